Source: an optimization exercise on an open RTL-to-GDS flow (aim: small area). Production flows keep margins and buffers that such runs may drop. Where RTL was checked, it was by simulation tests only, not by an equivalence proof against the original. The runs stand in the order in which they began. Some may have run side by side, so a run need not build on the results above it, and the first need not be the original design. Not every run is shown, and edits may drop behaviour that the tests do not exercise. Only the layout flow was run in runs 1, 2, 12 and 15 to 19; the RTL was not checked for function there.

## config.mk

```make
export PLATFORM = sky130hd
export DESIGN_NAME = fir
export DESIGN_NICKNAME = fir
export VERILOG_FILES = /design/flow/design.v
export SDC_FILE = /design/flow/constraint.sdc
export NUM_CORES = 4
export LEC_CHECK = 0
export CAP_MARGIN = 20
export CORE_MARGIN = 2
export CORE_UTILIZATION = 40
export SLEW_MARGIN = 20
```

## constraint.sdc

```tcl
create_clock -name core_clock -period 8.0 [get_ports {clk}]
set_input_delay 1.6000 -clock core_clock [delete_from_list [all_inputs] [get_ports {clk}]]
set_output_delay 1.6000 -clock core_clock [all_outputs]
set_load 0.01 [all_outputs]
```

## design.v

```verilog
`timescale 1ns / 1ps
module fir_stage #(parameter DWIDTH = 16)
(
	input clk, 
	input rstn, 
	input signed [DWIDTH-1:0] i_data,
	input signed [DWIDTH-1:0] coeff,
	input signed [(2*DWIDTH)-1:0] i_accdata,
	output signed [DWIDTH-1:0]     o_data,
	output signed [(2*DWIDTH)-1:0] o_accdata
);
reg signed [DWIDTH-1:0]     xin_d;		 
reg signed [DWIDTH-1:0]     xin_dd;		 
reg signed [(2*DWIDTH)-1:0] a_data;    
always @(posedge clk) begin
	if (!rstn) begin
		xin_d  <= {DWIDTH{1'b0}};
		xin_dd <= {DWIDTH{1'b0}};
		a_data <= {2*DWIDTH{1'b0}};
	end else begin
		xin_d  <= i_data;
		xin_dd <= xin_d;
		a_data <= i_accdata + (i_data * coeff);
	end
end
assign o_accdata = a_data;
assign o_data    = xin_dd;
endmodule
`timescale 1ns / 1ps
module fir #(parameter DWIDTH = 16)
(
  input clk,
  input rstn,
	input signed [DWIDTH-1:0] i_data,
	output signed [(2*DWIDTH)-1:0] o_data
 );
localparam NUM_TAPS = 15;
wire signed [DWIDTH-1:0] taps[0:NUM_TAPS-1];
wire signed [DWIDTH-1:0] stage_data[0:NUM_TAPS];
wire signed [(2*DWIDTH)-1:0] stage_accdata[0:NUM_TAPS];
assign stage_data[0]    = i_data;
assign stage_accdata[0] = {2*DWIDTH{1'b0}};
assign taps[0]  = 16'hFC9C;   
assign taps[1]  = 16'h0000;   
assign taps[2]  = 16'h05A5;   
assign taps[3]  = 16'h0000;   
assign taps[4]  = 16'hF40C;   
assign taps[5]  = 16'h0000;   
assign taps[6]  = 16'h282D;   
assign taps[7]  = 16'h4000;   
assign taps[8]  = 16'h282D;   
assign taps[9]  = 16'h0000;   
assign taps[10] = 16'hF40C;   
assign taps[11] = 16'h0000;   
assign taps[12] = 16'h05A5;   
assign taps[13] = 16'h0000;   
assign taps[14] = 16'hFC9C;   
genvar i;
generate 
	for (i = 0; i < NUM_TAPS; i = i+1) begin  : stage
		fir_stage #(.DWIDTH(DWIDTH)) u_fir_stage
		(
			.clk       (clk),
			.rstn      (rstn),
			.i_data    (stage_data[i]),
			.coeff     (taps[i]),
			.i_accdata (stage_accdata[i]),
			.o_data    (stage_data[i+1]),
			.o_accdata (stage_accdata[i+1])
		);
	end
endgenerate
assign o_data = stage_accdata[NUM_TAPS];
endmodule
```

## run.sh

```bash
#!/bin/bash
# synth_recipe.tcl (not shown) runs the flow's synth.tcl, then flattens the netlist and writes it again
# the make line also repeats each setting of config.mk as NAME=value (left out here)
make -C /OpenROAD-flow-scripts/flow DESIGN_CONFIG=/design/flow/config.mk WORK_HOME=/design/flow/orfs CLKGATE_MAP_FILE= SYNTH_SCRIPT=/design/flow/synth_recipe.tcl finish
```

==> results by group, run 1 <==
GRT
  • Antenna violations before repair: 3
  • Vias in the first global route: between 40000 and 50000
  • First-pass GRT wire length: between 200000 and 250000 um
  • GRT overflow: 0
  • Met3 Usage GRT: under 10%
  • GR Layer Usage met2: approximately 29%
  • GRT busiest layer: met2
  • GRT met1 Usage: a little under a quarter
  • GR Util All Layers: 16.9%
  • Largest net degree at the start of global routing: about 250

Run
  • Max-cap violations: 0

Timing
  • Final TNS setup: 0 ps
  • Slew HR: around 28%
  • RSZ-0062 raised after global routing: no
  • Final hold vios: 0
  • Slew Limit Fails: 0
  • Setup violations, final: 0
  • Final clock skew: between 40 and 50 ps
  • Fin crit period: ~7400 ps
  • Worst setup margin: about 640 ps
  • Max frequency: about 140 MHz
  • Hold Slack: 406 ps
  • Worst Max-Slew Pin Slew: about 1100 ps
  • Ratio of final minimum period to clock period: 92.1%

Critical path
  • CP peak stage delay: 530 ps
  • Critical path class: flop to flop
  • Crit start category: flop
  • Critical-path top delay cell: fa_1
  • Worst Path Arrival: between 7000 and 8000 ps
  • CP Max Fanout: 7
  • CP Capture Type: flop
  • Most used cell along the critical path: ha_1
  • Critical path required time: about 8500 ps

Yosys
  • Net count after synthesis: ~7600
  • Ys Warns: 2
  • Syn avg cell area: around 9.6 um^2
  • Area of the mapped netlist: 0.0597 mm^2
  • Post-synthesis sequential area ratio: a little under a third
  • Fraction of registers with async set/reset: 0%
  • Flops & latches, synth: ~900
  • Distinct cells, synth: between 80 and 90
  • Primary FF master, synth: dfxtp_1
  • Cells after synthesis: 6192
  • Number of synthesized flops with an enable pin: 0

Place
  • Routability Congestion: roughly 0.86
  • I/O Buffers: 49
  • Pre-CTS WS: 621 ps
  • DP HPWL: between 100000 and 150000 um

Clock tree
  • Clock sink total: ~900
  • Hold buffers post-CTS: 0
  • CTS tree: yes
  • Clock Pin Slew Worst Setup and Hold Paths: around 60 ps
  • Htree depth: 3
  • # resized after CTS: 0
  • Latest clock arrival within the worst-skew pair: 700 ps
  • Post-CTS Setup Bufs: 0
  • Longest Clk Path Bufs: 3
  • CTS buffer count: 96
  • Root buffer cell: clkbuf_16

Detailed routing
  • Total iterations of the first detailed-routing run: 5
  • Vias: 39784
  • Initial DRC Count: approximately 1500
  • DRC Markers: 0
  • Antenna-violating nets left: 0
  • Final wirelength: between 100000 and 150000 um
  • Post-DR vias/cell: 4.82
  • Routed length per instance: 15.2 um

Die
  • I/O pin count: 50
  • Die H: 390 um
  • Cell Rows: between 100 and 150
  • Starting density of the core: approximately two fifths
  • CORE AREA: approximately 0.15 mm^2
  • Chip width: 390 um
  • Die area: between 0.15 and 0.2 mm^2

Final layout
  • Layout cells sized above 1: between 3 and 4%
  • Post-layout util: between 40 and 50%
  • Nets: 7655
  • Syn-to-layout area delta: 10.0%

Status
  • Status: complete, no violations

Hold path
  • HP Class: flop to flop
[critical path: cells and delay by family, from the launching register on]
kind	cells	cell delay (ps)
simple gates	5	410
buf+inv	4	190
flops	1	360
compound gates	13	2770
fa+ha+maj	8	3140
xor+xnor	2	320
[logic make-up after synthesis]
| group | count (synthesis) | synth area share (%) |
|---|---|---|
| XOR/XNOR | 335 | 4.97 |
| flip-flops | 904 | 30.3 |
| AND/OR/NAND/NOR | 1584 | 14.1 |
| adder cells (fa/ha/maj) | 1392 | 33.9 |
| multiplexers | 4 | 0.0671 |
| AO/OA/AOI/OAI | 927 | 10.0 |
| buffers and inverters | 1046 | 6.58 |
[final cells by class]
class                   instances  area (um^2)
diodes                          2         5.00
clock buffers                 121         2630
clock inverters                55          684
fillers                     14249        82200
inverters                     937         3520
multi-input cells            4242        37600
flip-flops and latches        904        18100
well taps                    1930         2410
repair buffers                 64          633
[placed cells by master, fill, tap and decap left out, types with 15 or more instances in the layout]
master,synthesis,layout
a21o_1,147,147
clkdlybuf4s50_1,0,48
or3_1,17,17
nand2_1,141,141
nor3_1,70,70
and4_1,15,15
dfxtp_1,904,904
and3_1,34,34
nand2b_1,63,63
o21ai_0,170,170
clkinv_2,0,18
fa_1,377,377
a211oi_1,34,34
nand3_1,80,80
o21a_1,49,49
o31ai_1,19,19
inv_1,937,936
xor2_1,129,129
ha_1,1015,1015
nor2b_1,54,54
a21oi_1,299,299
and2_1,631,631
nor2_1,422,422
o21bai_1,33,33
clkbuf_16,0,97
a31oi_1,31,31
xnor2_1,204,204
[routing by layer]
layer | wire length (um) | vias up
met5 | 13 | -
met4 | 3020 | 2
li1 | - | 20385
met1 | 60600 | 18805
met3 | 3380 | 169
met2 | 58200 | 423
[metrics by stage]
stage	cells	area [um^2]
finish	8255	65600
CTS	8253	65600
floorplan	6192	59700
global placement	8077	62300
global route	8253	65600
detailed placement	8077	62300
[registers in the layout (all words and copies together), names as in the netlist]
register                  flops
stage.u_fir_stage.xin_dd    224
stage.u_fir_stage.xin_d     221
stage.u_fir_stage.a_data    459
[path summary, 6_finish.rpt]
check	startpoint	endpoint	slack (ps)	depth (start not counted)
worst min register to register	stage[10].u_fir_stage.xin_d[15]$_SDFF_PN0_	stage[10].u_fir_stage.xin_dd[15]$_SDFF_PN0_	410	1
worst max-delay path	stage[7].u_fir_stage.xin_dd[14]$_SDFF_PN0_	stage[8].u_fir_stage.a_data[31]$_SDFF_PN0_	640	32
worst max register to register	stage[7].u_fir_stage.xin_dd[14]$_SDFF_PN0_	stage[8].u_fir_stage.a_data[31]$_SDFF_PN0_	640	32
worst min-delay path	stage[10].u_fir_stage.xin_d[15]$_SDFF_PN0_	stage[10].u_fir_stage.xin_dd[15]$_SDFF_PN0_	410	1
[Yosys cell counts, drive strengths merged, types with 13 or more instances]
master | instances | share of area, %
nand3 | 80 | 0.67
and2 | 631 | 6.6
o21ai | 179 | 1.5
nand2 | 141 | 0.89
inv | 937 | 5.9
nor2b | 54 | 0.57
o21bai | 33 | 0.42
a21oi | 300 | 2.5
a31oi | 31 | 0.33
o31ai | 21 | 0.28
xor2 | 129 | 1.9
xnor2 | 204 | 3.0
nor2 | 422 | 2.7
clkbuf | 105 | 0.66
or2 | 13 | 0.14
nand2b | 63 | 0.66
or3 | 17 | 0.18
a211oi | 34 | 0.43
fa | 377 | 13
and4 | 15 | 0.22
dfxtp | 904 | 30
a21o | 147 | 1.9
o211ai | 13 | 0.16
and3 | 34 | 0.36
ha | 1015 | 21
nor3 | 70 | 0.59
o21a | 49 | 0.62
Power of run 1 is not shown: the default activity estimate is doubtful for this run.
==> run 2, diff against run 1 <==
==> design.v (replaced) <==
`timescale 1ns / 1ps
`timescale 1ns / 1ps
module fir #(parameter DWIDTH = 16)
(
  input clk,
  input rstn,
  input signed [DWIDTH-1:0] i_data,
  output signed [(2*DWIDTH)-1:0] o_data
);
reg signed [DWIDTH-1:0] d [0:27];
reg [4:0] cnt;                   
reg signed [(2*DWIDTH)-1:0] acc;
integer m;
always @(posedge clk) begin
  d[0] <= i_data;
  for (m = 1; m < 28; m = m + 1) d[m] <= d[m-1];
end
always @(posedge clk) begin
  if (!rstn)          cnt <= 5'd0;
  else if (cnt != 28) cnt <= cnt + 5'd1;
end
wire signed [DWIDTH-1:0] t [0:14];
genvar g;
generate
  for (g = 0; g < 15; g = g + 1) begin : taps
    assign t[g] = (rstn && cnt >= 14 + g) ? d[13+g] : {DWIDTH{1'b0}};
  end
endgenerate
wire signed [DWIDTH:0] p0 = t[0]  + t[14];
wire signed [DWIDTH:0] p2 = t[2]  + t[12];
wire signed [DWIDTH:0] p4 = t[4]  + t[10];
wire signed [DWIDTH:0] p6 = t[6]  + t[8];
wire signed [DWIDTH-1:0] c7 = t[7];
wire signed [31:0] q0 = p0, q2 = p2, q4 = p4, q6 = p6, q7 = c7;
wire signed [31:0] sum = -(q0<<10) + (q0<<7) + (q0<<5) - (q0<<2)
                       + (q2<<11) - (q2<<9) - (q2<<7) + (q2<<5) + (q2<<2) + q2
                       - (q4<<12) + (q4<<10) + (q4<<4) - (q4<<2)
                       + (q6<<13) + (q6<<11) + (q6<<6) - (q6<<4) - (q6<<2) + q6
                       + (q7<<14);
always @(posedge clk) acc <= sum;
assign o_data = acc;
endmodule
==> results by group, run 2 <==
Status
  • Status: complete, but fails checks (was complete, no violations)
  • SO Viols: setup timing

Clock tree
  • Htree depth: 2 (was 3)
  • Root buffer cell: clkbuf_16 (unchanged)
  • Longest Clk Path Bufs: 3 (unchanged)
  • Hold buffers post-CTS: 0 (unchanged)
  • Clock Pin Slew Worst Setup and Hold Paths: 60 ps (about the same)
  • CTS buffer count: 49 (was 96)
  • Latest clock arrival within the worst-skew pair: 610 ps (was 700 ps)
  • Clock sink total: 485 (was 904)
  • CTS tree: yes (unchanged)

Final layout
  • Area of the multi-input gates: 0.0147 mm^2 (was 0.0376 mm^2)
  • Biggest register: d (was stage.u_fir_stage.a_data)
  • Commonest non-fill, non-tap cell in the layout: dfxtp_1 (was ha_1)
  • FILL cells: 5387 (was 14249)
  • Layout cells sized above 1: 28.2% (was 3.42%)
  • Post-layout util: 53.8% (was 44.4%)
  • Top flop regs: d (448), acc (32), cnt (5) (was stage.u_fir_stage.a_data (459), stage.u_fir_stage.xin_dd (224), stage.u_fir_stage.xin_d (221))
  • Nets: 3240 (was 7655)
  • Commonest cells after routing, fill and taps aside: 485 x dfxtp_1, 448 x buf_4, 391 x inv_1 (was 1015 x ha_1, 936 x inv_1, 904 x dfxtp_1)
  • Post-route cell area: 0.0332 mm^2 (was 0.0656 mm^2)
  • Syn-to-layout area delta: 32.8% (was 10.0%)
  • Max reg flops: 448 (was 459)
  • Ant diodes: 0 (was 2)
  • Register area: 0.00971 mm^2 (was 0.0181 mm^2)

Run
  • Max-cap violations: 0 (unchanged)

Detailed routing
  • Vias: 15721 (was 39784)
  • Final wirelength: 61600 um (was 125000 um)
  • DRC Markers: 0 (unchanged)
  • Antenna-violating nets left: 0 (unchanged)
  • Total iterations of the first detailed-routing run: 5 (unchanged)
  • Routed length per instance: 17.4 um (was 15.2 um)
  • Post-DR vias/cell: 4.44 (was 4.82)
  • Initial DRC Count: 692 (was 1514)

Yosys
  • Net count after synthesis: 2674 (was 7602)
  • Flops & latches, synth: 485 (was 904)
  • Syn avg cell area: 11.9 um^2 (was 9.63 um^2)
  • Ys Warns: 2 (unchanged)
  • Number of synthesized flops with an enable pin: 0 (unchanged)
  • Area of the mapped netlist: 0.0250 mm^2 (was 0.0597 mm^2)
  • Post-synth top area share: 38.8% (was 30.3%)
  • Cells after synthesis: 2097 (was 6192)
  • Primary FF master, synth: dfxtp_1 (unchanged)
  • Synth area leaders: dfxtp_1 39%, fa_1 29%, ha_1 9.8%, inv_1 6.3%, and2_1 2.4% (was dfxtp_1 30%, ha_1 21%, fa_1 13%, and2_1 6.6%, inv_1 5.9%)
  • Most frequent cell after synthesis: dfxtp_1 (was ha_1)
  • Distinct cells, synth: 59 (was 82)
  • Synth cell count leaders: 485 x dfxtp_1, 419 x inv_1, 364 x fa_1 (was 1015 x ha_1, 937 x inv_1, 904 x dfxtp_1)
  • Fraction of registers with async set/reset: 0% (unchanged)
  • Area leader, netlist: dfxtp_1 (unchanged)
  • Post-synthesis sequential area ratio: 38.8% (was 30.3%)

Die
  • Die area: 0.0645 mm^2 (was 0.152 mm^2)
  • Chip width: 254 um (was 390 um)
  • Starting density of the core: 40.5% (was 40.3%)
  • I/O pin count: 50 (unchanged)
  • Cell Rows: 91 (was 141)
  • Die H: 254 um (was 390 um)
  • CORE AREA: 0.0617 mm^2 (was 0.148 mm^2)

Timing
  • Final TNS setup: -23990 ps (was 0 ps)
  • Max frequency: 103 MHz (was 136 MHz)
  • Slew Limit Fails: 0 (unchanged)
  • RSZ-0062 raised after global routing: yes (was no)
  • Final hold vios: 0 (unchanged)
  • Fin crit period: 9740 ps (was 7360 ps)
  • Worst setup margin: -1740 ps (was 635 ps)
  • Final clock skew: 48.2 ps (was 42.9 ps)
  • Worst Max-Slew Pin Slew: 717 ps (was 1070 ps)
  • Setup violations, final: 21 (was 0)
  • Slew HR: 51.8% (was 27.8%)
  • Ratio of final minimum period to clock period: 122% (was 92.1%)

Hold path
  • Hold path endpoint: d[17][13]$_DFF_P_ (was stage[10].u_fir_stage.xin_dd[15]$_SDFF_PN0_)
  • Hold Path Origin: d[16][13]$_DFF_P_ (was stage[10].u_fir_stage.xin_d[15]$_SDFF_PN0_)
  • Hold path depth: 0 (was 1)
  • HP Class: flop to flop (unchanged)

Critical path
  • Most used cell along the critical path: fa_1 (was ha_1)
  • Worst R2R End: acc[31]$_DFF_P_ (was stage[8].u_fir_stage.a_data[31]$_SDFF_PN0_)
  • Critical path required time: 8540 ps (about the same)
  • Critical path class: input port to flop (was flop to flop)
  • Worst r2r src: cnt[0]$_SDFFE_PN0P_ (was stage[7].u_fir_stage.xin_dd[14]$_SDFF_PN0_)
  • Reg2Reg Setup Slack: -1220 ps (was 640 ps)
  • Worst Reg-to-Reg Cells: 40 (was 32)
  • CP Capture Type: flop (unchanged)
  • Critical-path top delay cell: fa_1 (unchanged)
  • CP peak stage delay: 550 ps (was 530 ps)
  • Worst Path Arrival: 10280 ps (was 7900 ps)
  • Crit start category: input port (was flop)
  • CP Max Fanout: 3 (was 7)

GRT
  • Antenna violations before repair: 1 (was 3)
  • GRT overflow: 0 (unchanged)
  • First-pass GRT wire length: 94900 um (was 209000 um)
  • Vias in the first global route: 17228 (was 41000)
  • Largest net degree at the start of global routing: 20 (was 245)
  • GR Util All Layers: 19.7% (was 16.9%)

Place
  • Routability Congestion: 0.924 (was 0.858)
  • I/O Buffers: 49 (unchanged)
  • Placed inst area: 0.0300 mm^2 (was 0.0623 mm^2)
  • DP HPWL: 51800 um (was 100000 um)
==> run 2: cell count changes after synthesis, moves of 94 or more <==
cell | before | now
ha_1 | 1015 | 195
and2_1 | 631 | 94
inv_1 | 937 | 419
dfxtp_1 | 904 | 485
nor2_1 | 422 | 54
a21oi_1 | 299 | 50
o21ai_0 | 170 | 22
xnor2_1 | 204 | 67
a21o_1 | 147 | 21
nand2_1 | 141 | 46
xor2_1 | 129 | 35
==> run 2: routing by layer <==
layer,part of all wire [%],GRT usage (%),vias up,routed length [um]
met5,0,0,-,0
met4,3.4,6.86,0,2100
met3,3.7,3.21,113,2260
met2,47,32.4,277,28900
met1,46,26.3,7730,28300
li1,-,-,7601,-
==> run 2: through the flow <==
step,hold WS [ps],worst slack [ps],cells
3_3_place_gp,310,-3190,3388
3_5_place_dp,312,-3310,3388
2_1_floorplan,310,-1920,2097
4_1_cts,279,-1770,3511
6_report,277,-1740,3541
5_1_grt,288,-2030,3541
==> run 2: logic make-up after synthesis <==
kind of cell | after synthesis | synth area share, %
buf+inv | 441 | 6.62
simple gates | 325 | 6.99
xor+xnor | 103 | 3.64
mux | 1 | 0.0600
fa+ha+maj | 559 | 38.9
flops | 485 | 38.8
compound gates | 183 | 4.99
==> run 2: worst max path at each step <==
| stage | from | to | depth (start not counted) |
|---|---|---|---|
| final | rstn | acc[31]$_DFF_P_ | 39 |
| after global routing | rstn | acc[31]$_DFF_P_ | 39 |
| after CTS | rstn | acc[31]$_DFF_P_ | 39 |
| after detailed placement | rstn | acc[31]$_DFF_P_ | 37 |
| after global placement | rstn | acc[31]$_DFF_P_ | 36 |
| after floorplan | rstn | acc[31]$_DFF_P_ | 34 |
==> run 2: timing repair <==
action                     in CTS  in global routing
buffers inserted               31                 37
cloned                          1                  0
setup endpoints to repair      25                 24
pin swaps                      92                128
gates resized for setup       103                122
==> run 2: cell type report <==
class	instances	area share, %
repair buffers	535	13.2
clock buffers	65	4.17
well taps	837	3.15
multi-input cells	1171	44.4
flip-flops and latches	485	29.2
clock inverters	27	1.02
inverters	421	4.81
==> run 2: critical path: cells and delay by family <==
| kind | cells | cell delay (ps) |
|---|---|---|
| compound gates | 13 | 2900 |
| xor+xnor | 2 | 240 |
| fa+ha+maj | 10 | 4210 |
| buf+inv | 8 | 750 |
| simple gates | 6 | 590 |
Power of run 2 is not shown: the default activity estimate is doubtful for this run.
==> run 3, diff against run 2 <==
==> design.v (replaced) <==
`timescale 1ns / 1ps
module fir_fa (input a, input b, input c, output s, output co);
  assign s  = a ^ b ^ c;
  assign co = (a & b) | (a & c) | (b & c);
endmodule
module fir_ha (input a, input b, output s, output co);
  assign s  = a ^ b;
  assign co = a & b;
endmodule
`timescale 1ns / 1ps
module fir #(parameter DWIDTH = 16)
(
  input clk,
  input rstn,
  input signed [DWIDTH-1:0] i_data,
  output signed [(2*DWIDTH)-1:0] o_data
);
reg [15:0] d [0:26];
reg [4:0] cnt;       
reg [31:0] acc;
integer m;
always @(posedge clk) begin
  d[0] <= i_data;
  for (m = 1; m < 27; m = m + 1) d[m] <= d[m-1];
end
always @(posedge clk) begin
  if (!rstn)          cnt <= 5'd0;
  else if (cnt != 28) cnt <= cnt + 5'd1;
end
wire [15:0] u0 = ~(d[12] & {16{cnt >= 5'd13}});
wire [15:0] u2 = ~(d[14] & {16{cnt >= 5'd15}});
wire [15:0] u4 = ~(d[16] & {16{cnt >= 5'd17}});
wire [15:0] u6 = ~(d[18] & {16{cnt >= 5'd19}});
wire [15:0] u8 = ~(d[20] & {16{cnt >= 5'd21}});
wire [15:0] u10 = ~(d[22] & {16{cnt >= 5'd23}});
wire [15:0] u12 = ~(d[24] & {16{cnt >= 5'd25}});
wire [15:0] u14 = ~(d[26] & {16{cnt >= 5'd27}});
wire a_n1 = ~u0[15];
wire a_n2 = ~u14[15];
wire a_s3, a_c4;
fir_ha u_a_s3 (.a(u0[0]), .b(u14[0]), .s(a_s3), .co(a_c4));
wire a_s5, a_c6;
fir_fa u_a_s5 (.a(u0[1]), .b(u14[1]), .c(a_c4), .s(a_s5), .co(a_c6));
wire a_s7, a_c8;
fir_fa u_a_s7 (.a(u0[2]), .b(u14[2]), .c(a_c6), .s(a_s7), .co(a_c8));
wire a_s9, a_c10;
fir_fa u_a_s9 (.a(u0[3]), .b(u14[3]), .c(a_c8), .s(a_s9), .co(a_c10));
wire a_s11, a_c12;
fir_fa u_a_s11 (.a(u0[4]), .b(u14[4]), .c(a_c10), .s(a_s11), .co(a_c12));
wire a_s13, a_c14;
fir_fa u_a_s13 (.a(u0[5]), .b(u14[5]), .c(a_c12), .s(a_s13), .co(a_c14));
wire a_s15, a_c16;
fir_fa u_a_s15 (.a(u0[6]), .b(u14[6]), .c(a_c14), .s(a_s15), .co(a_c16));
wire a_s17, a_c18;
fir_fa u_a_s17 (.a(u0[7]), .b(u14[7]), .c(a_c16), .s(a_s17), .co(a_c18));
wire a_s19, a_c20;
fir_ha u_a_s19 (.a(u0[8]), .b(u14[8]), .s(a_s19), .co(a_c20));
wire a_s21, a_c22;
fir_fa u_a_s21 (.a(u0[9]), .b(u14[9]), .c(a_c20), .s(a_s21), .co(a_c22));
wire a_s23, a_c24;
fir_fa u_a_s23 (.a(u0[10]), .b(u14[10]), .c(a_c22), .s(a_s23), .co(a_c24));
wire a_s25, a_c26;
fir_fa u_a_s25 (.a(u0[11]), .b(u14[11]), .c(a_c24), .s(a_s25), .co(a_c26));
wire a_s27, a_c28;
fir_fa u_a_s27 (.a(u0[12]), .b(u14[12]), .c(a_c26), .s(a_s27), .co(a_c28));
wire a_s29, a_c30;
fir_fa u_a_s29 (.a(u0[13]), .b(u14[13]), .c(a_c28), .s(a_s29), .co(a_c30));
wire a_s31, a_c32;
fir_fa u_a_s31 (.a(u0[14]), .b(u14[14]), .c(a_c30), .s(a_s31), .co(a_c32));
wire a_s33, a_c34;
fir_fa u_a_s33 (.a(a_n1), .b(a_n2), .c(a_c32), .s(a_s33), .co(a_c34));
wire a_n35 = ~a_c34;
wire a_n36 = ~a_n35;
wire a_n37 = ~a_s3;
wire a_n38 = ~a_s5;
wire a_n39 = ~a_s7;
wire a_n40 = ~a_s9;
wire a_n41 = ~a_s11;
wire a_n42 = ~a_s13;
wire a_n43 = ~a_s15;
wire a_n44 = ~a_s17;
wire a_n45 = ~a_s19;
wire a_n46 = ~a_s21;
wire a_n47 = ~a_s23;
wire a_n48 = ~a_s25;
wire a_n49 = ~a_s27;
wire a_n50 = ~a_s29;
wire a_n51 = ~a_s31;
wire a_n52 = ~a_s33;
wire a_n53 = ~a_n36;
wire a_n54 = ~a_c18;
wire a_n55 = ~a_n37;
wire a_s56, a_c57;
fir_ha u_a_s56 (.a(a_n37), .b(a_n38), .s(a_s56), .co(a_c57));
wire a_s58, a_c59;
fir_ha u_a_s58 (.a(a_c57), .b(a_n39), .s(a_s58), .co(a_c59));
wire a_s60, a_c61;
fir_fa u_a_s60 (.a(a_s3), .b(a_c59), .c(a_n40), .s(a_s60), .co(a_c61));
wire a_s62, a_c63;
fir_fa u_a_s62 (.a(a_s5), .b(a_n41), .c(a_c61), .s(a_s62), .co(a_c63));
wire a_s64, a_c65;
fir_fa u_a_s64 (.a(a_s7), .b(a_n42), .c(a_c63), .s(a_s64), .co(a_c65));
wire a_s66, a_c67;
fir_fa u_a_s66 (.a(a_s9), .b(a_n43), .c(a_c65), .s(a_s66), .co(a_c67));
wire a_s68, a_c69;
fir_fa u_a_s68 (.a(a_s11), .b(a_c67), .c(a_n44), .s(a_s68), .co(a_c69));
wire a_s70 = ~(a_n45 ^ a_s13);
wire a_c71 = a_n45 | a_s13;
wire a_s72, a_c73;
fir_fa u_a_s72 (.a(a_s70), .b(a_n54), .c(a_c69), .s(a_s72), .co(a_c73));
wire a_s74 = ~(a_n46 ^ a_c71);
wire a_c75 = a_n46 | a_c71;
wire a_s76, a_c77;
fir_fa u_a_s76 (.a(a_s15), .b(a_s74), .c(a_c73), .s(a_s76), .co(a_c77));
wire a_s78 = ~(a_n47 ^ a_c75);
wire a_c79 = a_n47 | a_c75;
wire a_s80, a_c81;
fir_fa u_a_s80 (.a(a_s78), .b(a_s17), .c(a_c77), .s(a_s80), .co(a_c81));
wire a_s82 = ~(a_s19 ^ a_n48);
wire a_c83 = a_s19 | a_n48;
wire a_s84, a_c85;
fir_ha u_a_s84 (.a(a_s82), .b(a_c18), .s(a_s84), .co(a_c85));
wire a_s86 = ~(a_s21 ^ a_c83);
wire a_c87 = a_s21 | a_c83;
wire a_s88, a_c89;
fir_fa u_a_s88 (.a(a_n49), .b(a_s86), .c(a_c85), .s(a_s88), .co(a_c89));
wire a_s90 = ~(a_s23 ^ a_c87);
wire a_c91 = a_s23 | a_c87;
wire a_s92, a_c93;
fir_fa u_a_s92 (.a(a_s90), .b(a_n50), .c(a_c89), .s(a_s92), .co(a_c93));
wire a_s94 = ~(a_s25 ^ a_c91);
wire a_c95 = a_s25 | a_c91;
wire a_s96, a_c97;
fir_fa u_a_s96 (.a(a_s94), .b(a_n51), .c(a_c93), .s(a_s96), .co(a_c97));
wire a_s98 = ~(a_s27 ^ a_c95);
wire a_c99 = a_s27 | a_c95;
wire a_s100, a_c101;
fir_fa u_a_s100 (.a(a_s98), .b(a_n52), .c(a_c97), .s(a_s100), .co(a_c101));
wire a_s102 = ~(a_s29 ^ a_c99);
wire a_c103 = a_s29 | a_c99;
wire a_s104, a_c105;
fir_fa u_a_s104 (.a(a_s102), .b(a_n36), .c(a_c101), .s(a_s104), .co(a_c105));
wire a_s106, a_c107;
fir_fa u_a_s106 (.a(a_s31), .b(a_c103), .c(a_n53), .s(a_s106), .co(a_c107));
wire a_s108, a_c109;
fir_ha u_a_s108 (.a(a_s106), .b(a_c105), .s(a_s108), .co(a_c109));
wire a_s110 = ~(a_s33 ^ a_c107);
wire a_c111 = a_s33 | a_c107;
wire a_s112, a_c113;
fir_ha u_a_s112 (.a(a_s110), .b(a_c109), .s(a_s112), .co(a_c113));
wire a_s114 = ~(a_n35 ^ a_c111);
wire a_c115 = a_n35 | a_c111;
wire a_s116, a_c117;
fir_ha u_a_s116 (.a(a_s114), .b(a_c113), .s(a_s116), .co(a_c117));
wire a_s118, a_c119;
fir_fa u_a_s118 (.a(a_n36), .b(a_c115), .c(a_c117), .s(a_s118), .co(a_c119));
wire a_n120 = ~u2[15];
wire a_n121 = ~u12[15];
wire a_s122, a_c123;
fir_ha u_a_s122 (.a(u2[0]), .b(u12[0]), .s(a_s122), .co(a_c123));
wire a_s124, a_c125;
fir_fa u_a_s124 (.a(u2[1]), .b(u12[1]), .c(a_c123), .s(a_s124), .co(a_c125));
wire a_s126, a_c127;
fir_fa u_a_s126 (.a(u2[2]), .b(u12[2]), .c(a_c125), .s(a_s126), .co(a_c127));
wire a_s128, a_c129;
fir_fa u_a_s128 (.a(u2[3]), .b(u12[3]), .c(a_c127), .s(a_s128), .co(a_c129));
wire a_s130, a_c131;
fir_fa u_a_s130 (.a(u2[4]), .b(u12[4]), .c(a_c129), .s(a_s130), .co(a_c131));
wire a_s132, a_c133;
fir_fa u_a_s132 (.a(u2[5]), .b(u12[5]), .c(a_c131), .s(a_s132), .co(a_c133));
wire a_s134, a_c135;
fir_fa u_a_s134 (.a(u2[6]), .b(u12[6]), .c(a_c133), .s(a_s134), .co(a_c135));
wire a_s136, a_c137;
fir_fa u_a_s136 (.a(u2[7]), .b(u12[7]), .c(a_c135), .s(a_s136), .co(a_c137));
wire a_s138, a_c139;
fir_ha u_a_s138 (.a(u2[8]), .b(u12[8]), .s(a_s138), .co(a_c139));
wire a_s140, a_c141;
fir_fa u_a_s140 (.a(u2[9]), .b(u12[9]), .c(a_c139), .s(a_s140), .co(a_c141));
wire a_s142, a_c143;
fir_fa u_a_s142 (.a(u2[10]), .b(u12[10]), .c(a_c141), .s(a_s142), .co(a_c143));
wire a_s144, a_c145;
fir_fa u_a_s144 (.a(u2[11]), .b(u12[11]), .c(a_c143), .s(a_s144), .co(a_c145));
wire a_s146, a_c147;
fir_fa u_a_s146 (.a(u2[12]), .b(u12[12]), .c(a_c145), .s(a_s146), .co(a_c147));
wire a_s148, a_c149;
fir_fa u_a_s148 (.a(u2[13]), .b(u12[13]), .c(a_c147), .s(a_s148), .co(a_c149));
wire a_s150, a_c151;
fir_fa u_a_s150 (.a(u2[14]), .b(u12[14]), .c(a_c149), .s(a_s150), .co(a_c151));
wire a_s152, a_c153;
fir_fa u_a_s152 (.a(a_n120), .b(a_n121), .c(a_c151), .s(a_s152), .co(a_c153));
wire a_n154 = ~a_c153;
wire a_n155 = ~a_n154;
wire a_s156, a_c157;
fir_ha u_a_s156 (.a(a_s122), .b(a_s126), .s(a_s156), .co(a_c157));
wire a_s158, a_c159;
fir_fa u_a_s158 (.a(a_s124), .b(a_c157), .c(a_s128), .s(a_s158), .co(a_c159));
wire a_s160, a_c161;
fir_fa u_a_s160 (.a(a_s126), .b(a_s130), .c(a_c159), .s(a_s160), .co(a_c161));
wire a_s162, a_c163;
fir_fa u_a_s162 (.a(a_s128), .b(a_s132), .c(a_c161), .s(a_s162), .co(a_c163));
wire a_s164, a_c165;
fir_fa u_a_s164 (.a(a_s130), .b(a_s134), .c(a_c163), .s(a_s164), .co(a_c165));
wire a_s166, a_c167;
fir_fa u_a_s166 (.a(a_s132), .b(a_s136), .c(a_c165), .s(a_s166), .co(a_c167));
wire a_s168, a_c169;
fir_fa u_a_s168 (.a(a_s138), .b(a_s134), .c(a_c137), .s(a_s168), .co(a_c169));
wire a_s170, a_c171;
fir_ha u_a_s170 (.a(a_c167), .b(a_s168), .s(a_s170), .co(a_c171));
wire a_s172, a_c173;
fir_fa u_a_s172 (.a(a_s140), .b(a_s136), .c(a_c169), .s(a_s172), .co(a_c173));
wire a_s174, a_c175;
fir_ha u_a_s174 (.a(a_c171), .b(a_s172), .s(a_s174), .co(a_c175));
wire a_s176, a_c177;
fir_fa u_a_s176 (.a(a_s138), .b(a_s142), .c(a_c137), .s(a_s176), .co(a_c177));
wire a_s178, a_c179;
fir_fa u_a_s178 (.a(a_s176), .b(a_c173), .c(a_c175), .s(a_s178), .co(a_c179));
wire a_s180, a_c181;
fir_ha u_a_s180 (.a(a_s140), .b(a_s144), .s(a_s180), .co(a_c181));
wire a_s182, a_c183;
fir_fa u_a_s182 (.a(a_s142), .b(a_c181), .c(a_s146), .s(a_s182), .co(a_c183));
wire a_s184, a_c185;
fir_fa u_a_s184 (.a(a_s144), .b(a_s148), .c(a_c183), .s(a_s184), .co(a_c185));
wire a_s186, a_c187;
fir_fa u_a_s186 (.a(a_s146), .b(a_s150), .c(a_c185), .s(a_s186), .co(a_c187));
wire a_s188, a_c189;
fir_fa u_a_s188 (.a(a_s148), .b(a_s152), .c(a_c187), .s(a_s188), .co(a_c189));
wire a_s190, a_c191;
fir_fa u_a_s190 (.a(a_s150), .b(a_n154), .c(a_c189), .s(a_s190), .co(a_c191));
wire a_s192 = ~(a_s152 ^ a_n155);
wire a_c193 = a_s152 | a_n155;
wire a_s194, a_c195;
fir_ha u_a_s194 (.a(a_s192), .b(a_c191), .s(a_s194), .co(a_c195));
wire a_s196 = ~(a_n154 ^ a_c193);
wire a_c197 = a_n154 | a_c193;
wire a_s198, a_c199;
fir_ha u_a_s198 (.a(a_s196), .b(a_c195), .s(a_s198), .co(a_c199));
wire a_s200, a_c201;
fir_fa u_a_s200 (.a(a_n155), .b(a_c197), .c(a_c199), .s(a_s200), .co(a_c201));
wire a_n202 = ~a_c201;
wire a_n203 = ~u4[15];
wire a_n204 = ~u10[15];
wire a_s205, a_c206;
fir_ha u_a_s205 (.a(u4[0]), .b(u10[0]), .s(a_s205), .co(a_c206));
wire a_s207, a_c208;
fir_fa u_a_s207 (.a(u4[1]), .b(u10[1]), .c(a_c206), .s(a_s207), .co(a_c208));
wire a_s209, a_c210;
fir_fa u_a_s209 (.a(u4[2]), .b(u10[2]), .c(a_c208), .s(a_s209), .co(a_c210));
wire a_s211, a_c212;
fir_fa u_a_s211 (.a(u4[3]), .b(u10[3]), .c(a_c210), .s(a_s211), .co(a_c212));
wire a_s213, a_c214;
fir_fa u_a_s213 (.a(u4[4]), .b(u10[4]), .c(a_c212), .s(a_s213), .co(a_c214));
wire a_s215, a_c216;
fir_fa u_a_s215 (.a(u4[5]), .b(u10[5]), .c(a_c214), .s(a_s215), .co(a_c216));
wire a_s217, a_c218;
fir_fa u_a_s217 (.a(u4[6]), .b(u10[6]), .c(a_c216), .s(a_s217), .co(a_c218));
wire a_s219, a_c220;
fir_fa u_a_s219 (.a(u4[7]), .b(u10[7]), .c(a_c218), .s(a_s219), .co(a_c220));
wire a_s221, a_c222;
fir_ha u_a_s221 (.a(u4[8]), .b(u10[8]), .s(a_s221), .co(a_c222));
wire a_s223, a_c224;
fir_fa u_a_s223 (.a(u4[9]), .b(u10[9]), .c(a_c222), .s(a_s223), .co(a_c224));
wire a_s225, a_c226;
fir_fa u_a_s225 (.a(u4[10]), .b(u10[10]), .c(a_c224), .s(a_s225), .co(a_c226));
wire a_s227, a_c228;
fir_fa u_a_s227 (.a(u4[11]), .b(u10[11]), .c(a_c226), .s(a_s227), .co(a_c228));
wire a_s229, a_c230;
fir_fa u_a_s229 (.a(u4[12]), .b(u10[12]), .c(a_c228), .s(a_s229), .co(a_c230));
wire a_s231, a_c232;
fir_fa u_a_s231 (.a(u4[13]), .b(u10[13]), .c(a_c230), .s(a_s231), .co(a_c232));
wire a_s233, a_c234;
fir_fa u_a_s233 (.a(u4[14]), .b(u10[14]), .c(a_c232), .s(a_s233), .co(a_c234));
wire a_s235, a_c236;
fir_fa u_a_s235 (.a(a_n203), .b(a_n204), .c(a_c234), .s(a_s235), .co(a_c236));
wire a_n237 = ~a_c236;
wire a_n238 = ~a_n237;
wire a_s239, a_c240;
fir_ha u_a_s239 (.a(a_s205), .b(a_s207), .s(a_s239), .co(a_c240));
wire a_s241, a_c242;
fir_fa u_a_s241 (.a(a_s207), .b(a_c240), .c(a_s209), .s(a_s241), .co(a_c242));
wire a_s243, a_c244;
fir_fa u_a_s243 (.a(a_s209), .b(a_s211), .c(a_c242), .s(a_s243), .co(a_c244));
wire a_s245, a_c246;
fir_fa u_a_s245 (.a(a_s211), .b(a_s213), .c(a_c244), .s(a_s245), .co(a_c246));
wire a_s247, a_c248;
fir_fa u_a_s247 (.a(a_s213), .b(a_s215), .c(a_c246), .s(a_s247), .co(a_c248));
wire a_s249, a_c250;
fir_fa u_a_s249 (.a(a_s215), .b(a_s217), .c(a_c248), .s(a_s249), .co(a_c250));
wire a_s251, a_c252;
fir_fa u_a_s251 (.a(a_s217), .b(a_s219), .c(a_c250), .s(a_s251), .co(a_c252));
wire a_s253, a_c254;
fir_fa u_a_s253 (.a(a_s221), .b(a_c220), .c(a_s219), .s(a_s253), .co(a_c254));
wire a_s255, a_c256;
fir_ha u_a_s255 (.a(a_c252), .b(a_s253), .s(a_s255), .co(a_c256));
wire a_s257, a_c258;
fir_fa u_a_s257 (.a(a_s221), .b(a_s223), .c(a_c220), .s(a_s257), .co(a_c258));
wire a_s259, a_c260;
fir_fa u_a_s259 (.a(a_c254), .b(a_s257), .c(a_c256), .s(a_s259), .co(a_c260));
wire a_s261, a_c262;
fir_fa u_a_s261 (.a(a_s223), .b(a_s225), .c(a_c258), .s(a_s261), .co(a_c262));
wire a_s263, a_c264;
fir_ha u_a_s263 (.a(a_s261), .b(a_c260), .s(a_s263), .co(a_c264));
wire a_s265, a_c266;
fir_ha u_a_s265 (.a(a_s225), .b(a_s227), .s(a_s265), .co(a_c266));
wire a_s267, a_c268;
fir_fa u_a_s267 (.a(a_s227), .b(a_c266), .c(a_s229), .s(a_s267), .co(a_c268));
wire a_s269, a_c270;
fir_fa u_a_s269 (.a(a_s229), .b(a_s231), .c(a_c268), .s(a_s269), .co(a_c270));
wire a_s271, a_c272;
fir_fa u_a_s271 (.a(a_s231), .b(a_s233), .c(a_c270), .s(a_s271), .co(a_c272));
wire a_s273, a_c274;
fir_fa u_a_s273 (.a(a_s233), .b(a_s235), .c(a_c272), .s(a_s273), .co(a_c274));
wire a_s275, a_c276;
fir_fa u_a_s275 (.a(a_n237), .b(a_s235), .c(a_c274), .s(a_s275), .co(a_c276));
wire a_s277 = ~(a_n237 ^ a_n238);
wire a_c278 = a_n237 | a_n238;
wire a_s279, a_c280;
fir_ha u_a_s279 (.a(a_s277), .b(a_c276), .s(a_s279), .co(a_c280));
wire a_s281, a_c282;
fir_fa u_a_s281 (.a(a_n238), .b(a_c278), .c(a_c280), .s(a_s281), .co(a_c282));
wire a_n283 = ~a_c282;
wire a_n284 = ~u6[15];
wire a_n285 = ~u8[15];
wire a_s286, a_c287;
fir_ha u_a_s286 (.a(u6[0]), .b(u8[0]), .s(a_s286), .co(a_c287));
wire a_s288, a_c289;
fir_fa u_a_s288 (.a(u6[1]), .b(u8[1]), .c(a_c287), .s(a_s288), .co(a_c289));
wire a_s290, a_c291;
fir_fa u_a_s290 (.a(u6[2]), .b(u8[2]), .c(a_c289), .s(a_s290), .co(a_c291));
wire a_s292, a_c293;
fir_fa u_a_s292 (.a(u6[3]), .b(u8[3]), .c(a_c291), .s(a_s292), .co(a_c293));
wire a_s294, a_c295;
fir_fa u_a_s294 (.a(u6[4]), .b(u8[4]), .c(a_c293), .s(a_s294), .co(a_c295));
wire a_s296, a_c297;
fir_fa u_a_s296 (.a(u6[5]), .b(u8[5]), .c(a_c295), .s(a_s296), .co(a_c297));
wire a_s298, a_c299;
fir_fa u_a_s298 (.a(u6[6]), .b(u8[6]), .c(a_c297), .s(a_s298), .co(a_c299));
wire a_s300, a_c301;
fir_fa u_a_s300 (.a(u6[7]), .b(u8[7]), .c(a_c299), .s(a_s300), .co(a_c301));
wire a_s302, a_c303;
fir_ha u_a_s302 (.a(u6[8]), .b(u8[8]), .s(a_s302), .co(a_c303));
wire a_s304, a_c305;
fir_fa u_a_s304 (.a(u6[9]), .b(u8[9]), .c(a_c303), .s(a_s304), .co(a_c305));
wire a_s306, a_c307;
fir_fa u_a_s306 (.a(u6[10]), .b(u8[10]), .c(a_c305), .s(a_s306), .co(a_c307));
wire a_s308, a_c309;
fir_fa u_a_s308 (.a(u6[11]), .b(u8[11]), .c(a_c307), .s(a_s308), .co(a_c309));
wire a_s310, a_c311;
fir_fa u_a_s310 (.a(u6[12]), .b(u8[12]), .c(a_c309), .s(a_s310), .co(a_c311));
wire a_s312, a_c313;
fir_fa u_a_s312 (.a(u6[13]), .b(u8[13]), .c(a_c311), .s(a_s312), .co(a_c313));
wire a_s314, a_c315;
fir_fa u_a_s314 (.a(u6[14]), .b(u8[14]), .c(a_c313), .s(a_s314), .co(a_c315));
wire a_s316, a_c317;
fir_fa u_a_s316 (.a(a_n284), .b(a_n285), .c(a_c315), .s(a_s316), .co(a_c317));
wire a_n318 = ~a_c317;
wire a_n319 = ~a_n318;
wire a_s320, a_c321;
fir_ha u_a_s320 (.a(a_s286), .b(a_s290), .s(a_s320), .co(a_c321));
wire a_s322, a_c323;
fir_fa u_a_s322 (.a(a_s288), .b(a_c321), .c(a_s292), .s(a_s322), .co(a_c323));
wire a_s324, a_c325;
fir_fa u_a_s324 (.a(a_s290), .b(a_s294), .c(a_c323), .s(a_s324), .co(a_c325));
wire a_s326, a_c327;
fir_fa u_a_s326 (.a(a_s292), .b(a_s296), .c(a_c325), .s(a_s326), .co(a_c327));
wire a_s328, a_c329;
fir_fa u_a_s328 (.a(a_s294), .b(a_s298), .c(a_c327), .s(a_s328), .co(a_c329));
wire a_s330, a_c331;
fir_fa u_a_s330 (.a(a_s296), .b(a_s300), .c(a_c329), .s(a_s330), .co(a_c331));
wire a_s332, a_c333;
fir_fa u_a_s332 (.a(a_s302), .b(a_s298), .c(a_c301), .s(a_s332), .co(a_c333));
wire a_s334, a_c335;
fir_ha u_a_s334 (.a(a_c331), .b(a_s332), .s(a_s334), .co(a_c335));
wire a_s336, a_c337;
fir_fa u_a_s336 (.a(a_s304), .b(a_s300), .c(a_c333), .s(a_s336), .co(a_c337));
wire a_s338, a_c339;
fir_ha u_a_s338 (.a(a_c335), .b(a_s336), .s(a_s338), .co(a_c339));
wire a_s340, a_c341;
fir_fa u_a_s340 (.a(a_s302), .b(a_s306), .c(a_c301), .s(a_s340), .co(a_c341));
wire a_s342, a_c343;
fir_fa u_a_s342 (.a(a_s340), .b(a_c337), .c(a_c339), .s(a_s342), .co(a_c343));
wire a_s344, a_c345;
fir_ha u_a_s344 (.a(a_s304), .b(a_s308), .s(a_s344), .co(a_c345));
wire a_s346, a_c347;
fir_fa u_a_s346 (.a(a_s306), .b(a_c345), .c(a_s310), .s(a_s346), .co(a_c347));
wire a_s348, a_c349;
fir_fa u_a_s348 (.a(a_s308), .b(a_s312), .c(a_c347), .s(a_s348), .co(a_c349));
wire a_s350, a_c351;
fir_fa u_a_s350 (.a(a_s310), .b(a_s314), .c(a_c349), .s(a_s350), .co(a_c351));
wire a_s352, a_c353;
fir_fa u_a_s352 (.a(a_s312), .b(a_s316), .c(a_c351), .s(a_s352), .co(a_c353));
wire a_s354, a_c355;
fir_fa u_a_s354 (.a(a_s314), .b(a_n318), .c(a_c353), .s(a_s354), .co(a_c355));
wire a_s356 = ~(a_s316 ^ a_n319);
wire a_c357 = a_s316 | a_n319;
wire a_s358, a_c359;
fir_ha u_a_s358 (.a(a_s356), .b(a_c355), .s(a_s358), .co(a_c359));
wire a_s360 = ~(a_n318 ^ a_c357);
wire a_c361 = a_n318 | a_c357;
wire a_s362, a_c363;
fir_ha u_a_s362 (.a(a_s360), .b(a_c359), .s(a_s362), .co(a_c363));
wire a_s364, a_c365;
fir_fa u_a_s364 (.a(a_n319), .b(a_c361), .c(a_c363), .s(a_s364), .co(a_c365));
wire a_n366 = ~a_c365;
reg [22:0] x0;
reg [22:0] x2;
reg [21:0] x4;
reg [22:0] x6;
always @(posedge clk) begin
  x0 <= {a_c81, a_c79, a_s118, a_s116, a_s112, a_s108, a_s104, a_s100, a_s96, a_s92, a_s88, a_s84, a_s80, a_s76, a_s72, a_s68, a_s66, a_s64, a_s62, a_s60, a_s58, a_s56, a_n55};
  x2 <= {a_c179, a_c177, a_n202, a_s200, a_s198, a_s194, a_s190, a_s188, a_s186, a_s184, a_s182, a_s180, a_s178, a_s174, a_s170, a_s166, a_s164, a_s162, a_s160, a_s158, a_s156, a_s124, a_s122};
  x4 <= {a_c264, a_c262, a_n283, a_s281, a_s279, a_s275, a_s273, a_s271, a_s269, a_s267, a_s265, a_s263, a_s259, a_s255, a_s251, a_s249, a_s247, a_s245, a_s243, a_s241, a_s239, a_s205};
  x6 <= {a_c343, a_c341, a_n366, a_s364, a_s362, a_s358, a_s354, a_s352, a_s350, a_s348, a_s346, a_s344, a_s342, a_s338, a_s334, a_s330, a_s328, a_s326, a_s324, a_s322, a_s320, a_s288, a_s286};
end
wire [15:0] t7 = d[20] & {16{cnt >= 5'd21}};
wire b_n1 = ~x0[20];
wire b_n2 = ~x0[0];
wire b_n3 = ~x0[1];
wire b_n4 = ~x0[2];
wire b_n5 = ~x0[3];
wire b_n6 = ~x0[4];
wire b_n7 = ~x0[5];
wire b_n8 = ~x0[6];
wire b_n9 = ~x0[7];
wire b_n10 = ~x0[8];
wire b_n11 = ~x0[9];
wire b_n12 = ~x0[10];
wire b_n13 = ~x0[11];
wire b_n14 = ~x0[12];
wire b_n15 = ~x0[13];
wire b_n16 = ~x0[14];
wire b_n17 = ~x0[15];
wire b_n18 = ~x0[16];
wire b_n19 = ~x0[17];
wire b_n20 = ~x0[18];
wire b_n21 = ~x0[19];
wire b_n22 = ~b_n1;
wire b_n23 = ~x0[21];
wire b_n24 = ~x0[22];
wire b_n25 = ~x2[20];
wire b_n26 = ~x2[0];
wire b_n27 = ~x2[1];
wire b_n28 = ~x2[2];
wire b_n29 = ~x2[3];
wire b_n30 = ~x2[4];
wire b_n31 = ~x2[5];
wire b_n32 = ~x2[6];
wire b_n33 = ~x2[7];
wire b_n34 = ~x2[8];
wire b_n35 = ~x2[9];
wire b_n36 = ~x2[10];
wire b_n37 = ~x2[11];
wire b_n38 = ~x2[12];
wire b_n39 = ~x2[13];
wire b_n40 = ~x2[14];
wire b_n41 = ~x2[15];
wire b_n42 = ~x2[16];
wire b_n43 = ~x2[17];
wire b_n44 = ~x2[18];
wire b_n45 = ~x2[19];
wire b_n46 = ~b_n25;
wire b_n47 = ~x2[21];
wire b_n48 = ~x2[22];
wire b_n49 = ~x4[19];
wire b_n50 = ~x4[0];
wire b_n51 = ~x4[1];
wire b_n52 = ~x4[2];
wire b_n53 = ~x4[3];
wire b_n54 = ~x4[4];
wire b_n55 = ~x4[5];
wire b_n56 = ~x4[6];
wire b_n57 = ~x4[7];
wire b_n58 = ~x4[8];
wire b_n59 = ~x4[9];
wire b_n60 = ~x4[10];
wire b_n61 = ~x4[11];
wire b_n62 = ~x4[12];
wire b_n63 = ~x4[13];
wire b_n64 = ~x4[14];
wire b_n65 = ~x4[15];
wire b_n66 = ~x4[16];
wire b_n67 = ~x4[17];
wire b_n68 = ~x4[18];
wire b_n69 = ~b_n49;
wire b_n70 = ~x4[20];
wire b_n71 = ~x4[21];
wire b_n72 = ~x6[20];
wire b_n73 = ~x6[0];
wire b_n74 = ~x6[1];
wire b_n75 = ~x6[2];
wire b_n76 = ~x6[3];
wire b_n77 = ~x6[4];
wire b_n78 = ~x6[5];
wire b_n79 = ~x6[6];
wire b_n80 = ~x6[7];
wire b_n81 = ~x6[8];
wire b_n82 = ~x6[9];
wire b_n83 = ~x6[10];
wire b_n84 = ~x6[11];
wire b_n85 = ~x6[12];
wire b_n86 = ~x6[13];
wire b_n87 = ~x6[14];
wire b_n88 = ~x6[15];
wire b_n89 = ~x6[16];
wire b_n90 = ~x6[17];
wire b_n91 = ~x6[18];
wire b_n92 = ~x6[19];
wire b_n93 = ~b_n72;
wire b_n94 = ~x6[21];
wire b_n95 = ~x6[22];
wire b_n96 = ~t7[15];
wire b_s97 = ~(b_n27 ^ b_n74);
wire b_c98 = b_n27 | b_n74;
wire b_s99 = ~(b_n2 ^ b_n28);
wire b_c100 = b_n2 | b_n28;
wire b_s101, b_c102;
fir_fa u_b_s101 (.a(b_n50), .b(b_n75), .c(b_c98), .s(b_s101), .co(b_c102));
wire b_s103 = ~(b_n3 ^ b_n29);
wire b_c104 = b_n3 | b_n29;
wire b_s105, b_c106;
fir_fa u_b_s105 (.a(b_n51), .b(b_n73), .c(b_n76), .s(b_s105), .co(b_c106));
wire b_s107, b_c108;
fir_fa u_b_s107 (.a(b_c100), .b(b_s103), .c(b_s105), .s(b_s107), .co(b_c108));
wire b_s109 = ~(b_n4 ^ b_n30);
wire b_c110 = b_n4 | b_n30;
wire b_s111, b_c112;
fir_fa u_b_s111 (.a(b_n52), .b(b_n74), .c(b_n77), .s(b_s111), .co(b_c112));
wire b_s113, b_c114;
fir_fa u_b_s113 (.a(b_c104), .b(b_s109), .c(b_c106), .s(b_s113), .co(b_c114));
wire b_s115, b_c116;
fir_fa u_b_s115 (.a(b_s111), .b(b_c108), .c(b_s113), .s(b_s115), .co(b_c116));
wire b_s117 = ~(b_n5 ^ b_n26);
wire b_c118 = b_n5 | b_n26;
wire b_s119, b_c120;
fir_fa u_b_s119 (.a(b_n31), .b(b_n53), .c(b_n75), .s(b_s119), .co(b_c120));
wire b_s121, b_c122;
fir_fa u_b_s121 (.a(b_n78), .b(b_c110), .c(b_s117), .s(b_s121), .co(b_c122));
wire b_s123, b_c124;
fir_fa u_b_s123 (.a(b_c112), .b(b_s119), .c(b_s121), .s(b_s123), .co(b_c124));
wire b_s125, b_c126;
fir_fa u_b_s125 (.a(b_c114), .b(b_s123), .c(b_c116), .s(b_s125), .co(b_c126));
wire b_s127, b_c128;
fir_fa u_b_s127 (.a(b_n6), .b(b_n27), .c(b_n32), .s(b_s127), .co(b_c128));
wire b_s129, b_c130;
fir_fa u_b_s129 (.a(b_n54), .b(b_n76), .c(b_n79), .s(b_s129), .co(b_c130));
wire b_s131, b_c132;
fir_fa u_b_s131 (.a(b_c118), .b(b_c120), .c(b_s127), .s(b_s131), .co(b_c132));
wire b_s133, b_c134;
fir_fa u_b_s133 (.a(b_s129), .b(b_c122), .c(b_s131), .s(b_s133), .co(b_c134));
wire b_s135, b_c136;
fir_fa u_b_s135 (.a(b_c124), .b(b_s133), .c(b_c126), .s(b_s135), .co(b_c136));
wire b_s137, b_c138;
fir_fa u_b_s137 (.a(x0[0]), .b(b_n7), .c(b_n28), .s(b_s137), .co(b_c138));
wire b_s139, b_c140;
fir_fa u_b_s139 (.a(b_n33), .b(b_n55), .c(b_n77), .s(b_s139), .co(b_c140));
wire b_s141, b_c142;
fir_fa u_b_s141 (.a(b_n80), .b(b_c128), .c(b_c130), .s(b_s141), .co(b_c142));
wire b_s143, b_c144;
fir_fa u_b_s143 (.a(b_s137), .b(b_s139), .c(b_c132), .s(b_s143), .co(b_c144));
wire b_s145, b_c146;
fir_fa u_b_s145 (.a(b_s141), .b(b_c134), .c(b_s143), .s(b_s145), .co(b_c146));
wire b_s147, b_c148;
fir_fa u_b_s147 (.a(x0[1]), .b(b_n8), .c(b_n26), .s(b_s147), .co(b_c148));
wire b_s149, b_c150;
fir_fa u_b_s149 (.a(b_n29), .b(b_n34), .c(b_n56), .s(b_s149), .co(b_c150));
wire b_s151, b_c152;
fir_fa u_b_s151 (.a(b_n78), .b(b_n81), .c(b_c138), .s(b_s151), .co(b_c152));
wire b_s153, b_c154;
fir_fa u_b_s153 (.a(b_c140), .b(b_s147), .c(b_s149), .s(b_s153), .co(b_c154));
wire b_s155, b_c156;
fir_fa u_b_s155 (.a(b_c142), .b(b_s151), .c(b_s153), .s(b_s155), .co(b_c156));
wire b_s157, b_c158;
fir_fa u_b_s157 (.a(b_c144), .b(b_s155), .c(b_c146), .s(b_s157), .co(b_c158));
wire b_s159, b_c160;
fir_fa u_b_s159 (.a(x0[2]), .b(b_n9), .c(b_n27), .s(b_s159), .co(b_c160));
wire b_s161, b_c162;
fir_fa u_b_s161 (.a(b_n30), .b(b_n35), .c(b_n57), .s(b_s161), .co(b_c162));
wire b_s163, b_c164;
fir_fa u_b_s163 (.a(b_n79), .b(b_n82), .c(b_c148), .s(b_s163), .co(b_c164));
wire b_s165, b_c166;
fir_fa u_b_s165 (.a(b_c150), .b(b_s159), .c(b_s161), .s(b_s165), .co(b_c166));
wire b_s167, b_c168;
fir_fa u_b_s167 (.a(b_c152), .b(b_c154), .c(b_s163), .s(b_s167), .co(b_c168));
wire b_s169, b_c170;
fir_fa u_b_s169 (.a(b_s165), .b(b_c156), .c(b_s167), .s(b_s169), .co(b_c170));
wire b_s171 = ~(x0[3] ^ x4[0]);
wire b_c172 = x0[3] | x4[0];
wire b_s173, b_c174;
fir_fa u_b_s173 (.a(b_n10), .b(b_n28), .c(b_n31), .s(b_s173), .co(b_c174));
wire b_s175, b_c176;
fir_fa u_b_s175 (.a(b_n36), .b(b_n58), .c(b_n80), .s(b_s175), .co(b_c176));
wire b_s177, b_c178;
fir_fa u_b_s177 (.a(b_n83), .b(b_s171), .c(b_c160), .s(b_s177), .co(b_c178));
wire b_s179, b_c180;
fir_fa u_b_s179 (.a(b_c162), .b(b_s173), .c(b_s175), .s(b_s179), .co(b_c180));
wire b_s181, b_c182;
fir_fa u_b_s181 (.a(b_c164), .b(b_c166), .c(b_s177), .s(b_s181), .co(b_c182));
wire b_s183, b_c184;
fir_fa u_b_s183 (.a(b_s179), .b(b_c168), .c(b_s181), .s(b_s183), .co(b_c184));
wire b_s185 = ~(x0[4] ^ x4[1]);
wire b_c186 = x0[4] | x4[1];
wire b_s187, b_c188;
fir_fa u_b_s187 (.a(b_n11), .b(b_n29), .c(b_n32), .s(b_s187), .co(b_c188));
wire b_s189, b_c190;
fir_fa u_b_s189 (.a(b_n37), .b(b_n47), .c(b_n48), .s(b_s189), .co(b_c190));
wire b_s191, b_c192;
fir_fa u_b_s191 (.a(b_n59), .b(b_n73), .c(b_n81), .s(b_s191), .co(b_c192));
wire b_s193, b_c194;
fir_fa u_b_s193 (.a(b_n84), .b(b_n94), .c(b_n95), .s(b_s193), .co(b_c194));
wire b_s195, b_c196;
fir_fa u_b_s195 (.a(b_c172), .b(b_s185), .c(b_c174), .s(b_s195), .co(b_c196));
wire b_s197, b_c198;
fir_fa u_b_s197 (.a(b_c176), .b(b_s187), .c(b_s189), .s(b_s197), .co(b_c198));
wire b_s199, b_c200;
fir_fa u_b_s199 (.a(b_s191), .b(b_s193), .c(b_c178), .s(b_s199), .co(b_c200));
wire b_s201, b_c202;
fir_fa u_b_s201 (.a(b_c180), .b(b_s195), .c(b_s197), .s(b_s201), .co(b_c202));
wire b_s203, b_c204;
fir_fa u_b_s203 (.a(b_c182), .b(b_s199), .c(b_s201), .s(b_s203), .co(b_c204));
wire b_s205, b_c206;
fir_fa u_b_s205 (.a(x0[5]), .b(x4[2]), .c(b_n12), .s(b_s205), .co(b_c206));
wire b_s207, b_c208;
fir_fa u_b_s207 (.a(b_n30), .b(b_n33), .c(b_n38), .s(b_s207), .co(b_c208));
wire b_s209, b_c210;
fir_fa u_b_s209 (.a(b_n60), .b(b_n74), .c(b_n82), .s(b_s209), .co(b_c210));
wire b_s211, b_c212;
fir_fa u_b_s211 (.a(b_n85), .b(b_c186), .c(b_c188), .s(b_s211), .co(b_c212));
wire b_s213, b_c214;
fir_fa u_b_s213 (.a(b_c190), .b(b_c192), .c(b_c194), .s(b_s213), .co(b_c214));
wire b_s215, b_c216;
fir_fa u_b_s215 (.a(b_s205), .b(b_s207), .c(b_s209), .s(b_s215), .co(b_c216));
wire b_s217, b_c218;
fir_fa u_b_s217 (.a(b_c196), .b(b_c198), .c(b_s211), .s(b_s217), .co(b_c218));
wire b_s219, b_c220;
fir_fa u_b_s219 (.a(b_s213), .b(b_s215), .c(b_c200), .s(b_s219), .co(b_c220));
wire b_s221, b_c222;
fir_fa u_b_s221 (.a(b_c202), .b(b_s217), .c(b_s219), .s(b_s221), .co(b_c222));
wire b_s223 = ~(x0[6] ^ x4[3]);
wire b_c224 = x0[6] | x4[3];
wire b_s225, b_c226;
fir_fa u_b_s225 (.a(b_n13), .b(b_n23), .c(b_n24), .s(b_s225), .co(b_c226));
wire b_s227, b_c228;
fir_fa u_b_s227 (.a(b_n31), .b(b_n34), .c(b_n39), .s(b_s227), .co(b_c228));
wire b_s229, b_c230;
fir_fa u_b_s229 (.a(b_n61), .b(b_n70), .c(b_n71), .s(b_s229), .co(b_c230));
wire b_s231, b_c232;
fir_fa u_b_s231 (.a(b_n75), .b(b_n83), .c(b_n86), .s(b_s231), .co(b_c232));
wire b_s233, b_c234;
fir_fa u_b_s233 (.a(b_s223), .b(b_c206), .c(b_c208), .s(b_s233), .co(b_c234));
wire b_s235, b_c236;
fir_fa u_b_s235 (.a(b_c210), .b(b_s225), .c(b_s227), .s(b_s235), .co(b_c236));
wire b_s237, b_c238;
fir_fa u_b_s237 (.a(b_s229), .b(b_s231), .c(b_c212), .s(b_s237), .co(b_c238));
wire b_s239, b_c240;
fir_fa u_b_s239 (.a(b_c214), .b(b_c216), .c(b_s233), .s(b_s239), .co(b_c240));
wire b_s241, b_c242;
fir_fa u_b_s241 (.a(b_s235), .b(b_c218), .c(b_s237), .s(b_s241), .co(b_c242));
wire b_s243, b_c244;
fir_fa u_b_s243 (.a(b_s239), .b(b_c220), .c(b_s241), .s(b_s243), .co(b_c244));
wire b_s245, b_c246;
fir_fa u_b_s245 (.a(x0[7]), .b(x4[4]), .c(b_n14), .s(b_s245), .co(b_c246));
wire b_s247, b_c248;
fir_fa u_b_s247 (.a(b_n32), .b(b_n35), .c(b_n40), .s(b_s247), .co(b_c248));
wire b_s249, b_c250;
fir_fa u_b_s249 (.a(b_n62), .b(b_n76), .c(b_n84), .s(b_s249), .co(b_c250));
wire b_s251, b_c252;
fir_fa u_b_s251 (.a(b_n94), .b(b_n95), .c(b_n87), .s(b_s251), .co(b_c252));
wire b_s253, b_c254;
fir_fa u_b_s253 (.a(t7[0]), .b(b_c224), .c(b_c226), .s(b_s253), .co(b_c254));
wire b_s255, b_c256;
fir_fa u_b_s255 (.a(b_c228), .b(b_c230), .c(b_c232), .s(b_s255), .co(b_c256));
wire b_s257, b_c258;
fir_fa u_b_s257 (.a(b_s245), .b(b_s247), .c(b_s249), .s(b_s257), .co(b_c258));
wire b_s259, b_c260;
fir_fa u_b_s259 (.a(b_s251), .b(b_c234), .c(b_c236), .s(b_s259), .co(b_c260));
wire b_s261, b_c262;
fir_fa u_b_s261 (.a(b_s253), .b(b_s255), .c(b_s257), .s(b_s261), .co(b_c262));
wire b_s263, b_c264;
fir_fa u_b_s263 (.a(b_c238), .b(b_c240), .c(b_s259), .s(b_s263), .co(b_c264));
wire b_s265, b_c266;
fir_fa u_b_s265 (.a(b_s261), .b(b_c242), .c(b_s263), .s(b_s265), .co(b_c266));
wire b_s267 = ~(x0[8] ^ x4[5]);
wire b_c268 = x0[8] | x4[5];
wire b_s269, b_c270;
fir_fa u_b_s269 (.a(b_n15), .b(b_n33), .c(b_n36), .s(b_s269), .co(b_c270));
wire b_s271, b_c272;
fir_fa u_b_s271 (.a(b_n41), .b(b_n63), .c(b_n77), .s(b_s271), .co(b_c272));
wire b_s273, b_c274;
fir_fa u_b_s273 (.a(b_n85), .b(b_n88), .c(t7[1]), .s(b_s273), .co(b_c274));
wire b_s275, b_c276;
fir_fa u_b_s275 (.a(b_s267), .b(b_c246), .c(b_c248), .s(b_s275), .co(b_c276));
wire b_s277, b_c278;
fir_fa u_b_s277 (.a(b_c250), .b(b_c252), .c(b_s269), .s(b_s277), .co(b_c278));
wire b_s279, b_c280;
fir_fa u_b_s279 (.a(b_s271), .b(b_s273), .c(b_c254), .s(b_s279), .co(b_c280));
wire b_s281, b_c282;
fir_fa u_b_s281 (.a(b_c256), .b(b_c258), .c(b_s275), .s(b_s281), .co(b_c282));
wire b_s283, b_c284;
fir_fa u_b_s283 (.a(b_s277), .b(b_c260), .c(b_s279), .s(b_s283), .co(b_c284));
wire b_s285, b_c286;
fir_fa u_b_s285 (.a(b_c262), .b(b_s281), .c(b_c264), .s(b_s285), .co(b_c286));
wire b_s287, b_c288;
fir_fa u_b_s287 (.a(b_s283), .b(b_c266), .c(b_s285), .s(b_s287), .co(b_c288));
wire b_s289, b_c290;
fir_fa u_b_s289 (.a(x0[9]), .b(x4[6]), .c(b_n16), .s(b_s289), .co(b_c290));
wire b_s291, b_c292;
fir_fa u_b_s291 (.a(b_n34), .b(b_n37), .c(b_n47), .s(b_s291), .co(b_c292));
wire b_s293, b_c294;
fir_fa u_b_s293 (.a(b_n48), .b(b_n42), .c(b_n64), .s(b_s293), .co(b_c294));
wire b_s295, b_c296;
fir_fa u_b_s295 (.a(b_n78), .b(b_n86), .c(b_n89), .s(b_s295), .co(b_c296));
wire b_s297, b_c298;
fir_fa u_b_s297 (.a(t7[2]), .b(b_c268), .c(b_c270), .s(b_s297), .co(b_c298));
wire b_s299, b_c300;
fir_fa u_b_s299 (.a(b_c272), .b(b_s289), .c(b_s291), .s(b_s299), .co(b_c300));
wire b_s301, b_c302;
fir_fa u_b_s301 (.a(b_s293), .b(b_s295), .c(b_c274), .s(b_s301), .co(b_c302));
wire b_s303, b_c304;
fir_fa u_b_s303 (.a(b_c276), .b(b_c278), .c(b_s297), .s(b_s303), .co(b_c304));
wire b_s305, b_c306;
fir_fa u_b_s305 (.a(b_s299), .b(b_s301), .c(b_c280), .s(b_s305), .co(b_c306));
wire b_s307, b_c308;
fir_fa u_b_s307 (.a(b_c282), .b(b_s303), .c(b_c284), .s(b_s307), .co(b_c308));
wire b_s309, b_c310;
fir_fa u_b_s309 (.a(b_s305), .b(b_s307), .c(b_c286), .s(b_s309), .co(b_c310));
wire b_s311, b_c312;
fir_fa u_b_s311 (.a(x0[10]), .b(x4[7]), .c(b_n17), .s(b_s311), .co(b_c312));
wire b_s313, b_c314;
fir_fa u_b_s313 (.a(b_n35), .b(b_n38), .c(b_n43), .s(b_s313), .co(b_c314));
wire b_s315, b_c316;
fir_fa u_b_s315 (.a(b_n65), .b(b_n79), .c(b_n87), .s(b_s315), .co(b_c316));
wire b_s317, b_c318;
fir_fa u_b_s317 (.a(b_n90), .b(t7[3]), .c(b_c290), .s(b_s317), .co(b_c318));
wire b_s319, b_c320;
fir_fa u_b_s319 (.a(b_c292), .b(b_c294), .c(b_c296), .s(b_s319), .co(b_c320));
wire b_s321, b_c322;
fir_fa u_b_s321 (.a(b_s311), .b(b_s313), .c(b_s315), .s(b_s321), .co(b_c322));
wire b_s323, b_c324;
fir_fa u_b_s323 (.a(b_c298), .b(b_c300), .c(b_s317), .s(b_s323), .co(b_c324));
wire b_s325, b_c326;
fir_fa u_b_s325 (.a(b_s319), .b(b_c302), .c(b_s321), .s(b_s325), .co(b_c326));
wire b_s327, b_c328;
fir_fa u_b_s327 (.a(b_c304), .b(b_s323), .c(b_s325), .s(b_s327), .co(b_c328));
wire b_s329, b_c330;
fir_fa u_b_s329 (.a(b_c306), .b(b_s327), .c(b_c308), .s(b_s329), .co(b_c330));
wire b_s331 = ~(x0[11] ^ x0[21]);
wire b_c332 = x0[11] | x0[21];
wire b_s333, b_c334;
fir_fa u_b_s333 (.a(x0[22]), .b(x4[8]), .c(b_n18), .s(b_s333), .co(b_c334));
wire b_s335, b_c336;
fir_fa u_b_s335 (.a(b_n36), .b(b_n39), .c(b_n44), .s(b_s335), .co(b_c336));
wire b_s337, b_c338;
fir_fa u_b_s337 (.a(b_n66), .b(b_n80), .c(b_n88), .s(b_s337), .co(b_c338));
wire b_s339, b_c340;
fir_fa u_b_s339 (.a(b_n91), .b(t7[4]), .c(b_s331), .s(b_s339), .co(b_c340));
wire b_s341, b_c342;
fir_fa u_b_s341 (.a(b_c312), .b(b_c314), .c(b_c316), .s(b_s341), .co(b_c342));
wire b_s343, b_c344;
fir_fa u_b_s343 (.a(b_s333), .b(b_s335), .c(b_s337), .s(b_s343), .co(b_c344));
wire b_s345, b_c346;
fir_fa u_b_s345 (.a(b_s339), .b(b_c318), .c(b_c320), .s(b_s345), .co(b_c346));
wire b_s347, b_c348;
fir_fa u_b_s347 (.a(b_c322), .b(b_s341), .c(b_s343), .s(b_s347), .co(b_c348));
wire b_s349, b_c350;
fir_fa u_b_s349 (.a(b_c324), .b(b_s345), .c(b_c326), .s(b_s349), .co(b_c350));
wire b_s351, b_c352;
fir_fa u_b_s351 (.a(b_s347), .b(b_c328), .c(b_s349), .s(b_s351), .co(b_c352));
wire b_s353 = ~(x0[12] ^ x4[9]);
wire b_c354 = x0[12] | x4[9];
wire b_s355, b_c356;
fir_fa u_b_s355 (.a(b_n19), .b(b_n37), .c(b_n47), .s(b_s355), .co(b_c356));
wire b_s357, b_c358;
fir_fa u_b_s357 (.a(b_n48), .b(b_n40), .c(b_n45), .s(b_s357), .co(b_c358));
wire b_s359, b_c360;
fir_fa u_b_s359 (.a(b_n67), .b(b_n81), .c(b_n89), .s(b_s359), .co(b_c360));
wire b_s361, b_c362;
fir_fa u_b_s361 (.a(b_n92), .b(t7[5]), .c(b_c332), .s(b_s361), .co(b_c362));
wire b_s363, b_c364;
fir_fa u_b_s363 (.a(b_s353), .b(b_c334), .c(b_c336), .s(b_s363), .co(b_c364));
wire b_s365, b_c366;
fir_fa u_b_s365 (.a(b_c338), .b(b_s355), .c(b_s357), .s(b_s365), .co(b_c366));
wire b_s367, b_c368;
fir_fa u_b_s367 (.a(b_s359), .b(b_c340), .c(b_s361), .s(b_s367), .co(b_c368));
wire b_s369, b_c370;
fir_fa u_b_s369 (.a(b_c342), .b(b_c344), .c(b_s363), .s(b_s369), .co(b_c370));
wire b_s371, b_c372;
fir_fa u_b_s371 (.a(b_s365), .b(b_s367), .c(b_c346), .s(b_s371), .co(b_c372));
wire b_s373, b_c374;
fir_fa u_b_s373 (.a(b_c348), .b(b_s369), .c(b_s371), .s(b_s373), .co(b_c374));
wire b_s375, b_c376;
fir_fa u_b_s375 (.a(b_c350), .b(b_s373), .c(b_c352), .s(b_s375), .co(b_c376));
wire b_s377, b_c378;
fir_fa u_b_s377 (.a(x0[13]), .b(x4[10]), .c(b_n20), .s(b_s377), .co(b_c378));
wire b_s379, b_c380;
fir_fa u_b_s379 (.a(b_n38), .b(b_n41), .c(b_n68), .s(b_s379), .co(b_c380));
wire b_s381, b_c382;
fir_fa u_b_s381 (.a(b_n82), .b(b_n90), .c(b_n46), .s(b_s381), .co(b_c382));
wire b_s383, b_c384;
fir_fa u_b_s383 (.a(b_n93), .b(t7[6]), .c(b_c354), .s(b_s383), .co(b_c384));
wire b_s385, b_c386;
fir_fa u_b_s385 (.a(b_c356), .b(b_c358), .c(b_c360), .s(b_s385), .co(b_c386));
wire b_s387, b_c388;
fir_fa u_b_s387 (.a(b_s377), .b(b_s379), .c(b_c362), .s(b_s387), .co(b_c388));
wire b_s389, b_c390;
fir_fa u_b_s389 (.a(b_s381), .b(b_s383), .c(b_c364), .s(b_s389), .co(b_c390));
wire b_s391, b_c392;
fir_fa u_b_s391 (.a(b_c366), .b(b_s385), .c(b_c368), .s(b_s391), .co(b_c392));
wire b_s393, b_c394;
fir_fa u_b_s393 (.a(b_s387), .b(b_c370), .c(b_s389), .s(b_s393), .co(b_c394));
wire b_s395, b_c396;
fir_fa u_b_s395 (.a(b_s391), .b(b_c372), .c(b_s393), .s(b_s395), .co(b_c396));
wire b_s397, b_c398;
fir_fa u_b_s397 (.a(b_c374), .b(b_s395), .c(b_c376), .s(b_s397), .co(b_c398));
wire b_s399 = ~(x0[14] ^ x4[11]);
wire b_c400 = x0[14] | x4[11];
wire b_s401, b_c402;
fir_fa u_b_s401 (.a(x4[20]), .b(x4[21]), .c(b_n21), .s(b_s401), .co(b_c402));
wire b_s403, b_c404;
fir_fa u_b_s403 (.a(b_n39), .b(b_n42), .c(b_n83), .s(b_s403), .co(b_c404));
wire b_s405, b_c406;
fir_fa u_b_s405 (.a(b_n91), .b(b_n69), .c(t7[7]), .s(b_s405), .co(b_c406));
wire b_s407, b_c408;
fir_fa u_b_s407 (.a(b_s399), .b(b_c378), .c(b_c380), .s(b_s407), .co(b_c408));
wire b_s409, b_c410;
fir_fa u_b_s409 (.a(b_c382), .b(b_s401), .c(b_s403), .s(b_s409), .co(b_c410));
wire b_s411, b_c412;
fir_fa u_b_s411 (.a(b_c384), .b(b_s405), .c(b_c386), .s(b_s411), .co(b_c412));
wire b_s413, b_c414;
fir_fa u_b_s413 (.a(b_s407), .b(b_c388), .c(b_s409), .s(b_s413), .co(b_c414));
wire b_s415, b_c416;
fir_fa u_b_s415 (.a(b_c390), .b(b_s411), .c(b_c392), .s(b_s415), .co(b_c416));
wire b_s417, b_c418;
fir_fa u_b_s417 (.a(b_s413), .b(b_c394), .c(b_s415), .s(b_s417), .co(b_c418));
wire b_s419, b_c420;
fir_fa u_b_s419 (.a(b_c396), .b(b_s417), .c(b_c398), .s(b_s419), .co(b_c420));
wire b_s421 = ~(x0[15] ^ x4[12]);
wire b_c422 = x0[15] | x4[12];
wire b_s423, b_c424;
fir_fa u_b_s423 (.a(b_n40), .b(b_n43), .c(b_n84), .s(b_s423), .co(b_c424));
wire b_s425, b_c426;
fir_fa u_b_s425 (.a(b_n94), .b(b_n95), .c(b_n92), .s(b_s425), .co(b_c426));
wire b_s427, b_c428;
fir_fa u_b_s427 (.a(b_n22), .b(t7[8]), .c(b_c400), .s(b_s427), .co(b_c428));
wire b_s429, b_c430;
fir_fa u_b_s429 (.a(b_s421), .b(b_c402), .c(b_c404), .s(b_s429), .co(b_c430));
wire b_s431, b_c432;
fir_fa u_b_s431 (.a(b_s423), .b(b_s425), .c(b_c406), .s(b_s431), .co(b_c432));
wire b_s433, b_c434;
fir_fa u_b_s433 (.a(b_s427), .b(b_c408), .c(b_c410), .s(b_s433), .co(b_c434));
wire b_s435, b_c436;
fir_fa u_b_s435 (.a(b_s429), .b(b_s431), .c(b_c412), .s(b_s435), .co(b_c436));
wire b_s437, b_c438;
fir_fa u_b_s437 (.a(b_c414), .b(b_s433), .c(b_s435), .s(b_s437), .co(b_c438));
wire b_s439, b_c440;
fir_fa u_b_s439 (.a(b_c416), .b(b_s437), .c(b_c418), .s(b_s439), .co(b_c440));
wire b_s441, b_c442;
fir_fa u_b_s441 (.a(x0[16]), .b(x4[13]), .c(b_n41), .s(b_s441), .co(b_c442));
wire b_s443, b_c444;
fir_fa u_b_s443 (.a(b_n44), .b(b_n85), .c(b_n93), .s(b_s443), .co(b_c444));
wire b_s445, b_c446;
fir_fa u_b_s445 (.a(t7[9]), .b(b_c422), .c(b_c424), .s(b_s445), .co(b_c446));
wire b_s447, b_c448;
fir_fa u_b_s447 (.a(b_c426), .b(b_s441), .c(b_c428), .s(b_s447), .co(b_c448));
wire b_s449, b_c450;
fir_fa u_b_s449 (.a(b_s443), .b(b_c430), .c(b_s445), .s(b_s449), .co(b_c450));
wire b_s451, b_c452;
fir_fa u_b_s451 (.a(b_c432), .b(b_s447), .c(b_c434), .s(b_s451), .co(b_c452));
wire b_s453, b_c454;
fir_fa u_b_s453 (.a(b_s449), .b(b_c436), .c(b_s451), .s(b_s453), .co(b_c454));
wire b_s455, b_c456;
fir_fa u_b_s455 (.a(b_c438), .b(b_s453), .c(b_c440), .s(b_s455), .co(b_c456));
wire b_s457, b_c458;
fir_fa u_b_s457 (.a(x0[17]), .b(x4[14]), .c(b_n42), .s(b_s457), .co(b_c458));
wire b_s459, b_c460;
fir_fa u_b_s459 (.a(b_n45), .b(b_n86), .c(t7[10]), .s(b_s459), .co(b_c460));
wire b_s461, b_c462;
fir_fa u_b_s461 (.a(b_c442), .b(b_c444), .c(b_s457), .s(b_s461), .co(b_c462));
wire b_s463, b_c464;
fir_fa u_b_s463 (.a(b_s459), .b(b_c446), .c(b_c448), .s(b_s463), .co(b_c464));
wire b_s465, b_c466;
fir_fa u_b_s465 (.a(b_s461), .b(b_c450), .c(b_s463), .s(b_s465), .co(b_c466));
wire b_s467, b_c468;
fir_fa u_b_s467 (.a(b_c452), .b(b_s465), .c(b_c454), .s(b_s467), .co(b_c468));
wire b_s469, b_c470;
fir_fa u_b_s469 (.a(x0[18]), .b(x4[15]), .c(b_n43), .s(b_s469), .co(b_c470));
wire b_s471, b_c472;
fir_fa u_b_s471 (.a(b_n87), .b(b_n46), .c(t7[11]), .s(b_s471), .co(b_c472));
wire b_s473, b_c474;
fir_fa u_b_s473 (.a(b_c458), .b(b_s469), .c(b_c460), .s(b_s473), .co(b_c474));
wire b_s475, b_c476;
fir_fa u_b_s475 (.a(b_s471), .b(b_c462), .c(b_s473), .s(b_s475), .co(b_c476));
wire b_s477, b_c478;
fir_fa u_b_s477 (.a(b_c464), .b(b_s475), .c(b_c466), .s(b_s477), .co(b_c478));
wire b_s479 = ~(x0[19] ^ x4[16]);
wire b_c480 = x0[19] | x4[16];
wire b_s481, b_c482;
fir_fa u_b_s481 (.a(b_n44), .b(b_n88), .c(t7[12]), .s(b_s481), .co(b_c482));
wire b_s483, b_c484;
fir_fa u_b_s483 (.a(b_s479), .b(b_c470), .c(b_c472), .s(b_s483), .co(b_c484));
wire b_s485, b_c486;
fir_fa u_b_s485 (.a(b_s481), .b(b_c474), .c(b_s483), .s(b_s485), .co(b_c486));
wire b_s487, b_c488;
fir_fa u_b_s487 (.a(b_c476), .b(b_s485), .c(b_c478), .s(b_s487), .co(b_c488));
wire b_s489, b_c490;
fir_fa u_b_s489 (.a(x4[17]), .b(b_n1), .c(b_n45), .s(b_s489), .co(b_c490));
wire b_s491, b_c492;
fir_fa u_b_s491 (.a(b_n89), .b(t7[13]), .c(b_c480), .s(b_s491), .co(b_c492));
wire b_s493, b_c494;
fir_fa u_b_s493 (.a(b_s489), .b(b_c482), .c(b_s491), .s(b_s493), .co(b_c494));
wire b_s495, b_c496;
fir_fa u_b_s495 (.a(b_c484), .b(b_s493), .c(b_c486), .s(b_s495), .co(b_c496));
wire b_s497, b_c498;
fir_fa u_b_s497 (.a(x4[18]), .b(b_n90), .c(b_n46), .s(b_s497), .co(b_c498));
wire b_s499, b_c500;
fir_fa u_b_s499 (.a(t7[14]), .b(b_c490), .c(b_c492), .s(b_s499), .co(b_c500));
wire b_s501, b_c502;
fir_fa u_b_s501 (.a(b_s497), .b(b_c494), .c(b_s499), .s(b_s501), .co(b_c502));
wire b_s503 = ~(b_n49 ^ b_n91);
wire b_c504 = b_n49 | b_n91;
wire b_s505, b_c506;
fir_fa u_b_s505 (.a(b_n96), .b(b_s503), .c(b_c498), .s(b_s505), .co(b_c506));
wire b_s507, b_c508;
fir_fa u_b_s507 (.a(b_c500), .b(b_s505), .c(b_c502), .s(b_s507), .co(b_c508));
wire b_s509, b_c510;
fir_fa u_b_s509 (.a(b_n92), .b(b_c504), .c(b_c506), .s(b_s509), .co(b_c510));
wire b_s511, b_c512;
fir_ha u_b_s511 (.a(b_n26), .b(b_n73), .s(b_s511), .co(b_c512));
wire b_s513, b_c514;
fir_ha u_b_s513 (.a(b_c512), .b(b_s97), .s(b_s513), .co(b_c514));
wire b_s515, b_c516;
fir_fa u_b_s515 (.a(b_s99), .b(b_c514), .c(b_s101), .s(b_s515), .co(b_c516));
wire b_s517, b_c518;
fir_fa u_b_s517 (.a(b_c102), .b(b_s107), .c(b_c516), .s(b_s517), .co(b_c518));
wire b_s519, b_c520;
fir_ha u_b_s519 (.a(b_s115), .b(b_c518), .s(b_s519), .co(b_c520));
wire b_s521, b_c522;
fir_ha u_b_s521 (.a(b_c520), .b(b_s125), .s(b_s521), .co(b_c522));
wire b_s523, b_c524;
fir_ha u_b_s523 (.a(b_c522), .b(b_s135), .s(b_s523), .co(b_c524));
wire b_s525, b_c526;
fir_fa u_b_s525 (.a(b_s145), .b(b_c136), .c(b_c524), .s(b_s525), .co(b_c526));
wire b_s527, b_c528;
fir_ha u_b_s527 (.a(b_c158), .b(b_s169), .s(b_s527), .co(b_c528));
wire b_s529, b_c530;
fir_ha u_b_s529 (.a(b_c170), .b(b_s183), .s(b_s529), .co(b_c530));
wire b_s531, b_c532;
fir_ha u_b_s531 (.a(b_c184), .b(b_s203), .s(b_s531), .co(b_c532));
wire b_s533, b_c534;
fir_ha u_b_s533 (.a(b_c204), .b(b_s221), .s(b_s533), .co(b_c534));
wire b_s535, b_c536;
fir_ha u_b_s535 (.a(b_c222), .b(b_s243), .s(b_s535), .co(b_c536));
wire b_s537, b_c538;
fir_ha u_b_s537 (.a(b_c244), .b(b_s265), .s(b_s537), .co(b_c538));
wire b_s539, b_c540;
fir_ha u_b_s539 (.a(b_c288), .b(b_s309), .s(b_s539), .co(b_c540));
wire b_s541, b_c542;
fir_ha u_b_s541 (.a(b_c310), .b(b_s329), .s(b_s541), .co(b_c542));
wire b_s543, b_c544;
fir_ha u_b_s543 (.a(b_c330), .b(b_s351), .s(b_s543), .co(b_c544));
wire b_s545, b_c546;
fir_ha u_b_s545 (.a(b_c420), .b(b_s439), .s(b_s545), .co(b_c546));
wire b_s547, b_c548;
fir_ha u_b_s547 (.a(b_c456), .b(b_s467), .s(b_s547), .co(b_c548));
wire b_s549, b_c550;
fir_ha u_b_s549 (.a(b_c468), .b(b_s477), .s(b_s549), .co(b_c550));
wire b_s551, b_c552;
fir_ha u_b_s551 (.a(b_c488), .b(b_s495), .s(b_s551), .co(b_c552));
wire b_s553, b_c554;
fir_ha u_b_s553 (.a(b_c496), .b(b_s501), .s(b_s553), .co(b_c554));
wire b_s555, b_c556;
fir_ha u_b_s555 (.a(b_c508), .b(b_s509), .s(b_s555), .co(b_c556));
wire b_s557, b_c558;
fir_ha u_b_s557 (.a(b_n93), .b(b_c510), .s(b_s557), .co(b_c558));
wire b_g559 = 1'b0 | (b_s157 & b_c526);
wire b_g560 = b_c528 | (b_s527 & b_g559);
wire b_p561 = b_s527 & b_s157;
wire b_g562 = b_c532 | (b_s531 & b_c530);
wire b_p563 = b_s531 & b_s529;
wire b_g564 = b_c536 | (b_s535 & b_c534);
wire b_p565 = b_s535 & b_s533;
wire b_g566 = 1'b0 | (b_s287 & b_c538);
wire b_p567 = b_s287 & b_s537;
wire b_g568 = b_c542 | (b_s541 & b_c540);
wire b_p569 = b_s541 & b_s539;
wire b_g570 = 1'b0 | (b_s375 & b_c544);
wire b_p571 = b_s375 & b_s543;
wire b_g572 = 1'b0 | (b_s419 & 1'b0);
wire b_p573 = b_s419 & b_s397;
wire b_g574 = 1'b0 | (b_s455 & b_c546);
wire b_p575 = b_s455 & b_s545;
wire b_g576 = b_c550 | (b_s549 & b_c548);
wire b_p577 = b_s549 & b_s547;
wire b_g578 = b_c552 | (b_s551 & 1'b0);
wire b_p579 = b_s551 & b_s487;
wire b_g580 = 1'b0 | (b_s507 & b_c554);
wire b_p581 = b_s507 & b_s553;
wire b_g582 = b_c558 | (b_s557 & b_c556);
wire b_p583 = b_s557 & b_s555;
wire b_g584 = b_g562 | (b_p563 & b_g560);
wire b_p585 = b_p563 & b_p561;
wire b_g586 = b_g566 | (b_p567 & b_g564);
wire b_p587 = b_p567 & b_p565;
wire b_g588 = b_g570 | (b_p571 & b_g568);
wire b_p589 = b_p571 & b_p569;
wire b_g590 = b_g574 | (b_p575 & b_g572);
wire b_p591 = b_p575 & b_p573;
wire b_g592 = b_g578 | (b_p579 & b_g576);
wire b_p593 = b_p579 & b_p577;
wire b_g594 = b_g582 | (b_p583 & b_g580);
wire b_p595 = b_p583 & b_p581;
wire b_g596 = b_g586 | (b_p587 & b_g584);
wire b_p597 = b_p587 & b_p585;
wire b_g598 = b_g590 | (b_p591 & b_g588);
wire b_p599 = b_p591 & b_p589;
wire b_g600 = b_g594 | (b_p595 & b_g592);
wire b_p601 = b_p595 & b_p593;
wire b_g602 = b_g598 | (b_p599 & b_g596);
wire b_p603 = b_p599 & b_p597;
wire b_g604 = b_g600 | (b_p601 & b_g602);
wire b_p605 = b_p601 & b_p603;
wire b_g606 = b_g588 | (b_p589 & b_g596);
wire b_p607 = b_p589 & b_p597;
wire b_g608 = b_g592 | (b_p593 & b_g602);
wire b_p609 = b_p593 & b_p603;
wire b_g610 = b_g564 | (b_p565 & b_g584);
wire b_p611 = b_p565 & b_p585;
wire b_g612 = b_g568 | (b_p569 & b_g596);
wire b_p613 = b_p569 & b_p597;
wire b_g614 = b_g572 | (b_p573 & b_g606);
wire b_p615 = b_p573 & b_p607;
wire b_g616 = b_g576 | (b_p577 & b_g602);
wire b_p617 = b_p577 & b_p603;
wire b_g618 = b_g580 | (b_p581 & b_g608);
wire b_p619 = b_p581 & b_p609;
wire b_g620 = b_c530 | (b_s529 & b_g560);
wire b_p621 = b_s529 & b_p561;
wire b_g622 = b_c534 | (b_s533 & b_g584);
wire b_p623 = b_s533 & b_p585;
wire b_g624 = b_c538 | (b_s537 & b_g610);
wire b_p625 = b_s537 & b_p611;
wire b_g626 = b_c540 | (b_s539 & b_g596);
wire b_p627 = b_s539 & b_p597;
wire b_g628 = b_c544 | (b_s543 & b_g612);
wire b_p629 = b_s543 & b_p613;
wire b_g630 = 1'b0 | (b_s397 & b_g606);
wire b_p631 = b_s397 & b_p607;
wire b_g632 = b_c546 | (b_s545 & b_g614);
wire b_p633 = b_s545 & b_p615;
wire b_g634 = b_c548 | (b_s547 & b_g602);
wire b_p635 = b_s547 & b_p603;
wire b_g636 = 1'b0 | (b_s487 & b_g616);
wire b_p637 = b_s487 & b_p617;
wire b_g638 = b_c554 | (b_s553 & b_g608);
wire b_p639 = b_s553 & b_p609;
wire b_g640 = b_c556 | (b_s555 & b_g618);
wire b_p641 = b_s555 & b_p619;
wire b_z642 = b_s157 ^ b_c526;
wire b_z643 = b_s527 ^ b_g559;
wire b_z644 = b_s529 ^ b_g560;
wire b_z645 = b_s531 ^ b_g620;
wire b_z646 = b_s533 ^ b_g584;
wire b_z647 = b_s535 ^ b_g622;
wire b_z648 = b_s537 ^ b_g610;
wire b_z649 = b_s287 ^ b_g624;
wire b_z650 = b_s539 ^ b_g596;
wire b_z651 = b_s541 ^ b_g626;
wire b_z652 = b_s543 ^ b_g612;
wire b_z653 = b_s375 ^ b_g628;
wire b_z654 = b_s397 ^ b_g606;
wire b_z655 = b_s419 ^ b_g630;
wire b_z656 = b_s545 ^ b_g614;
wire b_z657 = b_s455 ^ b_g632;
wire b_z658 = b_s547 ^ b_g602;
wire b_z659 = b_s549 ^ b_g634;
wire b_z660 = b_s487 ^ b_g616;
wire b_z661 = b_s551 ^ b_g636;
wire b_z662 = b_s553 ^ b_g608;
wire b_z663 = b_s507 ^ b_g638;
wire b_z664 = b_s555 ^ b_g618;
wire b_z665 = b_s557 ^ b_g640;
wire [31:0] sum = {b_z665, b_z664, b_z663, b_z662, b_z661, b_z660, b_z659, b_z658, b_z657, b_z656, b_z655, b_z654, b_z653, b_z652, b_z651, b_z650, b_z649, b_z648, b_z647, b_z646, b_z645, b_z644, b_z643, b_z642, b_s525, b_s523, b_s521, b_s519, b_s517, b_s515, b_s513, b_s511};
always @(posedge clk) acc <= sum & {32{rstn && cnt != 5'd0}};
assign o_data = acc;
endmodule
--- a/config.mk
+++ b/config.mk
@@ -10,2 +10,5 @@
 export CORE_UTILIZATION = 40
+export CTS_BUF_LIST = sky130_fd_sc_hd__clkbuf_4
 export SLEW_MARGIN = 20
+export SYNTH_HIERARCHICAL = 1
+export SYNTH_MINIMUM_KEEP_SIZE = 0
==> results by group, run 3 <==
Clock tree
  • Clock Pin Slew Worst Setup and Hold Paths: 70 ps (was 60 ps)
  • Clock sink total: 560 (was 485)
  • Htree depth: 4 (was 2)
  • Longest Clk Path Bufs: 3 (unchanged)
  • # resized after CTS: 0 (was 103)
  • Hold buffers post-CTS: 0 (unchanged)
  • Post-CTS Setup Bufs: 0 (was 31)
  • CTS tree: yes (unchanged)
  • CTS buffer count: 144 (was 49)
  • Latest clock arrival within the worst-skew pair: 920 ps (was 610 ps)
  • Root buffer cell: clkbuf_4 (was clkbuf_16)

Yosys
  • Ys Warns: 8 (was 2)
  • Post-synthesis mux area share: 0% (was 0.0600%)
  • Synth area leaders: dfxtp_1 54%, fa_1 30%, ha_1 6.0%, inv_1 3.3%, nand2_1 2.4% (was dfxtp_1 39%, fa_1 29%, ha_1 9.8%, inv_1 6.3%, and2_1 2.4%)
  • Largest family of logic cells by synthesized area: adder cells (unchanged)
  • Most frequent cell after synthesis: dfxtp_1 (unchanged)
  • Primary FF master, synth: dfxtp_1 (unchanged)
  • Syn avg cell area: 14.6 um^2 (was 11.9 um^2)
  • Area leader, netlist: dfxtp_1 (unchanged)
  • Post-synthesis sequential area ratio: 54.2% (was 38.8%)
  • Number of synthesized flops with an enable pin: 0 (unchanged)
  • Fraction of registers with async set/reset: 0% (unchanged)
  • Simple-gate share of the synthesized area: 4.16% (was 6.99%)
  • Distinct cells, synth: 39 (was 59)
  • Cells after synthesis: 1413 (was 2097)
  • Area of the mapped netlist: 0.0207 mm^2 (was 0.0250 mm^2)
  • Synth Area in Adders: 36.2% (was 38.9%)
  • Net count after synthesis: 1842 (was 2674)
  • Synth Area in XOR/XNOR: 0.550% (was 3.64%)
  • Flops & latches, synth: 560 (was 485)
  • Compound-Gate Fraction of Synth Area: 1.29% (was 4.99%)
  • Post-synth top area share: 54.2% (was 38.8%)
  • Synth cell count leaders: 560 x dfxtp_1, 312 x fa_1, 181 x inv_1 (was 485 x dfxtp_1, 419 x inv_1, 364 x fa_1)

GRT
  • Antenna violations before repair: 1 (unchanged)
  • GRT busiest layer: met2 (unchanged)
  • Largest net degree at the start of global routing: 22 (was 20)
  • Vias in the first global route: 11358 (was 17228)
  • GR Layer Usage met2: 26.0% (was 32.4%)
  • GR Util All Layers: 15.9% (was 19.7%)
  • Met3 Usage GRT: 5.91% (was 3.21%)
  • GRT met1 Usage: 19.3% (was 26.3%)
  • GRT overflow: 0 (unchanged)
  • First-pass GRT wire length: 61900 um (was 94900 um)

Timing
  • Final TNS setup: 0 ps (was -23990 ps)
  • Setup violations, final: 0 (was 21)
  • RSZ-0062 raised after global routing: no (was yes)
  • Fin crit period: 7510 ps (was 9740 ps)
  • Slew HR: 42.2% (was 51.8%)
  • Final clock skew: 52.1 ps (was 48.2 ps)
  • Worst Max-Slew Pin Slew: 867 ps (was 717 ps)
  • Max frequency: 133 MHz (was 103 MHz)
  • Ratio of final minimum period to clock period: 93.8% (was 122%)
  • Final hold vios: 0 (unchanged)
  • Slew Limit Fails: 0 (unchanged)
  • Worst setup margin: 492 ps (was -1740 ps)

Place
  • I/O Buffers: 49 (unchanged)
  • Routability Congestion: 0.863 (was 0.924)
  • DP HPWL: 31400 um (was 51800 um)
  • Pre-CTS WS: 449 ps (was -3310 ps)

Critical path
  • Crit start category: flop (was input port)
  • CP Max Fanout: 15 (was 3)
  • Critical path class: flop to flop (was input port to flop)
  • Critical path required time: 8770 ps (was 8540 ps)
  • Worst Path Arrival: 8280 ps (was 10280 ps)
  • CP Capture Type: flop (unchanged)

Detailed routing
  • Antenna-violating nets left: 0 (unchanged)
  • Post-DR vias/cell: 4.19 (was 4.44)
  • Final wirelength: 39100 um (was 61600 um)
  • Total iterations of the first detailed-routing run: 4 (was 5)
  • DRC Markers: 0 (unchanged)
  • Routed length per instance: 16.5 um (was 17.4 um)
  • Initial DRC Count: 281 (was 692)
  • Vias: 9960 (was 15721)

Final layout
  • Commonest cells after routing, fill and taps aside: 559 x dfxtp_1, 312 x fa_1, 205 x clkbuf_4 (was 485 x dfxtp_1, 448 x buf_4, 391 x inv_1)
  • Biggest register: d (unchanged)
  • Syn-to-layout area delta: 14.8% (was 32.8%)
  • Top flop regs: d (432), acc (32) (was d (448), acc (32), cnt (5))
  • Max reg flops: 432 (was 448)
  • Layout cells sized above 1: 14.4% (was 28.2%)
  • Commonest non-fill, non-tap cell in the layout: dfxtp_1 (unchanged)
  • Nets: 2030 (was 3240)
  • FILL cells: 4601 (was 5387)

Run
  • Max-cap violations: 0 (unchanged)

Die
  • CORE AREA: 0.0512 mm^2 (was 0.0617 mm^2)
  • Die area: 0.0535 mm^2 (was 0.0645 mm^2)
  • Starting density of the core: 40.4% (was 40.5%)
  • Die H: 231 um (was 254 um)
  • Chip width: 231 um (was 254 um)
  • Cell Rows: 83 (was 91)
  • I/O pin count: 50 (unchanged)

Hold path
  • HP Class: flop to flop (unchanged)

Status
  • Status: complete, no violations (was complete, but fails checks)
==> run 3: cell types whose count changed in the layout (fill, tap and decap cells not counted), moves of 56 or more <==
cell      change
inv_1       -210
dfxtp_1      +74
ha_1         -75
nand2_1      +91
buf_4       -442
and2_1       -56
clkbuf_4    +205
==> run 3: area by class of cell <==
type | instances | area, um^2 | area share, %
flip-flops and latches | 560 | 11200 | 47.2
multi-input cells | 659 | 8740 | 36.8
clock buffers | 205 | 1540 | 6.48
well taps | 680 | 851 | 3.58
inverters | 181 | 679 | 2.86
repair buffers | 55 | 536 | 2.25
clock inverters | 36 | 188 | 0.790
diodes | 1 | 2.50 | 0.0105
==> run 3: through the flow <==
step                      instance area, um^2  std cells  util, %  hold slack, ps
final                                   23800       2377     46.4             301
after global routing                    23800       2377     46.4             298
after CTS                               23700       2376     46.4             302
after detailed placement                22000       2135     43.0             312
after global placement                  22000       2135     43.0             310
after floorplan                         20700       1413        -             310
==> run 3: logic make-up after synthesis <==
| family | count (synthesis) |
|---|---|
| xor gates and xnor gates | 13 |
| adders and majority gates | 411 |
| other | 2 |
| DFF | 560 |
| AOI/OAI and AO/OA | 34 |
| and+or+nand+nor | 199 |
| buffers and inverters | 194 |
==> run 3: worst paths after layout <==
kind                      endpoint  depth (start not counted)  slack, ps                start
setup / recovery    x0[20]$_DFF_P_                         22        490  cnt[1]$_SDFFE_PN0P_
hold / removal    d[21][5]$_DFF_P_                          0        300     d[20][5]$_DFF_P_
setup reg to reg    x0[20]$_DFF_P_                         22        490  cnt[1]$_SDFFE_PN0P_
hold reg to reg   d[21][5]$_DFF_P_                          0        300     d[20][5]$_DFF_P_
==> run 3: worst max-delay path: stages, from the launching register on <==
cell	delay, ps
dfxtp_1	440
ha_1	250
a21oi_1	90
a21oi_1	250
buf_4	250
nand2_1	100
fa_1	410
fa_1	400
fa_1	400
fa_1	400
fa_1	410
fa_1	400
fa_1	420
ha_1	220
fa_1	390
fa_1	390
fa_1	410
fa_1	400
fa_1	390
ha_1	190
ha_1	180
ha_1	190
fa_1	420
==> run 3: layer usage <==
layer / vias up / share of wire [%]
met3: 59 / 5.1
met5: - / 0
met4: 0 / 1.9
met1: 4950 / 45
met2: 211 / 48
li1: 4740 / -
==> run 3: per-module statistics from Yosys (local to each module, per instance) <==
module,flops+latches,copies in the design,cells inside,area [um^2]
fir_fa,0,312,1,20.0
fir_ha,0,52,1,12.5
fir,560,1,1049,13800
Power of run 3 is not shown: the default activity estimate is doubtful for this run.
==> run 4, diff against run 3 <==
--- a/config.mk
+++ b/config.mk
@@ -10,3 +10,4 @@
 export CORE_UTILIZATION = 40
-export CTS_BUF_LIST = sky130_fd_sc_hd__clkbuf_4
+export CTS_BUF_LIST = sky130_fd_sc_hd__clkbuf_2 sky130_fd_sc_hd__clkbuf_4 sky130_fd_sc_hd__clkbuf_8
+export CTS_CLUSTER_SIZE = 20
 export SLEW_MARGIN = 20
==> results by group, run 4 <==
Final layout
  • Biggest register: d (unchanged)
  • Nets: 1975 (was 2030)
  • Top flop regs: d (432), acc (32) (unchanged)
  • Ant diodes: 0 (was 1)
  • Post-layout util: 46.8% (was 46.4%)
  • Syn-to-layout area delta: 15.8% (was 14.8%)
  • Commonest cells after routing, fill and taps aside: 559 x dfxtp_1, 312 x fa_1, 181 x inv_1 (was 559 x dfxtp_1, 312 x fa_1, 205 x clkbuf_4)
  • Max reg flops: 432 (unchanged)
  • Layout cells sized above 1: 11.0% (was 14.4%)
  • Commonest non-fill, non-tap cell in the layout: dfxtp_1 (unchanged)

Clock tree
  • Clock sink total: 560 (unchanged)
  • # resized after CTS: 0 (unchanged)
  • Clock Pin Slew Worst Setup and Hold Paths: 70 ps (about the same)
  • CTS buffer count: 89 (was 144)
  • Hold buffers post-CTS: 0 (unchanged)
  • Latest clock arrival within the worst-skew pair: 660 ps (was 920 ps)
  • Root buffer cell: clkbuf_8 (was clkbuf_4)
  • Longest Clk Path Bufs: 3 (unchanged)
  • Post-CTS Setup Bufs: 0 (unchanged)
  • Htree depth: 3 (was 4)
  • CTS tree: yes (unchanged)

Yosys
  • Post-synthesis mux area share: 0% (unchanged)
  • Synth Area in XOR/XNOR: 0.550% (unchanged)
  • Flops & latches, synth: 560 (unchanged)
  • Net count after synthesis: 1842 (unchanged)
  • Post-synthesis sequential area ratio: 54.2% (unchanged)
  • Ys Warns: 8 (unchanged)
  • Largest family of logic cells by synthesized area: adder cells (unchanged)
  • Most frequent cell after synthesis: dfxtp_1 (unchanged)
  • Distinct cells, synth: 39 (unchanged)
  • Compound-Gate Fraction of Synth Area: 1.29% (unchanged)
  • Synth cell count leaders: 560 x dfxtp_1, 312 x fa_1, 181 x inv_1 (unchanged)
  • Simple-gate share of the synthesized area: 4.16% (unchanged)
  • Syn avg cell area: 14.6 um^2 (unchanged)
  • Cells after synthesis: 1413 (unchanged)
  • Synth area leaders: dfxtp_1 54%, fa_1 30%, ha_1 6.0%, inv_1 3.3%, nand2_1 2.4% (unchanged)
  • Number of synthesized flops with an enable pin: 0 (unchanged)
  • Area of the mapped netlist: 0.0207 mm^2 (unchanged)
  • Area leader, netlist: dfxtp_1 (unchanged)
  • Synth Area in Adders: 36.2% (unchanged)
  • Post-synth top area share: 54.2% (unchanged)
  • Fraction of registers with async set/reset: 0% (unchanged)
  • Primary FF master, synth: dfxtp_1 (unchanged)

Hold path
  • Hold path depth: 0 (unchanged)
  • HP Class: flop to flop (unchanged)
  • Hold Path Origin: d[19][4]$_DFF_P_ (was d[20][5]$_DFF_P_)
  • Hold path endpoint: d[20][4]$_DFF_P_ (was d[21][5]$_DFF_P_)

Timing
  • Worst Max-Slew Pin Slew: 860 ps (was 867 ps)
  • Final TNS setup: 0 ps (unchanged)
  • Final hold vios: 0 (unchanged)
  • Ratio of final minimum period to clock period: 94.3% (was 93.8%)
  • Slew Limit Fails: 0 (unchanged)
  • Slew HR: 42.7% (was 42.2%)
  • Fin crit period: 7540 ps (was 7510 ps)
  • Setup violations, final: 0 (unchanged)
  • Max frequency: 133 MHz (about the same)
  • RSZ-0062 raised after global routing: no (unchanged)
  • Final clock skew: 19.5 ps (was 52.1 ps)

Die
  • Cell Rows: 83 (unchanged)
  • Die area: 0.0535 mm^2 (unchanged)
  • I/O pin count: 50 (unchanged)
  • CORE AREA: 0.0512 mm^2 (unchanged)
  • Chip width: 231 um (unchanged)
  • Starting density of the core: 40.4% (unchanged)
  • Die H: 231 um (unchanged)

Detailed routing
  • Vias: 9642 (was 9960)
  • Final wirelength: 38900 um (was 39100 um)
  • Antenna-violating nets left: 0 (unchanged)
  • Total iterations of the first detailed-routing run: 4 (unchanged)
  • Uppermost layer routed: met4 (unchanged)
  • Initial DRC Count: 277 (was 281)
  • Wire length on met2: 18500 um (was 18900 um)
  • Post-DR vias/cell: 4.21 (was 4.19)
  • Routed length per instance: 17.0 um (was 16.5 um)
  • Met3 wire length: 1960 um (was 2020 um)
  • DRC Markers: 0 (unchanged)
  • Met1 wire length: 17400 um (was 17500 um)

Critical path
  • Critical path required time: 8520 ps (was 8770 ps)
  • Reg2Reg Setup Slack: 460 ps (was 490 ps)
  • CP Capture Type: flop (unchanged)
  • Worst Reg-to-Reg Cells: 22 (unchanged)
  • Worst Path Arrival: 8060 ps (was 8280 ps)
  • Worst r2r src: cnt[1]$_SDFFE_PN0P_ (unchanged)
  • Worst R2R End: x0[20]$_DFF_P_ (unchanged)
  • Critical path class: flop to flop (unchanged)
  • Crit start category: flop (unchanged)
  • CP Max Fanout: 15 (unchanged)

GRT
  • Largest net degree at the start of global routing: 22 (unchanged)
  • GRT overflow: 0 (unchanged)
  • First-pass GRT wire length: 61100 um (was 61900 um)
  • GR Util All Layers: 15.5% (was 15.9%)
  • Vias in the first global route: 10851 (was 11358)
  • Antenna violations before repair: 0 (was 1)

Run
  • Max-cap violations: 0 (unchanged)

Status
  • Status: complete, no violations (unchanged)

Place
  • I/O Buffers: 49 (unchanged)
  • Routability Congestion: 0.863 (unchanged)
  • DP HPWL: 31400 um (unchanged)
==> run 4: changes by cell type in the layout (fill, tap and decap cells not counted), sizes merged <==
cell and delta:
inv +1, diode -1, bufinv +2, clkinv -18, clkinvlp -1, clkbuf -71
==> run 4: layout make-up <==
cell class,count,area (um^2)
clock buffers,134,1700
clock inverters,20,225
fillers,4508,27300
inverters,181,679
multi-input cells,659,8740
flip-flops and latches,560,11200
well taps,680,851
repair buffers,55,536
==> run 4: per-stage QoR <==
stage               instances  area (um^2)  setup slack (ps)  hold slack [ps]
global route             2289        23900              83.2              323
CTS                      2289        23900               322              310
finish                   2289        23900               459              316
global placement         2135        22000               564              310
floorplan                1413        20700               843              310
detailed placement       2135        22000               449              312
==> run 4: how the worst max path moves through the flow <==
stage / from / endpoint / slack (ps) / depth (start not counted)
final: cnt[1]$_SDFFE_PN0P_ / x0[20]$_DFF_P_ / 460 / 22
after global routing: cnt[1]$_SDFFE_PN0P_ / x0[20]$_DFF_P_ / 80 / 22
after CTS: cnt[0]$_SDFFE_PN0P_ / x0[20]$_DFF_P_ / 320 / 22
after detailed placement: cnt[0]$_SDFFE_PN0P_ / x0[20]$_DFF_P_ / 450 / 22
after global placement: cnt[0]$_SDFFE_PN0P_ / x0[20]$_DFF_P_ / 560 / 22
after floorplan: cnt[0]$_SDFFE_PN0P_ / x0[20]$_DFF_P_ / 840 / 22
==> run 4: logic make-up (layout without fill, tap and decap cells) <==
| group | after synthesis | count (layout) |
|---|---|---|
| xor+xnor | 13 | 13 |
| simple gates | 199 | 199 |
| buf+inv | 194 | 390 |
| fa+ha+maj | 411 | 411 |
| flops | 560 | 560 |
| compound gates | 34 | 34 |
| other cells | 2 | 2 |
==> run 4: per-layer routing <==
layer / vias up / global-route usage [%]
met5: - / 0
met4: 0 / 4.94
met3: 77 / 4.07
met2: 203 / 25.7
met1: 4805 / 19.7
li1: 4557 / -
==> run 4: Yosys stat by module, one instance, submodules excluded <==
| module | cell area (um^2) | flops+latches |
|---|---|---|
| fir_fa | 20.0 | 0 |
| fir | 13800 | 560 |
| fir_ha | 12.5 | 0 |
==> run 4: worst max-delay path, cell delays in order (launching register included) <==
cell	delay, ps
dfxtp_1	440
ha_1	250
a21oi_1	90
a21oi_1	240
buf_4	250
nand2_1	100
fa_1	420
fa_1	420
fa_1	400
fa_1	400
fa_1	410
fa_1	400
fa_1	420
ha_1	220
fa_1	390
fa_1	390
fa_1	410
fa_1	400
fa_1	390
ha_1	190
ha_1	180
ha_1	190
fa_1	420
Power of run 4 is not shown: the default activity estimate is doubtful for this run.
==> run 5, diff against run 4 <==
--- a/config.mk
+++ b/config.mk
@@ -9,5 +9,3 @@
 export CORE_MARGIN = 2
-export CORE_UTILIZATION = 40
-export CTS_BUF_LIST = sky130_fd_sc_hd__clkbuf_2 sky130_fd_sc_hd__clkbuf_4 sky130_fd_sc_hd__clkbuf_8
-export CTS_CLUSTER_SIZE = 20
+export CORE_UTILIZATION = 70
 export SLEW_MARGIN = 20
==> results by group, run 5 <==
Critical path
  • Most used cell along the critical path: fa_1 (unchanged)
  • CP Max Fanout: 8 (was 15)
  • Critical-path top delay cell: fa_1 (was dfxtp_1)
  • Reg2Reg Setup Slack: -120 ps (was 460 ps)
  • Crit path cell chain: ha_2, a21oi_1, a21oi_2, nand2_1, ha_1, fa_1, fa_1, fa_1, fa_1, fa_1, fa_1, fa_2, ha_1, fa_1, fa_1, fa_1, fa_2, fa_1, ha_1, ha_1, ha_1, fa_1 (was ha_1, a21oi_1, a21oi_1, buf_4, nand2_1, fa_1, fa_1, fa_1, fa_1, fa_1, fa_1, fa_1, ha_1, fa_1, fa_1, fa_1, fa_1, fa_1, ha_1, ha_1, ha_1, fa_1)
  • Crit start category: flop (unchanged)
  • CP top delay family: adder cells (unchanged)
  • Critical path class: flop to flop (unchanged)
  • Worst Path Arrival: 8550 ps (was 8060 ps)
  • WP buf/inv: 0 (was 1)
  • CP Capture Type: flop (unchanged)
  • CP peak stage delay: 500 ps (was 440 ps)
  • Critical path required time: 8430 ps (was 8520 ps)

Clock tree
  • Latest clock arrival within the worst-skew pair: 600 ps (was 660 ps)
  • Root buffer cell: clkbuf_16 (was clkbuf_8)
  • Clock Pin Slew Worst Setup and Hold Paths: 70 ps (about the same)
  • CTS tree: yes (unchanged)
  • CTS buffer count: 51 (was 89)
  • Htree depth: 2 (was 3)
  • Post-CTS Setup Bufs: 0 (unchanged)
  • Hold buffers post-CTS: 0 (unchanged)
  • Longest Clk Path Bufs: 3 (unchanged)
  • Clock sink total: 560 (unchanged)

Final layout
  • Post-layout util: 80.9% (was 46.8%)
  • Nets: 1939 (was 1975)
  • FILL cells: 1340 (was 4508)
  • Top flop regs: d (432), acc (32) (unchanged)
  • Commonest non-fill, non-tap cell in the layout: dfxtp_1 (unchanged)
  • Max reg flops: 432 (unchanged)
  • Register area: 0.0112 mm^2 (about the same)
  • Layout cells sized above 1: 7.23% (was 11.0%)
  • Commonest cells after routing, fill and taps aside: 558 x dfxtp_1, 310 x fa_1, 181 x inv_1 (was 559 x dfxtp_1, 312 x fa_1, 181 x inv_1)
  • Ant diodes: 0 (unchanged)
  • Area of the multi-input gates: 0.00875 mm^2 (was 0.00874 mm^2)
  • Syn-to-layout area delta: 13.2% (was 15.8%)
  • Biggest register: d (unchanged)

Yosys
  • Syn avg cell area: 14.6 um^2 (unchanged)
  • Fraction of registers with async set/reset: 0% (unchanged)
  • Most frequent cell after synthesis: dfxtp_1 (unchanged)
  • Compound-Gate Fraction of Synth Area: 1.29% (unchanged)
  • Synth Area in Adders: 36.2% (unchanged)
  • Cells after synthesis: 1413 (unchanged)
  • Area leader, netlist: dfxtp_1 (unchanged)
  • Simple-gate share of the synthesized area: 4.16% (unchanged)
  • Synth Area in XOR/XNOR: 0.550% (unchanged)
  • Net count after synthesis: 1842 (unchanged)
  • Area of the mapped netlist: 0.0207 mm^2 (unchanged)
  • Ys Warns: 8 (unchanged)
  • Post-synthesis sequential area ratio: 54.2% (unchanged)
  • Flops & latches, synth: 560 (unchanged)
  • Post-synthesis mux area share: 0% (unchanged)
  • Primary FF master, synth: dfxtp_1 (unchanged)
  • Number of synthesized flops with an enable pin: 0 (unchanged)
  • Synth area leaders: dfxtp_1 54%, fa_1 30%, ha_1 6.0%, inv_1 3.3%, nand2_1 2.4% (unchanged)
  • Largest family of logic cells by synthesized area: adder cells (unchanged)
  • Post-synth top area share: 54.2% (unchanged)
  • Distinct cells, synth: 39 (unchanged)
  • Synth cell count leaders: 560 x dfxtp_1, 312 x fa_1, 181 x inv_1 (unchanged)

GRT
  • GR Util All Layers: 36.1% (was 15.5%)
  • GRT overflow: 0 (unchanged)
  • Antenna violations before repair: 1 (was 0)
  • Vias in the first global route: 12635 (was 10851)
  • Largest net degree at the start of global routing: 22 (unchanged)
  • First-pass GRT wire length: 79700 um (was 61100 um)

Timing
  • Fin crit period: 8120 ps (was 7540 ps)
  • Worst Max-Slew Pin Slew: 591 ps (was 860 ps)
  • Max frequency: 123 MHz (was 133 MHz)
  • Slew HR: 60.4% (was 42.7%)
  • Slew Limit Fails: 0 (unchanged)
  • Worst setup margin: -118 ps (was 459 ps)
  • Ratio of final minimum period to clock period: 101% (was 94.3%)
  • Final hold vios: 0 (unchanged)
  • Setup violations, final: 1 (was 0)
  • Final clock skew: 50.7 ps (was 19.5 ps)

Die
  • Die H: 176 um (was 231 um)
  • CORE AREA: 0.0289 mm^2 (was 0.0512 mm^2)
  • Cell Rows: 62 (was 83)
  • Starting density of the core: 71.5% (was 40.4%)
  • I/O pin count: 50 (unchanged)
  • Die area: 0.0309 mm^2 (was 0.0535 mm^2)
  • Chip width: 176 um (was 231 um)

Detailed routing
  • Final wirelength: 54500 um (was 38900 um)
  • Antenna-violating nets left: 0 (unchanged)
  • Total iterations of the first detailed-routing run: 5 (was 4)
  • Post-DR vias/cell: 5.72 (was 4.21)
  • DRC Markers: 0 (unchanged)
  • Vias: 11072 (was 9642)
  • Routed length per instance: 28.2 um (was 17.0 um)
  • Initial DRC Count: 1170 (was 277)

Status
  • SO Viols: setup timing
  • Status: complete, but fails checks (was complete, no violations)

Place
  • Routability Congestion: 0.898 (was 0.863)
  • DP HPWL: 32500 um (was 31400 um)
  • I/O Buffers: 49 (unchanged)

Run
  • Max-cap violations: 0 (unchanged)

Hold path
  • HP Class: flop to flop (unchanged)
-- run 5: cell counts after synthesis --
Identical to the previous run, type by type.
-- run 5: per-stage QoR --
stage	setup WS [ps]	setup TNS (ps)	cells	instance area, um^2	hold WS (ps)
floorplan	843	0	1413	20700	310
global placement	634	0	1841	21700	310
detailed placement	330	0	1841	21700	312
CTS	21.2	0	1934	23400	307
global route	-51.2	-51.2	1934	23400	319
finish	-118	-118	1934	23400	320
-- run 5: logic make-up after synthesis --
family                     count (synthesis)
xor gates and xnor gates                  13
DFF                                      560
adders and majority gates                411
AOI/OAI and AO/OA                         34
and+or+nand+nor                          199
other                                      2
buffers and inverters                    194
-- run 5: area by class of cell --
cell class,instances,share of cell area [%]
Timing Repair Buffer,57,2.38
Clock buffer,70,6.14
Tap cell,384,2.05
Sequential cell,560,47.9
Inverter,181,2.90
Clock inverter,23,1.23
Multi-Input combinational cell,659,37.4
-- run 5: modules after synthesis, one instance, submodules excluded --
module / flops+latches / copies in the design / area, um^2 / cells inside
fir: 560 / 1 / 13800 / 1049
fir_ha: 0 / 52 / 12.5 / 1
fir_fa: 0 / 312 / 20.0 / 1
-- run 5: worst register-to-register path: cells and delay by family (launching register included) --
kind	cells	cell delay [ps]
compound gates	2	390
fa+ha+maj	19	6980
flops	1	430
simple gates	1	170
-- run 5: final timing paths --
check        cells past startpoint                start         endpoint
max                             22  cnt[0]$_SDFFE_PN0P_   x0[20]$_DFF_P_
min                              0      d[8][0]$_DFF_P_  d[9][0]$_DFF_P_
max reg2reg                     22  cnt[0]$_SDFFE_PN0P_   x0[20]$_DFF_P_
min reg2reg                      0      d[8][0]$_DFF_P_  d[9][0]$_DFF_P_
-- run 5: layer usage --
layer | vias up | routed length (um) | track usage, %
met1 | 5587 | 20200 | 43.8
met5 | - | 0 | 0
met3 | 237 | 3900 | 5.82
met4 | 0 | 3400 | 17.7
met2 | 795 | 27000 | 63.3
li1 | 4453 | - | -
-- run 5: timing repair --
item | CTS | global route
resized for setup | 2 | 9
pin swaps | 0 | 1
cloned | 0 | 0
endpoints found under the setup margin | 1 | 2
Power of run 5 is not shown: the default activity estimate is doubtful for this run.
==> run 6, diff against run 5 <==
--- a/config.mk
+++ b/config.mk
@@ -10,2 +10,3 @@
 export CORE_UTILIZATION = 70
+export CTS_BUF_LIST = sky130_fd_sc_hd__clkbuf_8
 export SLEW_MARGIN = 20
==> results by group, run 6 <==
Status
  • Status: complete, but fails checks (unchanged)
  • SO Viols: setup timing (unchanged)

Die
  • CORE AREA: 0.0289 mm^2 (unchanged)
  • I/O pin count: 50 (unchanged)
  • Starting density of the core: 71.5% (unchanged)
  • Die area: 0.0309 mm^2 (unchanged)
  • Chip width: 176 um (unchanged)
  • Die H: 176 um (unchanged)
  • Cell Rows: 62 (unchanged)

GRT
  • First-pass GRT wire length: 71500 um (was 79700 um)
  • Antenna violations before repair: 0 (was 1)
  • Vias in the first global route: 12189 (was 12635)
  • Largest net degree at the start of global routing: 22 (unchanged)
  • GR Util All Layers: 32.0% (was 36.1%)
  • GRT overflow: 0 (unchanged)

Final layout
  • Biggest register: d (unchanged)
  • Commonest cells after routing, fill and taps aside: 558 x dfxtp_1, 312 x fa_1, 199 x inv_1 (was 558 x dfxtp_1, 310 x fa_1, 181 x inv_1)
  • Layout cells sized above 1: 9.38% (was 7.23%)
  • Max reg flops: 432 (unchanged)
  • Top flop regs: d (432), acc (32) (unchanged)
  • Final std cells w/o fill: 1983 (was 1934)
  • Nets: 1967 (was 1939)
  • Syn-to-layout area delta: 13.4% (was 13.2%)
  • Commonest non-fill, non-tap cell in the layout: dfxtp_1 (unchanged)
  • Ant diodes: 0 (unchanged)

Clock tree
  • CTS tree: yes (unchanged)
  • Root buffer cell: clkbuf_8 (was clkbuf_16)
  • Clock Pin Slew Worst Setup and Hold Paths: 70 ps (about the same)
  • Longest Clk Path Bufs: 3 (unchanged)
  • CTS buffer count: 79 (was 51)
  • Clock sink total: 560 (unchanged)
  • Htree depth: 3 (was 2)
  • Latest clock arrival within the worst-skew pair: 650 ps (was 600 ps)

Place
  • DP HPWL: 32500 um (unchanged)
  • Cells after DPL: 1841 (unchanged)
  • Routability Congestion: 0.898 (unchanged)
  • I/O Buffers: 49 (unchanged)

Yosys
  • Net count after synthesis: 1842 (unchanged)
  • Post-synth top area share: 54.2% (unchanged)
  • Most frequent cell after synthesis: dfxtp_1 (unchanged)
  • Area leader, netlist: dfxtp_1 (unchanged)
  • Primary FF master, synth: dfxtp_1 (unchanged)
  • Area of the mapped netlist: 0.0207 mm^2 (unchanged)
  • Cells after synthesis: 1413 (unchanged)
  • Post-synthesis sequential area ratio: 54.2% (unchanged)
  • Fraction of registers with async set/reset: 0% (unchanged)
  • Distinct cells, synth: 39 (unchanged)
  • Synth area leaders: dfxtp_1 54%, fa_1 30%, ha_1 6.0%, inv_1 3.3%, nand2_1 2.4% (unchanged)
  • Ys Warns: 8 (unchanged)
  • Flops & latches, synth: 560 (unchanged)
  • Synth cell count leaders: 560 x dfxtp_1, 312 x fa_1, 181 x inv_1 (unchanged)
  • Number of synthesized flops with an enable pin: 0 (unchanged)
  • Syn avg cell area: 14.6 um^2 (unchanged)

Detailed routing
  • Met3 wire length: 2770 um (was 3900 um)
  • Wire length on met2: 23200 um (was 27000 um)
  • Total iterations of the first detailed-routing run: 5 (unchanged)
  • Antenna-violating nets left: 0 (unchanged)
  • Final wirelength: 46500 um (was 54500 um)
  • Post-DR vias/cell: 5.28 (was 5.72)
  • Routed length per instance: 23.4 um (was 28.2 um)
  • Uppermost layer routed: met4 (unchanged)
  • Met1 wire length: 18800 um (was 20200 um)
  • Initial DRC Count: 787 (was 1170)
  • DRC Markers: 0 (unchanged)
  • Vias: 10473 (was 11072)

Timing
  • Slew Limit Fails: 0 (unchanged)
  • Ratio of final minimum period to clock period: 100% (was 101%)
  • Setup violations, final: 1 (unchanged)
  • Final hold vios: 0 (unchanged)
  • Final clock skew: 46.7 ps (was 50.7 ps)
  • Max frequency: 125 MHz (was 123 MHz)
  • Fin crit period: 8020 ps (was 8120 ps)
  • Worst setup margin: -20.8 ps (was -118 ps)

Critical path
  • CP Max Fanout: 15 (was 8)
  • Critical path class: flop to flop (unchanged)
  • Worst Path Arrival: 8520 ps (was 8550 ps)
  • Critical path required time: 8500 ps (was 8430 ps)
  • Crit start category: flop (unchanged)
  • CP Capture Type: flop (unchanged)

Run
  • Max-cap violations: 0 (unchanged)

Hold path
  • HP Class: flop to flop (unchanged)
[run 6: changes by cell type in the layout (fill, tap and decap cells not counted), sizes merged]
cell / before / now
inv: 185 / 202
clkinvlp: 3 / 1
clkinv: 13 / 10
bufinv: 3 / 4
clkbuf: 70 / 106
[run 6: path summary, 6_finish.rpt]
| kind | startpoint | endpoint | slack [ps] | cells after the start |
|---|---|---|---|---|
| max | cnt[1]$_SDFFE_PN0P_ | x0[20]$_DFF_P_ | -20 | 23 |
| min | d[9][12]$_DFF_P_ | d[10][12]$_DFF_P_ | 300 | 0 |
| max reg2reg | cnt[1]$_SDFFE_PN0P_ | x0[20]$_DFF_P_ | -20 | 23 |
| min reg2reg | d[9][12]$_DFF_P_ | d[10][12]$_DFF_P_ | 300 | 0 |
[run 6: routing by layer]
layer | GRT usage [%] | up-vias
li1 | - | 4526
met1 | 40.5 | 5333
met2 | 55.4 | 476
met3 | 6.19 | 138
met4 | 11.6 | 0
met5 | 0 | -
[run 6: cell families after synthesis]
family,count (synthesis),synth area share [%]
AOI/OAI and AO/OA,34,1.29
xor gates and xnor gates,13,0.550
adders and majority gates,411,36.2
other,2,0.0363
buffers and inverters,194,3.58
and+or+nand+nor,199,4.16
DFF,560,54.2
[run 6: cell type report]
class | count | area [um^2]
Sequential cell | 560 | 11200
Multi-Input combinational cell | 659 | 8740
Fill cell | 1352 | 5480
Clock buffer | 106 | 1460
Inverter | 181 | 679
Timing Repair Buffer | 57 | 558
Tap cell | 384 | 480
Clock inverter | 36 | 323
[run 6: stage by stage]
step           utilization, %  worst slack, ps  area, um^2  hold WS, ps  setup TNS [ps]
2_1_floorplan               -              843       20700          310               0
3_3_place_gp             74.8              634       21700          310               0
3_5_place_dp             74.8              330       21700          312               0
4_1_cts                  81.0             3.93       23400          295               0
5_1_grt                  81.1             -176       23500          305            -176
6_report                 81.1            -20.8       23500          303           -20.8
[run 6: modules after synthesis (local to each module, per instance)]
module | copies in the design | flops+latches
fir | 1 | 560
fir_fa | 312 | 0
fir_ha | 52 | 0
[run 6: timing repair]
| item | 4_1_cts | 5_1_grt |
|---|---|---|
| setup endpoints to repair | 0 | 1 |
| setup buffers | 0 | 0 |
| gates resized for setup | 0 | 6 |
| hold buffers | 0 | 0 |
[run 6: worst max-delay path, cell delays in order (launching register included)]
cell and delay (ps):
dfxtp_2 370, inv_1 140, ha_1 230, nor3_2 110, o21ai_2 290, buf_6 230
nand2_1 100, fa_1 470, fa_1 430, fa_1 490, fa_1 500, fa_1 420
fa_1 400, fa_1 450, ha_1 230, fa_1 380, fa_1 390, fa_1 400
fa_1 410, fa_1 430, ha_1 210, ha_1 190, ha_1 200, fa_1 420
Power of run 6 is not shown: the default activity estimate is doubtful for this run.
==> run 7, diff against run 6 <==
--- a/config.mk
+++ b/config.mk
@@ -9,4 +9,3 @@
 export CORE_MARGIN = 2
-export CORE_UTILIZATION = 70
-export CTS_BUF_LIST = sky130_fd_sc_hd__clkbuf_8
+export CORE_UTILIZATION = 40
 export SLEW_MARGIN = 20
==> results by group, run 7 <==
Timing
  • Ratio of final minimum period to clock period: 93.8% (was 100%)
  • Slew HR: between 40 and 50%
  • Setup violations, final: 0 (was 1)
  • Final hold vios: 0 (unchanged)
  • Max frequency: 133 MHz (was 125 MHz)
  • Slew Limit Fails: 0 (unchanged)
  • Worst Max-Slew Pin Slew: roughly 840 ps
  • Fin crit period: 7510 ps (was 8020 ps)
  • Final TNS setup: 0 ps (was -20.8 ps)
  • RSZ-0062 raised after global routing: no
  • Final clock skew: 26.3 ps (was 46.7 ps)
  • Hold Slack: 312 ps (was 303 ps)

Critical path
  • Reg2Reg Setup Slack: 490 ps (was -20 ps)
  • CP Capture Type: flop (unchanged)
  • Worst R2R End: x0[20]$_DFF_P_ (unchanged)
  • CP Max Fanout: 15 (unchanged)
  • Worst Reg-to-Reg Cells: 22 (was 23)
  • Crit start category: flop (unchanged)
  • Critical path required time: 8470 ps (was 8500 ps)
  • Worst Path Arrival: 7980 ps (was 8520 ps)
  • Critical path class: flop to flop (unchanged)
  • Worst r2r src: cnt[1]$_SDFFE_PN0P_ (unchanged)

Final layout
  • Max reg flops: 432 (unchanged)
  • Area of the multi-input gates: 0.00874 mm^2 (about the same)
  • Top flop regs: d (432), acc (32) (unchanged)
  • Post-layout util: 46.7% (was 81.1%)
  • Biggest register: d (unchanged)
  • Ant diodes: 0 (unchanged)
  • Register area: 0.0112 mm^2 (about the same)
  • Commonest non-fill, non-tap cell in the layout: dfxtp_1 (unchanged)
  • FILL cells: 4510 (was 1352)
  • Layout cells sized above 1: 7.27% (was 9.38%)
  • Nets: 1940 (was 1967)
  • Post-route cell area: 0.0239 mm^2 (was 0.0235 mm^2)
  • Commonest cells after routing, fill and taps aside: 559 x dfxtp_1, 312 x fa_1, 181 x inv_1 (was 558 x dfxtp_1, 312 x fa_1, 199 x inv_1)
  • Syn-to-layout area delta: 15.5% (was 13.4%)

Detailed routing
  • Post-DR vias/cell: 4.24 (was 5.28)
  • Routed length per instance: 17.2 um (was 23.4 um)
  • Uppermost layer routed: met4 (unchanged)
  • Antenna-violating nets left: 0 (unchanged)
  • Wire length on met2: 18300 um (was 23200 um)
  • Initial DRC Count: 307 (was 787)
  • DRC Markers: 0 (unchanged)
  • Total iterations of the first detailed-routing run: 4 (was 5)
  • Final wirelength: 38400 um (was 46500 um)
  • Met1 wire length: 17600 um (was 18800 um)
  • Met3 wire length: 1350 um (was 2770 um)
  • Vias: 9471 (was 10473)

Yosys
  • Net count after synthesis: 1842 (unchanged)
  • Most frequent cell after synthesis: dfxtp_1 (unchanged)
  • Post-synth top area share: 54.2% (unchanged)
  • Primary FF master, synth: dfxtp_1 (unchanged)
  • Cells after synthesis: 1413 (unchanged)
  • Area of the mapped netlist: 0.0207 mm^2 (unchanged)
  • Syn avg cell area: 14.6 um^2 (unchanged)
  • Fraction of registers with async set/reset: 0% (unchanged)
  • Number of synthesized flops with an enable pin: 0 (unchanged)
  • Post-synthesis sequential area ratio: 54.2% (unchanged)
  • Synth cell count leaders: 560 x dfxtp_1, 312 x fa_1, 181 x inv_1 (unchanged)
  • Distinct cells, synth: 39 (unchanged)
  • Synth area leaders: dfxtp_1 54%, fa_1 30%, ha_1 6.0%, inv_1 3.3%, nand2_1 2.4% (unchanged)
  • Ys Warns: 8 (unchanged)
  • Flops & latches, synth: 560 (unchanged)
  • Area leader, netlist: dfxtp_1 (unchanged)

Hold path
  • Hold path depth: 0 (unchanged)
  • Hold path endpoint: d[22][0]$_DFF_P_ (was d[10][12]$_DFF_P_)
  • HP Class: flop to flop (unchanged)
  • Hold Path Origin: d[21][0]$_DFF_P_ (was d[9][12]$_DFF_P_)

GRT
  • First-pass GRT wire length: 60400 um (was 71500 um)
  • Vias in the first global route: 10547 (was 12189)
  • GRT overflow: 0 (unchanged)
  • Antenna violations before repair: 0 (unchanged)
  • Largest net degree at the start of global routing: 22 (unchanged)
  • GR Util All Layers: 15.2% (was 32.0%)

Clock tree
  • CTS tree: yes (unchanged)
  • Root buffer cell: clkbuf_16 (was clkbuf_8)
  • Latest clock arrival within the worst-skew pair: 610 ps (was 650 ps)
  • CTS buffer count: 54 (was 79)
  • Post-CTS Setup Bufs: 0 (unchanged)
  • Htree depth: 2 (was 3)
  • Clock sink total: 560 (unchanged)
  • Clock Pin Slew Worst Setup and Hold Paths: 60 ps (was 70 ps)
  • Longest Clk Path Bufs: 3 (unchanged)

Place
  • DP HPWL: 31400 um (was 32500 um)
  • I/O Buffers: 49 (unchanged)
  • Routability Congestion: 0.863 (was 0.898)
  • Placed inst area: 0.0220 mm^2 (was 0.0217 mm^2)

Run
  • Max-cap violations: 0 (unchanged)

Die
  • Cell Rows: 83 (was 62)
  • Chip width: 231 um (was 176 um)
  • Die H: 231 um (was 176 um)
  • I/O pin count: 50 (unchanged)
  • Die area: 0.0535 mm^2 (was 0.0309 mm^2)
  • Starting density of the core: 40.4% (was 71.5%)
  • CORE AREA: 0.0512 mm^2 (was 0.0289 mm^2)

Status
  • Status: complete, no violations (was complete, but fails checks)
==> run 7: per-layer routing <==
layer	up-vias	track usage [%]
met2	155	25.5
met4	0	5.60
li1	4473	-
met1	4765	19.8
met5	-	0
met3	78	2.81
==> run 7: worst max path at each step <==
stage | start | end | cells after the start
detailed placement | cnt[0]$_SDFFE_PN0P_ | x0[20]$_DFF_P_ | 22
finish | cnt[1]$_SDFFE_PN0P_ | x0[20]$_DFF_P_ | 22
global route | cnt[1]$_SDFFE_PN0P_ | x0[20]$_DFF_P_ | 22
global placement | cnt[0]$_SDFFE_PN0P_ | x0[20]$_DFF_P_ | 22
floorplan | cnt[0]$_SDFFE_PN0P_ | x0[20]$_DFF_P_ | 22
CTS | cnt[0]$_SDFFE_PN0P_ | x0[20]$_DFF_P_ | 22
==> run 7: Yosys stat by module (local to each module, per instance) <==
module  flip-flops and latches  cells
fir_ha                       0      1
fir_fa                       0      1
fir                        560   1049
==> run 7: final cells by class <==
class                   instances  area share [%]
flip-flops and latches        560            46.9
repair buffers                 55            2.24
multi-input cells             659            36.6
clock inverters                27            1.55
inverters                     181            2.84
clock buffers                  72            6.31
well taps                     680            3.56
==> run 7: kinds of logic (layout without fill, tap and decap cells) <==
logic type,after synthesis,in the layout,synth area share [%]
other,2,2,0.0363
AO/OA/AOI/OAI,34,34,1.29
adder cells (fa/ha/maj),411,411,36.2
XOR/XNOR,13,13,0.550
AND/OR/NAND/NOR,199,199,4.16
flip-flops,560,560,54.2
buffers and inverters,194,335,3.58
==> run 7: what timing repair did <==
action,4_1_cts,5_1_grt
hold buffers,0,0
hold endpoints to repair,0,0
gates resized for setup,0,1
endpoints found under the setup margin,0,1
==> run 7: metrics by stage <==
stage	instances	setup WS, ps
3_5_place_dp	2135	449
5_1_grt	2234	91.4
6_report	2234	495
2_1_floorplan	1413	843
4_1_cts	2234	377
3_3_place_gp	2135	564
==> run 7: worst max-delay path: stages (launching register included) <==
cell and delay [ps]:
dfxtp_1 440, ha_1 250, a21oi_1 90, a21oi_1 240, buf_4 250, nand2_1 100
fa_1 410, fa_1 390, fa_1 400, fa_1 400, fa_1 410, fa_1 400
fa_1 410, ha_1 210, fa_1 390, fa_1 390, fa_1 410, fa_1 400
fa_1 390, ha_1 190, ha_1 180, ha_1 190, fa_1 410
Power of run 7 is not shown: the default activity estimate is doubtful for this run.
==> run 8, diff against run 7 <==
==> flow/run.sh (new file) <==
#!/bin/bash
set -euo pipefail
cd "$(dirname "$0")/.."
export CTS_ARGS="-sink_clustering_enable -repair_clock_nets -dont_use_dummy_load -buf_list {sky130_fd_sc_hd__clkbuf_4 sky130_fd_sc_hd__clkbuf_8}"
export BUFFER_PORTS_ARGS="-buffer_cell sky130_fd_sc_hd__buf_1"
bash standard.sh > flow_make.log 2>&1
==> standard.sh (new file) <==
#!/bin/bash
# synth_recipe.tcl (not shown) runs the flow's synth.tcl, then flattens the netlist and writes it again
# the make line also repeats each setting of config.mk as NAME=value (left out here)
make -C /OpenROAD-flow-scripts/flow DESIGN_CONFIG=/design/flow/config.mk WORK_HOME=/design/flow/orfs CLKGATE_MAP_FILE= SYNTH_SCRIPT=/design/flow/synth_recipe.tcl "${@:-finish}"
removed: run.sh
==> results by group, run 8 <==
Timing
  • Setup violations, final: 0 (unchanged)
  • Max frequency: 133 MHz (about the same)
  • Final hold vios: 0 (unchanged)
  • Fin crit period: 7500 ps (was 7510 ps)
  • Slew HR: 42.6% (was 43.8%)
  • Worst Max-Slew Pin Slew: 860 ps (was 843 ps)
  • Final clock skew: 59.3 ps (was 26.3 ps)
  • Hold Slack: 309 ps (was 312 ps)
  • Ratio of final minimum period to clock period: 93.8% (about the same)
  • RSZ-0062 raised after global routing: no (unchanged)
  • Slew Limit Fails: 0 (unchanged)
  • Final TNS setup: 0 ps (unchanged)

Final layout
  • Syn-to-layout area delta: 10.9% (was 15.5%)
  • Biggest register: d (unchanged)
  • Layout cells sized above 1: 7.32% (was 7.27%)
  • Commonest non-fill, non-tap cell in the layout: dfxtp_1 (unchanged)
  • Area of the multi-input gates: 0.00875 mm^2 (was 0.00874 mm^2)
  • Register area: 0.0112 mm^2 (unchanged)
  • Commonest cells after routing, fill and taps aside: 559 x dfxtp_1, 312 x fa_1, 181 x inv_1 (unchanged)
  • Final std cells w/o fill: 2224 (was 2234)
  • Nets: 1975 (was 1940)
  • Max reg flops: 432 (unchanged)
  • Ant diodes: 0 (unchanged)
  • FILL cells: 4609 (was 4510)
  • Post-route cell area: 0.0229 mm^2 (was 0.0239 mm^2)
  • Top flop regs: d (432), acc (32) (unchanged)

Critical path
  • Worst Path Arrival: 7980 ps (about the same)
  • Most used cell along the critical path: fa_1 (unchanged)
  • Critical-path top delay cell: dfxtp_1 (unchanged)
  • Worst Reg-to-Reg Cells: 22 (unchanged)
  • CP Capture Type: flop (unchanged)
  • Crit path cell chain: ha_1, a21oi_1, a21oi_2, buf_4, nand2_1, fa_1, fa_1, fa_1, fa_1, fa_1, fa_1, fa_1, ha_1, fa_1, fa_1, fa_1, fa_1, fa_1, ha_1, ha_1, ha_1, fa_1 (was ha_1, a21oi_1, a21oi_1, buf_4, nand2_1, fa_1, fa_1, fa_1, fa_1, fa_1, fa_1, fa_1, ha_1, fa_1, fa_1, fa_1, fa_1, fa_1, ha_1, ha_1, ha_1, fa_1)
  • CP peak stage delay: 420 ps (was 440 ps)
  • Crit start category: flop (unchanged)
  • Critical path class: flop to flop (unchanged)
  • CP Max Fanout: 15 (unchanged)
  • Critical path required time: 8480 ps (was 8470 ps)

Detailed routing
  • Vias: 9518 (was 9471)
  • Total iterations of the first detailed-routing run: 4 (unchanged)
  • DRC Markers: 0 (unchanged)
  • Initial DRC Count: 273 (was 307)
  • Final wirelength: 38800 um (was 38400 um)
  • Routed length per instance: 17.5 um (was 17.2 um)
  • Antenna-violating nets left: 0 (unchanged)
  • Post-DR vias/cell: 4.28 (was 4.24)

Die
  • Die H: 231 um (unchanged)
  • Cell Rows: 83 (unchanged)
  • I/O pin count: 50 (unchanged)
  • Die area: 0.0535 mm^2 (unchanged)
  • CORE AREA: 0.0512 mm^2 (unchanged)
  • Chip width: 231 um (unchanged)
  • Starting density of the core: 40.4% (unchanged)

Yosys
  • Fraction of registers with async set/reset: 0% (unchanged)
  • Cells after synthesis: 1413 (unchanged)
  • Synth cell count leaders: 560 x dfxtp_1, 312 x fa_1, 181 x inv_1 (unchanged)
  • Synth area leaders: dfxtp_1 54%, fa_1 30%, ha_1 6.0%, inv_1 3.3%, nand2_1 2.4% (unchanged)
  • Ys Warns: 8 (unchanged)
  • Post-synthesis mux area share: 0% (unchanged)
  • Number of synthesized flops with an enable pin: 0 (unchanged)
  • Synth Area in Adders: 36.2% (unchanged)
  • Area leader, netlist: dfxtp_1 (unchanged)
  • Primary FF master, synth: dfxtp_1 (unchanged)
  • Synth Area in XOR/XNOR: 0.550% (unchanged)
  • Post-synthesis sequential area ratio: 54.2% (unchanged)
  • Area of the mapped netlist: 0.0207 mm^2 (unchanged)
  • Flops & latches, synth: 560 (unchanged)
  • Net count after synthesis: 1842 (unchanged)
  • Compound-Gate Fraction of Synth Area: 1.29% (unchanged)
  • Most frequent cell after synthesis: dfxtp_1 (unchanged)
  • Post-synth top area share: 54.2% (unchanged)
  • Largest family of logic cells by synthesized area: adder cells (unchanged)
  • Distinct cells, synth: 39 (unchanged)
  • Syn avg cell area: 14.6 um^2 (unchanged)
  • Simple-gate share of the synthesized area: 4.16% (unchanged)

GRT
  • Largest net degree at the start of global routing: 22 (unchanged)
  • First-pass GRT wire length: 61400 um (was 60400 um)
  • GRT overflow: 0 (unchanged)
  • GR Util All Layers: 15.5% (was 15.2%)
  • Antenna violations before repair: 0 (unchanged)
  • Vias in the first global route: 11017 (was 10547)

Clock tree
  • Hold buffers post-CTS: 0 (unchanged)
  • CTS buffer count: 89 (was 54)
  • Longest Clk Path Bufs: 3 (unchanged)
  • Latest clock arrival within the worst-skew pair: 640 ps (was 610 ps)
  • Htree depth: 3 (was 2)
  • Root buffer cell: clkbuf_8 (was clkbuf_16)
  • Clock sink total: 560 (unchanged)
  • CTS tree: yes (unchanged)
  • Clock Pin Slew Worst Setup and Hold Paths: 60 ps (about the same)

Run
  • Max-cap violations: 0 (unchanged)

Hold path
  • HP Class: flop to flop (unchanged)
  • Hold path depth: 0 (unchanged)

Place
  • Cells after DPL: 2135 (unchanged)
  • Placed inst area: 0.0217 mm^2 (was 0.0220 mm^2)
  • Routability Congestion: 0.843 (was 0.863)
  • I/O Buffers: 49 (unchanged)
  • DP HPWL: 31900 um (was 31400 um)

Status
  • Status: complete, no violations (unchanged)
==> run 8: logic make-up after synthesis <==
family | after synthesis
buffers and inverters | 194
and+or+nand+nor | 199
other | 2
DFF | 560
AOI/OAI and AO/OA | 34
xor gates and xnor gates | 13
adders and majority gates | 411
==> run 8: stage by stage <==
stage               util, %  setup slack [ps]
floorplan                 -               843
global placement       42.4               562
detailed placement     42.4               387
CTS                    44.8               341
global route           44.8              91.1
finish                 44.8               499
==> run 8: metal layers <==
metal,GRT usage (%),wire (um),vias to the layer above
met5,0,0,-
met4,4.94,979,0
met3,3.54,1550,79
met2,26.2,18800,182
met1,19.7,17400,4767
li1,-,-,4490
==> run 8: worst paths after layout <==
check,start,end,slack [ps]
hold / removal,d[2][8]$_DFF_P_,d[3][8]$_DFF_P_,310
setup / recovery,cnt[1]$_SDFFE_PN0P_,x0[20]$_DFF_P_,500
setup reg to reg,cnt[1]$_SDFFE_PN0P_,x0[20]$_DFF_P_,500
hold reg to reg,d[2][8]$_DFF_P_,d[3][8]$_DFF_P_,310
==> run 8: worst max-delay path, delay by kind of cell, from the launching register on <==
family | cells | cell delay (ps)
fa+ha+maj | 18 | 6250
simple gates | 1 | 100
buf+inv | 1 | 240
flops | 1 | 420
compound gates | 2 | 350
==> run 8: repair_timing <==
item | in CTS | in global routing
gates resized for setup | 0 | 2
setup buffers | 0 | 0
endpoints found under the setup margin | 0 | 1
==> run 8: Yosys stat by module (local to each module, per instance) <==
module / flip-flops and latches / area (um^2) / cells inside
fir_ha: 0 / 12.5 / 1
fir_fa: 0 / 20.0 / 1
fir: 560 / 13800 / 1049
==> run 8: area by class of cell <==
class / instances / area share (%)
Sequential cell: 560 / 48.9
Multi-Input combinational cell: 659 / 38.1
Clock buffer: 89 / 5.34
Tap cell: 680 / 3.71
Inverter: 181 / 2.96
Timing Repair Buffer: 55 / 0.998
Power of run 8 is not shown: the default activity estimate is doubtful for this run.
==> run 9, diff against run 8 <==
==> flow/run.sh (replaced) <==
#!/bin/bash
set -euo pipefail
cd "$(dirname "$0")/.."
export CTS_ARGS="-sink_clustering_enable -repair_clock_nets -dont_use_dummy_load -sink_clustering_size 25 -sink_clustering_max_diameter 100 -buf_list {sky130_fd_sc_hd__clkbuf_16}"
export BUFFER_PORTS_ARGS="-buffer_cell sky130_fd_sc_hd__buf_1"
bash standard.sh > flow_make.log 2>&1
==> results by group, run 9 <==
Yosys
  • Synth cell count leaders: 560 x dfxtp_1, 312 x fa_1, 181 x inv_1 (unchanged)
  • Area of the mapped netlist: 0.0207 mm^2 (unchanged)
  • Syn avg cell area: 14.6 um^2 (unchanged)
  • Most frequent cell after synthesis: dfxtp_1 (unchanged)
  • Fraction of registers with async set/reset: 0% (unchanged)
  • Area leader, netlist: dfxtp_1 (unchanged)
  • Flops & latches, synth: 560 (unchanged)
  • Net count after synthesis: 1842 (unchanged)
  • Cells after synthesis: 1413 (unchanged)
  • Post-synthesis sequential area ratio: 54.2% (unchanged)
  • Distinct cells, synth: 39 (unchanged)
  • Synth area leaders: dfxtp_1 54%, fa_1 30%, ha_1 6.0%, inv_1 3.3%, nand2_1 2.4% (unchanged)
  • Number of synthesized flops with an enable pin: 0 (unchanged)
  • Post-synth top area share: 54.2% (unchanged)
  • Primary FF master, synth: dfxtp_1 (unchanged)
  • Ys Warns: 8 (unchanged)

Critical path
  • Critical-path top delay cell: dfxtp_1 (unchanged)
  • Worst r2r src: cnt[1]$_SDFFE_PN0P_ (unchanged)
  • Critical path launch point: cnt[1]$_SDFFE_PN0P_ (unchanged)
  • Crit start category: flop (unchanged)
  • Worst Path Arrival: 8070 ps (was 7980 ps)
  • Critical path required time: 8510 ps (was 8480 ps)
  • CP Max Fanout: 15 (unchanged)
  • Critical path class: flop to flop (unchanged)
  • CP Capture Type: flop (unchanged)
  • CP peak stage delay: 440 ps (was 420 ps)
  • Most used cell along the critical path: fa_1 (unchanged)
  • Crit path cell chain: ha_1, a21oi_1, a21oi_1, buf_4, nand2_1, fa_1, fa_1, fa_1, fa_1, fa_1, fa_1, fa_1, ha_1, fa_1, fa_1, fa_1, fa_1, fa_1, ha_1, ha_1, ha_1, fa_1 (was ha_1, a21oi_1, a21oi_2, buf_4, nand2_1, fa_1, fa_1, fa_1, fa_1, fa_1, fa_1, fa_1, ha_1, fa_1, fa_1, fa_1, fa_1, fa_1, ha_1, ha_1, ha_1, fa_1)

Place
  • Cells after DPL: 2135 (unchanged)
  • I/O Buffers: 49 (unchanged)
  • Routability Congestion: 0.843 (unchanged)
  • DP HPWL: 31900 um (unchanged)

Final layout
  • Ant diodes: 0 (unchanged)
  • Commonest non-fill, non-tap cell in the layout: dfxtp_1 (unchanged)
  • Final std cells w/o fill: 2163 (was 2224)
  • Top flop regs: d (432), acc (32) (unchanged)
  • Syn-to-layout area delta: 8.37% (was 10.9%)
  • Max reg flops: 432 (unchanged)
  • FILL cells: 4619 (was 4609)
  • Layout cells sized above 1: 3.44% (was 7.32%)
  • Commonest cells after routing, fill and taps aside: 559 x dfxtp_1, 312 x fa_1, 181 x inv_1 (unchanged)
  • Register area: 0.0112 mm^2 (unchanged)
  • Nets: 1914 (was 1975)
  • Biggest register: d (unchanged)
  • Area of the multi-input gates: 0.00874 mm^2 (was 0.00875 mm^2)

Timing
  • RSZ-0062 raised after global routing: no (unchanged)
  • Slew HR: 42.3% (was 42.6%)
  • Setup violations, final: 0 (unchanged)
  • Final clock skew: 98.4 ps (was 59.3 ps)
  • Worst Max-Slew Pin Slew: 865 ps (was 860 ps)
  • Final hold vios: 0 (unchanged)
  • Max frequency: 132 MHz (was 133 MHz)
  • Ratio of final minimum period to clock period: 94.5% (was 93.8%)
  • Slew Limit Fails: 0 (unchanged)
  • Fin crit period: 7560 ps (was 7500 ps)
  • Final TNS setup: 0 ps (unchanged)

Die
  • Die H: 231 um (unchanged)
  • Cell Rows: 83 (unchanged)
  • Starting density of the core: 40.4% (unchanged)
  • I/O pin count: 50 (unchanged)
  • Die area: 0.0535 mm^2 (unchanged)
  • CORE AREA: 0.0512 mm^2 (unchanged)
  • Chip width: 231 um (unchanged)

Clock tree
  • Latest clock arrival within the worst-skew pair: 620 ps (was 640 ps)
  • Htree depth: 1 (was 3)
  • Post-CTS Setup Bufs: 0 (unchanged)
  • CTS buffer count: 28 (was 89)
  • Root buffer cell: clkbuf_16 (was clkbuf_8)
  • Clock sink total: 560 (unchanged)
  • CTS tree: yes (unchanged)
  • Longest Clk Path Bufs: 3 (unchanged)
  • Clock Pin Slew Worst Setup and Hold Paths: 90 ps (was 60 ps)
  • Hold buffers post-CTS: 0 (unchanged)

Detailed routing
  • Antenna-violating nets left: 0 (unchanged)
  • Final wirelength: 38100 um (was 38800 um)
  • Vias: 9157 (was 9518)
  • Total iterations of the first detailed-routing run: 4 (unchanged)
  • Initial DRC Count: 356 (was 273)
  • Post-DR vias/cell: 4.23 (was 4.28)
  • DRC Markers: 0 (unchanged)
  • Routed length per instance: 17.6 um (was 17.5 um)

GRT
  • GR Util All Layers: 15.0% (was 15.5%)
  • First-pass GRT wire length: 59900 um (was 61400 um)
  • Vias in the first global route: 10421 (was 11017)
  • Antenna violations before repair: 0 (unchanged)
  • Largest net degree at the start of global routing: 26 (was 22)
  • GRT overflow: 0 (unchanged)

Hold path
  • Hold Path Origin: d[20][7]$_DFF_P_ (was d[2][8]$_DFF_P_)
  • HP Class: flop to flop (unchanged)

Status
  • Status: complete, no violations (unchanged)

Run
  • Max-cap violations: 0 (unchanged)
==> run 9: changes by cell type in the layout (fill, tap and decap cells not counted), sizes merged <==
cell    before  now
clkbuf      89   28
==> run 9: logic make-up after synthesis <==
group                      synth area share [%]
DFF                                        54.2
buffers and inverters                      3.58
adders and majority gates                  36.2
and+or+nand+nor                            4.16
AOI/OAI and AO/OA                          1.29
other                                    0.0363
xor gates and xnor gates                  0.550
==> run 9: layout make-up <==
| type | count | area share (%) |
|---|---|---|
| well taps | 680 | 3.80 |
| multi-input cells | 659 | 39.0 |
| flip-flops and latches | 560 | 50.0 |
| inverters | 181 | 3.03 |
| clock buffers | 28 | 3.13 |
| repair buffers | 55 | 1.02 |
==> run 9: path summary, 6_finish.rpt <==
check / to / slack (ps) / cells after the start
hold / removal: d[21][7]$_DFF_P_ / 270 / 0
setup reg to reg: x0[20]$_DFF_P_ / 440 / 22
hold reg to reg: d[21][7]$_DFF_P_ / 270 / 0
setup / recovery: x0[20]$_DFF_P_ / 440 / 22
==> run 9: modules after synthesis (local to each module, per instance) <==
module	times used	cells inside	cell area [um^2]	flip-flops and latches
fir	1	1049	13800	560
fir_fa	312	1	20.0	0
fir_ha	52	1	12.5	0
==> run 9: stage by stage <==
stage                     worst slack, ps  area, um^2  hold slack [ps]  util [%]
after global placement                562       21700              310      42.4
after CTS                             373       22400              264      43.8
after floorplan                       843       20700              310         -
after global routing                 27.2       22400              270      43.8
after detailed placement              387       21700              312      42.4
final                                 443       22400              272      43.8
==> run 9: critical path, delay by kind of cell (launching register included) <==
kind	cells	cell delay, ps
simple gates	1	100
fa+ha+maj	18	6250
flops	1	440
compound gates	2	390
buf+inv	1	260
==> run 9: routing by layer <==
layer	share of wire [%]	up-vias	wire length, um	global-route usage (%)
li1	-	4368	-	-
met1	47	4638	17900	20.0
met2	48	101	18400	25.9
met3	2.2	50	842	1.86
met4	2.4	0	919	3.77
met5	0	-	0	0
==> run 9: repair_timing <==
item | CTS | global route
hold endpoints to repair | 0 | 0
setup endpoints to repair | 0 | 1
gates resized for setup | 0 | 1
Power of run 9 is not shown: the default activity estimate is doubtful for this run.
==> run 10, diff against run 9 <==
==> flow/run.sh (replaced) <==
#!/bin/bash
set -euo pipefail
cd "$(dirname "$0")/.."
export CTS_ARGS="-sink_clustering_enable -repair_clock_nets -dont_use_dummy_load -sink_clustering_size 18 -sink_clustering_max_diameter 70 -buf_list {sky130_fd_sc_hd__clkbuf_8}"
export BUFFER_PORTS_ARGS="-buffer_cell sky130_fd_sc_hd__buf_1"
bash standard.sh > flow_make.log 2>&1
==> results by group, run 10 <==
Status
  • Status: complete, no violations (unchanged)

Timing
  • Slew HR: 42.6% (was 42.3%)
  • Hold Slack: 297 ps (was 272 ps)
  • Max frequency: 132 MHz (about the same)
  • Setup violations, final: 0 (unchanged)
  • Fin crit period: 7550 ps (was 7560 ps)
  • Final hold vios: 0 (unchanged)
  • Final TNS setup: 0 ps (unchanged)
  • Ratio of final minimum period to clock period: 94.4% (was 94.5%)
  • Worst setup margin: 445 ps (was 443 ps)
  • Slew Limit Fails: 0 (unchanged)
  • Worst Max-Slew Pin Slew: 861 ps (was 865 ps)
  • RSZ-0062 raised after global routing: no (unchanged)
  • Final clock skew: 86.1 ps (was 98.4 ps)

Place
  • DP HPWL: 31900 um (unchanged)
  • I/O Buffers: 49 (unchanged)
  • Pre-CTS WS: 387 ps (unchanged)
  • Routability Congestion: 0.843 (unchanged)
  • Cells after DPL: 2135 (unchanged)

Yosys
  • Net count after synthesis: 1842 (unchanged)
  • Post-synthesis mux area share: 0% (unchanged)
  • Compound-Gate Fraction of Synth Area: 1.29% (unchanged)
  • Syn avg cell area: 14.6 um^2 (unchanged)
  • Flops & latches, synth: 560 (unchanged)
  • Distinct cells, synth: 39 (unchanged)
  • Ys Warns: 8 (unchanged)
  • Area leader, netlist: dfxtp_1 (unchanged)
  • Cells after synthesis: 1413 (unchanged)
  • Primary FF master, synth: dfxtp_1 (unchanged)
  • Synth area leaders: dfxtp_1 54%, fa_1 30%, ha_1 6.0%, inv_1 3.3%, nand2_1 2.4% (unchanged)
  • Most frequent cell after synthesis: dfxtp_1 (unchanged)
  • Post-synth top area share: 54.2% (unchanged)
  • Area of the mapped netlist: 0.0207 mm^2 (unchanged)
  • Synth Area in XOR/XNOR: 0.550% (unchanged)
  • Synth Area in Adders: 36.2% (unchanged)
  • Largest family of logic cells by synthesized area: adder cells (unchanged)
  • Post-synthesis sequential area ratio: 54.2% (unchanged)
  • Simple-gate share of the synthesized area: 4.16% (unchanged)
  • Number of synthesized flops with an enable pin: 0 (unchanged)
  • Synth cell count leaders: 560 x dfxtp_1, 312 x fa_1, 181 x inv_1 (unchanged)
  • Fraction of registers with async set/reset: 0% (unchanged)

Die
  • Cell Rows: 83 (unchanged)
  • Starting density of the core: 40.4% (unchanged)
  • Die H: 231 um (unchanged)
  • I/O pin count: 50 (unchanged)
  • Chip width: 231 um (unchanged)
  • CORE AREA: 0.0512 mm^2 (unchanged)
  • Die area: 0.0535 mm^2 (unchanged)

Final layout
  • Syn-to-layout area delta: 7.65% (was 8.37%)
  • Final std cells w/o fill: 2176 (was 2163)
  • Commonest cells after routing, fill and taps aside: 559 x dfxtp_1, 312 x fa_1, 181 x inv_1 (unchanged)
  • Max reg flops: 432 (unchanged)
  • Layout cells sized above 1: 4.21% (was 3.44%)
  • Register area: 0.0112 mm^2 (unchanged)
  • Top flop regs: d (432), acc (32) (unchanged)
  • FILL cells: 4644 (was 4619)
  • Area of the multi-input gates: 0.00874 mm^2 (unchanged)
  • Commonest non-fill, non-tap cell in the layout: dfxtp_1 (unchanged)
  • Nets: 1926 (was 1914)
  • Biggest register: d (unchanged)

Critical path
  • Worst Reg-to-Reg Cells: 22 (unchanged)
  • Worst Path Arrival: 8050 ps (was 8070 ps)
  • Most used cell along the critical path: fa_1 (unchanged)
  • End of the critical path: x0[20]$_DFF_P_ (unchanged)
  • Worst R2R End: x0[20]$_DFF_P_ (unchanged)
  • Critical path launch point: cnt[1]$_SDFFE_PN0P_ (unchanged)
  • Instance count on the critical path: 22 (unchanged)
  • CP Max Fanout: 15 (unchanged)
  • Critical-path top delay cell: dfxtp_1 (unchanged)
  • Crit start category: flop (unchanged)
  • Crit path cell chain: ha_1, a21oi_1, a21oi_1, buf_4, nand2_1, fa_1, fa_1, fa_1, fa_1, fa_1, fa_1, fa_1, ha_1, fa_1, fa_1, fa_1, fa_1, fa_1, ha_1, ha_1, ha_1, fa_1 (unchanged)
  • Critical path class: flop to flop (unchanged)
  • CP peak stage delay: 440 ps (about the same)
  • Critical path required time: 8490 ps (was 8510 ps)
  • Reg2Reg Setup Slack: 450 ps (was 440 ps)
  • CP Capture Type: flop (unchanged)
  • CP top delay family: adder cells (unchanged)
  • WP buf/inv: 1 (unchanged)
  • Worst r2r src: cnt[1]$_SDFFE_PN0P_ (unchanged)

Hold path
  • HP Class: flop to flop (unchanged)

Clock tree
  • Clock Pin Slew Worst Setup and Hold Paths: 100 ps (was 90 ps)
  • Clock sink total: 560 (unchanged)
  • Longest Clk Path Bufs: 3 (unchanged)
  • Htree depth: 2 (was 1)
  • Latest clock arrival within the worst-skew pair: 640 ps (was 620 ps)
  • CTS buffer count: 40 (was 28)
  • Root buffer cell: clkbuf_8 (was clkbuf_16)
  • CTS tree: yes (unchanged)

GRT
  • Antenna violations before repair: 0 (unchanged)
  • GR Util All Layers: 15.2% (was 15.0%)
  • Vias in the first global route: 10553 (was 10421)
  • Largest net degree at the start of global routing: 22 (was 26)
  • GRT overflow: 0 (unchanged)
  • First-pass GRT wire length: 60000 um (was 59900 um)

Detailed routing
  • Routed length per instance: 17.6 um (about the same)
  • Initial DRC Count: 297 (was 356)
  • Final wirelength: 38300 um (was 38100 um)
  • Vias: 9211 (was 9157)
  • Post-DR vias/cell: 4.23 (about the same)
  • Total iterations of the first detailed-routing run: 4 (unchanged)
  • Antenna-violating nets left: 0 (unchanged)
  • DRC Markers: 0 (unchanged)

Run
  • Max-cap violations: 0 (unchanged)
==> run 10: Yosys stat by module, one instance, submodules excluded <==
module  flip-flops and latches  cell area (um^2)  copies in the design  cells inside
fir                        560             13800                     1          1049
fir_fa                       0              20.0                   312             1
fir_ha                       0              12.5                    52             1
==> run 10: metal layers <==
metal / wire [um] / track usage, %
met5: 0 / 0
met4: 981 / 5.02
met1: 17600 / 19.9
met3: 1330 / 2.04
met2: 18400 / 25.9
==> run 10: stage by stage <==
step / instance area (um^2) / util (%)
floorplan: 20700 / -
global placement: 21700 / 42.4
detailed placement: 21700 / 42.4
CTS: 22300 / 43.5
global route: 22300 / 43.5
finish: 22300 / 43.5
==> run 10: worst min path at each step <==
stage                     slack (ps)                 to  cells after the start         startpoint
after floorplan                  310   d[10][0]$_DFF_P_                      0    d[9][0]$_DFF_P_
after global placement           310  d[20][15]$_DFF_P_                      0  d[19][15]$_DFF_P_
after detailed placement         310   d[11][8]$_DFF_P_                      0   d[10][8]$_DFF_P_
after CTS                        280   d[22][6]$_DFF_P_                      0   d[21][6]$_DFF_P_
after global routing             290   d[22][6]$_DFF_P_                      0   d[21][6]$_DFF_P_
final                            300   d[9][13]$_DFF_P_                      0   d[8][13]$_DFF_P_
==> run 10: timing repair <==
action / in CTS / in global routing
hold buffers: 0 / 0
endpoints found under the hold margin: 0 / 0
endpoints found under the setup margin: 0 / 1
gates resized for setup: 0 / 1
buffers inserted: 0 / 0
==> run 10: logic make-up (layout without fill, tap and decap cells) <==
| group | after synthesis | after routing |
|---|---|---|
| flops | 560 | 560 |
| fa+ha+maj | 411 | 411 |
| simple gates | 199 | 199 |
| buf+inv | 194 | 276 |
| compound gates | 34 | 34 |
| xor+xnor | 13 | 13 |
| other cells | 2 | 3 |
==> run 10: final cells by class <==
type,instances,share of cell area (%)
tap,680,3.82
multi-input combinational,659,39.3
sequential,560,50.4
timing repair buffer,55,1.03
clock buffer,40,2.47
inverter,181,3.05
antenna,1,0.0112
==> run 10: worst reg2reg max path: stages (launching register included) <==
cell	delay (ps)
dfxtp_1	440
ha_1	280
a21oi_1	110
a21oi_1	290
buf_4	260
nand2_1	100
fa_1	420
fa_1	390
fa_1	390
fa_1	400
fa_1	400
fa_1	400
fa_1	410
ha_1	210
fa_1	390
fa_1	390
fa_1	410
fa_1	400
fa_1	380
ha_1	190
ha_1	180
ha_1	190
fa_1	420
Power of run 10 is not shown: the default activity estimate is doubtful for this run.
==> run 11, diff against run 10 <==
==> flow/run.sh (replaced) <==
#!/bin/bash
set -euo pipefail
cd "$(dirname "$0")/.."
export CTS_ARGS="-sink_clustering_enable -repair_clock_nets -dont_use_dummy_load -sink_clustering_size 10 -sink_clustering_max_diameter 50 -buf_list {sky130_fd_sc_hd__clkbuf_4}"
export BUFFER_PORTS_ARGS="-buffer_cell sky130_fd_sc_hd__buf_1"
bash standard.sh > flow_make.log 2>&1
==> results by group, run 11 <==
Status
  • Status: complete, no violations (unchanged)

Place
  • I/O Buffers: 49 (unchanged)
  • Cells after DPL: 2135 (unchanged)
  • DP HPWL: 31900 um (unchanged)
  • Placed inst area: 0.0217 mm^2 (unchanged)
  • Routability Congestion: 0.843 (unchanged)

Critical path
  • Worst r2r src: cnt[0]$_SDFFE_PN0P_ (was cnt[1]$_SDFFE_PN0P_)
  • CP Capture Type: flop (unchanged)
  • Reg2Reg Setup Slack: 400 ps (was 450 ps)
  • Critical path required time: 8640 ps (was 8490 ps)
  • Crit start category: flop (unchanged)
  • Critical path class: flop to flop (unchanged)
  • Worst Reg-to-Reg Cells: 22 (unchanged)
  • Worst Path Arrival: 8240 ps (was 8050 ps)
  • Worst R2R End: x0[20]$_DFF_P_ (unchanged)
  • CP Max Fanout: 15 (unchanged)

Yosys
  • Fraction of registers with async set/reset: 0% (unchanged)
  • Primary FF master, synth: dfxtp_1 (unchanged)
  • Post-synth top area share: 54.2% (unchanged)
  • Cells after synthesis: 1413 (unchanged)
  • Net count after synthesis: 1842 (unchanged)
  • Synth cell count leaders: 560 x dfxtp_1, 312 x fa_1, 181 x inv_1 (unchanged)
  • Most frequent cell after synthesis: dfxtp_1 (unchanged)
  • Flops & latches, synth: 560 (unchanged)
  • Area of the mapped netlist: 0.0207 mm^2 (unchanged)
  • Post-synthesis sequential area ratio: 54.2% (unchanged)
  • Distinct cells, synth: 39 (unchanged)
  • Syn avg cell area: 14.6 um^2 (unchanged)
  • Area leader, netlist: dfxtp_1 (unchanged)
  • Ys Warns: 8 (unchanged)
  • Number of synthesized flops with an enable pin: 0 (unchanged)
  • Synth area leaders: dfxtp_1 54%, fa_1 30%, ha_1 6.0%, inv_1 3.3%, nand2_1 2.4% (unchanged)

Detailed routing
  • Post-DR vias/cell: 4.24 (was 4.23)
  • DRC Markers: 0 (unchanged)
  • Routed length per instance: 17.4 um (was 17.6 um)
  • Initial DRC Count: 306 (was 297)
  • Antenna-violating nets left: 0 (unchanged)
  • Total iterations of the first detailed-routing run: 4 (unchanged)
  • Final wirelength: 38500 um (was 38300 um)
  • Vias: 9366 (was 9211)

Timing
  • RSZ-0062 raised after global routing: no (unchanged)
  • Slew Limit Fails: 0 (unchanged)
  • Setup violations, final: 0 (unchanged)
  • Hold Slack: 265 ps (was 297 ps)
  • Ratio of final minimum period to clock period: 95.0% (was 94.4%)
  • Max frequency: 132 MHz (about the same)
  • Worst Max-Slew Pin Slew: 851 ps (was 861 ps)
  • Final clock skew: 71.6 ps (was 86.1 ps)
  • Slew HR: 43.2% (was 42.6%)
  • Final hold vios: 0 (unchanged)
  • Fin crit period: 7600 ps (was 7550 ps)
  • Final TNS setup: 0 ps (unchanged)

Final layout
  • Register area: 0.0112 mm^2 (about the same)
  • Max reg flops: 432 (unchanged)
  • Nets: 1958 (was 1926)
  • Syn-to-layout area delta: 7.62% (was 7.65%)
  • Final std cells w/o fill: 2210 (was 2176)
  • Commonest cells after routing, fill and taps aside: 560 x dfxtp_1, 312 x fa_1, 181 x inv_1 (was 559 x dfxtp_1, 312 x fa_1, 181 x inv_1)
  • Commonest non-fill, non-tap cell in the layout: dfxtp_1 (unchanged)
  • Top flop regs: d (432), acc (32) (unchanged)
  • Biggest register: d (unchanged)
  • Area of the multi-input gates: 0.00874 mm^2 (unchanged)
  • FILL cells: 4671 (was 4644)
  • Post-route cell area: 0.0223 mm^2 (about the same)
  • Layout cells sized above 1: 6.16% (was 4.21%)

Hold path
  • Hold Path Origin: d[0][1]$_DFF_P_ (was d[8][13]$_DFF_P_)
  • HP Class: flop to flop (unchanged)
  • Hold path depth: 0 (unchanged)
  • Hold path endpoint: d[1][1]$_DFF_P_ (was d[9][13]$_DFF_P_)

Clock tree
  • Post-CTS Setup Bufs: 0 (unchanged)
  • CTS tree: yes (unchanged)
  • Htree depth: 3 (was 2)
  • Root buffer cell: clkbuf_4 (was clkbuf_8)
  • Clock Pin Slew Worst Setup and Hold Paths: 100 ps (about the same)
  • CTS buffer count: 72 (was 40)
  • # resized after CTS: 0 (unchanged)
  • Hold buffers post-CTS: 0 (unchanged)
  • Longest Clk Path Bufs: 3 (unchanged)
  • Latest clock arrival within the worst-skew pair: 760 ps (was 640 ps)
  • Clock sink total: 560 (unchanged)

Die
  • Chip width: 231 um (unchanged)
  • Die area: 0.0535 mm^2 (unchanged)
  • Die H: 231 um (unchanged)
  • CORE AREA: 0.0512 mm^2 (unchanged)
  • Starting density of the core: 40.4% (unchanged)
  • Cell Rows: 83 (unchanged)
  • I/O pin count: 50 (unchanged)

Run
  • Max-cap violations: 0 (unchanged)

GRT
  • GRT overflow: 0 (unchanged)
  • Vias in the first global route: 10830 (was 10553)
  • First-pass GRT wire length: 60700 um (was 60000 um)
  • Largest net degree at the start of global routing: 22 (unchanged)
  • Antenna violations before repair: 3 (was 0)
  • GR Util All Layers: 15.4% (was 15.2%)
-- run 11: cell counts after synthesis --
Identical to the previous run, type by type.
-- run 11: worst max-delay path: stages (launching register included) --
cell and delay [ps]:
dfxtp_1 490, ha_1 300, a21oi_1 110, a21oi_1 300, buf_4 260, nand2_1 100
fa_1 420, fa_1 390, fa_1 390, fa_1 400, fa_1 400, fa_1 400
fa_1 410, ha_1 210, fa_1 390, fa_1 390, fa_1 410, fa_1 400
fa_1 380, ha_1 190, ha_1 180, ha_1 190, fa_1 420
-- run 11: per-stage QoR --
stage | setup slack (ps) | util (%)
finish | 399 | 43.5
floorplan | 843 | -
global placement | 562 | 42.4
global route | 7.75 | 43.5
CTS | 422 | 43.5
detailed placement | 387 | 42.4
-- run 11: layout make-up --
class / count / area share (%)
Tap cell: 680 / 3.82
Sequential cell: 560 / 50.4
Inverter: 181 / 3.05
Clock buffer: 72 / 2.43
Antenna cell: 3 / 0.0337
Multi-Input combinational cell: 659 / 39.3
Timing Repair Buffer: 55 / 1.03
-- run 11: worst max-delay path by stage --
stage | startpoint | endpoint | slack, ps | depth (start not counted)
2_1_floorplan | cnt[0]$_SDFFE_PN0P_ | x0[20]$_DFF_P_ | 840 | 22
3_3_place_gp | cnt[0]$_SDFFE_PN0P_ | x0[20]$_DFF_P_ | 560 | 22
3_5_place_dp | cnt[0]$_SDFFE_PN0P_ | x0[20]$_DFF_P_ | 390 | 22
4_1_cts | cnt[0]$_SDFFE_PN0P_ | x0[20]$_DFF_P_ | 420 | 22
5_1_grt | cnt[0]$_SDFFE_PN0P_ | x0[20]$_DFF_P_ | 8 | 22
6_report | cnt[0]$_SDFFE_PN0P_ | x0[20]$_DFF_P_ | 400 | 22
-- run 11: Yosys stat by module, one instance, submodules excluded --
module,cells inside,times used
fir,1049,1
fir_fa,1,312
fir_ha,1,52
-- run 11: kinds of logic (layout without fill, tap and decap cells) --
family                     after synthesis  count (layout)  share of synthesized area [%]
AOI/OAI and AO/OA                       34              34                           1.29
other                                    2               5                         0.0363
adders and majority gates              411             411                           36.2
buffers and inverters                  194             308                           3.58
DFF                                    560             560                           54.2
and+or+nand+nor                        199             199                           4.16
xor gates and xnor gates                13              13                          0.550
-- run 11: layer usage --
metal	share of wire [%]	global-route usage [%]
met1	46	19.7
met2	48	26.1
met3	3.8	3.43
met4	2.1	4.44
met5	0	0
Power of run 11 is not shown: the default activity estimate is doubtful for this run.
==> run 12, diff against run 11 <==
==> design.v (replaced) <==
`timescale 1ns / 1ps
module fir_fa (input a, input b, input c, output s, output co);
  assign s  = a ^ b ^ c;
  assign co = (a & b) | (a & c) | (b & c);
endmodule
module fir_ha (input a, input b, output s, output co);
  assign s  = a ^ b;
  assign co = a & b;
endmodule
`timescale 1ns / 1ps
module fir #(parameter DWIDTH = 16)
(
  input clk,
  input rstn,
  input signed [DWIDTH-1:0] i_data,
  output signed [(2*DWIDTH)-1:0] o_data
);
reg [15:0] d [0:26];
reg [4:0] cnt;       
reg [31:0] acc;
integer m;
always @(posedge clk) begin
  d[0] <= i_data;
  for (m = 1; m < 27; m = m + 1) d[m] <= d[m-1];
end
always @(posedge clk) begin
  if (!rstn)          cnt <= 5'd0;
  else if (cnt != 28) cnt <= cnt + 5'd1;
end
reg v14, v15, v17, v19, v21, v23, v25, v27;
always @(posedge clk) begin
  v14 <= rstn && cnt >= 5'd13;
  v15 <= rstn && cnt >= 5'd14;
  v17 <= rstn && cnt >= 5'd16;
  v19 <= rstn && cnt >= 5'd18;
  v21 <= rstn && cnt >= 5'd20;
  v23 <= rstn && cnt >= 5'd22;
  v25 <= rstn && cnt >= 5'd24;
  v27 <= rstn && cnt >= 5'd26;
end
wire [15:0] u0 = ~d[12];
wire [15:0] u2 = (d[14] & {16{v15}});
wire [15:0] u4 = ~(d[16] & {16{v17}});
wire [15:0] u6 = (d[18] & {16{v19}});
wire [15:0] u8 = (d[20] & {16{v21}});
wire [15:0] u10 = ~(d[22] & {16{v23}});
wire [15:0] u12 = (d[24] & {16{v25}});
wire [15:0] u14 = ~(d[26] & {16{v27}});
wire a_n1 = ~u0[15];
wire a_n2 = ~u14[15];
wire a_s3, a_c4;
fir_ha u_a_s3 (.a(u0[0]), .b(u14[0]), .s(a_s3), .co(a_c4));
wire a_s5, a_c6;
fir_fa u_a_s5 (.a(u0[1]), .b(u14[1]), .c(a_c4), .s(a_s5), .co(a_c6));
wire a_s7, a_c8;
fir_fa u_a_s7 (.a(u0[2]), .b(u14[2]), .c(a_c6), .s(a_s7), .co(a_c8));
wire a_s9, a_c10;
fir_fa u_a_s9 (.a(u0[3]), .b(u14[3]), .c(a_c8), .s(a_s9), .co(a_c10));
wire a_s11, a_c12;
fir_fa u_a_s11 (.a(u0[4]), .b(u14[4]), .c(a_c10), .s(a_s11), .co(a_c12));
wire a_s13, a_c14;
fir_fa u_a_s13 (.a(u0[5]), .b(u14[5]), .c(a_c12), .s(a_s13), .co(a_c14));
wire a_s15, a_c16;
fir_fa u_a_s15 (.a(u0[6]), .b(u14[6]), .c(a_c14), .s(a_s15), .co(a_c16));
wire a_s17, a_c18;
fir_fa u_a_s17 (.a(u0[7]), .b(u14[7]), .c(a_c16), .s(a_s17), .co(a_c18));
wire a_s19, a_c20;
fir_fa u_a_s19 (.a(u0[8]), .b(u14[8]), .c(a_c18), .s(a_s19), .co(a_c20));
wire a_s21, a_c22;
fir_fa u_a_s21 (.a(u0[9]), .b(u14[9]), .c(a_c20), .s(a_s21), .co(a_c22));
wire a_s23, a_c24;
fir_fa u_a_s23 (.a(u0[10]), .b(u14[10]), .c(a_c22), .s(a_s23), .co(a_c24));
wire a_s25, a_c26;
fir_fa u_a_s25 (.a(u0[11]), .b(u14[11]), .c(a_c24), .s(a_s25), .co(a_c26));
wire a_s27, a_c28;
fir_fa u_a_s27 (.a(u0[12]), .b(u14[12]), .c(a_c26), .s(a_s27), .co(a_c28));
wire a_s29, a_c30;
fir_fa u_a_s29 (.a(u0[13]), .b(u14[13]), .c(a_c28), .s(a_s29), .co(a_c30));
wire a_s31, a_c32;
fir_fa u_a_s31 (.a(u0[14]), .b(u14[14]), .c(a_c30), .s(a_s31), .co(a_c32));
wire a_s33, a_c34;
fir_fa u_a_s33 (.a(a_n1), .b(a_n2), .c(a_c32), .s(a_s33), .co(a_c34));
wire a_n35 = ~a_c34;
wire a_n36 = ~a_s3;
wire a_n37 = ~a_s5;
wire a_n38 = ~a_s7;
wire a_n39 = ~a_s9;
wire a_n40 = ~a_s11;
wire a_n41 = ~a_s13;
wire a_n42 = ~a_s15;
wire a_n43 = ~a_s17;
wire a_n44 = ~a_s19;
wire a_n45 = ~a_s21;
wire a_n46 = ~a_s23;
wire a_n47 = ~a_s25;
wire a_n48 = ~a_s27;
wire a_n49 = ~a_s29;
wire a_n50 = ~a_s31;
wire a_n51 = ~a_s33;
wire a_s52, a_c53;
fir_ha u_a_s52 (.a(a_n36), .b(a_n37), .s(a_s52), .co(a_c53));
wire a_s54, a_c55;
fir_ha u_a_s54 (.a(a_c53), .b(a_n38), .s(a_s54), .co(a_c55));
wire a_s56, a_c57;
fir_fa u_a_s56 (.a(a_s3), .b(a_c55), .c(a_n39), .s(a_s56), .co(a_c57));
wire a_s58, a_c59;
fir_fa u_a_s58 (.a(a_s5), .b(a_n40), .c(a_c57), .s(a_s58), .co(a_c59));
wire a_s60, a_c61;
fir_fa u_a_s60 (.a(a_s7), .b(a_n41), .c(a_c59), .s(a_s60), .co(a_c61));
wire a_s62, a_c63;
fir_fa u_a_s62 (.a(a_s9), .b(a_n42), .c(a_c61), .s(a_s62), .co(a_c63));
wire a_s64, a_c65;
fir_fa u_a_s64 (.a(a_s11), .b(a_c63), .c(a_n43), .s(a_s64), .co(a_c65));
wire a_s66, a_c67;
fir_fa u_a_s66 (.a(a_s13), .b(a_n44), .c(a_c65), .s(a_s66), .co(a_c67));
wire a_s68, a_c69;
fir_fa u_a_s68 (.a(a_s15), .b(a_n45), .c(a_c67), .s(a_s68), .co(a_c69));
wire a_s70, a_c71;
fir_fa u_a_s70 (.a(a_s17), .b(a_n46), .c(a_c69), .s(a_s70), .co(a_c71));
wire a_s72, a_c73;
fir_fa u_a_s72 (.a(a_s19), .b(a_n47), .c(a_c71), .s(a_s72), .co(a_c73));
wire a_s74, a_c75;
fir_fa u_a_s74 (.a(a_s21), .b(a_n48), .c(a_c73), .s(a_s74), .co(a_c75));
wire a_s76, a_c77;
fir_fa u_a_s76 (.a(a_s23), .b(a_n49), .c(a_c75), .s(a_s76), .co(a_c77));
wire a_s78, a_c79;
fir_fa u_a_s78 (.a(a_s25), .b(a_n50), .c(a_c77), .s(a_s78), .co(a_c79));
wire a_s80, a_c81;
fir_fa u_a_s80 (.a(a_s27), .b(a_n51), .c(a_c79), .s(a_s80), .co(a_c81));
wire a_s82 = ~(a_s29 ^ a_n35);
wire a_c83 = a_s29 | a_n35;
wire a_s84, a_c85;
fir_ha u_a_s84 (.a(a_s82), .b(a_c81), .s(a_s84), .co(a_c85));
wire a_s86 = ~(a_s31 ^ a_c83);
wire a_c87 = a_s31 | a_c83;
wire a_s88, a_c89;
fir_ha u_a_s88 (.a(a_s86), .b(a_c85), .s(a_s88), .co(a_c89));
wire a_s90 = ~(a_s33 ^ a_c87);
wire a_c91 = a_s33 | a_c87;
wire a_s92, a_c93;
fir_ha u_a_s92 (.a(a_s90), .b(a_c89), .s(a_s92), .co(a_c93));
wire a_s94, a_c95;
fir_fa u_a_s94 (.a(a_c34), .b(a_c91), .c(a_c93), .s(a_s94), .co(a_c95));
wire a_n96 = ~u2[15];
wire a_n97 = ~u12[15];
wire a_s98, a_c99;
fir_ha u_a_s98 (.a(u2[0]), .b(u12[0]), .s(a_s98), .co(a_c99));
wire a_s100, a_c101;
fir_fa u_a_s100 (.a(u2[1]), .b(u12[1]), .c(a_c99), .s(a_s100), .co(a_c101));
wire a_s102, a_c103;
fir_fa u_a_s102 (.a(u2[2]), .b(u12[2]), .c(a_c101), .s(a_s102), .co(a_c103));
wire a_s104, a_c105;
fir_fa u_a_s104 (.a(u2[3]), .b(u12[3]), .c(a_c103), .s(a_s104), .co(a_c105));
wire a_s106, a_c107;
fir_fa u_a_s106 (.a(u2[4]), .b(u12[4]), .c(a_c105), .s(a_s106), .co(a_c107));
wire a_s108, a_c109;
fir_fa u_a_s108 (.a(u2[5]), .b(u12[5]), .c(a_c107), .s(a_s108), .co(a_c109));
wire a_s110, a_c111;
fir_fa u_a_s110 (.a(u2[6]), .b(u12[6]), .c(a_c109), .s(a_s110), .co(a_c111));
wire a_s112, a_c113;
fir_fa u_a_s112 (.a(u2[7]), .b(u12[7]), .c(a_c111), .s(a_s112), .co(a_c113));
wire a_s114, a_c115;
fir_fa u_a_s114 (.a(u2[8]), .b(u12[8]), .c(a_c113), .s(a_s114), .co(a_c115));
wire a_s116, a_c117;
fir_fa u_a_s116 (.a(u2[9]), .b(u12[9]), .c(a_c115), .s(a_s116), .co(a_c117));
wire a_s118, a_c119;
fir_fa u_a_s118 (.a(u2[10]), .b(u12[10]), .c(a_c117), .s(a_s118), .co(a_c119));
wire a_s120, a_c121;
fir_fa u_a_s120 (.a(u2[11]), .b(u12[11]), .c(a_c119), .s(a_s120), .co(a_c121));
wire a_s122, a_c123;
fir_fa u_a_s122 (.a(u2[12]), .b(u12[12]), .c(a_c121), .s(a_s122), .co(a_c123));
wire a_s124, a_c125;
fir_fa u_a_s124 (.a(u2[13]), .b(u12[13]), .c(a_c123), .s(a_s124), .co(a_c125));
wire a_s126, a_c127;
fir_fa u_a_s126 (.a(u2[14]), .b(u12[14]), .c(a_c125), .s(a_s126), .co(a_c127));
wire a_s128, a_c129;
fir_fa u_a_s128 (.a(a_n96), .b(a_n97), .c(a_c127), .s(a_s128), .co(a_c129));
wire a_n130 = ~a_c129;
wire a_s131, a_c132;
fir_ha u_a_s131 (.a(a_s98), .b(a_s102), .s(a_s131), .co(a_c132));
wire a_s133, a_c134;
fir_fa u_a_s133 (.a(a_s100), .b(a_c132), .c(a_s104), .s(a_s133), .co(a_c134));
wire a_s135, a_c136;
fir_fa u_a_s135 (.a(a_s102), .b(a_s106), .c(a_c134), .s(a_s135), .co(a_c136));
wire a_s137, a_c138;
fir_fa u_a_s137 (.a(a_s104), .b(a_s108), .c(a_c136), .s(a_s137), .co(a_c138));
wire a_s139, a_c140;
fir_fa u_a_s139 (.a(a_s106), .b(a_s110), .c(a_c138), .s(a_s139), .co(a_c140));
wire a_s141, a_c142;
fir_fa u_a_s141 (.a(a_s108), .b(a_s112), .c(a_c140), .s(a_s141), .co(a_c142));
wire a_s143, a_c144;
fir_fa u_a_s143 (.a(a_s110), .b(a_s114), .c(a_c142), .s(a_s143), .co(a_c144));
wire a_s145, a_c146;
fir_fa u_a_s145 (.a(a_s112), .b(a_s116), .c(a_c144), .s(a_s145), .co(a_c146));
wire a_s147, a_c148;
fir_fa u_a_s147 (.a(a_s114), .b(a_s118), .c(a_c146), .s(a_s147), .co(a_c148));
wire a_s149, a_c150;
fir_fa u_a_s149 (.a(a_s116), .b(a_s120), .c(a_c148), .s(a_s149), .co(a_c150));
wire a_s151, a_c152;
fir_fa u_a_s151 (.a(a_s118), .b(a_s122), .c(a_c150), .s(a_s151), .co(a_c152));
wire a_s153, a_c154;
fir_fa u_a_s153 (.a(a_s120), .b(a_s124), .c(a_c152), .s(a_s153), .co(a_c154));
wire a_s155, a_c156;
fir_fa u_a_s155 (.a(a_s122), .b(a_s126), .c(a_c154), .s(a_s155), .co(a_c156));
wire a_s157, a_c158;
fir_fa u_a_s157 (.a(a_s124), .b(a_s128), .c(a_c156), .s(a_s157), .co(a_c158));
wire a_s159 = ~(a_s126 ^ a_c129);
wire a_c160 = a_s126 | a_c129;
wire a_s161, a_c162;
fir_ha u_a_s161 (.a(a_s159), .b(a_c158), .s(a_s161), .co(a_c162));
wire a_s163 = ~(a_s128 ^ a_c160);
wire a_c164 = a_s128 | a_c160;
wire a_s165, a_c166;
fir_ha u_a_s165 (.a(a_s163), .b(a_c162), .s(a_s165), .co(a_c166));
wire a_s167, a_c168;
fir_fa u_a_s167 (.a(a_c129), .b(a_c164), .c(a_c166), .s(a_s167), .co(a_c168));
wire a_n169 = ~a_c168;
wire a_n170 = ~u4[15];
wire a_n171 = ~u10[15];
wire a_s172, a_c173;
fir_ha u_a_s172 (.a(u4[0]), .b(u10[0]), .s(a_s172), .co(a_c173));
wire a_s174, a_c175;
fir_fa u_a_s174 (.a(u4[1]), .b(u10[1]), .c(a_c173), .s(a_s174), .co(a_c175));
wire a_s176, a_c177;
fir_fa u_a_s176 (.a(u4[2]), .b(u10[2]), .c(a_c175), .s(a_s176), .co(a_c177));
wire a_s178, a_c179;
fir_fa u_a_s178 (.a(u4[3]), .b(u10[3]), .c(a_c177), .s(a_s178), .co(a_c179));
wire a_s180, a_c181;
fir_fa u_a_s180 (.a(u4[4]), .b(u10[4]), .c(a_c179), .s(a_s180), .co(a_c181));
wire a_s182, a_c183;
fir_fa u_a_s182 (.a(u4[5]), .b(u10[5]), .c(a_c181), .s(a_s182), .co(a_c183));
wire a_s184, a_c185;
fir_fa u_a_s184 (.a(u4[6]), .b(u10[6]), .c(a_c183), .s(a_s184), .co(a_c185));
wire a_s186, a_c187;
fir_fa u_a_s186 (.a(u4[7]), .b(u10[7]), .c(a_c185), .s(a_s186), .co(a_c187));
wire a_s188, a_c189;
fir_fa u_a_s188 (.a(u4[8]), .b(u10[8]), .c(a_c187), .s(a_s188), .co(a_c189));
wire a_s190, a_c191;
fir_fa u_a_s190 (.a(u4[9]), .b(u10[9]), .c(a_c189), .s(a_s190), .co(a_c191));
wire a_s192, a_c193;
fir_fa u_a_s192 (.a(u4[10]), .b(u10[10]), .c(a_c191), .s(a_s192), .co(a_c193));
wire a_s194, a_c195;
fir_fa u_a_s194 (.a(u4[11]), .b(u10[11]), .c(a_c193), .s(a_s194), .co(a_c195));
wire a_s196, a_c197;
fir_fa u_a_s196 (.a(u4[12]), .b(u10[12]), .c(a_c195), .s(a_s196), .co(a_c197));
wire a_s198, a_c199;
fir_fa u_a_s198 (.a(u4[13]), .b(u10[13]), .c(a_c197), .s(a_s198), .co(a_c199));
wire a_s200, a_c201;
fir_fa u_a_s200 (.a(u4[14]), .b(u10[14]), .c(a_c199), .s(a_s200), .co(a_c201));
wire a_s202, a_c203;
fir_fa u_a_s202 (.a(a_n170), .b(a_n171), .c(a_c201), .s(a_s202), .co(a_c203));
wire a_n204 = ~a_c203;
wire a_s205, a_c206;
fir_ha u_a_s205 (.a(a_s172), .b(a_s174), .s(a_s205), .co(a_c206));
wire a_s207, a_c208;
fir_fa u_a_s207 (.a(a_s174), .b(a_c206), .c(a_s176), .s(a_s207), .co(a_c208));
wire a_s209, a_c210;
fir_fa u_a_s209 (.a(a_s176), .b(a_s178), .c(a_c208), .s(a_s209), .co(a_c210));
wire a_s211, a_c212;
fir_fa u_a_s211 (.a(a_s178), .b(a_s180), .c(a_c210), .s(a_s211), .co(a_c212));
wire a_s213, a_c214;
fir_fa u_a_s213 (.a(a_s180), .b(a_s182), .c(a_c212), .s(a_s213), .co(a_c214));
wire a_s215, a_c216;
fir_fa u_a_s215 (.a(a_s182), .b(a_s184), .c(a_c214), .s(a_s215), .co(a_c216));
wire a_s217, a_c218;
fir_fa u_a_s217 (.a(a_s184), .b(a_s186), .c(a_c216), .s(a_s217), .co(a_c218));
wire a_s219, a_c220;
fir_fa u_a_s219 (.a(a_s186), .b(a_s188), .c(a_c218), .s(a_s219), .co(a_c220));
wire a_s221, a_c222;
fir_fa u_a_s221 (.a(a_s188), .b(a_s190), .c(a_c220), .s(a_s221), .co(a_c222));
wire a_s223, a_c224;
fir_fa u_a_s223 (.a(a_s190), .b(a_s192), .c(a_c222), .s(a_s223), .co(a_c224));
wire a_s225, a_c226;
fir_fa u_a_s225 (.a(a_s192), .b(a_s194), .c(a_c224), .s(a_s225), .co(a_c226));
wire a_s227, a_c228;
fir_fa u_a_s227 (.a(a_s194), .b(a_s196), .c(a_c226), .s(a_s227), .co(a_c228));
wire a_s229, a_c230;
fir_fa u_a_s229 (.a(a_s196), .b(a_s198), .c(a_c228), .s(a_s229), .co(a_c230));
wire a_s231, a_c232;
fir_fa u_a_s231 (.a(a_s198), .b(a_s200), .c(a_c230), .s(a_s231), .co(a_c232));
wire a_s233, a_c234;
fir_fa u_a_s233 (.a(a_s200), .b(a_s202), .c(a_c232), .s(a_s233), .co(a_c234));
wire a_s235 = ~(a_c203 ^ a_s202);
wire a_c236 = a_c203 | a_s202;
wire a_s237, a_c238;
fir_ha u_a_s237 (.a(a_s235), .b(a_c234), .s(a_s237), .co(a_c238));
wire a_s239, a_c240;
fir_fa u_a_s239 (.a(a_c203), .b(a_c236), .c(a_c238), .s(a_s239), .co(a_c240));
wire a_n241 = ~a_c240;
wire a_n242 = ~u6[15];
wire a_n243 = ~u8[15];
wire a_s244, a_c245;
fir_ha u_a_s244 (.a(u6[0]), .b(u8[0]), .s(a_s244), .co(a_c245));
wire a_s246, a_c247;
fir_fa u_a_s246 (.a(u6[1]), .b(u8[1]), .c(a_c245), .s(a_s246), .co(a_c247));
wire a_s248, a_c249;
fir_fa u_a_s248 (.a(u6[2]), .b(u8[2]), .c(a_c247), .s(a_s248), .co(a_c249));
wire a_s250, a_c251;
fir_fa u_a_s250 (.a(u6[3]), .b(u8[3]), .c(a_c249), .s(a_s250), .co(a_c251));
wire a_s252, a_c253;
fir_fa u_a_s252 (.a(u6[4]), .b(u8[4]), .c(a_c251), .s(a_s252), .co(a_c253));
wire a_s254, a_c255;
fir_fa u_a_s254 (.a(u6[5]), .b(u8[5]), .c(a_c253), .s(a_s254), .co(a_c255));
wire a_s256, a_c257;
fir_fa u_a_s256 (.a(u6[6]), .b(u8[6]), .c(a_c255), .s(a_s256), .co(a_c257));
wire a_s258, a_c259;
fir_fa u_a_s258 (.a(u6[7]), .b(u8[7]), .c(a_c257), .s(a_s258), .co(a_c259));
wire a_s260, a_c261;
fir_fa u_a_s260 (.a(u6[8]), .b(u8[8]), .c(a_c259), .s(a_s260), .co(a_c261));
wire a_s262, a_c263;
fir_fa u_a_s262 (.a(u6[9]), .b(u8[9]), .c(a_c261), .s(a_s262), .co(a_c263));
wire a_s264, a_c265;
fir_fa u_a_s264 (.a(u6[10]), .b(u8[10]), .c(a_c263), .s(a_s264), .co(a_c265));
wire a_s266, a_c267;
fir_fa u_a_s266 (.a(u6[11]), .b(u8[11]), .c(a_c265), .s(a_s266), .co(a_c267));
wire a_s268, a_c269;
fir_fa u_a_s268 (.a(u6[12]), .b(u8[12]), .c(a_c267), .s(a_s268), .co(a_c269));
wire a_s270, a_c271;
fir_fa u_a_s270 (.a(u6[13]), .b(u8[13]), .c(a_c269), .s(a_s270), .co(a_c271));
wire a_s272, a_c273;
fir_fa u_a_s272 (.a(u6[14]), .b(u8[14]), .c(a_c271), .s(a_s272), .co(a_c273));
wire a_s274, a_c275;
fir_fa u_a_s274 (.a(a_n242), .b(a_n243), .c(a_c273), .s(a_s274), .co(a_c275));
wire a_n276 = ~a_c275;
wire a_s277, a_c278;
fir_ha u_a_s277 (.a(a_s244), .b(a_s248), .s(a_s277), .co(a_c278));
wire a_s279, a_c280;
fir_fa u_a_s279 (.a(a_s246), .b(a_c278), .c(a_s250), .s(a_s279), .co(a_c280));
wire a_s281, a_c282;
fir_fa u_a_s281 (.a(a_s248), .b(a_s252), .c(a_c280), .s(a_s281), .co(a_c282));
wire a_s283, a_c284;
fir_fa u_a_s283 (.a(a_s250), .b(a_s254), .c(a_c282), .s(a_s283), .co(a_c284));
wire a_s285, a_c286;
fir_fa u_a_s285 (.a(a_s252), .b(a_s256), .c(a_c284), .s(a_s285), .co(a_c286));
wire a_s287, a_c288;
fir_fa u_a_s287 (.a(a_s254), .b(a_s258), .c(a_c286), .s(a_s287), .co(a_c288));
wire a_s289, a_c290;
fir_fa u_a_s289 (.a(a_s256), .b(a_s260), .c(a_c288), .s(a_s289), .co(a_c290));
wire a_s291, a_c292;
fir_fa u_a_s291 (.a(a_s258), .b(a_s262), .c(a_c290), .s(a_s291), .co(a_c292));
wire a_s293, a_c294;
fir_fa u_a_s293 (.a(a_s260), .b(a_s264), .c(a_c292), .s(a_s293), .co(a_c294));
wire a_s295, a_c296;
fir_fa u_a_s295 (.a(a_s262), .b(a_s266), .c(a_c294), .s(a_s295), .co(a_c296));
wire a_s297, a_c298;
fir_fa u_a_s297 (.a(a_s264), .b(a_s268), .c(a_c296), .s(a_s297), .co(a_c298));
wire a_s299, a_c300;
fir_fa u_a_s299 (.a(a_s266), .b(a_s270), .c(a_c298), .s(a_s299), .co(a_c300));
wire a_s301, a_c302;
fir_fa u_a_s301 (.a(a_s268), .b(a_s272), .c(a_c300), .s(a_s301), .co(a_c302));
wire a_s303, a_c304;
fir_fa u_a_s303 (.a(a_s270), .b(a_s274), .c(a_c302), .s(a_s303), .co(a_c304));
wire a_s305 = ~(a_s272 ^ a_c275);
wire a_c306 = a_s272 | a_c275;
wire a_s307, a_c308;
fir_ha u_a_s307 (.a(a_s305), .b(a_c304), .s(a_s307), .co(a_c308));
wire a_s309 = ~(a_s274 ^ a_c306);
wire a_c310 = a_s274 | a_c306;
wire a_s311, a_c312;
fir_ha u_a_s311 (.a(a_s309), .b(a_c308), .s(a_s311), .co(a_c312));
wire a_s313, a_c314;
fir_fa u_a_s313 (.a(a_c275), .b(a_c310), .c(a_c312), .s(a_s313), .co(a_c314));
wire a_n315 = ~a_c314;
reg [19:0] x0;
reg [19:0] x2;
reg [18:0] x4;
reg [19:0] x6;
always @(posedge clk) begin
  x0 <= {a_s94, a_s92, a_s88, a_s84, a_s80, a_s78, a_s76, a_s74, a_s72, a_s70, a_s68, a_s66, a_s64, a_s62, a_s60, a_s58, a_s56, a_s54, a_s52, a_s3};
  x2 <= {a_n169, a_s167, a_s165, a_s161, a_s157, a_s155, a_s153, a_s151, a_s149, a_s147, a_s145, a_s143, a_s141, a_s139, a_s137, a_s135, a_s133, a_s131, a_s100, a_s98};
  x4 <= {a_n241, a_s239, a_s237, a_s233, a_s231, a_s229, a_s227, a_s225, a_s223, a_s221, a_s219, a_s217, a_s215, a_s213, a_s211, a_s209, a_s207, a_s205, a_s172};
  x6 <= {a_n315, a_s313, a_s311, a_s307, a_s303, a_s301, a_s299, a_s297, a_s295, a_s293, a_s291, a_s289, a_s287, a_s285, a_s283, a_s281, a_s279, a_s277, a_s246, a_s244};
end
wire [15:0] t7 = d[20] & {16{v21}};
wire b_n1 = ~x0[19];
wire b_n2 = ~x0[0];
wire b_n3 = ~x0[1];
wire b_n4 = ~x0[2];
wire b_n5 = ~x0[3];
wire b_n6 = ~x0[4];
wire b_n7 = ~x0[5];
wire b_n8 = ~x0[6];
wire b_n9 = ~x0[7];
wire b_n10 = ~x0[8];
wire b_n11 = ~x0[9];
wire b_n12 = ~x0[10];
wire b_n13 = ~x0[11];
wire b_n14 = ~x0[12];
wire b_n15 = ~x0[13];
wire b_n16 = ~x0[14];
wire b_n17 = ~x0[15];
wire b_n18 = ~x0[16];
wire b_n19 = ~x0[17];
wire b_n20 = ~x0[18];
wire b_n21 = ~x2[19];
wire b_n22 = ~x4[18];
wire b_n23 = ~x4[0];
wire b_n24 = ~x4[1];
wire b_n25 = ~x4[2];
wire b_n26 = ~x4[3];
wire b_n27 = ~x4[4];
wire b_n28 = ~x4[5];
wire b_n29 = ~x4[6];
wire b_n30 = ~x4[7];
wire b_n31 = ~x4[8];
wire b_n32 = ~x4[9];
wire b_n33 = ~x4[10];
wire b_n34 = ~x4[11];
wire b_n35 = ~x4[12];
wire b_n36 = ~x4[13];
wire b_n37 = ~x4[14];
wire b_n38 = ~x4[15];
wire b_n39 = ~x4[16];
wire b_n40 = ~x4[17];
wire b_n41 = ~x6[19];
wire b_n42 = ~t7[15];
wire b_s43, b_c44;
fir_fa u_b_s43 (.a(x2[2]), .b(x6[2]), .c(b_n2), .s(b_s43), .co(b_c44));
wire b_s45 = ~(x2[3] ^ x6[0]);
wire b_c46 = x2[3] | x6[0];
wire b_s47, b_c48;
fir_fa u_b_s47 (.a(x6[3]), .b(b_n3), .c(b_n24), .s(b_s47), .co(b_c48));
wire b_s49, b_c50;
fir_fa u_b_s49 (.a(b_s45), .b(b_c44), .c(b_s47), .s(b_s49), .co(b_c50));
wire b_s51 = ~(x2[4] ^ x6[1]);
wire b_c52 = x2[4] | x6[1];
wire b_s53, b_c54;
fir_fa u_b_s53 (.a(x6[4]), .b(b_n4), .c(b_n25), .s(b_s53), .co(b_c54));
wire b_s55, b_c56;
fir_fa u_b_s55 (.a(b_c46), .b(b_s51), .c(b_c48), .s(b_s55), .co(b_c56));
wire b_s57, b_c58;
fir_fa u_b_s57 (.a(b_s53), .b(b_c50), .c(b_s55), .s(b_s57), .co(b_c58));
wire b_s59 = ~(x2[0] ^ x2[5]);
wire b_c60 = x2[0] | x2[5];
wire b_s61, b_c62;
fir_fa u_b_s61 (.a(x6[2]), .b(x6[5]), .c(b_n5), .s(b_s61), .co(b_c62));
wire b_s63, b_c64;
fir_fa u_b_s63 (.a(b_n26), .b(b_c52), .c(b_s59), .s(b_s63), .co(b_c64));
wire b_s65, b_c66;
fir_fa u_b_s65 (.a(b_c54), .b(b_s61), .c(b_s63), .s(b_s65), .co(b_c66));
wire b_s67, b_c68;
fir_fa u_b_s67 (.a(b_c56), .b(b_s65), .c(b_c58), .s(b_s67), .co(b_c68));
wire b_s69, b_c70;
fir_fa u_b_s69 (.a(x2[1]), .b(x2[6]), .c(x6[3]), .s(b_s69), .co(b_c70));
wire b_s71, b_c72;
fir_fa u_b_s71 (.a(x6[6]), .b(b_n6), .c(b_n27), .s(b_s71), .co(b_c72));
wire b_s73, b_c74;
fir_fa u_b_s73 (.a(b_c60), .b(b_c62), .c(b_s69), .s(b_s73), .co(b_c74));
wire b_s75, b_c76;
fir_fa u_b_s75 (.a(b_s71), .b(b_c64), .c(b_s73), .s(b_s75), .co(b_c76));
wire b_s77, b_c78;
fir_fa u_b_s77 (.a(b_c66), .b(b_s75), .c(b_c68), .s(b_s77), .co(b_c78));
wire b_s79 = ~(x0[0] ^ x2[2]);
wire b_c80 = x0[0] | x2[2];
wire b_s81, b_c82;
fir_fa u_b_s81 (.a(x2[7]), .b(x6[4]), .c(x6[7]), .s(b_s81), .co(b_c82));
wire b_s83, b_c84;
fir_fa u_b_s83 (.a(b_n7), .b(b_n28), .c(b_s79), .s(b_s83), .co(b_c84));
wire b_s85, b_c86;
fir_fa u_b_s85 (.a(b_c70), .b(b_c72), .c(b_s81), .s(b_s85), .co(b_c86));
wire b_s87, b_c88;
fir_fa u_b_s87 (.a(b_s83), .b(b_c74), .c(b_s85), .s(b_s87), .co(b_c88));
wire b_s89, b_c90;
fir_fa u_b_s89 (.a(b_c76), .b(b_s87), .c(b_c78), .s(b_s89), .co(b_c90));
wire b_s91, b_c92;
fir_fa u_b_s91 (.a(x0[1]), .b(x2[0]), .c(x2[3]), .s(b_s91), .co(b_c92));
wire b_s93, b_c94;
fir_fa u_b_s93 (.a(x2[8]), .b(x6[5]), .c(x6[8]), .s(b_s93), .co(b_c94));
wire b_s95, b_c96;
fir_fa u_b_s95 (.a(b_n8), .b(b_n29), .c(b_c80), .s(b_s95), .co(b_c96));
wire b_s97, b_c98;
fir_fa u_b_s97 (.a(b_c82), .b(b_s91), .c(b_s93), .s(b_s97), .co(b_c98));
wire b_s99, b_c100;
fir_fa u_b_s99 (.a(b_c84), .b(b_s95), .c(b_c86), .s(b_s99), .co(b_c100));
wire b_s101, b_c102;
fir_fa u_b_s101 (.a(b_s97), .b(b_c88), .c(b_s99), .s(b_s101), .co(b_c102));
wire b_s103 = ~(x0[2] ^ x2[1]);
wire b_c104 = x0[2] | x2[1];
wire b_s105, b_c106;
fir_fa u_b_s105 (.a(x2[4]), .b(x2[9]), .c(x6[6]), .s(b_s105), .co(b_c106));
wire b_s107, b_c108;
fir_fa u_b_s107 (.a(x6[9]), .b(b_n9), .c(b_n30), .s(b_s107), .co(b_c108));
wire b_s109, b_c110;
fir_fa u_b_s109 (.a(b_s103), .b(b_c92), .c(b_c94), .s(b_s109), .co(b_c110));
wire b_s111, b_c112;
fir_fa u_b_s111 (.a(b_s105), .b(b_s107), .c(b_c96), .s(b_s111), .co(b_c112));
wire b_s113, b_c114;
fir_fa u_b_s113 (.a(b_c98), .b(b_s109), .c(b_s111), .s(b_s113), .co(b_c114));
wire b_s115, b_c116;
fir_fa u_b_s115 (.a(b_c100), .b(b_s113), .c(b_c102), .s(b_s115), .co(b_c116));
wire b_s117 = ~(x0[3] ^ x2[2]);
wire b_c118 = x0[3] | x2[2];
wire b_s119, b_c120;
fir_fa u_b_s119 (.a(x2[5]), .b(x2[10]), .c(x4[0]), .s(b_s119), .co(b_c120));
wire b_s121, b_c122;
fir_fa u_b_s121 (.a(x6[7]), .b(x6[10]), .c(b_n10), .s(b_s121), .co(b_c122));
wire b_s123, b_c124;
fir_fa u_b_s123 (.a(b_n31), .b(b_c104), .c(b_s117), .s(b_s123), .co(b_c124));
wire b_s125, b_c126;
fir_fa u_b_s125 (.a(b_c106), .b(b_c108), .c(b_s119), .s(b_s125), .co(b_c126));
wire b_s127, b_c128;
fir_fa u_b_s127 (.a(b_s121), .b(b_s123), .c(b_c110), .s(b_s127), .co(b_c128));
wire b_s129, b_c130;
fir_fa u_b_s129 (.a(b_s125), .b(b_c112), .c(b_s127), .s(b_s129), .co(b_c130));
wire b_s131, b_c132;
fir_fa u_b_s131 (.a(b_c114), .b(b_s129), .c(b_c116), .s(b_s131), .co(b_c132));
wire b_s133 = ~(x0[4] ^ x2[3]);
wire b_c134 = x0[4] | x2[3];
wire b_s135, b_c136;
fir_fa u_b_s135 (.a(x2[6]), .b(x2[11]), .c(x4[1]), .s(b_s135), .co(b_c136));
wire b_s137, b_c138;
fir_fa u_b_s137 (.a(x6[0]), .b(x6[8]), .c(x6[11]), .s(b_s137), .co(b_c138));
wire b_s139, b_c140;
fir_fa u_b_s139 (.a(b_n11), .b(b_n32), .c(b_c118), .s(b_s139), .co(b_c140));
wire b_s141, b_c142;
fir_fa u_b_s141 (.a(b_s133), .b(b_c120), .c(b_c122), .s(b_s141), .co(b_c142));
wire b_s143, b_c144;
fir_fa u_b_s143 (.a(b_s135), .b(b_s137), .c(b_c124), .s(b_s143), .co(b_c144));
wire b_s145, b_c146;
fir_fa u_b_s145 (.a(b_s139), .b(b_c126), .c(b_s141), .s(b_s145), .co(b_c146));
wire b_s147, b_c148;
fir_fa u_b_s147 (.a(b_s143), .b(b_c128), .c(b_s145), .s(b_s147), .co(b_c148));
wire b_s149, b_c150;
fir_fa u_b_s149 (.a(b_c130), .b(b_s147), .c(b_c132), .s(b_s149), .co(b_c150));
wire b_s151 = ~(x0[5] ^ x2[4]);
wire b_c152 = x0[5] | x2[4];
wire b_s153, b_c154;
fir_fa u_b_s153 (.a(x2[7]), .b(x2[12]), .c(x4[2]), .s(b_s153), .co(b_c154));
wire b_s155, b_c156;
fir_fa u_b_s155 (.a(x6[1]), .b(x6[9]), .c(x6[12]), .s(b_s155), .co(b_c156));
wire b_s157, b_c158;
fir_fa u_b_s157 (.a(b_n12), .b(b_n33), .c(b_c134), .s(b_s157), .co(b_c158));
wire b_s159, b_c160;
fir_fa u_b_s159 (.a(b_s151), .b(b_c136), .c(b_c138), .s(b_s159), .co(b_c160));
wire b_s161, b_c162;
fir_fa u_b_s161 (.a(b_s153), .b(b_s155), .c(b_c140), .s(b_s161), .co(b_c162));
wire b_s163, b_c164;
fir_fa u_b_s163 (.a(b_s157), .b(b_c142), .c(b_s159), .s(b_s163), .co(b_c164));
wire b_s165, b_c166;
fir_fa u_b_s165 (.a(b_c144), .b(b_s161), .c(b_c146), .s(b_s165), .co(b_c166));
wire b_s167, b_c168;
fir_fa u_b_s167 (.a(b_s163), .b(b_s165), .c(b_c148), .s(b_s167), .co(b_c168));
wire b_s169, b_c170;
fir_fa u_b_s169 (.a(x0[6]), .b(x2[5]), .c(x2[8]), .s(b_s169), .co(b_c170));
wire b_s171, b_c172;
fir_fa u_b_s171 (.a(x2[13]), .b(x4[3]), .c(x6[2]), .s(b_s171), .co(b_c172));
wire b_s173, b_c174;
fir_fa u_b_s173 (.a(x6[10]), .b(x6[13]), .c(b_n13), .s(b_s173), .co(b_c174));
wire b_s175, b_c176;
fir_fa u_b_s175 (.a(b_n34), .b(b_c152), .c(b_c154), .s(b_s175), .co(b_c176));
wire b_s177, b_c178;
fir_fa u_b_s177 (.a(b_c156), .b(b_s169), .c(b_s171), .s(b_s177), .co(b_c178));
wire b_s179, b_c180;
fir_fa u_b_s179 (.a(b_s173), .b(b_c158), .c(b_c160), .s(b_s179), .co(b_c180));
wire b_s181, b_c182;
fir_fa u_b_s181 (.a(b_s175), .b(b_s177), .c(b_c162), .s(b_s181), .co(b_c182));
wire b_s183, b_c184;
fir_fa u_b_s183 (.a(b_c164), .b(b_s179), .c(b_s181), .s(b_s183), .co(b_c184));
wire b_s185, b_c186;
fir_fa u_b_s185 (.a(b_c166), .b(b_s183), .c(b_c168), .s(b_s185), .co(b_c186));
wire b_s187, b_c188;
fir_fa u_b_s187 (.a(x0[7]), .b(x2[6]), .c(x2[9]), .s(b_s187), .co(b_c188));
wire b_s189, b_c190;
fir_fa u_b_s189 (.a(x2[14]), .b(x4[4]), .c(x6[3]), .s(b_s189), .co(b_c190));
wire b_s191, b_c192;
fir_fa u_b_s191 (.a(x6[11]), .b(x6[14]), .c(b_n14), .s(b_s191), .co(b_c192));
wire b_s193, b_c194;
fir_fa u_b_s193 (.a(b_n35), .b(t7[0]), .c(b_c170), .s(b_s193), .co(b_c194));
wire b_s195, b_c196;
fir_fa u_b_s195 (.a(b_c172), .b(b_c174), .c(b_s187), .s(b_s195), .co(b_c196));
wire b_s197, b_c198;
fir_fa u_b_s197 (.a(b_s189), .b(b_s191), .c(b_c176), .s(b_s197), .co(b_c198));
wire b_s199, b_c200;
fir_fa u_b_s199 (.a(b_c178), .b(b_s193), .c(b_s195), .s(b_s199), .co(b_c200));
wire b_s201, b_c202;
fir_fa u_b_s201 (.a(b_c180), .b(b_s197), .c(b_c182), .s(b_s201), .co(b_c202));
wire b_s203, b_c204;
fir_fa u_b_s203 (.a(b_s199), .b(b_s201), .c(b_c184), .s(b_s203), .co(b_c204));
wire b_s205, b_c206;
fir_fa u_b_s205 (.a(x0[8]), .b(x2[7]), .c(x2[10]), .s(b_s205), .co(b_c206));
wire b_s207, b_c208;
fir_fa u_b_s207 (.a(x2[15]), .b(x4[5]), .c(x6[4]), .s(b_s207), .co(b_c208));
wire b_s209, b_c210;
fir_fa u_b_s209 (.a(x6[12]), .b(x6[15]), .c(b_n15), .s(b_s209), .co(b_c210));
wire b_s211, b_c212;
fir_fa u_b_s211 (.a(b_n36), .b(t7[1]), .c(b_c188), .s(b_s211), .co(b_c212));
wire b_s213, b_c214;
fir_fa u_b_s213 (.a(b_c190), .b(b_c192), .c(b_s205), .s(b_s213), .co(b_c214));
wire b_s215, b_c216;
fir_fa u_b_s215 (.a(b_s207), .b(b_s209), .c(b_c194), .s(b_s215), .co(b_c216));
wire b_s217, b_c218;
fir_fa u_b_s217 (.a(b_c196), .b(b_s211), .c(b_s213), .s(b_s217), .co(b_c218));
wire b_s219, b_c220;
fir_fa u_b_s219 (.a(b_c198), .b(b_s215), .c(b_c200), .s(b_s219), .co(b_c220));
wire b_s221, b_c222;
fir_fa u_b_s221 (.a(b_s217), .b(b_c202), .c(b_s219), .s(b_s221), .co(b_c222));
wire b_s223, b_c224;
fir_fa u_b_s223 (.a(x0[9]), .b(x2[8]), .c(x2[11]), .s(b_s223), .co(b_c224));
wire b_s225, b_c226;
fir_fa u_b_s225 (.a(x2[16]), .b(x4[6]), .c(x6[5]), .s(b_s225), .co(b_c226));
wire b_s227, b_c228;
fir_fa u_b_s227 (.a(x6[13]), .b(x6[16]), .c(b_n16), .s(b_s227), .co(b_c228));
wire b_s229, b_c230;
fir_fa u_b_s229 (.a(b_n37), .b(t7[2]), .c(b_c206), .s(b_s229), .co(b_c230));
wire b_s231, b_c232;
fir_fa u_b_s231 (.a(b_c208), .b(b_c210), .c(b_s223), .s(b_s231), .co(b_c232));
wire b_s233, b_c234;
fir_fa u_b_s233 (.a(b_s225), .b(b_s227), .c(b_c212), .s(b_s233), .co(b_c234));
wire b_s235, b_c236;
fir_fa u_b_s235 (.a(b_c214), .b(b_s229), .c(b_s231), .s(b_s235), .co(b_c236));
wire b_s237, b_c238;
fir_fa u_b_s237 (.a(b_c216), .b(b_s233), .c(b_c218), .s(b_s237), .co(b_c238));
wire b_s239, b_c240;
fir_fa u_b_s239 (.a(b_s235), .b(b_c220), .c(b_s237), .s(b_s239), .co(b_c240));
wire b_s241, b_c242;
fir_fa u_b_s241 (.a(x0[10]), .b(x2[9]), .c(x2[12]), .s(b_s241), .co(b_c242));
wire b_s243, b_c244;
fir_fa u_b_s243 (.a(x2[17]), .b(x4[7]), .c(x6[6]), .s(b_s243), .co(b_c244));
wire b_s245, b_c246;
fir_fa u_b_s245 (.a(x6[14]), .b(x6[17]), .c(b_n17), .s(b_s245), .co(b_c246));
wire b_s247, b_c248;
fir_fa u_b_s247 (.a(b_n38), .b(t7[3]), .c(b_c224), .s(b_s247), .co(b_c248));
wire b_s249, b_c250;
fir_fa u_b_s249 (.a(b_c226), .b(b_c228), .c(b_s241), .s(b_s249), .co(b_c250));
wire b_s251, b_c252;
fir_fa u_b_s251 (.a(b_s243), .b(b_s245), .c(b_c230), .s(b_s251), .co(b_c252));
wire b_s253, b_c254;
fir_fa u_b_s253 (.a(b_c232), .b(b_s247), .c(b_s249), .s(b_s253), .co(b_c254));
wire b_s255, b_c256;
fir_fa u_b_s255 (.a(b_c234), .b(b_s251), .c(b_c236), .s(b_s255), .co(b_c256));
wire b_s257, b_c258;
fir_fa u_b_s257 (.a(b_s253), .b(b_c238), .c(b_s255), .s(b_s257), .co(b_c258));
wire b_s259, b_c260;
fir_fa u_b_s259 (.a(x0[11]), .b(x2[10]), .c(x2[13]), .s(b_s259), .co(b_c260));
wire b_s261, b_c262;
fir_fa u_b_s261 (.a(x2[18]), .b(x4[8]), .c(x6[7]), .s(b_s261), .co(b_c262));
wire b_s263, b_c264;
fir_fa u_b_s263 (.a(x6[15]), .b(x6[18]), .c(b_n18), .s(b_s263), .co(b_c264));
wire b_s265, b_c266;
fir_fa u_b_s265 (.a(b_n39), .b(t7[4]), .c(b_c242), .s(b_s265), .co(b_c266));
wire b_s267, b_c268;
fir_fa u_b_s267 (.a(b_c244), .b(b_c246), .c(b_s259), .s(b_s267), .co(b_c268));
wire b_s269, b_c270;
fir_fa u_b_s269 (.a(b_s261), .b(b_s263), .c(b_c248), .s(b_s269), .co(b_c270));
wire b_s271, b_c272;
fir_fa u_b_s271 (.a(b_c250), .b(b_s265), .c(b_s267), .s(b_s271), .co(b_c272));
wire b_s273, b_c274;
fir_fa u_b_s273 (.a(b_c252), .b(b_s269), .c(b_c254), .s(b_s273), .co(b_c274));
wire b_s275, b_c276;
fir_fa u_b_s275 (.a(b_s271), .b(b_c256), .c(b_s273), .s(b_s275), .co(b_c276));
wire b_s277, b_c278;
fir_fa u_b_s277 (.a(x0[12]), .b(x2[11]), .c(x2[14]), .s(b_s277), .co(b_c278));
wire b_s279, b_c280;
fir_fa u_b_s279 (.a(x4[9]), .b(x6[8]), .c(x6[16]), .s(b_s279), .co(b_c280));
wire b_s281, b_c282;
fir_fa u_b_s281 (.a(b_n19), .b(b_n21), .c(b_n40), .s(b_s281), .co(b_c282));
wire b_s283, b_c284;
fir_fa u_b_s283 (.a(b_n41), .b(t7[5]), .c(b_c260), .s(b_s283), .co(b_c284));
wire b_s285, b_c286;
fir_fa u_b_s285 (.a(b_c262), .b(b_c264), .c(b_s277), .s(b_s285), .co(b_c286));
wire b_s287, b_c288;
fir_fa u_b_s287 (.a(b_s279), .b(b_s281), .c(b_c266), .s(b_s287), .co(b_c288));
wire b_s289, b_c290;
fir_fa u_b_s289 (.a(b_c268), .b(b_s283), .c(b_s285), .s(b_s289), .co(b_c290));
wire b_s291, b_c292;
fir_fa u_b_s291 (.a(b_c270), .b(b_s287), .c(b_c272), .s(b_s291), .co(b_c292));
wire b_s293, b_c294;
fir_fa u_b_s293 (.a(b_s289), .b(b_c274), .c(b_s291), .s(b_s293), .co(b_c294));
wire b_s295, b_c296;
fir_fa u_b_s295 (.a(x0[13]), .b(x2[12]), .c(x2[15]), .s(b_s295), .co(b_c296));
wire b_s297, b_c298;
fir_fa u_b_s297 (.a(x4[10]), .b(x4[18]), .c(x6[9]), .s(b_s297), .co(b_c298));
wire b_s299, b_c300;
fir_fa u_b_s299 (.a(x6[17]), .b(b_n20), .c(t7[6]), .s(b_s299), .co(b_c300));
wire b_s301, b_c302;
fir_fa u_b_s301 (.a(b_c278), .b(b_c280), .c(b_c282), .s(b_s301), .co(b_c302));
wire b_s303, b_c304;
fir_fa u_b_s303 (.a(b_s295), .b(b_s297), .c(b_s299), .s(b_s303), .co(b_c304));
wire b_s305, b_c306;
fir_fa u_b_s305 (.a(b_c284), .b(b_c286), .c(b_s301), .s(b_s305), .co(b_c306));
wire b_s307, b_c308;
fir_fa u_b_s307 (.a(b_s303), .b(b_c288), .c(b_c290), .s(b_s307), .co(b_c308));
wire b_s309, b_c310;
fir_fa u_b_s309 (.a(b_s305), .b(b_c292), .c(b_s307), .s(b_s309), .co(b_c310));
wire b_s311, b_c312;
fir_fa u_b_s311 (.a(x0[14]), .b(x0[19]), .c(x2[13]), .s(b_s311), .co(b_c312));
wire b_s313, b_c314;
fir_fa u_b_s313 (.a(x2[16]), .b(x4[11]), .c(x6[10]), .s(b_s313), .co(b_c314));
wire b_s315, b_c316;
fir_fa u_b_s315 (.a(x6[18]), .b(t7[7]), .c(b_c296), .s(b_s315), .co(b_c316));
wire b_s317, b_c318;
fir_fa u_b_s317 (.a(b_c298), .b(b_s311), .c(b_s313), .s(b_s317), .co(b_c318));
wire b_s319, b_c320;
fir_fa u_b_s319 (.a(b_c300), .b(b_c302), .c(b_s315), .s(b_s319), .co(b_c320));
wire b_s321, b_c322;
fir_fa u_b_s321 (.a(b_s317), .b(b_c304), .c(b_c306), .s(b_s321), .co(b_c322));
wire b_s323, b_c324;
fir_fa u_b_s323 (.a(b_s319), .b(b_c308), .c(b_s321), .s(b_s323), .co(b_c324));
wire b_s325, b_c326;
fir_fa u_b_s325 (.a(x0[15]), .b(x2[14]), .c(x2[17]), .s(b_s325), .co(b_c326));
wire b_s327, b_c328;
fir_fa u_b_s327 (.a(x4[12]), .b(x6[11]), .c(b_n41), .s(b_s327), .co(b_c328));
wire b_s329, b_c330;
fir_fa u_b_s329 (.a(t7[8]), .b(b_c312), .c(b_c314), .s(b_s329), .co(b_c330));
wire b_s331, b_c332;
fir_fa u_b_s331 (.a(b_s325), .b(b_s327), .c(b_c316), .s(b_s331), .co(b_c332));
wire b_s333, b_c334;
fir_fa u_b_s333 (.a(b_c318), .b(b_s329), .c(b_c320), .s(b_s333), .co(b_c334));
wire b_s335, b_c336;
fir_fa u_b_s335 (.a(b_s331), .b(b_c322), .c(b_s333), .s(b_s335), .co(b_c336));
wire b_s337 = ~(x0[16] ^ x2[15]);
wire b_c338 = x0[16] | x2[15];
wire b_s339, b_c340;
fir_fa u_b_s339 (.a(x2[18]), .b(x4[13]), .c(x6[12]), .s(b_s339), .co(b_c340));
wire b_s341, b_c342;
fir_fa u_b_s341 (.a(t7[9]), .b(b_s337), .c(b_c326), .s(b_s341), .co(b_c342));
wire b_s343, b_c344;
fir_fa u_b_s343 (.a(b_c328), .b(b_s339), .c(b_c330), .s(b_s343), .co(b_c344));
wire b_s345, b_c346;
fir_fa u_b_s345 (.a(b_s341), .b(b_c332), .c(b_s343), .s(b_s345), .co(b_c346));
wire b_s347, b_c348;
fir_fa u_b_s347 (.a(b_c334), .b(b_s345), .c(b_c336), .s(b_s347), .co(b_c348));
wire b_s349, b_c350;
fir_fa u_b_s349 (.a(x0[17]), .b(x2[16]), .c(x4[14]), .s(b_s349), .co(b_c350));
wire b_s351, b_c352;
fir_fa u_b_s351 (.a(x6[13]), .b(b_n21), .c(t7[10]), .s(b_s351), .co(b_c352));
wire b_s353, b_c354;
fir_fa u_b_s353 (.a(b_c338), .b(b_c340), .c(b_s349), .s(b_s353), .co(b_c354));
wire b_s355, b_c356;
fir_fa u_b_s355 (.a(b_s351), .b(b_c342), .c(b_s353), .s(b_s355), .co(b_c356));
wire b_s357, b_c358;
fir_fa u_b_s357 (.a(b_c344), .b(b_s355), .c(b_c346), .s(b_s357), .co(b_c358));
wire b_s359 = ~(x0[18] ^ x2[17]);
wire b_c360 = x0[18] | x2[17];
wire b_s361, b_c362;
fir_fa u_b_s361 (.a(x4[15]), .b(x6[14]), .c(t7[11]), .s(b_s361), .co(b_c362));
wire b_s363, b_c364;
fir_fa u_b_s363 (.a(b_s359), .b(b_c350), .c(b_c352), .s(b_s363), .co(b_c364));
wire b_s365, b_c366;
fir_fa u_b_s365 (.a(b_s361), .b(b_c354), .c(b_s363), .s(b_s365), .co(b_c366));
wire b_s367, b_c368;
fir_fa u_b_s367 (.a(b_c356), .b(b_s365), .c(b_c358), .s(b_s367), .co(b_c368));
wire b_s369, b_c370;
fir_fa u_b_s369 (.a(x2[18]), .b(x4[16]), .c(x6[15]), .s(b_s369), .co(b_c370));
wire b_s371, b_c372;
fir_fa u_b_s371 (.a(b_n1), .b(t7[12]), .c(b_c360), .s(b_s371), .co(b_c372));
wire b_s373, b_c374;
fir_fa u_b_s373 (.a(b_s369), .b(b_c362), .c(b_s371), .s(b_s373), .co(b_c374));
wire b_s375, b_c376;
fir_fa u_b_s375 (.a(b_c364), .b(b_s373), .c(b_c366), .s(b_s375), .co(b_c376));
wire b_s377, b_c378;
fir_fa u_b_s377 (.a(x4[17]), .b(x6[16]), .c(b_n21), .s(b_s377), .co(b_c378));
wire b_s379, b_c380;
fir_fa u_b_s379 (.a(t7[13]), .b(b_c370), .c(b_s377), .s(b_s379), .co(b_c380));
wire b_s381, b_c382;
fir_fa u_b_s381 (.a(b_c372), .b(b_s379), .c(b_c374), .s(b_s381), .co(b_c382));
wire b_s383, b_c384;
fir_fa u_b_s383 (.a(x6[17]), .b(b_n22), .c(t7[14]), .s(b_s383), .co(b_c384));
wire b_s385, b_c386;
fir_fa u_b_s385 (.a(b_c378), .b(b_s383), .c(b_c380), .s(b_s385), .co(b_c386));
wire b_s387, b_c388;
fir_fa u_b_s387 (.a(x6[18]), .b(b_n42), .c(b_c384), .s(b_s387), .co(b_c388));
wire b_s389, b_c390;
fir_ha u_b_s389 (.a(x2[0]), .b(x6[0]), .s(b_s389), .co(b_c390));
wire b_s391, b_c392;
fir_fa u_b_s391 (.a(x2[1]), .b(x6[1]), .c(b_c390), .s(b_s391), .co(b_c392));
wire b_s393, b_c394;
fir_fa u_b_s393 (.a(b_n23), .b(b_s43), .c(b_c392), .s(b_s393), .co(b_c394));
wire b_s395, b_c396;
fir_ha u_b_s395 (.a(b_c394), .b(b_s49), .s(b_s395), .co(b_c396));
wire b_s397, b_c398;
fir_ha u_b_s397 (.a(b_c396), .b(b_s57), .s(b_s397), .co(b_c398));
wire b_s399, b_c400;
fir_ha u_b_s399 (.a(b_c398), .b(b_s67), .s(b_s399), .co(b_c400));
wire b_s401, b_c402;
fir_ha u_b_s401 (.a(b_c400), .b(b_s77), .s(b_s401), .co(b_c402));
wire b_s403, b_c404;
fir_ha u_b_s403 (.a(b_c402), .b(b_s89), .s(b_s403), .co(b_c404));
wire b_s405, b_c406;
fir_fa u_b_s405 (.a(b_s101), .b(b_c90), .c(b_c404), .s(b_s405), .co(b_c406));
wire b_s407, b_c408;
fir_ha u_b_s407 (.a(b_s115), .b(b_c406), .s(b_s407), .co(b_c408));
wire b_s409, b_c410;
fir_ha u_b_s409 (.a(b_s131), .b(b_c408), .s(b_s409), .co(b_c410));
wire b_s411, b_c412;
fir_ha u_b_s411 (.a(b_s149), .b(b_c410), .s(b_s411), .co(b_c412));
wire b_s413, b_c414;
fir_fa u_b_s413 (.a(b_s167), .b(b_c150), .c(b_c412), .s(b_s413), .co(b_c414));
wire b_s415, b_c416;
fir_ha u_b_s415 (.a(b_s185), .b(b_c414), .s(b_s415), .co(b_c416));
wire b_s417, b_c418;
fir_ha u_b_s417 (.a(b_c186), .b(b_s203), .s(b_s417), .co(b_c418));
wire b_s419, b_c420;
fir_ha u_b_s419 (.a(b_c204), .b(b_s221), .s(b_s419), .co(b_c420));
wire b_s421, b_c422;
fir_ha u_b_s421 (.a(b_c222), .b(b_s239), .s(b_s421), .co(b_c422));
wire b_s423, b_c424;
fir_ha u_b_s423 (.a(b_c240), .b(b_s257), .s(b_s423), .co(b_c424));
wire b_s425, b_c426;
fir_ha u_b_s425 (.a(b_c258), .b(b_s275), .s(b_s425), .co(b_c426));
wire b_s427, b_c428;
fir_ha u_b_s427 (.a(b_c276), .b(b_s293), .s(b_s427), .co(b_c428));
wire b_s429, b_c430;
fir_ha u_b_s429 (.a(b_c294), .b(b_s309), .s(b_s429), .co(b_c430));
wire b_s431, b_c432;
fir_ha u_b_s431 (.a(b_c310), .b(b_s323), .s(b_s431), .co(b_c432));
wire b_s433, b_c434;
fir_ha u_b_s433 (.a(b_c324), .b(b_s335), .s(b_s433), .co(b_c434));
wire b_s435, b_c436;
fir_ha u_b_s435 (.a(b_c348), .b(b_s357), .s(b_s435), .co(b_c436));
wire b_s437, b_c438;
fir_ha u_b_s437 (.a(b_c368), .b(b_s375), .s(b_s437), .co(b_c438));
wire b_s439, b_c440;
fir_ha u_b_s439 (.a(b_c376), .b(b_s381), .s(b_s439), .co(b_c440));
wire b_s441, b_c442;
fir_ha u_b_s441 (.a(b_c382), .b(b_s385), .s(b_s441), .co(b_c442));
wire b_s443, b_c444;
fir_ha u_b_s443 (.a(b_c386), .b(b_s387), .s(b_s443), .co(b_c444));
wire b_s445, b_c446;
fir_ha u_b_s445 (.a(b_n41), .b(b_c388), .s(b_s445), .co(b_c446));
wire b_g447 = b_c418 | (b_s417 & b_c416);
wire b_g448 = b_c420 | (b_s419 & b_g447);
wire b_p449 = b_s419 & b_s417;
wire b_g450 = b_c424 | (b_s423 & b_c422);
wire b_p451 = b_s423 & b_s421;
wire b_g452 = b_c428 | (b_s427 & b_c426);
wire b_p453 = b_s427 & b_s425;
wire b_g454 = b_c432 | (b_s431 & b_c430);
wire b_p455 = b_s431 & b_s429;
wire b_g456 = 1'b0 | (b_s347 & b_c434);
wire b_p457 = b_s347 & b_s433;
wire b_g458 = 1'b0 | (b_s367 & b_c436);
wire b_p459 = b_s367 & b_s435;
wire b_g460 = b_c440 | (b_s439 & b_c438);
wire b_p461 = b_s439 & b_s437;
wire b_g462 = b_c444 | (b_s443 & b_c442);
wire b_p463 = b_s443 & b_s441;
wire b_g464 = 1'b0 | (1'b1 & b_c446);
wire b_p465 = 1'b1 & b_s445;
wire b_g466 = b_g450 | (b_p451 & b_g448);
wire b_p467 = b_p451 & b_p449;
wire b_g468 = b_g454 | (b_p455 & b_g452);
wire b_p469 = b_p455 & b_p453;
wire b_g470 = b_g458 | (b_p459 & b_g456);
wire b_p471 = b_p459 & b_p457;
wire b_g472 = b_g462 | (b_p463 & b_g460);
wire b_p473 = b_p463 & b_p461;
wire b_g474 = b_g468 | (b_p469 & b_g466);
wire b_p475 = b_p469 & b_p467;
wire b_g476 = b_g472 | (b_p473 & b_g470);
wire b_p477 = b_p473 & b_p471;
wire b_g478 = b_g476 | (b_p477 & b_g474);
wire b_p479 = b_p477 & b_p475;
wire b_g480 = b_g470 | (b_p471 & b_g474);
wire b_p481 = b_p471 & b_p475;
wire b_g482 = b_g452 | (b_p453 & b_g466);
wire b_p483 = b_p453 & b_p467;
wire b_g484 = b_g456 | (b_p457 & b_g474);
wire b_p485 = b_p457 & b_p475;
wire b_g486 = b_g460 | (b_p461 & b_g480);
wire b_p487 = b_p461 & b_p481;
wire b_g488 = b_g464 | (b_p465 & b_g478);
wire b_p489 = b_p465 & b_p479;
wire b_g490 = b_c422 | (b_s421 & b_g448);
wire b_p491 = b_s421 & b_p449;
wire b_g492 = b_c426 | (b_s425 & b_g466);
wire b_p493 = b_s425 & b_p467;
wire b_g494 = b_c430 | (b_s429 & b_g482);
wire b_p495 = b_s429 & b_p483;
wire b_g496 = b_c434 | (b_s433 & b_g474);
wire b_p497 = b_s433 & b_p475;
wire b_g498 = b_c436 | (b_s435 & b_g484);
wire b_p499 = b_s435 & b_p485;
wire b_g500 = b_c438 | (b_s437 & b_g480);
wire b_p501 = b_s437 & b_p481;
wire b_g502 = b_c442 | (b_s441 & b_g486);
wire b_p503 = b_s441 & b_p487;
wire b_g504 = b_c446 | (b_s445 & b_g478);
wire b_p505 = b_s445 & b_p479;
wire b_z506 = b_s417 ^ b_c416;
wire b_z507 = b_s419 ^ b_g447;
wire b_z508 = b_s421 ^ b_g448;
wire b_z509 = b_s423 ^ b_g490;
wire b_z510 = b_s425 ^ b_g466;
wire b_z511 = b_s427 ^ b_g492;
wire b_z512 = b_s429 ^ b_g482;
wire b_z513 = b_s431 ^ b_g494;
wire b_z514 = b_s433 ^ b_g474;
wire b_z515 = b_s347 ^ b_g496;
wire b_z516 = b_s435 ^ b_g484;
wire b_z517 = b_s367 ^ b_g498;
wire b_z518 = b_s437 ^ b_g480;
wire b_z519 = b_s439 ^ b_g500;
wire b_z520 = b_s441 ^ b_g486;
wire b_z521 = b_s443 ^ b_g502;
wire b_z522 = b_s445 ^ b_g478;
wire b_z523 = 1'b1 ^ b_g504;
wire [31:0] sum = {b_z523, b_z522, b_z521, b_z520, b_z519, b_z518, b_z517, b_z516, b_z515, b_z514, b_z513, b_z512, b_z511, b_z510, b_z509, b_z508, b_z507, b_z506, b_s415, b_s413, b_s411, b_s409, b_s407, b_s405, b_s403, b_s401, b_s399, b_s397, b_s395, b_s393, b_s391, b_s389};
always @(posedge clk) acc <= sum & {32{rstn && v14}};
assign o_data = acc;
endmodule
==> flow/run.sh (replaced) <==
#!/bin/bash
set -euo pipefail
cd "$(dirname "$0")/.."
export CTS_ARGS="-sink_clustering_enable -repair_clock_nets -dont_use_dummy_load -sink_clustering_size 18 -sink_clustering_max_diameter 70 -buf_list {sky130_fd_sc_hd__clkbuf_8}"
export BUFFER_PORTS_ARGS="-buffer_cell sky130_fd_sc_hd__buf_1"
bash standard.sh > flow_make.log 2>&1
==> results by group, run 12 <==
Critical path
  • Worst R2R End: x2[18]$_DFF_P_ (was x0[20]$_DFF_P_)
  • CP Max Fanout: 2 (was 15)
  • Worst r2r src: d[14][0]$_DFF_P_ (was cnt[0]$_SDFFE_PN0P_)
  • Critical path class: flop to flop (unchanged)
  • Crit start category: flop (unchanged)
  • CP Capture Type: flop (unchanged)
  • Worst Reg-to-Reg Cells: 21 (was 22)
  • Reg2Reg Setup Slack: 220 ps (was 400 ps)
  • Critical path required time: 8520 ps (was 8640 ps)
  • Worst Path Arrival: 8300 ps (was 8240 ps)

Clock tree
  • Longest Clk Path Bufs: 3 (unchanged)
  • CTS tree: yes (unchanged)
  • CTS buffer count: 42 (was 72)
  • Clock Pin Slew Worst Setup and Hold Paths: 100 ps (about the same)
  • Clock sink total: 556 (was 560)
  • Latest clock arrival within the worst-skew pair: 630 ps (was 760 ps)
  • Hold buffers post-CTS: 0 (unchanged)
  • Root buffer cell: clkbuf_8 (was clkbuf_4)
  • Htree depth: 2 (was 3)

Timing
  • Final hold vios: 0 (unchanged)
  • Slew Limit Fails: 0 (unchanged)
  • Max frequency: 128 MHz (was 132 MHz)
  • Fin crit period: 7780 ps (was 7600 ps)
  • Setup violations, final: 0 (unchanged)
  • Final clock skew: 74.7 ps (was 71.6 ps)
  • Ratio of final minimum period to clock period: 97.3% (was 95.0%)
  • RSZ-0062 raised after global routing: no (unchanged)
  • Slew HR: 72.4% (was 43.2%)
  • Final TNS setup: 0 ps (unchanged)
  • Worst Max-Slew Pin Slew: 413 ps (was 851 ps)

Final layout
  • Ant diodes: 0 (was 3)
  • Layout cells sized above 1: 12.5% (was 6.16%)
  • Max reg flops: 432 (unchanged)
  • Commonest non-fill, non-tap cell in the layout: dfxtp_1 (unchanged)
  • Nets: 1794 (was 1958)
  • Top flop regs: d (432), acc (32) (unchanged)
  • FILL cells: 4271 (was 4671)
  • Biggest register: d (unchanged)
  • Syn-to-layout area delta: 10.9% (was 7.62%)
  • Post-route cell area: 0.0216 mm^2 (was 0.0223 mm^2)
  • Commonest cells after routing, fill and taps aside: 552 x dfxtp_1, 225 x fa_1, 131 x inv_1 (was 560 x dfxtp_1, 312 x fa_1, 181 x inv_1)

Detailed routing
  • Antenna-violating nets left: 0 (unchanged)
  • Vias: 8734 (was 9366)
  • Total iterations of the first detailed-routing run: 4 (unchanged)
  • Initial DRC Count: 297 (was 306)
  • Post-DR vias/cell: 4.30 (was 4.24)
  • Routed length per instance: 16.8 um (was 17.4 um)
  • Final wirelength: 34200 um (was 38500 um)
  • DRC Markers: 0 (unchanged)

Yosys
  • Fraction of registers with async set/reset: 0% (unchanged)
  • Primary FF master, synth: dfxtp_1 (unchanged)
  • Syn avg cell area: 15.3 um^2 (was 14.6 um^2)
  • Post-synth top area share: 57.1% (was 54.2%)
  • Synth area leaders: dfxtp_1 57%, fa_1 29%, ha_1 4.8%, inv_1 2.5%, and2_1 2.0% (was dfxtp_1 54%, fa_1 30%, ha_1 6.0%, inv_1 3.3%, nand2_1 2.4%)
  • Most frequent cell after synthesis: dfxtp_1 (unchanged)
  • Number of synthesized flops with an enable pin: 0 (unchanged)
  • Post-synthesis sequential area ratio: 57.1% (was 54.2%)
  • Flops & latches, synth: 556 (was 560)
  • Ys Warns: 8 (unchanged)
  • Synth cell count leaders: 556 x dfxtp_1, 284 x fa_1, 131 x inv_1 (was 560 x dfxtp_1, 312 x fa_1, 181 x inv_1)
  • Distinct cells, synth: 32 (was 39)
  • Net count after synthesis: 1649 (was 1842)
  • Area leader, netlist: dfxtp_1 (unchanged)
  • Area of the mapped netlist: 0.0195 mm^2 (was 0.0207 mm^2)
  • Cells after synthesis: 1273 (was 1413)

GRT
  • GRT overflow: 0 (unchanged)
  • Antenna violations before repair: 1 (was 3)
  • Largest net degree at the start of global routing: 29 (was 22)
  • Vias in the first global route: 9710 (was 10830)
  • GR Util All Layers: 14.5% (was 15.4%)
  • First-pass GRT wire length: 53900 um (was 60700 um)

Die
  • Cell Rows: 80 (was 83)
  • Die area: 0.0505 mm^2 (was 0.0535 mm^2)
  • Starting density of the core: 40.6% (was 40.4%)
  • I/O pin count: 50 (unchanged)
  • Chip width: 225 um (was 231 um)
  • CORE AREA: 0.0479 mm^2 (was 0.0512 mm^2)
  • Die H: 225 um (was 231 um)

Place
  • I/O Buffers: 49 (unchanged)
  • Placed inst area: 0.0209 mm^2 (was 0.0217 mm^2)
  • Routability Congestion: 0.854 (was 0.843)
  • DP HPWL: 27900 um (was 31900 um)

Run
  • Max-cap violations: 0 (unchanged)

Hold path
  • Hold Path Origin: d[21][7]$_DFF_P_ (was d[0][1]$_DFF_P_)
  • Hold path depth: 0 (unchanged)
  • HP Class: flop to flop (unchanged)
  • Hold path endpoint: d[22][7]$_DFF_P_ (was d[1][1]$_DFF_P_)

Status
  • Status: complete, no violations (unchanged)
## run 12: area by class of cell
cell class / instances / area [um^2] / share of cell area [%]
Sequential cell: 556 / 11100 / 51.5
Multi-Input combinational cell: 572 / 7960 / 36.8
Tap cell: 615 / 769 / 3.56
Timing Repair Buffer: 115 / 679 / 3.14
Clock buffer: 42 / 578 / 2.67
Inverter: 131 / 492 / 2.28
## run 12: kinds of logic (layout without fill, tap and decap cells)
| group | Yosys count | in the layout | synth area share (%) |
|---|---|---|---|
| flip-flops | 556 | 556 | 57.1 |
| adder cells (fa/ha/maj) | 358 | 358 | 33.9 |
| AND/OR/NAND/NOR | 180 | 180 | 4.75 |
| buffers and inverters | 145 | 288 | 2.81 |
| AO/OA/AOI/OAI | 24 | 24 | 0.938 |
| XOR/XNOR | 10 | 10 | 0.450 |
## run 12: timing repair
item                                    in CTS  in global routing
gates cloned                                 0                  0
endpoints found under the setup margin       7                  7
resized for setup                           27                 35
setup buffers                                0                  1
pin swaps                                    6                  7
## run 12: routing by layer
layer	track usage, %	routed length, um	up-vias
met5	0	0	-
met3	2.76	1280	63
met4	5.43	1030	0
met1	19.2	15900	4424
met2	23.6	15900	119
li1	-	-	4128
## run 12: critical path, cell delays in order (launching register included)
cell and delay (ps):
dfxtp_1 330, and2_1 150, ha_1 200, fa_1 390, fa_2 360, fa_2 350, fa_1 390, fa_2 360
fa_2 350, fa_1 430, fa_1 430, fa_2 360, fa_2 350, fa_2 350, fa_1 410, fa_1 390
fa_2 360, fa_1 490, fa_1 410, ha_1 200, ha_1 190, fa_1 420
## run 12: worst max-delay path by stage
stage                     startpoint        endpoint  depth (start not counted)
floorplan                v27$_DFF_P_  x0[19]$_DFF_P_                         23
global placement         v27$_DFF_P_  x0[19]$_DFF_P_                         23
detailed placement  d[12][0]$_DFF_P_  x0[19]$_DFF_P_                         23
CTS                      v21$_DFF_P_  x6[18]$_DFF_P_                         21
global route             v23$_DFF_P_  x4[17]$_DFF_P_                         20
finish              d[14][0]$_DFF_P_  x2[18]$_DFF_P_                         21
## run 12: stage by stage
stage | hold slack (ps) | setup slack (ps) | instances | util [%]
2_1_floorplan | 310 | 23.6 | 1273 | -
3_3_place_gp | 310 | -151 | 1988 | 43.5
3_5_place_dp | 312 | -230 | 1988 | 43.5
4_1_cts | 265 | 3.00 | 2030 | 44.9
5_1_grt | 263 | 14.2 | 2031 | 45.1
6_report | 285 | 217 | 2031 | 45.1
## run 12: modules after synthesis (local to each module, per instance)
| module | cell area, um^2 | flops+latches | copies in the design |
|---|---|---|---|
| fir_ha | 12.5 | 0 | 42 |
| fir_fa | 20.0 | 0 | 284 |
| fir | 13300 | 556 | 1 |
Power of run 12 is not shown: the default activity estimate is doubtful for this run.
==> run 13, diff against run 12 <==
==> design.v (replaced) <==
`timescale 1ns / 1ps
module fir_fa (input a, input b, input c, output s, output co);
  assign s  = a ^ b ^ c;
  assign co = (a & b) | (a & c) | (b & c);
endmodule
module fir_ha (input a, input b, output s, output co);
  assign s  = a ^ b;
  assign co = a & b;
endmodule
`timescale 1ns / 1ps
module fir #(parameter DWIDTH = 16)
(
  input clk,
  input rstn,
  input signed [DWIDTH-1:0] i_data,
  output signed [(2*DWIDTH)-1:0] o_data
);
reg [15:0] d [0:26];
reg [4:0] cnt;       
reg [31:0] acc;
integer m;
always @(posedge clk) begin
  d[0] <= i_data;
  for (m = 1; m < 27; m = m + 1) d[m] <= d[m-1];
end
always @(posedge clk) begin
  if (!rstn)          cnt <= 5'd0;
  else if (cnt != 28) cnt <= cnt + 5'd1;
end
reg v14, v15, v17, v19, v21, v23, v25, v27;
always @(posedge clk) begin
  v14 <= rstn && cnt >= 5'd13;
  v15 <= rstn && cnt >= 5'd14;
  v17 <= rstn && cnt >= 5'd16;
  v19 <= rstn && cnt >= 5'd18;
  v21 <= rstn && cnt >= 5'd20;
  v23 <= rstn && cnt >= 5'd22;
  v25 <= rstn && cnt >= 5'd24;
  v27 <= rstn && cnt >= 5'd26;
end
wire [15:0] u0 = ~d[12];
wire [15:0] u2 = (d[14] & {16{v15}});
wire [15:0] u4 = ~(d[16] & {16{v17}});
wire [15:0] u6 = (d[18] & {16{v19}});
wire [15:0] u8 = (d[20] & {16{v21}});
wire [15:0] u10 = ~(d[22] & {16{v23}});
wire [15:0] u12 = (d[24] & {16{v25}});
wire [15:0] u14 = ~(d[26] & {16{v27}});
wire a_n1 = ~u0[15];
wire a_n2 = ~u14[15];
wire a_s3, a_c4;
fir_ha u_a_s3 (.a(u0[0]), .b(u14[0]), .s(a_s3), .co(a_c4));
wire a_s5, a_c6;
fir_fa u_a_s5 (.a(u0[1]), .b(u14[1]), .c(a_c4), .s(a_s5), .co(a_c6));
wire a_s7, a_c8;
fir_fa u_a_s7 (.a(u0[2]), .b(u14[2]), .c(a_c6), .s(a_s7), .co(a_c8));
wire a_s9, a_c10;
fir_fa u_a_s9 (.a(u0[3]), .b(u14[3]), .c(a_c8), .s(a_s9), .co(a_c10));
wire a_s11, a_c12;
fir_fa u_a_s11 (.a(u0[4]), .b(u14[4]), .c(a_c10), .s(a_s11), .co(a_c12));
wire a_s13, a_c14;
fir_fa u_a_s13 (.a(u0[5]), .b(u14[5]), .c(a_c12), .s(a_s13), .co(a_c14));
wire a_s15, a_c16;
fir_fa u_a_s15 (.a(u0[6]), .b(u14[6]), .c(a_c14), .s(a_s15), .co(a_c16));
wire a_s17, a_c18;
fir_fa u_a_s17 (.a(u0[7]), .b(u14[7]), .c(a_c16), .s(a_s17), .co(a_c18));
wire a_s19, a_c20;
fir_fa u_a_s19 (.a(u0[8]), .b(u14[8]), .c(a_c18), .s(a_s19), .co(a_c20));
wire a_s21, a_c22;
fir_fa u_a_s21 (.a(u0[9]), .b(u14[9]), .c(a_c20), .s(a_s21), .co(a_c22));
wire a_s23, a_c24;
fir_fa u_a_s23 (.a(u0[10]), .b(u14[10]), .c(a_c22), .s(a_s23), .co(a_c24));
wire a_s25, a_c26;
fir_fa u_a_s25 (.a(u0[11]), .b(u14[11]), .c(a_c24), .s(a_s25), .co(a_c26));
wire a_s27, a_c28;
fir_fa u_a_s27 (.a(u0[12]), .b(u14[12]), .c(a_c26), .s(a_s27), .co(a_c28));
wire a_s29, a_c30;
fir_fa u_a_s29 (.a(u0[13]), .b(u14[13]), .c(a_c28), .s(a_s29), .co(a_c30));
wire a_s31, a_c32;
fir_fa u_a_s31 (.a(u0[14]), .b(u14[14]), .c(a_c30), .s(a_s31), .co(a_c32));
wire a_s33, a_c34;
fir_fa u_a_s33 (.a(a_n1), .b(a_n2), .c(a_c32), .s(a_s33), .co(a_c34));
wire a_n35 = ~a_c34;
wire a_n36 = ~u2[15];
wire a_n37 = ~u12[15];
wire a_s38, a_c39;
fir_ha u_a_s38 (.a(u2[0]), .b(u12[0]), .s(a_s38), .co(a_c39));
wire a_s40, a_c41;
fir_fa u_a_s40 (.a(u2[1]), .b(u12[1]), .c(a_c39), .s(a_s40), .co(a_c41));
wire a_s42, a_c43;
fir_fa u_a_s42 (.a(u2[2]), .b(u12[2]), .c(a_c41), .s(a_s42), .co(a_c43));
wire a_s44, a_c45;
fir_fa u_a_s44 (.a(u2[3]), .b(u12[3]), .c(a_c43), .s(a_s44), .co(a_c45));
wire a_s46, a_c47;
fir_fa u_a_s46 (.a(u2[4]), .b(u12[4]), .c(a_c45), .s(a_s46), .co(a_c47));
wire a_s48, a_c49;
fir_fa u_a_s48 (.a(u2[5]), .b(u12[5]), .c(a_c47), .s(a_s48), .co(a_c49));
wire a_s50, a_c51;
fir_fa u_a_s50 (.a(u2[6]), .b(u12[6]), .c(a_c49), .s(a_s50), .co(a_c51));
wire a_s52, a_c53;
fir_fa u_a_s52 (.a(u2[7]), .b(u12[7]), .c(a_c51), .s(a_s52), .co(a_c53));
wire a_s54, a_c55;
fir_fa u_a_s54 (.a(u2[8]), .b(u12[8]), .c(a_c53), .s(a_s54), .co(a_c55));
wire a_s56, a_c57;
fir_fa u_a_s56 (.a(u2[9]), .b(u12[9]), .c(a_c55), .s(a_s56), .co(a_c57));
wire a_s58, a_c59;
fir_fa u_a_s58 (.a(u2[10]), .b(u12[10]), .c(a_c57), .s(a_s58), .co(a_c59));
wire a_s60, a_c61;
fir_fa u_a_s60 (.a(u2[11]), .b(u12[11]), .c(a_c59), .s(a_s60), .co(a_c61));
wire a_s62, a_c63;
fir_fa u_a_s62 (.a(u2[12]), .b(u12[12]), .c(a_c61), .s(a_s62), .co(a_c63));
wire a_s64, a_c65;
fir_fa u_a_s64 (.a(u2[13]), .b(u12[13]), .c(a_c63), .s(a_s64), .co(a_c65));
wire a_s66, a_c67;
fir_fa u_a_s66 (.a(u2[14]), .b(u12[14]), .c(a_c65), .s(a_s66), .co(a_c67));
wire a_s68, a_c69;
fir_fa u_a_s68 (.a(a_n36), .b(a_n37), .c(a_c67), .s(a_s68), .co(a_c69));
wire a_n70 = ~a_c69;
wire a_s71, a_c72;
fir_ha u_a_s71 (.a(a_s38), .b(a_s42), .s(a_s71), .co(a_c72));
wire a_s73, a_c74;
fir_fa u_a_s73 (.a(a_s40), .b(a_c72), .c(a_s44), .s(a_s73), .co(a_c74));
wire a_s75, a_c76;
fir_fa u_a_s75 (.a(a_s42), .b(a_s46), .c(a_c74), .s(a_s75), .co(a_c76));
wire a_s77, a_c78;
fir_fa u_a_s77 (.a(a_s44), .b(a_s48), .c(a_c76), .s(a_s77), .co(a_c78));
wire a_s79, a_c80;
fir_fa u_a_s79 (.a(a_s46), .b(a_s50), .c(a_c78), .s(a_s79), .co(a_c80));
wire a_s81, a_c82;
fir_fa u_a_s81 (.a(a_s48), .b(a_s52), .c(a_c80), .s(a_s81), .co(a_c82));
wire a_s83, a_c84;
fir_fa u_a_s83 (.a(a_s50), .b(a_s54), .c(a_c82), .s(a_s83), .co(a_c84));
wire a_s85, a_c86;
fir_fa u_a_s85 (.a(a_s52), .b(a_s56), .c(a_c84), .s(a_s85), .co(a_c86));
wire a_s87, a_c88;
fir_fa u_a_s87 (.a(a_s54), .b(a_s58), .c(a_c86), .s(a_s87), .co(a_c88));
wire a_s89, a_c90;
fir_fa u_a_s89 (.a(a_s56), .b(a_s60), .c(a_c88), .s(a_s89), .co(a_c90));
wire a_s91, a_c92;
fir_fa u_a_s91 (.a(a_s58), .b(a_s62), .c(a_c90), .s(a_s91), .co(a_c92));
wire a_s93, a_c94;
fir_fa u_a_s93 (.a(a_s60), .b(a_s64), .c(a_c92), .s(a_s93), .co(a_c94));
wire a_s95, a_c96;
fir_fa u_a_s95 (.a(a_s62), .b(a_s66), .c(a_c94), .s(a_s95), .co(a_c96));
wire a_s97, a_c98;
fir_fa u_a_s97 (.a(a_s64), .b(a_s68), .c(a_c96), .s(a_s97), .co(a_c98));
wire a_s99 = ~(a_s66 ^ a_c69);
wire a_c100 = a_s66 | a_c69;
wire a_s101, a_c102;
fir_ha u_a_s101 (.a(a_s99), .b(a_c98), .s(a_s101), .co(a_c102));
wire a_s103 = ~(a_s68 ^ a_c100);
wire a_c104 = a_s68 | a_c100;
wire a_s105, a_c106;
fir_ha u_a_s105 (.a(a_s103), .b(a_c102), .s(a_s105), .co(a_c106));
wire a_s107, a_c108;
fir_fa u_a_s107 (.a(a_c69), .b(a_c104), .c(a_c106), .s(a_s107), .co(a_c108));
wire a_n109 = ~a_c108;
wire a_n110 = ~u4[15];
wire a_n111 = ~u10[15];
wire a_s112, a_c113;
fir_ha u_a_s112 (.a(u4[0]), .b(u10[0]), .s(a_s112), .co(a_c113));
wire a_s114, a_c115;
fir_fa u_a_s114 (.a(u4[1]), .b(u10[1]), .c(a_c113), .s(a_s114), .co(a_c115));
wire a_s116, a_c117;
fir_fa u_a_s116 (.a(u4[2]), .b(u10[2]), .c(a_c115), .s(a_s116), .co(a_c117));
wire a_s118, a_c119;
fir_fa u_a_s118 (.a(u4[3]), .b(u10[3]), .c(a_c117), .s(a_s118), .co(a_c119));
wire a_s120, a_c121;
fir_fa u_a_s120 (.a(u4[4]), .b(u10[4]), .c(a_c119), .s(a_s120), .co(a_c121));
wire a_s122, a_c123;
fir_fa u_a_s122 (.a(u4[5]), .b(u10[5]), .c(a_c121), .s(a_s122), .co(a_c123));
wire a_s124, a_c125;
fir_fa u_a_s124 (.a(u4[6]), .b(u10[6]), .c(a_c123), .s(a_s124), .co(a_c125));
wire a_s126, a_c127;
fir_fa u_a_s126 (.a(u4[7]), .b(u10[7]), .c(a_c125), .s(a_s126), .co(a_c127));
wire a_s128, a_c129;
fir_fa u_a_s128 (.a(u4[8]), .b(u10[8]), .c(a_c127), .s(a_s128), .co(a_c129));
wire a_s130, a_c131;
fir_fa u_a_s130 (.a(u4[9]), .b(u10[9]), .c(a_c129), .s(a_s130), .co(a_c131));
wire a_s132, a_c133;
fir_fa u_a_s132 (.a(u4[10]), .b(u10[10]), .c(a_c131), .s(a_s132), .co(a_c133));
wire a_s134, a_c135;
fir_fa u_a_s134 (.a(u4[11]), .b(u10[11]), .c(a_c133), .s(a_s134), .co(a_c135));
wire a_s136, a_c137;
fir_fa u_a_s136 (.a(u4[12]), .b(u10[12]), .c(a_c135), .s(a_s136), .co(a_c137));
wire a_s138, a_c139;
fir_fa u_a_s138 (.a(u4[13]), .b(u10[13]), .c(a_c137), .s(a_s138), .co(a_c139));
wire a_s140, a_c141;
fir_fa u_a_s140 (.a(u4[14]), .b(u10[14]), .c(a_c139), .s(a_s140), .co(a_c141));
wire a_s142, a_c143;
fir_fa u_a_s142 (.a(a_n110), .b(a_n111), .c(a_c141), .s(a_s142), .co(a_c143));
wire a_n144 = ~a_c143;
wire a_s145, a_c146;
fir_ha u_a_s145 (.a(a_s112), .b(a_s114), .s(a_s145), .co(a_c146));
wire a_s147, a_c148;
fir_fa u_a_s147 (.a(a_s114), .b(a_c146), .c(a_s116), .s(a_s147), .co(a_c148));
wire a_s149, a_c150;
fir_fa u_a_s149 (.a(a_s116), .b(a_s118), .c(a_c148), .s(a_s149), .co(a_c150));
wire a_s151, a_c152;
fir_fa u_a_s151 (.a(a_s118), .b(a_s120), .c(a_c150), .s(a_s151), .co(a_c152));
wire a_s153, a_c154;
fir_fa u_a_s153 (.a(a_s120), .b(a_s122), .c(a_c152), .s(a_s153), .co(a_c154));
wire a_s155, a_c156;
fir_fa u_a_s155 (.a(a_s122), .b(a_s124), .c(a_c154), .s(a_s155), .co(a_c156));
wire a_s157, a_c158;
fir_fa u_a_s157 (.a(a_s124), .b(a_s126), .c(a_c156), .s(a_s157), .co(a_c158));
wire a_s159, a_c160;
fir_fa u_a_s159 (.a(a_s126), .b(a_s128), .c(a_c158), .s(a_s159), .co(a_c160));
wire a_s161, a_c162;
fir_fa u_a_s161 (.a(a_s128), .b(a_s130), .c(a_c160), .s(a_s161), .co(a_c162));
wire a_s163, a_c164;
fir_fa u_a_s163 (.a(a_s130), .b(a_s132), .c(a_c162), .s(a_s163), .co(a_c164));
wire a_s165, a_c166;
fir_fa u_a_s165 (.a(a_s132), .b(a_s134), .c(a_c164), .s(a_s165), .co(a_c166));
wire a_s167, a_c168;
fir_fa u_a_s167 (.a(a_s134), .b(a_s136), .c(a_c166), .s(a_s167), .co(a_c168));
wire a_s169, a_c170;
fir_fa u_a_s169 (.a(a_s136), .b(a_s138), .c(a_c168), .s(a_s169), .co(a_c170));
wire a_s171, a_c172;
fir_fa u_a_s171 (.a(a_s138), .b(a_s140), .c(a_c170), .s(a_s171), .co(a_c172));
wire a_s173, a_c174;
fir_fa u_a_s173 (.a(a_s140), .b(a_s142), .c(a_c172), .s(a_s173), .co(a_c174));
wire a_s175 = ~(a_c143 ^ a_s142);
wire a_c176 = a_c143 | a_s142;
wire a_s177, a_c178;
fir_ha u_a_s177 (.a(a_s175), .b(a_c174), .s(a_s177), .co(a_c178));
wire a_s179, a_c180;
fir_fa u_a_s179 (.a(a_c143), .b(a_c176), .c(a_c178), .s(a_s179), .co(a_c180));
wire a_n181 = ~a_c180;
wire a_n182 = ~u6[15];
wire a_n183 = ~u8[15];
wire a_s184, a_c185;
fir_ha u_a_s184 (.a(u6[0]), .b(u8[0]), .s(a_s184), .co(a_c185));
wire a_s186, a_c187;
fir_fa u_a_s186 (.a(u6[1]), .b(u8[1]), .c(a_c185), .s(a_s186), .co(a_c187));
wire a_s188, a_c189;
fir_fa u_a_s188 (.a(u6[2]), .b(u8[2]), .c(a_c187), .s(a_s188), .co(a_c189));
wire a_s190, a_c191;
fir_fa u_a_s190 (.a(u6[3]), .b(u8[3]), .c(a_c189), .s(a_s190), .co(a_c191));
wire a_s192, a_c193;
fir_fa u_a_s192 (.a(u6[4]), .b(u8[4]), .c(a_c191), .s(a_s192), .co(a_c193));
wire a_s194, a_c195;
fir_fa u_a_s194 (.a(u6[5]), .b(u8[5]), .c(a_c193), .s(a_s194), .co(a_c195));
wire a_s196, a_c197;
fir_fa u_a_s196 (.a(u6[6]), .b(u8[6]), .c(a_c195), .s(a_s196), .co(a_c197));
wire a_s198, a_c199;
fir_fa u_a_s198 (.a(u6[7]), .b(u8[7]), .c(a_c197), .s(a_s198), .co(a_c199));
wire a_s200, a_c201;
fir_fa u_a_s200 (.a(u6[8]), .b(u8[8]), .c(a_c199), .s(a_s200), .co(a_c201));
wire a_s202, a_c203;
fir_fa u_a_s202 (.a(u6[9]), .b(u8[9]), .c(a_c201), .s(a_s202), .co(a_c203));
wire a_s204, a_c205;
fir_fa u_a_s204 (.a(u6[10]), .b(u8[10]), .c(a_c203), .s(a_s204), .co(a_c205));
wire a_s206, a_c207;
fir_fa u_a_s206 (.a(u6[11]), .b(u8[11]), .c(a_c205), .s(a_s206), .co(a_c207));
wire a_s208, a_c209;
fir_fa u_a_s208 (.a(u6[12]), .b(u8[12]), .c(a_c207), .s(a_s208), .co(a_c209));
wire a_s210, a_c211;
fir_fa u_a_s210 (.a(u6[13]), .b(u8[13]), .c(a_c209), .s(a_s210), .co(a_c211));
wire a_s212, a_c213;
fir_fa u_a_s212 (.a(u6[14]), .b(u8[14]), .c(a_c211), .s(a_s212), .co(a_c213));
wire a_s214, a_c215;
fir_fa u_a_s214 (.a(a_n182), .b(a_n183), .c(a_c213), .s(a_s214), .co(a_c215));
wire a_n216 = ~a_c215;
wire a_s217, a_c218;
fir_ha u_a_s217 (.a(a_s184), .b(a_s188), .s(a_s217), .co(a_c218));
wire a_s219, a_c220;
fir_fa u_a_s219 (.a(a_s186), .b(a_c218), .c(a_s190), .s(a_s219), .co(a_c220));
wire a_s221, a_c222;
fir_fa u_a_s221 (.a(a_s188), .b(a_s192), .c(a_c220), .s(a_s221), .co(a_c222));
wire a_s223, a_c224;
fir_fa u_a_s223 (.a(a_s190), .b(a_s194), .c(a_c222), .s(a_s223), .co(a_c224));
wire a_s225, a_c226;
fir_fa u_a_s225 (.a(a_s192), .b(a_s196), .c(a_c224), .s(a_s225), .co(a_c226));
wire a_s227, a_c228;
fir_fa u_a_s227 (.a(a_s194), .b(a_s198), .c(a_c226), .s(a_s227), .co(a_c228));
wire a_s229, a_c230;
fir_fa u_a_s229 (.a(a_s196), .b(a_s200), .c(a_c228), .s(a_s229), .co(a_c230));
wire a_s231, a_c232;
fir_fa u_a_s231 (.a(a_s198), .b(a_s202), .c(a_c230), .s(a_s231), .co(a_c232));
wire a_s233, a_c234;
fir_fa u_a_s233 (.a(a_s200), .b(a_s204), .c(a_c232), .s(a_s233), .co(a_c234));
wire a_s235, a_c236;
fir_fa u_a_s235 (.a(a_s202), .b(a_s206), .c(a_c234), .s(a_s235), .co(a_c236));
wire a_s237, a_c238;
fir_fa u_a_s237 (.a(a_s204), .b(a_s208), .c(a_c236), .s(a_s237), .co(a_c238));
wire a_s239, a_c240;
fir_fa u_a_s239 (.a(a_s206), .b(a_s210), .c(a_c238), .s(a_s239), .co(a_c240));
wire a_s241, a_c242;
fir_fa u_a_s241 (.a(a_s208), .b(a_s212), .c(a_c240), .s(a_s241), .co(a_c242));
wire a_s243, a_c244;
fir_fa u_a_s243 (.a(a_s210), .b(a_s214), .c(a_c242), .s(a_s243), .co(a_c244));
wire a_s245 = ~(a_s212 ^ a_c215);
wire a_c246 = a_s212 | a_c215;
wire a_s247, a_c248;
fir_ha u_a_s247 (.a(a_s245), .b(a_c244), .s(a_s247), .co(a_c248));
wire a_s249 = ~(a_s214 ^ a_c246);
wire a_c250 = a_s214 | a_c246;
wire a_s251, a_c252;
fir_ha u_a_s251 (.a(a_s249), .b(a_c248), .s(a_s251), .co(a_c252));
wire a_s253, a_c254;
fir_fa u_a_s253 (.a(a_c215), .b(a_c250), .c(a_c252), .s(a_s253), .co(a_c254));
wire a_n255 = ~a_c254;
reg [16:0] x0;
reg [19:0] x2;
reg [18:0] x4;
reg [19:0] x6;
always @(posedge clk) begin
  x0 <= {a_n35, a_s33, a_s31, a_s29, a_s27, a_s25, a_s23, a_s21, a_s19, a_s17, a_s15, a_s13, a_s11, a_s9, a_s7, a_s5, a_s3};
  x2 <= {a_n109, a_s107, a_s105, a_s101, a_s97, a_s95, a_s93, a_s91, a_s89, a_s87, a_s85, a_s83, a_s81, a_s79, a_s77, a_s75, a_s73, a_s71, a_s40, a_s38};
  x4 <= {a_n181, a_s179, a_s177, a_s173, a_s171, a_s169, a_s167, a_s165, a_s163, a_s161, a_s159, a_s157, a_s155, a_s153, a_s151, a_s149, a_s147, a_s145, a_s112};
  x6 <= {a_n255, a_s253, a_s251, a_s247, a_s243, a_s241, a_s239, a_s237, a_s235, a_s233, a_s231, a_s229, a_s227, a_s225, a_s223, a_s221, a_s219, a_s217, a_s186, a_s184};
end
wire [15:0] t7 = d[20] & {16{v21}};
wire b_n1 = ~x0[16];
wire b_n2 = ~x0[0];
wire b_n3 = ~x0[1];
wire b_n4 = ~x0[2];
wire b_n5 = ~x0[3];
wire b_n6 = ~x0[4];
wire b_n7 = ~x0[5];
wire b_n8 = ~x0[6];
wire b_n9 = ~x0[7];
wire b_n10 = ~x0[8];
wire b_n11 = ~x0[9];
wire b_n12 = ~x0[10];
wire b_n13 = ~x0[11];
wire b_n14 = ~x0[12];
wire b_n15 = ~x0[13];
wire b_n16 = ~x0[14];
wire b_n17 = ~x0[15];
wire b_n18 = ~x2[19];
wire b_n19 = ~x4[18];
wire b_n20 = ~x4[0];
wire b_n21 = ~x4[1];
wire b_n22 = ~x4[2];
wire b_n23 = ~x4[3];
wire b_n24 = ~x4[4];
wire b_n25 = ~x4[5];
wire b_n26 = ~x4[6];
wire b_n27 = ~x4[7];
wire b_n28 = ~x4[8];
wire b_n29 = ~x4[9];
wire b_n30 = ~x4[10];
wire b_n31 = ~x4[11];
wire b_n32 = ~x4[12];
wire b_n33 = ~x4[13];
wire b_n34 = ~x4[14];
wire b_n35 = ~x4[15];
wire b_n36 = ~x4[16];
wire b_n37 = ~x4[17];
wire b_n38 = ~x6[19];
wire b_n39 = ~t7[15];
wire b_s40 = ~(x0[0] ^ x2[2]);
wire b_c41 = x0[0] | x2[2];
wire b_s42, b_c43;
fir_fa u_b_s42 (.a(x6[2]), .b(b_n20), .c(b_s40), .s(b_s42), .co(b_c43));
wire b_s44, b_c45;
fir_fa u_b_s44 (.a(x0[1]), .b(x2[3]), .c(x6[0]), .s(b_s44), .co(b_c45));
wire b_s46, b_c47;
fir_fa u_b_s46 (.a(x6[3]), .b(b_n21), .c(b_c41), .s(b_s46), .co(b_c47));
wire b_s48, b_c49;
fir_fa u_b_s48 (.a(b_s44), .b(b_c43), .c(b_s46), .s(b_s48), .co(b_c49));
wire b_s50 = ~(x0[2] ^ x2[4]);
wire b_c51 = x0[2] | x2[4];
wire b_s52, b_c53;
fir_fa u_b_s52 (.a(x6[1]), .b(x6[4]), .c(b_n22), .s(b_s52), .co(b_c53));
wire b_s54, b_c55;
fir_fa u_b_s54 (.a(b_s50), .b(b_c45), .c(b_s52), .s(b_s54), .co(b_c55));
wire b_s56, b_c57;
fir_fa u_b_s56 (.a(b_c47), .b(b_s54), .c(b_c49), .s(b_s56), .co(b_c57));
wire b_s58, b_c59;
fir_fa u_b_s58 (.a(x0[3]), .b(x2[0]), .c(x2[5]), .s(b_s58), .co(b_c59));
wire b_s60, b_c61;
fir_fa u_b_s60 (.a(x6[2]), .b(x6[5]), .c(b_n2), .s(b_s60), .co(b_c61));
wire b_s62, b_c63;
fir_fa u_b_s62 (.a(b_n23), .b(b_c51), .c(b_c53), .s(b_s62), .co(b_c63));
wire b_s64, b_c65;
fir_fa u_b_s64 (.a(b_s58), .b(b_s60), .c(b_c55), .s(b_s64), .co(b_c65));
wire b_s66, b_c67;
fir_fa u_b_s66 (.a(b_s62), .b(b_s64), .c(b_c57), .s(b_s66), .co(b_c67));
wire b_s68 = ~(x0[4] ^ x2[1]);
wire b_c69 = x0[4] | x2[1];
wire b_s70, b_c71;
fir_fa u_b_s70 (.a(x2[6]), .b(x6[3]), .c(x6[6]), .s(b_s70), .co(b_c71));
wire b_s72, b_c73;
fir_fa u_b_s72 (.a(b_n3), .b(b_n24), .c(b_s68), .s(b_s72), .co(b_c73));
wire b_s74, b_c75;
fir_fa u_b_s74 (.a(b_c59), .b(b_c61), .c(b_s70), .s(b_s74), .co(b_c75));
wire b_s76, b_c77;
fir_fa u_b_s76 (.a(b_s72), .b(b_c63), .c(b_s74), .s(b_s76), .co(b_c77));
wire b_s78, b_c79;
fir_fa u_b_s78 (.a(b_c65), .b(b_s76), .c(b_c67), .s(b_s78), .co(b_c79));
wire b_s80, b_c81;
fir_fa u_b_s80 (.a(x0[5]), .b(x2[2]), .c(x2[7]), .s(b_s80), .co(b_c81));
wire b_s82, b_c83;
fir_fa u_b_s82 (.a(x6[4]), .b(x6[7]), .c(b_n2), .s(b_s82), .co(b_c83));
wire b_s84, b_c85;
fir_fa u_b_s84 (.a(b_n4), .b(b_n25), .c(b_c69), .s(b_s84), .co(b_c85));
wire b_s86, b_c87;
fir_fa u_b_s86 (.a(b_c71), .b(b_s80), .c(b_s82), .s(b_s86), .co(b_c87));
wire b_s88, b_c89;
fir_fa u_b_s88 (.a(b_c73), .b(b_s84), .c(b_c75), .s(b_s88), .co(b_c89));
wire b_s90, b_c91;
fir_fa u_b_s90 (.a(b_s86), .b(b_c77), .c(b_s88), .s(b_s90), .co(b_c91));
wire b_s92 = ~(x0[6] ^ x2[0]);
wire b_c93 = x0[6] | x2[0];
wire b_s94, b_c95;
fir_fa u_b_s94 (.a(x2[3]), .b(x2[8]), .c(x6[5]), .s(b_s94), .co(b_c95));
wire b_s96, b_c97;
fir_fa u_b_s96 (.a(x6[8]), .b(b_n3), .c(b_n5), .s(b_s96), .co(b_c97));
wire b_s98, b_c99;
fir_fa u_b_s98 (.a(b_n26), .b(b_s92), .c(b_c81), .s(b_s98), .co(b_c99));
wire b_s100, b_c101;
fir_fa u_b_s100 (.a(b_c83), .b(b_s94), .c(b_s96), .s(b_s100), .co(b_c101));
wire b_s102, b_c103;
fir_fa u_b_s102 (.a(b_c85), .b(b_s98), .c(b_c87), .s(b_s102), .co(b_c103));
wire b_s104, b_c105;
fir_fa u_b_s104 (.a(b_s100), .b(b_c89), .c(b_s102), .s(b_s104), .co(b_c105));
wire b_s106 = ~(x0[7] ^ x2[1]);
wire b_c107 = x0[7] | x2[1];
wire b_s108, b_c109;
fir_fa u_b_s108 (.a(x2[4]), .b(x2[9]), .c(x6[6]), .s(b_s108), .co(b_c109));
wire b_s110, b_c111;
fir_fa u_b_s110 (.a(x6[9]), .b(b_n4), .c(b_n6), .s(b_s110), .co(b_c111));
wire b_s112, b_c113;
fir_fa u_b_s112 (.a(b_n27), .b(b_c93), .c(b_s106), .s(b_s112), .co(b_c113));
wire b_s114, b_c115;
fir_fa u_b_s114 (.a(b_c95), .b(b_c97), .c(b_s108), .s(b_s114), .co(b_c115));
wire b_s116, b_c117;
fir_fa u_b_s116 (.a(b_s110), .b(b_s112), .c(b_c99), .s(b_s116), .co(b_c117));
wire b_s118, b_c119;
fir_fa u_b_s118 (.a(b_c101), .b(b_s114), .c(b_s116), .s(b_s118), .co(b_c119));
wire b_s120, b_c121;
fir_fa u_b_s120 (.a(b_c103), .b(b_s118), .c(b_c105), .s(b_s120), .co(b_c121));
wire b_s122 = ~(x0[0] ^ x0[8]);
wire b_c123 = x0[0] | x0[8];
wire b_s124, b_c125;
fir_fa u_b_s124 (.a(x2[2]), .b(x2[5]), .c(x2[10]), .s(b_s124), .co(b_c125));
wire b_s126, b_c127;
fir_fa u_b_s126 (.a(x4[0]), .b(x6[7]), .c(x6[10]), .s(b_s126), .co(b_c127));
wire b_s128, b_c129;
fir_fa u_b_s128 (.a(b_n5), .b(b_n7), .c(b_n28), .s(b_s128), .co(b_c129));
wire b_s130, b_c131;
fir_fa u_b_s130 (.a(b_c107), .b(b_s122), .c(b_c109), .s(b_s130), .co(b_c131));
wire b_s132, b_c133;
fir_fa u_b_s132 (.a(b_c111), .b(b_s124), .c(b_s126), .s(b_s132), .co(b_c133));
wire b_s134, b_c135;
fir_fa u_b_s134 (.a(b_s128), .b(b_c113), .c(b_c115), .s(b_s134), .co(b_c135));
wire b_s136, b_c137;
fir_fa u_b_s136 (.a(b_s130), .b(b_s132), .c(b_c117), .s(b_s136), .co(b_c137));
wire b_s138, b_c139;
fir_fa u_b_s138 (.a(b_s134), .b(b_s136), .c(b_c119), .s(b_s138), .co(b_c139));
wire b_s140 = ~(x0[1] ^ x0[9]);
wire b_c141 = x0[1] | x0[9];
wire b_s142, b_c143;
fir_fa u_b_s142 (.a(x2[3]), .b(x2[6]), .c(x2[11]), .s(b_s142), .co(b_c143));
wire b_s144, b_c145;
fir_fa u_b_s144 (.a(x4[1]), .b(x6[0]), .c(x6[8]), .s(b_s144), .co(b_c145));
wire b_s146, b_c147;
fir_fa u_b_s146 (.a(x6[11]), .b(b_n6), .c(b_n8), .s(b_s146), .co(b_c147));
wire b_s148, b_c149;
fir_fa u_b_s148 (.a(b_n29), .b(b_c123), .c(b_s140), .s(b_s148), .co(b_c149));
wire b_s150, b_c151;
fir_fa u_b_s150 (.a(b_c125), .b(b_c127), .c(b_c129), .s(b_s150), .co(b_c151));
wire b_s152, b_c153;
fir_fa u_b_s152 (.a(b_s142), .b(b_s144), .c(b_s146), .s(b_s152), .co(b_c153));
wire b_s154, b_c155;
fir_fa u_b_s154 (.a(b_s148), .b(b_c131), .c(b_c133), .s(b_s154), .co(b_c155));
wire b_s156, b_c157;
fir_fa u_b_s156 (.a(b_s150), .b(b_s152), .c(b_c135), .s(b_s156), .co(b_c157));
wire b_s158, b_c159;
fir_fa u_b_s158 (.a(b_s154), .b(b_c137), .c(b_s156), .s(b_s158), .co(b_c159));
wire b_s160 = ~(x0[2] ^ x0[10]);
wire b_c161 = x0[2] | x0[10];
wire b_s162, b_c163;
fir_fa u_b_s162 (.a(x2[4]), .b(x2[7]), .c(x2[12]), .s(b_s162), .co(b_c163));
wire b_s164, b_c165;
fir_fa u_b_s164 (.a(x4[2]), .b(x6[1]), .c(x6[9]), .s(b_s164), .co(b_c165));
wire b_s166, b_c167;
fir_fa u_b_s166 (.a(x6[12]), .b(b_n7), .c(b_n9), .s(b_s166), .co(b_c167));
wire b_s168, b_c169;
fir_fa u_b_s168 (.a(b_n30), .b(b_c141), .c(b_s160), .s(b_s168), .co(b_c169));
wire b_s170, b_c171;
fir_fa u_b_s170 (.a(b_c143), .b(b_c145), .c(b_c147), .s(b_s170), .co(b_c171));
wire b_s172, b_c173;
fir_fa u_b_s172 (.a(b_s162), .b(b_s164), .c(b_s166), .s(b_s172), .co(b_c173));
wire b_s174, b_c175;
fir_fa u_b_s174 (.a(b_c149), .b(b_s168), .c(b_c151), .s(b_s174), .co(b_c175));
wire b_s176, b_c177;
fir_fa u_b_s176 (.a(b_c153), .b(b_s170), .c(b_s172), .s(b_s176), .co(b_c177));
wire b_s178, b_c179;
fir_fa u_b_s178 (.a(b_c155), .b(b_s174), .c(b_s176), .s(b_s178), .co(b_c179));
wire b_s180, b_c181;
fir_fa u_b_s180 (.a(b_c157), .b(b_s178), .c(b_c159), .s(b_s180), .co(b_c181));
wire b_s182, b_c183;
fir_fa u_b_s182 (.a(x0[3]), .b(x0[11]), .c(x2[5]), .s(b_s182), .co(b_c183));
wire b_s184, b_c185;
fir_fa u_b_s184 (.a(x2[8]), .b(x2[13]), .c(x4[3]), .s(b_s184), .co(b_c185));
wire b_s186, b_c187;
fir_fa u_b_s186 (.a(x6[2]), .b(x6[10]), .c(x6[13]), .s(b_s186), .co(b_c187));
wire b_s188, b_c189;
fir_fa u_b_s188 (.a(b_n8), .b(b_n10), .c(b_n31), .s(b_s188), .co(b_c189));
wire b_s190, b_c191;
fir_fa u_b_s190 (.a(b_c161), .b(b_c163), .c(b_c165), .s(b_s190), .co(b_c191));
wire b_s192, b_c193;
fir_fa u_b_s192 (.a(b_c167), .b(b_s182), .c(b_s184), .s(b_s192), .co(b_c193));
wire b_s194, b_c195;
fir_fa u_b_s194 (.a(b_s186), .b(b_s188), .c(b_c169), .s(b_s194), .co(b_c195));
wire b_s196, b_c197;
fir_fa u_b_s196 (.a(b_c171), .b(b_s190), .c(b_c173), .s(b_s196), .co(b_c197));
wire b_s198, b_c199;
fir_fa u_b_s198 (.a(b_s192), .b(b_s194), .c(b_c175), .s(b_s198), .co(b_c199));
wire b_s200, b_c201;
fir_fa u_b_s200 (.a(b_c177), .b(b_s196), .c(b_s198), .s(b_s200), .co(b_c201));
wire b_s202, b_c203;
fir_fa u_b_s202 (.a(b_c179), .b(b_s200), .c(b_c181), .s(b_s202), .co(b_c203));
wire b_s204, b_c205;
fir_fa u_b_s204 (.a(x0[4]), .b(x0[12]), .c(x2[6]), .s(b_s204), .co(b_c205));
wire b_s206, b_c207;
fir_fa u_b_s206 (.a(x2[9]), .b(x2[14]), .c(x4[4]), .s(b_s206), .co(b_c207));
wire b_s208, b_c209;
fir_fa u_b_s208 (.a(x6[3]), .b(x6[11]), .c(x6[14]), .s(b_s208), .co(b_c209));
wire b_s210, b_c211;
fir_fa u_b_s210 (.a(b_n9), .b(b_n11), .c(b_n32), .s(b_s210), .co(b_c211));
wire b_s212, b_c213;
fir_fa u_b_s212 (.a(t7[0]), .b(b_c183), .c(b_c185), .s(b_s212), .co(b_c213));
wire b_s214, b_c215;
fir_fa u_b_s214 (.a(b_c187), .b(b_c189), .c(b_s204), .s(b_s214), .co(b_c215));
wire b_s216, b_c217;
fir_fa u_b_s216 (.a(b_s206), .b(b_s208), .c(b_s210), .s(b_s216), .co(b_c217));
wire b_s218, b_c219;
fir_fa u_b_s218 (.a(b_c191), .b(b_c193), .c(b_s212), .s(b_s218), .co(b_c219));
wire b_s220, b_c221;
fir_fa u_b_s220 (.a(b_s214), .b(b_c195), .c(b_s216), .s(b_s220), .co(b_c221));
wire b_s222, b_c223;
fir_fa u_b_s222 (.a(b_c197), .b(b_s218), .c(b_s220), .s(b_s222), .co(b_c223));
wire b_s224, b_c225;
fir_fa u_b_s224 (.a(b_c199), .b(b_s222), .c(b_c201), .s(b_s224), .co(b_c225));
wire b_s226, b_c227;
fir_fa u_b_s226 (.a(x0[5]), .b(x0[13]), .c(x2[7]), .s(b_s226), .co(b_c227));
wire b_s228, b_c229;
fir_fa u_b_s228 (.a(x2[10]), .b(x2[15]), .c(x4[5]), .s(b_s228), .co(b_c229));
wire b_s230, b_c231;
fir_fa u_b_s230 (.a(x6[4]), .b(x6[12]), .c(x6[15]), .s(b_s230), .co(b_c231));
wire b_s232, b_c233;
fir_fa u_b_s232 (.a(b_n10), .b(b_n12), .c(b_n33), .s(b_s232), .co(b_c233));
wire b_s234, b_c235;
fir_fa u_b_s234 (.a(t7[1]), .b(b_c205), .c(b_c207), .s(b_s234), .co(b_c235));
wire b_s236, b_c237;
fir_fa u_b_s236 (.a(b_c209), .b(b_c211), .c(b_s226), .s(b_s236), .co(b_c237));
wire b_s238, b_c239;
fir_fa u_b_s238 (.a(b_s228), .b(b_s230), .c(b_s232), .s(b_s238), .co(b_c239));
wire b_s240, b_c241;
fir_fa u_b_s240 (.a(b_c213), .b(b_c215), .c(b_s234), .s(b_s240), .co(b_c241));
wire b_s242, b_c243;
fir_fa u_b_s242 (.a(b_c217), .b(b_s236), .c(b_s238), .s(b_s242), .co(b_c243));
wire b_s244, b_c245;
fir_fa u_b_s244 (.a(b_c219), .b(b_s240), .c(b_c221), .s(b_s244), .co(b_c245));
wire b_s246, b_c247;
fir_fa u_b_s246 (.a(b_s242), .b(b_c223), .c(b_s244), .s(b_s246), .co(b_c247));
wire b_s248, b_c249;
fir_fa u_b_s248 (.a(x0[6]), .b(x0[14]), .c(x2[8]), .s(b_s248), .co(b_c249));
wire b_s250, b_c251;
fir_fa u_b_s250 (.a(x2[11]), .b(x2[16]), .c(x4[6]), .s(b_s250), .co(b_c251));
wire b_s252, b_c253;
fir_fa u_b_s252 (.a(x6[5]), .b(x6[13]), .c(x6[16]), .s(b_s252), .co(b_c253));
wire b_s254, b_c255;
fir_fa u_b_s254 (.a(b_n11), .b(b_n13), .c(b_n34), .s(b_s254), .co(b_c255));
wire b_s256, b_c257;
fir_fa u_b_s256 (.a(t7[2]), .b(b_c227), .c(b_c229), .s(b_s256), .co(b_c257));
wire b_s258, b_c259;
fir_fa u_b_s258 (.a(b_c231), .b(b_c233), .c(b_s248), .s(b_s258), .co(b_c259));
wire b_s260, b_c261;
fir_fa u_b_s260 (.a(b_s250), .b(b_s252), .c(b_s254), .s(b_s260), .co(b_c261));
wire b_s262, b_c263;
fir_fa u_b_s262 (.a(b_c235), .b(b_c237), .c(b_s256), .s(b_s262), .co(b_c263));
wire b_s264, b_c265;
fir_fa u_b_s264 (.a(b_c239), .b(b_s258), .c(b_s260), .s(b_s264), .co(b_c265));
wire b_s266, b_c267;
fir_fa u_b_s266 (.a(b_c241), .b(b_s262), .c(b_c243), .s(b_s266), .co(b_c267));
wire b_s268, b_c269;
fir_fa u_b_s268 (.a(b_s264), .b(b_c245), .c(b_s266), .s(b_s268), .co(b_c269));
wire b_s270, b_c271;
fir_fa u_b_s270 (.a(x0[7]), .b(x0[15]), .c(x2[9]), .s(b_s270), .co(b_c271));
wire b_s272, b_c273;
fir_fa u_b_s272 (.a(x2[12]), .b(x2[17]), .c(x4[7]), .s(b_s272), .co(b_c273));
wire b_s274, b_c275;
fir_fa u_b_s274 (.a(x6[6]), .b(x6[14]), .c(x6[17]), .s(b_s274), .co(b_c275));
wire b_s276, b_c277;
fir_fa u_b_s276 (.a(b_n12), .b(b_n14), .c(b_n35), .s(b_s276), .co(b_c277));
wire b_s278, b_c279;
fir_fa u_b_s278 (.a(t7[3]), .b(b_c249), .c(b_c251), .s(b_s278), .co(b_c279));
wire b_s280, b_c281;
fir_fa u_b_s280 (.a(b_c253), .b(b_c255), .c(b_s270), .s(b_s280), .co(b_c281));
wire b_s282, b_c283;
fir_fa u_b_s282 (.a(b_s272), .b(b_s274), .c(b_s276), .s(b_s282), .co(b_c283));
wire b_s284, b_c285;
fir_fa u_b_s284 (.a(b_c257), .b(b_c259), .c(b_s278), .s(b_s284), .co(b_c285));
wire b_s286, b_c287;
fir_fa u_b_s286 (.a(b_c261), .b(b_s280), .c(b_s282), .s(b_s286), .co(b_c287));
wire b_s288, b_c289;
fir_fa u_b_s288 (.a(b_c263), .b(b_s284), .c(b_c265), .s(b_s288), .co(b_c289));
wire b_s290, b_c291;
fir_fa u_b_s290 (.a(b_s286), .b(b_c267), .c(b_s288), .s(b_s290), .co(b_c291));
wire b_s292 = ~(x0[8] ^ x2[10]);
wire b_c293 = x0[8] | x2[10];
wire b_s294, b_c295;
fir_fa u_b_s294 (.a(x2[13]), .b(x2[18]), .c(x4[8]), .s(b_s294), .co(b_c295));
wire b_s296, b_c297;
fir_fa u_b_s296 (.a(x6[7]), .b(x6[15]), .c(x6[18]), .s(b_s296), .co(b_c297));
wire b_s298, b_c299;
fir_fa u_b_s298 (.a(b_n13), .b(b_n15), .c(b_n1), .s(b_s298), .co(b_c299));
wire b_s300, b_c301;
fir_fa u_b_s300 (.a(b_n36), .b(t7[4]), .c(b_s292), .s(b_s300), .co(b_c301));
wire b_s302, b_c303;
fir_fa u_b_s302 (.a(b_c271), .b(b_c273), .c(b_c275), .s(b_s302), .co(b_c303));
wire b_s304, b_c305;
fir_fa u_b_s304 (.a(b_c277), .b(b_s294), .c(b_s296), .s(b_s304), .co(b_c305));
wire b_s306, b_c307;
fir_fa u_b_s306 (.a(b_s298), .b(b_s300), .c(b_c279), .s(b_s306), .co(b_c307));
wire b_s308, b_c309;
fir_fa u_b_s308 (.a(b_c281), .b(b_s302), .c(b_c283), .s(b_s308), .co(b_c309));
wire b_s310, b_c311;
fir_fa u_b_s310 (.a(b_s304), .b(b_c285), .c(b_s306), .s(b_s310), .co(b_c311));
wire b_s312, b_c313;
fir_fa u_b_s312 (.a(b_c287), .b(b_s308), .c(b_s310), .s(b_s312), .co(b_c313));
wire b_s314, b_c315;
fir_fa u_b_s314 (.a(b_c289), .b(b_s312), .c(b_c291), .s(b_s314), .co(b_c315));
wire b_s316 = ~(x0[9] ^ x2[11]);
wire b_c317 = x0[9] | x2[11];
wire b_s318, b_c319;
fir_fa u_b_s318 (.a(x2[14]), .b(x4[9]), .c(x6[8]), .s(b_s318), .co(b_c319));
wire b_s320, b_c321;
fir_fa u_b_s320 (.a(x6[16]), .b(b_n14), .c(b_n16), .s(b_s320), .co(b_c321));
wire b_s322, b_c323;
fir_fa u_b_s322 (.a(b_n18), .b(b_n37), .c(b_n38), .s(b_s322), .co(b_c323));
wire b_s324, b_c325;
fir_fa u_b_s324 (.a(t7[5]), .b(b_c293), .c(b_s316), .s(b_s324), .co(b_c325));
wire b_s326, b_c327;
fir_fa u_b_s326 (.a(b_c295), .b(b_c297), .c(b_c299), .s(b_s326), .co(b_c327));
wire b_s328, b_c329;
fir_fa u_b_s328 (.a(b_s318), .b(b_s320), .c(b_s322), .s(b_s328), .co(b_c329));
wire b_s330, b_c331;
fir_fa u_b_s330 (.a(b_c301), .b(b_s324), .c(b_c303), .s(b_s330), .co(b_c331));
wire b_s332, b_c333;
fir_fa u_b_s332 (.a(b_c305), .b(b_s326), .c(b_s328), .s(b_s332), .co(b_c333));
wire b_s334, b_c335;
fir_fa u_b_s334 (.a(b_c307), .b(b_s330), .c(b_c309), .s(b_s334), .co(b_c335));
wire b_s336, b_c337;
fir_fa u_b_s336 (.a(b_s332), .b(b_c311), .c(b_s334), .s(b_s336), .co(b_c337));
wire b_s338, b_c339;
fir_fa u_b_s338 (.a(b_c313), .b(b_s336), .c(b_c315), .s(b_s338), .co(b_c339));
wire b_s340 = ~(x0[10] ^ x2[12]);
wire b_c341 = x0[10] | x2[12];
wire b_s342, b_c343;
fir_fa u_b_s342 (.a(x2[15]), .b(x4[10]), .c(x4[18]), .s(b_s342), .co(b_c343));
wire b_s344, b_c345;
fir_fa u_b_s344 (.a(x6[9]), .b(x6[17]), .c(b_n15), .s(b_s344), .co(b_c345));
wire b_s346, b_c347;
fir_fa u_b_s346 (.a(b_n17), .b(t7[6]), .c(b_c317), .s(b_s346), .co(b_c347));
wire b_s348, b_c349;
fir_fa u_b_s348 (.a(b_s340), .b(b_c319), .c(b_c321), .s(b_s348), .co(b_c349));
wire b_s350, b_c351;
fir_fa u_b_s350 (.a(b_c323), .b(b_s342), .c(b_s344), .s(b_s350), .co(b_c351));
wire b_s352, b_c353;
fir_fa u_b_s352 (.a(b_c325), .b(b_s346), .c(b_c327), .s(b_s352), .co(b_c353));
wire b_s354, b_c355;
fir_fa u_b_s354 (.a(b_c329), .b(b_s348), .c(b_s350), .s(b_s354), .co(b_c355));
wire b_s356, b_c357;
fir_fa u_b_s356 (.a(b_c331), .b(b_s352), .c(b_c333), .s(b_s356), .co(b_c357));
wire b_s358, b_c359;
fir_fa u_b_s358 (.a(b_s354), .b(b_c335), .c(b_s356), .s(b_s358), .co(b_c359));
wire b_s360, b_c361;
fir_fa u_b_s360 (.a(b_c337), .b(b_s358), .c(b_c339), .s(b_s360), .co(b_c361));
wire b_s362 = ~(x0[11] ^ x0[16]);
wire b_c363 = x0[11] | x0[16];
wire b_s364, b_c365;
fir_fa u_b_s364 (.a(x2[13]), .b(x2[16]), .c(x4[11]), .s(b_s364), .co(b_c365));
wire b_s366, b_c367;
fir_fa u_b_s366 (.a(x6[10]), .b(x6[18]), .c(b_n16), .s(b_s366), .co(b_c367));
wire b_s368, b_c369;
fir_fa u_b_s368 (.a(t7[7]), .b(b_c341), .c(b_s362), .s(b_s368), .co(b_c369));
wire b_s370, b_c371;
fir_fa u_b_s370 (.a(b_c343), .b(b_c345), .c(b_s364), .s(b_s370), .co(b_c371));
wire b_s372, b_c373;
fir_fa u_b_s372 (.a(b_s366), .b(b_c347), .c(b_s368), .s(b_s372), .co(b_c373));
wire b_s374, b_c375;
fir_fa u_b_s374 (.a(b_c349), .b(b_c351), .c(b_s370), .s(b_s374), .co(b_c375));
wire b_s376, b_c377;
fir_fa u_b_s376 (.a(b_s372), .b(b_c353), .c(b_c355), .s(b_s376), .co(b_c377));
wire b_s378, b_c379;
fir_fa u_b_s378 (.a(b_s374), .b(b_c357), .c(b_s376), .s(b_s378), .co(b_c379));
wire b_s380, b_c381;
fir_fa u_b_s380 (.a(b_c359), .b(b_s378), .c(b_c361), .s(b_s380), .co(b_c381));
wire b_s382 = ~(x0[12] ^ x2[14]);
wire b_c383 = x0[12] | x2[14];
wire b_s384, b_c385;
fir_fa u_b_s384 (.a(x2[17]), .b(x4[12]), .c(x6[11]), .s(b_s384), .co(b_c385));
wire b_s386, b_c387;
fir_fa u_b_s386 (.a(b_n17), .b(b_n38), .c(t7[8]), .s(b_s386), .co(b_c387));
wire b_s388, b_c389;
fir_fa u_b_s388 (.a(b_c363), .b(b_s382), .c(b_c365), .s(b_s388), .co(b_c389));
wire b_s390, b_c391;
fir_fa u_b_s390 (.a(b_c367), .b(b_s384), .c(b_c369), .s(b_s390), .co(b_c391));
wire b_s392, b_c393;
fir_fa u_b_s392 (.a(b_s386), .b(b_c371), .c(b_s388), .s(b_s392), .co(b_c393));
wire b_s394, b_c395;
fir_fa u_b_s394 (.a(b_c373), .b(b_s390), .c(b_c375), .s(b_s394), .co(b_c395));
wire b_s396, b_c397;
fir_fa u_b_s396 (.a(b_s392), .b(b_c377), .c(b_s394), .s(b_s396), .co(b_c397));
wire b_s398, b_c399;
fir_fa u_b_s398 (.a(b_c379), .b(b_s396), .c(b_c381), .s(b_s398), .co(b_c399));
wire b_s400 = ~(x0[13] ^ x0[16]);
wire b_c401 = x0[13] | x0[16];
wire b_s402, b_c403;
fir_fa u_b_s402 (.a(x2[15]), .b(x2[18]), .c(x4[13]), .s(b_s402), .co(b_c403));
wire b_s404, b_c405;
fir_fa u_b_s404 (.a(x6[12]), .b(t7[9]), .c(b_c383), .s(b_s404), .co(b_c405));
wire b_s406, b_c407;
fir_fa u_b_s406 (.a(b_s400), .b(b_c385), .c(b_s402), .s(b_s406), .co(b_c407));
wire b_s408, b_c409;
fir_fa u_b_s408 (.a(b_c387), .b(b_s404), .c(b_c389), .s(b_s408), .co(b_c409));
wire b_s410, b_c411;
fir_fa u_b_s410 (.a(b_s406), .b(b_c391), .c(b_c393), .s(b_s410), .co(b_c411));
wire b_s412, b_c413;
fir_fa u_b_s412 (.a(b_s408), .b(b_c395), .c(b_s410), .s(b_s412), .co(b_c413));
wire b_s414, b_c415;
fir_fa u_b_s414 (.a(b_c397), .b(b_s412), .c(b_c399), .s(b_s414), .co(b_c415));
wire b_s416 = ~(x0[14] ^ x2[16]);
wire b_c417 = x0[14] | x2[16];
wire b_s418, b_c419;
fir_fa u_b_s418 (.a(x4[14]), .b(x6[13]), .c(b_n18), .s(b_s418), .co(b_c419));
wire b_s420, b_c421;
fir_fa u_b_s420 (.a(t7[10]), .b(b_c401), .c(b_s416), .s(b_s420), .co(b_c421));
wire b_s422, b_c423;
fir_fa u_b_s422 (.a(b_c403), .b(b_s418), .c(b_c405), .s(b_s422), .co(b_c423));
wire b_s424, b_c425;
fir_fa u_b_s424 (.a(b_s420), .b(b_c407), .c(b_s422), .s(b_s424), .co(b_c425));
wire b_s426, b_c427;
fir_fa u_b_s426 (.a(b_c409), .b(b_s424), .c(b_c411), .s(b_s426), .co(b_c427));
wire b_s428, b_c429;
fir_fa u_b_s428 (.a(b_c413), .b(b_s426), .c(b_c415), .s(b_s428), .co(b_c429));
wire b_s430, b_c431;
fir_fa u_b_s430 (.a(x0[15]), .b(x2[17]), .c(x4[15]), .s(b_s430), .co(b_c431));
wire b_s432, b_c433;
fir_fa u_b_s432 (.a(x6[14]), .b(t7[11]), .c(b_c417), .s(b_s432), .co(b_c433));
wire b_s434, b_c435;
fir_fa u_b_s434 (.a(b_c419), .b(b_s430), .c(b_c421), .s(b_s434), .co(b_c435));
wire b_s436, b_c437;
fir_fa u_b_s436 (.a(b_s432), .b(b_c423), .c(b_s434), .s(b_s436), .co(b_c437));
wire b_s438, b_c439;
fir_fa u_b_s438 (.a(b_c425), .b(b_s436), .c(b_c427), .s(b_s438), .co(b_c439));
wire b_s440, b_c441;
fir_fa u_b_s440 (.a(x2[18]), .b(x4[16]), .c(x6[15]), .s(b_s440), .co(b_c441));
wire b_s442, b_c443;
fir_fa u_b_s442 (.a(b_n1), .b(t7[12]), .c(b_c431), .s(b_s442), .co(b_c443));
wire b_s444, b_c445;
fir_fa u_b_s444 (.a(b_s440), .b(b_c433), .c(b_s442), .s(b_s444), .co(b_c445));
wire b_s446, b_c447;
fir_fa u_b_s446 (.a(b_c435), .b(b_s444), .c(b_c437), .s(b_s446), .co(b_c447));
wire b_s448, b_c449;
fir_fa u_b_s448 (.a(x4[17]), .b(x6[16]), .c(b_n18), .s(b_s448), .co(b_c449));
wire b_s450, b_c451;
fir_fa u_b_s450 (.a(t7[13]), .b(b_c441), .c(b_s448), .s(b_s450), .co(b_c451));
wire b_s452, b_c453;
fir_fa u_b_s452 (.a(b_c443), .b(b_s450), .c(b_c445), .s(b_s452), .co(b_c453));
wire b_s454, b_c455;
fir_fa u_b_s454 (.a(x6[17]), .b(b_n19), .c(t7[14]), .s(b_s454), .co(b_c455));
wire b_s456, b_c457;
fir_fa u_b_s456 (.a(b_c449), .b(b_s454), .c(b_c451), .s(b_s456), .co(b_c457));
wire b_s458, b_c459;
fir_fa u_b_s458 (.a(x6[18]), .b(b_n39), .c(b_c455), .s(b_s458), .co(b_c459));
wire b_s460, b_c461;
fir_ha u_b_s460 (.a(x2[0]), .b(x6[0]), .s(b_s460), .co(b_c461));
wire b_s462, b_c463;
fir_fa u_b_s462 (.a(x2[1]), .b(x6[1]), .c(b_c461), .s(b_s462), .co(b_c463));
wire b_s464, b_c465;
fir_ha u_b_s464 (.a(b_c463), .b(b_s42), .s(b_s464), .co(b_c465));
wire b_s466, b_c467;
fir_ha u_b_s466 (.a(b_c465), .b(b_s48), .s(b_s466), .co(b_c467));
wire b_s468, b_c469;
fir_ha u_b_s468 (.a(b_c467), .b(b_s56), .s(b_s468), .co(b_c469));
wire b_s470, b_c471;
fir_ha u_b_s470 (.a(b_c469), .b(b_s66), .s(b_s470), .co(b_c471));
wire b_s472, b_c473;
fir_ha u_b_s472 (.a(b_c471), .b(b_s78), .s(b_s472), .co(b_c473));
wire b_s474, b_c475;
fir_fa u_b_s474 (.a(b_s90), .b(b_c79), .c(b_c473), .s(b_s474), .co(b_c475));
wire b_s476, b_c477;
fir_fa u_b_s476 (.a(b_c91), .b(b_s104), .c(b_c475), .s(b_s476), .co(b_c477));
wire b_s478, b_c479;
fir_ha u_b_s478 (.a(b_s120), .b(b_c477), .s(b_s478), .co(b_c479));
wire b_s480, b_c481;
fir_fa u_b_s480 (.a(b_s138), .b(b_c121), .c(b_c479), .s(b_s480), .co(b_c481));
wire b_s482, b_c483;
fir_fa u_b_s482 (.a(b_c139), .b(b_s158), .c(b_c481), .s(b_s482), .co(b_c483));
wire b_s484, b_c485;
fir_ha u_b_s484 (.a(b_s180), .b(b_c483), .s(b_s484), .co(b_c485));
wire b_s486, b_c487;
fir_ha u_b_s486 (.a(b_s202), .b(b_c485), .s(b_s486), .co(b_c487));
wire b_s488, b_c489;
fir_ha u_b_s488 (.a(b_c203), .b(b_s224), .s(b_s488), .co(b_c489));
wire b_s490, b_c491;
fir_ha u_b_s490 (.a(b_c225), .b(b_s246), .s(b_s490), .co(b_c491));
wire b_s492, b_c493;
fir_ha u_b_s492 (.a(b_c247), .b(b_s268), .s(b_s492), .co(b_c493));
wire b_s494, b_c495;
fir_ha u_b_s494 (.a(b_c269), .b(b_s290), .s(b_s494), .co(b_c495));
wire b_s496, b_c497;
fir_ha u_b_s496 (.a(b_c429), .b(b_s438), .s(b_s496), .co(b_c497));
wire b_s498, b_c499;
fir_ha u_b_s498 (.a(b_c439), .b(b_s446), .s(b_s498), .co(b_c499));
wire b_s500, b_c501;
fir_ha u_b_s500 (.a(b_c447), .b(b_s452), .s(b_s500), .co(b_c501));
wire b_s502, b_c503;
fir_ha u_b_s502 (.a(b_c453), .b(b_s456), .s(b_s502), .co(b_c503));
wire b_s504, b_c505;
fir_ha u_b_s504 (.a(b_c457), .b(b_s458), .s(b_s504), .co(b_c505));
wire b_s506, b_c507;
fir_ha u_b_s506 (.a(b_n38), .b(b_c459), .s(b_s506), .co(b_c507));
wire b_g508 = b_c489 | (b_s488 & b_c487);
wire b_g509 = b_c491 | (b_s490 & b_g508);
wire b_p510 = b_s490 & b_s488;
wire b_g511 = b_c495 | (b_s494 & b_c493);
wire b_p512 = b_s494 & b_s492;
wire b_g513 = 1'b0 | (b_s338 & 1'b0);
wire b_p514 = b_s338 & b_s314;
wire b_g515 = 1'b0 | (b_s380 & 1'b0);
wire b_p516 = b_s380 & b_s360;
wire b_g517 = 1'b0 | (b_s414 & 1'b0);
wire b_p518 = b_s414 & b_s398;
wire b_g519 = b_c497 | (b_s496 & 1'b0);
wire b_p520 = b_s496 & b_s428;
wire b_g521 = b_c501 | (b_s500 & b_c499);
wire b_p522 = b_s500 & b_s498;
wire b_g523 = b_c505 | (b_s504 & b_c503);
wire b_p524 = b_s504 & b_s502;
wire b_g525 = 1'b0 | (1'b1 & b_c507);
wire b_p526 = 1'b1 & b_s506;
wire b_g527 = b_g511 | (b_p512 & b_g509);
wire b_p528 = b_p512 & b_p510;
wire b_g529 = b_g515 | (b_p516 & b_g513);
wire b_p530 = b_p516 & b_p514;
wire b_g531 = b_g519 | (b_p520 & b_g517);
wire b_p532 = b_p520 & b_p518;
wire b_g533 = b_g523 | (b_p524 & b_g521);
wire b_p534 = b_p524 & b_p522;
wire b_g535 = b_g529 | (b_p530 & b_g527);
wire b_p536 = b_p530 & b_p528;
wire b_g537 = b_g533 | (b_p534 & b_g531);
wire b_p538 = b_p534 & b_p532;
wire b_g539 = b_g537 | (b_p538 & b_g535);
wire b_p540 = b_p538 & b_p536;
wire b_g541 = b_g531 | (b_p532 & b_g535);
wire b_p542 = b_p532 & b_p536;
wire b_g543 = b_g513 | (b_p514 & b_g527);
wire b_p544 = b_p514 & b_p528;
wire b_g545 = b_g517 | (b_p518 & b_g535);
wire b_p546 = b_p518 & b_p536;
wire b_g547 = b_g521 | (b_p522 & b_g541);
wire b_p548 = b_p522 & b_p542;
wire b_g549 = b_g525 | (b_p526 & b_g539);
wire b_p550 = b_p526 & b_p540;
wire b_g551 = b_c493 | (b_s492 & b_g509);
wire b_p552 = b_s492 & b_p510;
wire b_g553 = 1'b0 | (b_s314 & b_g527);
wire b_p554 = b_s314 & b_p528;
wire b_g555 = 1'b0 | (b_s360 & b_g543);
wire b_p556 = b_s360 & b_p544;
wire b_g557 = 1'b0 | (b_s398 & b_g535);
wire b_p558 = b_s398 & b_p536;
wire b_g559 = 1'b0 | (b_s428 & b_g545);
wire b_p560 = b_s428 & b_p546;
wire b_g561 = b_c499 | (b_s498 & b_g541);
wire b_p562 = b_s498 & b_p542;
wire b_g563 = b_c503 | (b_s502 & b_g547);
wire b_p564 = b_s502 & b_p548;
wire b_g565 = b_c507 | (b_s506 & b_g539);
wire b_p566 = b_s506 & b_p540;
wire b_z567 = b_s488 ^ b_c487;
wire b_z568 = b_s490 ^ b_g508;
wire b_z569 = b_s492 ^ b_g509;
wire b_z570 = b_s494 ^ b_g551;
wire b_z571 = b_s314 ^ b_g527;
wire b_z572 = b_s338 ^ b_g553;
wire b_z573 = b_s360 ^ b_g543;
wire b_z574 = b_s380 ^ b_g555;
wire b_z575 = b_s398 ^ b_g535;
wire b_z576 = b_s414 ^ b_g557;
wire b_z577 = b_s428 ^ b_g545;
wire b_z578 = b_s496 ^ b_g559;
wire b_z579 = b_s498 ^ b_g541;
wire b_z580 = b_s500 ^ b_g561;
wire b_z581 = b_s502 ^ b_g547;
wire b_z582 = b_s504 ^ b_g563;
wire b_z583 = b_s506 ^ b_g539;
wire b_z584 = 1'b1 ^ b_g565;
wire [31:0] sum = {b_z584, b_z583, b_z582, b_z581, b_z580, b_z579, b_z578, b_z577, b_z576, b_z575, b_z574, b_z573, b_z572, b_z571, b_z570, b_z569, b_z568, b_z567, b_s486, b_s484, b_s482, b_s480, b_s478, b_s476, b_s474, b_s472, b_s470, b_s468, b_s466, b_s464, b_s462, b_s460};
always @(posedge clk) acc <= sum & {32{rstn && v14}};
assign o_data = acc;
endmodule
==> results by group, run 13 <==
Place
  • Routability Congestion: 0.858 (was 0.854)
  • Placed inst area: 0.0208 mm^2 (was 0.0209 mm^2)
  • DP HPWL: 27900 um (about the same)
  • Cells after DPL: 1954 (was 1988)
  • I/O Buffers: 49 (unchanged)

Timing
  • Max frequency: 129 MHz (was 128 MHz)
  • Worst Max-Slew Pin Slew: 455 ps (was 413 ps)
  • Slew Limit Fails: 0 (unchanged)
  • Final hold vios: 0 (unchanged)
  • Setup violations, final: 0 (unchanged)
  • Final TNS setup: 0 ps (unchanged)
  • Final clock skew: 89.3 ps (was 74.7 ps)
  • Slew HR: 69.7% (was 72.4%)
  • Ratio of final minimum period to clock period: 96.7% (was 97.3%)
  • RSZ-0062 raised after global routing: no (unchanged)
  • Fin crit period: 7740 ps (was 7780 ps)

Die
  • Starting density of the core: 40.2% (was 40.6%)
  • I/O pin count: 50 (unchanged)
  • Chip width: 225 um (about the same)
  • CORE AREA: 0.0486 mm^2 (was 0.0479 mm^2)
  • Die area: 0.0507 mm^2 (was 0.0505 mm^2)
  • Die H: 225 um (about the same)
  • Cell Rows: 81 (was 80)

Clock tree
  • CTS tree: yes (unchanged)
  • Clock sink total: 553 (was 556)
  • Latest clock arrival within the worst-skew pair: 640 ps (was 630 ps)
  • CTS buffer count: 40 (was 42)
  • Htree depth: 2 (unchanged)
  • Root buffer cell: clkbuf_8 (unchanged)
  • Longest Clk Path Bufs: 3 (unchanged)
  • Hold buffers post-CTS: 0 (unchanged)
  • Clock Pin Slew Worst Setup and Hold Paths: 100 ps (about the same)

Final layout
  • Syn-to-layout area delta: 9.52% (was 10.9%)
  • Post-layout util: 44.1% (was 45.1%)
  • Biggest register: d (unchanged)
  • Nets: 1761 (was 1794)
  • Ant diodes: 0 (unchanged)
  • Area of the multi-input gates: 0.00808 mm^2 (was 0.00796 mm^2)
  • Final std cells w/o fill: 1995 (was 2031)
  • Commonest cells after routing, fill and taps aside: 552 x dfxtp_1, 267 x fa_1, 119 x inv_1 (was 552 x dfxtp_1, 225 x fa_1, 131 x inv_1)
  • Commonest non-fill, non-tap cell in the layout: dfxtp_1 (unchanged)
  • Post-route cell area: 0.0214 mm^2 (was 0.0216 mm^2)
  • Max reg flops: 432 (unchanged)
  • Layout cells sized above 1: 9.25% (was 12.5%)
  • Register area: 0.0111 mm^2 (about the same)
  • Top flop regs: d (432), acc (32) (unchanged)
  • FILL cells: 4355 (was 4271)

Critical path
  • Critical path class: flop to flop (unchanged)
  • CP Capture Type: flop (unchanged)
  • CP Max Fanout: 2 (unchanged)
  • Crit start category: flop (unchanged)
  • Worst Path Arrival: 8190 ps (was 8300 ps)
  • Critical path required time: 8450 ps (was 8520 ps)

Yosys
  • Most frequent cell after synthesis: dfxtp_1 (unchanged)
  • Simple-gate share of the synthesized area: 4.65% (was 4.75%)
  • Number of synthesized flops with an enable pin: 0 (unchanged)
  • Compound-Gate Fraction of Synth Area: 0.588% (was 0.938%)
  • Post-synthesis sequential area ratio: 56.6% (was 57.1%)
  • Post-synthesis mux area share: 0% (unchanged)
  • Net count after synthesis: 1642 (was 1649)
  • Distinct cells, synth: 28 (was 32)
  • Ys Warns: 8 (unchanged)
  • Synth Area in XOR/XNOR: 0.448% (was 0.449%)
  • Largest family of logic cells by synthesized area: adder cells (unchanged)
  • Flops & latches, synth: 553 (was 556)
  • Synth area leaders: dfxtp_1 57%, fa_1 31%, ha_1 4.2%, inv_1 2.3%, and2_1 2.0% (was dfxtp_1 57%, fa_1 29%, ha_1 4.8%, inv_1 2.5%, and2_1 2.0%)
  • Area leader, netlist: dfxtp_1 (unchanged)
  • Synth Area in Adders: 35.2% (was 33.9%)
  • Primary FF master, synth: dfxtp_1 (unchanged)
  • Area of the mapped netlist: 0.0196 mm^2 (was 0.0195 mm^2)
  • Cells after synthesis: 1256 (was 1273)
  • Syn avg cell area: 15.6 um^2 (was 15.3 um^2)
  • Fraction of registers with async set/reset: 0% (unchanged)
  • Post-synth top area share: 56.6% (was 57.1%)
  • Synth cell count leaders: 553 x dfxtp_1, 303 x fa_1, 119 x inv_1 (was 556 x dfxtp_1, 284 x fa_1, 131 x inv_1)

Status
  • Status: complete, no violations (unchanged)

GRT
  • GR Util All Layers: 14.4% (was 14.5%)
  • Largest net degree at the start of global routing: 29 (unchanged)
  • Antenna violations before repair: 1 (unchanged)
  • GRT overflow: 0 (unchanged)
  • First-pass GRT wire length: 54000 um (was 53900 um)
  • Vias in the first global route: 9572 (was 9710)

Run
  • Max-cap violations: 0 (unchanged)

Detailed routing
  • Total iterations of the first detailed-routing run: 4 (unchanged)
  • DRC Markers: 0 (unchanged)
  • Initial DRC Count: 293 (was 297)
  • Post-DR vias/cell: 4.29 (was 4.30)
  • Antenna-violating nets left: 0 (unchanged)
  • Final wirelength: 34000 um (was 34200 um)
  • Vias: 8554 (was 8734)
  • Routed length per instance: 17.0 um (was 16.8 um)

Hold path
  • HP Class: flop to flop (unchanged)
run 13: changes by cell type after synthesis, moves of 2 or more:
cell / change
inv_1: -12
xnor2_1: +4
xor2_1: -4
nand2_1: -3
nand3_1: -3
dfxtp_1: -3
fa_1: +19
nand4_2: +2
nor2_1: -4
ha_1: -9
run 13: Yosys stat by module (local to each module, per instance):
| module | copies in the design | flip-flops and latches | cell area (um^2) |
|---|---|---|---|
| fir | 1 | 553 | 13100 |
| fir_fa | 303 | 0 | 20.0 |
| fir_ha | 31 | 0 | 12.5 |
run 13: path summary, 6_finish.rpt:
kind / from / to / slack, ps / depth (start not counted)
worst max register to register: d[18][0]$_DFF_P_ / x6[18]$_DFF_P_ / 260 / 21
worst min register to register: d[10][13]$_DFF_P_ / d[11][13]$_DFF_P_ / 310 / 0
worst max-delay path: d[18][0]$_DFF_P_ / x6[18]$_DFF_P_ / 260 / 21
worst min-delay path: d[10][13]$_DFF_P_ / d[11][13]$_DFF_P_ / 310 / 0
run 13: what timing repair did:
action	CTS	global route
endpoints found under the hold margin	0	0
pin swaps	3	6
gates resized for setup	11	26
setup buffers	0	1
setup endpoints to repair	3	6
run 13: critical path: stages, from the launching register on:
cell and delay [ps]:
dfxtp_1 320, and2_1 160, ha_1 210, fa_2 340, fa_1 390, fa_2 350, fa_2 350, fa_1 390
fa_2 360, fa_1 440, fa_2 360, fa_2 350, fa_2 360, fa_2 400, fa_2 400, fa_2 350
fa_2 350, fa_1 490, fa_1 410, ha_1 190, ha_1 190, fa_1 430
run 13: final cells by class:
class | instances | share of cell area [%]
clock buffer | 40 | 2.57
inverter | 120 | 2.10
multi-input combinational | 569 | 37.7
sequential | 553 | 51.7
tap | 622 | 3.63
timing repair buffer | 91 | 2.33
run 13: metrics by stage:
step	hold WS [ps]	setup slack, ps
final	310	262
after global routing	318	7.12
after CTS	293	19.6
after detailed placement	312	-73.6
after global placement	309	42.2
after floorplan	310	211
run 13: kinds of logic (layout without fill, tap and decap cells):
kind of cell | after synthesis | count (layout)
XOR/XNOR | 10 | 10
AND/OR/NAND/NOR | 172 | 172
adder cells (fa/ha/maj) | 368 | 368
buffers and inverters | 134 | 251
AO/OA/AOI/OAI | 19 | 19
flip-flops | 553 | 553
run 13: routing by layer:
layer	vias to the layer above	wire, um	global-route usage [%]
li1	4018	-	-
met1	4370	16300	19.5
met2	112	15900	23.7
met3	54	1020	2.32
met4	0	813	4.68
met5	-	0	0
Power of run 13 is not shown: the default activity estimate is doubtful for this run.
==> run 14, diff against run 13 <==
--- a/config.mk
+++ b/config.mk
@@ -9,3 +9,3 @@
 export CORE_MARGIN = 2
-export CORE_UTILIZATION = 40
+export CORE_UTILIZATION = 55
 export SLEW_MARGIN = 20
==> results by group, run 14 <==
Critical path
  • CP Max Fanout: 2 (unchanged)
  • WP buf/inv: 0 (unchanged)
  • Critical-path top delay cell: fa_1 (unchanged)
  • Critical path required time: 8410 ps (was 8450 ps)
  • Worst Path Arrival: 8160 ps (was 8190 ps)
  • Worst r2r src: d[18][0]$_DFF_P_ (unchanged)
  • Critical path class: flop to flop (unchanged)
  • CP peak stage delay: 480 ps (was 490 ps)
  • Crit start category: flop (unchanged)
  • CP Capture Type: flop (unchanged)
  • Most used cell along the critical path: fa_2 (unchanged)
  • Crit path cell chain: and2_1, ha_1, fa_1, fa_2, fa_1, fa_1, fa_2, fa_2, fa_2, fa_2, fa_2, fa_2, fa_2, fa_2, fa_2, fa_2, fa_1, fa_1, ha_1, ha_1, fa_1 (was and2_1, ha_1, fa_2, fa_1, fa_2, fa_2, fa_1, fa_2, fa_1, fa_2, fa_2, fa_2, fa_2, fa_2, fa_2, fa_2, fa_1, fa_1, ha_1, ha_1, fa_1)
  • Critical path launch point: d[18][0]$_DFF_P_ (unchanged)
  • CP top delay family: adder cells (unchanged)

Timing
  • RSZ-0062 raised after global routing: no (unchanged)
  • Final hold vios: 0 (unchanged)
  • Worst Max-Slew Pin Slew: 429 ps (was 455 ps)
  • Ratio of final minimum period to clock period: 96.9% (was 96.7%)
  • Slew HR: 71.3% (was 69.7%)
  • Worst setup margin: 252 ps (was 262 ps)
  • Max frequency: 129 MHz (about the same)
  • Final clock skew: 73.6 ps (was 89.3 ps)
  • Slew Limit Fails: 0 (unchanged)
  • Setup violations, final: 0 (unchanged)
  • Fin crit period: 7750 ps (was 7740 ps)

Yosys
  • Net count after synthesis: 1642 (unchanged)
  • Ys Warns: 8 (unchanged)
  • Syn avg cell area: 15.6 um^2 (unchanged)
  • Area of the mapped netlist: 0.0196 mm^2 (unchanged)
  • Primary FF master, synth: dfxtp_1 (unchanged)
  • Cells after synthesis: 1256 (unchanged)
  • Number of synthesized flops with an enable pin: 0 (unchanged)
  • Distinct cells, synth: 28 (unchanged)
  • Fraction of registers with async set/reset: 0% (unchanged)
  • Post-synth top area share: 56.6% (unchanged)
  • Synth area leaders: dfxtp_1 57%, fa_1 31%, ha_1 4.2%, inv_1 2.3%, and2_1 2.0% (unchanged)
  • Synth cell count leaders: 553 x dfxtp_1, 303 x fa_1, 119 x inv_1 (unchanged)
  • Flops & latches, synth: 553 (unchanged)
  • Most frequent cell after synthesis: dfxtp_1 (unchanged)
  • Post-synthesis sequential area ratio: 56.6% (unchanged)
  • Area leader, netlist: dfxtp_1 (unchanged)

Final layout
  • Max reg flops: 432 (unchanged)
  • Nets: 1761 (unchanged)
  • Top flop regs: d (432), acc (32) (unchanged)
  • Register area: 0.0111 mm^2 (about the same)
  • Post-route cell area: 0.0212 mm^2 (was 0.0214 mm^2)
  • Ant diodes: 0 (unchanged)
  • FILL cells: 2776 (was 4355)
  • Syn-to-layout area delta: 8.48% (was 9.52%)
  • Layout cells sized above 1: 9.40% (was 9.25%)
  • Area of the multi-input gates: 0.00808 mm^2 (about the same)
  • Commonest non-fill, non-tap cell in the layout: dfxtp_1 (unchanged)
  • Commonest cells after routing, fill and taps aside: 551 x dfxtp_1, 266 x fa_1, 119 x inv_1 (was 552 x dfxtp_1, 267 x fa_1, 119 x inv_1)
  • Final std cells w/o fill: 1834 (was 1995)
  • Biggest register: d (unchanged)

Detailed routing
  • Final wirelength: 33500 um (was 34000 um)
  • Routed length per instance: 18.3 um (was 17.0 um)
  • Antenna-violating nets left: 0 (unchanged)
  • Post-DR vias/cell: 4.58 (was 4.29)
  • Initial DRC Count: 288 (was 293)
  • Total iterations of the first detailed-routing run: 4 (unchanged)
  • DRC Markers: 0 (unchanged)
  • Vias: 8402 (was 8554)

Clock tree
  • Htree depth: 2 (unchanged)
  • Longest Clk Path Bufs: 3 (unchanged)
  • Clock sink total: 553 (unchanged)
  • Clock Pin Slew Worst Setup and Hold Paths: 100 ps (about the same)
  • Hold buffers post-CTS: 0 (unchanged)
  • CTS buffer count: 39 (was 40)
  • CTS tree: yes (unchanged)
  • Root buffer cell: clkbuf_8 (unchanged)
  • Latest clock arrival within the worst-skew pair: 610 ps (was 640 ps)

GRT
  • Largest net degree at the start of global routing: 29 (unchanged)
  • First-pass GRT wire length: 51900 um (was 54000 um)
  • Antenna violations before repair: 1 (unchanged)
  • GRT overflow: 0 (unchanged)
  • Vias in the first global route: 9267 (was 9572)
  • GR Util All Layers: 19.6% (was 14.4%)

Die
  • Die area: 0.0371 mm^2 (was 0.0507 mm^2)
  • I/O pin count: 50 (unchanged)
  • CORE AREA: 0.0353 mm^2 (was 0.0486 mm^2)
  • Starting density of the core: 55.4% (was 40.2%)
  • Chip width: 193 um (was 225 um)
  • Cell Rows: 69 (was 81)
  • Die H: 193 um (was 225 um)

Place
  • Routability Congestion: 0.850 (was 0.858)
  • I/O Buffers: 49 (unchanged)
  • Pre-CTS WS: -32.7 ps (was -73.6 ps)
  • Placed inst area: 0.0206 mm^2 (was 0.0208 mm^2)
  • DP HPWL: 27700 um (was 27900 um)
  • Cells after DPL: 1795 (was 1954)

Run
  • Max-cap violations: 0 (unchanged)

Hold path
  • HP Class: flop to flop (unchanged)
  • Hold Path Origin: d[17][9]$_DFF_P_ (was d[10][13]$_DFF_P_)

Status
  • Status: complete, no violations (unchanged)
[run 14: logic make-up (layout without fill, tap and decap cells)]
kind of cell,after synthesis,after routing,synth area share (%)
flops,553,553,56.6
fa+ha+maj,368,368,35.2
simple gates,172,172,4.65
buf+inv,134,251,2.59
compound gates,19,19,0.588
xor+xnor,10,10,0.448
[run 14: worst register-to-register path: cells and delay by family, from the launching register on]
kind | cells | cell delay [ps]
flip-flops | 1 | 320
AND/OR/NAND/NOR | 1 | 160
adder cells (fa/ha/maj) | 20 | 7110
[run 14: final timing paths]
kind	end	slack [ps]	depth (start not counted)
hold / removal	d[18][9]$_DFF_P_	310	0
hold reg to reg	d[18][9]$_DFF_P_	310	0
setup / recovery	x6[18]$_DFF_P_	250	21
setup reg to reg	x6[18]$_DFF_P_	250	21
[run 14: modules after synthesis (local to each module, per instance)]
module,times used,flip-flops and latches,cells
fir_fa,303,0,1
fir,1,553,922
fir_ha,31,0,1
[run 14: area by class of cell]
class / instances / area share (%)
Clock buffer: 39 / 2.53
Inverter: 120 / 2.12
Multi-Input combinational cell: 569 / 38.1
Sequential cell: 553 / 52.2
Tap cell: 461 / 2.72
Timing Repair Buffer: 92 / 2.39
[run 14: layer usage]
layer | vias to the layer above | part of all wire (%) | global-route usage, % | wire length (um)
li1 | 4019 | - | - | -
met1 | 4199 | 48 | 27.4 | 16000
met2 | 133 | 45 | 31.0 | 15200
met3 | 51 | 4.1 | 4.16 | 1370
met4 | 0 | 2.6 | 5.99 | 873
met5 | - | 0 | 0 | 0
[run 14: repair_timing]
item                                    CTS  global route
pin swaps                                 9             4
gates cloned                              0             0
endpoints found under the hold margin     0             0
endpoints found under the setup margin    3             6
setup buffers                             0             0
resized for setup                        22            17
[run 14: metrics by stage]
| stage | util, % | hold slack (ps) | setup TNS [ps] |
|---|---|---|---|
| finish | 60.1 | 314 | 0 |
| global route | 60.1 | 317 | 0 |
| CTS | 60.0 | 307 | 0 |
| detailed placement | 58.3 | 312 | -62.5 |
| global placement | 58.3 | 310 | 0 |
| floorplan | - | 310 | 0 |
Power of run 14 is not shown: the default activity estimate is doubtful for this run.
==> run 15, diff against run 14 <==
--- a/design.v
+++ b/design.v
@@ -802,5 +802,5 @@
 wire b_s488, b_c489;
-fir_ha u_b_s488 (.a(b_c203), .b(b_s224), .s(b_s488), .co(b_c489));
+fir_fa u_b_s488 (.a(b_s224), .b(b_c203), .c(b_c487), .s(b_s488), .co(b_c489));
 wire b_s490, b_c491;
-fir_ha u_b_s490 (.a(b_c225), .b(b_s246), .s(b_s490), .co(b_c491));
+fir_fa u_b_s490 (.a(b_s246), .b(b_c225), .c(b_c489), .s(b_s490), .co(b_c491));
 wire b_s492, b_c493;
@@ -821,80 +821,72 @@
 fir_ha u_b_s506 (.a(b_n38), .b(b_c459), .s(b_s506), .co(b_c507));
-wire b_g508 = b_c489 | (b_s488 & b_c487);
-wire b_g509 = b_c491 | (b_s490 & b_g508);
-wire b_p510 = b_s490 & b_s488;
-wire b_g511 = b_c495 | (b_s494 & b_c493);
-wire b_p512 = b_s494 & b_s492;
-wire b_g513 = 1'b0 | (b_s338 & 1'b0);
-wire b_p514 = b_s338 & b_s314;
-wire b_g515 = 1'b0 | (b_s380 & 1'b0);
-wire b_p516 = b_s380 & b_s360;
-wire b_g517 = 1'b0 | (b_s414 & 1'b0);
-wire b_p518 = b_s414 & b_s398;
-wire b_g519 = b_c497 | (b_s496 & 1'b0);
-wire b_p520 = b_s496 & b_s428;
-wire b_g521 = b_c501 | (b_s500 & b_c499);
-wire b_p522 = b_s500 & b_s498;
-wire b_g523 = b_c505 | (b_s504 & b_c503);
-wire b_p524 = b_s504 & b_s502;
-wire b_g525 = 1'b0 | (1'b1 & b_c507);
-wire b_p526 = 1'b1 & b_s506;
-wire b_g527 = b_g511 | (b_p512 & b_g509);
-wire b_p528 = b_p512 & b_p510;
-wire b_g529 = b_g515 | (b_p516 & b_g513);
-wire b_p530 = b_p516 & b_p514;
-wire b_g531 = b_g519 | (b_p520 & b_g517);
-wire b_p532 = b_p520 & b_p518;
-wire b_g533 = b_g523 | (b_p524 & b_g521);
-wire b_p534 = b_p524 & b_p522;
-wire b_g535 = b_g529 | (b_p530 & b_g527);
-wire b_p536 = b_p530 & b_p528;
-wire b_g537 = b_g533 | (b_p534 & b_g531);
-wire b_p538 = b_p534 & b_p532;
-wire b_g539 = b_g537 | (b_p538 & b_g535);
-wire b_p540 = b_p538 & b_p536;
-wire b_g541 = b_g531 | (b_p532 & b_g535);
-wire b_p542 = b_p532 & b_p536;
-wire b_g543 = b_g513 | (b_p514 & b_g527);
-wire b_p544 = b_p514 & b_p528;
-wire b_g545 = b_g517 | (b_p518 & b_g535);
-wire b_p546 = b_p518 & b_p536;
-wire b_g547 = b_g521 | (b_p522 & b_g541);
-wire b_p548 = b_p522 & b_p542;
-wire b_g549 = b_g525 | (b_p526 & b_g539);
-wire b_p550 = b_p526 & b_p540;
-wire b_g551 = b_c493 | (b_s492 & b_g509);
-wire b_p552 = b_s492 & b_p510;
-wire b_g553 = 1'b0 | (b_s314 & b_g527);
-wire b_p554 = b_s314 & b_p528;
-wire b_g555 = 1'b0 | (b_s360 & b_g543);
-wire b_p556 = b_s360 & b_p544;
-wire b_g557 = 1'b0 | (b_s398 & b_g535);
-wire b_p558 = b_s398 & b_p536;
-wire b_g559 = 1'b0 | (b_s428 & b_g545);
-wire b_p560 = b_s428 & b_p546;
-wire b_g561 = b_c499 | (b_s498 & b_g541);
-wire b_p562 = b_s498 & b_p542;
-wire b_g563 = b_c503 | (b_s502 & b_g547);
-wire b_p564 = b_s502 & b_p548;
-wire b_g565 = b_c507 | (b_s506 & b_g539);
-wire b_p566 = b_s506 & b_p540;
-wire b_z567 = b_s488 ^ b_c487;
-wire b_z568 = b_s490 ^ b_g508;
-wire b_z569 = b_s492 ^ b_g509;
-wire b_z570 = b_s494 ^ b_g551;
-wire b_z571 = b_s314 ^ b_g527;
-wire b_z572 = b_s338 ^ b_g553;
-wire b_z573 = b_s360 ^ b_g543;
-wire b_z574 = b_s380 ^ b_g555;
-wire b_z575 = b_s398 ^ b_g535;
-wire b_z576 = b_s414 ^ b_g557;
-wire b_z577 = b_s428 ^ b_g545;
-wire b_z578 = b_s496 ^ b_g559;
-wire b_z579 = b_s498 ^ b_g541;
-wire b_z580 = b_s500 ^ b_g561;
-wire b_z581 = b_s502 ^ b_g547;
-wire b_z582 = b_s504 ^ b_g563;
-wire b_z583 = b_s506 ^ b_g539;
-wire b_z584 = 1'b1 ^ b_g565;
-wire [31:0] sum = {b_z584, b_z583, b_z582, b_z581, b_z580, b_z579, b_z578, b_z577, b_z576, b_z575, b_z574, b_z573, b_z572, b_z571, b_z570, b_z569, b_z568, b_z567, b_s486, b_s484, b_s482, b_s480, b_s478, b_s476, b_s474, b_s472, b_s470, b_s468, b_s466, b_s464, b_s462, b_s460};
+wire b_g508 = b_c493 | (b_s492 & b_c491);
+wire b_g509 = b_c495 | (b_s494 & b_g508);
+wire b_p510 = b_s494 & b_s492;
+wire b_g511 = 1'b0 | (b_s338 & 1'b0);
+wire b_p512 = b_s338 & b_s314;
+wire b_g513 = 1'b0 | (b_s380 & 1'b0);
+wire b_p514 = b_s380 & b_s360;
+wire b_g515 = 1'b0 | (b_s414 & 1'b0);
+wire b_p516 = b_s414 & b_s398;
+wire b_g517 = b_c497 | (b_s496 & 1'b0);
+wire b_p518 = b_s496 & b_s428;
+wire b_g519 = b_c501 | (b_s500 & b_c499);
+wire b_p520 = b_s500 & b_s498;
+wire b_g521 = b_c505 | (b_s504 & b_c503);
+wire b_p522 = b_s504 & b_s502;
+wire b_g523 = 1'b0 | (1'b1 & b_c507);
+wire b_p524 = 1'b1 & b_s506;
+wire b_g525 = b_g511 | (b_p512 & b_g509);
+wire b_p526 = b_p512 & b_p510;
+wire b_g527 = b_g515 | (b_p516 & b_g513);
+wire b_p528 = b_p516 & b_p514;
+wire b_g529 = b_g519 | (b_p520 & b_g517);
+wire b_p530 = b_p520 & b_p518;
+wire b_g531 = b_g523 | (b_p524 & b_g521);
+wire b_p532 = b_p524 & b_p522;
+wire b_g533 = b_g527 | (b_p528 & b_g525);
+wire b_p534 = b_p528 & b_p526;
+wire b_g535 = b_g531 | (b_p532 & b_g529);
+wire b_p536 = b_p532 & b_p530;
+wire b_g537 = b_g535 | (b_p536 & b_g533);
+wire b_p538 = b_p536 & b_p534;
+wire b_g539 = b_g529 | (b_p530 & b_g533);
+wire b_p540 = b_p530 & b_p534;
+wire b_g541 = b_g513 | (b_p514 & b_g525);
+wire b_p542 = b_p514 & b_p526;
+wire b_g543 = b_g517 | (b_p518 & b_g533);
+wire b_p544 = b_p518 & b_p534;
+wire b_g545 = b_g521 | (b_p522 & b_g539);
+wire b_p546 = b_p522 & b_p540;
+wire b_g547 = 1'b0 | (b_s314 & b_g509);
+wire b_p548 = b_s314 & b_p510;
+wire b_g549 = 1'b0 | (b_s360 & b_g525);
+wire b_p550 = b_s360 & b_p526;
+wire b_g551 = 1'b0 | (b_s398 & b_g541);
+wire b_p552 = b_s398 & b_p542;
+wire b_g553 = 1'b0 | (b_s428 & b_g533);
+wire b_p554 = b_s428 & b_p534;
+wire b_g555 = b_c499 | (b_s498 & b_g543);
+wire b_p556 = b_s498 & b_p544;
+wire b_g557 = b_c503 | (b_s502 & b_g539);
+wire b_p558 = b_s502 & b_p540;
+wire b_g559 = b_c507 | (b_s506 & b_g545);
+wire b_p560 = b_s506 & b_p546;
+wire b_z561 = b_s492 ^ b_c491;
+wire b_z562 = b_s494 ^ b_g508;
+wire b_z563 = b_s314 ^ b_g509;
+wire b_z564 = b_s338 ^ b_g547;
+wire b_z565 = b_s360 ^ b_g525;
+wire b_z566 = b_s380 ^ b_g549;
+wire b_z567 = b_s398 ^ b_g541;
+wire b_z568 = b_s414 ^ b_g551;
+wire b_z569 = b_s428 ^ b_g533;
+wire b_z570 = b_s496 ^ b_g553;
+wire b_z571 = b_s498 ^ b_g543;
+wire b_z572 = b_s500 ^ b_g555;
+wire b_z573 = b_s502 ^ b_g539;
+wire b_z574 = b_s504 ^ b_g557;
+wire b_z575 = b_s506 ^ b_g545;
+wire b_z576 = 1'b1 ^ b_g559;
+wire [31:0] sum = {b_z576, b_z575, b_z574, b_z573, b_z572, b_z571, b_z570, b_z569, b_z568, b_z567, b_z566, b_z565, b_z564, b_z563, b_z562, b_z561, b_s490, b_s488, b_s486, b_s484, b_s482, b_s480, b_s478, b_s476, b_s474, b_s472, b_s470, b_s468, b_s466, b_s464, b_s462, b_s460};
 always @(posedge clk) acc <= sum & {32{rstn && v14}};
--- a/config.mk
+++ b/config.mk
@@ -9,3 +9,3 @@
 export CORE_MARGIN = 2
-export CORE_UTILIZATION = 55
+export CORE_UTILIZATION = 40
 export SLEW_MARGIN = 20
==> results by group, run 15 <==
Detailed routing
  • Vias: 8606 (was 8402)
  • Routed length per instance: 17.1 um (was 18.3 um)
  • DRC Markers: 0 (unchanged)
  • Initial DRC Count: 328 (was 288)
  • Total iterations of the first detailed-routing run: 4 (unchanged)
  • Final wirelength: 34100 um (was 33500 um)
  • Antenna-violating nets left: 0 (unchanged)
  • Post-DR vias/cell: 4.32 (was 4.58)

Yosys
  • Ys Warns: 8 (unchanged)
  • Primary FF master, synth: dfxtp_1 (unchanged)
  • Most frequent cell after synthesis: dfxtp_1 (unchanged)
  • Number of synthesized flops with an enable pin: 0 (unchanged)
  • Synth cell count leaders: 553 x dfxtp_1, 305 x fa_1, 117 x inv_1 (was 553 x dfxtp_1, 303 x fa_1, 119 x inv_1)
  • Post-synth top area share: 56.7% (was 56.6%)
  • Net count after synthesis: 1631 (was 1642)
  • Flops & latches, synth: 553 (unchanged)
  • Syn avg cell area: 15.7 um^2 (was 15.6 um^2)
  • Fraction of registers with async set/reset: 0% (unchanged)
  • Post-synthesis sequential area ratio: 56.7% (was 56.6%)
  • Area of the mapped netlist: 0.0195 mm^2 (was 0.0196 mm^2)
  • Synth area leaders: dfxtp_1 57%, fa_1 31%, ha_1 4.0%, inv_1 2.2%, and2_1 2.0% (was dfxtp_1 57%, fa_1 31%, ha_1 4.2%, inv_1 2.3%, and2_1 2.0%)
  • Area leader, netlist: dfxtp_1 (unchanged)
  • Cells after synthesis: 1246 (was 1256)
  • Distinct cells, synth: 30 (was 28)

Run
  • Max-cap violations: 0 (unchanged)

Timing
  • Slew Limit Fails: 0 (unchanged)
  • Max frequency: 129 MHz (about the same)
  • Setup violations, final: 0 (unchanged)
  • Fin crit period: 7780 ps (was 7750 ps)
  • Worst Max-Slew Pin Slew: 412 ps (was 429 ps)
  • Slew HR: 72.5% (was 71.3%)
  • Hold Slack: 292 ps (was 314 ps)
  • Final clock skew: 96.6 ps (was 73.6 ps)
  • Final hold vios: 0 (unchanged)
  • Ratio of final minimum period to clock period: 97.2% (was 96.9%)

GRT
  • Antenna violations before repair: 2 (was 1)
  • First-pass GRT wire length: 54200 um (was 51900 um)
  • GRT overflow: 0 (unchanged)
  • GR Util All Layers: 14.5% (was 19.6%)
  • Vias in the first global route: 9642 (was 9267)
  • Largest net degree at the start of global routing: 30 (was 29)

Clock tree
  • CTS tree: yes (unchanged)
  • Htree depth: 2 (unchanged)
  • Longest Clk Path Bufs: 3 (unchanged)
  • Clock sink total: 553 (unchanged)
  • Clock Pin Slew Worst Setup and Hold Paths: 100 ps (about the same)
  • Root buffer cell: clkbuf_8 (unchanged)
  • Hold buffers post-CTS: 0 (unchanged)
  • Latest clock arrival within the worst-skew pair: 620 ps (was 610 ps)
  • CTS buffer count: 41 (was 39)

Die
  • CORE AREA: 0.0479 mm^2 (was 0.0353 mm^2)
  • I/O pin count: 50 (unchanged)
  • Die H: 225 um (was 193 um)
  • Die area: 0.0506 mm^2 (was 0.0371 mm^2)
  • Chip width: 225 um (was 193 um)
  • Cell Rows: 80 (was 69)
  • Starting density of the core: 40.8% (was 55.4%)

Place
  • Routability Congestion: 0.858 (was 0.850)
  • Placed inst area: 0.0208 mm^2 (was 0.0206 mm^2)
  • Cells after DPL: 1945 (was 1795)
  • DP HPWL: 28000 um (was 27700 um)
  • I/O Buffers: 49 (unchanged)

Critical path
  • Crit start category: flop (unchanged)
  • Worst Reg-to-Reg Cells: 21 (unchanged)
  • Worst Path Arrival: 8290 ps (was 8160 ps)
  • Critical path class: flop to flop (unchanged)
  • CP Capture Type: flop (unchanged)
  • Critical path required time: 8520 ps (was 8410 ps)
  • CP Max Fanout: 2 (unchanged)

Final layout
  • Top flop regs: d (432), acc (32) (unchanged)
  • FILL cells: 4302 (was 2776)
  • Post-route cell area: 0.0216 mm^2 (was 0.0212 mm^2)
  • Final std cells w/o fill: 1994 (was 1834)
  • Layout cells sized above 1: 11.2% (was 9.40%)
  • Commonest non-fill, non-tap cell in the layout: dfxtp_1 (unchanged)
  • Biggest register: d (unchanged)
  • Nets: 1765 (was 1761)
  • Max reg flops: 432 (unchanged)
  • Syn-to-layout area delta: 10.3% (was 8.48%)
  • Commonest cells after routing, fill and taps aside: 550 x dfxtp_1, 259 x fa_1, 116 x inv_1 (was 551 x dfxtp_1, 266 x fa_1, 119 x inv_1)

Hold path
  • Hold path depth: 0 (unchanged)
  • HP Class: flop to flop (unchanged)

Status
  • Status: complete, no violations (unchanged)
==> run 15: cell count changes in the layout (fill, tap and decap cells not counted), sizes merged, moves of 2 or more <==
cell    previous run  this run
ha                65        62
buf               92       105
clkbuf            39        41
a21oi             11         7
inv              120       118
nand2             54        52
o21ai              2         0
fa               303       305
==> run 15: modules after synthesis (local to each module, per instance) <==
| module | cell area (um^2) | times used | cells | flip-flops and latches |
|---|---|---|---|---|
| fir_ha | 12.5 | 29 | 1 | 0 |
| fir_fa | 20.0 | 305 | 1 | 0 |
| fir | 13100 | 1 | 912 | 553 |
==> run 15: kinds of logic (layout without fill, tap and decap cells) <==
group | after synthesis | after routing | share of synthesized area, %
buf+inv | 132 | 264 | 2.55
simple gates | 169 | 169 | 4.57
other cells | 0 | 1 | 0
fa+ha+maj | 367 | 367 | 35.2
mux | 1 | 1 | 0.0512
xor+xnor | 9 | 9 | 0.403
compound gates | 15 | 15 | 0.563
flops | 553 | 553 | 56.7
==> run 15: timing repair <==
item,4_1_cts,5_1_grt
gates resized for setup,12,40
endpoints found under the setup margin,9,14
setup buffers,0,7
pin swaps,2,12
==> run 15: worst max-delay path, cell delays in order (launching register included) <==
cell and delay [ps]:
dfxtp_1 320, and2_1 150, ha_1 200, fa_1 390
fa_2 360, fa_1 440, fa_2 360, fa_2 360
fa_2 380, fa_2 370, fa_2 360, fa_2 370
fa_2 350, fa_1 420, fa_1 390, fa_1 390
fa_2 360, fa_1 510, fa_1 400, ha_1 190
ha_1 190, fa_1 420
==> run 15: worst paths after layout <==
kind / startpoint / end / slack, ps
worst min-delay path: d[2][1]$_DFF_P_ / d[3][1]$_DFF_P_ / 290
worst min register to register: d[2][1]$_DFF_P_ / d[3][1]$_DFF_P_ / 290
worst max register to register: d[14][0]$_DFF_P_ / x2[18]$_DFF_P_ / 220
worst max-delay path: d[14][0]$_DFF_P_ / x2[18]$_DFF_P_ / 220
==> run 15: stage by stage <==
| step | setup TNS [ps] | worst slack (ps) | utilization, % |
|---|---|---|---|
| after floorplan | 0 | 211 | - |
| final | 0 | 222 | 44.9 |
| after CTS | 0 | 1.20 | 44.6 |
| after detailed placement | -163 | -73.3 | 43.4 |
| after global placement | 0 | 21.5 | 43.4 |
| after global routing | -48.0 | -24.8 | 44.9 |
==> run 15: metal layers <==
layer	global-route usage [%]	vias up	wire length [um]
met2	23.5	136	15800
met3	2.49	65	1360
li1	-	4021	-
met4	5.26	0	965
met1	19.7	4384	15900
met5	0	-	0
==> run 15: area by class of cell <==
cell class	count	area, um^2	share of cell area [%]
clock buffer	41	564	2.62
timing repair buffer	105	604	2.80
multi-input combinational	561	8090	37.5
tap	615	769	3.57
sequential	553	11100	51.4
antenna	1	2.50	0.0116
inverter	118	443	2.06
Power of run 15 is not shown: the default activity estimate is doubtful for this run.
## Run 16: large edit since run 15, in outline
design.v: 894 -> 920 lines; modules unchanged: 2
  fir: edited, 884 -> 910 lines, shown in part
==> module fir, changes in run 16, first 40 of 1174 lines <==
@@ -138,50 +138,50 @@
 wire a_c100 = a_s66 | a_c69;
-wire a_s101, a_c102;
-fir_ha u_a_s101 (.a(a_s99), .b(a_c98), .s(a_s101), .co(a_c102));
-wire a_s103 = ~(a_s68 ^ a_c100);
-wire a_c104 = a_s68 | a_c100;
-wire a_s105, a_c106;
-fir_ha u_a_s105 (.a(a_s103), .b(a_c102), .s(a_s105), .co(a_c106));
-wire a_s107, a_c108;
-fir_fa u_a_s107 (.a(a_c69), .b(a_c104), .c(a_c106), .s(a_s107), .co(a_c108));
-wire a_n109 = ~a_c108;
-wire a_n110 = ~u4[15];
-wire a_n111 = ~u10[15];
+wire a_s101 = ~(a_s68 ^ a_c100);
+wire a_c102 = a_s68 | a_c100;
+wire a_s103, a_c104;
+fir_ha u_a_s103 (.a(a_c69), .b(a_c102), .s(a_s103), .co(a_c104));
+wire a_n105 = ~a_c104;
+wire a_n106 = ~u4[15];
+wire a_n107 = ~u10[15];
+wire a_s108, a_c109;
+fir_ha u_a_s108 (.a(u4[0]), .b(u10[0]), .s(a_s108), .co(a_c109));
+wire a_s110, a_c111;
+fir_fa u_a_s110 (.a(u4[1]), .b(u10[1]), .c(a_c109), .s(a_s110), .co(a_c111));
 wire a_s112, a_c113;
-fir_ha u_a_s112 (.a(u4[0]), .b(u10[0]), .s(a_s112), .co(a_c113));
+fir_fa u_a_s112 (.a(u4[2]), .b(u10[2]), .c(a_c111), .s(a_s112), .co(a_c113));
 wire a_s114, a_c115;
-fir_fa u_a_s114 (.a(u4[1]), .b(u10[1]), .c(a_c113), .s(a_s114), .co(a_c115));
+fir_fa u_a_s114 (.a(u4[3]), .b(u10[3]), .c(a_c113), .s(a_s114), .co(a_c115));
 wire a_s116, a_c117;
-fir_fa u_a_s116 (.a(u4[2]), .b(u10[2]), .c(a_c115), .s(a_s116), .co(a_c117));
+fir_fa u_a_s116 (.a(u4[4]), .b(u10[4]), .c(a_c115), .s(a_s116), .co(a_c117));
 wire a_s118, a_c119;
-fir_fa u_a_s118 (.a(u4[3]), .b(u10[3]), .c(a_c117), .s(a_s118), .co(a_c119));
+fir_fa u_a_s118 (.a(u4[5]), .b(u10[5]), .c(a_c117), .s(a_s118), .co(a_c119));
 wire a_s120, a_c121;
-fir_fa u_a_s120 (.a(u4[4]), .b(u10[4]), .c(a_c119), .s(a_s120), .co(a_c121));
+fir_fa u_a_s120 (.a(u4[6]), .b(u10[6]), .c(a_c119), .s(a_s120), .co(a_c121));
 wire a_s122, a_c123;
==> results by group, run 16 <==
Detailed routing
  • Vias: 8591 (was 8606)
  • Post-DR vias/cell: 4.24 (was 4.32)
  • Antenna-violating nets left: 0 (unchanged)
  • Total iterations of the first detailed-routing run: 4 (unchanged)
  • Final wirelength: 35600 um (was 34100 um)
  • Initial DRC Count: 389 (was 328)
  • DRC Markers: 0 (unchanged)
  • Routed length per instance: 17.6 um (was 17.1 um)

Timing
  • Worst Max-Slew Pin Slew: 469 ps (was 412 ps)
  • Final hold vios: 0 (unchanged)
  • Setup violations, final: 0 (unchanged)
  • Final clock skew: 85.8 ps (was 96.6 ps)
  • Slew HR: 68.7% (was 72.5%)
  • Slew Limit Fails: 0 (unchanged)
  • RSZ-0062 raised after global routing: no
  • Final TNS setup: 0 ps (unchanged)
  • Ratio of final minimum period to clock period: 94.8% (was 97.2%)
  • Max frequency: 132 MHz (was 129 MHz)
  • Fin crit period: 7580 ps (was 7780 ps)

GRT
  • Met3 Usage GRT: 2.76% (was 2.49%)
  • GRT met1 Usage: 19.9% (was 19.7%)
  • GRT overflow: 0 (unchanged)
  • First-pass GRT wire length: 55800 um (was 54200 um)
  • GRT busiest layer: met2 (unchanged)
  • Largest net degree at the start of global routing: 29 (was 30)
  • Antenna violations before repair: 0 (was 2)
  • GR Util All Layers: 14.9% (was 14.5%)
  • Vias in the first global route: 9744 (was 9642)
  • GR Layer Usage met2: 24.3% (was 23.5%)

Clock tree
  • Clock sink total: 556 (was 553)
  • CTS buffer count: 41 (unchanged)
  • # resized after CTS: 0 (was 12)
  • Hold buffers post-CTS: 0 (unchanged)
  • Latest clock arrival within the worst-skew pair: 630 ps (was 620 ps)
  • Root buffer cell: clkbuf_8 (unchanged)
  • CTS tree: yes (unchanged)
  • Htree depth: 2 (unchanged)
  • Longest Clk Path Bufs: 3 (unchanged)
  • Clock Pin Slew Worst Setup and Hold Paths: 100 ps (about the same)
  • Post-CTS Setup Bufs: 0 (unchanged)

Yosys
  • Ys Warns: 8 (unchanged)
  • Post-synthesis sequential area ratio: 56.1% (was 56.7%)
  • Area leader, netlist: dfxtp_1 (unchanged)
  • Fraction of registers with async set/reset: 0% (unchanged)
  • Synth area leaders: dfxtp_1 56%, fa_1 31%, ha_1 4.2%, inv_1 2.3%, and2_1 2.0% (was dfxtp_1 57%, fa_1 31%, ha_1 4.0%, inv_1 2.2%, and2_1 2.0%)
  • Primary FF master, synth: dfxtp_1 (unchanged)
  • Area of the mapped netlist: 0.0198 mm^2 (was 0.0195 mm^2)
  • Synth cell count leaders: 556 x dfxtp_1, 310 x fa_1, 122 x inv_1 (was 553 x dfxtp_1, 305 x fa_1, 117 x inv_1)
  • Syn avg cell area: 15.5 um^2 (was 15.7 um^2)
  • Net count after synthesis: 1673 (was 1631)
  • Most frequent cell after synthesis: dfxtp_1 (unchanged)
  • Flops & latches, synth: 556 (was 553)
  • Post-synth top area share: 56.1% (was 56.7%)
  • Cells after synthesis: 1279 (was 1246)
  • Number of synthesized flops with an enable pin: 0 (unchanged)
  • Distinct cells, synth: 28 (was 30)

Die
  • Die H: 227 um (was 225 um)
  • I/O pin count: 50 (unchanged)
  • CORE AREA: 0.0490 mm^2 (was 0.0479 mm^2)
  • Die area: 0.0514 mm^2 (was 0.0506 mm^2)
  • Starting density of the core: 40.5% (was 40.8%)
  • Cell Rows: 81 (was 80)
  • Chip width: 227 um (was 225 um)

Hold path
  • HP Class: flop to flop (unchanged)
  • Hold path endpoint: d[8][15]$_DFF_P_ (was d[3][1]$_DFF_P_)
  • Hold path depth: 0 (unchanged)
  • Hold Path Origin: d[7][15]$_DFF_P_ (was d[2][1]$_DFF_P_)

Critical path
  • Reg2Reg Setup Slack: 420 ps (was 220 ps)
  • WP buf/inv: 2 (was 0)
  • Crit path cell chain: and2_1, ha_1, fa_1, fa_1, fa_1, fa_1, fa_1, fa_1, fa_1, fa_1, fa_1, fa_1, fa_1, fa_1, fa_1, fa_1, fa_1, inv_1, ha_1, inv_1, ha_1 (was and2_1, ha_1, fa_1, fa_2, fa_1, fa_2, fa_2, fa_2, fa_2, fa_2, fa_2, fa_2, fa_1, fa_1, fa_1, fa_2, fa_1, fa_1, ha_1, ha_1, fa_1)
  • Crit start category: flop (unchanged)
  • CP Max Fanout: 16 (was 2)
  • Critical-path top delay cell: fa_1 (unchanged)
  • Worst r2r src: v21$_DFF_P_ (was d[14][0]$_DFF_P_)
  • Critical path launch point: v21$_DFF_P_ (was d[14][0]$_DFF_P_)
  • Worst Reg-to-Reg Cells: 21 (unchanged)
  • Critical path required time: 8480 ps (was 8520 ps)
  • Most used cell along the critical path: fa_1 (was fa_2)
  • Worst R2R End: x6[18]$_DFF_P_ (was x2[18]$_DFF_P_)
  • Critical path class: flop to flop (unchanged)
  • CP top delay family: adder cells (unchanged)
  • Worst Path Arrival: 8060 ps (was 8290 ps)
  • CP Capture Type: flop (unchanged)
  • CP peak stage delay: 540 ps (was 510 ps)

Final layout
  • Biggest register: d (unchanged)
  • Ant diodes: 0 (was 1)
  • Post-route cell area: 0.0214 mm^2 (was 0.0216 mm^2)
  • Top flop regs: d (432), acc (32) (unchanged)
  • Commonest cells after routing, fill and taps aside: 556 x dfxtp_1, 310 x fa_1, 122 x inv_1 (was 550 x dfxtp_1, 259 x fa_1, 116 x inv_1)
  • Nets: 1756 (was 1765)
  • Final std cells w/o fill: 2024 (was 1994)
  • Commonest non-fill, non-tap cell in the layout: dfxtp_1 (unchanged)
  • Syn-to-layout area delta: 7.86% (was 10.3%)
  • Layout cells sized above 1: 3.82% (was 11.2%)
  • Max reg flops: 432 (unchanged)

Place
  • Cells after DPL: 1983 (was 1945)
  • DP HPWL: 29200 um (was 28000 um)
  • Routability Congestion: 0.869 (was 0.858)
  • I/O Buffers: 49 (unchanged)
  • Placed inst area: 0.0208 mm^2 (about the same)

Status
  • Status: complete, no violations (unchanged)

Run
  • Max-cap violations: 0 (unchanged)
run 16: worst max-delay path by stage:
stage	to	slack (ps)	depth (start not counted)
floorplan	x6[18]$_DFF_P_	900	21
global placement	x6[18]$_DFF_P_	530	21
detailed placement	x2[18]$_DFF_P_	460	22
CTS	x2[20]$_DFF_P_	370	18
global route	x6[18]$_DFF_P_	90	22
finish	x6[18]$_DFF_P_	420	21
run 16: cells by family after synthesis:
family,synth area share [%]
AO/OA/AOI/OAI,0.732
XOR/XNOR,0.486
adder cells (fa/ha/maj),35.4
buffers and inverters,2.59
flip-flops,56.1
AND/OR/NAND/NOR,4.64
run 16: per-module statistics from Yosys, one instance, submodules excluded:
| module | cells | flip-flops and latches | cell area, um^2 | times used |
|---|---|---|---|---|
| fir | 939 | 556 | 13300 | 1 |
| fir_fa | 1 | 0 | 20.0 | 310 |
| fir_ha | 1 | 0 | 12.5 | 30 |
run 16: area by class of cell:
| class | count | area, um^2 |
|---|---|---|
| fill | 4402 | 27600 |
| sequential | 556 | 11100 |
| multi-input combinational | 587 | 8190 |
| tap | 664 | 831 |
| clock buffer | 41 | 564 |
| inverter | 122 | 458 |
| timing repair buffer | 54 | 221 |
run 16: per-stage QoR:
| stage | hold WS, ps | utilization, % | setup slack [ps] |
|---|---|---|---|
| finish | 291 | 43.7 | 419 |
| CTS | 288 | 43.7 | 373 |
| floorplan | 310 | - | 899 |
| detailed placement | 312 | 42.6 | 464 |
| global route | 279 | 43.7 | 89.4 |
| global placement | 310 | 42.6 | 526 |
run 16: routing by layer:
| metal | up-vias | share of wire [%] |
|---|---|---|
| met5 | - | 0 |
| met1 | 4373 | 47 |
| met3 | 62 | 3.8 |
| li1 | 4011 | - |
| met4 | 0 | 2.9 |
| met2 | 145 | 46 |
Power of run 16 is not shown: the default activity estimate is doubtful for this run.
==> run 17, diff against run 16 <==
--- a/config.mk
+++ b/config.mk
@@ -10,2 +10,3 @@
 export CORE_UTILIZATION = 40
+export GPL_TIMING_DRIVEN = 0
 export SLEW_MARGIN = 20
==> results by group, run 17 <==
Die
  • Die H: 227 um (unchanged)
  • Starting density of the core: 40.5% (unchanged)
  • I/O pin count: 50 (unchanged)
  • CORE AREA: 0.0490 mm^2 (unchanged)
  • Die area: 0.0514 mm^2 (unchanged)
  • Cell Rows: 81 (unchanged)
  • Chip width: 227 um (unchanged)

GRT
  • GRT met1 Usage: 18.7% (was 19.9%)
  • GR Layer Usage met2: 24.9% (was 24.3%)
  • GRT overflow: 0 (unchanged)
  • Met3 Usage GRT: 3.20% (was 2.76%)
  • Vias in the first global route: 9780 (was 9744)
  • First-pass GRT wire length: 55000 um (was 55800 um)
  • GR Util All Layers: 14.7% (was 14.9%)
  • Antenna violations before repair: 0 (unchanged)
  • Largest net degree at the start of global routing: 19 (was 29)
  • GRT busiest layer: met2 (unchanged)

Yosys
  • Flops & latches, synth: 556 (unchanged)
  • Ys Warns: 8 (unchanged)
  • Synth area leaders: dfxtp_1 56%, fa_1 31%, ha_1 4.2%, inv_1 2.3%, and2_1 2.0% (unchanged)
  • Syn avg cell area: 15.5 um^2 (unchanged)
  • Cells after synthesis: 1279 (unchanged)
  • Area leader, netlist: dfxtp_1 (unchanged)
  • Synth cell count leaders: 556 x dfxtp_1, 310 x fa_1, 122 x inv_1 (unchanged)
  • Distinct cells, synth: 28 (unchanged)
  • Primary FF master, synth: dfxtp_1 (unchanged)
  • Most frequent cell after synthesis: dfxtp_1 (unchanged)
  • Fraction of registers with async set/reset: 0% (unchanged)
  • Net count after synthesis: 1673 (unchanged)
  • Number of synthesized flops with an enable pin: 0 (unchanged)
  • Post-synth top area share: 56.1% (unchanged)
  • Post-synthesis sequential area ratio: 56.1% (unchanged)
  • Area of the mapped netlist: 0.0198 mm^2 (unchanged)

Timing
  • Slew Limit Fails: 0 (unchanged)
  • Max frequency: 131 MHz (was 132 MHz)
  • Fin crit period: 7640 ps (was 7580 ps)
  • RSZ-0062 raised after global routing: no (unchanged)
  • Worst Max-Slew Pin Slew: 638 ps (was 469 ps)
  • Final clock skew: 79.5 ps (was 85.8 ps)
  • Final TNS setup: 0 ps (unchanged)
  • Ratio of final minimum period to clock period: 95.5% (was 94.8%)
  • Setup violations, final: 0 (unchanged)
  • Final hold vios: 0 (unchanged)
  • Slew HR: 57.4% (was 68.7%)
  • Hold Slack: 269 ps (was 291 ps)

Critical path
  • Worst Path Arrival: 8130 ps (was 8060 ps)
  • CP Capture Type: flop (unchanged)
  • Critical path class: flop to flop (unchanged)
  • Crit start category: flop (unchanged)
  • CP Max Fanout: 7 (was 16)
  • Critical path required time: 8490 ps (was 8480 ps)

Final layout
  • Commonest non-fill, non-tap cell in the layout: dfxtp_1 (unchanged)
  • Commonest cells after routing, fill and taps aside: 553 x dfxtp_1, 310 x fa_1, 122 x inv_1 (was 556 x dfxtp_1, 310 x fa_1, 122 x inv_1)
  • Area of the multi-input gates: 0.00819 mm^2 (unchanged)
  • Top flop regs: d (432), acc (32) (unchanged)
  • Max reg flops: 432 (unchanged)
  • Register area: 0.0111 mm^2 (about the same)
  • Syn-to-layout area delta: 7.96% (was 7.86%)
  • Layout cells sized above 1: 3.87% (was 3.82%)
  • FILL cells: 4390 (was 4402)
  • Biggest register: d (unchanged)
  • Nets: 1764 (was 1756)
  • Ant diodes: 0 (unchanged)
  • Post-route cell area: 0.0214 mm^2 (about the same)

Place
  • Routability Congestion: 0.859 (was 0.869)
  • DP HPWL: 28600 um (was 29200 um)
  • Placed inst area: 0.0208 mm^2 (about the same)
  • I/O Buffers: 48 (was 49)

Detailed routing
  • Antenna-violating nets left: 0 (unchanged)
  • DRC Markers: 0 (unchanged)
  • Total iterations of the first detailed-routing run: 4 (unchanged)
  • Post-DR vias/cell: 4.18 (was 4.24)
  • Routed length per instance: 17.1 um (was 17.6 um)
  • Vias: 8489 (was 8591)
  • Initial DRC Count: 308 (was 389)
  • Final wirelength: 34800 um (was 35600 um)

Run
  • Max-cap violations: 0 (unchanged)

Clock tree
  • Root buffer cell: clkbuf_8 (unchanged)
  • CTS tree: yes (unchanged)
  • Clock sink total: 556 (unchanged)
  • Latest clock arrival within the worst-skew pair: 630 ps (about the same)
  • Post-CTS Setup Bufs: 0 (unchanged)
  • Longest Clk Path Bufs: 3 (unchanged)
  • Clock Pin Slew Worst Setup and Hold Paths: 110 ps (was 100 ps)
  • CTS buffer count: 41 (unchanged)
  • Htree depth: 2 (unchanged)

Hold path
  • HP Class: flop to flop (unchanged)

Status
  • Status: complete, no violations (unchanged)
## run 17: cell counts after synthesis
No cell type changed its count.
## run 17: layout make-up
type | count | share of cell area [%]
Inverter | 122 | 2.14
Sequential cell | 556 | 52.0
Multi-Input combinational cell | 587 | 38.3
Tap cell | 664 | 3.88
Buffer | 14 | 0.263
Timing Repair Buffer | 48 | 0.841
Clock buffer | 41 | 2.63
## run 17: cells by family after synthesis
group | after synthesis | synth area share [%]
fa+ha+maj | 376 | 35.4
xor+xnor | 11 | 0.486
buf+inv | 136 | 2.59
simple gates | 179 | 4.64
compound gates | 21 | 0.732
flops | 556 | 56.1
## run 17: worst max-delay path, cell delays in order (launching register included)
cell and delay, ps:
dfxtp_1 390, and2_1 170, ha_1 210, fa_1 380, fa_1 390, fa_1 410
fa_1 390, fa_1 400, fa_1 410, fa_1 400, fa_1 400, fa_1 400
fa_1 410, fa_1 400, fa_1 410, fa_1 390, fa_1 420, fa_1 600
inv_1 80, ha_1 190, inv_1 50, ha_1 210
## run 17: modules after synthesis (local to each module, per instance)
module | cells inside | times used | cell area [um^2] | flops+latches
fir | 939 | 1 | 13300 | 556
fir_fa | 1 | 310 | 20.0 | 0
fir_ha | 1 | 30 | 12.5 | 0
## run 17: path summary, 6_finish.rpt
| kind | end | start | cells past startpoint | slack [ps] |
|---|---|---|---|---|
| setup / recovery | x2[18]$_DFF_P_ | v15$_DFF_P_ | 21 | 360 |
| hold / removal | d[4][2]$_DFF_P_ | d[3][2]$_DFF_P_ | 0 | 270 |
| setup reg to reg | x2[18]$_DFF_P_ | v15$_DFF_P_ | 21 | 360 |
| hold reg to reg | d[4][2]$_DFF_P_ | d[3][2]$_DFF_P_ | 0 | 270 |
## run 17: repair_timing
item | 4_1_cts | 5_1_grt
endpoints found under the hold margin | 0 | 0
hold buffers | 0 | 0
setup endpoints to repair | 0 | 3
resized for setup | 0 | 3
## run 17: layer usage
layer | vias to the layer above | part of all wire [%]
met1 | 4275 | 45
met4 | 0 | 3.0
met5 | - | 0
li1 | 4032 | -
met3 | 62 | 3.8
met2 | 120 | 48
## run 17: per-stage QoR
step | cells | util, % | setup WS (ps)
2_1_floorplan | 1279 | - | 899
3_3_place_gp | 1991 | 42.6 | 267
3_5_place_dp | 1991 | 42.6 | 254
4_1_cts | 2032 | 43.7 | 200
5_1_grt | 2032 | 43.8 | 37.1
6_report | 2032 | 43.8 | 361
Power of run 17 is not shown: the default activity estimate is doubtful for this run.
==> run 18, diff against run 17 <==
--- a/config.mk
+++ b/config.mk
@@ -10,3 +10,5 @@
 export CORE_UTILIZATION = 40
+export GPL_ROUTABILITY_DRIVEN = 0
 export GPL_TIMING_DRIVEN = 0
+export PLACE_DENSITY = 0.7
 export SLEW_MARGIN = 20
==> results by group, run 18 <==
Status
  • Status: complete, no violations (unchanged)

Clock tree
  • Hold buffers post-CTS: 0 (unchanged)
  • CTS tree: yes (unchanged)
  • Root buffer cell: clkbuf_8 (unchanged)
  • Clock Pin Slew Worst Setup and Hold Paths: 100 ps (was 110 ps)
  • Htree depth: 2 (unchanged)
  • Clock sink total: 556 (unchanged)
  • # resized after CTS: 0 (unchanged)
  • Post-CTS Setup Bufs: 0 (unchanged)
  • CTS buffer count: 40 (was 41)
  • Latest clock arrival within the worst-skew pair: 610 ps (was 630 ps)
  • Longest Clk Path Bufs: 3 (unchanged)

Die
  • Die H: 227 um (unchanged)
  • Chip width: 227 um (unchanged)
  • Die area: 0.0514 mm^2 (unchanged)
  • Cell Rows: 81 (unchanged)
  • I/O pin count: 50 (unchanged)
  • CORE AREA: 0.0490 mm^2 (unchanged)
  • Starting density of the core: 40.5% (unchanged)

Final layout
  • Commonest non-fill, non-tap cell in the layout: dfxtp_1 (unchanged)
  • Top flop regs: d (432), acc (32) (unchanged)
  • Biggest register: d (unchanged)
  • Syn-to-layout area delta: 7.87% (was 7.96%)
  • Max reg flops: 432 (unchanged)
  • Commonest cells after routing, fill and taps aside: 556 x dfxtp_1, 310 x fa_1, 122 x inv_1 (was 553 x dfxtp_1, 310 x fa_1, 122 x inv_1)
  • Layout cells sized above 1: 3.58% (was 3.87%)
  • Register area: 0.0111 mm^2 (about the same)
  • Area of the multi-input gates: 0.00819 mm^2 (unchanged)
  • Nets: 1763 (was 1764)
  • Ant diodes: 0 (unchanged)
  • FILL cells: 4359 (was 4390)

Critical path
  • CP Max Fanout: 7 (unchanged)
  • Critical path required time: 8480 ps (was 8490 ps)
  • Critical path class: flop to flop (unchanged)
  • Critical-path top delay cell: fa_1 (unchanged)
  • Worst Path Arrival: 8130 ps (about the same)
  • CP top delay family: adder cells (unchanged)
  • CP peak stage delay: 540 ps (was 600 ps)
  • CP Capture Type: flop (unchanged)
  • Crit start category: flop (unchanged)
  • Crit path cell chain: and2_1, ha_1, fa_1, fa_1, fa_1, fa_1, fa_1, fa_1, fa_1, fa_1, fa_1, fa_1, fa_1, fa_1, fa_1, fa_1, fa_1, fa_1 (was and2_1, ha_1, fa_1, fa_1, fa_1, fa_1, fa_1, fa_1, fa_1, fa_1, fa_1, fa_1, fa_1, fa_1, fa_1, fa_1, fa_1, inv_1, ha_1, inv_1, ha_1)
  • Most used cell along the critical path: fa_1 (unchanged)
  • WP buf/inv: 0 (was 2)

Yosys
  • Post-synthesis sequential area ratio: 56.1% (unchanged)
  • Most frequent cell after synthesis: dfxtp_1 (unchanged)
  • Cells after synthesis: 1279 (unchanged)
  • Fraction of registers with async set/reset: 0% (unchanged)
  • Area of the mapped netlist: 0.0198 mm^2 (unchanged)
  • Synth cell count leaders: 556 x dfxtp_1, 310 x fa_1, 122 x inv_1 (unchanged)
  • Post-synth top area share: 56.1% (unchanged)
  • Ys Warns: 8 (unchanged)
  • Flops & latches, synth: 556 (unchanged)
  • Primary FF master, synth: dfxtp_1 (unchanged)
  • Net count after synthesis: 1673 (unchanged)
  • Area leader, netlist: dfxtp_1 (unchanged)
  • Number of synthesized flops with an enable pin: 0 (unchanged)
  • Syn avg cell area: 15.5 um^2 (unchanged)
  • Distinct cells, synth: 28 (unchanged)
  • Synth area leaders: dfxtp_1 56%, fa_1 31%, ha_1 4.2%, inv_1 2.3%, and2_1 2.0% (unchanged)

Detailed routing
  • Routed length per instance: 15.8 um (was 17.1 um)
  • Antenna-violating nets left: 0 (unchanged)
  • DRC Markers: 0 (unchanged)
  • Total iterations of the first detailed-routing run: 6 (was 4)
  • Vias: 8573 (was 8489)
  • Final wirelength: 32100 um (was 34800 um)
  • Post-DR vias/cell: 4.22 (was 4.18)
  • Initial DRC Count: 363 (was 308)

Hold path
  • HP Class: flop to flop (unchanged)

Timing
  • Final TNS setup: 0 ps (unchanged)
  • Slew Limit Fails: 0 (unchanged)
  • Final hold vios: 0 (unchanged)
  • Worst Max-Slew Pin Slew: 627 ps (was 638 ps)
  • Setup violations, final: 0 (unchanged)
  • Fin crit period: 7650 ps (was 7640 ps)
  • Slew HR: 58.2% (was 57.4%)
  • Ratio of final minimum period to clock period: 95.6% (was 95.5%)
  • Final clock skew: 63.8 ps (was 79.5 ps)
  • Max frequency: 131 MHz (about the same)
  • RSZ-0062 raised after global routing: no (unchanged)

GRT
  • GRT overflow: 0 (unchanged)
  • First-pass GRT wire length: 51600 um (was 55000 um)
  • Largest net degree at the start of global routing: 19 (unchanged)
  • GR Util All Layers: 13.4% (was 14.7%)
  • Vias in the first global route: 9912 (was 9780)
  • Antenna violations before repair: 2 (was 0)

Run
  • Max-cap violations: 0 (unchanged)

Place
  • DP HPWL: 26200 um (was 28600 um)
  • I/O Buffers: 48 (unchanged)
[run 18: cell counts after synthesis]
No cell type changed its count.
[run 18: cell families after synthesis]
kind of cell | synth area share (%)
compound gates | 0.732
xor+xnor | 0.486
fa+ha+maj | 35.4
buf+inv | 2.59
flops | 56.1
simple gates | 4.64
[run 18: modules after synthesis, one instance, submodules excluded]
module,copies in the design,area (um^2),cells,flip-flops and latches
fir_ha,30,12.5,1,0
fir,1,13300,939,556
fir_fa,310,20.0,1,0
[run 18: path summary, 6_finish.rpt]
| kind | from | end | slack (ps) | cells past startpoint |
|---|---|---|---|---|
| worst max register to register | v21$_DFF_P_ | x6[15]$_DFF_P_ | 350 | 18 |
| worst min register to register | d[3][2]$_DFF_P_ | d[4][2]$_DFF_P_ | 290 | 0 |
| worst max-delay path | v21$_DFF_P_ | x6[15]$_DFF_P_ | 350 | 18 |
| worst min-delay path | d[3][2]$_DFF_P_ | d[4][2]$_DFF_P_ | 290 | 0 |
[run 18: layout make-up]
| class | instances | share of cell area, % |
|---|---|---|
| sequential | 556 | 52.0 |
| clock buffer | 40 | 2.57 |
| buffer | 14 | 0.263 |
| timing repair buffer | 48 | 0.842 |
| tap | 664 | 3.88 |
| inverter | 122 | 2.14 |
| multi-input combinational | 587 | 38.3 |
[run 18: metrics by stage]
step	worst slack [ps]	cell area [um^2]	std cells	hold WS (ps)	utilization, %
floorplan	899	19800	1279	310	-
global route	42.1	21400	2031	282	43.7
finish	349	21400	2031	290	43.7
global placement	318	20800	1991	310	42.6
CTS	306	21400	2031	284	43.7
detailed placement	315	20800	1991	312	42.6
[run 18: per-layer routing]
layer	global-route usage [%]	vias up	wire, um
met5	0	-	0
met4	6.05	0	1230
met3	2.33	78	1390
met2	23.5	167	15900
met1	16.2	4301	13600
li1	-	4027	-
Power of run 18 is not shown: the default activity estimate is doubtful for this run.
==> run 19, diff against run 18 <==
==> flow/run.sh (replaced) <==
#!/bin/bash
set -euo pipefail
cd "$(dirname "$0")/.."
export CTS_ARGS="-sink_clustering_enable -repair_clock_nets -dont_use_dummy_load -sink_clustering_size 16 -sink_clustering_max_diameter 60 -buf_list {sky130_fd_sc_hd__clkbuf_8}"
export BUFFER_PORTS_ARGS="-buffer_cell sky130_fd_sc_hd__buf_1"
bash standard.sh > flow_make.log 2>&1
--- a/config.mk
+++ b/config.mk
@@ -10,5 +10,2 @@
 export CORE_UTILIZATION = 40
-export GPL_ROUTABILITY_DRIVEN = 0
-export GPL_TIMING_DRIVEN = 0
-export PLACE_DENSITY = 0.7
 export SLEW_MARGIN = 20
==> results by group, run 19 <==
Clock tree
  • Hold buffers post-CTS: 0 (unchanged)
  • Longest Clk Path Bufs: 3 (unchanged)
  • Latest clock arrival within the worst-skew pair: 650 ps (was 610 ps)
  • Htree depth: 2 (unchanged)
  • Root buffer cell: clkbuf_8 (unchanged)
  • Clock Pin Slew Worst Setup and Hold Paths: 90 ps (was 100 ps)
  • Clock sink total: 556 (unchanged)
  • CTS tree: yes (unchanged)
  • # resized after CTS: 0 (unchanged)
  • CTS buffer count: 46 (was 40)
  • Post-CTS Setup Bufs: 0 (unchanged)

Detailed routing
  • Routed length per instance: 17.5 um (was 15.8 um)
  • Wire length on met2: 16400 um (was 15900 um)
  • Vias: 8608 (was 8573)
  • Post-DR vias/cell: 4.24 (was 4.22)
  • Total iterations of the first detailed-routing run: 4 (was 6)
  • Antenna-violating nets left: 0 (unchanged)
  • Met3 wire length: 1420 um (was 1390 um)
  • Met1 wire length: 16700 um (was 13600 um)
  • DRC Markers: 0 (unchanged)
  • Initial DRC Count: 408 (was 363)
  • Uppermost layer routed: met4 (unchanged)
  • Final wirelength: 35600 um (was 32100 um)

Timing
  • Setup violations, final: 0 (unchanged)
  • Slew Limit Fails: 0 (unchanged)
  • Ratio of final minimum period to clock period: 94.3% (was 95.6%)
  • Worst Max-Slew Pin Slew: 473 ps (was 627 ps)
  • Final TNS setup: 0 ps (unchanged)
  • Final clock skew: 109 ps (was 63.8 ps)
  • Final hold vios: 0 (unchanged)
  • RSZ-0062 raised after global routing: no (unchanged)
  • Slew HR: 68.4% (was 58.2%)
  • Fin crit period: 7550 ps (was 7650 ps)
  • Max frequency: 133 MHz (was 131 MHz)

Die
  • Cell Rows: 81 (unchanged)
  • Chip width: 227 um (unchanged)
  • Die area: 0.0514 mm^2 (unchanged)
  • Starting density of the core: 40.5% (unchanged)
  • I/O pin count: 50 (unchanged)
  • Die H: 227 um (unchanged)
  • CORE AREA: 0.0490 mm^2 (unchanged)

Yosys
  • Fraction of registers with async set/reset: 0% (unchanged)
  • Net count after synthesis: 1673 (unchanged)
  • Most frequent cell after synthesis: dfxtp_1 (unchanged)
  • Area leader, netlist: dfxtp_1 (unchanged)
  • Synth cell count leaders: 556 x dfxtp_1, 310 x fa_1, 122 x inv_1 (unchanged)
  • Synth area leaders: dfxtp_1 56%, fa_1 31%, ha_1 4.2%, inv_1 2.3%, and2_1 2.0% (unchanged)
  • Primary FF master, synth: dfxtp_1 (unchanged)
  • Post-synthesis sequential area ratio: 56.1% (unchanged)
  • Post-synth top area share: 56.1% (unchanged)
  • Flops & latches, synth: 556 (unchanged)
  • Syn avg cell area: 15.5 um^2 (unchanged)
  • Ys Warns: 8 (unchanged)
  • Area of the mapped netlist: 0.0198 mm^2 (unchanged)
  • Cells after synthesis: 1279 (unchanged)
  • Distinct cells, synth: 28 (unchanged)
  • Number of synthesized flops with an enable pin: 0 (unchanged)

Final layout
  • Ant diodes: 0 (unchanged)
  • Post-layout util: 43.9% (was 43.7%)
  • Top flop regs: d (432), acc (32) (unchanged)
  • Commonest non-fill, non-tap cell in the layout: dfxtp_1 (unchanged)
  • Syn-to-layout area delta: 8.21% (was 7.87%)
  • Post-route cell area: 0.0215 mm^2 (was 0.0214 mm^2)
  • Max reg flops: 432 (unchanged)
  • Nets: 1761 (was 1763)
  • Commonest cells after routing, fill and taps aside: 556 x dfxtp_1, 310 x fa_1, 122 x inv_1 (unchanged)
  • Layout cells sized above 1: 4.18% (was 3.58%)
  • Biggest register: d (unchanged)

Critical path
  • Critical path required time: 8480 ps (about the same)
  • CP top delay family: adder cells (unchanged)
  • Most used cell along the critical path: fa_1 (unchanged)
  • CP Capture Type: flop (unchanged)
  • Worst r2r src: v21$_DFF_P_ (unchanged)
  • Crit start category: flop (unchanged)
  • CP Max Fanout: 16 (was 7)
  • Critical path class: flop to flop (unchanged)
  • CP peak stage delay: 540 ps (about the same)
  • Critical path launch point: v21$_DFF_P_ (unchanged)
  • Critical-path top delay cell: fa_1 (unchanged)
  • Worst Path Arrival: 8030 ps (was 8130 ps)
  • Crit path cell chain: and2_1, ha_1, fa_1, fa_1, fa_1, fa_1, fa_1, fa_1, fa_1, fa_1, fa_1, fa_1, fa_1, fa_1, fa_1, fa_1, fa_1, inv_1, ha_1, inv_1, ha_1 (was and2_1, ha_1, fa_1, fa_1, fa_1, fa_1, fa_1, fa_1, fa_1, fa_1, fa_1, fa_1, fa_1, fa_1, fa_1, fa_1, fa_1, fa_1)
  • WP buf/inv: 2 (was 0)

Place
  • I/O Buffers: 49 (was 48)
  • Placed inst area: 0.0208 mm^2 (about the same)
  • DP HPWL: 29200 um (was 26200 um)
  • Routability Congestion: 0.869

Status
  • Status: complete, no violations (unchanged)

Hold path
  • Hold Path Origin: d[4][2]$_DFF_P_ (was d[3][2]$_DFF_P_)
  • HP Class: flop to flop (unchanged)

GRT
  • GR Util All Layers: 15.0% (was 13.4%)
  • First-pass GRT wire length: 56000 um (was 51600 um)
  • Vias in the first global route: 9819 (was 9912)
  • Largest net degree at the start of global routing: 29 (was 19)
  • Antenna violations before repair: 0 (was 2)
  • GRT overflow: 0 (unchanged)

Run
  • Max-cap violations: 0 (unchanged)
## run 19: metrics by stage
step | std cells | hold slack (ps) | worst slack (ps)
6_report | 2029 | 287 | 455
5_1_grt | 2029 | 288 | 144
4_1_cts | 2029 | 268 | 396
3_5_place_dp | 1983 | 312 | 464
3_3_place_gp | 1983 | 310 | 526
2_1_floorplan | 1279 | 310 | 899
## run 19: cell type report
cell class,count,area (um^2)
inverter,122,458
sequential,556,11100
clock buffer,46,633
timing repair buffer,54,221
fill,4397,27500
multi-input combinational,587,8190
tap,664,831
## run 19: final timing paths
kind	endpoint	cells past startpoint	slack [ps]
worst max register to register	x6[18]$_DFF_P_	21	450
worst min-delay path	d[5][2]$_DFF_P_	0	290
worst min register to register	d[5][2]$_DFF_P_	0	290
worst max-delay path	x6[18]$_DFF_P_	21	450
## run 19: layer usage
layer / vias to the layer above / GRT usage [%]
met1: 4371 / 20.0
met3: 69 / 2.62
met4: 0 / 5.58
met5: - / 0
li1: 4023 / -
met2: 145 / 24.4
## run 19: cells by family after synthesis
| family | share of synthesized area (%) |
|---|---|
| flip-flops | 56.1 |
| adder cells (fa/ha/maj) | 35.4 |
| AND/OR/NAND/NOR | 4.64 |
| buffers and inverters | 2.59 |
| AO/OA/AOI/OAI | 0.732 |
| XOR/XNOR | 0.486 |
## run 19: modules after synthesis (local to each module, per instance)
module  cell area (um^2)  cells inside
fir                13300           939
fir_fa              20.0             1
fir_ha              12.5             1
Power of run 19 is not shown: the default activity estimate is doubtful for this run.
==> run 20: too many edits to list; what changed since run 19 <==
design.v: 920 -> 902 lines; modules unchanged: 2
  fir: edited, 910 -> 892 lines, shown in part
==> module fir, changes in run 20, first 43 of 931 lines <==
@@ -30,10 +30,10 @@
 end
-wire [15:0] u0 = ~d[12];
+wire [15:0] u0 = d[12];
 wire [15:0] u2 = (d[14] & {16{v15}});
-wire [15:0] u4 = ~(d[16] & {16{v17}});
+wire [15:0] u4 = (d[16] & {16{v17}});
 wire [15:0] u6 = (d[18] & {16{v19}});
 wire [15:0] u8 = (d[20] & {16{v21}});
-wire [15:0] u10 = ~(d[22] & {16{v23}});
+wire [15:0] u10 = (d[22] & {16{v23}});
 wire [15:0] u12 = (d[24] & {16{v25}});
-wire [15:0] u14 = ~(d[26] & {16{v27}});
+wire [15:0] u14 = (d[26] & {16{v27}});
 wire a_n1 = ~u0[15];
@@ -335,574 +335,556 @@
 wire b_n41 = ~t7[15];
-wire b_s42 = ~(x0[0] ^ x2[2]);
-wire b_c43 = x0[0] | x2[2];
+wire b_s42 = ~(x2[2] ^ x4[0]);
+wire b_c43 = x2[2] | x4[0];
 wire b_s44, b_c45;
-fir_fa u_b_s44 (.a(x6[2]), .b(b_n21), .c(b_s42), .s(b_s44), .co(b_c45));
+fir_fa u_b_s44 (.a(x6[2]), .b(b_n2), .c(b_s42), .s(b_s44), .co(b_c45));
 wire b_s46, b_c47;
-fir_fa u_b_s46 (.a(x0[1]), .b(x2[3]), .c(x6[0]), .s(b_s46), .co(b_c47));
+fir_fa u_b_s46 (.a(x2[3]), .b(x4[1]), .c(x6[0]), .s(b_s46), .co(b_c47));
 wire b_s48, b_c49;
-fir_fa u_b_s48 (.a(x6[3]), .b(b_n22), .c(b_c43), .s(b_s48), .co(b_c49));
+fir_fa u_b_s48 (.a(x6[3]), .b(b_n3), .c(b_c43), .s(b_s48), .co(b_c49));
 wire b_s50, b_c51;
 fir_fa u_b_s50 (.a(b_s46), .b(b_c45), .c(b_s48), .s(b_s50), .co(b_c51));
-wire b_s52 = ~(x0[2] ^ x2[4]);
-wire b_c53 = x0[2] | x2[4];
+wire b_s52, b_c53;
+fir_fa u_b_s52 (.a(x2[4]), .b(x4[2]), .c(x6[1]), .s(b_s52), .co(b_c53));
 wire b_s54, b_c55;
-fir_fa u_b_s54 (.a(x6[1]), .b(x6[4]), .c(b_n23), .s(b_s54), .co(b_c55));
+fir_fa u_b_s54 (.a(x6[4]), .b(b_n4), .c(b_c47), .s(b_s54), .co(b_c55));
 wire b_s56, b_c57;
-fir_fa u_b_s56 (.a(b_s52), .b(b_c47), .c(b_s54), .s(b_s56), .co(b_c57));
+fir_fa u_b_s56 (.a(b_s52), .b(b_c49), .c(b_s54), .s(b_s56), .co(b_c57));
 wire b_s58, b_c59;
==> flow/run.sh (replaced) <==
#!/bin/bash
set -euo pipefail
cd "$(dirname "$0")/.."
export CTS_ARGS="-sink_clustering_enable -repair_clock_nets -dont_use_dummy_load -sink_clustering_size 10 -sink_clustering_max_diameter 50 -buf_list {sky130_fd_sc_hd__clkbuf_4}"
export BUFFER_PORTS_ARGS="-buffer_cell sky130_fd_sc_hd__buf_1"
bash standard.sh > flow_make.log 2>&1
==> results by group, run 20 <==
Yosys
  • Area leader, netlist: dfxtp_1 (unchanged)
  • Synth cell count leaders: 556 x dfxtp_1, 311 x fa_1, 105 x and2_1 (was 556 x dfxtp_1, 310 x fa_1, 122 x inv_1)
  • Synth area leaders: dfxtp_1 56%, fa_1 32%, ha_1 3.6%, and2_1 3.3%, inv_1 1.7% (was dfxtp_1 56%, fa_1 31%, ha_1 4.2%, inv_1 2.3%, and2_1 2.0%)
  • Primary FF master, synth: dfxtp_1 (unchanged)
  • Ys Warns: 8 (unchanged)
  • Area of the mapped netlist: 0.0197 mm^2 (was 0.0198 mm^2)
  • Syn avg cell area: 15.9 um^2 (was 15.5 um^2)
  • Post-synth top area share: 56.4% (was 56.1%)
  • Flops & latches, synth: 556 (unchanged)
  • Net count after synthesis: 1624 (was 1673)
  • Number of synthesized flops with an enable pin: 0 (unchanged)
  • Most frequent cell after synthesis: dfxtp_1 (unchanged)
  • Distinct cells, synth: 32 (was 28)
  • Post-synthesis sequential area ratio: 56.4% (was 56.1%)
  • Fraction of registers with async set/reset: 0% (unchanged)
  • Cells after synthesis: 1239 (was 1279)

GRT
  • First-pass GRT wire length: 56900 um (was 56000 um)
  • Largest net degree at the start of global routing: 29 (unchanged)
  • Vias in the first global route: 9845 (was 9819)
  • GRT overflow: 0 (unchanged)
  • GR Util All Layers: 15.5% (was 15.0%)
  • Antenna violations before repair: 4 (was 0)

Critical path
  • Worst Path Arrival: 8230 ps (was 8030 ps)
  • Crit start category: flop (unchanged)
  • Crit path cell chain: and2_1, ha_1, fa_1, fa_1, fa_1, fa_1, fa_1, fa_1, fa_1, fa_1, fa_1, fa_1, fa_1, fa_1, fa_1, fa_1, fa_1, inv_1, ha_1, ha_1, inv_1, ha_1 (was and2_1, ha_1, fa_1, fa_1, fa_1, fa_1, fa_1, fa_1, fa_1, fa_1, fa_1, fa_1, fa_1, fa_1, fa_1, fa_1, fa_1, inv_1, ha_1, inv_1, ha_1)
  • Critical-path top delay cell: dfxtp_1 (was fa_1)
  • CP peak stage delay: 450 ps (was 540 ps)
  • Critical path class: flop to flop (unchanged)
  • Worst r2r src: v21$_DFF_P_ (unchanged)
  • Critical path required time: 8610 ps (was 8480 ps)
  • Worst Reg-to-Reg Cells: 22 (was 21)
  • Most used cell along the critical path: fa_1 (unchanged)
  • CP Capture Type: flop (unchanged)
  • WP buf/inv: 2 (unchanged)
  • CP Max Fanout: 16 (unchanged)
  • Worst R2R End: x6[18]$_DFF_P_ (unchanged)
  • CP top delay family: adder cells (unchanged)
  • Reg2Reg Setup Slack: 380 ps (was 450 ps)

Final layout
  • Max reg flops: 432 (unchanged)
  • Area of the multi-input gates: 0.00820 mm^2 (was 0.00819 mm^2)
  • Nets: 1734 (was 1761)
  • Biggest register: d (unchanged)
  • Top flop regs: d (432), acc (32) (unchanged)
  • Commonest cells after routing, fill and taps aside: 556 x dfxtp_1, 311 x fa_1, 105 x and2_1 (was 556 x dfxtp_1, 310 x fa_1, 122 x inv_1)
  • Post-route cell area: 0.0212 mm^2 (was 0.0215 mm^2)
  • Commonest non-fill, non-tap cell in the layout: dfxtp_1 (unchanged)
  • Layout cells sized above 1: 5.72% (was 4.18%)
  • FILL cells: 4383 (was 4397)
  • Syn-to-layout area delta: 7.68% (was 8.21%)
  • Register area: 0.0111 mm^2 (unchanged)

Timing
  • Setup violations, final: 0 (unchanged)
  • Slew Limit Fails: 0 (unchanged)
  • Final TNS setup: 0 ps (unchanged)
  • RSZ-0062 raised after global routing: no (unchanged)
  • Max frequency: 131 MHz (was 133 MHz)
  • Final clock skew: 83.6 ps (was 109 ps)
  • Slew HR: 59.8% (was 68.4%)
  • Final hold vios: 0 (unchanged)
  • Fin crit period: 7620 ps (was 7550 ps)
  • Ratio of final minimum period to clock period: 95.2% (was 94.3%)
  • Worst Max-Slew Pin Slew: 603 ps (was 473 ps)

Detailed routing
  • Vias: 8691 (was 8608)
  • Routed length per instance: 18.2 um (was 17.5 um)
  • Initial DRC Count: 388 (was 408)
  • Post-DR vias/cell: 4.32 (was 4.24)
  • Final wirelength: 36700 um (was 35600 um)
  • Antenna-violating nets left: 0 (unchanged)
  • Total iterations of the first detailed-routing run: 4 (unchanged)
  • DRC Markers: 0 (unchanged)

Status
  • Status: complete, no violations (unchanged)

Hold path
  • Hold path endpoint: d[12][15]$_DFF_P_ (was d[5][2]$_DFF_P_)
  • Hold Path Origin: d[11][15]$_DFF_P_ (was d[4][2]$_DFF_P_)
  • HP Class: flop to flop (unchanged)
  • Hold path depth: 0 (unchanged)

Clock tree
  • CTS tree: yes (unchanged)
  • Longest Clk Path Bufs: 3 (unchanged)
  • # resized after CTS: 0 (unchanged)
  • Hold buffers post-CTS: 0 (unchanged)
  • CTS buffer count: 71 (was 46)
  • Htree depth: 3 (was 2)
  • Latest clock arrival within the worst-skew pair: 780 ps (was 650 ps)
  • Clock Pin Slew Worst Setup and Hold Paths: 100 ps (was 90 ps)
  • Root buffer cell: clkbuf_4 (was clkbuf_8)
  • Clock sink total: 556 (unchanged)
  • Post-CTS Setup Bufs: 0 (unchanged)

Place
  • Routability Congestion: 0.872 (was 0.869)
  • I/O Buffers: 49 (unchanged)
  • DP HPWL: 30100 um (was 29200 um)
  • Placed inst area: 0.0207 mm^2 (was 0.0208 mm^2)

Die
  • Starting density of the core: 40.4% (was 40.5%)
  • Cell Rows: 81 (unchanged)
  • Die H: 226 um (was 227 um)
  • Chip width: 226 um (was 227 um)
  • I/O pin count: 50 (unchanged)
  • Die area: 0.0511 mm^2 (was 0.0514 mm^2)
  • CORE AREA: 0.0488 mm^2 (was 0.0490 mm^2)

Run
  • Max-cap violations: 0 (unchanged)
## run 20: layout make-up
type / count / area share, %
sequential: 556 / 52.4
multi-input combinational: 578 / 38.6
tap: 664 / 3.91
clock buffer: 71 / 2.51
inverter: 91 / 1.61
timing repair buffer: 51 / 0.937
antenna: 3 / 0.0353
## run 20: worst max path at each step
| stage | from | end | slack [ps] | depth (start not counted) |
|---|---|---|---|---|
| floorplan | v21$_DFF_P_ | x6[18]$_DFF_P_ | 900 | 21 |
| global placement | v15$_DFF_P_ | x2[18]$_DFF_P_ | 560 | 21 |
| detailed placement | v21$_DFF_P_ | x6[18]$_DFF_P_ | 420 | 21 |
| CTS | v21$_DFF_P_ | x6[18]$_DFF_P_ | 360 | 22 |
| global route | v21$_DFF_P_ | x6[18]$_DFF_P_ | 80 | 21 |
| finish | v21$_DFF_P_ | x6[18]$_DFF_P_ | 380 | 22 |
## run 20: cells by family after synthesis
group,synth area share (%)
buffers and inverters,2.01
and+or+nand+nor,5.11
adders and majority gates,35.1
AOI/OAI and AO/OA,0.856
xor gates and xnor gates,0.488
DFF,56.4
## run 20: per-module statistics from Yosys, one instance, submodules excluded
| module | cell area [um^2] | flip-flops and latches |
|---|---|---|
| fir | 13200 | 556 |
| fir_fa | 20.0 | 0 |
| fir_ha | 12.5 | 0 |
## run 20: layer usage
layer | part of all wire [%] | track usage [%] | vias up | wire, um
met5 | 0.035 | 0 | - | 13
met1 | 45 | 20.2 | 4395 | 16400
li1 | - | - | 4010 | -
met2 | 45 | 24.6 | 189 | 16600
met4 | 3.6 | 5.86 | 2 | 1330
met3 | 6.3 | 4.71 | 95 | 2310
## run 20: per-stage QoR
stage               utilization [%]  setup WS [ps]  hold slack (ps)  instances
finish                         43.5            383              295       2014
global route                   43.5           79.3              287       2014
CTS                            43.5            363              281       2011
detailed placement             42.4            423              312       1940
global placement               42.4            561              310       1940
floorplan                         -            899              310       1239
Power of run 20 is not shown: the default activity estimate is doubtful for this run.
==> run 21, diff against run 20 <==
==> flow/run.sh (replaced) <==
#!/bin/bash
set -euo pipefail
cd "$(dirname "$0")/.."
export CTS_ARGS="-sink_clustering_enable -repair_clock_nets -dont_use_dummy_load -sink_clustering_size 18 -sink_clustering_max_diameter 70 -buf_list {sky130_fd_sc_hd__clkbuf_8}"
export BUFFER_PORTS_ARGS="-buffer_cell sky130_fd_sc_hd__buf_1"
bash standard.sh > flow_make.log 2>&1
==> results by group, run 21 <==
Yosys
  • Ys Warns: 8 (unchanged)
  • Post-synthesis sequential area ratio: 56.4% (unchanged)
  • Synth cell count leaders: 556 x dfxtp_1, 311 x fa_1, 105 x and2_1 (unchanged)
  • Most frequent cell after synthesis: dfxtp_1 (unchanged)
  • Cells after synthesis: 1239 (unchanged)
  • Net count after synthesis: 1624 (unchanged)
  • Post-synth top area share: 56.4% (unchanged)
  • Syn avg cell area: 15.9 um^2 (unchanged)
  • Area leader, netlist: dfxtp_1 (unchanged)
  • Area of the mapped netlist: 0.0197 mm^2 (unchanged)
  • Primary FF master, synth: dfxtp_1 (unchanged)
  • Synth area leaders: dfxtp_1 56%, fa_1 32%, ha_1 3.6%, and2_1 3.3%, inv_1 1.7% (unchanged)
  • Fraction of registers with async set/reset: 0% (unchanged)
  • Distinct cells, synth: 32 (unchanged)
  • Number of synthesized flops with an enable pin: 0 (unchanged)
  • Flops & latches, synth: 556 (unchanged)

GRT
  • First-pass GRT wire length: 56400 um (was 56900 um)
  • Antenna violations before repair: 2 (was 4)
  • GR Util All Layers: 15.4% (was 15.5%)
  • GRT overflow: 0 (unchanged)
  • Vias in the first global route: 9566 (was 9845)
  • Largest net degree at the start of global routing: 29 (unchanged)

Detailed routing
  • Vias: 8523 (was 8691)
  • Total iterations of the first detailed-routing run: 4 (unchanged)
  • DRC Markers: 0 (unchanged)
  • Final wirelength: 36500 um (was 36700 um)
  • Initial DRC Count: 507 (was 388)
  • Antenna-violating nets left: 0 (unchanged)
  • Post-DR vias/cell: 4.30 (was 4.32)
  • Routed length per instance: 18.4 um (was 18.2 um)

Final layout
  • Ant diodes: 0 (was 3)
  • Biggest register: d (unchanged)
  • FILL cells: 4376 (was 4383)
  • Top flop regs: d (432), acc (32) (unchanged)
  • Syn-to-layout area delta: 7.73% (was 7.68%)
  • Commonest non-fill, non-tap cell in the layout: dfxtp_1 (unchanged)
  • Layout cells sized above 1: 3.50% (was 5.72%)
  • Max reg flops: 432 (unchanged)
  • Nets: 1703 (was 1734)
  • Commonest cells after routing, fill and taps aside: 556 x dfxtp_1, 311 x fa_1, 105 x and2_1 (unchanged)

Critical path
  • Critical path class: flop to flop (unchanged)
  • Worst Path Arrival: 8070 ps (was 8230 ps)
  • Crit start category: flop (unchanged)
  • Reg2Reg Setup Slack: 420 ps (was 380 ps)
  • Critical-path top delay cell: dfxtp_1 (unchanged)
  • CP peak stage delay: 450 ps (about the same)
  • Most used cell along the critical path: fa_1 (unchanged)
  • CP Max Fanout: 16 (unchanged)
  • CP Capture Type: flop (unchanged)
  • Critical path required time: 8490 ps (was 8610 ps)
  • Crit path cell chain: and2_1, ha_1, fa_1, fa_1, fa_1, fa_1, fa_1, fa_1, fa_1, fa_1, fa_1, fa_1, fa_1, fa_1, fa_1, fa_1, fa_1, inv_1, ha_1, ha_1, inv_1, ha_1 (unchanged)

Hold path
  • HP Class: flop to flop (unchanged)

Timing
  • Fin crit period: 7580 ps (was 7620 ps)
  • Slew Limit Fails: 0 (unchanged)
  • Final TNS setup: 0 ps (unchanged)
  • Worst Max-Slew Pin Slew: 622 ps (was 603 ps)
  • Slew HR: 58.5% (was 59.8%)
  • Final hold vios: 0 (unchanged)
  • Setup violations, final: 0 (unchanged)
  • Ratio of final minimum period to clock period: 94.7% (was 95.2%)
  • Max frequency: 132 MHz (was 131 MHz)
  • RSZ-0062 raised after global routing: no (unchanged)
  • Final clock skew: 76.7 ps (was 83.6 ps)

Clock tree
  • CTS tree: yes (unchanged)
  • Clock sink total: 556 (unchanged)
  • Htree depth: 2 (was 3)
  • # resized after CTS: 0 (unchanged)
  • Latest clock arrival within the worst-skew pair: 620 ps (was 780 ps)
  • Root buffer cell: clkbuf_8 (was clkbuf_4)
  • Post-CTS Setup Bufs: 0 (unchanged)
  • Longest Clk Path Bufs: 3 (unchanged)
  • Hold buffers post-CTS: 0 (unchanged)
  • CTS buffer count: 40 (was 71)
  • Clock Pin Slew Worst Setup and Hold Paths: 100 ps (about the same)

Die
  • Chip width: 226 um (unchanged)
  • I/O pin count: 50 (unchanged)
  • Cell Rows: 81 (unchanged)
  • Die area: 0.0511 mm^2 (unchanged)
  • CORE AREA: 0.0488 mm^2 (unchanged)
  • Die H: 226 um (unchanged)
  • Starting density of the core: 40.4% (unchanged)

Place
  • I/O Buffers: 49 (unchanged)
  • DP HPWL: 30100 um (unchanged)
  • Routability Congestion: 0.872 (unchanged)

Status
  • Status: complete, no violations (unchanged)

Run
  • Max-cap violations: 0 (unchanged)
==> run 21: cell counts after synthesis <==
No cell type changed its count.
==> run 21: critical path, delay by kind of cell, from the launching register on <==
kind	cells	cell delay, ps
buffers and inverters	2	120
adders and majority gates	19	6660
DFF	1	450
and+or+nand+nor	1	240
==> run 21: per-module statistics from Yosys (local to each module, per instance) <==
module	copies in the design	cells inside
fir_ha	27	1
fir	1	901
fir_fa	311	1
==> run 21: kinds of logic (layout without fill, tap and decap cells) <==
logic type | count (synthesis) | after routing | share of synthesized area [%]
flops | 556 | 556 | 56.4
fa+ha+maj | 367 | 367 | 35.1
simple gates | 176 | 176 | 5.11
buf+inv | 105 | 182 | 2.01
compound gates | 24 | 24 | 0.856
xor+xnor | 11 | 11 | 0.488
==> run 21: per-layer routing <==
metal | routed length (um) | GRT usage, %
met5 | 13 | 0
met1 | 16600 | 20.6
met3 | 2130 | 3.21
met4 | 1080 | 5.79
met2 | 16700 | 24.6
==> run 21: worst paths after layout <==
kind,start,end,depth (start not counted)
max reg2reg,v21$_DFF_P_,x6[18]$_DFF_P_,22
min reg2reg,d[3][3]$_DFF_P_,d[4][3]$_DFF_P_,0
min,d[3][3]$_DFF_P_,d[4][3]$_DFF_P_,0
max,v21$_DFF_P_,x6[18]$_DFF_P_,22
==> run 21: final cells by class <==
| type | count | area [um^2] | share of cell area, % |
|---|---|---|---|
| flip-flops and latches | 556 | 11100 | 52.4 |
| well taps | 664 | 831 | 3.91 |
| repair buffers | 51 | 199 | 0.936 |
| multi-input cells | 578 | 8200 | 38.6 |
| clock buffers | 40 | 551 | 2.59 |
| inverters | 91 | 342 | 1.61 |
==> run 21: stage by stage <==
stage	worst slack [ps]	instances	hold WS (ps)	util (%)	cell area, um^2
after floorplan	899	1239	310	-	19700
after global placement	561	1940	310	42.4	20700
after detailed placement	423	1940	312	42.4	20700
after CTS	405	1980	281	43.5	21300
after global routing	121	1980	279	43.5	21300
final	420	1980	286	43.5	21300
Power of run 21 is not shown: the default activity estimate is doubtful for this run.
==> run 22, diff against run 21 <==
==> design.v (replaced) <==
`timescale 1ns / 1ps
module fir_fa (input a, input b, input c, output s, output co);
  assign s  = a ^ b ^ c;
  assign co = (a & b) | (a & c) | (b & c);
endmodule
module fir_ha (input a, input b, output s, output co);
  assign s  = a ^ b;
  assign co = a & b;
endmodule
`timescale 1ns / 1ps
module fir #(parameter DWIDTH = 16)
(
  input clk,
  input rstn,
  input signed [DWIDTH-1:0] i_data,
  output signed [(2*DWIDTH)-1:0] o_data
);
reg [15:0] d [0:26];
reg [4:0] cnt;       
reg [31:0] acc;
integer m;
always @(posedge clk) begin
  d[0] <= i_data;
  for (m = 1; m < 27; m = m + 1) d[m] <= d[m-1];
end
always @(posedge clk) begin
  if (!rstn)          cnt <= 5'd0;
  else if (cnt != 28) cnt <= cnt + 5'd1;
end
reg v14, v15, v17, v19, v21, v23, v25, v27;
always @(posedge clk) begin
  v14 <= rstn && cnt >= 5'd13;
  v15 <= rstn && cnt >= 5'd14;
  v17 <= rstn && cnt >= 5'd16;
  v19 <= rstn && cnt >= 5'd18;
  v21 <= rstn && cnt >= 5'd20;
  v23 <= rstn && cnt >= 5'd22;
  v25 <= rstn && cnt >= 5'd24;
  v27 <= rstn && cnt >= 5'd26;
end
wire [15:0] u0 = d[12];
wire [15:0] u2 = (d[14] & {16{v15}});
wire [15:0] u4 = (d[16] & {16{v17}});
wire [15:0] u6 = (d[18] & {16{v19}});
wire [15:0] u8 = (d[20] & {16{v21}});
wire [15:0] u10 = (d[22] & {16{v23}});
wire [15:0] u12 = (d[24] & {16{v25}});
wire [15:0] u14 = (d[26] & {16{v27}});
wire a_n1 = ~u0[15];
wire a_n2 = ~u14[15];
wire a_s3, a_c4;
fir_ha u_a_s3 (.a(u0[0]), .b(u14[0]), .s(a_s3), .co(a_c4));
wire a_s5, a_c6;
fir_fa u_a_s5 (.a(u0[1]), .b(u14[1]), .c(a_c4), .s(a_s5), .co(a_c6));
wire a_s7, a_c8;
fir_fa u_a_s7 (.a(u0[2]), .b(u14[2]), .c(a_c6), .s(a_s7), .co(a_c8));
wire a_s9, a_c10;
fir_fa u_a_s9 (.a(u0[3]), .b(u14[3]), .c(a_c8), .s(a_s9), .co(a_c10));
wire a_s11, a_c12;
fir_fa u_a_s11 (.a(u0[4]), .b(u14[4]), .c(a_c10), .s(a_s11), .co(a_c12));
wire a_s13, a_c14;
fir_fa u_a_s13 (.a(u0[5]), .b(u14[5]), .c(a_c12), .s(a_s13), .co(a_c14));
wire a_s15, a_c16;
fir_fa u_a_s15 (.a(u0[6]), .b(u14[6]), .c(a_c14), .s(a_s15), .co(a_c16));
wire a_s17, a_c18;
fir_fa u_a_s17 (.a(u0[7]), .b(u14[7]), .c(a_c16), .s(a_s17), .co(a_c18));
wire a_s19, a_c20;
fir_fa u_a_s19 (.a(u0[8]), .b(u14[8]), .c(a_c18), .s(a_s19), .co(a_c20));
wire a_s21, a_c22;
fir_fa u_a_s21 (.a(u0[9]), .b(u14[9]), .c(a_c20), .s(a_s21), .co(a_c22));
wire a_s23, a_c24;
fir_fa u_a_s23 (.a(u0[10]), .b(u14[10]), .c(a_c22), .s(a_s23), .co(a_c24));
wire a_s25, a_c26;
fir_fa u_a_s25 (.a(u0[11]), .b(u14[11]), .c(a_c24), .s(a_s25), .co(a_c26));
wire a_s27, a_c28;
fir_fa u_a_s27 (.a(u0[12]), .b(u14[12]), .c(a_c26), .s(a_s27), .co(a_c28));
wire a_s29, a_c30;
fir_fa u_a_s29 (.a(u0[13]), .b(u14[13]), .c(a_c28), .s(a_s29), .co(a_c30));
wire a_s31, a_c32;
fir_fa u_a_s31 (.a(u0[14]), .b(u14[14]), .c(a_c30), .s(a_s31), .co(a_c32));
wire a_s33, a_c34;
fir_fa u_a_s33 (.a(a_n1), .b(a_n2), .c(a_c32), .s(a_s33), .co(a_c34));
wire a_n35 = ~a_c34;
wire a_n36 = ~a_s3;
wire a_n37 = ~a_s5;
wire a_n38 = ~a_s7;
wire a_n39 = ~a_s9;
wire a_n40 = ~a_s11;
wire a_n41 = ~a_s13;
wire a_n42 = ~a_s15;
wire a_n43 = ~a_s17;
wire a_n44 = ~a_s19;
wire a_n45 = ~a_s21;
wire a_n46 = ~a_s23;
wire a_n47 = ~a_s25;
wire a_n48 = ~a_s27;
wire a_n49 = ~a_s29;
wire a_n50 = ~a_s31;
wire a_n51 = ~a_s33;
wire a_s52, a_c53;
fir_ha u_a_s52 (.a(a_n36), .b(a_n37), .s(a_s52), .co(a_c53));
wire a_s54, a_c55;
fir_ha u_a_s54 (.a(a_c53), .b(a_n38), .s(a_s54), .co(a_c55));
wire a_s56, a_c57;
fir_fa u_a_s56 (.a(a_s3), .b(a_c55), .c(a_n39), .s(a_s56), .co(a_c57));
wire a_s58, a_c59;
fir_fa u_a_s58 (.a(a_s5), .b(a_n40), .c(a_c57), .s(a_s58), .co(a_c59));
wire a_s60, a_c61;
fir_fa u_a_s60 (.a(a_s7), .b(a_n41), .c(a_c59), .s(a_s60), .co(a_c61));
wire a_s62, a_c63;
fir_fa u_a_s62 (.a(a_s9), .b(a_n42), .c(a_c61), .s(a_s62), .co(a_c63));
wire a_s64, a_c65;
fir_fa u_a_s64 (.a(a_s11), .b(a_c63), .c(a_n43), .s(a_s64), .co(a_c65));
wire a_s66, a_c67;
fir_fa u_a_s66 (.a(a_s13), .b(a_n44), .c(a_c65), .s(a_s66), .co(a_c67));
wire a_s68, a_c69;
fir_fa u_a_s68 (.a(a_s15), .b(a_n45), .c(a_c67), .s(a_s68), .co(a_c69));
wire a_s70, a_c71;
fir_fa u_a_s70 (.a(a_s17), .b(a_n46), .c(a_c69), .s(a_s70), .co(a_c71));
wire a_s72, a_c73;
fir_fa u_a_s72 (.a(a_s19), .b(a_n47), .c(a_c71), .s(a_s72), .co(a_c73));
wire a_s74, a_c75;
fir_fa u_a_s74 (.a(a_s21), .b(a_n48), .c(a_c73), .s(a_s74), .co(a_c75));
wire a_s76, a_c77;
fir_fa u_a_s76 (.a(a_s23), .b(a_n49), .c(a_c75), .s(a_s76), .co(a_c77));
wire a_s78, a_c79;
fir_fa u_a_s78 (.a(a_s25), .b(a_n50), .c(a_c77), .s(a_s78), .co(a_c79));
wire a_s80, a_c81;
fir_fa u_a_s80 (.a(a_s27), .b(a_n51), .c(a_c79), .s(a_s80), .co(a_c81));
wire a_s82 = ~(a_s29 ^ a_n35);
wire a_c83 = a_s29 | a_n35;
wire a_s84 = ~(a_s31 ^ a_c83);
wire a_c85 = a_s31 | a_c83;
wire a_s86 = ~(a_s33 ^ a_c85);
wire a_c87 = a_s33 | a_c85;
wire a_s88, a_c89;
fir_ha u_a_s88 (.a(a_c34), .b(a_c87), .s(a_s88), .co(a_c89));
wire a_n90 = ~u2[15];
wire a_n91 = ~u12[15];
wire a_s92, a_c93;
fir_ha u_a_s92 (.a(u2[0]), .b(u12[0]), .s(a_s92), .co(a_c93));
wire a_s94, a_c95;
fir_fa u_a_s94 (.a(u2[1]), .b(u12[1]), .c(a_c93), .s(a_s94), .co(a_c95));
wire a_s96, a_c97;
fir_fa u_a_s96 (.a(u2[2]), .b(u12[2]), .c(a_c95), .s(a_s96), .co(a_c97));
wire a_s98, a_c99;
fir_fa u_a_s98 (.a(u2[3]), .b(u12[3]), .c(a_c97), .s(a_s98), .co(a_c99));
wire a_s100, a_c101;
fir_fa u_a_s100 (.a(u2[4]), .b(u12[4]), .c(a_c99), .s(a_s100), .co(a_c101));
wire a_s102, a_c103;
fir_fa u_a_s102 (.a(u2[5]), .b(u12[5]), .c(a_c101), .s(a_s102), .co(a_c103));
wire a_s104, a_c105;
fir_fa u_a_s104 (.a(u2[6]), .b(u12[6]), .c(a_c103), .s(a_s104), .co(a_c105));
wire a_s106, a_c107;
fir_fa u_a_s106 (.a(u2[7]), .b(u12[7]), .c(a_c105), .s(a_s106), .co(a_c107));
wire a_s108, a_c109;
fir_fa u_a_s108 (.a(u2[8]), .b(u12[8]), .c(a_c107), .s(a_s108), .co(a_c109));
wire a_s110, a_c111;
fir_fa u_a_s110 (.a(u2[9]), .b(u12[9]), .c(a_c109), .s(a_s110), .co(a_c111));
wire a_s112, a_c113;
fir_fa u_a_s112 (.a(u2[10]), .b(u12[10]), .c(a_c111), .s(a_s112), .co(a_c113));
wire a_s114, a_c115;
fir_fa u_a_s114 (.a(u2[11]), .b(u12[11]), .c(a_c113), .s(a_s114), .co(a_c115));
wire a_s116, a_c117;
fir_fa u_a_s116 (.a(u2[12]), .b(u12[12]), .c(a_c115), .s(a_s116), .co(a_c117));
wire a_s118, a_c119;
fir_fa u_a_s118 (.a(u2[13]), .b(u12[13]), .c(a_c117), .s(a_s118), .co(a_c119));
wire a_s120, a_c121;
fir_fa u_a_s120 (.a(u2[14]), .b(u12[14]), .c(a_c119), .s(a_s120), .co(a_c121));
wire a_s122, a_c123;
fir_fa u_a_s122 (.a(a_n90), .b(a_n91), .c(a_c121), .s(a_s122), .co(a_c123));
wire a_n124 = ~a_c123;
wire a_s125, a_c126;
fir_ha u_a_s125 (.a(a_s92), .b(a_s96), .s(a_s125), .co(a_c126));
wire a_s127, a_c128;
fir_fa u_a_s127 (.a(a_s94), .b(a_c126), .c(a_s98), .s(a_s127), .co(a_c128));
wire a_s129, a_c130;
fir_fa u_a_s129 (.a(a_s96), .b(a_s100), .c(a_c128), .s(a_s129), .co(a_c130));
wire a_s131, a_c132;
fir_fa u_a_s131 (.a(a_s98), .b(a_s102), .c(a_c130), .s(a_s131), .co(a_c132));
wire a_s133, a_c134;
fir_fa u_a_s133 (.a(a_s100), .b(a_s104), .c(a_c132), .s(a_s133), .co(a_c134));
wire a_s135, a_c136;
fir_fa u_a_s135 (.a(a_s102), .b(a_s106), .c(a_c134), .s(a_s135), .co(a_c136));
wire a_s137, a_c138;
fir_fa u_a_s137 (.a(a_s104), .b(a_s108), .c(a_c136), .s(a_s137), .co(a_c138));
wire a_s139, a_c140;
fir_fa u_a_s139 (.a(a_s106), .b(a_s110), .c(a_c138), .s(a_s139), .co(a_c140));
wire a_s141, a_c142;
fir_fa u_a_s141 (.a(a_s108), .b(a_s112), .c(a_c140), .s(a_s141), .co(a_c142));
wire a_s143, a_c144;
fir_fa u_a_s143 (.a(a_s110), .b(a_s114), .c(a_c142), .s(a_s143), .co(a_c144));
wire a_s145, a_c146;
fir_fa u_a_s145 (.a(a_s112), .b(a_s116), .c(a_c144), .s(a_s145), .co(a_c146));
wire a_s147, a_c148;
fir_fa u_a_s147 (.a(a_s114), .b(a_s118), .c(a_c146), .s(a_s147), .co(a_c148));
wire a_s149, a_c150;
fir_fa u_a_s149 (.a(a_s116), .b(a_s120), .c(a_c148), .s(a_s149), .co(a_c150));
wire a_s151, a_c152;
fir_fa u_a_s151 (.a(a_s118), .b(a_s122), .c(a_c150), .s(a_s151), .co(a_c152));
wire a_s153 = ~(a_s120 ^ a_c123);
wire a_c154 = a_s120 | a_c123;
wire a_s155 = ~(a_s122 ^ a_c154);
wire a_c156 = a_s122 | a_c154;
wire a_s157, a_c158;
fir_ha u_a_s157 (.a(a_c123), .b(a_c156), .s(a_s157), .co(a_c158));
wire a_n159 = ~a_c158;
wire a_n160 = ~u4[15];
wire a_n161 = ~u10[15];
wire a_s162, a_c163;
fir_ha u_a_s162 (.a(u4[0]), .b(u10[0]), .s(a_s162), .co(a_c163));
wire a_s164, a_c165;
fir_fa u_a_s164 (.a(u4[1]), .b(u10[1]), .c(a_c163), .s(a_s164), .co(a_c165));
wire a_s166, a_c167;
fir_fa u_a_s166 (.a(u4[2]), .b(u10[2]), .c(a_c165), .s(a_s166), .co(a_c167));
wire a_s168, a_c169;
fir_fa u_a_s168 (.a(u4[3]), .b(u10[3]), .c(a_c167), .s(a_s168), .co(a_c169));
wire a_s170, a_c171;
fir_fa u_a_s170 (.a(u4[4]), .b(u10[4]), .c(a_c169), .s(a_s170), .co(a_c171));
wire a_s172, a_c173;
fir_fa u_a_s172 (.a(u4[5]), .b(u10[5]), .c(a_c171), .s(a_s172), .co(a_c173));
wire a_s174, a_c175;
fir_fa u_a_s174 (.a(u4[6]), .b(u10[6]), .c(a_c173), .s(a_s174), .co(a_c175));
wire a_s176, a_c177;
fir_fa u_a_s176 (.a(u4[7]), .b(u10[7]), .c(a_c175), .s(a_s176), .co(a_c177));
wire a_s178, a_c179;
fir_fa u_a_s178 (.a(u4[8]), .b(u10[8]), .c(a_c177), .s(a_s178), .co(a_c179));
wire a_s180, a_c181;
fir_fa u_a_s180 (.a(u4[9]), .b(u10[9]), .c(a_c179), .s(a_s180), .co(a_c181));
wire a_s182, a_c183;
fir_fa u_a_s182 (.a(u4[10]), .b(u10[10]), .c(a_c181), .s(a_s182), .co(a_c183));
wire a_s184, a_c185;
fir_fa u_a_s184 (.a(u4[11]), .b(u10[11]), .c(a_c183), .s(a_s184), .co(a_c185));
wire a_s186, a_c187;
fir_fa u_a_s186 (.a(u4[12]), .b(u10[12]), .c(a_c185), .s(a_s186), .co(a_c187));
wire a_s188, a_c189;
fir_fa u_a_s188 (.a(u4[13]), .b(u10[13]), .c(a_c187), .s(a_s188), .co(a_c189));
wire a_s190, a_c191;
fir_fa u_a_s190 (.a(u4[14]), .b(u10[14]), .c(a_c189), .s(a_s190), .co(a_c191));
wire a_s192, a_c193;
fir_fa u_a_s192 (.a(a_n160), .b(a_n161), .c(a_c191), .s(a_s192), .co(a_c193));
wire a_n194 = ~a_c193;
wire a_s195, a_c196;
fir_ha u_a_s195 (.a(a_s162), .b(a_s164), .s(a_s195), .co(a_c196));
wire a_s197, a_c198;
fir_fa u_a_s197 (.a(a_s164), .b(a_c196), .c(a_s166), .s(a_s197), .co(a_c198));
wire a_s199, a_c200;
fir_fa u_a_s199 (.a(a_s166), .b(a_s168), .c(a_c198), .s(a_s199), .co(a_c200));
wire a_s201, a_c202;
fir_fa u_a_s201 (.a(a_s168), .b(a_s170), .c(a_c200), .s(a_s201), .co(a_c202));
wire a_s203, a_c204;
fir_fa u_a_s203 (.a(a_s170), .b(a_s172), .c(a_c202), .s(a_s203), .co(a_c204));
wire a_s205, a_c206;
fir_fa u_a_s205 (.a(a_s172), .b(a_s174), .c(a_c204), .s(a_s205), .co(a_c206));
wire a_s207, a_c208;
fir_fa u_a_s207 (.a(a_s174), .b(a_s176), .c(a_c206), .s(a_s207), .co(a_c208));
wire a_s209, a_c210;
fir_fa u_a_s209 (.a(a_s176), .b(a_s178), .c(a_c208), .s(a_s209), .co(a_c210));
wire a_s211, a_c212;
fir_fa u_a_s211 (.a(a_s178), .b(a_s180), .c(a_c210), .s(a_s211), .co(a_c212));
wire a_s213, a_c214;
fir_fa u_a_s213 (.a(a_s180), .b(a_s182), .c(a_c212), .s(a_s213), .co(a_c214));
wire a_s215, a_c216;
fir_fa u_a_s215 (.a(a_s182), .b(a_s184), .c(a_c214), .s(a_s215), .co(a_c216));
wire a_s217, a_c218;
fir_fa u_a_s217 (.a(a_s184), .b(a_s186), .c(a_c216), .s(a_s217), .co(a_c218));
wire a_s219, a_c220;
fir_fa u_a_s219 (.a(a_s186), .b(a_s188), .c(a_c218), .s(a_s219), .co(a_c220));
wire a_s221, a_c222;
fir_fa u_a_s221 (.a(a_s188), .b(a_s190), .c(a_c220), .s(a_s221), .co(a_c222));
wire a_s223, a_c224;
fir_fa u_a_s223 (.a(a_s190), .b(a_s192), .c(a_c222), .s(a_s223), .co(a_c224));
wire a_s225 = ~(a_c193 ^ a_s192);
wire a_c226 = a_c193 | a_s192;
wire a_s227, a_c228;
fir_ha u_a_s227 (.a(a_c193), .b(a_c226), .s(a_s227), .co(a_c228));
wire a_n229 = ~a_c228;
wire a_n230 = ~u6[15];
wire a_n231 = ~u8[15];
wire a_s232, a_c233;
fir_ha u_a_s232 (.a(u6[0]), .b(u8[0]), .s(a_s232), .co(a_c233));
wire a_s234, a_c235;
fir_fa u_a_s234 (.a(u6[1]), .b(u8[1]), .c(a_c233), .s(a_s234), .co(a_c235));
wire a_s236, a_c237;
fir_fa u_a_s236 (.a(u6[2]), .b(u8[2]), .c(a_c235), .s(a_s236), .co(a_c237));
wire a_s238, a_c239;
fir_fa u_a_s238 (.a(u6[3]), .b(u8[3]), .c(a_c237), .s(a_s238), .co(a_c239));
wire a_s240, a_c241;
fir_fa u_a_s240 (.a(u6[4]), .b(u8[4]), .c(a_c239), .s(a_s240), .co(a_c241));
wire a_s242, a_c243;
fir_fa u_a_s242 (.a(u6[5]), .b(u8[5]), .c(a_c241), .s(a_s242), .co(a_c243));
wire a_s244, a_c245;
fir_fa u_a_s244 (.a(u6[6]), .b(u8[6]), .c(a_c243), .s(a_s244), .co(a_c245));
wire a_s246, a_c247;
fir_fa u_a_s246 (.a(u6[7]), .b(u8[7]), .c(a_c245), .s(a_s246), .co(a_c247));
wire a_s248, a_c249;
fir_fa u_a_s248 (.a(u6[8]), .b(u8[8]), .c(a_c247), .s(a_s248), .co(a_c249));
wire a_s250, a_c251;
fir_fa u_a_s250 (.a(u6[9]), .b(u8[9]), .c(a_c249), .s(a_s250), .co(a_c251));
wire a_s252, a_c253;
fir_fa u_a_s252 (.a(u6[10]), .b(u8[10]), .c(a_c251), .s(a_s252), .co(a_c253));
wire a_s254, a_c255;
fir_fa u_a_s254 (.a(u6[11]), .b(u8[11]), .c(a_c253), .s(a_s254), .co(a_c255));
wire a_s256, a_c257;
fir_fa u_a_s256 (.a(u6[12]), .b(u8[12]), .c(a_c255), .s(a_s256), .co(a_c257));
wire a_s258, a_c259;
fir_fa u_a_s258 (.a(u6[13]), .b(u8[13]), .c(a_c257), .s(a_s258), .co(a_c259));
wire a_s260, a_c261;
fir_fa u_a_s260 (.a(u6[14]), .b(u8[14]), .c(a_c259), .s(a_s260), .co(a_c261));
wire a_s262, a_c263;
fir_fa u_a_s262 (.a(a_n230), .b(a_n231), .c(a_c261), .s(a_s262), .co(a_c263));
wire a_n264 = ~a_c263;
wire a_s265, a_c266;
fir_ha u_a_s265 (.a(a_s232), .b(a_s236), .s(a_s265), .co(a_c266));
wire a_s267, a_c268;
fir_fa u_a_s267 (.a(a_s234), .b(a_c266), .c(a_s238), .s(a_s267), .co(a_c268));
wire a_s269, a_c270;
fir_fa u_a_s269 (.a(a_s236), .b(a_s240), .c(a_c268), .s(a_s269), .co(a_c270));
wire a_s271, a_c272;
fir_fa u_a_s271 (.a(a_s238), .b(a_s242), .c(a_c270), .s(a_s271), .co(a_c272));
wire a_s273, a_c274;
fir_fa u_a_s273 (.a(a_s240), .b(a_s244), .c(a_c272), .s(a_s273), .co(a_c274));
wire a_s275, a_c276;
fir_fa u_a_s275 (.a(a_s242), .b(a_s246), .c(a_c274), .s(a_s275), .co(a_c276));
wire a_s277, a_c278;
fir_fa u_a_s277 (.a(a_s244), .b(a_s248), .c(a_c276), .s(a_s277), .co(a_c278));
wire a_s279, a_c280;
fir_fa u_a_s279 (.a(a_s246), .b(a_s250), .c(a_c278), .s(a_s279), .co(a_c280));
wire a_s281, a_c282;
fir_fa u_a_s281 (.a(a_s248), .b(a_s252), .c(a_c280), .s(a_s281), .co(a_c282));
wire a_s283, a_c284;
fir_fa u_a_s283 (.a(a_s250), .b(a_s254), .c(a_c282), .s(a_s283), .co(a_c284));
wire a_s285, a_c286;
fir_fa u_a_s285 (.a(a_s252), .b(a_s256), .c(a_c284), .s(a_s285), .co(a_c286));
wire a_s287, a_c288;
fir_fa u_a_s287 (.a(a_s254), .b(a_s258), .c(a_c286), .s(a_s287), .co(a_c288));
wire a_s289, a_c290;
fir_fa u_a_s289 (.a(a_s256), .b(a_s260), .c(a_c288), .s(a_s289), .co(a_c290));
wire a_s291, a_c292;
fir_fa u_a_s291 (.a(a_s258), .b(a_s262), .c(a_c290), .s(a_s291), .co(a_c292));
wire a_s293 = ~(a_s260 ^ a_c263);
wire a_c294 = a_s260 | a_c263;
wire a_s295 = ~(a_s262 ^ a_c294);
wire a_c296 = a_s262 | a_c294;
wire a_s297, a_c298;
fir_ha u_a_s297 (.a(a_c263), .b(a_c296), .s(a_s297), .co(a_c298));
wire a_n299 = ~a_c298;
reg [20:0] x0;
reg [20:0] x2;
reg [19:0] x4;
reg [20:0] x6;
always @(posedge clk) begin
  x0 <= {a_c81, a_s88, a_s86, a_s84, a_s82, a_s80, a_s78, a_s76, a_s74, a_s72, a_s70, a_s68, a_s66, a_s64, a_s62, a_s60, a_s58, a_s56, a_s54, a_s52, a_s3};
  x2 <= {a_c152, a_n159, a_s157, a_s155, a_s153, a_s151, a_s149, a_s147, a_s145, a_s143, a_s141, a_s139, a_s137, a_s135, a_s133, a_s131, a_s129, a_s127, a_s125, a_s94, a_s92};
  x4 <= {a_c224, a_n229, a_s227, a_s225, a_s223, a_s221, a_s219, a_s217, a_s215, a_s213, a_s211, a_s209, a_s207, a_s205, a_s203, a_s201, a_s199, a_s197, a_s195, a_s162};
  x6 <= {a_c292, a_n299, a_s297, a_s295, a_s293, a_s291, a_s289, a_s287, a_s285, a_s283, a_s281, a_s279, a_s277, a_s275, a_s273, a_s271, a_s269, a_s267, a_s265, a_s234, a_s232};
end
wire [15:0] t7 = d[20] & {16{v21}};
wire b_n1 = ~x0[19];
wire b_n2 = ~x0[0];
wire b_n3 = ~x0[1];
wire b_n4 = ~x0[2];
wire b_n5 = ~x0[3];
wire b_n6 = ~x0[4];
wire b_n7 = ~x0[5];
wire b_n8 = ~x0[6];
wire b_n9 = ~x0[7];
wire b_n10 = ~x0[8];
wire b_n11 = ~x0[9];
wire b_n12 = ~x0[10];
wire b_n13 = ~x0[11];
wire b_n14 = ~x0[12];
wire b_n15 = ~x0[13];
wire b_n16 = ~x0[14];
wire b_n17 = ~x0[15];
wire b_n18 = ~x0[16];
wire b_n19 = ~x0[17];
wire b_n20 = ~x0[18];
wire b_n21 = ~x0[20];
wire b_n22 = ~x2[19];
wire b_n23 = ~x4[18];
wire b_n24 = ~x4[0];
wire b_n25 = ~x4[1];
wire b_n26 = ~x4[2];
wire b_n27 = ~x4[3];
wire b_n28 = ~x4[4];
wire b_n29 = ~x4[5];
wire b_n30 = ~x4[6];
wire b_n31 = ~x4[7];
wire b_n32 = ~x4[8];
wire b_n33 = ~x4[9];
wire b_n34 = ~x4[10];
wire b_n35 = ~x4[11];
wire b_n36 = ~x4[12];
wire b_n37 = ~x4[13];
wire b_n38 = ~x4[14];
wire b_n39 = ~x4[15];
wire b_n40 = ~x4[16];
wire b_n41 = ~x4[17];
wire b_n42 = ~x4[19];
wire b_n43 = ~x6[19];
wire b_n44 = ~t7[15];
wire b_s45, b_c46;
fir_fa u_b_s45 (.a(x0[0]), .b(x2[2]), .c(x4[0]), .s(b_s45), .co(b_c46));
wire b_s47, b_c48;
fir_fa u_b_s47 (.a(x0[1]), .b(x2[3]), .c(x4[1]), .s(b_s47), .co(b_c48));
wire b_s49, b_c50;
fir_fa u_b_s49 (.a(x6[0]), .b(x6[3]), .c(b_c46), .s(b_s49), .co(b_c50));
wire b_s51, b_c52;
fir_fa u_b_s51 (.a(x0[2]), .b(x2[4]), .c(x4[2]), .s(b_s51), .co(b_c52));
wire b_s53, b_c54;
fir_fa u_b_s53 (.a(x6[1]), .b(x6[4]), .c(b_c48), .s(b_s53), .co(b_c54));
wire b_s55, b_c56;
fir_fa u_b_s55 (.a(b_s51), .b(b_c50), .c(b_s53), .s(b_s55), .co(b_c56));
wire b_s57, b_c58;
fir_fa u_b_s57 (.a(x0[3]), .b(x2[0]), .c(x2[5]), .s(b_s57), .co(b_c58));
wire b_s59, b_c60;
fir_fa u_b_s59 (.a(x4[3]), .b(x6[2]), .c(x6[5]), .s(b_s59), .co(b_c60));
wire b_s61, b_c62;
fir_fa u_b_s61 (.a(b_c52), .b(b_s57), .c(b_s59), .s(b_s61), .co(b_c62));
wire b_s63, b_c64;
fir_fa u_b_s63 (.a(b_c54), .b(b_s61), .c(b_c56), .s(b_s63), .co(b_c64));
wire b_s65, b_c66;
fir_fa u_b_s65 (.a(x0[4]), .b(x2[1]), .c(x2[6]), .s(b_s65), .co(b_c66));
wire b_s67, b_c68;
fir_fa u_b_s67 (.a(x4[4]), .b(x6[3]), .c(x6[6]), .s(b_s67), .co(b_c68));
wire b_s69, b_c70;
fir_fa u_b_s69 (.a(b_c58), .b(b_c60), .c(b_s65), .s(b_s69), .co(b_c70));
wire b_s71, b_c72;
fir_fa u_b_s71 (.a(b_s67), .b(b_c62), .c(b_s69), .s(b_s71), .co(b_c72));
wire b_s73 = ~(x0[5] ^ x2[2]);
wire b_c74 = x0[5] | x2[2];
wire b_s75, b_c76;
fir_fa u_b_s75 (.a(x2[7]), .b(x4[5]), .c(x6[4]), .s(b_s75), .co(b_c76));
wire b_s77, b_c78;
fir_fa u_b_s77 (.a(x6[7]), .b(b_n2), .c(b_s73), .s(b_s77), .co(b_c78));
wire b_s79, b_c80;
fir_fa u_b_s79 (.a(b_c66), .b(b_c68), .c(b_s75), .s(b_s79), .co(b_c80));
wire b_s81, b_c82;
fir_fa u_b_s81 (.a(b_s77), .b(b_c70), .c(b_s79), .s(b_s81), .co(b_c82));
wire b_s83, b_c84;
fir_fa u_b_s83 (.a(x0[6]), .b(x2[0]), .c(x2[3]), .s(b_s83), .co(b_c84));
wire b_s85, b_c86;
fir_fa u_b_s85 (.a(x2[8]), .b(x4[6]), .c(x6[5]), .s(b_s85), .co(b_c86));
wire b_s87, b_c88;
fir_fa u_b_s87 (.a(x6[8]), .b(b_n3), .c(b_c74), .s(b_s87), .co(b_c88));
wire b_s89, b_c90;
fir_fa u_b_s89 (.a(b_c76), .b(b_s83), .c(b_s85), .s(b_s89), .co(b_c90));
wire b_s91, b_c92;
fir_fa u_b_s91 (.a(b_c78), .b(b_s87), .c(b_c80), .s(b_s91), .co(b_c92));
wire b_s93, b_c94;
fir_fa u_b_s93 (.a(b_s89), .b(b_c82), .c(b_s91), .s(b_s93), .co(b_c94));
wire b_s95, b_c96;
fir_fa u_b_s95 (.a(x0[7]), .b(x2[1]), .c(x2[4]), .s(b_s95), .co(b_c96));
wire b_s97, b_c98;
fir_fa u_b_s97 (.a(x2[9]), .b(x4[7]), .c(x6[6]), .s(b_s97), .co(b_c98));
wire b_s99, b_c100;
fir_fa u_b_s99 (.a(x6[9]), .b(b_n4), .c(b_c84), .s(b_s99), .co(b_c100));
wire b_s101, b_c102;
fir_fa u_b_s101 (.a(b_c86), .b(b_s95), .c(b_s97), .s(b_s101), .co(b_c102));
wire b_s103, b_c104;
fir_fa u_b_s103 (.a(b_c88), .b(b_c90), .c(b_s99), .s(b_s103), .co(b_c104));
wire b_s105, b_c106;
fir_fa u_b_s105 (.a(b_s101), .b(b_c92), .c(b_s103), .s(b_s105), .co(b_c106));
wire b_s107 = ~(x0[8] ^ x2[2]);
wire b_c108 = x0[8] | x2[2];
wire b_s109, b_c110;
fir_fa u_b_s109 (.a(x2[5]), .b(x2[10]), .c(x4[8]), .s(b_s109), .co(b_c110));
wire b_s111, b_c112;
fir_fa u_b_s111 (.a(x6[7]), .b(x6[10]), .c(b_n5), .s(b_s111), .co(b_c112));
wire b_s113, b_c114;
fir_fa u_b_s113 (.a(b_n24), .b(b_s107), .c(b_c96), .s(b_s113), .co(b_c114));
wire b_s115, b_c116;
fir_fa u_b_s115 (.a(b_c98), .b(b_s109), .c(b_s111), .s(b_s115), .co(b_c116));
wire b_s117, b_c118;
fir_fa u_b_s117 (.a(b_c100), .b(b_c102), .c(b_s113), .s(b_s117), .co(b_c118));
wire b_s119, b_c120;
fir_fa u_b_s119 (.a(b_s115), .b(b_c104), .c(b_s117), .s(b_s119), .co(b_c120));
wire b_s121, b_c122;
fir_fa u_b_s121 (.a(x0[9]), .b(x2[3]), .c(x2[6]), .s(b_s121), .co(b_c122));
wire b_s123, b_c124;
fir_fa u_b_s123 (.a(x2[11]), .b(x4[9]), .c(x6[0]), .s(b_s123), .co(b_c124));
wire b_s125, b_c126;
fir_fa u_b_s125 (.a(x6[8]), .b(x6[11]), .c(b_n6), .s(b_s125), .co(b_c126));
wire b_s127, b_c128;
fir_fa u_b_s127 (.a(b_n25), .b(b_c108), .c(b_c110), .s(b_s127), .co(b_c128));
wire b_s129, b_c130;
fir_fa u_b_s129 (.a(b_c112), .b(b_s121), .c(b_s123), .s(b_s129), .co(b_c130));
wire b_s131, b_c132;
fir_fa u_b_s131 (.a(b_s125), .b(b_c114), .c(b_s127), .s(b_s131), .co(b_c132));
wire b_s133, b_c134;
fir_fa u_b_s133 (.a(b_c116), .b(b_s129), .c(b_c118), .s(b_s133), .co(b_c134));
wire b_s135, b_c136;
fir_fa u_b_s135 (.a(b_s131), .b(b_c120), .c(b_s133), .s(b_s135), .co(b_c136));
wire b_s137, b_c138;
fir_fa u_b_s137 (.a(x0[10]), .b(x2[4]), .c(x2[7]), .s(b_s137), .co(b_c138));
wire b_s139, b_c140;
fir_fa u_b_s139 (.a(x2[12]), .b(x4[10]), .c(x6[1]), .s(b_s139), .co(b_c140));
wire b_s141, b_c142;
fir_fa u_b_s141 (.a(x6[9]), .b(x6[12]), .c(b_n7), .s(b_s141), .co(b_c142));
wire b_s143, b_c144;
fir_fa u_b_s143 (.a(b_n26), .b(b_c122), .c(b_c124), .s(b_s143), .co(b_c144));
wire b_s145, b_c146;
fir_fa u_b_s145 (.a(b_c126), .b(b_s137), .c(b_s139), .s(b_s145), .co(b_c146));
wire b_s147, b_c148;
fir_fa u_b_s147 (.a(b_s141), .b(b_c128), .c(b_c130), .s(b_s147), .co(b_c148));
wire b_s149, b_c150;
fir_fa u_b_s149 (.a(b_s143), .b(b_s145), .c(b_c132), .s(b_s149), .co(b_c150));
wire b_s151, b_c152;
fir_fa u_b_s151 (.a(b_s147), .b(b_c134), .c(b_s149), .s(b_s151), .co(b_c152));
wire b_s153, b_c154;
fir_fa u_b_s153 (.a(x0[11]), .b(x2[5]), .c(x2[8]), .s(b_s153), .co(b_c154));
wire b_s155, b_c156;
fir_fa u_b_s155 (.a(x2[13]), .b(x4[11]), .c(x6[2]), .s(b_s155), .co(b_c156));
wire b_s157, b_c158;
fir_fa u_b_s157 (.a(x6[10]), .b(x6[13]), .c(b_n8), .s(b_s157), .co(b_c158));
wire b_s159, b_c160;
fir_fa u_b_s159 (.a(b_n27), .b(b_c138), .c(b_c140), .s(b_s159), .co(b_c160));
wire b_s161, b_c162;
fir_fa u_b_s161 (.a(b_c142), .b(b_s153), .c(b_s155), .s(b_s161), .co(b_c162));
wire b_s163, b_c164;
fir_fa u_b_s163 (.a(b_s157), .b(b_c144), .c(b_c146), .s(b_s163), .co(b_c164));
wire b_s165, b_c166;
fir_fa u_b_s165 (.a(b_s159), .b(b_s161), .c(b_c148), .s(b_s165), .co(b_c166));
wire b_s167, b_c168;
fir_fa u_b_s167 (.a(b_s163), .b(b_c150), .c(b_s165), .s(b_s167), .co(b_c168));
wire b_s169, b_c170;
fir_fa u_b_s169 (.a(x0[12]), .b(x2[6]), .c(x2[9]), .s(b_s169), .co(b_c170));
wire b_s171, b_c172;
fir_fa u_b_s171 (.a(x2[14]), .b(x4[12]), .c(x6[3]), .s(b_s171), .co(b_c172));
wire b_s173, b_c174;
fir_fa u_b_s173 (.a(x6[11]), .b(x6[14]), .c(b_n9), .s(b_s173), .co(b_c174));
wire b_s175, b_c176;
fir_fa u_b_s175 (.a(b_n28), .b(t7[0]), .c(b_c154), .s(b_s175), .co(b_c176));
wire b_s177, b_c178;
fir_fa u_b_s177 (.a(b_c156), .b(b_c158), .c(b_s169), .s(b_s177), .co(b_c178));
wire b_s179, b_c180;
fir_fa u_b_s179 (.a(b_s171), .b(b_s173), .c(b_c160), .s(b_s179), .co(b_c180));
wire b_s181, b_c182;
fir_fa u_b_s181 (.a(b_c162), .b(b_s175), .c(b_s177), .s(b_s181), .co(b_c182));
wire b_s183, b_c184;
fir_fa u_b_s183 (.a(b_c164), .b(b_s179), .c(b_s181), .s(b_s183), .co(b_c184));
wire b_s185, b_c186;
fir_fa u_b_s185 (.a(b_c166), .b(b_s183), .c(b_c168), .s(b_s185), .co(b_c186));
wire b_s187, b_c188;
fir_fa u_b_s187 (.a(x0[13]), .b(x2[7]), .c(x2[10]), .s(b_s187), .co(b_c188));
wire b_s189, b_c190;
fir_fa u_b_s189 (.a(x2[15]), .b(x4[13]), .c(x6[4]), .s(b_s189), .co(b_c190));
wire b_s191, b_c192;
fir_fa u_b_s191 (.a(x6[12]), .b(x6[15]), .c(b_n10), .s(b_s191), .co(b_c192));
wire b_s193, b_c194;
fir_fa u_b_s193 (.a(b_n29), .b(t7[1]), .c(b_c170), .s(b_s193), .co(b_c194));
wire b_s195, b_c196;
fir_fa u_b_s195 (.a(b_c172), .b(b_c174), .c(b_s187), .s(b_s195), .co(b_c196));
wire b_s197, b_c198;
fir_fa u_b_s197 (.a(b_s189), .b(b_s191), .c(b_c176), .s(b_s197), .co(b_c198));
wire b_s199, b_c200;
fir_fa u_b_s199 (.a(b_c178), .b(b_s193), .c(b_s195), .s(b_s199), .co(b_c200));
wire b_s201, b_c202;
fir_fa u_b_s201 (.a(b_c180), .b(b_s197), .c(b_c182), .s(b_s201), .co(b_c202));
wire b_s203, b_c204;
fir_fa u_b_s203 (.a(b_s199), .b(b_c184), .c(b_s201), .s(b_s203), .co(b_c204));
wire b_s205, b_c206;
fir_fa u_b_s205 (.a(x0[14]), .b(x2[8]), .c(x2[11]), .s(b_s205), .co(b_c206));
wire b_s207, b_c208;
fir_fa u_b_s207 (.a(x2[16]), .b(x2[20]), .c(x4[14]), .s(b_s207), .co(b_c208));
wire b_s209, b_c210;
fir_fa u_b_s209 (.a(x6[5]), .b(x6[13]), .c(x6[16]), .s(b_s209), .co(b_c210));
wire b_s211, b_c212;
fir_fa u_b_s211 (.a(x6[20]), .b(b_n11), .c(b_n30), .s(b_s211), .co(b_c212));
wire b_s213, b_c214;
fir_fa u_b_s213 (.a(t7[2]), .b(b_c188), .c(b_c190), .s(b_s213), .co(b_c214));
wire b_s215, b_c216;
fir_fa u_b_s215 (.a(b_c192), .b(b_s205), .c(b_s207), .s(b_s215), .co(b_c216));
wire b_s217, b_c218;
fir_fa u_b_s217 (.a(b_s209), .b(b_s211), .c(b_c194), .s(b_s217), .co(b_c218));
wire b_s219, b_c220;
fir_fa u_b_s219 (.a(b_c196), .b(b_s213), .c(b_s215), .s(b_s219), .co(b_c220));
wire b_s221, b_c222;
fir_fa u_b_s221 (.a(b_c198), .b(b_s217), .c(b_c200), .s(b_s221), .co(b_c222));
wire b_s223, b_c224;
fir_fa u_b_s223 (.a(b_s219), .b(b_c202), .c(b_s221), .s(b_s223), .co(b_c224));
wire b_s225, b_c226;
fir_fa u_b_s225 (.a(x0[15]), .b(x2[9]), .c(x2[12]), .s(b_s225), .co(b_c226));
wire b_s227, b_c228;
fir_fa u_b_s227 (.a(x2[17]), .b(x4[15]), .c(x6[6]), .s(b_s227), .co(b_c228));
wire b_s229, b_c230;
fir_fa u_b_s229 (.a(x6[14]), .b(x6[17]), .c(b_n12), .s(b_s229), .co(b_c230));
wire b_s231, b_c232;
fir_fa u_b_s231 (.a(b_n31), .b(t7[3]), .c(b_c206), .s(b_s231), .co(b_c232));
wire b_s233, b_c234;
fir_fa u_b_s233 (.a(b_c208), .b(b_c210), .c(b_c212), .s(b_s233), .co(b_c234));
wire b_s235, b_c236;
fir_fa u_b_s235 (.a(b_s225), .b(b_s227), .c(b_s229), .s(b_s235), .co(b_c236));
wire b_s237, b_c238;
fir_fa u_b_s237 (.a(b_c214), .b(b_c216), .c(b_s231), .s(b_s237), .co(b_c238));
wire b_s239, b_c240;
fir_fa u_b_s239 (.a(b_s233), .b(b_s235), .c(b_c218), .s(b_s239), .co(b_c240));
wire b_s241, b_c242;
fir_fa u_b_s241 (.a(b_c220), .b(b_s237), .c(b_s239), .s(b_s241), .co(b_c242));
wire b_s243, b_c244;
fir_fa u_b_s243 (.a(b_c222), .b(b_s241), .c(b_c224), .s(b_s243), .co(b_c244));
wire b_s245, b_c246;
fir_fa u_b_s245 (.a(x0[16]), .b(x0[20]), .c(x2[10]), .s(b_s245), .co(b_c246));
wire b_s247, b_c248;
fir_fa u_b_s247 (.a(x2[13]), .b(x2[18]), .c(x4[16]), .s(b_s247), .co(b_c248));
wire b_s249, b_c250;
fir_fa u_b_s249 (.a(x4[19]), .b(x6[7]), .c(x6[15]), .s(b_s249), .co(b_c250));
wire b_s251, b_c252;
fir_fa u_b_s251 (.a(x6[18]), .b(b_n13), .c(b_n32), .s(b_s251), .co(b_c252));
wire b_s253, b_c254;
fir_fa u_b_s253 (.a(t7[4]), .b(b_c226), .c(b_c228), .s(b_s253), .co(b_c254));
wire b_s255, b_c256;
fir_fa u_b_s255 (.a(b_c230), .b(b_s245), .c(b_s247), .s(b_s255), .co(b_c256));
wire b_s257, b_c258;
fir_fa u_b_s257 (.a(b_s249), .b(b_s251), .c(b_c232), .s(b_s257), .co(b_c258));
wire b_s259, b_c260;
fir_fa u_b_s259 (.a(b_c234), .b(b_s253), .c(b_c236), .s(b_s259), .co(b_c260));
wire b_s261, b_c262;
fir_fa u_b_s261 (.a(b_s255), .b(b_c238), .c(b_s257), .s(b_s261), .co(b_c262));
wire b_s263, b_c264;
fir_fa u_b_s263 (.a(b_s259), .b(b_c240), .c(b_s261), .s(b_s263), .co(b_c264));
wire b_s265, b_c266;
fir_fa u_b_s265 (.a(b_c242), .b(b_s263), .c(b_c244), .s(b_s265), .co(b_c266));
wire b_s267, b_c268;
fir_fa u_b_s267 (.a(x0[17]), .b(x2[11]), .c(x2[14]), .s(b_s267), .co(b_c268));
wire b_s269, b_c270;
fir_fa u_b_s269 (.a(x4[17]), .b(x6[8]), .c(x6[16]), .s(b_s269), .co(b_c270));
wire b_s271, b_c272;
fir_fa u_b_s271 (.a(x6[20]), .b(b_n14), .c(b_n22), .s(b_s271), .co(b_c272));
wire b_s273, b_c274;
fir_fa u_b_s273 (.a(b_n33), .b(b_n43), .c(t7[5]), .s(b_s273), .co(b_c274));
wire b_s275, b_c276;
fir_fa u_b_s275 (.a(b_c246), .b(b_c248), .c(b_c250), .s(b_s275), .co(b_c276));
wire b_s277, b_c278;
fir_fa u_b_s277 (.a(b_c252), .b(b_s267), .c(b_s269), .s(b_s277), .co(b_c278));
wire b_s279, b_c280;
fir_fa u_b_s279 (.a(b_s271), .b(b_s273), .c(b_c254), .s(b_s279), .co(b_c280));
wire b_s281, b_c282;
fir_fa u_b_s281 (.a(b_c256), .b(b_s275), .c(b_s277), .s(b_s281), .co(b_c282));
wire b_s283, b_c284;
fir_fa u_b_s283 (.a(b_c258), .b(b_s279), .c(b_c260), .s(b_s283), .co(b_c284));
wire b_s285, b_c286;
fir_fa u_b_s285 (.a(b_s281), .b(b_c262), .c(b_s283), .s(b_s285), .co(b_c286));
wire b_s287, b_c288;
fir_fa u_b_s287 (.a(b_c264), .b(b_s285), .c(b_c266), .s(b_s287), .co(b_c288));
wire b_s289, b_c290;
fir_fa u_b_s289 (.a(x0[18]), .b(x2[12]), .c(x2[15]), .s(b_s289), .co(b_c290));
wire b_s291, b_c292;
fir_fa u_b_s291 (.a(x6[9]), .b(x6[17]), .c(b_n15), .s(b_s291), .co(b_c292));
wire b_s293, b_c294;
fir_fa u_b_s293 (.a(b_n34), .b(b_n23), .c(t7[6]), .s(b_s293), .co(b_c294));
wire b_s295, b_c296;
fir_fa u_b_s295 (.a(b_c268), .b(b_c270), .c(b_c272), .s(b_s295), .co(b_c296));
wire b_s297, b_c298;
fir_fa u_b_s297 (.a(b_s289), .b(b_s291), .c(b_c274), .s(b_s297), .co(b_c298));
wire b_s299, b_c300;
fir_fa u_b_s299 (.a(b_s293), .b(b_c276), .c(b_c278), .s(b_s299), .co(b_c300));
wire b_s301, b_c302;
fir_fa u_b_s301 (.a(b_s295), .b(b_s297), .c(b_c280), .s(b_s301), .co(b_c302));
wire b_s303, b_c304;
fir_fa u_b_s303 (.a(b_c282), .b(b_s299), .c(b_s301), .s(b_s303), .co(b_c304));
wire b_s305, b_c306;
fir_fa u_b_s305 (.a(b_c284), .b(b_s303), .c(b_c286), .s(b_s305), .co(b_c306));
wire b_s307, b_c308;
fir_fa u_b_s307 (.a(x2[13]), .b(x2[16]), .c(x2[20]), .s(b_s307), .co(b_c308));
wire b_s309, b_c310;
fir_fa u_b_s309 (.a(x6[10]), .b(x6[18]), .c(b_n16), .s(b_s309), .co(b_c310));
wire b_s311, b_c312;
fir_fa u_b_s311 (.a(b_n1), .b(b_n35), .c(t7[7]), .s(b_s311), .co(b_c312));
wire b_s313, b_c314;
fir_fa u_b_s313 (.a(b_c290), .b(b_c292), .c(b_s307), .s(b_s313), .co(b_c314));
wire b_s315, b_c316;
fir_fa u_b_s315 (.a(b_s309), .b(b_c294), .c(b_s311), .s(b_s315), .co(b_c316));
wire b_s317, b_c318;
fir_fa u_b_s317 (.a(b_c296), .b(b_c298), .c(b_s313), .s(b_s317), .co(b_c318));
wire b_s319, b_c320;
fir_fa u_b_s319 (.a(b_s315), .b(b_c300), .c(b_s317), .s(b_s319), .co(b_c320));
wire b_s321, b_c322;
fir_fa u_b_s321 (.a(b_c302), .b(b_s319), .c(b_c304), .s(b_s321), .co(b_c322));
wire b_s323, b_c324;
fir_fa u_b_s323 (.a(x2[14]), .b(x2[17]), .c(x6[11]), .s(b_s323), .co(b_c324));
wire b_s325, b_c326;
fir_fa u_b_s325 (.a(b_n17), .b(b_n36), .c(b_n43), .s(b_s325), .co(b_c326));
wire b_s327, b_c328;
fir_fa u_b_s327 (.a(t7[8]), .b(b_c308), .c(b_c310), .s(b_s327), .co(b_c328));
wire b_s329, b_c330;
fir_fa u_b_s329 (.a(b_s323), .b(b_s325), .c(b_c312), .s(b_s329), .co(b_c330));
wire b_s331, b_c332;
fir_fa u_b_s331 (.a(b_c314), .b(b_s327), .c(b_c316), .s(b_s331), .co(b_c332));
wire b_s333, b_c334;
fir_fa u_b_s333 (.a(b_s329), .b(b_c318), .c(b_s331), .s(b_s333), .co(b_c334));
wire b_s335, b_c336;
fir_fa u_b_s335 (.a(b_c320), .b(b_s333), .c(b_c322), .s(b_s335), .co(b_c336));
wire b_s337, b_c338;
fir_fa u_b_s337 (.a(x2[15]), .b(x2[18]), .c(x6[12]), .s(b_s337), .co(b_c338));
wire b_s339, b_c340;
fir_fa u_b_s339 (.a(b_n18), .b(b_n21), .c(b_n37), .s(b_s339), .co(b_c340));
wire b_s341, b_c342;
fir_fa u_b_s341 (.a(t7[9]), .b(b_c324), .c(b_c326), .s(b_s341), .co(b_c342));
wire b_s343, b_c344;
fir_fa u_b_s343 (.a(b_s337), .b(b_s339), .c(b_c328), .s(b_s343), .co(b_c344));
wire b_s345, b_c346;
fir_fa u_b_s345 (.a(b_s341), .b(b_c330), .c(b_s343), .s(b_s345), .co(b_c346));
wire b_s347, b_c348;
fir_fa u_b_s347 (.a(b_c332), .b(b_s345), .c(b_c334), .s(b_s347), .co(b_c348));
wire b_s349, b_c350;
fir_fa u_b_s349 (.a(x2[16]), .b(x2[20]), .c(x6[13]), .s(b_s349), .co(b_c350));
wire b_s351, b_c352;
fir_fa u_b_s351 (.a(b_n19), .b(b_n22), .c(b_n38), .s(b_s351), .co(b_c352));
wire b_s353, b_c354;
fir_fa u_b_s353 (.a(t7[10]), .b(b_c338), .c(b_c340), .s(b_s353), .co(b_c354));
wire b_s355, b_c356;
fir_fa u_b_s355 (.a(b_s349), .b(b_s351), .c(b_c342), .s(b_s355), .co(b_c356));
wire b_s357, b_c358;
fir_fa u_b_s357 (.a(b_s353), .b(b_c344), .c(b_s355), .s(b_s357), .co(b_c358));
wire b_s359, b_c360;
fir_fa u_b_s359 (.a(b_c346), .b(b_s357), .c(b_c348), .s(b_s359), .co(b_c360));
wire b_s361 = ~(x2[17] ^ x6[14]);
wire b_c362 = x2[17] | x6[14];
wire b_s363, b_c364;
fir_fa u_b_s363 (.a(b_n20), .b(b_n39), .c(t7[11]), .s(b_s363), .co(b_c364));
wire b_s365, b_c366;
fir_fa u_b_s365 (.a(b_s361), .b(b_c350), .c(b_c352), .s(b_s365), .co(b_c366));
wire b_s367, b_c368;
fir_fa u_b_s367 (.a(b_s363), .b(b_c354), .c(b_s365), .s(b_s367), .co(b_c368));
wire b_s369, b_c370;
fir_fa u_b_s369 (.a(b_c356), .b(b_s367), .c(b_c358), .s(b_s369), .co(b_c370));
wire b_s371 = ~(x0[19] ^ x2[18]);
wire b_c372 = x0[19] | x2[18];
wire b_s373, b_c374;
fir_fa u_b_s373 (.a(x6[15]), .b(b_n40), .c(b_n42), .s(b_s373), .co(b_c374));
wire b_s375, b_c376;
fir_fa u_b_s375 (.a(t7[12]), .b(b_c362), .c(b_s371), .s(b_s375), .co(b_c376));
wire b_s377, b_c378;
fir_fa u_b_s377 (.a(b_s373), .b(b_c364), .c(b_s375), .s(b_s377), .co(b_c378));
wire b_s379, b_c380;
fir_fa u_b_s379 (.a(b_c366), .b(b_s377), .c(b_c368), .s(b_s379), .co(b_c380));
wire b_s381 = ~(x6[16] ^ x6[20]);
wire b_c382 = x6[16] | x6[20];
wire b_s383, b_c384;
fir_fa u_b_s383 (.a(b_n22), .b(b_n41), .c(t7[13]), .s(b_s383), .co(b_c384));
wire b_s385, b_c386;
fir_fa u_b_s385 (.a(b_c372), .b(b_s381), .c(b_c374), .s(b_s385), .co(b_c386));
wire b_s387, b_c388;
fir_fa u_b_s387 (.a(b_c376), .b(b_s383), .c(b_s385), .s(b_s387), .co(b_c388));
wire b_s389, b_c390;
fir_fa u_b_s389 (.a(b_c378), .b(b_s387), .c(b_c380), .s(b_s389), .co(b_c390));
wire b_s391 = ~(x4[18] ^ x6[17]);
wire b_c392 = x4[18] | x6[17];
wire b_s393, b_c394;
fir_fa u_b_s393 (.a(t7[14]), .b(b_c382), .c(b_s391), .s(b_s393), .co(b_c394));
wire b_s395, b_c396;
fir_fa u_b_s395 (.a(b_c384), .b(b_s393), .c(b_c386), .s(b_s395), .co(b_c396));
wire b_s397, b_c398;
fir_fa u_b_s397 (.a(b_c388), .b(b_s395), .c(b_c390), .s(b_s397), .co(b_c398));
wire b_s399 = ~(x6[18] ^ b_c392);
wire b_c400 = x6[18] | b_c392;
wire b_s401, b_c402;
fir_fa u_b_s401 (.a(b_n44), .b(b_s399), .c(b_c394), .s(b_s401), .co(b_c402));
wire b_s403, b_c404;
fir_fa u_b_s403 (.a(b_s401), .b(b_c396), .c(b_c398), .s(b_s403), .co(b_c404));
wire b_s405 = ~(b_n43 ^ b_c400);
wire b_c406 = b_n43 | b_c400;
wire b_s407, b_c408;
fir_fa u_b_s407 (.a(b_s405), .b(b_c402), .c(b_c404), .s(b_s407), .co(b_c408));
wire b_s409, b_c410;
fir_ha u_b_s409 (.a(x2[0]), .b(x6[0]), .s(b_s409), .co(b_c410));
wire b_s411, b_c412;
fir_fa u_b_s411 (.a(x2[1]), .b(x6[1]), .c(b_c410), .s(b_s411), .co(b_c412));
wire b_s413, b_c414;
fir_fa u_b_s413 (.a(x6[2]), .b(b_s45), .c(b_c412), .s(b_s413), .co(b_c414));
wire b_s415, b_c416;
fir_fa u_b_s415 (.a(b_s47), .b(b_s49), .c(b_c414), .s(b_s415), .co(b_c416));
wire b_s417, b_c418;
fir_ha u_b_s417 (.a(b_c416), .b(b_s55), .s(b_s417), .co(b_c418));
wire b_s419, b_c420;
fir_ha u_b_s419 (.a(b_c418), .b(b_s63), .s(b_s419), .co(b_c420));
wire b_s421, b_c422;
fir_fa u_b_s421 (.a(b_s71), .b(b_c64), .c(b_c420), .s(b_s421), .co(b_c422));
wire b_s423, b_c424;
fir_fa u_b_s423 (.a(b_c72), .b(b_s81), .c(b_c422), .s(b_s423), .co(b_c424));
wire b_s425, b_c426;
fir_ha u_b_s425 (.a(b_s93), .b(b_c424), .s(b_s425), .co(b_c426));
wire b_s427, b_c428;
fir_fa u_b_s427 (.a(b_c94), .b(b_s105), .c(b_c426), .s(b_s427), .co(b_c428));
wire b_s429, b_c430;
fir_fa u_b_s429 (.a(b_c106), .b(b_s119), .c(b_c428), .s(b_s429), .co(b_c430));
wire b_s431, b_c432;
fir_ha u_b_s431 (.a(b_s135), .b(b_c430), .s(b_s431), .co(b_c432));
wire b_s433, b_c434;
fir_fa u_b_s433 (.a(b_c136), .b(b_s151), .c(b_c432), .s(b_s433), .co(b_c434));
wire b_s435, b_c436;
fir_fa u_b_s435 (.a(b_c152), .b(b_s167), .c(b_c434), .s(b_s435), .co(b_c436));
wire b_s437, b_c438;
fir_ha u_b_s437 (.a(b_c186), .b(b_s203), .s(b_s437), .co(b_c438));
wire b_s439, b_c440;
fir_ha u_b_s439 (.a(b_c204), .b(b_s223), .s(b_s439), .co(b_c440));
wire b_s441, b_c442;
fir_ha u_b_s441 (.a(b_c288), .b(b_s305), .s(b_s441), .co(b_c442));
wire b_s443, b_c444;
fir_ha u_b_s443 (.a(b_c306), .b(b_s321), .s(b_s443), .co(b_c444));
wire b_s445, b_c446;
fir_ha u_b_s445 (.a(b_c336), .b(b_s347), .s(b_s445), .co(b_c446));
wire b_s447, b_c448;
fir_ha u_b_s447 (.a(b_c360), .b(b_s369), .s(b_s447), .co(b_c448));
wire b_s449, b_c450;
fir_ha u_b_s449 (.a(b_c370), .b(b_s379), .s(b_s449), .co(b_c450));
wire b_s451, b_c452;
fir_ha u_b_s451 (.a(b_c406), .b(b_c408), .s(b_s451), .co(b_c452));
wire b_g453 = 1'b0 | (b_s185 & b_c436);
wire b_g454 = b_c438 | (b_s437 & b_g453);
wire b_p455 = b_s437 & b_s185;
wire b_g456 = 1'b0 | (b_s243 & b_c440);
wire b_p457 = b_s243 & b_s439;
wire b_g458 = 1'b0 | (b_s287 & 1'b0);
wire b_p459 = b_s287 & b_s265;
wire b_g460 = b_c444 | (b_s443 & b_c442);
wire b_p461 = b_s443 & b_s441;
wire b_g462 = b_c446 | (b_s445 & 1'b0);
wire b_p463 = b_s445 & b_s335;
wire b_g464 = b_c448 | (b_s447 & 1'b0);
wire b_p465 = b_s447 & b_s359;
wire b_g466 = 1'b0 | (b_s389 & b_c450);
wire b_p467 = b_s389 & b_s449;
wire b_g468 = 1'b0 | (b_s403 & 1'b0);
wire b_p469 = b_s403 & b_s397;
wire b_g470 = b_c452 | (b_s451 & 1'b0);
wire b_p471 = b_s451 & b_s407;
wire b_g472 = b_g456 | (b_p457 & b_g454);
wire b_p473 = b_p457 & b_p455;
wire b_g474 = b_g460 | (b_p461 & b_g458);
wire b_p475 = b_p461 & b_p459;
wire b_g476 = b_g464 | (b_p465 & b_g462);
wire b_p477 = b_p465 & b_p463;
wire b_g478 = b_g468 | (b_p469 & b_g466);
wire b_p479 = b_p469 & b_p467;
wire b_g480 = b_g474 | (b_p475 & b_g472);
wire b_p481 = b_p475 & b_p473;
wire b_g482 = b_g478 | (b_p479 & b_g476);
wire b_p483 = b_p479 & b_p477;
wire b_g484 = b_g482 | (b_p483 & b_g480);
wire b_p485 = b_p483 & b_p481;
wire b_g486 = b_g476 | (b_p477 & b_g480);
wire b_p487 = b_p477 & b_p481;
wire b_g488 = b_g458 | (b_p459 & b_g472);
wire b_p489 = b_p459 & b_p473;
wire b_g490 = b_g462 | (b_p463 & b_g480);
wire b_p491 = b_p463 & b_p481;
wire b_g492 = b_g466 | (b_p467 & b_g486);
wire b_p493 = b_p467 & b_p487;
wire b_g494 = b_g470 | (b_p471 & b_g484);
wire b_p495 = b_p471 & b_p485;
wire b_g496 = b_c440 | (b_s439 & b_g454);
wire b_p497 = b_s439 & b_p455;
wire b_g498 = 1'b0 | (b_s265 & b_g472);
wire b_p499 = b_s265 & b_p473;
wire b_g500 = b_c442 | (b_s441 & b_g488);
wire b_p501 = b_s441 & b_p489;
wire b_g502 = 1'b0 | (b_s335 & b_g480);
wire b_p503 = b_s335 & b_p481;
wire b_g504 = 1'b0 | (b_s359 & b_g490);
wire b_p505 = b_s359 & b_p491;
wire b_g506 = b_c450 | (b_s449 & b_g486);
wire b_p507 = b_s449 & b_p487;
wire b_g508 = 1'b0 | (b_s397 & b_g492);
wire b_p509 = b_s397 & b_p493;
wire b_g510 = 1'b0 | (b_s407 & b_g484);
wire b_p511 = b_s407 & b_p485;
wire b_z512 = b_s185 ^ b_c436;
wire b_z513 = b_s437 ^ b_g453;
wire b_z514 = b_s439 ^ b_g454;
wire b_z515 = b_s243 ^ b_g496;
wire b_z516 = b_s265 ^ b_g472;
wire b_z517 = b_s287 ^ b_g498;
wire b_z518 = b_s441 ^ b_g488;
wire b_z519 = b_s443 ^ b_g500;
wire b_z520 = b_s335 ^ b_g480;
wire b_z521 = b_s445 ^ b_g502;
wire b_z522 = b_s359 ^ b_g490;
wire b_z523 = b_s447 ^ b_g504;
wire b_z524 = b_s449 ^ b_g486;
wire b_z525 = b_s389 ^ b_g506;
wire b_z526 = b_s397 ^ b_g492;
wire b_z527 = b_s403 ^ b_g508;
wire b_z528 = b_s407 ^ b_g484;
wire b_z529 = b_s451 ^ b_g510;
wire [31:0] sum = {b_z529, b_z528, b_z527, b_z526, b_z525, b_z524, b_z523, b_z522, b_z521, b_z520, b_z519, b_z518, b_z517, b_z516, b_z515, b_z514, b_z513, b_z512, b_s435, b_s433, b_s431, b_s429, b_s427, b_s425, b_s423, b_s421, b_s419, b_s417, b_s415, b_s413, b_s411, b_s409};
always @(posedge clk) acc <= sum & {32{rstn && v14}};
assign o_data = acc;
endmodule
==> results by group, run 22 <==
Detailed routing
  • Vias: 8337 (was 8523)
  • Antenna-violating nets left: 0 (unchanged)
  • Post-DR vias/cell: 4.28 (was 4.30)
  • Initial DRC Count: 313 (was 507)
  • Total iterations of the first detailed-routing run: 4 (unchanged)
  • Final wirelength: 34200 um (was 36500 um)
  • Routed length per instance: 17.6 um (was 18.4 um)
  • DRC Markers: 0 (unchanged)

Yosys
  • Most frequent cell after synthesis: dfxtp_1 (unchanged)
  • Distinct cells, synth: 29 (was 32)
  • Area of the mapped netlist: 0.0195 mm^2 (was 0.0197 mm^2)
  • Primary FF master, synth: dfxtp_1 (unchanged)
  • Synth area leaders: dfxtp_1 57%, fa_1 30%, ha_1 3.6%, and2_1 3.4%, inv_1 2.2% (was dfxtp_1 56%, fa_1 32%, ha_1 3.6%, and2_1 3.3%, inv_1 1.7%)
  • Ys Warns: 8 (unchanged)
  • Number of synthesized flops with an enable pin: 0 (unchanged)
  • Post-synthesis sequential area ratio: 57.4% (was 56.4%)
  • Post-synth top area share: 57.4% (was 56.4%)
  • Flops & latches, synth: 560 (was 556)
  • Cells after synthesis: 1244 (was 1239)
  • Synth cell count leaders: 560 x dfxtp_1, 296 x fa_1, 112 x inv_1 (was 556 x dfxtp_1, 311 x fa_1, 105 x and2_1)
  • Syn avg cell area: 15.7 um^2 (was 15.9 um^2)
  • Fraction of registers with async set/reset: 0% (unchanged)
  • Area leader, netlist: dfxtp_1 (unchanged)
  • Net count after synthesis: 1614 (was 1624)

Timing
  • Worst Max-Slew Pin Slew: 412 ps (was 622 ps)
  • Setup violations, final: 0 (unchanged)
  • Final hold vios: 0 (unchanged)
  • RSZ-0062 raised after global routing: no (unchanged)
  • Slew HR: 72.5% (was 58.5%)
  • Fin crit period: 7640 ps (was 7580 ps)
  • Ratio of final minimum period to clock period: 95.5% (was 94.7%)
  • Max frequency: 131 MHz (was 132 MHz)
  • Final TNS setup: 0 ps (unchanged)
  • Slew Limit Fails: 0 (unchanged)
  • Final clock skew: 90.5 ps (was 76.7 ps)

Critical path
  • Worst R2R End: x0[19]$_DFF_P_ (was x6[18]$_DFF_P_)
  • CP Max Fanout: 16 (unchanged)
  • Critical path required time: 8510 ps (was 8490 ps)
  • Worst Reg-to-Reg Cells: 22 (unchanged)
  • Crit start category: flop (unchanged)
  • CP Capture Type: flop (unchanged)
  • Worst r2r src: v27$_DFF_P_ (was v21$_DFF_P_)
  • Critical path class: flop to flop (unchanged)
  • Critical path launch point: v27$_DFF_P_ (was v21$_DFF_P_)
  • Reg2Reg Setup Slack: 360 ps (was 420 ps)
  • Worst Path Arrival: 8150 ps (was 8070 ps)

Place
  • Routability Congestion: 0.869 (was 0.872)
  • I/O Buffers: 49 (unchanged)
  • DP HPWL: 28000 um (was 30100 um)

Clock tree
  • Htree depth: 2 (unchanged)
  • Clock Pin Slew Worst Setup and Hold Paths: 110 ps (was 100 ps)
  • Post-CTS Setup Bufs: 0 (unchanged)
  • Hold buffers post-CTS: 0 (unchanged)
  • Latest clock arrival within the worst-skew pair: 620 ps (about the same)
  • CTS buffer count: 41 (was 40)
  • CTS tree: yes (unchanged)
  • # resized after CTS: 0 (unchanged)
  • Root buffer cell: clkbuf_8 (unchanged)
  • Clock sink total: 560 (was 556)
  • Longest Clk Path Bufs: 3 (unchanged)

GRT
  • First-pass GRT wire length: 55000 um (was 56400 um)
  • GR Util All Layers: 14.7% (was 15.4%)
  • GRT overflow: 0 (unchanged)
  • Antenna violations before repair: 0 (was 2)
  • Vias in the first global route: 9691 (was 9566)
  • Largest net degree at the start of global routing: 29 (unchanged)

Die
  • Die H: 225 um (was 226 um)
  • Starting density of the core: 40.3% (was 40.4%)
  • Cell Rows: 81 (unchanged)
  • Chip width: 225 um (was 226 um)
  • CORE AREA: 0.0485 mm^2 (was 0.0488 mm^2)
  • I/O pin count: 50 (unchanged)
  • Die area: 0.0507 mm^2 (was 0.0511 mm^2)

Final layout
  • Top flop regs: d (432), acc (32) (unchanged)
  • Layout cells sized above 1: 4.07% (was 3.50%)
  • Commonest cells after routing, fill and taps aside: 559 x dfxtp_1, 296 x fa_1, 112 x inv_1 (was 556 x dfxtp_1, 311 x fa_1, 105 x and2_1)
  • Nets: 1700 (was 1703)
  • Biggest register: d (unchanged)
  • Max reg flops: 432 (unchanged)
  • Syn-to-layout area delta: 7.83% (was 7.73%)
  • Commonest non-fill, non-tap cell in the layout: dfxtp_1 (unchanged)
  • Ant diodes: 0 (unchanged)

Hold path
  • HP Class: flop to flop (unchanged)
  • Hold Path Origin: d[20][14]$_DFF_P_ (was d[3][3]$_DFF_P_)
  • Hold path depth: 0 (unchanged)
  • Hold path endpoint: d[21][14]$_DFF_P_ (was d[4][3]$_DFF_P_)

Run
  • Max-cap violations: 0 (unchanged)

Status
  • Status: complete, no violations (unchanged)
-- run 22: layout make-up --
cell class,count,area [um^2]
Inverter,112,420
Tap cell,622,778
Sequential cell,560,11200
Multi-Input combinational cell,558,7860
Clock buffer,41,564
Timing Repair Buffer,57,244
Fill cell,4346,27500
-- run 22: layer usage --
layer | wire (um) | global-route usage, % | vias to the layer above
li1 | - | - | 3918
met1 | 16100 | 19.7 | 4256
met2 | 16300 | 24.5 | 113
met3 | 931 | 2.22 | 50
met4 | 922 | 4.96 | 0
met5 | 0 | 0 | -
-- run 22: cells by family (layout without fill, tap and decap cells) --
family                   count (synthesis)  count (layout)  share of synthesized area (%)
XOR/XNOR                                11              11                          0.493
AND/OR/NAND/NOR                        174             174                           5.14
adder cells (fa/ha/maj)                352             352                           33.9
AO/OA/AOI/OAI                           21              21                          0.678
buffers and inverters                  126             210                           2.44
flip-flops                             560             560                           57.4
-- run 22: worst max path at each step --
| stage | to | slack, ps | depth (start not counted) |
|---|---|---|---|
| global route | x0[19]$_DFF_P_ | 40 | 22 |
| global placement | x0[19]$_DFF_P_ | 370 | 22 |
| finish | x0[19]$_DFF_P_ | 360 | 22 |
| CTS | x0[19]$_DFF_P_ | 240 | 22 |
| floorplan | x0[19]$_DFF_P_ | 780 | 22 |
| detailed placement | x0[19]$_DFF_P_ | 260 | 22 |
-- run 22: stage by stage --
step / instances / utilization (%) / worst slack (ps) / instance area (um^2) / hold slack [ps]
6_report: 1950 / 43.4 / 362 / 21100 / 269
5_1_grt: 1950 / 43.4 / 35.2 / 21100 / 259
4_1_cts: 1950 / 43.4 / 236 / 21100 / 257
3_5_place_dp: 1909 / 42.3 / 255 / 20500 / 312
3_3_place_gp: 1909 / 42.3 / 374 / 20500 / 310
2_1_floorplan: 1244 / - / 779 / 19500 / 310
-- run 22: per-module statistics from Yosys, one instance, submodules excluded --
module / times used / cells / cell area (um^2) / flip-flops and latches
fir: 1 / 922 / 13300 / 560
fir_fa: 296 / 1 / 20.0 / 0
fir_ha: 26 / 1 / 12.5 / 0
-- run 22: worst max-delay path, cell delays in order, from the launching register on --
cell and delay [ps]:
dfxtp_2 400, and2_1 160, ha_1 190, fa_1 380, fa_1 390, fa_1 390, fa_1 390, fa_1 400
fa_1 400, fa_1 400, fa_1 400, fa_1 400, fa_1 400, fa_1 390, fa_1 400, fa_1 400
fa_1 400, fa_1 410, ha_1 200, ha_1 180, ha_1 180, inv_1 60, ha_1 210
Power of run 22 is not shown: the default activity estimate is doubtful for this run.
==> run 23, diff against run 22 <==
==> flow/run.sh (replaced) <==
#!/bin/bash
set -euo pipefail
cd "$(dirname "$0")/.."
export CTS_ARGS="-sink_clustering_enable -repair_clock_nets -dont_use_dummy_load -sink_clustering_size 10 -sink_clustering_max_diameter 50 -buf_list {sky130_fd_sc_hd__clkbuf_4}"
export BUFFER_PORTS_ARGS="-buffer_cell sky130_fd_sc_hd__buf_1"
bash standard.sh > flow_make.log 2>&1
==> results by group, run 23 <==
Yosys
  • Primary FF master, synth: dfxtp_1 (unchanged)
  • Flops & latches, synth: 560 (unchanged)
  • Net count after synthesis: 1614 (unchanged)
  • Post-synth top area share: 57.4% (unchanged)
  • Cells after synthesis: 1244 (unchanged)
  • Area of the mapped netlist: 0.0195 mm^2 (unchanged)
  • Number of synthesized flops with an enable pin: 0 (unchanged)
  • Syn avg cell area: 15.7 um^2 (unchanged)
  • Distinct cells, synth: 29 (unchanged)
  • Fraction of registers with async set/reset: 0% (unchanged)
  • Most frequent cell after synthesis: dfxtp_1 (unchanged)
  • Ys Warns: 8 (unchanged)
  • Synth area leaders: dfxtp_1 57%, fa_1 30%, ha_1 3.6%, and2_1 3.4%, inv_1 2.2% (unchanged)
  • Post-synthesis sequential area ratio: 57.4% (unchanged)
  • Synth cell count leaders: 560 x dfxtp_1, 296 x fa_1, 112 x inv_1 (unchanged)
  • Area leader, netlist: dfxtp_1 (unchanged)

Clock tree
  • Htree depth: 3 (was 2)
  • Longest Clk Path Bufs: 3 (unchanged)
  • Root buffer cell: clkbuf_4 (was clkbuf_8)
  • Clock sink total: 560 (unchanged)
  • CTS buffer count: 70 (was 41)
  • Post-CTS Setup Bufs: 0 (unchanged)
  • Latest clock arrival within the worst-skew pair: 800 ps (was 620 ps)
  • Hold buffers post-CTS: 0 (unchanged)
  • Clock Pin Slew Worst Setup and Hold Paths: 100 ps (was 110 ps)
  • CTS tree: yes (unchanged)
  • # resized after CTS: 0 (unchanged)

Final layout
  • Commonest cells after routing, fill and taps aside: 559 x dfxtp_1, 296 x fa_1, 112 x inv_1 (unchanged)
  • Commonest non-fill, non-tap cell in the layout: dfxtp_1 (unchanged)
  • Biggest register: d (unchanged)
  • Syn-to-layout area delta: 7.69% (was 7.83%)
  • Post-route cell area: 0.0211 mm^2 (about the same)
  • Max reg flops: 432 (unchanged)
  • Top flop regs: d (432), acc (32) (unchanged)
  • Nets: 1729 (was 1700)
  • Post-layout util: 43.4% (about the same)
  • Layout cells sized above 1: 6.12% (was 4.07%)

Place
  • Placed inst area: 0.0205 mm^2 (unchanged)
  • Routability Congestion: 0.869 (unchanged)
  • Pre-CTS WS: 255 ps (unchanged)
  • DP HPWL: 28000 um (unchanged)
  • I/O Buffers: 49 (unchanged)

Detailed routing
  • Routed length per instance: 17.4 um (was 17.6 um)
  • Post-DR vias/cell: 4.30 (was 4.28)
  • Wire length on met2: 16400 um (was 16300 um)
  • Final wirelength: 34600 um (was 34200 um)
  • Met3 wire length: 1310 um (was 931 um)
  • Initial DRC Count: 304 (was 313)
  • Uppermost layer routed: met4 (unchanged)
  • Vias: 8518 (was 8337)
  • Total iterations of the first detailed-routing run: 4 (unchanged)
  • Met1 wire length: 15900 um (was 16100 um)
  • DRC Markers: 0 (unchanged)
  • Antenna-violating nets left: 0 (unchanged)

Die
  • CORE AREA: 0.0485 mm^2 (unchanged)
  • Cell Rows: 81 (unchanged)
  • Starting density of the core: 40.3% (unchanged)
  • Chip width: 225 um (unchanged)
  • Die area: 0.0507 mm^2 (unchanged)
  • I/O pin count: 50 (unchanged)
  • Die H: 225 um (unchanged)

Timing
  • Final clock skew: 103 ps (was 90.5 ps)
  • Worst setup margin: 357 ps (was 362 ps)
  • Final TNS setup: 0 ps (unchanged)
  • Worst Max-Slew Pin Slew: 423 ps (was 412 ps)
  • Final hold vios: 0 (unchanged)
  • Slew Limit Fails: 0 (unchanged)
  • Slew HR: 71.7% (was 72.5%)
  • Max frequency: 131 MHz (about the same)
  • Setup violations, final: 0 (unchanged)
  • RSZ-0062 raised after global routing: no (unchanged)
  • Fin crit period: 7640 ps (about the same)
  • Ratio of final minimum period to clock period: 95.5% (about the same)

GRT
  • First-pass GRT wire length: 55500 um (was 55000 um)
  • GR Util All Layers: 14.9% (was 14.7%)
  • Antenna violations before repair: 2 (was 0)
  • Vias in the first global route: 9894 (was 9691)
  • Largest net degree at the start of global routing: 29 (unchanged)
  • GRT overflow: 0 (unchanged)

Critical path
  • CP Max Fanout: 16 (unchanged)
  • Reg2Reg Setup Slack: 360 ps (about the same)
  • Worst r2r src: v27$_DFF_P_ (unchanged)
  • Crit start category: flop (unchanged)
  • Worst Reg-to-Reg Cells: 22 (unchanged)
  • Worst Path Arrival: 8330 ps (was 8150 ps)
  • Critical path required time: 8690 ps (was 8510 ps)
  • CP Capture Type: flop (unchanged)
  • Critical path class: flop to flop (unchanged)
  • Worst R2R End: x0[19]$_DFF_P_ (unchanged)

Status
  • Status: complete, no violations (unchanged)

Hold path
  • Hold Path Origin: d[23][5]$_DFF_P_ (was d[20][14]$_DFF_P_)
  • Hold path depth: 0 (unchanged)
  • HP Class: flop to flop (unchanged)
  • Hold path endpoint: d[24][5]$_DFF_P_ (was d[21][14]$_DFF_P_)

Run
  • Max-cap violations: 0 (unchanged)
==> run 23: cell counts after synthesis <==
No cell type changed its count.
==> run 23: routing by layer <==
layer / vias to the layer above / GRT usage (%)
li1: 4004 / -
met1: 4298 / 19.6
met2: 147 / 24.6
met3: 69 / 3.30
met4: 0 / 5.17
met5: - / 0
==> run 23: how the worst max path moves through the flow <==
| stage | start | endpoint | slack, ps |
|---|---|---|---|
| floorplan | v27$_DFF_P_ | x0[19]$_DFF_P_ | 780 |
| global placement | v27$_DFF_P_ | x0[19]$_DFF_P_ | 370 |
| detailed placement | v27$_DFF_P_ | x0[19]$_DFF_P_ | 260 |
| CTS | v27$_DFF_P_ | x0[19]$_DFF_P_ | 230 |
| global route | v27$_DFF_P_ | x0[19]$_DFF_P_ | 50 |
| finish | v27$_DFF_P_ | x0[19]$_DFF_P_ | 360 |
==> run 23: area by class of cell <==
cell class	instances	area (um^2)
fillers	4371	27500
flip-flops and latches	560	11200
multi-input cells	558	7860
well taps	622	778
clock buffers	70	526
inverters	112	420
repair buffers	57	244
diodes	4	10.0
==> run 23: metrics by stage <==
stage	hold WS (ps)	cells
after CTS	282	1979
after global placement	310	1909
after floorplan	310	1244
after detailed placement	312	1909
after global routing	267	1983
final	278	1983
==> run 23: kinds of logic after synthesis <==
family | Yosys count | share of synthesized area [%]
buffers and inverters | 126 | 2.44
adder cells (fa/ha/maj) | 352 | 33.9
AND/OR/NAND/NOR | 174 | 5.14
XOR/XNOR | 11 | 0.493
flip-flops | 560 | 57.4
AO/OA/AOI/OAI | 21 | 0.678
==> run 23: worst max-delay path, stage by stage, from the launching register on <==
cell and delay [ps]:
dfxtp_2 400, and2_1 170, ha_1 190, fa_1 380
fa_1 390, fa_1 390, fa_1 400, fa_1 400
fa_1 400, fa_1 400, fa_1 400, fa_1 400
fa_1 400, fa_1 390, fa_1 390, fa_1 400
fa_1 400, fa_1 410, ha_1 210, ha_1 180
ha_1 180, inv_1 50, ha_1 210
==> run 23: modules after synthesis, one instance, submodules excluded <==
module,cell area (um^2),copies in the design,flip-flops and latches,cells inside
fir_ha,12.5,26,0,1
fir,13300,1,560,922
fir_fa,20.0,296,0,1
Power of run 23 is not shown: the default activity estimate is doubtful for this run.
==> run 24, diff against run 23 <==
--- a/design.v
+++ b/design.v
@@ -22,3 +22,3 @@
 always @(posedge clk) begin
-  d[0] <= i_data;
+  d[0] <= ~i_data;
   for (m = 1; m < 27; m = m + 1) d[m] <= d[m-1];
@@ -29,21 +29,21 @@
 end
-reg v14, v15, v17, v19, v21, v23, v25, v27;
+reg n14, n15, n17, n19, n21, n23, n25, n27;
 always @(posedge clk) begin
-  v14 <= rstn && cnt >= 5'd13;
-  v15 <= rstn && cnt >= 5'd14;
-  v17 <= rstn && cnt >= 5'd16;
-  v19 <= rstn && cnt >= 5'd18;
-  v21 <= rstn && cnt >= 5'd20;
-  v23 <= rstn && cnt >= 5'd22;
-  v25 <= rstn && cnt >= 5'd24;
-  v27 <= rstn && cnt >= 5'd26;
+  n14 <= !(rstn && cnt >= 5'd13);
+  n15 <= !(rstn && cnt >= 5'd14);
+  n17 <= !(rstn && cnt >= 5'd16);
+  n19 <= !(rstn && cnt >= 5'd18);
+  n21 <= !(rstn && cnt >= 5'd20);
+  n23 <= !(rstn && cnt >= 5'd22);
+  n25 <= !(rstn && cnt >= 5'd24);
+  n27 <= !(rstn && cnt >= 5'd26);
 end
-wire [15:0] u0 = d[12];
-wire [15:0] u2 = (d[14] & {16{v15}});
-wire [15:0] u4 = (d[16] & {16{v17}});
-wire [15:0] u6 = (d[18] & {16{v19}});
-wire [15:0] u8 = (d[20] & {16{v21}});
-wire [15:0] u10 = (d[22] & {16{v23}});
-wire [15:0] u12 = (d[24] & {16{v25}});
-wire [15:0] u14 = (d[26] & {16{v27}});
+wire [15:0] u0 = ~d[12];
+wire [15:0] u2 = ~(d[14] | {16{n15}});
+wire [15:0] u4 = ~(d[16] | {16{n17}});
+wire [15:0] u6 = ~(d[18] | {16{n19}});
+wire [15:0] u8 = ~(d[20] | {16{n21}});
+wire [15:0] u10 = ~(d[22] | {16{n23}});
+wire [15:0] u12 = ~(d[24] | {16{n25}});
+wire [15:0] u14 = ~(d[26] | {16{n27}});
 wire a_n1 = ~u0[15];
@@ -357,3 +357,3 @@
 end
-wire [15:0] t7 = d[20] & {16{v21}};
+wire [15:0] t7 = ~(d[20] | {16{n21}});
 wire b_n1 = ~x0[19];
@@ -888,3 +888,3 @@
 wire [31:0] sum = {b_z529, b_z528, b_z527, b_z526, b_z525, b_z524, b_z523, b_z522, b_z521, b_z520, b_z519, b_z518, b_z517, b_z516, b_z515, b_z514, b_z513, b_z512, b_s435, b_s433, b_s431, b_s429, b_s427, b_s425, b_s423, b_s421, b_s419, b_s417, b_s415, b_s413, b_s411, b_s409};
-always @(posedge clk) acc <= sum & {32{rstn && v14}};
+always @(posedge clk) acc <= sum & {32{rstn && !n14}};
 assign o_data = acc;
==> results by group, run 24 <==
Clock tree
  • Htree depth: 3 (unchanged)
  • Post-CTS Setup Bufs: 0 (unchanged)
  • Clock sink total: 560 (unchanged)
  • Root buffer cell: clkbuf_4 (unchanged)
  • Hold buffers post-CTS: 0 (unchanged)
  • Clock Pin Slew Worst Setup and Hold Paths: 100 ps (about the same)
  • Longest Clk Path Bufs: 3 (unchanged)
  • # resized after CTS: 0 (unchanged)
  • CTS buffer count: 68 (was 70)
  • Latest clock arrival within the worst-skew pair: 780 ps (was 800 ps)
  • CTS tree: yes (unchanged)

Yosys
  • Post-synthesis sequential area ratio: 57.5% (was 57.4%)
  • Number of synthesized flops with an enable pin: 0 (unchanged)
  • Synth area leaders: dfxtp_1 58%, fa_1 30%, ha_1 3.6%, inv_1 2.6%, nor2_1 2.4% (was dfxtp_1 57%, fa_1 30%, ha_1 3.6%, and2_1 3.4%, inv_1 2.2%)
  • Post-synth top area share: 57.5% (was 57.4%)
  • Cells after synthesis: 1271 (was 1244)
  • Net count after synthesis: 1641 (was 1614)
  • Synth cell count leaders: 560 x dfxtp_1, 296 x fa_1, 137 x inv_1 (was 560 x dfxtp_1, 296 x fa_1, 112 x inv_1)
  • Syn avg cell area: 15.3 um^2 (was 15.7 um^2)
  • Primary FF master, synth: dfxtp_1 (unchanged)
  • Area leader, netlist: dfxtp_1 (unchanged)
  • Ys Warns: 8 (unchanged)
  • Distinct cells, synth: 36 (was 29)
  • Fraction of registers with async set/reset: 0% (unchanged)
  • Flops & latches, synth: 560 (unchanged)
  • Area of the mapped netlist: 0.0195 mm^2 (about the same)
  • Most frequent cell after synthesis: dfxtp_1 (unchanged)

Hold path
  • Hold path depth: 0 (unchanged)
  • Hold path endpoint: d[2][2]$_DFF_P_ (was d[24][5]$_DFF_P_)
  • HP Class: flop to flop (unchanged)
  • Hold Path Origin: d[1][2]$_DFF_P_ (was d[23][5]$_DFF_P_)

Timing
  • Slew Limit Fails: 0 (unchanged)
  • Slew HR: 61.6% (was 71.7%)
  • RSZ-0062 raised after global routing: no (unchanged)
  • Setup violations, final: 0 (unchanged)
  • Ratio of final minimum period to clock period: 96.2% (was 95.5%)
  • Worst Max-Slew Pin Slew: 576 ps (was 423 ps)
  • Final clock skew: 63.7 ps (was 103 ps)
  • Fin crit period: 7690 ps (was 7640 ps)
  • Max frequency: 130 MHz (was 131 MHz)
  • Final hold vios: 0 (unchanged)
  • Final TNS setup: 0 ps (unchanged)

Critical path
  • Worst Path Arrival: 8320 ps (was 8330 ps)
  • Crit path cell chain: nor2_1, ha_1, fa_1, fa_1, fa_1, fa_1, fa_1, fa_1, fa_1, fa_1, fa_1, fa_1, fa_1, fa_1, fa_1, fa_1, fa_1, inv_1, ha_1, ha_1, inv_1, ha_1 (was and2_1, ha_1, fa_1, fa_1, fa_1, fa_1, fa_1, fa_1, fa_1, fa_1, fa_1, fa_1, fa_1, fa_1, fa_1, fa_1, fa_1, ha_1, ha_1, ha_1, inv_1, ha_1)
  • Worst Reg-to-Reg Cells: 22 (unchanged)
  • Worst R2R End: x2[18]$_DFF_P_ (was x0[19]$_DFF_P_)
  • CP top delay family: adder cells (unchanged)
  • CP Max Fanout: 16 (unchanged)
  • CP peak stage delay: 650 ps (was 410 ps)
  • CP Capture Type: flop (unchanged)
  • Critical path class: flop to flop (unchanged)
  • Most used cell along the critical path: fa_1 (unchanged)
  • Worst r2r src: n15$_DFF_P_ (was v27$_DFF_P_)
  • Reg2Reg Setup Slack: 310 ps (was 360 ps)
  • Critical path required time: 8630 ps (was 8690 ps)
  • WP buf/inv: 2 (was 1)
  • Critical-path top delay cell: dfxtp_1 (was fa_1)
  • Crit start category: flop (unchanged)
  • Critical path launch point: n15$_DFF_P_ (was v27$_DFF_P_)

Final layout
  • Post-layout util: 43.7% (was 43.4%)
  • Biggest register: d (unchanged)
  • Register area: 0.0112 mm^2 (about the same)
  • Commonest non-fill, non-tap cell in the layout: dfxtp_1 (unchanged)
  • Commonest cells after routing, fill and taps aside: 560 x dfxtp_1, 296 x fa_1, 137 x inv_1 (was 559 x dfxtp_1, 296 x fa_1, 112 x inv_1)
  • Top flop regs: d (432), acc (32) (unchanged)
  • Post-route cell area: 0.0209 mm^2 (was 0.0211 mm^2)
  • Max reg flops: 432 (unchanged)
  • Area of the multi-input gates: 0.00768 mm^2 (was 0.00786 mm^2)
  • Syn-to-layout area delta: 7.44% (was 7.69%)
  • Layout cells sized above 1: 7.39% (was 6.12%)
  • FILL cells: 4351 (was 4371)
  • Nets: 1752 (was 1729)

Place
  • Routability Congestion: 0.860 (was 0.869)
  • Placed inst area: 0.0204 mm^2 (was 0.0205 mm^2)
  • I/O Buffers: 49 (unchanged)
  • DP HPWL: 28300 um (was 28000 um)

Detailed routing
  • DRC Markers: 0 (unchanged)
  • Total iterations of the first detailed-routing run: 4 (unchanged)
  • Final wirelength: 34500 um (was 34600 um)
  • Antenna-violating nets left: 0 (unchanged)
  • Vias: 8652 (was 8518)
  • Initial DRC Count: 367 (was 304)
  • Post-DR vias/cell: 4.33 (was 4.30)
  • Routed length per instance: 17.2 um (was 17.4 um)

Die
  • Starting density of the core: 40.6% (was 40.3%)
  • CORE AREA: 0.0479 mm^2 (was 0.0485 mm^2)
  • Chip width: 225 um (about the same)
  • Die H: 225 um (about the same)
  • Die area: 0.0505 mm^2 (was 0.0507 mm^2)
  • I/O pin count: 50 (unchanged)
  • Cell Rows: 80 (was 81)

GRT
  • Vias in the first global route: 9596 (was 9894)
  • Largest net degree at the start of global routing: 25 (was 29)
  • GR Util All Layers: 14.7% (was 14.9%)
  • First-pass GRT wire length: 54100 um (was 55500 um)
  • GRT overflow: 0 (unchanged)
  • Antenna violations before repair: 2 (unchanged)

Run
  • Max-cap violations: 0 (unchanged)

Status
  • Status: complete, no violations (unchanged)
run 24: cell count changes after synthesis, moves of 2 or more:
cell and change:
and4_1 +2, or2_2 +8, and2_2 +17, buf_6 +2, inv_1 +25, and3_1 -23
and2_1 -98, a31oi_1 +2, o21a_1 +2, nand2_1 -11, clkbuf_1 -3, nor2_1 +102
run 24: worst max path at each step:
stage | end | depth (start not counted) | slack [ps]
finish | x2[18]$_DFF_P_ | 22 | 310
global route | x2[15]$_DFF_P_ | 18 | 40
CTS | x2[18]$_DFF_P_ | 21 | 350
detailed placement | x2[18]$_DFF_P_ | 21 | 340
global placement | x4[15]$_DFF_P_ | 18 | 470
floorplan | x0[19]$_DFF_P_ | 22 | 780
run 24: cells by family after synthesis:
family	after synthesis	synth area share, %
compound gates	26	0.906
xor+xnor	11	0.494
fa+ha+maj	352	34.0
buf+inv	152	3.03
flops	560	57.5
mux	1	0.0514
simple gates	169	3.96
run 24: per-module statistics from Yosys, one instance, submodules excluded:
module | area (um^2) | flops+latches
fir_fa | 20.0 | 0
fir_ha | 12.5 | 0
fir | 13200 | 560
run 24: layout make-up:
| cell class | instances | area share [%] |
|---|---|---|
| multi-input cells | 559 | 36.7 |
| inverters | 138 | 2.47 |
| diodes | 5 | 0.0598 |
| flip-flops and latches | 560 | 53.6 |
| repair buffers | 55 | 1.09 |
| clock buffers | 68 | 2.44 |
| well taps | 615 | 3.68 |
run 24: metal layers:
layer	vias up	GRT usage (%)	part of all wire, %
met3	72	3.70	4.7
met4	0	5.32	2.9
li1	4045	-	-
met5	-	0	0
met1	4354	19.7	47
met2	181	23.2	46
run 24: stage by stage:
step           setup WS, ps  std cells  hold WS, ps
3_5_place_dp            343       1927          312
4_1_cts                 348       1995          269
6_report                307       2000          271
3_3_place_gp            467       1927          310
5_1_grt                43.8       1999          263
2_1_floorplan           781       1271          310
Power of run 24 is not shown: the default activity estimate is doubtful for this run.
==> run 25, diff against run 24 <==
==> flow/run.sh (replaced) <==
#!/bin/bash
set -euo pipefail
cd "$(dirname "$0")/.."
export CTS_ARGS="-sink_clustering_enable -repair_clock_nets -dont_use_dummy_load -sink_clustering_size 12 -sink_clustering_max_diameter 45 -buf_list {sky130_fd_sc_hd__clkbuf_4}"
export BUFFER_PORTS_ARGS="-buffer_cell sky130_fd_sc_hd__buf_1"
bash standard.sh > flow_make.log 2>&1
==> results by group, run 25 <==
Status
  • Status: complete, no violations (unchanged)

Clock tree
  • Clock Pin Slew Worst Setup and Hold Paths: 110 ps (was 100 ps)
  • Clock sink total: 560 (unchanged)
  • Latest clock arrival within the worst-skew pair: 810 ps (was 780 ps)
  • Post-CTS Setup Bufs: 0 (unchanged)
  • Htree depth: 2 (was 3)
  • CTS buffer count: 59 (was 68)
  • Root buffer cell: clkbuf_4 (unchanged)
  • Hold buffers post-CTS: 0 (unchanged)
  • Longest Clk Path Bufs: 3 (unchanged)
  • CTS tree: yes (unchanged)

Yosys
  • Area leader, netlist: dfxtp_1 (unchanged)
  • Area of the mapped netlist: 0.0195 mm^2 (unchanged)
  • Net count after synthesis: 1641 (unchanged)
  • Number of synthesized flops with an enable pin: 0 (unchanged)
  • Syn avg cell area: 15.3 um^2 (unchanged)
  • Post-synthesis sequential area ratio: 57.5% (unchanged)
  • Distinct cells, synth: 36 (unchanged)
  • Synth area leaders: dfxtp_1 58%, fa_1 30%, ha_1 3.6%, inv_1 2.6%, nor2_1 2.4% (unchanged)
  • Synth cell count leaders: 560 x dfxtp_1, 296 x fa_1, 137 x inv_1 (unchanged)
  • Flops & latches, synth: 560 (unchanged)
  • Primary FF master, synth: dfxtp_1 (unchanged)
  • Ys Warns: 8 (unchanged)
  • Most frequent cell after synthesis: dfxtp_1 (unchanged)
  • Cells after synthesis: 1271 (unchanged)
  • Post-synth top area share: 57.5% (unchanged)
  • Fraction of registers with async set/reset: 0% (unchanged)

Detailed routing
  • Vias: 8565 (was 8652)
  • Post-DR vias/cell: 4.31 (was 4.33)
  • Total iterations of the first detailed-routing run: 4 (unchanged)
  • Routed length per instance: 17.1 um (was 17.2 um)
  • Initial DRC Count: 336 (was 367)
  • DRC Markers: 0 (unchanged)
  • Antenna-violating nets left: 0 (unchanged)
  • Final wirelength: 34100 um (was 34500 um)

Critical path
  • CP Capture Type: flop (unchanged)
  • CP Max Fanout: 15 (was 16)
  • Most used cell along the critical path: fa_1 (unchanged)
  • Critical-path top delay cell: fa_1 (was dfxtp_1)
  • Instance count on the critical path: 21 (was 22)
  • Crit path cell chain: buf_4, nor2_1, fa_1, fa_1, fa_1, fa_1, fa_1, fa_1, fa_1, fa_1, fa_1, fa_1, fa_1, fa_1, fa_1, fa_1, fa_1, inv_1, ha_1, inv_1, ha_1 (was nor2_1, ha_1, fa_1, fa_1, fa_1, fa_1, fa_1, fa_1, fa_1, fa_1, fa_1, fa_1, fa_1, fa_1, fa_1, fa_1, fa_1, inv_1, ha_1, ha_1, inv_1, ha_1)
  • CP peak stage delay: 580 ps (was 650 ps)
  • Worst Reg-to-Reg Cells: 21 (was 22)
  • Critical path class: flop to flop (unchanged)
  • WP buf/inv: 3 (was 2)
  • Worst Path Arrival: 8210 ps (was 8320 ps)
  • CP top delay family: adder cells (unchanged)
  • Reg2Reg Setup Slack: 440 ps (was 310 ps)
  • Crit start category: flop (unchanged)
  • Critical path required time: 8640 ps (was 8630 ps)

Timing
  • Final clock skew: 87.8 ps (was 63.7 ps)
  • Fin crit period: 7560 ps (was 7690 ps)
  • Final hold vios: 0 (unchanged)
  • Worst setup margin: 436 ps (was 307 ps)
  • Worst Max-Slew Pin Slew: 572 ps (was 576 ps)
  • Slew HR: 61.9% (was 61.6%)
  • Ratio of final minimum period to clock period: 94.6% (was 96.2%)
  • Slew Limit Fails: 0 (unchanged)
  • Setup violations, final: 0 (unchanged)
  • Max frequency: 132 MHz (was 130 MHz)
  • Final TNS setup: 0 ps (unchanged)
  • RSZ-0062 raised after global routing: no (unchanged)

GRT
  • GRT overflow: 0 (unchanged)
  • First-pass GRT wire length: 53800 um (was 54100 um)
  • GR Util All Layers: 14.5% (was 14.7%)
  • Antenna violations before repair: 2 (unchanged)
  • Largest net degree at the start of global routing: 25 (unchanged)
  • Vias in the first global route: 9562 (was 9596)

Final layout
  • Commonest cells after routing, fill and taps aside: 559 x dfxtp_1, 296 x fa_1, 137 x inv_1 (was 560 x dfxtp_1, 296 x fa_1, 137 x inv_1)
  • Top flop regs: d (432), acc (32) (unchanged)
  • Final std cells w/o fill: 1988 (was 2000)
  • Max reg flops: 432 (unchanged)
  • Biggest register: d (unchanged)
  • Nets: 1743 (was 1752)
  • Commonest non-fill, non-tap cell in the layout: dfxtp_1 (unchanged)
  • Layout cells sized above 1: 6.86% (was 7.39%)
  • Post-layout util: 43.5% (was 43.7%)
  • Syn-to-layout area delta: 7.06% (was 7.44%)

Die
  • I/O pin count: 50 (unchanged)
  • CORE AREA: 0.0479 mm^2 (unchanged)
  • Die H: 225 um (unchanged)
  • Chip width: 225 um (unchanged)
  • Die area: 0.0505 mm^2 (unchanged)
  • Cell Rows: 80 (unchanged)
  • Starting density of the core: 40.6% (unchanged)

Hold path
  • Hold path depth: 0 (unchanged)
  • HP Class: flop to flop (unchanged)

Place
  • Routability Congestion: 0.860 (unchanged)
  • DP HPWL: 28300 um (unchanged)
  • Pre-CTS WS: 343 ps (unchanged)
  • Cells after DPL: 1927 (unchanged)
  • I/O Buffers: 49 (unchanged)

Run
  • Max-cap violations: 0 (unchanged)
## run 25: cell counts after synthesis
Identical to the previous run, type by type.
## run 25: area by class of cell
class / count / area, um^2
diodes: 2 / 5.00
repair buffers: 55 / 229
inverters: 138 / 518
fillers: 4372 / 27100
well taps: 615 / 769
multi-input cells: 559 / 7680
flip-flops and latches: 560 / 11200
clock buffers: 59 / 443
## run 25: final timing paths
| kind | startpoint | endpoint |
|---|---|---|
| hold / removal | d[2][0]$_DFF_P_ | d[3][0]$_DFF_P_ |
| hold reg to reg | d[2][0]$_DFF_P_ | d[3][0]$_DFF_P_ |
| setup / recovery | n17$_DFF_P_ | x4[17]$_DFF_P_ |
| setup reg to reg | n17$_DFF_P_ | x4[17]$_DFF_P_ |
## run 25: metal layers
layer  part of all wire [%]  track usage (%)
met1                     47             19.6
met2                     46             23.3
met3                    4.4             2.93
met4                    3.0             5.36
met5                  0.023                0
## run 25: worst register-to-register path: cells and delay by family, from the launching register on
kind	cells	cell delay [ps]
adder cells (fa/ha/maj)	17	6660
flip-flops	1	350
buffers and inverters	3	340
AND/OR/NAND/NOR	1	90
## run 25: what timing repair did
action / 4_1_cts / 5_1_grt
gates resized for setup: 0 / 1
hold endpoints to repair: 0 / 0
endpoints found under the setup margin: 0 / 1
## run 25: kinds of logic after synthesis
family / after synthesis / share of synthesized area (%)
DFF: 560 / 57.5
adders and majority gates: 352 / 34.0
and+or+nand+nor: 169 / 3.96
buffers and inverters: 152 / 3.03
AOI/OAI and AO/OA: 26 / 0.906
xor gates and xnor gates: 11 / 0.494
muxes: 1 / 0.0514
## run 25: modules after synthesis (local to each module, per instance)
module | times used | flip-flops and latches
fir_fa | 296 | 0
fir | 1 | 560
fir_ha | 26 | 0
## run 25: metrics by stage
step / hold slack [ps] / instance area (um^2)
floorplan: 310 / 19500
CTS: 302 / 20900
global placement: 310 / 20400
global route: 309 / 20900
detailed placement: 312 / 20400
finish: 308 / 20900
Power of run 25 is not shown: the default activity estimate is doubtful for this run.

-- separate check: timing with driven ports --
No port has a modelled driver above. Below, the same layouts with a new extraction and two added sets of constraints.
Step 1, drivers: a clkbuf_16 drives clk and a buf_2 each remaining input, both assumed.
Step 2 moves the port delays by t, midway between the first and last clock arrival at a register: inputs arrive t later, outputs are due t later. That takes back most of the time a late clock gives input paths.
Slacks: ideal ports / drivers / drivers and shift; pairs: ideal ports / drivers.
run | t, ns | slack for setup (ns) | slew at the worst register clock pin (ns) | worst slew at a driven data input, ns | pins driven straight from the clock port
run 1 | 0.760 | 0.635 / 0.635 / 0.635 | 0.07 / 0.07 | 0.05 | 1
run 2 | 0.645 | -1.743 / -1.741 / -2.386 | 0.07 / 0.07 | 0.07 | 1
run 3 | 0.948 | 0.492 / 0.492 / 0.492 | 0.08 / 0.08 | 0.04 | 1
run 4 | 0.697 | 0.459 / 0.459 / 0.459 | 0.07 / 0.07 | 0.05 | 1
run 5 | 0.632 | -0.118 / -0.118 / -0.118 | 0.08 / 0.08 | 0.04 | 1
run 6 | 0.674 | -0.021 / -0.021 / -0.021 | 0.08 / 0.08 | 0.04 | 1
run 7 | 0.649 | 0.495 / 0.495 / 0.495 | 0.07 / 0.07 | 0.04 | 1
run 8 | 0.658 | 0.499 / 0.499 / 0.499 | 0.06 / 0.06 | 0.04 | 1
run 9 | 0.627 | 0.443 / 0.443 / 0.443 | 0.10 / 0.10 | 0.04 | 1
run 10 | 0.646 | 0.445 / 0.445 / 0.445 | 0.12 / 0.12 | 0.04 | 1
run 11 | 0.781 | 0.399 / 0.399 / 0.399 | 0.11 / 0.11 | 0.04 | 1
run 12 | 0.635 | 0.217 / 0.217 / 0.217 | 0.11 / 0.11 | 0.03 | 1
run 13 | 0.646 | 0.262 / 0.262 / 0.262 | 0.11 / 0.11 | 0.03 | 1
run 14 | 0.621 | 0.252 / 0.252 / 0.252 | 0.11 / 0.11 | 0.03 | 1
run 15 | 0.629 | 0.222 / 0.222 / 0.222 | 0.10 / 0.10 | 0.03 | 1
run 16 | 0.637 | 0.419 / 0.419 / 0.419 | 0.11 / 0.11 | 0.03 | 1
run 17 | 0.638 | 0.361 / 0.361 / 0.361 | 0.11 / 0.11 | 0.03 | 1
run 18 | 0.629 | 0.349 / 0.349 / 0.349 | 0.10 / 0.10 | 0.03 | 1
run 19 | 0.649 | 0.455 / 0.455 / 0.455 | 0.10 / 0.10 | 0.03 | 1
run 20 | 0.786 | 0.383 / 0.383 / 0.383 | 0.11 / 0.11 | 0.03 | 1
run 21 | 0.640 | 0.420 / 0.420 / 0.420 | 0.11 / 0.11 | 0.03 | 1
run 22 | 0.629 | 0.362 / 0.362 / 0.362 | 0.11 / 0.11 | 0.03 | 1
run 23 | 0.792 | 0.357 / 0.357 / 0.357 | 0.12 / 0.12 | 0.03 | 1
run 24 | 0.792 | 0.307 / 0.307 / 0.307 | 0.11 / 0.11 | 0.03 | 1
run 25 | 0.806 | 0.436 / 0.436 / 0.436 | 0.12 / 0.12 | 0.03 | 1
For run 2, which loses most, drivers alone change the setup slack by +0.002 ns; drivers and shift together by -0.643 ns.
